Context: an optimization exercise on an open-source flow, tuned for small area. The choices shown serve that exercise and are no tape-out recipe. At most, simulation tests tie the RTL to the original design; equivalence was not proved. Runs are listed by start time; runs that overlapped did not see each other's results, and the first one shown may already differ from the original design. Some runs may be left out. An edit can pass the tests and still lose a function that they never use. For runs 3, 4, 23, 27 and 30, only the layout was checked, not whether the RTL still works. No driver is modelled on the clock port, so clocking that relies on it looks cheaper here than on a real chip. Power and IR drop assume default switching activity.

$ cat flow/design.v
`timescale 1ns / 1ps
module ALU(
    input  [7:0] SrcA, 
    input  [7:0] SrcB,
    input  [3:0] ALUControl,
    output reg [7:0] ALUResult,
    output reg Zero
);
parameter ADD          = 4'b1000;
parameter SUBTRACT     = 4'b1001;
parameter MULTIPLY     = 4'b1010;
parameter DIVIDE       = 4'b1011;
parameter AND          = 4'b1100;
parameter OR           = 4'b1101;
parameter NOT          = 4'b1110;
parameter XOR          = 4'b1111;
parameter Right_Shift  = 4'b0110;
parameter Left_Shift   = 4'b0111;
parameter LOAD         = 4'b0010;  
parameter STORE        = 4'b0011;   
parameter JUMP         = 4'b0100;
parameter Equal_to     = 4'b0101;
always @(*) begin
    case (ALUControl)
        ADD:          ALUResult = SrcA + SrcB;
        SUBTRACT:     ALUResult = SrcA + (~SrcB + 1'b1);
        MULTIPLY:     ALUResult = SrcA * SrcB;
        DIVIDE:       ALUResult = (SrcB != 0) ? SrcA / SrcB : 8'b0;
        AND:          ALUResult = SrcA & SrcB;
        OR:           ALUResult = SrcA | SrcB;
        NOT:          ALUResult = ~SrcA;
        XOR:          ALUResult = SrcA ^ SrcB;
        Right_Shift:  ALUResult = $signed(SrcA) >>> 1;
        Left_Shift:   ALUResult = $signed(SrcA) << 1;
        Equal_to:    ALUResult = (SrcA == SrcB) ? 8'b00000001 : 8'b00000000;
        default:   begin
          ALUResult = 8'b00000000;
        end
    endcase
      Zero = (ALUResult == 0) ? 1'b1 : 1'b0;
end
endmodule
module ControlUnit(
    input [3:0] opcode,
    input [2:0] funct,
    input Zero,
    output reg RegWrite,
    output reg ALUSrc,
    output reg MemWrite,
    output reg [3:0] ALUControl,
    output reg ResultSrc,
    output reg PCSrc
);
parameter OP_RTYPE        = 4'b0000;
parameter OP_LOAD_IM      = 4'b0001;
parameter OP_LOAD         = 4'b0010;
parameter OP_STORE        = 4'b0011;
parameter OP_JUMP         = 4'b0100;
parameter OP_EQUAL_TO     = 4'b0101;
parameter OP_RIGHT_SHIFT  = 4'b0110;
parameter OP_LEFT_SHIFT   = 4'b0111;
parameter OP_ADDI         = 4'b1000;
parameter OP_BEQ          = 4'b1001;
parameter F_ADD           = 3'b000;
parameter F_SUBTRACT      = 3'b001;
parameter F_MULTIPLY      = 3'b010;
parameter F_DIVIDE        = 3'b011;
parameter F_AND           = 3'b100;
parameter F_OR            = 3'b101;
parameter F_XOR           = 3'b110;
parameter F_NOT           = 3'b111;
parameter ALU_ADD         = 4'b1000;
parameter ALU_SUBTRACT    = 4'b1001;
parameter ALU_MULTIPLY    = 4'b1010;
parameter ALU_DIVIDE      = 4'b1011;
parameter ALU_AND         = 4'b1100;
parameter ALU_OR          = 4'b1101;
parameter ALU_NOT         = 4'b1110;
parameter ALU_XOR         = 4'b1111;
parameter ALU_RIGHT_SHIFT = 4'b0110;
parameter ALU_LEFT_SHIFT  = 4'b0111;
parameter ALU_EQUAL_TO    = 4'b0101;
  always @(*) begin
    RegWrite    = 0;
    ALUSrc      = 0;
    MemWrite    = 0;
    ALUControl  = 4'b0000;
    ResultSrc   = 0;
    PCSrc       = 0;
    case (opcode)
        OP_RTYPE: begin
            RegWrite = 1;
            ALUSrc   = 0;
            case (funct)
                F_ADD:      ALUControl = ALU_ADD;
                F_SUBTRACT: ALUControl = ALU_SUBTRACT;
                F_MULTIPLY: ALUControl = ALU_MULTIPLY;
                F_DIVIDE:   ALUControl = ALU_DIVIDE;
                F_AND:      ALUControl = ALU_AND;
                F_OR:       ALUControl = ALU_OR;
                F_XOR:      ALUControl = ALU_XOR;
                F_NOT:      ALUControl = ALU_NOT;
            endcase
        end
        OP_LOAD_IM: begin
            RegWrite   = 1;
            ALUSrc     = 1;
            ALUControl = ALU_ADD;
            ResultSrc  = 0;
        end
        OP_LOAD: begin
            RegWrite   = 1;
            ALUSrc     = 1;
            ALUControl = ALU_ADD;
            ResultSrc  = 1;
        end
        OP_STORE: begin
        RegWrite = 1;
            ALUSrc     = 1;
            ResultSrc = 0;
            MemWrite   = 1;
            ALUControl = ALU_ADD;
        end
        OP_EQUAL_TO: begin
            ALUControl = ALU_EQUAL_TO;
            PCSrc      = Zero;
        end
        OP_JUMP: begin
            PCSrc = 1;
        end
        OP_RIGHT_SHIFT: begin
            RegWrite   = 1;
            ALUSrc     = 0;
            ALUControl = ALU_RIGHT_SHIFT;
        end
        OP_LEFT_SHIFT: begin
            RegWrite   = 1;
            ALUSrc     = 0;
            ALUControl = ALU_LEFT_SHIFT;
        end
        OP_ADDI: begin
        RegWrite   = 1;
    ALUSrc     = 1;
    ALUControl = ALU_ADD;
    ResultSrc  = 0;
        end
        OP_BEQ: begin
       RegWrite = 0;
       ALUControl = ALU_EQUAL_TO;
       MemWrite = 0;
       ResultSrc = 0;
       ALUSrc = 0;
       PCSrc = Zero;
       end
        default: ALUControl = 4'b0000;
    endcase
end
endmodule
module Extender(
    input  [2:0] in0,
    output reg [7:0] ImmExt
);
    always @(*) begin
        if (in0[2] == 0)
            ImmExt = {5'b00000, in0};  
        else
            ImmExt = {5'b11111, in0};  
    end
endmodule
module Register_file(rdata1, rdata2, wrtData, srcreg1, srcreg2, destreg, write, clk, reset);
input clk, reset, write;
input [2:0] srcreg1, srcreg2, destreg;
input [7:0] wrtData;
output [7:0] rdata1, rdata2;
integer i;
reg [7:0] regfile [0:7];
assign rdata1 = regfile[srcreg1];
assign rdata2 = regfile[srcreg2];
always @ (posedge   clk or posedge reset )begin
if (reset) begin
  for ( i = 0; i < 8; i = i + 1)
    regfile[i] <= i;
end
else  if (write) begin 
    regfile[destreg] <= wrtData;
end
end
endmodule
module MUX_2x1(
input [7:0] in0, input [7:0] in1, input select, output [7:0] out0
    );
    assign out0 = (select ==0) ? in0 : in1;
endmodule
module Forwarding_Mux( Src_in, Result, ALU_Result, forward, Src_out);
input [7:0] Src_in;
input [7:0] Result;
input [7:0] ALU_Result;
input [1:0] forward;
output [7:0] Src_out;
assign Src_out = (forward == 2'b00) ? Src_in:
                 (forward == 2'b01) ? ALU_Result:
                 (forward == 2'b10) ? Result:
                 Src_in;
                 endmodule 
module pc(pc, clk, reset, pcnext, stallF);
input clk, reset;
input [7:0] pcnext;
input stallF;
output reg [7:0] pc;
always  @(posedge   clk or posedge reset) begin
if(reset)
pc <= 8'b0;
else if (!stallF)
pc <= pcnext;
end
endmodule
module IF_ID(
  input [7:0] pcplus1_f,
  input [15:0] instr_f,
  input [7:0] pc_f,
  output reg [7:0] pc_d,
  output reg [7:0] pcplus1_d,
  output reg [15:0] instr_d,
  input clk, input reset,
  input stallD, flushD
);
 always @(posedge clk or posedge reset) begin
  if (reset) begin
    pcplus1_d <= 8'd0;
    instr_d <= 16'd0;
    pc_d <= 8'd0;
  end else if (flushD) begin
    pcplus1_d <= 8'd0;
    instr_d <= 16'd0;
    pc_d <= 8'd0;
  end else if (!stallD) begin
    pcplus1_d <= pcplus1_f;
    instr_d <= instr_f;
    pc_d <= pc_f;
  end
end
endmodule
module ID_EX(
  input [7:0] SrcA, SrcB_reg, pcplus1, ImmExt,
  input [2:0] destreg, Rs1D, Rs2D,
  input RegWrite, ALUSrc, ResultSrc, MemWrite,
  input [3:0] ALUControl,
  output reg [7:0] SrcA_out, SrcB_reg_out, pcplus1_out, ImmExt_out,
  output reg [2:0] destreg_out, Rs1E, Rs2E,
  output reg RegWrite_out, ALUSrc_out, ResultSrc_out, MemWrite_out,
  output reg [3:0] ALUControl_out,
  input clk, input reset, flushE
);
  always @(posedge clk or posedge reset) begin
  if (reset) begin
    SrcA_out <= 0; SrcB_reg_out <= 0; pcplus1_out <= 0; ImmExt_out <= 0;
    destreg_out <= 0; Rs1E <= 0; Rs2E <= 0; RegWrite_out <= 0; ALUSrc_out <= 0; ResultSrc_out <= 0;
    MemWrite_out <= 0; ALUControl_out <= 0;
  end else begin
    if (flushE) begin
      SrcA_out <= 0; SrcB_reg_out <= 0; pcplus1_out <= 0; ImmExt_out <= 0;
      destreg_out <= 0; Rs1E <= 0; Rs2E <= 0; RegWrite_out <= 0; ALUSrc_out <= 0; ResultSrc_out <= 0;
      MemWrite_out <= 0; ALUControl_out <= 0;
    end else begin
      SrcA_out <= SrcA; SrcB_reg_out <= SrcB_reg; pcplus1_out <= pcplus1; ImmExt_out <= ImmExt;
      destreg_out <= destreg; Rs1E <= Rs1D; Rs2E <= Rs2D;
      RegWrite_out <= RegWrite; ALUSrc_out <= ALUSrc; ResultSrc_out <= ResultSrc;
      MemWrite_out <= MemWrite; ALUControl_out <= ALUControl;
    end
  end
end
endmodule
module EX_MEM(
  input [7:0] ALUResult, SrcB_reg, pcplus1,
  input [2:0] destreg,
  input RegWrite, MemWrite, ResultSrc,
  output reg [7:0] ALUResult_out, WriteData_out, pcplus1_out,
  output reg [2:0] destreg_out,
  output reg RegWrite_out, MemWrite_out, ResultSrc_out,
  input clk, input reset
);
  always @(posedge clk or posedge reset) begin
    if (reset) begin
      ALUResult_out <= 0; WriteData_out <= 0; pcplus1_out <= 0;
      destreg_out <= 0; RegWrite_out <= 0; MemWrite_out <= 0; ResultSrc_out <= 0;
    end else begin
      ALUResult_out <= ALUResult; WriteData_out <= SrcB_reg; pcplus1_out <= pcplus1;
      destreg_out <= destreg;
      RegWrite_out <= RegWrite; MemWrite_out <= MemWrite; ResultSrc_out <= ResultSrc;
    end
  end
endmodule
module MEM_WB(
  input [7:0] ReadData, ALUResult, pcplus1,
  input [2:0] destreg,
  input RegWrite, ResultSrc,
  output reg [7:0] ReadData_out, ALUResult_out, pcplus1_out,
  output reg [2:0] destreg_out,
  output reg RegWrite_out, ResultSrc_out,
  input clk, input reset
);
  always @(posedge clk or posedge reset) begin
    if (reset) begin
      ReadData_out <= 0; ALUResult_out <= 0; pcplus1_out <= 0;
      destreg_out <= 0; RegWrite_out <= 0; ResultSrc_out <= 0;
    end else begin
      ReadData_out <= ReadData; ALUResult_out <= ALUResult; pcplus1_out <= pcplus1;
      destreg_out <= destreg;
      RegWrite_out <= RegWrite; ResultSrc_out <= ResultSrc;
    end
  end
endmodule
module Hazard_unit( 
input [2:0] Rs1D, Rs2D, Rs1E, Rs2E, a1_d, a1_e, a1_w, a1_m,
input [3:0] opcode,
input regwrite_m, regwrite_w, ResultSrc_e, pcsrc,
output reg StallF, StallD, FlushD, FlushE,
output reg [1:0] ForwardAE, ForwardBE);
wire hzd;
assign hzd = (ResultSrc_e && (a1_e != 0) &&
              ((a1_e == a1_d) || (a1_e == Rs1D) || (a1_e == Rs2D)) &&
              (opcode != 4'b0101) && (opcode != 4'b0100));
always @(*) begin
        StallF = hzd;
        StallD = hzd;
        FlushE = hzd;
        FlushD = pcsrc;  
    end                           
always @(*) begin
        if (regwrite_m && (a1_m != 0) && (a1_m == Rs1E))
            ForwardAE = 2'b01;  
        else if (regwrite_w && (a1_w != 0) && (a1_w == Rs1E))
            ForwardAE = 2'b10;  
        else
            ForwardAE = 2'b00;  
        if (regwrite_m && (a1_m != 0) && (a1_m == Rs2E))
            ForwardBE = 2'b01;  
        else if (regwrite_w && (a1_w != 0) && (a1_w == Rs2E))
            ForwardBE = 2'b10;  
        else
            ForwardBE = 2'b00;  
    end
endmodule
module Pipelined_Processor(
input CLK,
input reset,
output [7:0] imem_addr,
input [15:0] imem_data,
output [7:0] dmem_addr,
output [7:0] dmem_wdata,
output dmem_we,
input [7:0] dmem_rdata,
output [7:0] result 
   );
wire pcsrc;
wire [7:0] pcplus1_f;
wire [7:0] pcnext_f;
wire [7:0] pc_f, pc_d;
wire [15:0] instr_f, instr_d;
wire signed [7:0] SrcA_d, SrcA_e;
wire signed [7:0] RD1e, RD2e;  
wire signed [7:0] SrcB ;
wire Zero;
wire [7:0] ALUResult_e, ALUResult_m, ALUResult_w;
wire [3:0] ALUControl_d, ALUControl_e;
wire ALUSrc_d, ALUSrc_e, ResultSrc_e, ResultSrc_d, ResultSrc_m, ResultSrc_w;
wire [7:0] pcplus1_d, pcplus1_e, pcplus1_m, pcplus1_w;
wire [2:0] a1_d, Rs1D, Rs2D;
wire [2:0] Rs1E, Rs2E;
wire [2:0] a1_e, a1_m, a1_w;  
wire [3:0] opcode;
wire [2:0] funct;
wire [7:0] SrcB_reg, SrcB_reg_e, SrcB_reg_m;
wire [7:0] wrtdata;
wire [7:0] read_data_w, read_data_m;
wire MemWrite_d, MemWrite_e, MemWrite_m;
wire regwrite_d, regwrite_e, regwrite_w, regwrite_m;
wire [7:0] ImmExt_d, ImmExt_e;  
wire [1:0] ForwardAE, ForwardBE;
wire stallF, flushD, stallD, flushE;
pc p0(.pcnext(pcnext_f),. reset(reset), .pc(pc_f), .stallF(stallF), .clk(CLK));
assign pcplus1_f = pc_f + 1;
assign imem_addr = pc_f;
assign instr_f = imem_data;
assign opcode = instr_f[15:12];
assign pcnext_f = (opcode == 4'b0101 && Zero) ? (pc_f + ImmExt_d) : 
  (pcsrc) ? ImmExt_d :
                (pc_f + 1);
assign a1_d = instr_f[8:6];   
assign funct = instr_f[11:9];
assign Rs1D = instr_f[5:3];
assign Rs2D = instr_f[2:0];
  Extender e0(.in0(Rs2D), .ImmExt(ImmExt_d));
IF_ID l0(.clk(CLK), .flushD(flushD), .stallD(stallD), .pcplus1_f(pcnext_f), .pcplus1_d(pcplus1_d),  .reset(reset), .pc_f(pc_f), .pc_d(pc_d),  .instr_d(instr_d), .instr_f(instr_f));
ControlUnit c0(.opcode(opcode), .funct(funct), .Zero(Zero), .ALUSrc(ALUSrc_d), .MemWrite(MemWrite_d), .ALUControl(ALUControl_d), .ResultSrc(ResultSrc_d), .PCSrc(pcsrc), .RegWrite(regwrite_d));
  Register_file r0(.clk(CLK), .reset(reset), .write(regwrite_w), .destreg(a1_w), .srcreg1(Rs1D), .srcreg2(Rs2D), .rdata1(SrcA_d), .rdata2(SrcB_reg), .wrtData(wrtdata));
ID_EX l1(.clk(CLK), .flushE(flushE), .reset(reset), .SrcA(SrcA_d), .SrcB_reg(SrcB_reg), 
.pcplus1(pcplus1_d), .ImmExt(ImmExt_d), 
.destreg(a1_d), .Rs1D(Rs1D), .Rs2D(Rs2D), .Rs1E(Rs1E), .Rs2E(Rs2E),
.RegWrite(regwrite_d), .ALUSrc(ALUSrc_d), .ResultSrc(ResultSrc_d), 
.MemWrite(MemWrite_d), .ALUControl(ALUControl_d), 
.SrcA_out(RD1e),
.SrcB_reg_out(RD2e), 
.pcplus1_out(pcplus1_e),
.ImmExt_out(ImmExt_e), .destreg_out(a1_e), 
.RegWrite_out(regwrite_e), .ALUSrc_out(ALUSrc_e), 
.ResultSrc_out(ResultSrc_e), 
.MemWrite_out(MemWrite_e), 
.ALUControl_out(ALUControl_e));
Forwarding_Mux m0(.Src_in(RD1e), .Result(wrtdata), .ALU_Result(ALUResult_m), .forward(ForwardAE), .Src_out(SrcA_e));
Forwarding_Mux m1(.Src_in(RD2e), .Result(wrtdata), .ALU_Result(ALUResult_m), .forward(ForwardBE), .Src_out(SrcB_reg_e));
MUX_2x1 alu(.in0(SrcB_reg_e), .in1(ImmExt_e), .select(ALUSrc_e), .out0(SrcB));
ALU a0( .SrcA(SrcA_e), .SrcB(SrcB), .Zero(Zero), .ALUResult(ALUResult_e), .ALUControl(ALUControl_e));
EX_MEM l2(.clk(CLK), .reset(reset), 
.ALUResult(ALUResult_e), .SrcB_reg(SrcB_reg_e),
.pcplus1(pcplus1_e), 
          .RegWrite(regwrite_e), .MemWrite(MemWrite_e),
          .ResultSrc(ResultSrc_e), 
.ALUResult_out(ALUResult_m), .destreg(a1_e), 
.WriteData_out(SrcB_reg_m ), .pcplus1_out(pcplus1_m), .destreg_out(a1_m), .RegWrite_out(regwrite_m), .MemWrite_out(MemWrite_m), .ResultSrc_out(ResultSrc_m));
assign dmem_addr = ALUResult_m;
assign dmem_wdata = SrcB_reg_m;
assign dmem_we = MemWrite_m;
assign read_data_m = dmem_rdata;
MEM_WB l3(.clk(CLK), .reset(reset), .ReadData(read_data_m), .ALUResult(ALUResult_m), .pcplus1(pcplus1_m), .destreg(a1_m), .RegWrite(regwrite_m), .ResultSrc(ResultSrc_m), .ReadData_out(read_data_w), .ALUResult_out(ALUResult_w), .pcplus1_out(pcplus1_w), .destreg_out(a1_w), .RegWrite_out(regwrite_w), .ResultSrc_out(ResultSrc_w));
MUX_2x1 read(.in0(ALUResult_w), .in1(read_data_w), .select(ResultSrc_w), .out0(wrtdata));
assign result = wrtdata;
Hazard_unit h0(.Rs1D(Rs1D), .Rs2D(Rs2D), .Rs1E(Rs1E), .Rs2E(Rs2E), .a1_d(a1_d), .a1_e(a1_e), .a1_w(a1_w), .a1_m(a1_m), .opcode(opcode), .regwrite_m(regwrite_m), .regwrite_w(regwrite_w), .ResultSrc_e(ResultSrc_e), .pcsrc(pcsrc), .StallF(stallF), .StallD(stallD), .FlushD(flushD), .FlushE(flushE), .ForwardAE(ForwardAE), .ForwardBE(ForwardBE));
endmodule
$ cat flow/run.sh
#!/bin/bash
# synth_recipe.tcl (not shown) runs the flow's synth.tcl, then flattens the netlist and writes it again
# the make line also repeats each setting of config.mk as NAME=value (left out here)
make -C /OpenROAD-flow-scripts/flow DESIGN_CONFIG=/design/flow/config.mk WORK_HOME=/design/flow/orfs CLKGATE_MAP_FILE= SYNTH_SCRIPT=/design/flow/synth_recipe.tcl finish
$ cat flow/config.mk
export PLATFORM = sky130hd
export DESIGN_NAME = Pipelined_Processor
export DESIGN_NICKNAME = Pipelined_Processor
export VERILOG_FILES = /design/flow/design.v
export SDC_FILE = /design/flow/constraint.sdc
export NUM_CORES = 4
export LEC_CHECK = 0
export CAP_MARGIN = 20
export CORE_MARGIN = 2
export CORE_UTILIZATION = 40
export SLEW_MARGIN = 20
$ cat flow/constraint.sdc
create_clock -name core_clock -period 13.5 [get_ports {CLK}]
set_input_delay 2.7000 -clock core_clock [delete_from_list [all_inputs] [get_ports {CLK}]]
set_output_delay 2.7000 -clock core_clock [all_outputs]
set_load 0.01 [all_outputs]
==> impl_metrics.csv, run 1 <==
group,metric,value,unit
status,outcome,"complete, no violations",
power_and_ir_drop,sw_frac_of_total,0.4385,
setup_path,worstPathRequired,13.82,ns
yosys,synth.largest_area_cell,"dfrtp_1",
sta,fin_crit_sh,0.9572,
grt,grt_overflow,0,
setup_path,reg2reg_to,"p0.pc[7]",
route,wl,35.84,mm
yosys,synth-compound-area-share,0.2146,
yosys,syn_avg_cell_area,8.804,um2
yosys,postSynthCellCount,1287,
power_and_ir_drop,power_leakage,6.009,nW
floorplan,core,27860,um2
setup_path,cp-endpoint,"p0.pc[7]",
setup_path,startpoint_type,"flop",
sta,worstMarginPinSlew,1.063,ns
finish,area.growth.synth_to_final,19.94,%
floorplan,die_area,29690,um2
floorplan,io_pins,59,
placed_design,globalplace.congestion,0.9357,
setup_path,cp.depth,71,
grt,grt_max_degree,81,
yosys,yosysSeqAreaShare,0.3282,
placed_design,io_buffers,58,
yosys,synth.distinct_cells,94,
floorplan,die_h,172.3,um
sta,timing.final.ws_setup,0.5774,ns
cts,clk_path_buf_depth,2,
floorplan,start_util,0.4067,
sta,maxSlewHeadroom,0.2819,
setup_path,worstPathArrival,13.25,ns
power_and_ir_drop,p_int,1.621,mW
job,drv_cap,0,
setup_path,critPathSlowestCell,"dfrtp_2",
cts,clkTransAtPathRegs,0.07,ns
yosys,synthMuxAreaShare,0.06868,
sta,worst_clock_skew,0.01579,ns
yosys,ys_warn_count,11,
grt,grt.total_usage,0.2494,
setup_path,r2r_slack,0.58,ns
yosys,synth_top_area_share,0.3004,
route,dr.first_iter.drc_count,821,
placed_design,pre_cts_ws,-0.5845,ns
power_and_ir_drop,p_comb_frac,0.601,
cts,htree_levels,4,
setup_path,crit_path_end_kind,"flop",
yosys,synthArstFlopShare,1.000,
route,vias_per_cell,5.724,
setup_path,slowest_delay,0.45,ns
yosys,synth_top_family_by_area,"compound AO/OA/AOI/OAI gates",
cts,root_buffer,"clkbuf_16",
cts,hold_buffers,0,
yosys,synth.net_count,1414,
grt,grt_pass1_vias,9930,
grt,antenna_found_initial,1,
cts,cts_tree,"built",
min_path,min_from,"l1.MemWrite_out",
setup_path,r2r-start,"l2.destreg_out[2]",
setup_path,reg2regPathDepth,71,
setup_path,critPathBufInv,2,
route,firstDrtPassIters,5,
sta,drv_slew,0,
cts,cts_inserted_buffers,17,
setup_path,worstSetupPathType,"flop to flop",
finish,fin_nets,1513,
cts,worstSkewPairLatency,0.44,ns
power_and_ir_drop,powerDensity,212.3,nW/um2
grt,grt_pass1_wl,56.33,mm
power_and_ir_drop,irDropWorstVdd,0.00008810,V
route,drc,0,
cts,cts_sinks,148,
sta,setup_viol,0,
setup_path,cpLargestDelayFamily,"compound AO/OA/AOI/OAI gates",
route,final_antenna_net_count,0,
yosys,synth_simple_gate_area_frac,0.1676,
setup_path,cpMostUsedCell,"o21a_1",
power_and_ir_drop,p_switching,1.265,mW
power_and_ir_drop,seq_power_share,0.233,
floorplan,die_w,172.3,um
yosys,synth_ff_type,"dfrtp_1",
setup_path,cp_max_fo,8,
yosys,synth-edff-count,0,
power_and_ir_drop,pwr-share-clk,0.165,
yosys,synth_area_leaders,"dfrtp_1 30%, ha_1 9.5%, nor2_1 4.4%",
yosys,synth_adder_area_share,0.1215,
sta,fmax,77.38,MHz
setup_path,crit_start,"l2.destreg_out[2]",
route,wl_per_cell,20.16,um
sta,hold_viol,0,
yosys,synth_area,11330,um2
placed_design,detailed_place_hpwl,26.27,mm
floorplan,rows,61,
finish,fillers,2658,
yosys,synth_xor_area_frac,0.04859,
sta,min_period,12.92,ns
route,num_vias,10180,
min_path,hold_path_class,"flop to flop",
sta,tns,0,ns
yosys,ys_ff_latch,148,
finish,final_util,0.4879,
finish,drive_above_1_share,0.1658,
## registers in the layout, summed over array words and instances (netlist names), 2 cells and up
| name | flops |
|---|---|
| p0.pc | 8 |
| r0.regfile | 64 |
| l2.destreg_out | 3 |
| l2.WriteData_out | 8 |
| l1.Rs2E | 2 |
| l1.SrcB_reg_out | 8 |
| l1.destreg_out | 3 |
| l2.ALUResult_out | 8 |
| l1.ALUControl_out | 4 |
| l3.destreg_out | 3 |
| l3.ReadData_out | 8 |
| l1.SrcA_out | 8 |
| l1.Rs1E | 3 |
| l3.ALUResult_out | 8 |
## cell usage in the layout, fill, tap and decap left out, drive strengths merged, types with 8 or more instances in the layout
master | netlist | final
mux2i | 36 | 36
and3 | 8 | 8
o21a | 18 | 18
o21bai | 10 | 10
clkinv | 3 | 9
nand2b | 16 | 16
ha | 86 | 86
clkdlybuf4s50 | 0 | 58
mux2 | 26 | 26
nand2 | 108 | 108
xor2 | 16 | 16
a21o | 14 | 14
o21ai | 98 | 98
a22oi | 9 | 9
clkbuf | 42 | 17
xnor2 | 40 | 40
dfstp | 12 | 12
a221oi | 8 | 8
o221ai | 12 | 12
a31oi | 8 | 8
fa | 15 | 15
nor2b | 18 | 18
a211oi | 19 | 19
o22ai | 17 | 17
dfrtp | 136 | 136
a21oi | 97 | 97
o211ai | 8 | 8
nor3 | 36 | 36
nor2 | 135 | 135
nand3 | 32 | 32
buf | 18 | 82
inv | 78 | 87
and2 | 8 | 8
## cell usage after synthesis (all sizes together) (14+ instances only)
cell type	instances
inv	78
nor2	135
nand2b	16
a21oi	97
nor3	36
nand2	108
ha	86
o21a	18
dfrtp	136
xor2	16
xnor2	40
a21o	14
o21ai	98
nand3	32
a211oi	19
mux2i	36
buf	18
mux2	26
nor2b	18
clkbuf	42
o22ai	17
fa	15
## worst min path at each step
stage	to	cells past startpoint
finish	l2.MemWrite_out	0
global route	l2.MemWrite_out	0
CTS	l2.MemWrite_out	0
detailed placement	l2.MemWrite_out	0
global placement	l2.MemWrite_out	0
floorplan	l2.MemWrite_out	0
## power groups by stage
stage	Sequential [mW]	Clock (mW)	Combinational, mW
2_1_floorplan	0.659	0	1.12
3_3_place_gp	0.676	0	1.57
3_5_place_dp	0.676	0	1.59
4_1_cts	0.669	0.488	1.62
5_1_grt	0.689	0.506	1.92
6_report	0.673	0.478	1.74
## worst reg2reg max path, delay by kind of cell, from the launching register on
| family | cells | cell delay [ns] |
|---|---|---|
| mux | 3 | 0.82 |
| compound gates | 34 | 5.54 |
| buf+inv | 2 | 0.24 |
| flops | 1 | 0.45 |
| simple gates | 24 | 3.37 |
| fa+ha+maj | 8 | 2.37 |
## metrics by stage
step                instance area [um2]  power (mW)  instances  hold slack [ns]
floorplan                         11330       1.777       1287           0.3312
global placement                  12660       2.242       1731           0.3354
detailed placement                12660       2.268       1731           0.3397
CTS                               13300       2.772       1764           0.3567
global route                      13590       3.111       1777           0.3829
finish                            13590       2.886       1778           0.3548
## cell type report
cell class / count / area, um2 / share of cell area
Sequential cell: 148 / 3720 / 0.2737
Multi-Input combinational cell: 998 / 7283 / 0.5359
Clock buffer: 17 / 425.4 / 0.03130
Timing Repair Buffer: 140 / 1196 / 0.08801
Clock inverter: 15 / 176.4 / 0.01298
Antenna cell: 1 / 2.502 / 0.0001841
Tap cell: 378 / 473.0 / 0.03480
Inverter: 81 / 314.1 / 0.02311
## kinds of logic (layout without fill, tap and decap cells)
logic type	count (synthesis)	in the layout
buf+inv	141	253
flops	148	148
simple gates	402	402
mux	67	67
xor+xnor	58	58
other cells	0	1
compound gates	370	370
fa+ha+maj	101	101
## timing repair
item | 4_1_cts | 5_1_grt
gates resized for setup | 7 | 44
cloned | 0 | 0
endpoints found under the setup margin | 8 | 9
buffers inserted | 1 | 13
pin swaps | 1 | 17
## layer usage
layer,vias up,wire (um),GRT usage
met1,4943,16320,0.3466
met3,58,2575,0.05631
met4,0,852,0.07673
li1,4809,-,-
met5,-,0,0
met2,367,16090,0.3873
==> inputs of run 2 (changes only) <==
==> flow/design.v (replaced) <==
`timescale 1ns / 1ps
module Pipelined_Processor(
    input CLK,
    input reset,
    output [7:0] imem_addr,
    input [15:0] imem_data,
    output [7:0] dmem_addr,
    output [7:0] dmem_wdata,
    output dmem_we,
    input [7:0] dmem_rdata,
    output [7:0] result
);
localparam ALU_NOP = 4'b0000, ALU_EQ  = 4'b0101, ALU_SRA = 4'b0110, ALU_SLL = 4'b0111,
           ALU_ADD = 4'b1000, ALU_SUB = 4'b1001, ALU_MUL = 4'b1010, ALU_DIV = 4'b1011,
           ALU_AND = 4'b1100, ALU_OR  = 4'b1101, ALU_NOT = 4'b1110, ALU_XOR = 4'b1111;
reg  [7:0] pc;
reg  [7:0] rf [0:7];
reg  [7:0] a_e, b_e;
reg  [2:0] imm_e, rd_e;
reg  [3:0] alu_e;
reg        rw_e, mw_e, ld_e, src_e;
reg  [7:0] res_m, wd_m;
reg  [2:0] rd_m;
reg        rw_m, mw_m, ld_m;
reg  [7:0] res_w;
reg  [2:0] rd_w;
reg        rw_w;
wire [3:0] op  = imem_data[15:12];
wire [2:0] fn  = imem_data[11:9];
wire [2:0] rd  = imem_data[8:6];
wire [2:0] rs1 = imem_data[5:3];
wire [2:0] rs2 = imem_data[2:0];
wire [7:0] imm = {{5{rs2[2]}}, rs2};
reg        rw_d, mw_d, ld_d, src_d;
reg  [3:0] alu_d;
always @(*) begin
    rw_d = 1'b0; mw_d = 1'b0; ld_d = 1'b0; src_d = 1'b0; alu_d = ALU_NOP;
    case (op)
        4'b0000: begin
            rw_d = 1'b1;
            case (fn)
                3'b000: alu_d = ALU_ADD;
                3'b001: alu_d = ALU_SUB;
                3'b010: alu_d = ALU_MUL;
                3'b011: alu_d = ALU_DIV;
                3'b100: alu_d = ALU_AND;
                3'b101: alu_d = ALU_OR;
                3'b110: alu_d = ALU_XOR;
                default: alu_d = ALU_NOT;
            endcase
        end
        4'b0001, 4'b1000: begin rw_d = 1'b1; src_d = 1'b1; alu_d = ALU_ADD; end
        4'b0010: begin rw_d = 1'b1; src_d = 1'b1; ld_d = 1'b1; alu_d = ALU_ADD; end
        4'b0011: begin rw_d = 1'b1; src_d = 1'b1; mw_d = 1'b1; alu_d = ALU_ADD; end
        4'b0101, 4'b1001: alu_d = ALU_EQ;
        4'b0110: begin rw_d = 1'b1; alu_d = ALU_SRA; end
        4'b0111: begin rw_d = 1'b1; alu_d = ALU_SLL; end
        default: ;
    endcase
end
wire [7:0] a = a_e;
wire [7:0] b = b_e;
wire [7:0] addb = src_e ? {{5{imm_e[2]}}, imm_e} : b;
wire [8:1] bz;                       
assign bz[8] = 1'b1;
genvar k;
generate
    for (k = 7; k >= 1; k = k - 1) begin : gbz
        assign bz[k] = bz[k+1] & ~b[k];
    end
endgenerate
wire [7:0] quo;
generate
    for (k = 0; k < 8; k = k + 1) begin : dv
        wire [k:0]   t;
        wire [k+1:0] d;
        wire         q;
        wire [k:0]   r;
        if (k == 0) begin : g0
            assign t = a[7];
        end else begin : gn
            assign t = {dv[k-1].r, a[7-k]};
        end
        assign d = {1'b0, t} - {1'b0, b[k:0]};
        assign q = ~d[k+1] & bz[k+1];
        assign r = q ? d[k:0] : t;
        assign quo[7-k] = q;
    end
endgenerate
wire bnz = ~(bz[1] & ~b[0]);
wire [7:0] prod = a * b;
reg [7:0] y;
always @(*) begin
    case (alu_e)
        ALU_ADD: y = a + addb;
        ALU_SUB: y = a - b;
        ALU_MUL: y = prod;
        ALU_DIV: y = bnz ? quo : 8'd0;
        ALU_AND: y = a & b;
        ALU_OR:  y = a | b;
        ALU_NOT: y = ~a;
        ALU_XOR: y = a ^ b;
        ALU_SRA: y = {a[7], a[7:1]};
        ALU_SLL: y = {a[6:0], 1'b0};
        ALU_EQ:  y = {7'd0, a == b};
        default: y = 8'd0;
    endcase
end
wire zero = (y == 8'd0);
wire hzd = ld_e && (rd_e != 3'd0) &&
           ((rd_e == rd) || (rd_e == rs1) || (rd_e == rs2)) &&
           (op != 4'b0101) && (op != 4'b0100);
wire [7:0] wb_m = ld_m ? dmem_rdata : res_m;    
wire fe1 = rw_e && (rd_e != 3'd0) && (rd_e == rs1);
wire fm1 = rw_m && (rd_m != 3'd0) && (rd_m == rs1);
wire fe2 = rw_e && (rd_e != 3'd0) && (rd_e == rs2);
wire fm2 = rw_m && (rd_m != 3'd0) && (rd_m == rs2);
wire [7:0] opa = fe1 ? y : fm1 ? wb_m : rf[rs1];
wire [7:0] opb = fe2 ? y : fm2 ? wb_m : rf[rs2];
wire rel   = (op == 4'b0101) && zero;
wire pcsrc = (op == 4'b0100) || (((op == 4'b0101) || (op == 4'b1001)) && zero);
wire [7:0] pcnext = rel ? pc + imm : pcsrc ? imm : pc + 8'd1;
always @(posedge CLK or posedge reset) begin
    if (reset)
        pc <= 8'd0;
    else if (!hzd)
        pc <= pcnext;
end
always @(posedge CLK or posedge reset) begin
    if (reset) begin
        rw_e <= 1'b0; mw_e <= 1'b0; ld_e <= 1'b0; alu_e <= ALU_NOP;
    end else if (hzd) begin
        rw_e <= 1'b0; mw_e <= 1'b0; ld_e <= 1'b0; alu_e <= ALU_NOP;
    end else begin
        rw_e <= rw_d; mw_e <= mw_d; ld_e <= ld_d; alu_e <= alu_d;
    end
end
always @(posedge CLK) begin
    a_e <= opa; b_e <= opb; imm_e <= rs2; rd_e <= rd; src_e <= src_d;
    wd_m <= b_e; rd_m <= rd_e;
    rd_w <= rd_m;
end
always @(posedge CLK or posedge reset) begin
    if (reset) begin
        res_m <= 8'd0; rw_m <= 1'b0; mw_m <= 1'b0; ld_m <= 1'b0;
        res_w <= 8'd0; rw_w <= 1'b0;
    end else begin
        res_m <= y; rw_m <= rw_e; mw_m <= mw_e; ld_m <= ld_e;
        res_w <= wb_m; rw_w <= rw_m;
    end
end
integer i;
always @(posedge CLK or posedge reset) begin
    if (reset) begin
        for (i = 0; i < 8; i = i + 1)
            rf[i] <= i;
    end else if (rw_w) begin
        rf[rd_w] <= res_w;
    end
end
assign imem_addr  = pc;
assign dmem_addr  = res_m;
assign dmem_wdata = wd_m;
assign dmem_we    = mw_m;
assign result     = res_w;
endmodule
==> impl_metrics.csv, run 2 <==
group,metric,value,unit
job,drv_cap,0,
yosys,synthTopCellsByCount,"95 x ha_1, 89 x nor2_1, 87 x dfrtp_1",
route,firstDrtPassIters,8,
setup_path,reg2reg_to,"pc[5]",
floorplan,start_util,0.4034,
yosys,synth_ff_type,"dfrtp_1",
finish,fillers,2591,
finish,layout_common_cells,"95 x ha_1, 88 x nor2_1, 87 x dfrtp_1",
route,vias_per_cell,5.722,
sta,worstMarginPinSlew,1.027,ns
finish,top_register,"rf",
yosys,synth.net_count,1279,
grt,antenna_found_initial,0,
grt,use_met1,0.3156,
grt,grt.total_usage,0.2228,
sta,drv_slew,0,
placed_design,detailed_place_hpwl,22.20,mm
yosys,synth.largest_area_cell,"dfrtp_1",
yosys,synth_area_leaders,"dfrtp_1 20%, ha_1 11%, mux2_2 8.9%",
floorplan,core,26730,um2
status,outcome,"complete, no violations",
grt,grt_max_degree,61,
finish,area.growth.synth_to_final,14.26,%
finish,fin_cells,1536,
setup_path,cp_max_fo,13,
finish,final_util,0.4610,
yosys,ys_ff_latch,136,
sta,worst_clock_skew,0.01168,ns
grt,use_met2,0.3626,
finish,final_common_cell,"ha_1",
cts,hold_buffers,0,
route,num_vias,8789,
finish,largest_register_ff_count,64,
floorplan,die_h,168.2,um
yosys,synth_most_common_cell,"ha_1",
setup_path,worstSetupPathType,"flop to flop",
cts,htree_levels,4,
min_path,min_from,"mw_e",
yosys,synth-edff-count,0,
yosys,synthArstFlopShare,0.7279,
setup_path,startpoint_type,"flop",
grt,grt_pass1_vias,8675,
grt,grt_overflow,0,
finish,fin_nets,1324,
setup_path,reg2regPathDepth,54,
finish,drive_above_1_share,0.1598,
placed_design,globalplace.congestion,0.8819,
setup_path,slowest_delay,0.61,ns
cts,clkTransAtPathRegs,0.06,ns
floorplan,rows,60,
placed_design,io_buffers,58,
finish,num_antenna_cells,0,
grt,grt-busiest-layer,"met2",
setup_path,worstPathRequired,13.81,ns
sta,fmax,79.24,MHz
sta,hold_viol,0,
setup_path,r2r_slack,0.88,ns
grt,grt_use_met3,0.02703,
cts,root_buffer,"clkbuf_16",
yosys,postSynthCellCount,1137,
sta,timing.final.ws_setup,0.8805,ns
setup_path,r2r-start,"b_e[4]",
route,final_antenna_net_count,0,
min_path,hold_path_end,"mw_m",
floorplan,die_area,28280,um2
setup_path,crit_path_end_kind,"flop",
sta,min_period,12.62,ns
sta,maxSlewHeadroom,0.3113,
cts,cts_inserted_buffers,17,
yosys,syn_avg_cell_area,9.482,um2
min_path,hold_path_class,"flop to flop",
yosys,synth_top_area_share,0.2019,
route,wl,30.86,mm
setup_path,worstPathArrival,12.93,ns
yosys,ys_warn_count,2,
grt,grt_pass1_wl,49.62,mm
route,wl_per_cell,20.09,um
sta,setup_viol,0,
yosys,synth.distinct_cells,88,
cts,worstSkewPairLatency,0.43,ns
cts,cts_sinks,136,
floorplan,io_pins,59,
sta,fin_crit_sh,0.9348,
min_path,hold_path_depth,0,
setup_path,critPathSlowestCell,"or4_4",
sta,whs,0.3550,ns
setup_path,crit_start,"b_e[4]",
cts,cts_tree,"built",
placed_design,pre_cts_ws,0.8217,ns
floorplan,die_w,168.2,um
yosys,yosysSeqAreaShare,0.2999,
route,drc,0,
route,dr.first_iter.drc_count,684,
yosys,synth_area,10780,um2
placed_design,placed_cells,1504,
cts,clk_path_buf_depth,2,
==> run 2: repair_timing <==
item	CTS	global route
endpoints found under the setup margin	0	8
resized for setup	0	3
buffers inserted	0	0
==> run 2: layout make-up <==
cell class / instances / area (um2) / area share
tap: 341 / 426.7 / 0.03463
timing repair buffer: 77 / 718.2 / 0.05830
clock inverter: 12 / 163.9 / 0.01330
clock buffer: 20 / 456.7 / 0.03707
sequential: 136 / 3233 / 0.2624
multi-input combinational: 873 / 7029 / 0.5706
inverter: 77 / 291.5 / 0.02366
==> run 2: kinds of logic after synthesis <==
kind of cell | count (synthesis) | share of synthesized area
simple gates | 306 | 0.1469
fa+ha+maj | 116 | 0.1492
mux | 129 | 0.1436
flops | 136 | 0.2999
compound gates | 264 | 0.1578
buf+inv | 128 | 0.05118
xor+xnor | 58 | 0.05141
==> run 2: how the worst max path moves through the flow <==
stage | endpoint | slack (ns)
6_report | pc[5] | 0.88
5_1_grt | pc[5] | -0.007
4_1_cts | pc[5] | 0.74
3_5_place_dp | pc[5] | 0.82
3_3_place_gp | pc[5] | 1.26
2_1_floorplan | pc[5] | 1.46
==> run 2: routing by layer <==
metal,vias to the layer above,part of all wire
met5,-,0
li1,4177,-
met1,4293,0.46
met3,42,0.046
met4,0,0.019
met2,277,0.47
==> run 2: metrics by stage <==
step / instance area (um2) / setup TNS, ns
6_report: 12320 / 0
5_1_grt: 12320 / -0.01127
4_1_cts: 12300 / 0
3_5_place_dp: 11680 / 0
3_3_place_gp: 11680 / 0
2_1_floorplan: 10780 / 0
==> run 2: critical path, delay by kind of cell, from the launching register on <==
kind | cells | cell delay (ns)
mux | 6 | 1.61
buf+inv | 3 | 0.51
flops | 1 | 0.35
compound gates | 25 | 5.60
simple gates | 13 | 2.10
fa+ha+maj | 7 | 2.28
Power of run 2 is not shown: the default activity estimate is doubtful for this run.
==> inputs of run 3 (changes only) <==
==> flow/design.v (replaced) <==
`timescale 1ns / 1ps
module Pipelined_Processor(
    input CLK,
    input reset,
    output [7:0] imem_addr,
    input [15:0] imem_data,
    output [7:0] dmem_addr,
    output [7:0] dmem_wdata,
    output dmem_we,
    input [7:0] dmem_rdata,
    output [7:0] result
);
localparam C_NOP = 4'b0000, C_EQ  = 4'b0001, C_SRA = 4'b0010, C_SLL  = 4'b0011,
           C_AND = 4'b0100, C_OR  = 4'b0101, C_XOR = 4'b0110, C_NOT  = 4'b0111,
           C_ADD = 4'b1000, C_SUB = 4'b1001, C_MUL = 4'b1010, C_DIV  = 4'b1011,
           C_ADI = 4'b1100, C_LD  = 4'b1101, C_ST  = 4'b1110;
reg  [7:0] pc;
reg  [7:0] rf [0:7];
reg  [7:0] a_e, b_e;
reg  [2:0] imm_e, rd_e;
reg  [3:0] c_e;
reg  [7:0] res_m, wd_m;
reg  [2:0] rd_m;
reg        rw_m, mw_m, ld_m;
reg  [7:0] res_w;
reg  [2:0] rd_w;
reg        rw_w;
wire [3:0] op  = imem_data[15:12];
wire [2:0] fn  = imem_data[11:9];
wire [2:0] rd  = imem_data[8:6];
wire [2:0] rs1 = imem_data[5:3];
wire [2:0] rs2 = imem_data[2:0];
reg  [3:0] c_d;
always @(*) begin
    case (op)
        4'b0000:
            case (fn)
                3'b000: c_d = C_ADD;
                3'b001: c_d = C_SUB;
                3'b010: c_d = C_MUL;
                3'b011: c_d = C_DIV;
                3'b100: c_d = C_AND;
                3'b101: c_d = C_OR;
                3'b110: c_d = C_XOR;
                default: c_d = C_NOT;
            endcase
        4'b0001, 4'b1000: c_d = C_ADI;
        4'b0010: c_d = C_LD;
        4'b0011: c_d = C_ST;
        4'b0101, 4'b1001: c_d = C_EQ;
        4'b0110: c_d = C_SRA;
        4'b0111: c_d = C_SLL;
        default: c_d = C_NOP;
    endcase
end
wire [7:0] a = a_e;
wire [7:0] b = b_e;
wire rw_e = c_e[3] | c_e[2] | c_e[1];
wire ld_e = (c_e == C_LD);
wire mw_e = (c_e == C_ST);
wire src  = c_e[3] & c_e[2];
wire sub  = c_e[0] & ~c_e[2];       
wire dvm  = c_e[0];                  
genvar k, i;
wire [7:0] addb = src ? {{5{imm_e[2]}}, imm_e} : b;
wire [7:0] addx = addb ^ {8{sub}};
wire [7:0] sum;
wire [8:0] ac;                       
assign ac[0] = sub;
generate
    for (i = 0; i < 8; i = i + 1) begin : ad
        assign sum[i]  = a[i] ^ addx[i] ^ ac[i];
        assign ac[i+1] = (a[i] & addx[i]) | (ac[i] & (a[i] ^ addx[i]));
    end
endgenerate
wire [8:1] bz;                       
assign bz[8] = 1'b1;
generate
    for (k = 7; k >= 1; k = k - 1) begin : gbz
        assign bz[k] = bz[k+1] & ~b[k];
    end
endgenerate
wire [7:0] quo;
generate
    for (k = 0; k < 8; k = k + 1) begin : st
        wire [k:0]   x, yy, s, o;
        wire [k+1:0] c;
        wire         q;
        wire         m = dvm | a[7-k];
        assign c[0] = 1'b0;
        for (i = 0; i <= k; i = i + 1) begin : cb
            if (i == 0) begin : g0
                assign x[0] = dvm & ~a[7-k];
            end else begin : gn
                assign x[i] = st[k-1].o[i-1];
            end
            assign yy[i] = b[i] & m;
            assign s[i] = x[i] ^ yy[i] ^ c[i];
            assign c[i+1] = (x[i] & yy[i]) | (x[i] & c[i]) | (yy[i] & c[i]);
            if (k == 7) begin : gl
                assign o[i] = s[i];
            end else begin : gm
                assign o[i] = (q | ~dvm) ? s[i] : x[i];
            end
        end
        assign q = ~c[k+1] & bz[k+1];
        assign quo[7-k] = q;
    end
endgenerate
wire bnz = ~(bz[1] & ~b[0]);
wire [7:0] prod = st[7].o;
wire [7:0] axb = a ^ b;
reg  [7:0] ynd;                      
always @(*) begin
    case (c_e)
        C_ADD, C_SUB, C_ADI, C_LD, C_ST, 4'b1111: ynd = sum;
        C_MUL: ynd = prod;
        C_AND: ynd = a & b;
        C_OR:  ynd = a | b;
        C_NOT: ynd = ~a;
        C_XOR: ynd = axb;
        C_SRA: ynd = {a[7], a[7:1]};
        C_SLL: ynd = {a[6:0], 1'b0};
        C_EQ:  ynd = {7'd0, ~|axb};
        default: ynd = 8'd0;
    endcase
end
wire isdiv = (c_e == C_DIV);
wire [7:0] y = isdiv ? (bnz ? quo : 8'd0) : ynd;
wire zero = isdiv ? (~bnz | ~ac[8]) : (ynd == 8'd0);
wire hzd = ld_e && (rd_e != 3'd0) &&
           ((rd_e == rd) || (rd_e == rs1) || (rd_e == rs2)) &&
           (op != 4'b0101) && (op != 4'b0100);
wire [7:0] wb_m = ld_m ? dmem_rdata : res_m;    
wire fe1 = rw_e && (rd_e != 3'd0) && (rd_e == rs1);
wire fm1 = rw_m && (rd_m != 3'd0) && (rd_m == rs1);
wire fe2 = rw_e && (rd_e != 3'd0) && (rd_e == rs2);
wire fm2 = rw_m && (rd_m != 3'd0) && (rd_m == rs2);
wire [7:0] opa = fe1 ? y : fm1 ? wb_m : rf[rs1];
wire [7:0] opb = fe2 ? y : fm2 ? wb_m : rf[rs2];
wire [7:0] imm   = {{5{rs2[2]}}, rs2};
wire [7:0] pc1   = pc + 8'd1;
wire [7:0] pcimm = pc + imm;
wire [7:0] pcnz  = (op == 4'b0100) ? imm : pc1;
wire [7:0] pcz   = (op == 4'b0101) ? pcimm :
                   ((op == 4'b0100) || (op == 4'b1001)) ? imm : pc1;
wire [7:0] pcnext = zero ? pcz : pcnz;
always @(posedge CLK or posedge reset) begin
    if (reset)
        pc <= 8'd0;
    else if (!hzd)
        pc <= pcnext;
end
always @(posedge CLK or posedge reset) begin
    if (reset)
        c_e <= C_NOP;
    else if (hzd)
        c_e <= C_NOP;
    else
        c_e <= c_d;
end
always @(posedge CLK) begin
    a_e <= opa; b_e <= opb; imm_e <= rs2; rd_e <= rd;
    wd_m <= b_e; rd_m <= rd_e;
    rd_w <= rd_m;
end
always @(posedge CLK or posedge reset) begin
    if (reset) begin
        res_m <= 8'd0; rw_m <= 1'b0; mw_m <= 1'b0; ld_m <= 1'b0;
        res_w <= 8'd0; rw_w <= 1'b0;
    end else begin
        res_m <= y; rw_m <= rw_e; mw_m <= mw_e; ld_m <= ld_e;
        res_w <= wb_m; rw_w <= rw_m;
    end
end
integer n;
always @(posedge CLK or posedge reset) begin
    if (reset) begin
        for (n = 0; n < 8; n = n + 1)
            rf[n] <= n;
    end else if (rw_w) begin
        rf[rd_w] <= res_w;
    end
end
assign imem_addr  = pc;
assign dmem_addr  = res_m;
assign dmem_wdata = wd_m;
assign dmem_we    = mw_m;
assign result     = res_w;
endmodule
--- a/flow/config.mk
+++ b/flow/config.mk
@@ -5,7 +5,9 @@
 export SDC_FILE = /design/flow/constraint.sdc
 export NUM_CORES = 4
 export LEC_CHECK = 0
+export ABC_AREA = 1
 export CAP_MARGIN = 20
 export CORE_MARGIN = 2
-export CORE_UTILIZATION = 40
+export CORE_UTILIZATION = 50
+export CTS_BUF_LIST = sky130_fd_sc_hd__clkbuf_8
 export SLEW_MARGIN = 20
==> impl_metrics.csv, run 3 <==
group,metric,value,unit
status,outcome,"finished with violations",
status,violations,"setup timing",
cts,cts_inserted_buffers,17,
finish,largest_register_ff_count,64,
setup_path,critPathSlowestCell,"fa_2",
floorplan,core,17300,um2
finish,final_common_cell,"nand2_1",
placed_design,detailed_place_hpwl,20.76,mm
cts,clk_path_buf_depth,2,
floorplan,start_util,0.5101,
cts,worstSkewPairLatency,0.47,ns
setup_path,reg2regPathDepth,74,
setup_path,r2r-start,"b_e[7]",
grt,antenna_found_initial,0,
route,wl,28.54,mm
yosys,synth.net_count,1275,
yosys,yosysSeqAreaShare,0.3556,
yosys,postSynthCellCount,1181,
route,wl_per_cell,18.01,um
cts,cts_sinks,132,
cts,htree_levels,4,
cts,cts_tree,"built",
yosys,synth_area,8823,um2
grt,grt_pass1_wl,43.84,mm
placed_design,io_buffers,58,
setup_path,worstPathRequired,13.84,ns
placed_design,globalplace.congestion,0.9827,
sta,fmax,71.34,MHz
setup_path,startpoint_type,"flop",
yosys,ys_warn_count,2,
min_path,hold_path_class,"flop to flop",
yosys,synth.distinct_cells,49,
finish,fin_cells,1585,
route,firstDrtPassIters,6,
yosys,synth_ff_type,"dfrtp_1",
yosys,synth_top_area_share,0.2382,
route,dr.first_iter.drc_count,905,
cts,clkTransAtPathRegs,0.09,ns
grt,grt_pass1_vias,8082,
finish,layout_common_cells,"315 x nand2_1, 120 x inv_1, 119 x o21ai_0",
sta,drv_slew,0,
setup_path,r2r_slack,-0.52,ns
yosys,synthTopCellsByCount,"333 x nand2_1, 132 x inv_1, 125 x o21ai_0",
sta,timing.final.ws_setup,-0.5179,ns
finish,fin_nets,1441,
yosys,synth-edff-count,0,
finish,area.growth.synth_to_final,26.74,%
floorplan,die_h,136.8,um
floorplan,die_area,18730,um2
setup_path,cpMostUsedCell,"fa_2",
yosys,synth_area_leaders,"dfrtp_1 24%, nand2_1 14%, dfxtp_1 8.2%",
setup_path,slowest_delay,0.42,ns
sta,maxSlewHeadroom,0.2876,
setup_path,worstSetupPathType,"flop to flop",
setup_path,crit_path_end_kind,"flop",
power_and_ir_drop,powerDensity,215.1,nW/um2
placed_design,placed_cells,1509,
sta,worstMarginPinSlew,1.060,ns
finish,num_antenna_cells,0,
sta,rsz0062_at_grt,"true",
finish,drive_above_1_share,0.1949,
sta,setup_viol,14,
floorplan,rows,48,
cts,hold_buffers,0,
route,drc,0,
sta,hold_viol,0,
yosys,syn_avg_cell_area,7.471,um2
sta,whs,0.4165,ns
route,vias_per_cell,5.588,
sta,fin_crit_sh,1.038,
floorplan,io_pins,59,
setup_path,worstPathArrival,14.36,ns
power_and_ir_drop,irDropWorstVdd,0.0001406,V
yosys,synth_most_common_cell,"nand2_1",
grt,grt_overflow,0,
route,final_antenna_net_count,0,
setup_path,cp_max_fo,8,
yosys,synth.largest_area_cell,"dfrtp_1",
min_path,min_from,"rd_m[2]",
finish,top_register,"rf",
yosys,ys_ff_latch,132,
route,num_vias,8857,
yosys,synthArstFlopShare,0.7273,
job,drv_cap,0,
min_path,hold_path_end,"rd_w[2]",
grt,grt.total_usage,0.3113,
cts,root_buffer,"clkbuf_8",
min_path,hold_path_depth,0,
grt,grt_max_degree,77,
power_and_ir_drop,power_leakage,5.243,nW
setup_path,reg2reg_to,"pc[7]",
sta,min_period,14.02,ns
floorplan,die_w,136.8,um
sta,worst_clock_skew,0.01848,ns
run 3: how the worst max path moves through the flow:
stage	from	end	slack [ns]	cells after the start
final	b_e[7]	pc[7]	-0.52	74
after global routing	b_e[7]	pc[7]	-1.07	74
after CTS	c_e[0]	pc[7]	-0.40	75
after detailed placement	b_e[6]	pc[7]	-0.71	76
after global placement	b_e[6]	pc[4]	-0.46	76
after floorplan	c_e[0]	pc[2]	-0.33	77
run 3: through the flow:
stage	TNS (ns)	area (um2)	util	power [mW]	setup slack, ns
after CTS	-3.583	10970	0.6342	2.319	-0.3976
after floorplan	-2.452	8967	-	1.389	-0.3337
after detailed placement	-7.284	10260	0.5932	1.894	-0.7086
final	-5.508	11180	0.6466	2.406	-0.5179
after global routing	-13.98	11180	0.6466	2.607	-1.071
after global placement	-4.258	10260	0.5932	1.884	-0.4610
run 3: cell families (layout without fill, tap and decap cells):
family / count (synthesis) / in the layout / share of synthesized area
muxes: 8 / 8 / 0.009501
and+or+nand+nor: 554 / 554 / 0.2611
AOI/OAI and AO/OA: 225 / 225 / 0.1468
DFF: 132 / 132 / 0.3556
xor gates and xnor gates: 30 / 30 / 0.02978
adders and majority gates: 68 / 68 / 0.1271
buffers and inverters: 164 / 343 / 0.07019
run 3: timing repair:
action                                  4_1_cts  5_1_grt
buffers inserted                             32       11
pin swaps                                    17       27
gates resized for setup                      21       31
endpoints found under the setup margin       16       25
run 3: cell type report:
cell class | instances | area, um2
clock inverters | 15 | 157.7
well taps | 225 | 281.5
fillers | 1560 | 6113
repair buffers | 172 | 1469
inverters | 139 | 531.8
flip-flops and latches | 132 | 3141
multi-input cells | 885 | 5369
clock buffers | 17 | 234.0
run 3: power by group:
part | total, mW | switching [mW] | internal, mW
clock network | 0.340 | 0.186 | 0.154
logic | 1.40 | 0.766 | 0.635
registers | 0.665 | 0.131 | 0.534
total | 2.41 | 1.08 | 1.32
run 3: metal layers:
metal / track usage / up-vias / part of all wire
met1: 0.4585 / 4185 / 0.45
met4: 0.09622 / 0 / 0.024
li1: - / 4224 / -
met3: 0.06037 / 53 / 0.082
met5: 0 / - / 0
met2: 0.4631 / 395 / 0.44
run 3: critical path, delay by kind of cell, from the launching register on:
family | cells | cell delay [ns]
buffers and inverters | 8 | 0.51
AND/OR/NAND/NOR | 32 | 3.21
adder cells (fa/ha/maj) | 28 | 9.36
AO/OA/AOI/OAI | 6 | 0.49
flip-flops | 1 | 0.34
==> inputs of run 4 (changes only) <==
--- a/flow/config.mk
+++ b/flow/config.mk
@@ -9,5 +9,4 @@
 export CAP_MARGIN = 20
 export CORE_MARGIN = 2
 export CORE_UTILIZATION = 50
-export CTS_BUF_LIST = sky130_fd_sc_hd__clkbuf_8
 export SLEW_MARGIN = 20
==> impl_metrics.csv, run 4 <==
group,metric,value,unit
sta,min_period,14.06,ns
yosys,synthMuxAreaShare,0.009501,
yosys,ys_ff_latch,132,
floorplan,core,17300,um2
route,dr.first_iter.drc_count,998,
cts,clkTransAtPathRegs,0.06,ns
yosys,synth.distinct_cells,49,
power_and_ir_drop,powerDensity,224.9,nW/um2
route,drc,0,
sta,timing.final.ws_setup,-0.5633,ns
finish,final_util,0.6663,
cts,hold_buffers,0,
setup_path,critPathSlowestCell,"fa_2",
yosys,synth_area,8823,um2
sta,worst_clock_skew,0.01374,ns
setup_path,worstPathRequired,13.81,ns
power_and_ir_drop,power_leakage,5.416,nW
finish,largest_register_ff_count,64,
setup_path,slowest_delay,0.42,ns
yosys,synthTopCellsByCount,"333 x nand2_1, 132 x inv_1, 125 x o21ai_0",
grt,grt_use_met3,0.05667,
status,violations,"setup timing",
sta,drv_slew,0,
finish,num_antenna_cells,0,
cts,htree_levels,4,
cts,worstSkewPairLatency,0.43,ns
yosys,postSynthCellCount,1181,
yosys,yosysSeqAreaShare,0.3556,
cts,root_buffer,"clkbuf_16",
route,vias_per_cell,5.619,
yosys,synth-edff-count,0,
route,wl,28.86,mm
finish,area.growth.synth_to_final,30.62,%
yosys,synth_xor_area_frac,0.02978,
sta,fin_crit_sh,1.042,
setup_path,worstPathArrival,14.38,ns
sta,rsz0062_at_grt,"true",
min_path,hold_path_class,"flop to flop",
power_and_ir_drop,irDropWorstVdd,0.0001411,V
yosys,synth.largest_area_cell,"dfrtp_1",
grt,grt_overflow,0,
sta,setup_viol,14,
cts,cts_tree,"built",
power_and_ir_drop,seq_power_share,0.257,
grt,grt-busiest-layer,"met2",
placed_design,io_buffers,58,
power_and_ir_drop,power.total,2.592,mW
floorplan,io_pins,59,
sta,tns,-5.583,ns
yosys,synth-compound-area-share,0.1468,
cts,cts_sinks,132,
finish,top_register,"rf",
grt,use_met1,0.4616,
status,outcome,"finished with violations",
finish,layout_common_cells,"315 x nand2_1, 127 x buf_4, 119 x inv_1",
yosys,synth_top_family_by_area,"simple AND/OR/NAND/NOR gates",
sta,hold_viol,0,
route,firstDrtPassIters,6,
finish,drive_above_1_share,0.2077,
grt,grt_pass1_vias,8194,
grt,use_met2,0.4739,
grt,antenna_found_initial,0,
finish,final_common_cell,"nand2_1",
placed_design,pre_cts_ws,-0.7086,ns
floorplan,die_area,18730,um2
job,drv_cap,0,
floorplan,die_w,136.8,um
yosys,ys_warn_count,2,
route,final_antenna_net_count,0,
power_and_ir_drop,p_int,1.476,mW
yosys,synth.net_count,1275,
grt,grt_pass1_wl,44.42,mm
setup_path,cp_max_fo,8,
floorplan,die_h,136.8,um
floorplan,start_util,0.5101,
finish,fin_nets,1458,
power_and_ir_drop,p_switching,1.116,mW
yosys,synth_simple_gate_area_frac,0.2611,
finish,design_area,11520,um2
yosys,synth_adder_area_share,0.1271,
setup_path,crit_path_end_kind,"flop",
setup_path,startpoint_type,"flop",
placed_design,globalplace.congestion,0.9827,
sta,maxSlewHeadroom,0.2465,
sta,fmax,71.11,MHz
yosys,synth_ff_type,"dfrtp_1",
yosys,synth_top_area_share,0.2382,
route,num_vias,9001,
yosys,synth_most_common_cell,"nand2_1",
placed_design,postPlaceCellArea,10260,um2
grt,grt.total_usage,0.3138,
cts,clk_path_buf_depth,2,
yosys,synth_area_leaders,"dfrtp_1 24%, nand2_1 14%, dfxtp_1 8.2%",
placed_design,detailed_place_hpwl,20.76,mm
power_and_ir_drop,p_comb_frac,0.564,
grt,grt_max_degree,77,
floorplan,rows,48,
yosys,synthArstFlopShare,0.7273,
setup_path,worstSetupPathType,"flop to flop",
power_and_ir_drop,pwr-share-clk,0.179,
power_and_ir_drop,sw_frac_of_total,0.4305,
cts,cts_inserted_buffers,17,
setup_path,cpMostUsedCell,"fa_2",
yosys,syn_avg_cell_area,7.471,um2
route,wl_per_cell,18.02,um
sta,worstMarginPinSlew,1.122,ns
## run 4: kinds of logic (layout without fill, tap and decap cells)
logic type | after synthesis | in the layout
AOI/OAI and AO/OA | 225 | 225
muxes | 8 | 8
xor gates and xnor gates | 30 | 30
DFF | 132 | 132
and+or+nand+nor | 554 | 554
buffers and inverters | 164 | 360
adders and majority gates | 68 | 68
## run 4: layout make-up
type	count	area [um2]
clock inverters	15	157.7
repair buffers	189	1597
inverters	139	531.8
flip-flops and latches	132	3142
multi-input cells	885	5390
clock buffers	17	425.4
fillers	1520	5772
well taps	225	281.5
## run 4: power groups by stage
stage	Sequential, mW	Clock (mW)	Combinational, mW
finish	0.665	0.463	1.46
global route	0.682	0.487	1.62
CTS	0.660	0.467	1.36
detailed placement	0.663	0	1.23
global placement	0.664	0	1.22
floorplan	0.647	0	0.743
## run 4: critical path: cells and delay by family (launching register included)
| kind | cells | cell delay [ns] |
|---|---|---|
| compound gates | 5 | 0.44 |
| fa+ha+maj | 25 | 8.37 |
| buf+inv | 23 | 2.44 |
| flops | 1 | 0.34 |
| simple gates | 24 | 2.35 |
## run 4: layer usage
| metal | vias to the layer above | share of wire |
|---|---|---|
| met2 | 456 | 0.44 |
| met3 | 71 | 0.088 |
| met4 | 0 | 0.027 |
| met1 | 4223 | 0.44 |
| li1 | 4251 | - |
| met5 | - | 0 |
## run 4: stage by stage
stage	hold WS, ns	cells
4_1_cts	0.4150	1589
2_1_floorplan	0.3537	1181
5_1_grt	0.4244	1602
3_5_place_dp	0.3816	1509
3_3_place_gp	0.3970	1509
6_report	0.4153	1602
## run 4: worst paths after layout
check / from / to / slack [ns] / cells past startpoint
worst max-delay path: b_e[7] / pc[3] / -0.56 / 77
worst min-delay path: rd_m[2] / rd_w[2] / 0.42 / 0
worst max register to register: b_e[7] / pc[3] / -0.56 / 77
worst min register to register: rd_m[2] / rd_w[2] / 0.42 / 0
max in group asynchronous: reset / rf[6][2] / 9.85 / 4
min in group asynchronous: reset / rf[4][1] / 2.56 / 2
## run 4: what timing repair did
action / CTS / global route
endpoints found under the hold margin: 0 / 0
endpoints found under the setup margin: 16 / 26
gates cloned: 0 / 0
pin swaps: 20 / 34
buffers inserted: 48 / 15
gates resized for setup: 23 / 40
==> inputs of run 5 (changes only) <==
--- a/flow/design.v
+++ b/flow/design.v
@@ -83,10 +83,11 @@
 wire [7:0] quo;
 generate
     for (k = 0; k < 8; k = k + 1) begin : st
-        wire [k:0]   x, yy, s, o;
+        wire [k:0]   x, yy, o;
         wire [k+1:0] c;
         wire         q;
-        wire         m = dvm | a[7-k];
+        wire         m   = dvm | a[7-k];
+        wire         sel = q | ~dvm;         
         assign c[0] = 1'b0;
         for (i = 0; i <= k; i = i + 1) begin : cb
             if (i == 0) begin : g0
@@ -94,13 +95,12 @@
             end else begin : gn
                 assign x[i] = st[k-1].o[i-1];
             end
-            assign yy[i] = b[i] & m;
-            assign s[i] = x[i] ^ yy[i] ^ c[i];
-            assign c[i+1] = (x[i] & yy[i]) | (x[i] & c[i]) | (yy[i] & c[i]);
+            assign yy[i]  = b[i] & m;
+            assign c[i+1] = (x[i] & yy[i]) | (c[i] & (x[i] | yy[i]));
             if (k == 7) begin : gl
-                assign o[i] = s[i];
+                assign o[i] = x[i] ^ yy[i] ^ c[i];
             end else begin : gm
-                assign o[i] = (q | ~dvm) ? s[i] : x[i];
+                assign o[i] = x[i] ^ (sel & (yy[i] ^ c[i]));
             end
         end
         assign q = ~c[k+1] & bz[k+1];
--- a/flow/config.mk
+++ b/flow/config.mk
@@ -9,4 +9,5 @@
 export CAP_MARGIN = 20
 export CORE_MARGIN = 2
 export CORE_UTILIZATION = 50
+export CTS_BUF_LIST = sky130_fd_sc_hd__clkbuf_8
 export SLEW_MARGIN = 20
==> impl_metrics.csv, run 5 <==
group,metric,value,unit
placed_design,postPlaceCellArea,9796,um2
cts,htree_levels,4,
setup_path,critPathBufInv,7,
setup_path,reg2regPathDepth,66,
min_path,hold_path_class,"flop to flop",
finish,layout_common_cells,"279 x nand2_1, 169 x inv_1, 124 x o21ai_0",
power_and_ir_drop,p_switching,976.4,uW
cts,worstSkewPairLatency,0.46,ns
yosys,yosysSeqAreaShare,0.3499,
sta,hold_viol,0,
yosys,synth_area,8969,um2
min_path,hold_path_end,"wd_m[5]",
yosys,synth_most_common_cell,"nand2_1",
finish,final_common_cell,"nand2_1",
yosys,synth_ff_type,"dfrtp_1",
route,dr.first_iter.drc_count,706,
cts,cts_resized,0,
yosys,synth.net_count,1293,
setup_path,worstPathRequired,13.83,ns
placed_design,detailed_place_hpwl,20.38,mm
sta,maxSlewHeadroom,0.2151,
setup_path,reg2reg_to,"pc[1]",
finish,fin_nets,1356,
cts,postCtsSetupRepairBufs,0,
setup_path,cp_max_fo,14,
cts,cts_sinks,132,
power_and_ir_drop,pwr-share-clk,0.166,
sta,tns,0,ns
yosys,synth_top_area_share,0.2344,
finish,design_area,10220,um2
floorplan,io_pins,59,
grt,grt_pass1_wl,42.22,mm
yosys,synth.distinct_cells,56,
power_and_ir_drop,p_comb_frac,0.507,
yosys,ys_ff_latch,132,
sta,fmax,97.91,MHz
power_and_ir_drop,seq_power_share,0.327,
setup_path,worstSetupPathType,"flop to flop",
placed_design,pre_cts_ws,3.484,ns
route,wl_per_cell,17.55,um
sta,worst_clock_skew,0.01508,ns
grt,grt_pass1_vias,7876,
sta,rsz0062_at_grt,"false",
yosys,synth.largest_area_cell,"dfrtp_1",
cts,hold_buffers,0,
setup_path,r2r-start,"b_e[0]",
yosys,postSynthCellCount,1227,
floorplan,die_area,19020,um2
power_and_ir_drop,power.total,2.087,mW
setup_path,critPathSlowestCell,"nor4_1",
finish,top_register,"rf",
sta,drv_slew,0,
setup_path,worstPathArrival,10.55,ns
yosys,synth_area_leaders,"dfrtp_1 23%, nand2_1 12%, dfxtp_1 8.0%",
sta,worstMarginPinSlew,1.168,ns
grt,use_met1,0.4369,
setup_path,r2r_slack,3.29,ns
sta,min_period,10.21,ns
power_and_ir_drop,sw_frac_of_total,0.4679,
grt,grt_max_degree,78,
power_and_ir_drop,irDropWorstVdd,0.0001260,V
route,vias_per_cell,5.503,
yosys,synthArstFlopShare,0.7273,
min_path,hold_path_depth,0,
yosys,synth-edff-count,0,
grt,grt-busiest-layer,"met1",
cts,root_buffer,"clkbuf_8",
route,wl,26.81,mm
yosys,synthTopCellsByCount,"279 x nand2_1, 170 x inv_1, 124 x o21ai_0",
grt,use_met2,0.4365,
power_and_ir_drop,p_int,1.110,mW
setup_path,slowest_delay,0.53,ns
finish,largest_register_ff_count,64,
power_and_ir_drop,power_leakage,4.723,nW
grt,grt_use_met3,0.05848,
sta,timing.final.ws_setup,3.286,ns
cts,cts_inserted_buffers,17,
route,firstDrtPassIters,5,
grt,grt.total_usage,0.2933,
yosys,ys_warn_count,2,
placed_design,globalplace.congestion,0.9978,
placed_design,io_buffers,58,
sta,fin_crit_sh,0.7566,
route,drc,0,
floorplan,start_util,0.5149,
route,num_vias,8408,
cts,cts_tree,"built",
finish,fillers,1687,
job,drv_cap,0,
setup_path,cpMostUsedCell,"nand2_1",
min_path,min_from,"b_e[5]",
cts,clk_path_buf_depth,2,
grt,antenna_found_initial,0,
sta,setup_viol,0,
finish,area.growth.synth_to_final,13.94,%
floorplan,core,17420,um2
status,outcome,"complete, no violations",
route,final_antenna_net_count,0,
floorplan,rows,48,
setup_path,startpoint_type,"flop",
setup_path,cpLargestDelayFamily,"simple AND/OR/NAND/NOR gates",
yosys,syn_avg_cell_area,7.309,um2
power_and_ir_drop,powerDensity,204.2,nW/um2
setup_path,crit_path_end_kind,"flop",
grt,grt_overflow,0,
finish,num_antenna_cells,0,
finish,drive_above_1_share,0.08596,
floorplan,die_h,137.9,um
floorplan,die_w,137.9,um
cts,clkTransAtPathRegs,0.09,ns
==> run 5: layout make-up <==
type                       count  area [um2]  area share
clock inverter                14       160.2     0.01567
sequential                   132        3138      0.3071
multi-input combinational    891        5061      0.4953
timing repair buffer          67       648.1     0.06343
inverter                     181       681.9     0.06673
clock buffer                  18       247.7     0.02424
tap                          225       281.5     0.02755
==> run 5: routing by layer <==
layer / wire (um) / share of wire / vias up
met5: 0 / 0 / -
met4: 467 / 0.017 / 0
met3: 2179 / 0.081 / 43
met2: 11530 / 0.43 / 307
met1: 12630 / 0.47 / 3858
li1: - / - / 4200
==> run 5: through the flow <==
stage | instances | util | hold slack, ns
after global routing | 1528 | 0.5867 | 0.4082
after global placement | 1496 | 0.5624 | 0.3738
after CTS | 1528 | 0.5858 | 0.4030
final | 1528 | 0.5867 | 0.3987
after floorplan | 1227 | - | 0.3497
after detailed placement | 1496 | 0.5624 | 0.3889
==> run 5: worst max path at each step <==
stage | start | endpoint | slack, ns | cells after the start
2_1_floorplan | b_e[7] | pc[1] | 5.02 | 70
3_3_place_gp | b_e[0] | pc[1] | 3.73 | 63
3_5_place_dp | b_e[0] | pc[1] | 3.48 | 68
4_1_cts | b_e[0] | pc[1] | 3.48 | 66
5_1_grt | b_e[0] | pc[1] | 2.29 | 65
6_report | b_e[0] | pc[1] | 3.29 | 66
==> run 5: kinds of logic (layout without fill, tap and decap cells) <==
kind of cell,after synthesis,in the layout,share of synthesized area
AND/OR/NAND/NOR,535,535,0.2617
buffers and inverters,204,280,0.08747
flip-flops,132,132,0.3499
XOR/XNOR,46,46,0.04660
adder cells (fa/ha/maj),40,40,0.06836
AO/OA/AOI/OAI,262,262,0.1763
multiplexers,8,8,0.009626
==> run 5: power by group through the flow <==
stage / clock network (mW) / logic [mW] / registers, mW
floorplan: 0 / 0.723 / 0.663
global placement: 0 / 1.04 / 0.686
detailed placement: 0 / 1.05 / 0.686
CTS: 0.350 / 1.05 / 0.680
global route: 0.371 / 1.20 / 0.701
finish: 0.346 / 1.06 / 0.683
==> inputs of run 6 (changes only) <==
--- a/flow/config.mk
+++ b/flow/config.mk
@@ -8,6 +8,6 @@
 export ABC_AREA = 1
 export CAP_MARGIN = 20
 export CORE_MARGIN = 2
-export CORE_UTILIZATION = 50
+export CORE_UTILIZATION = 65
 export CTS_BUF_LIST = sky130_fd_sc_hd__clkbuf_8
 export SLEW_MARGIN = 20
==> impl_metrics.csv, run 6 <==
group,metric,value,unit
route,firstDrtPassIters,6,
cts,cts_resized,0,
yosys,synth_area,8969,um2
power_and_ir_drop,powerDensity,210.0,nW/um2
placed_design,globalplace.congestion,1.022,
yosys,synth_adder_area_share,0.06836,
job,drv_cap,0,
setup_path,worstPathRequired,13.84,ns
grt,grt.total_usage,0.3717,
cts,worstSkewPairLatency,0.47,ns
min_path,min_from,"b_e[4]",
route,wl,26.24,mm
route,num_vias,8893,
yosys,synth_top_area_share,0.2344,
route,drc,0,
sta,tns,0,ns
yosys,synth.largest_area_cell,"dfrtp_1",
cts,clk_path_buf_depth,2,
setup_path,reg2reg_to,"pc[1]",
floorplan,die_w,121.5,um
sta,rsz0062_at_grt,"false",
setup_path,worstSetupPathType,"flop to flop",
route,vias_per_cell,6.029,
finish,fin_cells,1475,
route,final_antenna_net_count,0,
grt,grt_max_degree,69,
setup_path,crit_path_end_kind,"flop",
cts,hold_buffers,0,
yosys,synth_most_common_cell,"nand2_1",
power_and_ir_drop,p_comb_frac,0.499,
yosys,synth_area_leaders,"dfrtp_1 23%, nand2_1 12%, dfxtp_1 8.0%",
power_and_ir_drop,pwr-share-clk,0.179,
sta,setup_viol,0,
power_and_ir_drop,sw_frac_of_total,0.4557,
cts,cts_inserted_buffers,17,
sta,min_period,10.39,ns
yosys,synth.distinct_cells,56,
yosys,postSynthCellCount,1227,
sta,fmax,96.24,MHz
setup_path,r2r-start,"c_e[0]",
power_and_ir_drop,p_int,1.161,mW
yosys,ys_warn_count,2,
cts,cts_tree,"built",
floorplan,die_area,14750,um2
finish,num_antenna_cells,0,
status,outcome,"complete, no violations",
finish,area.growth.synth_to_final,13.23,%
setup_path,reg2regPathDepth,69,
placed_design,io_buffers,58,
yosys,synth_xor_area_frac,0.04660,
yosys,synthTopCellsByCount,"279 x nand2_1, 170 x inv_1, 124 x o21ai_0",
setup_path,cp_max_fo,20,
placed_design,detailed_place_hpwl,19.28,mm
yosys,yosysSeqAreaShare,0.3499,
finish,largest_register_ff_count,64,
grt,grt_pass1_vias,8349,
setup_path,worstPathArrival,10.73,ns
yosys,syn_avg_cell_area,7.309,um2
floorplan,die_h,121.5,um
cts,cts_sinks,132,
route,wl_per_cell,17.79,um
sta,worstMarginPinSlew,1.246,ns
sta,fin_crit_sh,0.7697,
finish,final_common_cell,"nand2_1",
min_path,hold_path_depth,0,
route,dr.first_iter.drc_count,1217,
yosys,synth-compound-area-share,0.1763,
sta,worst_clock_skew,0.01518,ns
power_and_ir_drop,p_switching,971.9,uW
sta,hold_viol,0,
yosys,ys_ff_latch,132,
cts,root_buffer,"clkbuf_8",
power_and_ir_drop,power_leakage,4.716,nW
yosys,synthMuxAreaShare,0.009626,
setup_path,r2r_slack,3.11,ns
grt,grt_pass1_wl,42.19,mm
yosys,synthArstFlopShare,0.7273,
setup_path,startpoint_type,"flop",
floorplan,rows,42,
finish,top_register,"rf",
yosys,synth_top_family_by_area,"simple AND/OR/NAND/NOR gates",
sta,whs,0.3911,ns
setup_path,critPathSlowestCell,"a2111oi_0",
setup_path,cpMostUsedCell,"nand2_1",
grt,antenna_found_initial,0,
finish,fin_nets,1352,
cts,htree_levels,4,
min_path,hold_path_end,"wd_m[4]",
setup_path,slowest_delay,0.78,ns
floorplan,core,13350,um2
yosys,synth.net_count,1293,
grt,grt_overflow,0,
placed_design,placed_cells,1443,
floorplan,io_pins,59,
yosys,synth-edff-count,0,
cts,postCtsSetupRepairBufs,0,
finish,layout_common_cells,"279 x nand2_1, 170 x inv_1, 124 x o21ai_0",
sta,maxSlewHeadroom,0.1631,
cts,clkTransAtPathRegs,0.08,ns
floorplan,start_util,0.6719,
yosys,synth_ff_type,"dfrtp_1",
finish,drive_above_1_share,0.08006,
yosys,synth_simple_gate_area_frac,0.2617,
power_and_ir_drop,irDropWorstVdd,0.0001206,V
power_and_ir_drop,seq_power_share,0.322,
min_path,hold_path_class,"flop to flop",
sta,drv_slew,0,
run 6: cell counts after synthesis:
No cell type changed its count.
run 6: cell type report:
| class | instances | area [um2] |
|---|---|---|
| multi-input cells | 891 | 5046 |
| clock buffers | 18 | 247.7 |
| fillers | 1059 | 3193 |
| well taps | 176 | 220.2 |
| clock inverters | 14 | 202.7 |
| inverters | 181 | 681.9 |
| flip-flops and latches | 132 | 3138 |
| repair buffers | 63 | 618.1 |
run 6: worst max path at each step:
stage	from	depth (start not counted)	slack, ns	endpoint
after floorplan	b_e[7]	70	5.02	pc[1]
after global placement	c_e[0]	69	3.68	pc[1]
after detailed placement	c_e[0]	69	3.41	pc[1]
after CTS	c_e[0]	69	3.36	pc[1]
after global routing	c_e[0]	67	2.19	pc[1]
final	c_e[0]	69	3.11	pc[1]
run 6: power groups by stage:
stage          sequential [mW]  clock, mW  combinational [mW]
3_3_place_gp             0.684          0                1.02
5_1_grt                  0.703      0.397                1.19
6_report                 0.687      0.382                1.06
3_5_place_dp             0.686          0                1.04
4_1_cts                  0.681      0.381                1.05
2_1_floorplan            0.663          0               0.723
run 6: cells by family (layout without fill, tap and decap cells):
logic type	after synthesis	in the layout
AOI/OAI and AO/OA	262	262
xor gates and xnor gates	46	46
adders and majority gates	40	40
buffers and inverters	204	276
DFF	132	132
muxes	8	8
and+or+nand+nor	535	535
run 6: critical path: cells and delay by family, from the launching register on:
kind / cells / cell delay (ns)
XOR/XNOR: 2 / 0.52
flip-flops: 1 / 0.33
adder cells (fa/ha/maj): 6 / 2.37
AND/OR/NAND/NOR: 50 / 4.70
AO/OA/AOI/OAI: 4 / 1.07
buffers and inverters: 7 / 1.24
run 6: metrics by stage:
stage               power [mW]    util  setup WS (ns)  instance area (um2)
floorplan                1.386       -          5.017                 8969
global placement         1.704  0.7270          3.676                 9704
detailed placement       1.727  0.7270          3.409                 9704
CTS                      2.112  0.7608          3.362                10150
global route             2.288  0.7608          2.185                10150
finish                   2.133  0.7608          3.110                10150
run 6: metal layers:
metal / track usage / share of wire
met5: 0 / 0
met4: 0.1394 / 0.029
met3: 0.09821 / 0.11
met2: 0.5600 / 0.45
met1: 0.5160 / 0.41
==> inputs of run 7 (changes only) <==
==> flow/flow/run.sh (new file) <==
#!/bin/bash
# Standard layout, but the port buffers use the smallest buffer cell.
set -euo pipefail
bash standard.sh "BUFFER_PORTS_ARGS=-buffer_cell sky130_fd_sc_hd__buf_1" finish > make_finish.log 2>&1
==> flow/standard.sh (new file) <==
#!/bin/bash
# synth_recipe.tcl (not shown) runs the flow's synth.tcl, then flattens the netlist and writes it again
# the make line also repeats each setting of config.mk as NAME=value (left out here)
make -C /OpenROAD-flow-scripts/flow DESIGN_CONFIG=/design/flow/config.mk WORK_HOME=/design/flow/orfs CLKGATE_MAP_FILE= SYNTH_SCRIPT=/design/flow/synth_recipe.tcl "${@:-finish}"
--- a/flow/config.mk
+++ b/flow/config.mk
@@ -8,6 +8,6 @@
 export ABC_AREA = 1
 export CAP_MARGIN = 20
 export CORE_MARGIN = 2
-export CORE_UTILIZATION = 65
+export CORE_UTILIZATION = 50
 export CTS_BUF_LIST = sky130_fd_sc_hd__clkbuf_8
 export SLEW_MARGIN = 20
removed: flow/run.sh
==> impl_metrics.csv, run 7 <==
group,metric,value,unit
floorplan,die_w,137.9,um
status,outcome,"complete, no violations",
cts,htree_levels,4,
sta,drv_slew,0,
yosys,postSynthCellCount,1227,
grt,grt.total_usage,0.2991,
route,drc,0,
cts,cts_inserted_buffers,17,
setup_path,cpMostUsedCell,"nand2_1",
job,drv_cap,0,
power_and_ir_drop,p_int,1.073,mW
grt,grt_overflow,0,
setup_path,crit_path_end_kind,"flop",
sta,worstMarginPinSlew,1.181,ns
yosys,synth_ff_type,"dfrtp_1",
min_path,hold_path_end,"wd_m[4]",
yosys,yosysSeqAreaShare,0.3499,
finish,fin_cells,1530,
min_path,hold_path_class,"flop to flop",
cts,clkTransAtPathRegs,0.09,ns
sta,whs,0.3941,ns
setup_path,critPathSlowestCell,"a2111oi_0",
power_and_ir_drop,power.total,2.039,mW
power_and_ir_drop,pwr-share-clk,0.166,
yosys,synth_most_common_cell,"nand2_1",
min_path,hold_path_depth,0,
route,num_vias,8567,
cts,hold_buffers,0,
sta,fin_crit_sh,0.7638,
finish,layout_common_cells,"279 x nand2_1, 170 x inv_1, 124 x o21ai_0",
route,final_antenna_net_count,0,
finish,regArea,3138,um2
finish,area.growth.synth_to_final,10.09,%
finish,multi_input_area,5071,um2
floorplan,die_area,19020,um2
route,wl,27.22,mm
route,vias_per_cell,5.599,
finish,final_util,0.5669,
grt,grt_pass1_wl,42.85,mm
sta,setup_viol,0,
cts,cts_tree,"built",
yosys,synth.distinct_cells,56,
power_and_ir_drop,sw_frac_of_total,0.4737,
placed_design,globalplace.congestion,0.9617,
setup_path,cp_max_fo,20,
floorplan,io_pins,59,
setup_path,r2r-start,"c_e[0]",
setup_path,slowest_delay,0.71,ns
grt,grt_max_degree,55,
sta,fmax,96.98,MHz
power_and_ir_drop,p_switching,966.1,uW
setup_path,reg2regPathDepth,69,
finish,final_common_cell,"nand2_1",
setup_path,worstSetupPathType,"flop to flop",
yosys,synth_top_area_share,0.2344,
sta,rsz0062_at_grt,"false",
finish,drive_above_1_share,0.08812,
yosys,syn_avg_cell_area,7.309,um2
cts,root_buffer,"clkbuf_8",
finish,top_register,"rf",
yosys,synth.net_count,1293,
finish,num_antenna_cells,0,
setup_path,startpoint_type,"flop",
sta,min_period,10.31,ns
setup_path,reg2reg_to,"pc[1]",
finish,fillers,1686,
yosys,ys_ff_latch,132,
setup_path,r2r_slack,3.19,ns
sta,tns,0,ns
finish,fin_nets,1358,
power_and_ir_drop,irDropWorstVdd,0.0001713,V
cts,worstSkewPairLatency,0.45,ns
finish,largest_register_ff_count,64,
yosys,synthArstFlopShare,0.7273,
sta,maxSlewHeadroom,0.2067,
setup_path,worstPathArrival,10.64,ns
sta,worst_clock_skew,0.01688,ns
placed_design,detailed_place_hpwl,20.28,mm
power_and_ir_drop,seq_power_share,0.335,
power_and_ir_drop,p_comb_frac,0.498,
yosys,synth_area_leaders,"dfrtp_1 23%, nand2_1 12%, dfxtp_1 8.0%",
floorplan,rows,48,
power_and_ir_drop,power_leakage,4.582,nW
cts,cts_resized,0,
grt,antenna_found_initial,0,
sta,hold_viol,0,
cts,postCtsSetupRepairBufs,0,
placed_design,placed_cells,1498,
grt,grt_pass1_vias,7940,
cts,clk_path_buf_depth,2,
yosys,synth_area,8969,um2
power_and_ir_drop,powerDensity,206.5,nW/um2
route,dr.first_iter.drc_count,683,
min_path,min_from,"b_e[4]",
route,wl_per_cell,17.79,um
yosys,synthTopCellsByCount,"279 x nand2_1, 170 x inv_1, 124 x o21ai_0",
placed_design,io_buffers,58,
yosys,synth.largest_area_cell,"dfrtp_1",
route,firstDrtPassIters,5,
floorplan,core,17420,um2
setup_path,worstPathRequired,13.83,ns
yosys,ys_warn_count,2,
cts,cts_sinks,132,
floorplan,die_h,137.9,um
yosys,synth-edff-count,0,
floorplan,start_util,0.5149,
==> run 7: cell count changes in the layout (fill, tap and decap cells not counted) <==
cell             change
clkinv_4             -1
nor3_2               +5
clkinv_2             +2
clkdlybuf4s50_1     -58
nor3_1               -5
buf_4                +6
inv_6                +1
buf_1               +58
bufinv_16            -2
==> run 7: how the worst max path moves through the flow <==
stage	startpoint	end	slack [ns]	depth (start not counted)
2_1_floorplan	b_e[7]	pc[1]	5.02	70
3_3_place_gp	c_e[0]	pc[1]	3.63	69
3_5_place_dp	c_e[0]	pc[1]	3.43	69
4_1_cts	c_e[0]	pc[1]	3.41	69
5_1_grt	c_e[0]	pc[1]	2.15	66
6_report	c_e[0]	pc[1]	3.19	69
==> run 7: kinds of logic (layout without fill, tap and decap cells) <==
group                      Yosys count  after routing  synth area share
and+or+nand+nor                    535            535            0.2617
AOI/OAI and AO/OA                  262            262            0.1763
buffers and inverters              204            282           0.08747
DFF                                132            132            0.3499
xor gates and xnor gates            46             46           0.04660
adders and majority gates           40             40           0.06836
muxes                                8              8          0.009626
==> run 7: power by group through the flow <==
stage	Sequential, mW	Clock [mW]	Combinational [mW]
finish	0.684	0.339	1.02
global route	0.702	0.364	1.15
CTS	0.681	0.346	1.01
detailed placement	0.686	0	1.01
global placement	0.687	0	1.00
floorplan	0.663	0	0.723
==> run 7: layout make-up <==
type / count / area share
sequential: 132 / 0.3178
timing repair buffer: 69 / 0.03041
inverter: 181 / 0.06907
clock inverter: 14 / 0.01546
multi-input combinational: 891 / 0.5136
tap: 225 / 0.02851
clock buffer: 18 / 0.02509
==> run 7: metrics by stage <==
step	instance area [um2]	setup slack, ns
floorplan	8969	5.017
global placement	9448	3.629
detailed placement	9463	3.427
CTS	9863	3.411
global route	9873	2.154
finish	9873	3.189
==> run 7: critical path, delay by kind of cell, from the launching register on <==
family	cells	cell delay [ns]
AND/OR/NAND/NOR	51	4.92
flip-flops	1	0.32
buffers and inverters	7	1.23
AO/OA/AOI/OAI	4	1.01
adder cells (fa/ha/maj)	6	2.36
XOR/XNOR	1	0.29
==> run 7: metal layers <==
metal | share of wire | up-vias | GRT usage
met5 | 0 | - | 0
met4 | 0.016 | 0 | 0.08220
met3 | 0.069 | 31 | 0.05592
met2 | 0.43 | 328 | 0.4321
met1 | 0.49 | 4006 | 0.4556
li1 | - | 4202 | -
==> inputs of run 8 (changes only) <==
==> flow/run.sh (new file) <==
#!/bin/bash
# synth_recipe.tcl (not shown) runs the flow's synth.tcl, then flattens the netlist and writes it again
# the make line also repeats each setting of config.mk as NAME=value (left out here)
make -C /OpenROAD-flow-scripts/flow DESIGN_CONFIG=/design/flow/config.mk WORK_HOME=/design/flow/orfs CLKGATE_MAP_FILE= SYNTH_SCRIPT=/design/flow/synth_recipe.tcl finish
--- a/flow/config.mk
+++ b/flow/config.mk
@@ -10,4 +10,6 @@
 export CORE_MARGIN = 2
 export CORE_UTILIZATION = 50
 export CTS_BUF_LIST = sky130_fd_sc_hd__clkbuf_8
+export CTS_CLUSTER_DIAMETER = 100
+export CTS_CLUSTER_SIZE = 30
 export SLEW_MARGIN = 20
removed: flow/flow/run.sh
removed: flow/standard.sh
==> impl_metrics.csv, run 8 <==
group,metric,value,unit
power_and_ir_drop,p_comb_frac,0.507,
sta,fmax,97.91,MHz
power_and_ir_drop,sw_frac_of_total,0.4679,
power_and_ir_drop,powerDensity,204.2,nW/um2
setup_path,cp_max_fo,14,
sta,whs,0.3987,ns
placed_design,io_buffers,58,
sta,tns,0,ns
setup_path,worstPathArrival,10.55,ns
cts,htree_levels,4,
grt,antenna_found_initial,0,
yosys,ys_ff_latch,132,
route,routed-wl-met3,2.179,mm
cts,postCtsSetupRepairBufs,0,
finish,final_common_cell,"nand2_1",
yosys,synth.largest_area_cell,"dfrtp_1",
yosys,postSynthCellCount,1227,
yosys,synthArstFlopShare,0.7273,
sta,setup_viol,0,
power_and_ir_drop,power_leakage,4.723,nW
yosys,yosysSeqAreaShare,0.3499,
cts,worstSkewPairLatency,0.46,ns
sta,worstMarginPinSlew,1.168,ns
route,wl_met2,11.53,mm
yosys,ys_warn_count,2,
yosys,syn_avg_cell_area,7.309,um2
grt,grt_pass1_wl,42.22,mm
finish,layout_common_cells,"279 x nand2_1, 169 x inv_1, 124 x o21ai_0",
finish,top_register,"rf",
sta,fin_crit_sh,0.7566,
route,wl_per_cell,17.55,um
floorplan,die_w,137.9,um
cts,clk_path_buf_depth,2,
finish,num_antenna_cells,0,
finish,regArea,3138,um2
setup_path,cpMostUsedCell,"nand2_1",
yosys,synth.distinct_cells,56,
cts,cts_inserted_buffers,17,
route,dr.first_iter.drc_count,706,
sta,rsz0062_at_grt,"false",
yosys,synth_most_common_cell,"nand2_1",
route,num_vias,8408,
floorplan,start_util,0.5149,
placed_design,postPlaceCellArea,9796,um2
placed_design,detailed_place_hpwl,20.38,mm
yosys,synth_area,8969,um2
finish,fillers,1687,
route,vias_per_cell,5.503,
finish,fin_nets,1356,
floorplan,io_pins,59,
route,drc,0,
finish,drive_above_1_share,0.08596,
placed_design,pre_cts_ws,3.484,ns
grt,grt_pass1_vias,7876,
sta,drv_slew,0,
floorplan,die_h,137.9,um
power_and_ir_drop,irDropWorstVdd,0.0001260,V
setup_path,critPathSlowestCell,"nor4_1",
floorplan,rows,48,
setup_path,worstSetupPathType,"flop to flop",
finish,final_util,0.5867,
setup_path,startpoint_type,"flop",
grt,grt.total_usage,0.2933,
status,outcome,"complete, no violations",
power_and_ir_drop,seq_power_share,0.327,
finish,largest_register_ff_count,64,
sta,worst_clock_skew,0.01508,ns
yosys,synth_ff_type,"dfrtp_1",
min_path,hold_path_class,"flop to flop",
grt,grt_overflow,0,
yosys,synth-edff-count,0,
yosys,synth_top_area_share,0.2344,
cts,cts_sinks,132,
power_and_ir_drop,p_int,1.110,mW
placed_design,globalplace.congestion,0.9978,
setup_path,crit_path_end_kind,"flop",
sta,timing.final.ws_setup,3.286,ns
finish,multi_input_area,5061,um2
finish,area.growth.synth_to_final,13.94,%
route,firstDrtPassIters,5,
power_and_ir_drop,pwr-share-clk,0.166,
sta,hold_viol,0,
route,wl,26.81,mm
sta,maxSlewHeadroom,0.2151,
setup_path,slowest_delay,0.53,ns
route,final_antenna_net_count,0,
yosys,synth_area_leaders,"dfrtp_1 23%, nand2_1 12%, dfxtp_1 8.0%",
power_and_ir_drop,p_switching,976.4,uW
cts,cts_resized,0,
yosys,synthTopCellsByCount,"279 x nand2_1, 170 x inv_1, 124 x o21ai_0",
floorplan,die_area,19020,um2
yosys,synth.net_count,1293,
cts,root_buffer,"clkbuf_8",
setup_path,worstPathRequired,13.83,ns
finish,design_area,10220,um2
cts,hold_buffers,0,
cts,cts_tree,"built",
job,drv_cap,0,
sta,min_period,10.21,ns
route,highest_layer,"met4",
cts,clkTransAtPathRegs,0.09,ns
grt,grt_max_degree,78,
route,met1_length,12.63,mm
floorplan,core,17420,um2
-- run 8: cell types whose count changed in the layout (fill, tap and decap cells not counted), sizes merged --
| cell | change |
|---|---|
| bufinv | -1 |
| clkinv | -3 |
| inv | +5 |
| buf | -60 |
| clkinvlp | -1 |
| clkdlybuf4s50 | +58 |
-- run 8: power by group through the flow --
stage	Sequential, mW	Clock (mW)	Combinational, mW
2_1_floorplan	0.663	0	0.723
3_3_place_gp	0.686	0	1.04
3_5_place_dp	0.686	0	1.05
4_1_cts	0.680	0.350	1.05
5_1_grt	0.701	0.371	1.20
6_report	0.683	0.346	1.06
-- run 8: worst max-delay path: cells and delay by family, from the launching register on --
family	cells	cell delay [ns]
compound gates	5	0.57
xor+xnor	2	0.61
fa+ha+maj	7	2.61
buf+inv	7	1.24
flops	1	0.30
simple gates	45	4.77
-- run 8: area by class of cell --
type | instances | share of cell area
tap | 225 | 0.02755
sequential | 132 | 0.3071
timing repair buffer | 67 | 0.06343
clock inverter | 14 | 0.01567
multi-input combinational | 891 | 0.4953
clock buffer | 18 | 0.02424
inverter | 181 | 0.06673
-- run 8: final timing paths --
kind | to | start | slack [ns] | cells after the start
setup / recovery | pc[1] | b_e[0] | 3.29 | 66
hold / removal | wd_m[5] | b_e[5] | 0.40 | 0
setup reg to reg | pc[1] | b_e[0] | 3.29 | 66
hold reg to reg | wd_m[5] | b_e[5] | 0.40 | 0
max in group asynchronous | res_m[4] | reset | 9.71 | 3
min in group asynchronous | rf[2][0] | reset | 2.53 | 2
-- run 8: logic make-up after synthesis --
kind of cell,count (synthesis),synth area share
AO/OA/AOI/OAI,262,0.1763
XOR/XNOR,46,0.04660
adder cells (fa/ha/maj),40,0.06836
buffers and inverters,204,0.08747
flip-flops,132,0.3499
multiplexers,8,0.009626
AND/OR/NAND/NOR,535,0.2617
-- run 8: per-layer routing --
layer / vias up / track usage
met2: 307 / 0.4365
met5: - / 0
met4: 0 / 0.07256
li1: 4200 / -
met1: 3858 / 0.4369
met3: 43 / 0.05848
-- run 8: metrics by stage --
step,cells,power (mW)
after floorplan,1227,1.386
after global placement,1496,1.728
after detailed placement,1496,1.734
after CTS,1528,2.083
after global routing,1528,2.268
final,1528,2.087
==> inputs of run 9 (changes only) <==
--- a/flow/design.v
+++ b/flow/design.v
@@ -110,24 +110,40 @@
 wire bnz = ~(bz[1] & ~b[0]);
 wire [7:0] prod = st[7].o;
 wire [7:0] axb = a ^ b;
-reg  [7:0] ynd;                      
+reg  [7:0] yl;                       
 always @(*) begin
     case (c_e)
-        C_ADD, C_SUB, C_ADI, C_LD, C_ST, 4'b1111: ynd = sum;
-        C_MUL: ynd = prod;
-        C_AND: ynd = a & b;
-        C_OR:  ynd = a | b;
-        C_NOT: ynd = ~a;
-        C_XOR: ynd = axb;
-        C_SRA: ynd = {a[7], a[7:1]};
-        C_SLL: ynd = {a[6:0], 1'b0};
-        C_EQ:  ynd = {7'd0, ~|axb};
-        default: ynd = 8'd0;
+        C_ADD, C_SUB, C_ADI, C_LD, C_ST, 4'b1111: yl = sum;
+        C_AND: yl = a & b;
+        C_OR:  yl = a | b;
+        C_NOT: yl = ~a;
+        C_XOR: yl = axb;
+        C_SRA: yl = {a[7], a[7:1]};
+        C_SLL: yl = {a[6:0], 1'b0};
+        C_EQ:  yl = {7'd0, ~|axb};
+        default: yl = 8'd0;
     endcase
 end
 wire isdiv = (c_e == C_DIV);
-wire [7:0] y = isdiv ? (bnz ? quo : 8'd0) : ynd;
-wire zero = isdiv ? (~bnz | ~ac[8]) : (ynd == 8'd0);
+wire ismul = (c_e == C_MUL);
+wire [7:0] y = isdiv ? (bnz ? quo : 8'd0) : ismul ? prod : yl;
+wire [8:0] za, zb;                   
+assign za[0] = 1'b1;
+assign zb[0] = 1'b1;
+generate
+    for (k = 0; k < 8; k = k + 1) begin : gz
+        assign za[k+1] = za[k] & ~a[k];
+        assign zb[k+1] = zb[k] & ~b[k];
+    end
+endgenerate
+reg zmul;
+integer z;
+always @(*) begin
+    zmul = 1'b0;
+    for (z = 0; z <= 8; z = z + 1)
+        zmul = zmul | (za[z] & zb[8-z]);
+end
+wire zero = isdiv ? (~bnz | ~ac[8]) : ismul ? zmul : (yl == 8'd0);
 wire hzd = ld_e && (rd_e != 3'd0) &&
            ((rd_e == rd) || (rd_e == rs1) || (rd_e == rs2)) &&
            (op != 4'b0101) && (op != 4'b0100);
@@ -136,8 +152,18 @@
 wire fm1 = rw_m && (rd_m != 3'd0) && (rd_m == rs1);
 wire fe2 = rw_e && (rd_e != 3'd0) && (rd_e == rs2);
 wire fm2 = rw_m && (rd_m != 3'd0) && (rd_m == rs2);
-wire [7:0] opa = fe1 ? y : fm1 ? wb_m : rf[rs1];
-wire [7:0] opb = fe2 ? y : fm2 ? wb_m : rf[rs2];
+wire       se1 = fe1, sm1 = fm1 & ~fe1, sr1 = ~fe1 & ~fm1;
+wire       se2 = fe2, sm2 = fm2 & ~fe2, sr2 = ~fe2 & ~fm2;
+reg  [7:0] opa, opb;
+integer j;
+always @(*) begin
+    opa = (y & {8{se1}}) | (wb_m & {8{sm1}});
+    opb = (y & {8{se2}}) | (wb_m & {8{sm2}});
+    for (j = 0; j < 8; j = j + 1) begin
+        opa = opa | (rf[j] & {8{sr1 & (rs1 == j)}});
+        opb = opb | (rf[j] & {8{sr2 & (rs2 == j)}});
+    end
+end
 wire [7:0] imm   = {{5{rs2[2]}}, rs2};
 wire [7:0] pc1   = pc + 8'd1;
 wire [7:0] pcimm = pc + imm;
==> flow/flow/run.sh (new file) <==
#!/bin/bash
# Own layout flow: the standard ORFS flow (standard.sh) with three changes:
#  - synthesis maps logic with flow/abc.script, an area-oriented ABC script,
#    instead of ORFS's speed script (everything else in synthesis is unchanged);
#  - the port buffers use the smallest buffer cell;
#  - the clock tree is built without dummy loads.
# Each make run's full output goes to a log file in this folder; ORFS's own
# per-step logs are under orfs/logs.
set -euo pipefail
W=$PWD
F=$W/flow
sed "s#source \$::env(SCRIPTS_DIR)/synth.tcl#source $W/synth_abc.tcl#" synth_recipe.tcl > $W/synth_recipe_abc.tcl
sed "s#log_cmd abc {\*}\$abc_args#log_cmd abc {*}[lreplace \$abc_args 1 1 $F/abc.script]#" \
    $FLOW_HOME/scripts/synth.tcl > $W/synth_abc.tcl
grep -q "$W/synth_abc.tcl" $W/synth_recipe_abc.tcl
grep -q "$F/abc.script" $W/synth_abc.tcl
CTS="-sink_clustering_enable -repair_clock_nets -dont_use_dummy_load -buf_list sky130_fd_sc_hd__clkbuf_8"
bash standard.sh SYNTH_SCRIPT=$W/synth_recipe_abc.tcl \
    "BUFFER_PORTS_ARGS=-buffer_cell sky130_fd_sc_hd__buf_1" \
    "CTS_ARGS=$CTS" finish > $W/make_finish.log 2>&1
==> flow/flow/abc.script (new file) <==
strash
dch
amap
topo
stime -c
==> flow/standard.sh (new file) <==
#!/bin/bash
# synth_recipe.tcl (not shown) runs the flow's synth.tcl, then flattens the netlist and writes it again
# the make line also repeats each setting of config.mk as NAME=value (left out here)
make -C /OpenROAD-flow-scripts/flow DESIGN_CONFIG=/design/flow/config.mk WORK_HOME=/design/flow/orfs CLKGATE_MAP_FILE= SYNTH_SCRIPT=/design/flow/synth_recipe.tcl "${@:-finish}"
--- a/flow/config.mk
+++ b/flow/config.mk
@@ -5,11 +5,8 @@
 export SDC_FILE = /design/flow/constraint.sdc
 export NUM_CORES = 4
 export LEC_CHECK = 0
-export ABC_AREA = 1
 export CAP_MARGIN = 20
 export CORE_MARGIN = 2
 export CORE_UTILIZATION = 50
 export CTS_BUF_LIST = sky130_fd_sc_hd__clkbuf_8
-export CTS_CLUSTER_DIAMETER = 100
-export CTS_CLUSTER_SIZE = 30
 export SLEW_MARGIN = 20
removed: flow/run.sh
==> impl_metrics.csv, run 9 <==
group,metric,value,unit
yosys,synthMuxAreaShare,0,
setup_path,slowest_delay,0.46,ns
cts,clk_path_buf_depth,2,
yosys,synth_adder_area_share,0.07465,
yosys,yosysSeqAreaShare,0.3821,
setup_path,critPathSlowestCell,"fa_1",
sta,min_period,12.39,ns
finish,final_util,0.5914,
power_and_ir_drop,irDropWorstVdd,0.0001399,V
finish,largest_register_ff_count,64,
grt,grt.total_usage,0.3277,
route,firstDrtPassIters,5,
route,drc,0,
route,num_vias,8600,
finish,layout_common_cells,"195 x nor2_1, 183 x clkinv_1, 143 x o22ai_1",
setup_path,worstSetupPathType,"flop to flop",
sta,drv_slew,0,
yosys,synth_top_family_by_area,"compound AO/OA/AOI/OAI gates",
sta,fmax,80.72,MHz
route,final_antenna_net_count,0,
route,dr.first_iter.drc_count,1005,
yosys,syn_avg_cell_area,7.748,um2
cts,worstSkewPairLatency,0.45,ns
placed_design,detailed_place_hpwl,21.07,mm
cts,clkTransAtPathRegs,0.07,ns
job,drv_cap,0,
power_and_ir_drop,power_leakage,3.542,nW
sta,fin_crit_sh,0.9176,
setup_path,cp_max_fo,5,
route,wl,28.70,mm
grt,antenna_found_initial,0,
yosys,synth_most_common_cell,"nor2_1",
yosys,synth_ff_type,"dfrtp_1",
cts,htree_levels,4,
yosys,synth_xor_area_frac,0,
setup_path,worstPathArrival,12.67,ns
yosys,synth.net_count,1126,
setup_path,crit_path_end_kind,"flop",
sta,worstMarginPinSlew,1.067,ns
sta,setup_viol,0,
grt,grt_max_degree,59,
floorplan,die_h,132.2,um
floorplan,rows,46,
yosys,synth_area,8213,um2
sta,worst_clock_skew,0.03963,ns
floorplan,start_util,0.5151,
yosys,synth-compound-area-share,0.2715,
route,wl_per_cell,20.68,um
finish,top_register,"rf",
yosys,synth-edff-count,0,
cts,hold_buffers,0,
cts,cts_tree,"built",
yosys,postSynthCellCount,1060,
setup_path,worstPathRequired,13.78,ns
floorplan,core,15940,um2
min_path,hold_path_class,"flop to flop",
yosys,synth.distinct_cells,43,
cts,cts_inserted_buffers,17,
finish,num_antenna_cells,0,
finish,fin_nets,1240,
yosys,synthTopCellsByCount,"202 x nor2_1, 188 x clkinv_1, 150 x o22ai_1",
grt,grt_pass1_wl,44.41,mm
yosys,synth_area_leaders,"dfrtp_1 26%, o22ai_1 11%, nor2_1 9.2%",
placed_design,globalplace.congestion,1.010,
floorplan,io_pins,59,
sta,hold_viol,0,
finish,drive_above_1_share,0.09727,
sta,maxSlewHeadroom,0.2832,
route,vias_per_cell,6.196,
status,outcome,"complete, no violations",
finish,area.growth.synth_to_final,14.81,%
yosys,synthArstFlopShare,0.7273,
yosys,synth_simple_gate_area_frac,0.1859,
setup_path,startpoint_type,"flop",
yosys,synth_top_area_share,0.2559,
cts,root_buffer,"clkbuf_8",
yosys,ys_ff_latch,132,
finish,final_common_cell,"nor2_1",
floorplan,die_w,132.2,um
yosys,ys_warn_count,2,
grt,grt_overflow,0,
cts,cts_sinks,132,
yosys,synth.largest_area_cell,"dfrtp_1",
power_and_ir_drop,powerDensity,215.9,nW/um2
setup_path,cpMostUsedCell,"fa_1",
grt,grt_pass1_vias,7883,
floorplan,die_area,17470,um2
power_and_ir_drop,power.total,2.036,mW
placed_design,io_buffers,58,
[run 9: cell count changes after synthesis, moves of 16 or more]
| cell | delta |
|---|---|
| or3_1 | +17 |
| o21ai_0 | -69 |
| xor2_1 | -26 |
| o22ai_1 | +129 |
| nor3_1 | +22 |
| clkbuf_1 | -16 |
| inv_1 | -170 |
| nor2_1 | +86 |
| clkinv_1 | +185 |
| nand2_2 | -17 |
| nand2_1 | -226 |
| nor4_1 | +18 |
| nand3_1 | -53 |
| xnor2_1 | -18 |
[run 9: worst max-delay path, delay by kind of cell, from the launching register on]
family | cells | cell delay, ns
AOI/OAI and AO/OA | 31 | 4.73
adders and majority gates | 7 | 3.05
buffers and inverters | 9 | 0.87
DFF | 1 | 0.33
and+or+nand+nor | 30 | 3.25
[run 9: layout make-up]
class                      count  area, um2
clock buffer                  17      234.0
fill                        1529       6514
inverter                     188      708.2
multi-input combinational    740       4583
sequential                   132       3138
tap                          216      270.3
timing repair buffer          95      495.5
[run 9: through the flow]
stage                     std cells  instance area, um2  TNS [ns]  setup slack, ns  hold slack [ns]
after global routing           1388                9429  -0.09539         -0.04994           0.3979
after floorplan                1060                8213         0           0.2032           0.3537
final                          1388                9429         0            1.112           0.3912
after global placement         1366                8950         0           0.1875           0.3895
after detailed placement       1366                8950    -1.849          -0.4575           0.3818
after CTS                      1383                9225         0          0.03234           0.3928
[run 9: timing repair]
item	CTS	global route
setup buffers	0	5
cloned	0	0
setup endpoints to repair	9	22
pin swaps	0	10
gates resized for setup	11	52
[run 9: kinds of logic after synthesis]
logic type                 count (synthesis)
DFF                                      132
and+or+nand+nor                          355
buffers and inverters                    188
AOI/OAI and AO/OA                        345
adders and majority gates                 40
[run 9: layer usage]
layer,vias to the layer above,share of wire,global-route usage
met1,3987,0.45,0.4873
li1,4048,-,-
met5,-,0,0.01667
met4,0,0.020,0.08575
met2,514,0.42,0.4711
met3,51,0.11,0.08535
[run 9: path summary, 6_finish.rpt]
check	startpoint	end	slack, ns	depth (start not counted)
setup / recovery	b_e[6]	a_e[7]	1.11	77
hold / removal	rw_m	rw_w	0.39	0
setup reg to reg	b_e[6]	a_e[7]	1.11	77
hold reg to reg	rw_m	rw_w	0.39	0
max in group asynchronous	reset	rf[5][3]	10.07	3
min in group asynchronous	reset	rf[1][6]	2.28	2
[run 9: power by group]
| group | switching, mW | internal, mW | total (mW) |
|---|---|---|---|
| Combinational | 0.741 | 0.398 | 1.14 |
| Sequential | 0.100 | 0.553 | 0.654 |
| Clock | 0.132 | 0.111 | 0.242 |
==> inputs of run 10 (changes only) <==
--- a/flow/flow/run.sh
+++ b/flow/flow/run.sh
@@ -14,7 +14,7 @@
     $FLOW_HOME/scripts/synth.tcl > $W/synth_abc.tcl
 grep -q "$W/synth_abc.tcl" $W/synth_recipe_abc.tcl
 grep -q "$F/abc.script" $W/synth_abc.tcl
-CTS="-sink_clustering_enable -repair_clock_nets -dont_use_dummy_load -buf_list sky130_fd_sc_hd__clkbuf_8"
+CTS="-sink_clustering_enable -repair_clock_nets -dont_use_dummy_load -buf_list \"sky130_fd_sc_hd__clkbuf_4 sky130_fd_sc_hd__clkbuf_8 sky130_fd_sc_hd__clkbuf_16\""
 bash standard.sh SYNTH_SCRIPT=$W/synth_recipe_abc.tcl \
     "BUFFER_PORTS_ARGS=-buffer_cell sky130_fd_sc_hd__buf_1" \
     "CTS_ARGS=$CTS" finish > $W/make_finish.log 2>&1
==> flow/flow/abc.script (replaced) <==
strash
dch
map -D 7000
topo
stime -c
==> impl_metrics.csv, run 10 <==
group,metric,value,unit
placed_design,io_buffers,58,
yosys,ys_warn_count,2,
yosys,synth.largest_area_cell,"dfrtp_1",
yosys,synth_top_area_share,0.2504,
floorplan,die_w,133.6,um
yosys,synth_most_common_cell,"nand2_1",
status,error_line,"[ERROR STA-0564] clock_tree_synthesis positional arguments not supported.",
yosys,postSynthCellCount,1114,
yosys,synthTopCellsByCount,"185 x nand2_1, 177 x clkinv_1, 170 x nor2_1",
yosys,synth-edff-count,0,
floorplan,start_util,0.5081,
yosys,yosysSeqAreaShare,0.3738,
yosys,synth_area_leaders,"dfrtp_1 25%, dfxtp_1 8.6%, nand2_1 8.3%",
floorplan,rows,47,
status,outcome,"did not finish",
placed_design,globalplace.congestion,0.9680,
placed_design,detailed_place_hpwl,20.95,mm
floorplan,die_h,133.6,um
yosys,synth_ff_type,"dfrtp_1",
yosys,synth_area,8396,um2
yosys,syn_avg_cell_area,7.536,um2
floorplan,io_pins,59,
placed_design,pre_cts_ws,0.1659,ns
yosys,synth.net_count,1180,
status,haltStage,"clock tree synthesis (4_1_cts)",
yosys,ys_ff_latch,132,
yosys,synth.distinct_cells,38,
yosys,synthArstFlopShare,0.7273,
-- run 10: cell count changes after synthesis, moves of 13 or more --
cell / before / now
nand2_1: 53 / 185
o22ai_1: 150 / 24
o21ai_0: 55 / 124
xor2_1: 0 / 33
nor2_1: 202 / 170
nor3_1: 38 / 11
a221oi_1: 8 / 27
xnor2_1: 0 / 19
or3_1: 18 / 0
nor4_1: 21 / 5
a21oi_1: 41 / 54
-- run 10: how the worst max path moves through the flow --
stage,startpoint,end,depth (start not counted)
after global placement,b_e[7],a_e[0],83
after detailed placement,b_e[7],a_e[0],85
after floorplan,c_e[0],a_e[0],80
-- run 10: through the flow --
stage               hold slack, ns    util  instance area, um2  std cells
floorplan                   0.3539       -                8396       1114
global placement            0.4181  0.5443                8994       1405
detailed placement          0.3965  0.5443                8994       1405
-- run 10: cell families after synthesis --
kind of cell | after synthesis | share of synthesized area
adder cells (fa/ha/maj) | 43 | 0.07660
buffers and inverters | 177 | 0.07914
flip-flops | 132 | 0.3738
multiplexers | 2 | 0.002385
XOR/XNOR | 52 | 0.05425
AO/OA/AOI/OAI | 300 | 0.2192
AND/OR/NAND/NOR | 408 | 0.1946
==> inputs of run 11 (changes only) <==
--- a/flow/flow/run.sh
+++ b/flow/flow/run.sh
@@ -14,7 +14,7 @@
     $FLOW_HOME/scripts/synth.tcl > $W/synth_abc.tcl
 grep -q "$W/synth_abc.tcl" $W/synth_recipe_abc.tcl
 grep -q "$F/abc.script" $W/synth_abc.tcl
-CTS="-sink_clustering_enable -repair_clock_nets -dont_use_dummy_load -buf_list \"sky130_fd_sc_hd__clkbuf_4 sky130_fd_sc_hd__clkbuf_8 sky130_fd_sc_hd__clkbuf_16\""
+CTS="-sink_clustering_enable -repair_clock_nets -dont_use_dummy_load -sink_clustering_size 40 -sink_clustering_max_diameter 200 -buf_list sky130_fd_sc_hd__clkbuf_16"
 bash standard.sh SYNTH_SCRIPT=$W/synth_recipe_abc.tcl \
     "BUFFER_PORTS_ARGS=-buffer_cell sky130_fd_sc_hd__buf_1" \
     "CTS_ARGS=$CTS" finish > $W/make_finish.log 2>&1
==> impl_metrics.csv, run 11 <==
group,metric,value,unit
route,wl_per_cell,19.39,um
power_and_ir_drop,power_leakage,3.762,nW
route,dr.first_iter.drc_count,856,
grt,grt_pass1_vias,7739,
setup_path,critPathSlowestCell,"fa_2",
floorplan,die_area,17840,um2
floorplan,rows,47,
finish,drive_above_1_share,0.07337,
min_path,hold_path_class,"flop to flop",
cts,hold_buffers,0,
sta,hold_viol,0,
power_and_ir_drop,p_comb_frac,0.464,
finish,fin_nets,1281,
floorplan,start_util,0.5081,
placed_design,globalplace.congestion,0.9680,
floorplan,io_pins,59,
grt,grt_max_degree,75,
yosys,ys_warn_count,2,
min_path,min_from,"rw_m",
yosys,synth_most_common_cell,"nand2_1",
setup_path,worstPathRequired,13.78,ns
yosys,synth-edff-count,0,
sta,timing.final.ws_setup,1.161,ns
yosys,synth_top_area_share,0.2504,
yosys,synth_area,8396,um2
yosys,synth_ff_type,"dfrtp_1",
min_path,hold_path_end,"rw_w",
setup_path,cp_max_fo,7,
power_and_ir_drop,p_int,1.094,mW
sta,min_period,12.34,ns
status,outcome,"complete, no violations",
yosys,synth.largest_area_cell,"dfrtp_1",
route,vias_per_cell,5.809,
setup_path,startpoint_type,"flop",
setup_path,cpMostUsedCell,"nand2_1",
power_and_ir_drop,powerDensity,207.5,nW/um2
grt,use_met1,0.4438,
cts,clkTransAtPathRegs,0.06,ns
yosys,synth.distinct_cells,38,
grt,antenna_found_initial,0,
sta,fin_crit_sh,0.9140,
power_and_ir_drop,p_switching,896.1,uW
yosys,synthTopCellsByCount,"185 x nand2_1, 177 x clkinv_1, 170 x nor2_1",
cts,root_buffer,"clkbuf_16",
sta,fmax,81.04,MHz
cts,cts_inserted_buffers,17,
min_path,hold_path_depth,0,
power_and_ir_drop,sw_frac_of_total,0.4502,
placed_design,io_buffers,58,
finish,fin_cells,1433,
sta,worstMarginPinSlew,0.9934,ns
grt,grt_overflow,0,
finish,layout_common_cells,"183 x nand2_1, 174 x clkinv_1, 162 x nor2_1",
power_and_ir_drop,pwr-share-clk,0.184,
yosys,synth.net_count,1180,
route,final_antenna_net_count,0,
grt,use_met2,0.4897,
finish,largest_register_ff_count,64,
sta,drv_slew,0,
cts,clk_path_buf_depth,2,
sta,maxSlewHeadroom,0.3327,
route,drc,0,
grt,grt_use_met3,0.05099,
setup_path,crit_path_end_kind,"flop",
finish,final_common_cell,"nand2_1",
setup_path,worstPathArrival,12.62,ns
finish,final_util,0.5805,
finish,num_antenna_cells,0,
sta,worst_clock_skew,0.02966,ns
finish,top_register,"rf",
sta,setup_viol,0,
cts,worstSkewPairLatency,0.43,ns
placed_design,pre_cts_ws,0.1659,ns
yosys,postSynthCellCount,1114,
floorplan,core,16520,um2
grt,grt_pass1_wl,43.18,mm
setup_path,crit_start,"b_e[7]",
power_and_ir_drop,irDropWorstVdd,0.0001103,V
power_and_ir_drop,power.total,1.990,mW
floorplan,die_h,133.6,um
setup_path,worstSetupPathType,"flop to flop",
setup_path,r2r_slack,1.16,ns
setup_path,reg2regPathDepth,83,
yosys,syn_avg_cell_area,7.536,um2
power_and_ir_drop,seq_power_share,0.352,
route,num_vias,8324,
yosys,yosysSeqAreaShare,0.3738,
job,drv_cap,0,
grt,grt-busiest-layer,"met2",
route,wl,27.78,mm
placed_design,detailed_place_hpwl,20.95,mm
cts,htree_levels,4,
route,firstDrtPassIters,6,
finish,area.growth.synth_to_final,14.25,%
yosys,ys_ff_latch,132,
cts,cts_sinks,132,
placed_design,placed_cells,1405,
setup_path,r2r-start,"b_e[7]",
floorplan,die_w,133.6,um
setup_path,slowest_delay,0.43,ns
setup_path,reg2reg_to,"a_e[0]",
yosys,synth_area_leaders,"dfrtp_1 25%, dfxtp_1 8.6%, nand2_1 8.3%",
cts,cts_tree,"built",
grt,grt.total_usage,0.3175,
yosys,synthArstFlopShare,0.7273,
[run 11: worst max path at each step]
stage	slack, ns	endpoint	cells after the start
CTS	0.08	a_e[0]	85
global placement	0.53	a_e[0]	83
floorplan	1.44	a_e[0]	80
global route	-0.06	a_e[0]	83
finish	1.16	a_e[0]	83
detailed placement	0.17	a_e[0]	85
[run 11: worst max-delay path, delay by kind of cell, from the launching register on]
family	cells	cell delay [ns]
AOI/OAI and AO/OA	32	4.32
buffers and inverters	6	0.42
and+or+nand+nor	34	3.22
adders and majority gates	10	3.65
xor gates and xnor gates	1	0.24
DFF	1	0.36
[run 11: routing by layer]
| layer | wire [um] | up-vias |
|---|---|---|
| met5 | 0 | - |
| met4 | 1119 | 0 |
| met3 | 1750 | 84 |
| met2 | 12360 | 354 |
| met1 | 12550 | 3904 |
| li1 | - | 3982 |
[run 11: area by class of cell]
class                      count  area (um2)
tap                          220       275.3
inverter                     177       666.9
clock buffer                  17       425.4
sequential                   132        3139
fill                        1571        6933
timing repair buffer          82       397.9
multi-input combinational    805        4687
[run 11: metrics by stage]
| step | instance area [um2] | TNS (ns) | hold WS (ns) |
|---|---|---|---|
| 5_1_grt | 9592 | -0.05923 | 0.4448 |
| 3_5_place_dp | 8994 | 0 | 0.3965 |
| 4_1_cts | 9419 | 0 | 0.4366 |
| 3_3_place_gp | 8994 | 0 | 0.4181 |
| 2_1_floorplan | 8396 | 0 | 0.3539 |
| 6_report | 9592 | 0 | 0.4313 |
[run 11: kinds of logic after synthesis]
logic type	after synthesis	share of synthesized area
fa+ha+maj	43	0.07660
simple gates	408	0.1946
flops	132	0.3738
mux	2	0.002385
compound gates	300	0.2192
buf+inv	177	0.07914
xor+xnor	52	0.05425
[run 11: timing repair]
| action | in CTS | in global routing |
|---|---|---|
| buffers inserted | 0 | 11 |
| resized for setup | 0 | 36 |
| endpoints found under the setup margin | 0 | 14 |
[run 11: power groups by stage]
stage / Sequential [mW] / Clock, mW / Combinational, mW
2_1_floorplan: 0.670 / 0 / 0.582
3_3_place_gp: 0.696 / 0 / 0.870
3_5_place_dp: 0.696 / 0 / 0.869
4_1_cts: 0.692 / 0.374 / 0.874
5_1_grt: 0.714 / 0.389 / 1.03
6_report: 0.700 / 0.367 / 0.923
==> inputs of run 12 (changes only) <==
--- a/flow/flow/run.sh
+++ b/flow/flow/run.sh
@@ -14,7 +14,7 @@
     $FLOW_HOME/scripts/synth.tcl > $W/synth_abc.tcl
 grep -q "$W/synth_abc.tcl" $W/synth_recipe_abc.tcl
 grep -q "$F/abc.script" $W/synth_abc.tcl
-CTS="-sink_clustering_enable -repair_clock_nets -dont_use_dummy_load -sink_clustering_size 40 -sink_clustering_max_diameter 200 -buf_list sky130_fd_sc_hd__clkbuf_16"
+CTS="-sink_clustering_enable -repair_clock_nets -dont_use_dummy_load -buf_list {sky130_fd_sc_hd__clkbuf_4 sky130_fd_sc_hd__clkbuf_8 sky130_fd_sc_hd__clkbuf_16}"
 bash standard.sh SYNTH_SCRIPT=$W/synth_recipe_abc.tcl \
     "BUFFER_PORTS_ARGS=-buffer_cell sky130_fd_sc_hd__buf_1" \
     "CTS_ARGS=$CTS" finish > $W/make_finish.log 2>&1
==> impl_metrics.csv, run 12 <==
group,metric,value,unit
setup_path,worstPathRequired,13.78,ns
cts,cts_tree,"built",
power_and_ir_drop,p_comb_frac,0.464,
setup_path,worstSetupPathType,"flop to flop",
min_path,hold_path_depth,0,
setup_path,reg2reg_to,"a_e[0]",
yosys,synth_top_area_share,0.2504,
min_path,hold_path_end,"rw_w",
setup_path,cpMostUsedCell,"nand2_1",
sta,fin_crit_sh,0.9140,
grt,grt_max_degree,75,
floorplan,die_area,17840,um2
cts,cts_sinks,132,
setup_path,startpoint_type,"flop",
cts,root_buffer,"clkbuf_16",
yosys,synthArstFlopShare,0.7273,
finish,top_register,"rf",
cts,clkTransAtPathRegs,0.06,ns
sta,fmax,81.04,MHz
setup_path,slowest_delay,0.43,ns
finish,regArea,3139,um2
sta,drv_slew,0,
power_and_ir_drop,powerDensity,207.5,nW/um2
grt,grt_overflow,0,
min_path,min_from,"rw_m",
finish,design_area,9592,um2
placed_design,detailed_place_hpwl,20.95,mm
cts,cts_inserted_buffers,17,
power_and_ir_drop,irDropWorstVdd,0.0001103,V
route,met1_length,12.55,mm
yosys,synth_most_common_cell,"nand2_1",
setup_path,reg2regPathDepth,83,
job,drv_cap,0,
min_path,hold_path_class,"flop to flop",
floorplan,rows,47,
cts,htree_levels,4,
route,num_vias,8324,
finish,layout_common_cells,"183 x nand2_1, 174 x clkinv_1, 162 x nor2_1",
grt,antenna_found_initial,0,
yosys,synth_ff_type,"dfrtp_1",
placed_design,io_buffers,58,
sta,hold_viol,0,
route,highest_layer,"met4",
power_and_ir_drop,power_leakage,3.762,nW
sta,tns,0,ns
sta,worstMarginPinSlew,0.9934,ns
finish,final_common_cell,"nand2_1",
yosys,yosysSeqAreaShare,0.3738,
yosys,synth_area,8396,um2
power_and_ir_drop,seq_power_share,0.352,
yosys,postSynthCellCount,1114,
status,outcome,"complete, no violations",
route,wl_met2,12.36,mm
cts,hold_buffers,0,
finish,area.growth.synth_to_final,14.25,%
finish,fin_cells,1433,
route,wl_per_cell,19.39,um
setup_path,r2r-start,"b_e[7]",
route,final_antenna_net_count,0,
route,dr.first_iter.drc_count,856,
setup_path,critPathSlowestCell,"fa_2",
cts,worstSkewPairLatency,0.43,ns
finish,fin_nets,1281,
floorplan,start_util,0.5081,
yosys,synth.net_count,1180,
yosys,synth-edff-count,0,
sta,timing.final.ws_setup,1.161,ns
setup_path,crit_path_end_kind,"flop",
setup_path,cp_max_fo,7,
finish,fillers,1571,
placed_design,pre_cts_ws,0.1659,ns
route,wl,27.78,mm
cts,clk_path_buf_depth,2,
route,vias_per_cell,5.809,
placed_design,globalplace.congestion,0.9680,
yosys,synth_area_leaders,"dfrtp_1 25%, dfxtp_1 8.6%, nand2_1 8.3%",
yosys,synth.distinct_cells,38,
yosys,ys_warn_count,2,
route,drc,0,
floorplan,core,16520,um2
sta,maxSlewHeadroom,0.3327,
floorplan,die_h,133.6,um
sta,worst_clock_skew,0.02966,ns
sta,whs,0.4313,ns
grt,grt_pass1_wl,43.18,mm
sta,min_period,12.34,ns
finish,drive_above_1_share,0.07337,
setup_path,r2r_slack,1.16,ns
yosys,synth.largest_area_cell,"dfrtp_1",
grt,grt_pass1_vias,7739,
floorplan,io_pins,59,
placed_design,postPlaceCellArea,8994,um2
placed_design,placed_cells,1405,
yosys,ys_ff_latch,132,
power_and_ir_drop,pwr-share-clk,0.184,
yosys,synthTopCellsByCount,"185 x nand2_1, 177 x clkinv_1, 170 x nor2_1",
route,routed-wl-met3,1.750,mm
sta,setup_viol,0,
finish,num_antenna_cells,0,
power_and_ir_drop,sw_frac_of_total,0.4502,
yosys,syn_avg_cell_area,7.536,um2
power_and_ir_drop,p_int,1.094,mW
floorplan,die_w,133.6,um
grt,grt.total_usage,0.3175,
route,firstDrtPassIters,6,
setup_path,worstPathArrival,12.62,ns
power_and_ir_drop,p_switching,896.1,uW
finish,multi_input_area,4687,um2
finish,largest_register_ff_count,64,
==> run 12: stage by stage <==
step | power [mW] | utilization
after floorplan | 1.252 | -
after global placement | 1.565 | 0.5443
after detailed placement | 1.566 | 0.5443
after CTS | 1.939 | 0.5700
after global routing | 2.136 | 0.5805
final | 1.990 | 0.5805
==> run 12: cells by family (layout without fill, tap and decap cells) <==
logic type / after synthesis / in the layout / synth area share
compound gates: 300 / 300 / 0.2192
xor+xnor: 52 / 52 / 0.05425
fa+ha+maj: 43 / 43 / 0.07660
buf+inv: 177 / 276 / 0.07914
flops: 132 / 132 / 0.3738
mux: 2 / 2 / 0.002385
simple gates: 408 / 408 / 0.1946
==> run 12: how the worst max path moves through the flow <==
stage           start  endpoint  slack [ns]  cells after the start
2_1_floorplan  c_e[0]    a_e[0]        1.44                     80
3_3_place_gp   b_e[7]    a_e[0]        0.53                     83
3_5_place_dp   b_e[7]    a_e[0]        0.17                     85
4_1_cts        b_e[7]    a_e[0]        0.08                     85
5_1_grt        b_e[7]    a_e[0]       -0.06                     83
6_report       b_e[7]    a_e[0]        1.16                     83
==> run 12: what timing repair did <==
item	4_1_cts	5_1_grt
resized for setup	0	36
setup buffers	0	11
endpoints found under the setup margin	0	14
==> run 12: layout make-up <==
type,count,area share
Timing Repair Buffer,82,0.04148
Tap cell,220,0.02870
Inverter,177,0.06953
Multi-Input combinational cell,805,0.4887
Clock buffer,17,0.04435
Sequential cell,132,0.3273
==> run 12: worst max-delay path, delay by kind of cell, from the launching register on <==
kind | cells | cell delay, ns
fa+ha+maj | 10 | 3.65
xor+xnor | 1 | 0.24
flops | 1 | 0.36
simple gates | 34 | 3.22
compound gates | 32 | 4.32
buf+inv | 6 | 0.42
==> run 12: per-layer routing <==
| metal | track usage | up-vias |
|---|---|---|
| met5 | 0 | - |
| met4 | 0.1383 | 0 |
| met3 | 0.05099 | 84 |
| met2 | 0.4897 | 354 |
| met1 | 0.4438 | 3904 |
| li1 | - | 3982 |
==> run 12: power groups by stage <==
stage / registers (mW) / logic, mW / clock network, mW
after CTS: 0.692 / 0.874 / 0.374
final: 0.700 / 0.923 / 0.367
after detailed placement: 0.696 / 0.869 / 0
after global routing: 0.714 / 1.03 / 0.389
after global placement: 0.696 / 0.870 / 0
after floorplan: 0.670 / 0.582 / 0
==> inputs of run 13 (changes only) <==
--- a/flow/flow/run.sh
+++ b/flow/flow/run.sh
@@ -14,7 +14,7 @@
     $FLOW_HOME/scripts/synth.tcl > $W/synth_abc.tcl
 grep -q "$W/synth_abc.tcl" $W/synth_recipe_abc.tcl
 grep -q "$F/abc.script" $W/synth_abc.tcl
-CTS="-sink_clustering_enable -repair_clock_nets -dont_use_dummy_load -buf_list {sky130_fd_sc_hd__clkbuf_4 sky130_fd_sc_hd__clkbuf_8 sky130_fd_sc_hd__clkbuf_16}"
+CTS="-sink_clustering_enable -repair_clock_nets -dont_use_dummy_load -buf_list sky130_fd_sc_hd__clkbuf_8"
 bash standard.sh SYNTH_SCRIPT=$W/synth_recipe_abc.tcl \
     "BUFFER_PORTS_ARGS=-buffer_cell sky130_fd_sc_hd__buf_1" \
     "CTS_ARGS=$CTS" finish > $W/make_finish.log 2>&1
==> impl_metrics.csv, run 13 <==
group,metric,value,unit
floorplan,core,16520,um2
setup_path,cpLargestDelayFamily,"compound AO/OA/AOI/OAI gates",
grt,grt_pass1_vias,7711,
sta,worstMarginPinSlew,0.9952,ns
yosys,synthArstFlopShare,0.7273,
route,drc,0,
setup_path,startpoint_type,"flop",
min_path,hold_path_class,"flop to flop",
finish,multi_input_area,4687,um2
power_and_ir_drop,p_int,986.9,uW
sta,setup_viol,0,
finish,fin_nets,1281,
cts,htree_levels,4,
cts,cts_sinks,132,
yosys,synth.net_count,1180,
floorplan,die_w,133.6,um
power_and_ir_drop,p_switching,881.9,uW
finish,largest_register_ff_count,64,
setup_path,critPathSlowestCell,"fa_2",
route,num_vias,8331,
finish,top_register,"rf",
grt,grt.total_usage,0.3167,
placed_design,globalplace.congestion,0.9680,
sta,tns,0,ns
yosys,ys_ff_latch,132,
yosys,synth_xor_area_frac,0.05425,
power_and_ir_drop,irDropWorstVdd,0.00009676,V
yosys,synth_ff_type,"dfrtp_1",
sta,drv_slew,0,
floorplan,io_pins,59,
grt,grt_pass1_wl,43.14,mm
power_and_ir_drop,power_leakage,3.674,nW
route,wl_per_cell,19.35,um
route,vias_per_cell,5.814,
cts,clk_path_buf_depth,2,
sta,hold_viol,0,
yosys,synth_area,8396,um2
power_and_ir_drop,pwr-share-clk,0.131,
route,dr.first_iter.drc_count,814,
cts,cts_inserted_buffers,17,
yosys,synth_most_common_cell,"nand2_1",
yosys,synth.largest_area_cell,"dfrtp_1",
yosys,syn_avg_cell_area,7.536,um2
finish,design_area,9400,um2
finish,final_common_cell,"nand2_1",
finish,final_util,0.5689,
grt,grt_max_degree,75,
cts,cts_tree,"built",
sta,min_period,12.41,ns
power_and_ir_drop,p_comb_frac,0.494,
finish,fin_cells,1433,
placed_design,io_buffers,58,
finish,drive_above_1_share,0.07337,
sta,timing.final.ws_setup,1.094,ns
setup_path,r2r-start,"b_e[7]",
power_and_ir_drop,powerDensity,198.8,nW/um2
sta,whs,0.4390,ns
power_and_ir_drop,seq_power_share,0.375,
yosys,synth_top_family_by_area,"compound AO/OA/AOI/OAI gates",
status,outcome,"complete, no violations",
setup_path,slowest_delay,0.43,ns
yosys,ys_warn_count,2,
placed_design,placed_cells,1405,
floorplan,die_area,17840,um2
route,firstDrtPassIters,5,
yosys,synth-edff-count,0,
yosys,synth-compound-area-share,0.2192,
cts,worstSkewPairLatency,0.46,ns
sta,fin_crit_sh,0.9189,
sta,maxSlewHeadroom,0.3314,
finish,fillers,1599,
power_and_ir_drop,power.total,1.869,mW
grt,antenna_found_initial,0,
setup_path,worstPathArrival,12.71,ns
floorplan,start_util,0.5081,
setup_path,crit_path_end_kind,"flop",
finish,layout_common_cells,"183 x nand2_1, 174 x clkinv_1, 162 x nor2_1",
setup_path,worstSetupPathType,"flop to flop",
yosys,synth_area_leaders,"dfrtp_1 25%, dfxtp_1 8.6%, nand2_1 8.3%",
power_and_ir_drop,sw_frac_of_total,0.4719,
sta,fmax,80.61,MHz
yosys,yosysSeqAreaShare,0.3738,
floorplan,rows,47,
setup_path,cpMostUsedCell,"nand2_1",
cts,clkTransAtPathRegs,0.08,ns
finish,regArea,3139,um2
floorplan,die_h,133.6,um
setup_path,critPathBufInv,6,
setup_path,worstPathRequired,13.80,ns
yosys,synth_top_area_share,0.2504,
yosys,synthMuxAreaShare,0.002385,
finish,area.growth.synth_to_final,11.97,%
placed_design,pre_cts_ws,0.1659,ns
yosys,synthTopCellsByCount,"185 x nand2_1, 177 x clkinv_1, 170 x nor2_1",
route,wl,27.73,mm
yosys,synth_adder_area_share,0.07660,
yosys,synth.distinct_cells,38,
min_path,min_from,"rw_m",
cts,root_buffer,"clkbuf_8",
job,drv_cap,0,
setup_path,crit_start,"b_e[7]",
grt,grt_overflow,0,
yosys,postSynthCellCount,1114,
placed_design,detailed_place_hpwl,20.95,mm
setup_path,cp_max_fo,7,
finish,num_antenna_cells,0,
sta,worst_clock_skew,0.04755,ns
placed_design,postPlaceCellArea,8994,um2
yosys,synth_simple_gate_area_frac,0.1946,
route,final_antenna_net_count,0,
[run 13: cell counts after synthesis]
No cell type changed its count.
[run 13: power groups by stage]
| stage | sequential, mW | combinational, mW | clock [mW] |
|---|---|---|---|
| 2_1_floorplan | 0.670 | 0.582 | 0 |
| 3_3_place_gp | 0.696 | 0.870 | 0 |
| 3_5_place_dp | 0.696 | 0.869 | 0 |
| 4_1_cts | 0.691 | 0.874 | 0.250 |
| 5_1_grt | 0.713 | 1.03 | 0.267 |
| 6_report | 0.700 | 0.924 | 0.245 |
[run 13: cell families after synthesis]
family | after synthesis
compound gates | 300
xor+xnor | 52
fa+ha+maj | 43
buf+inv | 177
flops | 132
mux | 2
simple gates | 408
[run 13: path summary, 6_finish.rpt]
kind                             to  slack [ns]  cells past startpoint
setup reg to reg             a_e[0]        1.09                     83
min in group asynchronous    c_e[3]        2.23                      2
hold / removal                 rw_w        0.44                      0
setup / recovery             a_e[0]        1.09                     83
hold reg to reg                rw_w        0.44                      0
max in group asynchronous  rf[4][1]       10.00                      3
[run 13: what timing repair did]
action,in CTS,in global routing
hold buffers,0,0
endpoints found under the hold margin,0,0
resized for setup,0,36
buffers inserted,0,11
endpoints found under the setup margin,0,14
[run 13: layer usage]
metal  vias to the layer above  global-route usage  routed length [um]
met2                       351              0.4897               12440
met3                        69             0.05099                1677
met1                      3934              0.4408               12590
met5                         -                   0                   0
li1                       3977                   -                   -
met4                         0              0.1401                1028
[run 13: layout make-up]
class / count / share of cell area
clock buffer: 17 / 0.02489
inverter: 177 / 0.07094
multi-input combinational: 805 / 0.4986
sequential: 132 / 0.3340
tap: 220 / 0.02928
timing repair buffer: 82 / 0.04233
==> inputs of run 14 (changes only) <==
--- a/flow/config.mk
+++ b/flow/config.mk
@@ -5,8 +5,8 @@
 export SDC_FILE = /design/flow/constraint.sdc
 export NUM_CORES = 4
 export LEC_CHECK = 0
-export CAP_MARGIN = 20
+export CAP_MARGIN = 0
 export CORE_MARGIN = 2
 export CORE_UTILIZATION = 50
 export CTS_BUF_LIST = sky130_fd_sc_hd__clkbuf_8
-export SLEW_MARGIN = 20
+export SLEW_MARGIN = 0
==> impl_metrics.csv, run 14 <==
group,metric,value,unit
status,outcome,"complete, no violations",
yosys,ys_warn_count,2,
floorplan,core,16520,um2
min_path,hold_path_class,"flop to flop",
yosys,synth.net_count,1180,
floorplan,die_h,133.6,um
power_and_ir_drop,power_leakage,3.672,nW
route,dr.first_iter.drc_count,904,
grt,grt.total_usage,0.3167,
sta,worstMarginPinSlew,1.044,ns
setup_path,startpoint_type,"flop",
grt,grt_max_degree,75,
placed_design,globalplace.congestion,0.9680,
power_and_ir_drop,p_comb_frac,0.494,
setup_path,r2r_slack,1.14,ns
yosys,synth_most_common_cell,"nand2_1",
sta,min_period,12.36,ns
setup_path,reg2reg_to,"a_e[0]",
cts,clkTransAtPathRegs,0.07,ns
placed_design,postPlaceCellArea,8994,um2
power_and_ir_drop,pwr-share-clk,0.131,
power_and_ir_drop,irDropWorstVdd,0.00009576,V
floorplan,die_area,17840,um2
route,wl_per_cell,19.33,um
cts,cts_sinks,132,
setup_path,worstPathRequired,13.80,ns
route,final_antenna_net_count,0,
finish,fin_cells,1433,
cts,root_buffer,"clkbuf_8",
cts,cts_tree,"built",
finish,design_area,9394,um2
setup_path,slowest_delay,0.44,ns
yosys,synth.distinct_cells,38,
yosys,postSynthCellCount,1114,
sta,maxSlewHeadroom,0.3002,
setup_path,critPathSlowestCell,"fa_2",
cts,cts_inserted_buffers,17,
setup_path,crit_path_end_kind,"flop",
yosys,synth_ff_type,"dfrtp_1",
yosys,synthArstFlopShare,0.7273,
floorplan,io_pins,59,
setup_path,reg2regPathDepth,83,
power_and_ir_drop,p_int,986.6,uW
yosys,ys_ff_latch,132,
grt,grt_pass1_vias,7711,
route,num_vias,8316,
placed_design,placed_cells,1405,
finish,fin_nets,1281,
setup_path,worstSetupPathType,"flop to flop",
finish,final_util,0.5685,
sta,fin_crit_sh,0.9158,
job,drv_cap,0,
setup_path,cp_max_fo,7,
finish,multi_input_area,4681,um2
sta,worst_clock_skew,0.04744,ns
grt,antenna_found_initial,0,
yosys,synthTopCellsByCount,"185 x nand2_1, 177 x clkinv_1, 170 x nor2_1",
placed_design,io_buffers,58,
grt,grt_overflow,0,
sta,fmax,80.88,MHz
route,wl,27.70,mm
power_and_ir_drop,p_switching,881.3,uW
cts,worstSkewPairLatency,0.45,ns
finish,regArea,3139,um2
setup_path,worstPathArrival,12.67,ns
sta,timing.final.ws_setup,1.136,ns
route,firstDrtPassIters,5,
finish,num_antenna_cells,0,
finish,fillers,1601,
route,drc,0,
setup_path,cpMostUsedCell,"nand2_1",
floorplan,rows,47,
cts,htree_levels,4,
cts,clk_path_buf_depth,2,
grt,grt_pass1_wl,43.14,mm
cts,hold_buffers,0,
min_path,hold_path_end,"wd_m[7]",
sta,setup_viol,0,
min_path,min_from,"b_e[7]",
finish,drive_above_1_share,0.07337,
sta,hold_viol,0,
route,vias_per_cell,5.803,
yosys,synth_area_leaders,"dfrtp_1 25%, dfxtp_1 8.6%, nand2_1 8.3%",
placed_design,detailed_place_hpwl,20.95,mm
yosys,syn_avg_cell_area,7.536,um2
yosys,synth-edff-count,0,
sta,drv_slew,0,
finish,area.growth.synth_to_final,11.89,%
placed_design,pre_cts_ws,0.1659,ns
finish,top_register,"rf",
sta,whs,0.4428,ns
floorplan,die_w,133.6,um
yosys,synth_top_area_share,0.2504,
floorplan,start_util,0.5081,
min_path,hold_path_depth,0,
yosys,yosysSeqAreaShare,0.3738,
power_and_ir_drop,powerDensity,198.8,nW/um2
yosys,synth.largest_area_cell,"dfrtp_1",
finish,largest_register_ff_count,64,
finish,layout_common_cells,"183 x nand2_1, 174 x clkinv_1, 162 x nor2_1",
finish,final_common_cell,"nand2_1",
yosys,synth_area,8396,um2
setup_path,r2r-start,"b_e[7]",
power_and_ir_drop,seq_power_share,0.375,
power_and_ir_drop,sw_frac_of_total,0.4718,
-- run 14: per-stage QoR --
step	total power, mW	TNS (ns)
4_1_cts	1.814	0
3_5_place_dp	1.566	0
6_report	1.868	0
5_1_grt	2.011	-0.07045
3_3_place_gp	1.565	0
2_1_floorplan	1.252	0
-- run 14: cell type report --
class,count,share of cell area
Inverter,177,0.07099
Tap cell,220,0.02930
Multi-Input combinational cell,805,0.4983
Sequential cell,132,0.3342
Clock buffer,17,0.02491
Timing Repair Buffer,82,0.04235
-- run 14: kinds of logic (layout without fill, tap and decap cells) --
family / after synthesis / in the layout / share of synthesized area
AOI/OAI and AO/OA: 300 / 300 / 0.2192
buffers and inverters: 177 / 276 / 0.07914
adders and majority gates: 43 / 43 / 0.07660
DFF: 132 / 132 / 0.3738
and+or+nand+nor: 408 / 408 / 0.1946
muxes: 2 / 2 / 0.002385
xor gates and xnor gates: 52 / 52 / 0.05425
-- run 14: critical path: cells and delay by family, from the launching register on --
kind	cells	cell delay, ns
and+or+nand+nor	34	3.23
xor gates and xnor gates	1	0.24
buffers and inverters	6	0.42
AOI/OAI and AO/OA	32	4.30
DFF	1	0.37
adders and majority gates	10	3.64
-- run 14: power groups by stage --
| stage | combinational, mW | sequential, mW | clock, mW |
|---|---|---|---|
| global placement | 0.870 | 0.696 | 0 |
| finish | 0.923 | 0.700 | 0.245 |
| floorplan | 0.582 | 0.670 | 0 |
| detailed placement | 0.869 | 0.696 | 0 |
| global route | 1.03 | 0.713 | 0.267 |
| CTS | 0.874 | 0.691 | 0.250 |
-- run 14: metal layers --
layer	vias to the layer above	wire length, um	GRT usage
li1	3966	-	-
met1	3919	12440	0.4408
met2	354	12380	0.4897
met3	77	1782	0.05099
met4	0	1097	0.1401
met5	-	0	0
-- run 14: repair_timing --
item | in CTS | in global routing
setup buffers | 0 | 11
gates resized for setup | 0 | 36
setup endpoints to repair | 0 | 14
-- run 14: worst max-delay path by stage --
stage	slack (ns)	endpoint	startpoint	depth (start not counted)
global placement	0.53	a_e[0]	b_e[7]	83
CTS	0.07	a_e[0]	b_e[7]	85
floorplan	1.44	a_e[0]	c_e[0]	80
global route	-0.07	a_e[0]	b_e[7]	83
detailed placement	0.17	a_e[0]	b_e[7]	85
finish	1.14	a_e[0]	b_e[7]	83
==> inputs of run 15 (changes only) <==
--- a/flow/config.mk
+++ b/flow/config.mk
@@ -5,8 +5,9 @@
 export SDC_FILE = /design/flow/constraint.sdc
 export NUM_CORES = 4
 export LEC_CHECK = 0
-export CAP_MARGIN = 0
+export CAP_MARGIN = 20
 export CORE_MARGIN = 2
 export CORE_UTILIZATION = 50
 export CTS_BUF_LIST = sky130_fd_sc_hd__clkbuf_8
-export SLEW_MARGIN = 0
+export GPL_TIMING_DRIVEN = 0
+export SLEW_MARGIN = 20
==> impl_metrics.csv, run 15 <==
group,metric,value,unit
status,outcome,"complete, no violations",
placed_design,detailed_place_hpwl,19.80,mm
route,num_vias,8287,
cts,clkTransAtPathRegs,0.07,ns
yosys,synthArstFlopShare,0.7273,
min_path,min_from,"rw_m",
setup_path,worstPathRequired,13.79,ns
grt,grt_max_degree,52,
yosys,synth_top_family_by_area,"compound AO/OA/AOI/OAI gates",
grt,grt_pass1_wl,43.30,mm
cts,root_buffer,"clkbuf_8",
sta,worstMarginPinSlew,1.010,ns
floorplan,start_util,0.5081,
finish,fin_nets,1278,
yosys,synth_area_leaders,"dfrtp_1 25%, dfxtp_1 8.6%, nand2_1 8.3%",
yosys,synth-edff-count,0,
route,vias_per_cell,5.795,
sta,setup_viol,0,
cts,worstSkewPairLatency,0.44,ns
route,dr.first_iter.drc_count,763,
route,final_antenna_net_count,0,
grt,antenna_found_initial,0,
setup_path,slowest_delay,0.43,ns
yosys,syn_avg_cell_area,7.536,um2
yosys,synth_ff_type,"dfrtp_1",
finish,final_common_cell,"nand2_1",
sta,fin_crit_sh,0.9447,
sta,worst_clock_skew,0.02410,ns
floorplan,io_pins,59,
finish,layout_common_cells,"182 x nand2_1, 170 x clkinv_1, 162 x nor2_1",
floorplan,die_h,133.6,um
floorplan,die_area,17840,um2
floorplan,die_w,133.6,um
power_and_ir_drop,irDropWorstVdd,0.00009147,V
placed_design,io_buffers,58,
finish,area.growth.synth_to_final,12.74,%
power_and_ir_drop,power_leakage,3.681,nW
grt,grt_pass1_vias,7924,
finish,final_util,0.5728,
finish,largest_register_ff_count,64,
job,drv_cap,0,
yosys,synthMuxAreaShare,0.002385,
route,wl_per_cell,19.14,um
cts,htree_levels,4,
setup_path,critPathSlowestCell,"fa_2",
yosys,ys_warn_count,2,
setup_path,cp_max_fo,7,
sta,fmax,78.41,MHz
setup_path,startpoint_type,"flop",
floorplan,rows,47,
yosys,synth_top_area_share,0.2504,
yosys,synth.largest_area_cell,"dfrtp_1",
sta,min_period,12.75,ns
yosys,synth_area,8396,um2
setup_path,r2r-start,"b_e[6]",
power_and_ir_drop,powerDensity,199.7,nW/um2
setup_path,r2r_slack,0.75,ns
yosys,synth_most_common_cell,"nand2_1",
sta,hold_viol,0,
yosys,synthTopCellsByCount,"185 x nand2_1, 177 x clkinv_1, 170 x nor2_1",
yosys,ys_ff_latch,132,
route,wl,27.37,mm
power_and_ir_drop,power.total,1.890,mW
route,firstDrtPassIters,5,
sta,drv_slew,0,
yosys,yosysSeqAreaShare,0.3738,
finish,num_antenna_cells,0,
setup_path,reg2regPathDepth,83,
cts,clk_path_buf_depth,2,
setup_path,worstSetupPathType,"flop to flop",
yosys,synth_adder_area_share,0.07660,
yosys,synth.net_count,1180,
yosys,postSynthCellCount,1114,
setup_path,worstPathArrival,13.05,ns
cts,cts_sinks,132,
yosys,synth_xor_area_frac,0.05425,
route,drc,0,
finish,drive_above_1_share,0.08182,
cts,cts_inserted_buffers,17,
sta,maxSlewHeadroom,0.3193,
min_path,hold_path_depth,0,
yosys,synth.distinct_cells,38,
cts,hold_buffers,0,
min_path,hold_path_end,"rw_w",
floorplan,core,16520,um2
min_path,hold_path_class,"flop to flop",
placed_design,globalplace.congestion,0.9897,
setup_path,reg2reg_to,"a_e[0]",
yosys,synth_simple_gate_area_frac,0.1946,
grt,grt_overflow,0,
setup_path,crit_path_end_kind,"flop",
cts,cts_tree,"built",
finish,top_register,"rf",
grt,grt.total_usage,0.3179,
yosys,synth-compound-area-share,0.2192,
setup_path,cpMostUsedCell,"nand2_1",
sta,tns,0,ns
## run 15: how the worst max path moves through the flow
stage,endpoint,from
after global routing,a_e[0],b_e[6]
after floorplan,a_e[0],c_e[0]
after CTS,a_e[0],c_e[0]
final,a_e[0],b_e[6]
after detailed placement,a_e[0],c_e[0]
after global placement,a_e[0],c_e[0]
## run 15: final cells by class
type / instances / area, um2
Tap cell: 220 / 275.3
Sequential cell: 132 / 3153
Clock buffer: 17 / 234.0
Timing Repair Buffer: 79 / 399.1
Fill cell: 1647 / 7059
Inverter: 177 / 680.7
Multi-Input combinational cell: 805 / 4723
## run 15: power breakdown
group / total [mW] / internal [mW] / switching (mW)
registers: 0.710 / 0.546 / 0.164
logic: 0.933 / 0.344 / 0.588
clock network: 0.247 / 0.111 / 0.137
## run 15: logic make-up after synthesis
kind of cell | Yosys count
and+or+nand+nor | 408
xor gates and xnor gates | 52
buffers and inverters | 177
AOI/OAI and AO/OA | 300
DFF | 132
muxes | 2
adders and majority gates | 43
## run 15: worst max-delay path: cells and delay by family, from the launching register on
kind / cells / cell delay, ns
XOR/XNOR: 1 / 0.23
AND/OR/NAND/NOR: 34 / 3.45
buffers and inverters: 6 / 0.44
adder cells (fa/ha/maj): 10 / 3.59
AO/OA/AOI/OAI: 32 / 4.48
flip-flops: 1 / 0.39
## run 15: through the flow
| step | area [um2] | setup slack, ns | std cells | hold slack (ns) |
|---|---|---|---|---|
| 2_1_floorplan | 8396 | 1.441 | 1114 | 0.3539 |
| 3_3_place_gp | 8889 | -1.252 | 1392 | 0.3882 |
| 3_5_place_dp | 8937 | -1.331 | 1394 | 0.3745 |
| 4_1_cts | 9266 | 0.006793 | 1416 | 0.3836 |
| 5_1_grt | 9465 | -0.1348 | 1430 | 0.3958 |
| 6_report | 9465 | 0.7459 | 1430 | 0.3793 |
## run 15: routing by layer
layer,up-vias,GRT usage,part of all wire
li1,3964,-,-
met1,3891,0.4254,0.44
met2,369,0.5054,0.46
met3,63,0.07040,0.070
met4,0,0.1223,0.030
met5,-,0,0
## run 15: timing repair
item	in CTS	in global routing
setup endpoints to repair	9	9
setup buffers	5	14
resized for setup	20	38
pin swaps	3	22
==> inputs of run 16 (changes only) <==
--- a/flow/design.v
+++ b/flow/design.v
@@ -110,20 +110,30 @@
 wire bnz = ~(bz[1] & ~b[0]);
 wire [7:0] prod = st[7].o;
 wire [7:0] axb = a ^ b;
-reg  [7:0] yl;                       
+reg  [3:0] lu;
 always @(*) begin
     case (c_e)
-        C_ADD, C_SUB, C_ADI, C_LD, C_ST, 4'b1111: yl = sum;
-        C_AND: yl = a & b;
-        C_OR:  yl = a | b;
-        C_NOT: yl = ~a;
-        C_XOR: yl = axb;
-        C_SRA: yl = {a[7], a[7:1]};
-        C_SLL: yl = {a[6:0], 1'b0};
-        C_EQ:  yl = {7'd0, ~|axb};
-        default: yl = 8'd0;
+        C_AND:   lu = 4'b1000;
+        C_OR:    lu = 4'b1110;
+        C_XOR:   lu = 4'b0110;
+        C_NOT:   lu = 4'b0011;
+        default: lu = 4'b0000;
     endcase
 end
+wire en_sum = c_e[3] & ~(c_e[1] & ~c_e[2]);      
+wire en_sra = (c_e == C_SRA);
+wire en_sll = (c_e == C_SLL);
+wire en_eq  = (c_e == C_EQ);
+wire [7:0] yl;                       
+generate
+    for (i = 0; i < 8; i = i + 1) begin : gl
+        wire sra_i = (i == 7) ? a[7] : a[(i == 7) ? 7 : i + 1];
+        wire sll_i = (i == 0) ? 1'b0 : a[(i == 0) ? 0 : i - 1];
+        wire eq_i  = (i == 0) ? (en_eq & ~|axb) : 1'b0;
+        assign yl[i] = (en_sum & sum[i]) | lu[{a[i], b[i]}] |
+                       (en_sra & sra_i) | (en_sll & sll_i) | eq_i;
+    end
+endgenerate
 wire isdiv = (c_e == C_DIV);
 wire ismul = (c_e == C_MUL);
 wire [7:0] y = isdiv ? (bnz ? quo : 8'd0) : ismul ? prod : yl;
@@ -165,12 +175,19 @@
     end
 end
 wire [7:0] imm   = {{5{rs2[2]}}, rs2};
-wire [7:0] pc1   = pc + 8'd1;
-wire [7:0] pcimm = pc + imm;
-wire [7:0] pcnz  = (op == 4'b0100) ? imm : pc1;
-wire [7:0] pcz   = (op == 4'b0101) ? pcimm :
-                   ((op == 4'b0100) || (op == 4'b1001)) ? imm : pc1;
-wire [7:0] pcnext = zero ? pcz : pcnz;
+wire       selimm = (op == 4'b0100) || ((op == 4'b1001) && zero);
+wire       selrel = (op == 4'b0101) && zero;
+wire [7:0] pbase  = pc & {8{~selimm}};
+wire [7:0] poff   = (selimm || selrel) ? imm : 8'd1;
+wire [7:0] pcnext;
+wire [8:0] pcc;
+assign pcc[0] = 1'b0;
+generate
+    for (i = 0; i < 8; i = i + 1) begin : pa
+        assign pcnext[i] = pbase[i] ^ poff[i] ^ pcc[i];
+        assign pcc[i+1]  = (pbase[i] & poff[i]) | (pcc[i] & (pbase[i] | poff[i]));
+    end
+endgenerate
 always @(posedge CLK or posedge reset) begin
     if (reset)
         pc <= 8'd0;
==> flow/flow/abc.script (replaced) <==
strash
dch
amap
topo
stime -c
--- a/flow/config.mk
+++ b/flow/config.mk
@@ -9,5 +9,4 @@
 export CORE_MARGIN = 2
 export CORE_UTILIZATION = 50
 export CTS_BUF_LIST = sky130_fd_sc_hd__clkbuf_8
-export GPL_TIMING_DRIVEN = 0
 export SLEW_MARGIN = 20
==> impl_metrics.csv, run 16 <==
group,metric,value,unit
route,num_vias,8091,
yosys,synth_top_area_share,0.2735,
setup_path,cp_max_fo,4,
min_path,hold_path_end,"rd_m[2]",
finish,final_util,0.5983,
sta,fmax,79.37,MHz
setup_path,worstPathArrival,12.90,ns
finish,final_common_cell,"clkinv_1",
grt,grt.total_usage,0.3318,
grt,grt_max_degree,68,
sta,drv_slew,0,
floorplan,rows,45,
cts,clkTransAtPathRegs,0.06,ns
yosys,synth-edff-count,0,
sta,maxSlewHeadroom,0.1636,
finish,fillers,1443,
setup_path,cpMostUsedCell,"nor2_1",
yosys,synth_most_common_cell,"nor2_1",
cts,cts_inserted_buffers,17,
route,wl,26.86,mm
finish,area.growth.synth_to_final,17.47,%
route,wl_per_cell,20.72,um
setup_path,crit_start,"b_e[6]",
route,dr.first_iter.drc_count,807,
yosys,postSynthCellCount,975,
floorplan,die_h,128.0,um
finish,drive_above_1_share,0.1327,
yosys,syn_avg_cell_area,7.883,um2
sta,hold_viol,0,
grt,grt_pass1_wl,41.02,mm
yosys,synth_area_leaders,"dfrtp_1 27%, o22ai_1 12%, dfxtp_1 9.4%",
yosys,yosysSeqAreaShare,0.4083,
cts,cts_tree,"built",
cts,clk_path_buf_depth,2,
cts,htree_levels,4,
sta,whs,0.4061,ns
setup_path,worstPathRequired,13.80,ns
placed_design,io_buffers,58,
grt,grt_overflow,0,
setup_path,startpoint_type,"flop",
grt,antenna_found_initial,0,
yosys,synth.largest_area_cell,"dfrtp_1",
floorplan,core,15090,um2
floorplan,start_util,0.5094,
route,vias_per_cell,6.243,
yosys,synth.distinct_cells,45,
floorplan,die_w,128.0,um
cts,root_buffer,"clkbuf_8",
yosys,synth.net_count,1023,
route,drc,0,
finish,fin_nets,1158,
grt,grt_pass1_vias,7355,
status,outcome,"complete, no violations",
job,drv_cap,0,
placed_design,postPlaceCellArea,8517,um2
sta,setup_viol,0,
min_path,hold_path_class,"flop to flop",
min_path,min_from,"rd_e[2]",
power_and_ir_drop,irDropWorstVdd,0.0001026,V
yosys,ys_ff_latch,132,
power_and_ir_drop,powerDensity,206.7,nW/um2
cts,worstSkewPairLatency,0.45,ns
setup_path,r2r_slack,0.90,ns
sta,worst_clock_skew,0.03049,ns
placed_design,pre_cts_ws,-0.4461,ns
min_path,hold_path_depth,0,
route,final_antenna_net_count,0,
finish,fin_cells,1296,
setup_path,reg2regPathDepth,87,
setup_path,crit_path_end_kind,"flop",
yosys,synthArstFlopShare,0.7273,
setup_path,slowest_delay,0.54,ns
floorplan,io_pins,59,
yosys,ys_warn_count,2,
setup_path,critPathSlowestCell,"fa_1",
setup_path,r2r-start,"b_e[6]",
power_and_ir_drop,power_leakage,3.360,nW
placed_design,detailed_place_hpwl,19.46,mm
sta,worstMarginPinSlew,1.247,ns
floorplan,die_area,16380,um2
finish,layout_common_cells,"161 x clkinv_1, 159 x nor2_1, 143 x o22ai_1",
placed_design,globalplace.congestion,0.9958,
placed_design,placed_cells,1270,
finish,largest_register_ff_count,64,
cts,cts_sinks,132,
finish,design_area,9029,um2
route,firstDrtPassIters,6,
setup_path,reg2reg_to,"b_e[6]",
setup_path,worstSetupPathType,"flop to flop",
sta,fin_crit_sh,0.9333,
yosys,synth_area,7686,um2
sta,tns,0,ns
sta,min_period,12.60,ns
yosys,synth_ff_type,"dfrtp_1",
yosys,synthTopCellsByCount,"170 x nor2_1, 168 x clkinv_1, 146 x o22ai_1",
sta,timing.final.ws_setup,0.9001,ns
finish,top_register,"rf",
power_and_ir_drop,power.total,1.866,mW
finish,num_antenna_cells,0,
## run 16: layout make-up
| class | count | area, um2 | area share |
|---|---|---|---|
| Tap cell | 188 | 235.2 | 0.02605 |
| Timing Repair Buffer | 116 | 650.6 | 0.07206 |
| Inverter | 168 | 633.1 | 0.07012 |
| Multi-Input combinational cell | 675 | 4136 | 0.4581 |
| Sequential cell | 132 | 3139 | 0.3477 |
| Clock buffer | 17 | 234.0 | 0.02591 |
## run 16: how the worst max path moves through the flow
stage,end,cells after the start
finish,b_e[6],87
global route,b_e[6],88
CTS,a_e[0],86
detailed placement,a_e[0],86
global placement,a_e[0],87
floorplan,b_e[6],86
## run 16: cell families after synthesis
kind of cell,synth area share
AO/OA/AOI/OAI,0.2715
AND/OR/NAND/NOR,0.1817
buffers and inverters,0.08204
flip-flops,0.4083
adder cells (fa/ha/maj),0.05535
XOR/XNOR,0.001140
## run 16: timing repair
action,in CTS,in global routing
gates resized for setup,12,62
setup buffers,0,8
hold buffers,0,0
pin swaps,1,40
endpoints found under the setup margin,4,16
## run 16: metal layers
metal / vias up / part of all wire / track usage
met4: 0 / 0.036 / 0.1099
met3: 89 / 0.11 / 0.09516
li1: 3767 / - / -
met5: - / 0 / 0
met2: 464 / 0.42 / 0.4781
met1: 3771 / 0.44 / 0.4812
## run 16: where the power goes
| group | total (mW) | switching (mW) | internal, mW |
|---|---|---|---|
| Clock | 0.241 | 0.131 | 0.110 |
| Combinational | 0.996 | 0.630 | 0.365 |
| Sequential | 0.629 | 0.0870 | 0.542 |
| Total | 1.87 | 0.848 | 1.02 |
## run 16: critical path, delay by kind of cell, from the launching register on
kind,cells,cell delay [ns]
compound gates,36,5.20
flops,1,0.33
buf+inv,9,0.71
simple gates,36,3.85
fa+ha+maj,6,2.38
==> inputs of run 17 (changes only) <==
==> flow/flow/abc.script (replaced) <==
strash
dch
map -D 7000
topo
stime -c
==> impl_metrics.csv, run 17 <==
group,metric,value,unit
power_and_ir_drop,powerDensity,198.3,nW/um2
grt,grt_overflow,0,
finish,fillers,1570,
sta,worstMarginPinSlew,0.9153,ns
yosys,synth.largest_area_cell,"dfrtp_1",
setup_path,worstPathRequired,13.77,ns
placed_design,placed_cells,1334,
finish,final_common_cell,"nand2_1",
route,drc,0,
power_and_ir_drop,sw_frac_of_total,0.4623,
cts,root_buffer,"clkbuf_8",
yosys,postSynthCellCount,1047,
floorplan,die_h,130.1,um
cts,cts_tree,"built",
yosys,synth_most_common_cell,"nand2_1",
yosys,synthArstFlopShare,0.7273,
power_and_ir_drop,irDropWorstVdd,0.0001007,V
route,firstDrtPassIters,7,
yosys,synth_top_area_share,0.2645,
yosys,syn_avg_cell_area,7.591,um2
yosys,synth_area,7948,um2
finish,top_register,"rf",
floorplan,die_w,130.1,um
cts,worstSkewPairLatency,0.44,ns
finish,area.growth.synth_to_final,12.15,%
setup_path,cp_max_fo,7,
sta,fmax,80.07,MHz
power_and_ir_drop,power_leakage,3.405,nW
route,final_antenna_net_count,0,
cts,clk_path_buf_depth,2,
setup_path,worstPathArrival,12.76,ns
job,drv_cap,0,
cts,hold_buffers,0,
floorplan,core,15710,um2
route,vias_per_cell,5.765,
finish,layout_common_cells,"178 x nand2_1, 167 x clkinv_1, 144 x nor2_1",
route,wl_per_cell,18.94,um
grt,grt_pass1_wl,39.25,mm
finish,largest_register_ff_count,64,
grt,grt_max_degree,62,
sta,setup_viol,0,
sta,min_period,12.49,ns
placed_design,detailed_place_hpwl,18.89,mm
route,wl,25.72,mm
setup_path,crit_path_end_kind,"flop",
floorplan,die_area,16920,um2
status,outcome,"complete, no violations",
placed_design,postPlaceCellArea,8541,um2
power_and_ir_drop,pwr-share-clk,0.139,
route,num_vias,7829,
floorplan,rows,46,
setup_path,worstSetupPathType,"flop to flop",
yosys,synth_ff_type,"dfrtp_1",
sta,worst_clock_skew,0.03445,ns
cts,clkTransAtPathRegs,0.06,ns
placed_design,pre_cts_ws,0.04053,ns
finish,design_area,8914,um2
cts,htree_levels,4,
setup_path,critPathSlowestCell,"fa_1",
route,dr.first_iter.drc_count,698,
cts,cts_sinks,132,
yosys,synthTopCellsByCount,"180 x nand2_1, 169 x clkinv_1, 149 x nor2_1",
grt,antenna_found_initial,0,
min_path,hold_path_class,"flop to flop",
sta,drv_slew,0,
yosys,synth.net_count,1095,
placed_design,io_buffers,58,
grt,grt_pass1_vias,7063,
finish,drive_above_1_share,0.07093,
floorplan,start_util,0.5058,
setup_path,slowest_delay,0.58,ns
power_and_ir_drop,p_int,950.3,uW
yosys,ys_warn_count,2,
yosys,yosysSeqAreaShare,0.3948,
yosys,ys_ff_latch,132,
sta,timing.final.ws_setup,1.011,ns
finish,fin_cells,1358,
floorplan,io_pins,59,
yosys,synth-edff-count,0,
power_and_ir_drop,seq_power_share,0.384,
setup_path,startpoint_type,"flop",
power_and_ir_drop,p_switching,817.1,uW
power_and_ir_drop,p_comb_frac,0.476,
yosys,synth.distinct_cells,41,
cts,cts_inserted_buffers,17,
finish,num_antenna_cells,0,
finish,final_util,0.5673,
yosys,synth_area_leaders,"dfrtp_1 26%, dfxtp_1 9.1%, nand2_1 8.5%",
setup_path,cpMostUsedCell,"nand2_1",
grt,grt.total_usage,0.3101,
finish,fin_nets,1192,
sta,hold_viol,0,
placed_design,globalplace.congestion,1.019,
sta,tns,0,ns
sta,fin_crit_sh,0.9251,
sta,maxSlewHeadroom,0.3876,
## run 17: cell count changes after synthesis, sizes merged, moves of 14 or more
cell,change
nor4,-16
a221oi,+16
xor2,+21
o22ai,-124
nand2,+112
or3,-14
nor2,-21
a21oi,+39
xnor2,+34
o21ai,+39
## run 17: area by class of cell
class                      instances  area [um2]  area share
clock buffer                      17       234.0     0.02625
tap                              216       270.3     0.03032
sequential                       132        3147      0.3530
timing repair buffer              78       367.9     0.04127
multi-input combinational        746        4254      0.4773
inverter                         169       640.6     0.07187
## run 17: per-layer routing
| layer | vias up | part of all wire | GRT usage |
|---|---|---|---|
| li1 | 3706 | - | - |
| met2 | 445 | 0.43 | 0.4601 |
| met4 | 0 | 0.027 | 0.1031 |
| met5 | - | 0 | 0 |
| met1 | 3599 | 0.45 | 0.4501 |
| met3 | 79 | 0.093 | 0.07052 |
## run 17: metrics by stage
step	power, mW	hold WS (ns)
after global placement	1.476	0.3936
after CTS	1.723	0.4069
after floorplan	1.187	0.3539
after detailed placement	1.472	0.3857
after global routing	1.896	0.4126
final	1.767	0.4056
## run 17: kinds of logic after synthesis
| group | Yosys count | share of synthesized area |
|---|---|---|
| flops | 132 | 0.3948 |
| xor+xnor | 56 | 0.06171 |
| compound gates | 277 | 0.2083 |
| fa+ha+maj | 22 | 0.05353 |
| simple gates | 388 | 0.1979 |
| buf+inv | 169 | 0.07982 |
| mux | 3 | 0.003936 |
## run 17: path summary, 6_finish.rpt
path                              from  endpoint  slack, ns  depth (start not counted)
worst min-delay path              rw_m      rw_w       0.41                          0
min in group asynchronous        reset  res_w[6]       2.27                          2
max in group asynchronous        reset  res_m[1]      10.04                          3
worst max register to register  b_e[5]    b_e[6]       1.01                         81
worst min register to register    rw_m      rw_w       0.41                          0
worst max-delay path            b_e[5]    b_e[6]       1.01                         81
## run 17: worst max-delay path: cells and delay by family (launching register included)
| family | cells | cell delay, ns |
|---|---|---|
| adders and majority gates | 6 | 2.86 |
| buffers and inverters | 4 | 0.42 |
| and+or+nand+nor | 39 | 3.63 |
| DFF | 1 | 0.39 |
| AOI/OAI and AO/OA | 32 | 5.01 |
## run 17: what timing repair did
action                                  4_1_cts  5_1_grt
gates resized for setup                       1       33
setup buffers                                 0        7
pin swaps                                     0        5
endpoints found under the setup margin        1       14
cloned                                        0        0
## run 17: power by group through the flow
stage	registers (mW)	logic, mW	clock network, mW
2_1_floorplan	0.659	0.529	0
3_3_place_gp	0.678	0.798	0
3_5_place_dp	0.676	0.796	0
4_1_cts	0.671	0.803	0.250
5_1_grt	0.694	0.936	0.265
6_report	0.679	0.842	0.246
==> inputs of run 18 (changes only) <==
--- a/flow/design.v
+++ b/flow/design.v
@@ -162,18 +162,26 @@
 wire fm1 = rw_m && (rd_m != 3'd0) && (rd_m == rs1);
 wire fe2 = rw_e && (rd_e != 3'd0) && (rd_e == rs2);
 wire fm2 = rw_m && (rd_m != 3'd0) && (rd_m == rs2);
-wire       se1 = fe1, sm1 = fm1 & ~fe1, sr1 = ~fe1 & ~fm1;
-wire       se2 = fe2, sm2 = fm2 & ~fe2, sr2 = ~fe2 & ~fm2;
-reg  [7:0] opa, opb;
-integer j;
-always @(*) begin
-    opa = (y & {8{se1}}) | (wb_m & {8{sm1}});
-    opb = (y & {8{se2}}) | (wb_m & {8{sm2}});
-    for (j = 0; j < 8; j = j + 1) begin
-        opa = opa | (rf[j] & {8{sr1 & (rs1 == j)}});
-        opb = opb | (rf[j] & {8{sr2 & (rs2 == j)}});
-    end
-end
+wire [9:0] sel1, sel2;
+assign sel1[8] = fe1;
+assign sel1[9] = fm1 & ~fe1;
+assign sel2[8] = fe2;
+assign sel2[9] = fm2 & ~fe2;
+generate
+    for (k = 0; k < 8; k = k + 1) begin : gsel
+        assign sel1[k] = ~fe1 & ~fm1 & (rs1 == k);
+        assign sel2[k] = ~fe2 & ~fm2 & (rs2 == k);
+    end
+endgenerate
+wire [7:0] opa, opb;
+generate
+    for (i = 0; i < 8; i = i + 1) begin : gop
+        wire [9:0] d = {wb_m[i], y[i], rf[7][i], rf[6][i], rf[5][i], rf[4][i],
+                        rf[3][i], rf[2][i], rf[1][i], rf[0][i]};
+        AndOr10 ua (.s(sel1), .d(d), .y(opa[i]));
+        AndOr10 ub (.s(sel2), .d(d), .y(opb[i]));
+    end
+endgenerate
 wire [7:0] imm   = {{5{rs2[2]}}, rs2};
 wire       selimm = (op == 4'b0100) || ((op == 4'b1001) && zero);
 wire       selrel = (op == 4'b0101) && zero;
@@ -231,3 +239,10 @@
 assign dmem_we    = mw_m;
 assign result     = res_w;
 endmodule
+module AndOr10(
+    input  [9:0] s,
+    input  [9:0] d,
+    output       y
+);
+assign y = |(s & d);
+endmodule
--- a/flow/config.mk
+++ b/flow/config.mk
@@ -10,3 +10,4 @@
 export CORE_UTILIZATION = 50
 export CTS_BUF_LIST = sky130_fd_sc_hd__clkbuf_8
 export SLEW_MARGIN = 20
+export SYNTH_HIERARCHICAL = 1
==> impl_metrics.csv, run 18 <==
group,metric,value,unit
floorplan,core,15150,um2
grt,grt.total_usage,0.3126,
finish,area.growth.synth_to_final,11.60,%
route,wl,24.66,mm
floorplan,die_area,16400,um2
cts,cts_sinks,132,
job,drv_cap,0,
finish,largest_register_ff_count,64,
setup_path,worstSetupPathType,"flop to flop",
sta,min_period,12.35,ns
finish,num_antenna_cells,0,
cts,worstSkewPairLatency,0.43,ns
route,firstDrtPassIters,6,
route,final_antenna_net_count,0,
cts,htree_levels,4,
cts,root_buffer,"clkbuf_8",
power_and_ir_drop,powerDensity,192.8,nW/um2
setup_path,r2r_slack,1.15,ns
sta,timing.final.ws_setup,1.148,ns
setup_path,critPathBufInv,5,
setup_path,cp_max_fo,7,
setup_path,critPathSlowestCell,"fa_1",
setup_path,reg2regPathDepth,78,
finish,design_area,8586,um2
placed_design,pre_cts_ws,0.07879,ns
route,vias_per_cell,5.997,
setup_path,worstPathArrival,12.62,ns
power_and_ir_drop,irDropWorstVdd,0.0001063,V
sta,fmax,80.96,MHz
yosys,yosysSeqAreaShare,0.4079,
floorplan,die_h,128.0,um
min_path,min_from,"rd_m[1]",
route,drc,0,
route,num_vias,7358,
status,outcome,"complete, no violations",
sta,hold_viol,0,
finish,drive_above_1_share,0.09240,
floorplan,die_w,128.0,um
cts,cts_tree,"built",
grt,grt_pass1_wl,38.85,mm
yosys,synth.largest_area_cell,"dfrtp_1",
setup_path,reg2reg_to,"a_e[7]",
placed_design,postPlaceCellArea,8260,um2
finish,final_common_cell,"nand2_1",
finish,fin_nets,1089,
yosys,synth_ff_type,"dfrtp_1",
yosys,synth_most_common_cell,"nand2_1",
min_path,hold_path_depth,0,
route,dr.first_iter.drc_count,763,
yosys,synth_area_leaders,"dfrtp_1 27%, dfxtp_1 9.4%, nand2_1 7.9%",
route,wl_per_cell,20.10,um
yosys,synth-edff-count,0,
yosys,synthArstFlopShare,0.7273,
floorplan,io_pins,59,
setup_path,startpoint_type,"flop",
floorplan,start_util,0.5080,
yosys,synthTopCellsByCount,"162 x nand2_1, 144 x nor2_1, 97 x clkinv_1",
placed_design,detailed_place_hpwl,18.52,mm
power_and_ir_drop,power_leakage,3.402,nW
setup_path,cpLargestDelayFamily,"compound AO/OA/AOI/OAI gates",
cts,cts_inserted_buffers,17,
sta,worstMarginPinSlew,1.129,ns
yosys,ys_warn_count,8,
finish,top_register,"rf",
sta,worst_clock_skew,0.02570,ns
setup_path,slowest_delay,0.47,ns
sta,setup_viol,0,
sta,drv_slew,0,
sta,tns,0,ns
yosys,synth_top_area_share,0.2732,
yosys,syn_avg_cell_area,8.116,um2
finish,layout_common_cells,"162 x nand2_1, 139 x nor2_1, 95 x clkinv_1",
setup_path,worstPathRequired,13.77,ns
yosys,synth.distinct_cells,42,
sta,fin_crit_sh,0.9149,
grt,grt_overflow,0,
min_path,hold_path_class,"flop to flop",
grt,grt_max_degree,86,
setup_path,r2r-start,"b_e[6]",
cts,clk_path_buf_depth,2,
yosys,synth_area,7694,um2
sta,maxSlewHeadroom,0.2418,
grt,grt_pass1_vias,6880,
placed_design,io_buffers,58,
setup_path,crit_path_end_kind,"flop",
floorplan,rows,45,
min_path,hold_path_end,"rd_w[1]",
yosys,postSynthCellCount,948,
placed_design,globalplace.congestion,1.011,
yosys,ys_ff_latch,132,
yosys,synth.net_count,996,
cts,clkTransAtPathRegs,0.07,ns
grt,antenna_found_initial,0,
==> run 18: cell types whose count changed after synthesis, moves of 7 or more <==
cell | before | now
nand2_1 | 180 | 162
mux2_2 | 1 | 8
o22ai_1 | 22 | 2
xnor2_1 | 34 | 19
a22o_2 | 0 | 16
o21ai_0 | 115 | 95
a22oi_1 | 13 | 52
nand4_1 | 11 | 23
a21oi_1 | 65 | 55
o2111ai_1 | 8 | 1
clkinv_1 | 169 | 97
==> run 18: cell families after synthesis <==
logic type,after synthesis,share of synthesized area
xor gates and xnor gates,47,0.05351
DFF,132,0.4079
adders and majority gates,23,0.05659
and+or+nand+nor,375,0.2020
buffers and inverters,97,0.04732
muxes,8,0.01171
AOI/OAI and AO/OA,266,0.2210
==> run 18: cell type report <==
| cell class | instances | area, um2 |
|---|---|---|
| Inverter | 97 | 366.6 |
| Timing Repair Buffer | 74 | 341.6 |
| Fill cell | 1450 | 6560 |
| Tap cell | 188 | 235.2 |
| Sequential cell | 132 | 3139 |
| Clock buffer | 17 | 234.0 |
| Multi-Input combinational cell | 719 | 4269 |
==> run 18: worst max-delay path by stage <==
stage | cells past startpoint | start | slack [ns] | to
detailed placement | 78 | b_e[6] | 0.08 | a_e[7]
finish | 78 | b_e[6] | 1.15 | a_e[7]
global route | 78 | b_e[6] | -0.05 | a_e[7]
global placement | 79 | b_e[6] | 0.69 | b_e[7]
CTS | 78 | b_e[6] | 0.02 | a_e[7]
floorplan | 78 | b_e[5] | 1.49 | a_e[7]
==> run 18: where the power goes <==
| part | leakage, nW | internal, mW | total, mW | switching (mW) |
|---|---|---|---|---|
| sequential | 1.53 | 0.531 | 0.664 | 0.134 |
| clock | 0.122 | 0.111 | 0.238 | 0.128 |
| combinational | 1.75 | 0.266 | 0.753 | 0.487 |
==> run 18: per-module statistics from Yosys, one instance, submodules excluded <==
module,cells inside,times used,flops+latches
AndOr10,6,16,0
Pipelined_Processor,852,1,132
==> run 18: per-layer routing <==
layer,global-route usage,share of wire
met2,0.4517,0.42
met5,0,0
met4,0.08339,0.019
met3,0.08723,0.090
met1,0.4622,0.47
==> run 18: per-stage QoR <==
stage	util	hold slack (ns)	total power, mW	instances
6_report	0.5669	0.4104	1.655	1227
4_1_cts	0.5608	0.4074	1.626	1225
3_5_place_dp	0.5454	0.4025	1.381	1208
5_1_grt	0.5669	0.4191	1.787	1227
3_3_place_gp	0.5454	0.3891	1.389	1208
2_1_floorplan	-	0.3539	1.123	948
==> run 18: repair_timing <==
action | 4_1_cts | 5_1_grt
resized for setup | 0 | 27
endpoints found under the setup margin | 0 | 17
buffers inserted | 0 | 2
endpoints found under the hold margin | 0 | 0
hold buffers | 0 | 0
==> inputs of run 19 (changes only) <==
==> flow/flow/abc.script (replaced) <==
strash
dch
amap
topo
stime -c
==> impl_metrics.csv, run 19 <==
group,metric,value,unit
status,outcome,"complete, no violations",
power_and_ir_drop,seq_power_share,0.364,
route,firstDrtPassIters,6,
yosys,synth.largest_area_cell,"dfrtp_1",
setup_path,worstSetupPathType,"flop to flop",
cts,cts_tree,"built",
finish,drive_above_1_share,0.1020,
placed_design,placed_cells,1184,
sta,min_period,12.88,ns
setup_path,crit_path_end_kind,"flop",
yosys,ys_warn_count,8,
yosys,ys_ff_latch,132,
setup_path,worstPathArrival,13.19,ns
cts,cts_inserted_buffers,17,
cts,worstSkewPairLatency,0.45,ns
route,wl_per_cell,19.44,um
setup_path,worstPathRequired,13.80,ns
min_path,hold_path_class,"flop to flop",
yosys,synth-edff-count,0,
cts,clkTransAtPathRegs,0.07,ns
sta,timing.final.ws_setup,0.6172,ns
yosys,synth.distinct_cells,43,
finish,final_common_cell,"nor2_1",
route,num_vias,7703,
setup_path,critPathBufInv,10,
sta,worst_clock_skew,0.02775,ns
route,wl,23.58,mm
job,drv_cap,0,
finish,fillers,1329,
power_and_ir_drop,p_comb_frac,0.506,
yosys,postSynthCellCount,917,
power_and_ir_drop,p_int,998.0,uW
cts,root_buffer,"clkbuf_8",
yosys,yosysSeqAreaShare,0.4175,
route,dr.first_iter.drc_count,796,
finish,fin_cells,1213,
power_and_ir_drop,sw_frac_of_total,0.4602,
floorplan,die_h,126.6,um
finish,multi_input_area,4215,um2
cts,clk_path_buf_depth,2,
finish,top_register,"rf",
sta,fmax,77.62,MHz
grt,antenna_found_initial,0,
setup_path,cpLargestDelayFamily,"compound AO/OA/AOI/OAI gates",
setup_path,slowest_delay,0.46,ns
power_and_ir_drop,irDropWorstVdd,0.00008515,V
sta,tns,0,ns
sta,setup_viol,0,
yosys,synth_most_common_cell,"nor2_1",
grt,grt_max_degree,77,
finish,fin_nets,1079,
power_and_ir_drop,p_switching,850.8,uW
yosys,synthArstFlopShare,0.7273,
yosys,synth_ff_type,"dfrtp_1",
sta,hold_viol,0,
finish,num_antenna_cells,0,
setup_path,startpoint_type,"flop",
sta,fin_crit_sh,0.9543,
placed_design,detailed_place_hpwl,17.80,mm
route,vias_per_cell,6.350,
placed_design,globalplace.congestion,1.022,
yosys,synth_area_leaders,"dfrtp_1 28%, dfxtp_1 9.6%, nor2_1 9.5%",
yosys,synth_top_area_share,0.2797,
route,drc,0,
yosys,synth.net_count,965,
sta,worstMarginPinSlew,1.083,ns
floorplan,die_area,16030,um2
grt,grt.total_usage,0.2952,
finish,area.growth.synth_to_final,15.03,%
route,final_antenna_net_count,0,
grt,grt_overflow,0,
power_and_ir_drop,pwr-share-clk,0.131,
power_and_ir_drop,powerDensity,213.8,nW/um2
floorplan,start_util,0.5152,
cts,htree_levels,4,
finish,regArea,3139,um2
grt,grt_pass1_wl,37.46,mm
yosys,synth_area,7516,um2
floorplan,core,14590,um2
sta,whs,0.3923,ns
yosys,syn_avg_cell_area,8.196,um2
placed_design,pre_cts_ws,-0.4906,ns
setup_path,critPathSlowestCell,"fa_1",
cts,cts_sinks,132,
floorplan,die_w,126.6,um
finish,largest_register_ff_count,64,
finish,layout_common_cells,"183 x nor2_1, 89 x a21oi_1, 85 x clkinv_1",
floorplan,rows,44,
floorplan,io_pins,59,
yosys,synthTopCellsByCount,"191 x nor2_1, 97 x a21oi_1, 88 x clkinv_1",
power_and_ir_drop,power.total,1.849,mW
placed_design,io_buffers,58,
grt,grt_pass1_vias,7249,
sta,maxSlewHeadroom,0.2753,
sta,drv_slew,0,
setup_path,cp_max_fo,6,
power_and_ir_drop,power_leakage,3.241,nW
==> run 19: changes by cell type in the layout (fill, tap and decap cells not counted), moves of 26 or more <==
| cell | change |
|---|---|
| a21oi_1 | +37 |
| o22ai_1 | +26 |
| xor2_1 | -28 |
| o21ai_0 | -36 |
| nor2_1 | +44 |
| nand2_1 | -89 |
==> run 19: through the flow <==
step / area, um2 / util
finish: 8646 / 0.5926
global route: 8646 / 0.5926
CTS: 8406 / 0.5762
detailed placement: 8153 / 0.5588
global placement: 8153 / 0.5588
floorplan: 7516 / -
==> run 19: final timing paths <==
| path | start | to | slack, ns | cells after the start |
|---|---|---|---|---|
| hold reg to reg | b_e[5] | wd_m[5] | 0.39 | 0 |
| min in group asynchronous | reset | pc[6] | 2.21 | 2 |
| setup reg to reg | b_e[5] | b_e[7] | 0.62 | 80 |
| max in group asynchronous | reset | rf[5][4] | 10.03 | 3 |
| hold / removal | b_e[5] | wd_m[5] | 0.39 | 0 |
| setup / recovery | b_e[5] | b_e[7] | 0.62 | 80 |
==> run 19: kinds of logic after synthesis <==
family / synth area share
AOI/OAI and AO/OA: 0.2972
adders and majority gates: 0.05660
DFF: 0.4175
and+or+nand+nor: 0.1848
buffers and inverters: 0.04395
==> run 19: modules after synthesis (local to each module, per instance) <==
module	area (um2)	cells inside	flops+latches
AndOr10	46.29	6	0
Pipelined_Processor	6775	821	132
==> run 19: power by group through the flow <==
stage	Clock (mW)	Combinational, mW	Sequential, mW
after CTS	0.247	0.856	0.666
final	0.242	0.935	0.672
after floorplan	0	0.551	0.661
after global placement	0	0.831	0.667
after detailed placement	0	0.845	0.672
after global routing	0.265	1.04	0.688
==> run 19: worst reg2reg max path, delay by kind of cell (launching register included) <==
kind | cells | cell delay [ns]
compound gates | 35 | 5.07
fa+ha+maj | 7 | 2.84
buf+inv | 10 | 1.06
flops | 1 | 0.35
simple gates | 28 | 3.48
==> run 19: what timing repair did <==
action | 4_1_cts | 5_1_grt
setup buffers | 0 | 12
hold buffers | 0 | 0
pin swaps | 0 | 16
resized for setup | 10 | 43
setup endpoints to repair | 9 | 15
cloned | 0 | 0
==> run 19: final cells by class <==
class	count	area share
Timing Repair Buffer	95	0.05731
Multi-Input combinational cell	697	0.4876
Inverter	88	0.03835
Sequential cell	132	0.3631
Clock buffer	17	0.02706
Tap cell	184	0.02663
==> run 19: layer usage <==
layer	part of all wire	wire length (um)	track usage
met5	0	0	0
met4	0.033	769	0.1209
met2	0.49	11600	0.4958
met3	0.065	1527	0.05652
met1	0.41	9677	0.3758
==> inputs of run 20 (changes only) <==
==> flow/flow/run.sh (replaced) <==
#!/bin/bash
set -euo pipefail
W=$PWD
F=$W/flow
sed "s#source \$::env(SCRIPTS_DIR)/synth.tcl#source $W/synth_abc.tcl#" synth_recipe.tcl > $W/synth_recipe_abc.tcl
sed "s#log_cmd abc {\*}\$abc_args#log_cmd abc {*}[lreplace \$abc_args 1 1 $F/abc.script]#" \
    $FLOW_HOME/scripts/synth.tcl > $W/synth_abc.tcl
grep -q "$W/synth_abc.tcl" $W/synth_recipe_abc.tcl
grep -q "$F/abc.script" $W/synth_abc.tcl
CTS="-sink_clustering_enable -repair_clock_nets -dont_use_dummy_load -buf_list sky130_fd_sc_hd__clkbuf_8"
export CTS_LEAF_SINKS=24
export CTS_LEAF_PY=$F/cts_leaf.py
cp $F/openroad_wrap.sh $W/openroad_wrap.sh
chmod +x $W/openroad_wrap.sh
bash standard.sh SYNTH_SCRIPT=$W/synth_recipe_abc.tcl \
    OPENROAD_EXE=$W/openroad_wrap.sh \
    "BUFFER_PORTS_ARGS=-buffer_cell sky130_fd_sc_hd__buf_1" \
    "CTS_ARGS=$CTS" POST_CTS_TCL=$F/cts_post.tcl finish > $W/make_finish.log 2>&1
==> flow/flow/abc.script (replaced) <==
strash
dch
map -D 7000
topo
stime -c
==> flow/flow/cts_leaf.py (new file) <==
# Run ORFS's cts.tcl with a larger limit on sinks per clock-tree leaf.
import os
from openroad import Tech, Design
tech = Tech()
design = Design(tech)
parms = design.getTritonCts().getParms()
parms.setNumMaxLeafSinks(int(os.environ.get("CTS_LEAF_SINKS", "24")))
print("clock tree: at most %d sinks per leaf" % parms.getNumMaxLeafSinks())
design.evalTclString("source $::env(SCRIPTS_DIR)/cts.tcl")
==> flow/flow/cts_post.tcl (new file) <==
# After clock-tree synthesis: upsize any clock buffer whose flip-flop loads see
# a slow clock edge, then legalize the placement again.
estimate_parasitics -placement
set upsized 0
foreach inst [get_cells -quiet -filter "ref_name == sky130_fd_sc_hd__clkbuf_8"] {
    set out [get_pins -quiet [get_full_name $inst]/X]
    if { [llength $out] == 0 } { continue }
    set worst 0.0
    foreach pin [get_pins -quiet -of_objects [get_nets -of_objects $out] -filter "direction == input"] {
        set s [get_property $pin slew_max]
        if { $s > $worst } { set worst $s }
    }
    if { $worst > 0.105 } {
        puts "upsizing [get_full_name $inst]: clock slew [format %.3f $worst] ns"
        replace_cell $inst sky130_fd_sc_hd__clkbuf_16
        incr upsized
    }
}
if { $upsized > 0 } {
    detailed_placement
    check_placement -verbose
    estimate_parasitics -placement
}
==> flow/flow/openroad_wrap.sh (new file) <==
#!/bin/bash
# OpenROAD for the ORFS steps. The clock-tree step (cts.tcl) runs through
# OpenROAD's Python mode, which can raise TritonCTS's limit on sinks per
# H-tree leaf (fixed at 15 in the Tcl command) before sourcing ORFS's cts.tcl.
OR=/OpenROAD-flow-scripts/tools/install/OpenROAD/bin/openroad
for a in "$@"; do
    case "$a" in
        */scripts/cts.tcl)
            exec "$OR" -python -no_init -exit "$CTS_LEAF_PY" ;;
    esac
done
exec "$OR" "$@"
==> impl_metrics.csv, run 20 <==
group,metric,value,unit
status,outcome,"complete, no violations",
sta,min_period,12.38,ns
yosys,synthTopCellsByCount,"162 x nand2_1, 144 x nor2_1, 97 x clkinv_1",
route,wl,24.52,mm
min_path,hold_path_depth,0,
job,drv_cap,0,
setup_path,worstPathRequired,13.71,ns
sta,hold_viol,0,
cts,cts_sinks,132,
setup_path,r2r-start,"b_e[6]",
finish,area.growth.synth_to_final,10.78,%
setup_path,reg2reg_to,"a_e[7]",
yosys,synth_area,7694,um2
cts,cts_tree,"built",
setup_path,startpoint_type,"flop",
yosys,synth.distinct_cells,42,
route,dr.first_iter.drc_count,680,
route,num_vias,7313,
sta,tns,0,ns
route,firstDrtPassIters,6,
setup_path,crit_path_end_kind,"flop",
yosys,synth_area_leaders,"dfrtp_1 27%, dfxtp_1 9.4%, nand2_1 7.9%",
yosys,synth_top_area_share,0.2732,
placed_design,io_buffers,58,
finish,drive_above_1_share,0.08535,
grt,grt_pass1_wl,38.72,mm
grt,grt_pass1_vias,6799,
floorplan,io_pins,59,
floorplan,die_h,128.0,um
yosys,synth_most_common_cell,"nand2_1",
finish,design_area,8523,um2
sta,timing.final.ws_setup,1.125,ns
sta,worst_clock_skew,0.02744,ns
power_and_ir_drop,power_leakage,3.365,nW
placed_design,detailed_place_hpwl,18.52,mm
cts,worstSkewPairLatency,0.35,ns
finish,fin_cells,1220,
route,final_antenna_net_count,0,
grt,grt_overflow,0,
sta,fmax,80.81,MHz
placed_design,postPlaceCellArea,8260,um2
sta,setup_viol,0,
floorplan,die_w,128.0,um
sta,whs,0.4109,ns
setup_path,r2r_slack,1.12,ns
placed_design,placed_cells,1208,
sta,maxSlewHeadroom,0.2476,
setup_path,worstPathArrival,12.59,ns
finish,largest_register_ff_count,64,
min_path,min_from,"rd_m[1]",
placed_design,pre_cts_ws,0.07879,ns
finish,regArea,3139,um2
power_and_ir_drop,power.total,1.620,mW
grt,grt.total_usage,0.3099,
placed_design,globalplace.congestion,1.011,
yosys,synth.largest_area_cell,"dfrtp_1",
finish,multi_input_area,4269,um2
floorplan,core,15150,um2
yosys,postSynthCellCount,948,
yosys,ys_ff_latch,132,
setup_path,critPathSlowestCell,"fa_1",
sta,fin_crit_sh,0.9167,
finish,final_common_cell,"nand2_1",
setup_path,reg2regPathDepth,78,
min_path,hold_path_end,"rd_w[1]",
min_path,hold_path_class,"flop to flop",
finish,fin_nets,1081,
yosys,yosysSeqAreaShare,0.4079,
route,vias_per_cell,5.994,
finish,final_util,0.5627,
yosys,synthArstFlopShare,0.7273,
yosys,synth_ff_type,"dfrtp_1",
finish,layout_common_cells,"162 x nand2_1, 139 x nor2_1, 95 x clkinv_1",
yosys,synth.net_count,996,
yosys,ys_warn_count,8,
setup_path,slowest_delay,0.47,ns
grt,grt_max_degree,86,
route,drc,0,
sta,drv_slew,0,
floorplan,die_area,16400,um2
finish,fillers,1461,
floorplan,start_util,0.5080,
power_and_ir_drop,powerDensity,190.1,nW/um2
sta,worstMarginPinSlew,1.120,ns
setup_path,worstSetupPathType,"flop to flop",
yosys,syn_avg_cell_area,8.116,um2
grt,antenna_found_initial,0,
floorplan,rows,45,
cts,clkTransAtPathRegs,0.10,ns
setup_path,cp_max_fo,7,
route,wl_per_cell,20.10,um
finish,top_register,"rf",
yosys,synth-edff-count,0,
power_and_ir_drop,irDropWorstVdd,0.00009617,V
-- run 20: changes by cell type after synthesis, sizes merged, moves of 12 or more --
cell	change
xnor2	+19
nand2	+89
a221o	-18
nor2	-47
a221oi	+12
a22oi	-15
o22ai	-28
o21ai	+33
a21oi	-42
xor2	+28
-- run 20: cells by family (layout without fill, tap and decap cells) --
| kind of cell | Yosys count | in the layout | share of synthesized area |
|---|---|---|---|
| and+or+nand+nor | 375 | 375 | 0.2020 |
| AOI/OAI and AO/OA | 266 | 266 | 0.2210 |
| DFF | 132 | 132 | 0.4079 |
| buffers and inverters | 97 | 180 | 0.04732 |
| xor gates and xnor gates | 47 | 47 | 0.05351 |
| adders and majority gates | 23 | 23 | 0.05659 |
| muxes | 8 | 8 | 0.01171 |
| other | 0 | 1 | 0 |
-- run 20: area by class of cell --
cell class	count	area share
Timing Repair Buffer	74	0.04008
Antenna cell	1	0.0002936
Tap cell	188	0.02760
Clock buffer	9	0.01982
Inverter	97	0.04301
Multi-Input combinational cell	719	0.5009
Sequential cell	132	0.3683
-- run 20: worst max-delay path by stage --
stage               endpoint  slack (ns)  depth (start not counted)    from
floorplan             a_e[7]        1.49                         78  b_e[5]
global placement      b_e[7]        0.69                         79  b_e[6]
detailed placement    a_e[7]        0.08                         78  b_e[6]
global route          a_e[7]       -0.05                         78  b_e[6]
finish                a_e[7]        1.12                         78  b_e[6]
-- run 20: metal layers --
metal,track usage,vias up,share of wire
met5,0,-,0
met4,0.08209,0,0.018
met3,0.07387,39,0.078
met2,0.4527,315,0.43
met1,0.4624,3480,0.48
li1,-,3479,-
-- run 20: Yosys stat by module (local to each module, per instance) --
| module | cell area (um2) | copies in the design | flops+latches |
|---|---|---|---|
| AndOr10 | 47.55 | 16 | 0 |
| Pipelined_Processor | 6933 | 1 | 132 |
-- run 20: report_power, final --
group | internal, mW | leakage (nW) | switching [mW]
registers | 0.530 | 1.53 | 0.134
clock network | 0.0869 | 0.0852 | 0.120
logic | 0.266 | 1.75 | 0.485
total | 0.882 | 3.37 | 0.738
-- run 20: critical path: cells and delay by family, from the launching register on --
kind                       cells  cell delay (ns)
buffers and inverters          5             0.55
AOI/OAI and AO/OA             28             4.27
xor gates and xnor gates       1             0.27
and+or+nand+nor               36             3.51
DFF                            1             0.44
adders and majority gates      8             3.21
==> inputs of run 21 (changes only) <==
==> flow/flow/abc.script (replaced) <==
strash
dch
map -D 7000
strash
dch
map -D 7000
topo
stime -c
==> impl_metrics.csv, run 21 <==
group,metric,value,unit
yosys,synth.distinct_cells,39,
grt,use_met2,0.4687,
yosys,synth_ff_type,"dfrtp_1",
floorplan,io_pins,59,
yosys,synthArstFlopShare,0.7273,
setup_path,worstPathRequired,13.71,ns
floorplan,die_area,16220,um2
yosys,synth.net_count,983,
setup_path,critPathSlowestCell,"fa_1",
finish,fin_nets,1069,
route,final_antenna_net_count,0,
sta,setup_viol,0,
floorplan,die_w,127.4,um
sta,whs,0.4078,ns
floorplan,start_util,0.5061,
finish,largest_register_ff_count,64,
floorplan,rows,45,
finish,area.growth.synth_to_final,11.45,%
cts,cts_tree,"built",
placed_design,detailed_place_hpwl,18.18,mm
sta,worstMarginPinSlew,1.248,ns
power_and_ir_drop,p_int,908.5,uW
placed_design,io_buffers,58,
route,wl_per_cell,20.08,um
status,outcome,"complete, no violations",
route,drc,0,
sta,min_period,12.37,ns
min_path,hold_path_class,"flop to flop",
yosys,synth-edff-count,0,
grt,grt_overflow,0,
grt,grt.total_usage,0.2990,
setup_path,startpoint_type,"flop",
placed_design,globalplace.congestion,0.9563,
power_and_ir_drop,powerDensity,198.7,nW/um2
power_and_ir_drop,seq_power_share,0.395,
sta,fin_crit_sh,0.9166,
grt,grt_pass1_wl,37.78,mm
setup_path,r2r_slack,1.13,ns
yosys,synth_area,7609,um2
power_and_ir_drop,p_switching,776.5,uW
setup_path,cp_max_fo,12,
yosys,synth_top_area_share,0.2763,
cts,clkTransAtPathRegs,0.08,ns
finish,final_util,0.5640,
finish,final_common_cell,"nand2_1",
route,firstDrtPassIters,7,
route,vias_per_cell,6.206,
sta,worst_clock_skew,0.03051,ns
yosys,syn_avg_cell_area,8.137,um2
yosys,synth.largest_area_cell,"dfrtp_1",
yosys,ys_ff_latch,132,
setup_path,crit_path_end_kind,"flop",
finish,layout_common_cells,"189 x nand2_1, 88 x o21ai_0, 86 x clkinv_1",
min_path,hold_path_depth,0,
power_and_ir_drop,p_comb_frac,0.479,
cts,cts_sinks,132,
setup_path,worstSetupPathType,"flop to flop",
route,dr.first_iter.drc_count,911,
finish,drive_above_1_share,0.07949,
grt,grt-busiest-layer,"met2",
setup_path,cpMostUsedCell,"nand2_1",
grt,grt_use_met3,0.05863,
job,drv_cap,0,
sta,fmax,80.81,MHz
power_and_ir_drop,pwr-share-clk,0.126,
yosys,postSynthCellCount,935,
yosys,ys_warn_count,8,
setup_path,worstPathArrival,12.58,ns
yosys,yosysSeqAreaShare,0.4124,
grt,grt_pass1_vias,7004,
yosys,synth_area_leaders,"dfrtp_1 28%, dfxtp_1 9.5%, nand2_1 9.4%",
grt,antenna_found_initial,1,
sta,maxSlewHeadroom,0.1618,
finish,num_antenna_cells,0,
floorplan,core,15030,um2
setup_path,slowest_delay,0.47,ns
power_and_ir_drop,power_leakage,3.329,nW
sta,hold_viol,0,
finish,top_register,"rf",
grt,use_met1,0.3955,
route,num_vias,7491,
floorplan,die_h,127.4,um
sta,drv_slew,0,
yosys,synth_most_common_cell,"nand2_1",
yosys,synthTopCellsByCount,"190 x nand2_1, 91 x o21ai_0, 89 x clkinv_1",
route,wl,24.23,mm
power_and_ir_drop,irDropWorstVdd,0.0001087,V
grt,grt_max_degree,78,
power_and_ir_drop,sw_frac_of_total,0.4608,
cts,worstSkewPairLatency,0.35,ns
setup_path,reg2regPathDepth,83,
[run 21: cell types whose count changed after synthesis, sizes merged, moves of 8 or more]
| cell | before | now |
|---|---|---|
| clkinv | 97 | 89 |
| nand4 | 23 | 6 |
| nor3 | 15 | 39 |
| a22oi | 52 | 68 |
| xor2 | 28 | 19 |
| nand2 | 162 | 190 |
| nor2 | 144 | 83 |
| a22o | 16 | 0 |
| nand3 | 15 | 47 |
[run 21: path summary, 6_finish.rpt]
| check | startpoint | end |
|---|---|---|
| setup / recovery | b_e[2] | a_e[7] |
| min in group asynchronous | reset | pc[2] |
| hold reg to reg | rd_m[0] | rd_w[0] |
| max in group asynchronous | reset | res_w[6] |
| hold / removal | rd_m[0] | rd_w[0] |
| setup reg to reg | b_e[2] | a_e[7] |
[run 21: worst max-delay path, delay by kind of cell (launching register included)]
| kind | cells | cell delay (ns) |
|---|---|---|
| flops | 1 | 0.31 |
| simple gates | 44 | 4.49 |
| fa+ha+maj | 7 | 2.85 |
| compound gates | 27 | 3.91 |
| buf+inv | 5 | 0.73 |
[run 21: cells by family after synthesis]
family | after synthesis | synth area share
multiplexers | 8 | 0.01184
buffers and inverters | 89 | 0.04391
adder cells (fa/ha/maj) | 22 | 0.05591
AO/OA/AOI/OAI | 268 | 0.2230
flip-flops | 132 | 0.4124
XOR/XNOR | 44 | 0.05065
AND/OR/NAND/NOR | 372 | 0.2023
[run 21: layout make-up]
| cell class | instances | area, um2 |
|---|---|---|
| multi-input cells | 714 | 4238 |
| repair buffers | 75 | 340.3 |
| inverters | 89 | 344.1 |
| fillers | 1373 | 6554 |
| flip-flops and latches | 132 | 3142 |
| clock buffers | 9 | 180.2 |
| well taps | 188 | 235.2 |
[run 21: through the flow]
stage / cells / setup TNS [ns] / setup WS (ns) / power, mW / cell area [um2]
6_report: 1207 / 0 / 1.125 / 1.685 / 8479
5_1_grt: 1207 / -0.08903 / -0.04511 / 1.799 / 8479
3_5_place_dp: 1190 / 0 / 0.5461 / 1.425 / 8132
3_3_place_gp: 1190 / 0 / 1.394 / 1.412 / 8132
2_1_floorplan: 935 / 0 / 2.248 / 1.155 / 7609
[run 21: Yosys stat by module (local to each module, per instance)]
module | times used | cells inside
AndOr10 | 16 | 7
Pipelined_Processor | 1 | 823
[run 21: routing by layer]
| layer | vias to the layer above | wire length (um) |
|---|---|---|
| met3 | 87 | 1668 |
| met1 | 3605 | 10160 |
| met5 | - | 16 |
| met2 | 334 | 11260 |
| li1 | 3463 | - |
| met4 | 2 | 1125 |
[run 21: power groups by stage]
stage	logic (mW)	registers, mW	clock network, mW
after floorplan	0.504	0.651	0
after global placement	0.753	0.659	0
after detailed placement	0.761	0.664	0
after global routing	0.889	0.679	0.231
final	0.806	0.666	0.212
==> inputs of run 22 (changes only) <==
==> flow/flow/cts_post.tcl (replaced) <==
# After clock-tree synthesis: upsize any clock buffer whose flip-flop clock
# pins see a slow clock edge, then legalize the placement again.
estimate_parasitics -placement
set upsized 0
foreach inst [get_cells -quiet -filter "ref_name == sky130_fd_sc_hd__clkbuf_8"] {
    set out [get_pins -quiet [get_full_name $inst]/X]
    if { [llength $out] == 0 } { continue }
    set worst 0.0
    foreach pin [get_pins -quiet -of_objects [get_nets -of_objects $out] -filter "direction == input"] {
        if { [get_property $pin lib_pin_name] != "CLK" } { continue }
        set s [get_property $pin slew_max]
        if { $s > $worst } { set worst $s }
    }
    if { $worst > 0.120 } {
        puts "upsizing [get_full_name $inst]: flip-flop clock slew [format %.3f $worst] ns"
        replace_cell $inst sky130_fd_sc_hd__clkbuf_16
        incr upsized
    }
}
if { $upsized > 0 } {
    detailed_placement
    check_placement -verbose
    estimate_parasitics -placement
}
==> impl_metrics.csv, run 22 <==
group,metric,value,unit
status,outcome,"complete, no violations",
route,dr.first_iter.drc_count,998,
placed_design,pre_cts_ws,0.5461,ns
sta,fin_crit_sh,0.9186,
setup_path,cp_max_fo,10,
route,final_antenna_net_count,0,
setup_path,slowest_delay,0.52,ns
yosys,synth_ff_type,"dfrtp_1",
finish,num_antenna_cells,0,
placed_design,io_buffers,58,
power_and_ir_drop,powerDensity,196.3,nW/um2
yosys,synth_area,7609,um2
setup_path,cpLargestDelayFamily,"simple AND/OR/NAND/NOR gates",
route,firstDrtPassIters,7,
power_and_ir_drop,sw_frac_of_total,0.4672,
yosys,synthArstFlopShare,0.7273,
setup_path,worstPathRequired,13.74,ns
yosys,syn_avg_cell_area,8.137,um2
cts,clkTransAtPathRegs,0.10,ns
setup_path,critPathBufInv,3,
grt,use_met1,0.3980,
finish,area.growth.synth_to_final,10.99,%
sta,tns,0,ns
sta,worst_clock_skew,0.03857,ns
floorplan,start_util,0.5061,
power_and_ir_drop,pwr-share-clk,0.110,
yosys,postSynthCellCount,935,
yosys,synth.distinct_cells,39,
yosys,synth.net_count,983,
power_and_ir_drop,power_leakage,3.312,nW
floorplan,core,15030,um2
yosys,ys_warn_count,8,
setup_path,worstPathArrival,12.64,ns
finish,layout_common_cells,"189 x nand2_1, 88 x o21ai_0, 86 x clkinv_1",
yosys,synth-edff-count,0,
finish,fin_nets,1069,
power_and_ir_drop,p_switching,774.5,uW
power_and_ir_drop,seq_power_share,0.401,
sta,drv_slew,0,
setup_path,critPathSlowestCell,"nor2_1",
floorplan,die_w,127.4,um
finish,final_common_cell,"nand2_1",
setup_path,startpoint_type,"flop",
cts,cts_tree,"built",
yosys,synth_area_leaders,"dfrtp_1 28%, dfxtp_1 9.5%, nand2_1 9.4%",
route,drc,0,
finish,regArea,3142,um2
sta,timing.final.ws_setup,1.100,ns
sta,maxSlewHeadroom,0.1763,
setup_path,cpMostUsedCell,"nand2_1",
route,wl,24.17,mm
finish,drive_above_1_share,0.08047,
power_and_ir_drop,power.total,1.658,mW
yosys,synth.largest_area_cell,"dfrtp_1",
finish,fin_cells,1207,
placed_design,globalplace.congestion,0.9563,
power_and_ir_drop,p_comb_frac,0.488,
yosys,yosysSeqAreaShare,0.4124,
cts,cts_sinks,132,
floorplan,die_area,16220,um2
power_and_ir_drop,irDropWorstVdd,0.0001089,V
yosys,ys_ff_latch,132,
finish,multi_input_area,4244,um2
finish,fillers,1381,
floorplan,io_pins,59,
setup_path,worstSetupPathType,"flop to flop",
power_and_ir_drop,p_int,883.4,uW
cts,worstSkewPairLatency,0.40,ns
floorplan,die_h,127.4,um
finish,top_register,"rf",
placed_design,detailed_place_hpwl,18.18,mm
yosys,synthTopCellsByCount,"190 x nand2_1, 91 x o21ai_0, 89 x clkinv_1",
sta,hold_viol,0,
grt,grt_pass1_wl,37.76,mm
route,vias_per_cell,6.291,
placed_design,postPlaceCellArea,8132,um2
grt,grt_use_met3,0.05360,
grt,grt_max_degree,78,
yosys,synth_most_common_cell,"nand2_1",
job,drv_cap,0,
grt,grt_pass1_vias,6997,
finish,design_area,8444,um2
grt,grt.total_usage,0.2990,
grt,use_met2,0.4700,
sta,setup_viol,0,
finish,largest_register_ff_count,64,
min_path,hold_path_class,"flop to flop",
sta,fmax,80.64,MHz
sta,min_period,12.40,ns
setup_path,crit_path_end_kind,"flop",
grt,antenna_found_initial,0,
floorplan,rows,45,
grt,grt_overflow,0,
route,num_vias,7593,
route,wl_per_cell,20.03,um
placed_design,placed_cells,1190,
grt,grt-busiest-layer,"met2",
sta,worstMarginPinSlew,1.226,ns
yosys,synth_top_area_share,0.2763,
run 22: cell counts after synthesis:
No cell type changed its count.
run 22: cell families (layout without fill, tap and decap cells):
group / after synthesis / after routing / synth area share
xor gates and xnor gates: 44 / 44 / 0.05065
buffers and inverters: 89 / 173 / 0.04391
and+or+nand+nor: 372 / 372 / 0.2023
DFF: 132 / 132 / 0.4124
adders and majority gates: 22 / 22 / 0.05591
muxes: 8 / 8 / 0.01184
AOI/OAI and AO/OA: 268 / 268 / 0.2230
run 22: power groups by stage:
stage | combinational [mW] | clock, mW | sequential, mW
after floorplan | 0.504 | 0 | 0.651
after global placement | 0.753 | 0 | 0.659
after detailed placement | 0.761 | 0 | 0.664
after global routing | 0.892 | 0.202 | 0.679
final | 0.810 | 0.183 | 0.666
run 22: routing by layer:
metal  up-vias  part of all wire
met5         -                 0
met3        84             0.071
met1      3654              0.42
met2       386              0.46
met4         0             0.048
li1       3469                 -
run 22: per-stage QoR:
step / utilization / hold WS [ns]
after floorplan: - / 0.3539
after global placement: 0.5409 / 0.3975
after detailed placement: 0.5409 / 0.3984
after global routing: 0.5617 / 0.4205
final: 0.5617 / 0.4123
run 22: worst paths after layout:
| path | start | endpoint | slack [ns] | cells after the start |
|---|---|---|---|---|
| hold reg to reg | rd_m[0] | rd_w[0] | 0.41 | 0 |
| min in group asynchronous | reset | rw_w | 2.24 | 2 |
| hold / removal | rd_m[0] | rd_w[0] | 0.41 | 0 |
| max in group asynchronous | reset | res_w[6] | 10.01 | 3 |
| setup reg to reg | b_e[1] | a_e[7] | 1.10 | 78 |
| setup / recovery | b_e[1] | a_e[7] | 1.10 | 78 |
run 22: layout make-up:
cell class,instances,share of cell area
Clock buffer,9,0.01600
Tap cell,188,0.02786
Multi-Input combinational cell,714,0.5026
Timing Repair Buffer,75,0.04075
Sequential cell,132,0.3721
Inverter,89,0.04075
run 22: worst register-to-register path, delay by kind of cell, from the launching register on:
kind / cells / cell delay (ns)
AND/OR/NAND/NOR: 42 / 4.71
adder cells (fa/ha/maj): 7 / 2.86
AO/OA/AOI/OAI: 26 / 3.79
buffers and inverters: 3 / 0.61
flip-flops: 1 / 0.35
run 22: per-module statistics from Yosys, one instance, submodules excluded:
module | cell area (um2) | flip-flops and latches | times used | cells inside
AndOr10 | 47.55 | 0 | 16 | 7
Pipelined_Processor | 6848 | 132 | 1 | 823
==> inputs of run 23 (changes only) <==
--- a/flow/design.v
+++ b/flow/design.v
@@ -244,5 +244,16 @@
     input  [9:0] d,
     output       y
 );
-assign y = |(s & d);
+wire n0, n1, n2;
+AndOrInv6 g0 (.s(s[2:0]), .d(d[2:0]), .y(n0));
+AndOrInv6 g1 (.s(s[5:3]), .d(d[5:3]), .y(n1));
+AndOrInv6 g2 (.s(s[8:6]), .d(d[8:6]), .y(n2));
+assign y = ~(n0 & n1 & n2 & ~(s[9] & d[9]));
 endmodule
+module AndOrInv6(
+    input  [2:0] s,
+    input  [2:0] d,
+    output       y
+);
+assign y = ~|(s & d);
+endmodule
--- a/flow/flow/run.sh
+++ b/flow/flow/run.sh
@@ -3,10 +3,13 @@
 W=$PWD
 F=$W/flow
 sed "s#source \$::env(SCRIPTS_DIR)/synth.tcl#source $W/synth_abc.tcl#" synth_recipe.tcl > $W/synth_recipe_abc.tcl
-sed "s#log_cmd abc {\*}\$abc_args#log_cmd abc {*}[lreplace \$abc_args 1 1 $F/abc.script]#" \
+# ABC maps the small AND-OR-invert cells (AndOrInv6) with an area-only script
+# (flow/abc_area.script) and every other module with flow/abc.script.
+sed "s#log_cmd abc {\*}\$abc_args#log_cmd abc {*}[lreplace \$abc_args 1 1 $F/abc.script] AndOrInv6 %n\n  log_cmd abc {*}[lreplace \$abc_args 1 1 $F/abc_area.script] AndOrInv6#" \
     $FLOW_HOME/scripts/synth.tcl > $W/synth_abc.tcl
 grep -q "$W/synth_abc.tcl" $W/synth_recipe_abc.tcl
 grep -q "$F/abc.script" $W/synth_abc.tcl
+grep -q "$F/abc_area.script" $W/synth_abc.tcl
 CTS="-sink_clustering_enable -repair_clock_nets -dont_use_dummy_load -buf_list sky130_fd_sc_hd__clkbuf_8"
 export CTS_LEAF_SINKS=24
 export CTS_LEAF_PY=$F/cts_leaf.py
==> flow/flow/abc_area.script (new file) <==
strash
dch
amap
topo
stime -c
==> impl_metrics.csv, run 23 <==
group,metric,value,unit
status,outcome,"complete, no violations",
floorplan,io_pins,59,
cts,cts_tree,"built",
floorplan,die_area,16050,um2
yosys,ys_ff_latch,132,
cts,cts_sinks,132,
power_and_ir_drop,irDropWorstVdd,0.00009462,V
setup_path,cpMostUsedCell,"nand2_1",
setup_path,critPathSlowestCell,"or4_2",
grt,grt_pass1_wl,38.34,mm
power_and_ir_drop,power_leakage,3.258,nW
route,final_antenna_net_count,0,
setup_path,crit_path_end_kind,"flop",
finish,final_common_cell,"nand2_1",
yosys,synth_most_common_cell,"nand2_1",
yosys,synth_area,7526,um2
power_and_ir_drop,pwr-share-clk,0.107,
yosys,yosysSeqAreaShare,0.4170,
yosys,synth.largest_area_cell,"dfrtp_1",
sta,drv_slew,0,
sta,hold_viol,0,
route,drc,0,
placed_design,globalplace.congestion,0.9848,
power_and_ir_drop,seq_power_share,0.403,
grt,grt.total_usage,0.3066,
grt,grt_overflow,0,
yosys,synth-edff-count,0,
setup_path,worstPathArrival,12.89,ns
grt,grt_pass1_vias,7130,
job,drv_cap,0,
power_and_ir_drop,powerDensity,198.2,nW/um2
setup_path,cpLargestDelayFamily,"simple AND/OR/NAND/NOR gates",
setup_path,worstSetupPathType,"flop to flop",
sta,timing.final.ws_setup,0.8289,ns
setup_path,cp_max_fo,6,
finish,drive_above_1_share,0.09443,
setup_path,worstPathRequired,13.72,ns
grt,grt_max_degree,60,
sta,maxSlewHeadroom,0.1897,
setup_path,slowest_delay,0.56,ns
placed_design,pre_cts_ws,0.1288,ns
grt,antenna_found_initial,0,
yosys,synth_area_leaders,"dfrtp_1 28%, dfxtp_1 9.6%, nand2_1 8.9%",
finish,fillers,1375,
placed_design,detailed_place_hpwl,18.27,mm
route,wl_per_cell,20.54,um
power_and_ir_drop,p_int,901.9,uW
yosys,synthTopCellsByCount,"179 x nand2_1, 106 x o21ai_0, 99 x clkinv_1",
yosys,synth.net_count,962,
sta,min_period,12.67,ns
sta,setup_viol,0,
floorplan,rows,44,
floorplan,start_util,0.5139,
floorplan,die_w,126.7,um
sta,worst_clock_skew,0.03636,ns
finish,area.growth.synth_to_final,12.17,%
sta,fmax,78.92,MHz
power_and_ir_drop,p_switching,771.5,uW
yosys,synthArstFlopShare,0.7273,
power_and_ir_drop,p_comb_frac,0.490,
cts,worstSkewPairLatency,0.39,ns
route,wl,24.44,mm
placed_design,io_buffers,58,
finish,design_area,8442,um2
route,firstDrtPassIters,8,
sta,fin_crit_sh,0.9386,
finish,largest_register_ff_count,64,
placed_design,postPlaceCellArea,8083,um2
min_path,hold_path_class,"flop to flop",
route,dr.first_iter.drc_count,1135,
finish,layout_common_cells,"178 x nand2_1, 96 x clkinv_1, 95 x o21ai_0",
route,num_vias,7517,
route,vias_per_cell,6.317,
power_and_ir_drop,sw_frac_of_total,0.4610,
yosys,postSynthCellCount,914,
setup_path,critPathBufInv,3,
finish,num_antenna_cells,0,
floorplan,core,14640,um2
yosys,synth.distinct_cells,40,
yosys,synth_top_area_share,0.2793,
power_and_ir_drop,power.total,1.673,mW
finish,top_register,"rf",
yosys,syn_avg_cell_area,8.234,um2
yosys,ys_warn_count,8,
yosys,synth_ff_type,"dfrtp_1",
cts,clkTransAtPathRegs,0.10,ns
floorplan,die_h,126.7,um
setup_path,startpoint_type,"flop",
sta,worstMarginPinSlew,1.206,ns
finish,fin_nets,1056,
run 23: power by group through the flow:
stage | Sequential, mW | Clock, mW | Combinational [mW]
finish | 0.675 | 0.178 | 0.820
global route | 0.689 | 0.197 | 0.909
detailed placement | 0.671 | 0 | 0.760
global placement | 0.666 | 0 | 0.749
floorplan | 0.649 | 0 | 0.511
run 23: worst paths after layout:
check,cells past startpoint,to,slack (ns),start
max in group asynchronous,3,res_m[4],10.03,reset
worst max register to register,80,b_e[7],0.83,b_e[5]
worst min-delay path,0,rd_w[0],0.42,rd_m[0]
worst max-delay path,80,b_e[7],0.83,b_e[5]
worst min register to register,0,rd_w[0],0.42,rd_m[0]
min in group asynchronous,2,rf[2][2],2.32,reset
run 23: Yosys stat by module, one instance, submodules excluded:
module / copies in the design / cells inside / area (um2) / flip-flops and latches
AndOr10: 16 / 2 / 10.01 / 0
AndOrInv6: 48 / 1 / 10.01 / 0
Pipelined_Processor: 1 / 834 / 6885 / 132
run 23: metal layers:
layer  vias up  share of wire  GRT usage
met4         0          0.025     0.1047
met5         -              0          0
met3        64          0.097    0.06369
met2       451           0.45     0.4798
met1      3555           0.42     0.4285
li1       3447              -          -
run 23: final cells by class:
cell class,instances,area (um2),share of cell area
Clock buffer,9,135.1,0.01601
Inverter,99,381.6,0.04521
Multi-Input combinational cell,683,4145,0.4910
Sequential cell,132,3148,0.3729
Tap cell,184,230.2,0.02727
Timing Repair Buffer,83,401.6,0.04758
run 23: kinds of logic after synthesis:
logic type | synth area share
compound gates | 0.2093
simple gates | 0.2058
flops | 0.4170
mux | 0.01197
buf+inv | 0.04938
fa+ha+maj | 0.05652
xor+xnor | 0.05004
run 23: metrics by stage:
| step | cells | util | hold WS [ns] | setup TNS [ns] |
|---|---|---|---|---|
| floorplan | 914 | - | 0.3539 | 0 |
| global placement | 1168 | 0.5513 | 0.4102 | 0 |
| detailed placement | 1168 | 0.5519 | 0.4157 | 0 |
| global route | 1190 | 0.5765 | 0.4382 | -0.2584 |
| finish | 1190 | 0.5765 | 0.4220 | 0 |
==> inputs of run 24 (changes only) <==
--- a/flow/design.v
+++ b/flow/design.v
@@ -244,16 +244,5 @@
     input  [9:0] d,
     output       y
 );
-wire n0, n1, n2;
-AndOrInv6 g0 (.s(s[2:0]), .d(d[2:0]), .y(n0));
-AndOrInv6 g1 (.s(s[5:3]), .d(d[5:3]), .y(n1));
-AndOrInv6 g2 (.s(s[8:6]), .d(d[8:6]), .y(n2));
-assign y = ~(n0 & n1 & n2 & ~(s[9] & d[9]));
+assign y = |(s & d);
 endmodule
-module AndOrInv6(
-    input  [2:0] s,
-    input  [2:0] d,
-    output       y
-);
-assign y = ~|(s & d);
-endmodule
==> flow/flow/run.sh (replaced) <==
#!/bin/bash
set -euo pipefail
W=$PWD
F=$W/flow
sed "s#source \$::env(SCRIPTS_DIR)/synth.tcl#source $W/synth_abc.tcl#" synth_recipe.tcl > $W/synth_recipe_abc.tcl
sed "s#log_cmd abc {\*}\$abc_args#log_cmd abc {*}[lreplace \$abc_args 1 1 $F/abc.script]#" \
    $FLOW_HOME/scripts/synth.tcl > $W/synth_abc.tcl
grep -q "$W/synth_abc.tcl" $W/synth_recipe_abc.tcl
grep -q "$F/abc.script" $W/synth_abc.tcl
CTS="-sink_clustering_enable -repair_clock_nets -dont_use_dummy_load -buf_list sky130_fd_sc_hd__clkbuf_8"
export CTS_LEAF_SINKS=24
export CTS_LEAF_PY=$F/cts_leaf.py
cp $F/openroad_wrap.sh $W/openroad_wrap.sh
chmod +x $W/openroad_wrap.sh
bash standard.sh SYNTH_SCRIPT=$W/synth_recipe_abc.tcl \
    OPENROAD_EXE=$W/openroad_wrap.sh \
    "BUFFER_PORTS_ARGS=-buffer_cell sky130_fd_sc_hd__buf_1" \
    "CTS_ARGS=$CTS" POST_CTS_TCL=$F/cts_post.tcl finish > $W/make_finish.log 2>&1
--- a/flow/config.mk
+++ b/flow/config.mk
@@ -9,5 +9,6 @@
 export CORE_MARGIN = 2
 export CORE_UTILIZATION = 50
 export CTS_BUF_LIST = sky130_fd_sc_hd__clkbuf_8
+export SETUP_SLACK_MARGIN = -0.4
 export SLEW_MARGIN = 20
 export SYNTH_HIERARCHICAL = 1
removed: flow/flow/abc_area.script
==> impl_metrics.csv, run 24 <==
group,metric,value,unit
status,outcome,"complete, no violations",
setup_path,crit_path_end_kind,"flop",
placed_design,placed_cells,1190,
yosys,synth_ff_type,"dfrtp_1",
finish,drive_above_1_share,0.06693,
route,vias_per_cell,6.266,
route,met1_length,10.18,mm
floorplan,core,15030,um2
finish,final_util,0.5571,
sta,fmax,78.34,MHz
grt,grt_max_degree,78,
route,routed-wl-met3,1.702,mm
setup_path,critPathSlowestCell,"fa_1",
yosys,synthTopCellsByCount,"190 x nand2_1, 91 x o21ai_0, 89 x clkinv_1",
finish,fillers,1391,
yosys,synthArstFlopShare,0.7273,
finish,num_antenna_cells,0,
route,final_antenna_net_count,0,
yosys,ys_ff_latch,132,
finish,fin_nets,1066,
power_and_ir_drop,seq_power_share,0.405,
power_and_ir_drop,powerDensity,196.1,nW/um2
grt,grt.total_usage,0.2990,
sta,maxSlewHeadroom,0.1894,
grt,grt_overflow,0,
route,highest_layer,"met4",
setup_path,reg2reg_to,"a_e[7]",
finish,largest_register_ff_count,64,
route,dr.first_iter.drc_count,950,
finish,area.growth.synth_to_final,10.08,%
setup_path,worstPathRequired,13.74,ns
finish,final_common_cell,"nand2_1",
placed_design,detailed_place_hpwl,18.18,mm
setup_path,cp_max_fo,12,
yosys,ys_warn_count,8,
sta,hold_viol,0,
setup_path,r2r_slack,0.73,ns
finish,fin_cells,1204,
cts,clkTransAtPathRegs,0.12,ns
sta,worst_clock_skew,0.04285,ns
floorplan,start_util,0.5061,
floorplan,rows,45,
route,drc,0,
power_and_ir_drop,sw_frac_of_total,0.4674,
power_and_ir_drop,pwr-share-clk,0.112,
yosys,synth.net_count,983,
yosys,synth_top_area_share,0.2763,
placed_design,io_buffers,58,
sta,tns,0,ns
setup_path,slowest_delay,0.47,ns
sta,drv_slew,0,
cts,cts_sinks,132,
setup_path,cp-endpoint,"a_e[7]",
route,wl,24.21,mm
grt,grt_pass1_wl,37.76,mm
power_and_ir_drop,irDropWorstVdd,0.0001098,V
route,wl_met2,11.13,mm
sta,fin_crit_sh,0.9456,
route,num_vias,7544,
sta,worstMarginPinSlew,1.207,ns
yosys,postSynthCellCount,935,
yosys,syn_avg_cell_area,8.137,um2
finish,top_register,"rf",
min_path,hold_path_class,"flop to flop",
sta,whs,0.4117,ns
yosys,synth.distinct_cells,39,
sta,setup_viol,0,
cts,worstSkewPairLatency,0.40,ns
floorplan,die_area,16220,um2
setup_path,cpMostUsedCell,"nand2_1",
yosys,synth.largest_area_cell,"dfrtp_1",
route,firstDrtPassIters,7,
setup_path,worstSetupPathType,"flop to flop",
power_and_ir_drop,power.total,1.643,mW
cts,cts_tree,"built",
power_and_ir_drop,power_leakage,3.284,nW
floorplan,io_pins,59,
power_and_ir_drop,p_switching,767.8,uW
yosys,yosysSeqAreaShare,0.4124,
job,drv_cap,0,
yosys,synth_area_leaders,"dfrtp_1 28%, dfxtp_1 9.5%, nand2_1 9.4%",
grt,antenna_found_initial,0,
placed_design,globalplace.congestion,0.9563,
power_and_ir_drop,p_int,874.8,uW
yosys,synth_most_common_cell,"nand2_1",
floorplan,die_h,127.4,um
setup_path,reg2regPathDepth,83,
yosys,synth_area,7609,um2
setup_path,crit_start,"b_e[2]",
sta,min_period,12.77,ns
yosys,synth-edff-count,0,
power_and_ir_drop,p_comb_frac,0.483,
grt,grt_pass1_vias,6997,
floorplan,die_w,127.4,um
setup_path,worstPathArrival,13.00,ns
route,wl_per_cell,20.10,um
setup_path,startpoint_type,"flop",
setup_path,r2r-start,"b_e[2]",
finish,layout_common_cells,"190 x nand2_1, 88 x o21ai_0, 86 x clkinv_1",
==> run 24: stage by stage <==
| stage | instance area, um2 | setup slack (ns) |
|---|---|---|
| floorplan | 7609 | 2.248 |
| global placement | 8132 | 1.394 |
| detailed placement | 8132 | 0.5461 |
| global route | 8376 | -0.4102 |
| finish | 8376 | 0.7345 |
==> run 24: modules after synthesis, one instance, submodules excluded <==
module | cells inside | flip-flops and latches | copies in the design | area, um2
AndOr10 | 7 | 0 | 16 | 47.55
Pipelined_Processor | 823 | 132 | 1 | 6848
==> run 24: per-layer routing <==
| metal | vias to the layer above | GRT usage |
|---|---|---|
| met4 | 0 | 0.1545 |
| met2 | 378 | 0.4700 |
| met3 | 92 | 0.05360 |
| met5 | - | 0 |
| li1 | 3461 | - |
| met1 | 3613 | 0.3980 |
==> run 24: worst min path at each step <==
stage	from	endpoint	slack, ns	cells after the start
after detailed placement	rd_m[0]	rd_w[0]	0.40	0
final	rd_m[0]	rd_w[0]	0.41	0
after global routing	b_e[6]	wd_m[6]	0.42	0
after global placement	rd_m[0]	rd_w[0]	0.40	0
after floorplan	rw_m	rw_w	0.35	0
==> run 24: final cells by class <==
| cell class | count | area [um2] | share of cell area |
|---|---|---|---|
| inverter | 89 | 344.1 | 0.04108 |
| tap | 188 | 235.2 | 0.02808 |
| timing repair buffer | 72 | 317.8 | 0.03794 |
| multi-input combinational | 714 | 4203 | 0.5018 |
| sequential | 132 | 3141 | 0.3750 |
| clock buffer | 9 | 135.1 | 0.01613 |
==> run 24: power groups by stage <==
stage | combinational, mW | sequential [mW] | clock (mW)
finish | 0.793 | 0.666 | 0.183
global route | 0.875 | 0.679 | 0.202
detailed placement | 0.761 | 0.664 | 0
global placement | 0.753 | 0.659 | 0
floorplan | 0.504 | 0.651 | 0
==> run 24: cells by family (layout without fill, tap and decap cells) <==
| logic type | count (synthesis) | count (layout) | share of synthesized area |
|---|---|---|---|
| adders and majority gates | 22 | 22 | 0.05591 |
| AOI/OAI and AO/OA | 268 | 268 | 0.2230 |
| muxes | 8 | 8 | 0.01184 |
| and+or+nand+nor | 372 | 372 | 0.2023 |
| buffers and inverters | 89 | 170 | 0.04391 |
| xor gates and xnor gates | 44 | 44 | 0.05065 |
| DFF | 132 | 132 | 0.4124 |
==> run 24: worst max-delay path, delay by kind of cell (launching register included) <==
kind,cells,cell delay (ns)
AND/OR/NAND/NOR,44,4.55
flip-flops,1,0.33
buffers and inverters,5,0.74
adder cells (fa/ha/maj),7,2.84
AO/OA/AOI/OAI,27,4.13
==> inputs of run 25 (changes only) <==
--- a/flow/config.mk
+++ b/flow/config.mk
@@ -9,6 +9,6 @@
 export CORE_MARGIN = 2
 export CORE_UTILIZATION = 50
 export CTS_BUF_LIST = sky130_fd_sc_hd__clkbuf_8
-export SETUP_SLACK_MARGIN = -0.4
+export GPL_TIMING_DRIVEN = 0
 export SLEW_MARGIN = 20
 export SYNTH_HIERARCHICAL = 1
==> impl_metrics.csv, run 25 <==
group,metric,value,unit
status,outcome,"complete, no violations",
sta,fin_crit_sh,0.9157,
placed_design,io_buffers,58,
power_and_ir_drop,seq_power_share,0.422,
placed_design,detailed_place_hpwl,18.23,mm
sta,setup_viol,0,
setup_path,worstPathRequired,13.75,ns
sta,hold_viol,0,
sta,worstMarginPinSlew,1.305,ns
setup_path,worstSetupPathType,"flop to flop",
setup_path,slowest_delay,0.48,ns
yosys,synth_most_common_cell,"nand2_1",
power_and_ir_drop,sw_frac_of_total,0.4646,
setup_path,cp_max_fo,7,
finish,drive_above_1_share,0.08540,
finish,top_register,"rf",
finish,fin_nets,1057,
route,final_antenna_net_count,0,
yosys,synth-edff-count,0,
placed_design,pre_cts_ws,-0.1443,ns
yosys,ys_ff_latch,132,
power_and_ir_drop,pwr-share-clk,0.111,
setup_path,startpoint_type,"flop",
power_and_ir_drop,power_leakage,3.277,nW
finish,largest_register_ff_count,64,
finish,final_common_cell,"nand2_1",
yosys,synthArstFlopShare,0.7273,
finish,fillers,1434,
setup_path,r2r-start,"b_e[6]",
grt,grt_pass1_wl,38.41,mm
yosys,postSynthCellCount,935,
floorplan,io_pins,59,
yosys,synthTopCellsByCount,"190 x nand2_1, 91 x o21ai_0, 89 x clkinv_1",
floorplan,die_h,127.4,um
cts,cts_tree,"built",
yosys,yosysSeqAreaShare,0.4124,
floorplan,start_util,0.5061,
floorplan,core,15030,um2
route,num_vias,7433,
setup_path,reg2regPathDepth,82,
sta,drv_slew,0,
cts,clkTransAtPathRegs,0.11,ns
grt,grt_overflow,0,
yosys,synth_area,7609,um2
route,dr.first_iter.drc_count,609,
min_path,hold_path_class,"flop to flop",
yosys,ys_warn_count,8,
route,wl,24.23,mm
power_and_ir_drop,powerDensity,193.3,nW/um2
sta,worst_clock_skew,0.03043,ns
route,firstDrtPassIters,5,
yosys,synth_ff_type,"dfrtp_1",
grt,grt_pass1_vias,7151,
sta,min_period,12.36,ns
placed_design,postPlaceCellArea,8139,um2
min_path,min_from,"rd_m[0]",
sta,maxSlewHeadroom,0.1235,
power_and_ir_drop,p_int,874.9,uW
route,vias_per_cell,6.220,
yosys,syn_avg_cell_area,8.137,um2
setup_path,worstPathArrival,12.61,ns
setup_path,crit_path_end_kind,"flop",
grt,grt_max_degree,78,
sta,fmax,80.90,MHz
yosys,synth.largest_area_cell,"dfrtp_1",
finish,num_antenna_cells,0,
setup_path,cpMostUsedCell,"nand2_1",
yosys,synth_area_leaders,"dfrtp_1 28%, dfxtp_1 9.5%, nand2_1 9.4%",
route,drc,0,
setup_path,reg2reg_to,"b_e[7]",
finish,area.growth.synth_to_final,11.12,%
finish,layout_common_cells,"189 x nand2_1, 88 x o21ai_0, 83 x dfrtp_1",
cts,cts_sinks,132,
min_path,hold_path_depth,0,
power_and_ir_drop,irDropWorstVdd,0.0001012,V
sta,tns,0,ns
placed_design,globalplace.congestion,0.9602,
grt,antenna_found_initial,0,
yosys,synth.net_count,983,
grt,grt.total_usage,0.3041,
power_and_ir_drop,p_comb_frac,0.466,
floorplan,die_w,127.4,um
power_and_ir_drop,p_switching,759.3,uW
route,wl_per_cell,20.27,um
setup_path,r2r_slack,1.14,ns
floorplan,rows,45,
floorplan,die_area,16220,um2
job,drv_cap,0,
sta,timing.final.ws_setup,1.138,ns
yosys,synth.distinct_cells,39,
setup_path,critPathSlowestCell,"fa_1",
min_path,hold_path_end,"rd_w[0]",
cts,worstSkewPairLatency,0.39,ns
finish,design_area,8454,um2
yosys,synth_top_area_share,0.2763,
==> run 25: cell count changes in the layout (fill, tap and decap cells not counted), sizes merged <==
cell	previous run	this run
clkinvlp	2	3
buf	72	63
clkinv	86	83
inv	1	3
==> run 25: critical path: cells and delay by family, from the launching register on <==
family | cells | cell delay (ns)
compound gates | 25 | 3.61
fa+ha+maj | 7 | 2.84
buf+inv | 2 | 0.15
flops | 1 | 0.40
simple gates | 48 | 5.26
==> run 25: kinds of logic after synthesis <==
kind of cell / share of synthesized area
AO/OA/AOI/OAI: 0.2230
adder cells (fa/ha/maj): 0.05591
flip-flops: 0.4124
multiplexers: 0.01184
buffers and inverters: 0.04391
XOR/XNOR: 0.05065
AND/OR/NAND/NOR: 0.2023
==> run 25: Yosys stat by module (local to each module, per instance) <==
module / cell area (um2) / flip-flops and latches / copies in the design / cells
AndOr10: 47.55 / 0 / 16 / 7
Pipelined_Processor: 6848 / 132 / 1 / 823
==> run 25: how the worst max path moves through the flow <==
stage / from / endpoint / slack, ns / depth (start not counted)
6_report: b_e[6] / b_e[7] / 1.14 / 82
3_5_place_dp: c_e[0] / b_e[7] / -0.14 / 79
5_1_grt: b_e[6] / b_e[7] / -0.05 / 85
3_3_place_gp: c_e[0] / a_e[7] / 0.25 / 79
2_1_floorplan: c_e[0] / a_e[7] / 2.25 / 79
==> run 25: power groups by stage <==
stage / Sequential, mW / Combinational (mW) / Clock [mW]
after floorplan: 0.651 / 0.504 / 0
after global placement: 0.678 / 0.703 / 0
after detailed placement: 0.683 / 0.730 / 0
after global routing: 0.707 / 0.854 / 0.201
final: 0.690 / 0.762 / 0.182
==> run 25: through the flow <==
stage	total power [mW]	std cells	hold WS, ns	utilization
floorplan	1.155	935	0.3539	-
global placement	1.381	1181	0.3947	0.5362
detailed placement	1.413	1183	0.3921	0.5414
global route	1.762	1195	0.4284	0.5624
finish	1.634	1195	0.4077	0.5624
==> run 25: layer usage <==
metal  vias up  GRT usage  wire (um)
met5         -          0          0
met4         0     0.1080        719
met3        57    0.04648       1469
met2       320     0.5077      11960
met1      3606     0.4051      10080
li1       3450          -          -
==> run 25: layout make-up <==
class                           count  area, um2  share of cell area
Clock buffer                        9      135.1             0.01598
Timing Repair Buffer               63      272.8             0.03226
Sequential cell                   132       3163              0.3741
Multi-Input combinational cell    714       4293              0.5078
Tap cell                          188      235.2             0.02782
Inverter                           89      355.3             0.04203
==> inputs of run 26 (changes only) <==
--- a/flow/config.mk
+++ b/flow/config.mk
@@ -9,6 +9,6 @@
 export CORE_MARGIN = 2
 export CORE_UTILIZATION = 50
 export CTS_BUF_LIST = sky130_fd_sc_hd__clkbuf_8
-export GPL_TIMING_DRIVEN = 0
+export SETUP_SLACK_MARGIN = -0.7
 export SLEW_MARGIN = 20
 export SYNTH_HIERARCHICAL = 1
==> impl_metrics.csv, run 26 <==
group,metric,value,unit
status,outcome,"complete, no violations",
sta,whs,0.4171,ns
placed_design,globalplace.congestion,0.9563,
grt,antenna_found_initial,0,
job,drv_cap,0,
grt,grt_overflow,0,
route,wl,24.10,mm
floorplan,die_w,127.4,um
floorplan,die_h,127.4,um
floorplan,core,15030,um2
sta,min_period,12.91,ns
power_and_ir_drop,irDropWorstVdd,0.0001091,V
yosys,synth.net_count,983,
power_and_ir_drop,powerDensity,195.7,nW/um2
sta,drv_slew,0,
setup_path,cp_max_fo,8,
grt,grt_pass1_vias,6997,
setup_path,critPathSlowestCell,"dfxtp_1",
route,dr.first_iter.drc_count,857,
sta,fmax,77.46,MHz
finish,area.growth.synth_to_final,9.669,%
yosys,synth.distinct_cells,39,
setup_path,r2r_slack,0.59,ns
power_and_ir_drop,power_leakage,3.277,nW
grt,grt_pass1_wl,37.76,mm
floorplan,rows,45,
floorplan,start_util,0.5061,
finish,fin_nets,1065,
setup_path,reg2reg_to,"a_e[7]",
yosys,synth_ff_type,"dfrtp_1",
route,final_antenna_net_count,0,
finish,layout_common_cells,"190 x nand2_1, 89 x o21ai_0, 86 x clkinv_1",
finish,top_register,"rf",
yosys,synth-edff-count,0,
finish,multi_input_area,4182,um2
finish,drive_above_1_share,0.05911,
power_and_ir_drop,power.total,1.633,mW
route,wl_per_cell,20.04,um
yosys,postSynthCellCount,935,
cts,cts_tree,"built",
floorplan,die_area,16220,um2
cts,worstSkewPairLatency,0.40,ns
route,vias_per_cell,6.249,
yosys,synthArstFlopShare,0.7273,
grt,grt.total_usage,0.2990,
setup_path,crit_path_end_kind,"flop",
setup_path,cpMostUsedCell,"nand2_1",
yosys,synth_top_area_share,0.2763,
yosys,synthTopCellsByCount,"190 x nand2_1, 91 x o21ai_0, 89 x clkinv_1",
setup_path,r2r-start,"b_e[7]",
sta,hold_viol,0,
finish,fillers,1395,
sta,fin_crit_sh,0.9563,
floorplan,io_pins,59,
cts,cts_sinks,132,
grt,grt_max_degree,78,
yosys,ys_ff_latch,132,
sta,worst_clock_skew,0.04261,ns
route,drc,0,
setup_path,worstPathRequired,13.74,ns
yosys,synth_most_common_cell,"nand2_1",
yosys,synth.largest_area_cell,"dfrtp_1",
placed_design,detailed_place_hpwl,18.18,mm
setup_path,reg2regPathDepth,84,
sta,maxSlewHeadroom,0.1604,
setup_path,worstPathArrival,13.15,ns
setup_path,crit_start,"b_e[7]",
setup_path,cp-endpoint,"a_e[7]",
yosys,synth_area,7609,um2
route,num_vias,7517,
sta,setup_viol,0,
yosys,synth_area_leaders,"dfrtp_1 28%, dfxtp_1 9.5%, nand2_1 9.4%",
setup_path,startpoint_type,"flop",
finish,regArea,3138,um2
setup_path,slowest_delay,0.62,ns
finish,num_antenna_cells,0,
finish,final_common_cell,"nand2_1",
route,firstDrtPassIters,7,
yosys,yosysSeqAreaShare,0.4124,
cts,clkTransAtPathRegs,0.10,ns
sta,worstMarginPinSlew,1.250,ns
min_path,hold_path_class,"flop to flop",
setup_path,worstSetupPathType,"flop to flop",
yosys,ys_warn_count,8,
placed_design,io_buffers,58,
finish,largest_register_ff_count,64,
yosys,syn_avg_cell_area,8.137,um2
## run 26: cell types whose count changed in the layout (fill, tap and decap cells not counted), sizes merged
cell      previous run  this run
buf                 63        71
clkinv              83        86
clkinvlp             3         2
inv                  3         1
## run 26: worst min path at each step
stage / startpoint / endpoint / slack, ns / cells past startpoint
after floorplan: rw_m / rw_w / 0.35 / 0
after global placement: rd_m[0] / rd_w[0] / 0.40 / 0
after detailed placement: rd_m[0] / rd_w[0] / 0.40 / 0
after global routing: rd_m[0] / rd_w[0] / 0.42 / 0
final: rd_m[0] / rd_w[0] / 0.42 / 0
## run 26: metrics by stage
stage / util / area (um2) / setup slack, ns / instances / setup TNS [ns]
floorplan: - / 7609 / 2.248 / 935 / 0
global placement: 0.5409 / 8132 / 1.394 / 1190 / 0
detailed placement: 0.5409 / 8132 / 0.5461 / 1190 / 0
global route: 0.5551 / 8344 / -0.6588 / 1203 / -3.362
finish: 0.5551 / 8344 / 0.5894 / 1203 / 0
## run 26: cells by family after synthesis
kind of cell / count (synthesis) / synth area share
compound gates: 268 / 0.2230
xor+xnor: 44 / 0.05065
fa+ha+maj: 22 / 0.05591
buf+inv: 89 / 0.04391
flops: 132 / 0.4124
mux: 8 / 0.01184
simple gates: 372 / 0.2023
## run 26: cell type report
class                           instances  share of cell area
Multi-Input combinational cell        714              0.5011
Sequential cell                       132              0.3761
Inverter                               89             0.04124
Timing Repair Buffer                   71             0.03719
Tap cell                              188             0.02819
Clock buffer                            9             0.01619
## run 26: metal layers
layer	track usage	vias to the layer above	share of wire
met5	0	-	0
met4	0.1545	0	0.047
met3	0.05360	87	0.070
met2	0.4700	368	0.46
met1	0.3980	3601	0.42
li1	-	3461	-
## run 26: per-module statistics from Yosys (local to each module, per instance)
module | flops+latches | cells inside | copies in the design
Pipelined_Processor | 132 | 823 | 1
AndOr10 | 0 | 7 | 16
## run 26: worst max-delay path: cells and delay by family, from the launching register on
family | cells | cell delay [ns]
buf+inv | 3 | 0.31
compound gates | 24 | 3.84
simple gates | 50 | 5.16
fa+ha+maj | 7 | 2.84
flops | 1 | 0.62
## run 26: power by group
part	total [mW]	switching, mW	leakage, nW	internal (mW)
Sequential	0.663	0.131	1.52	0.532
Combinational	0.787	0.515	1.69	0.272
Clock	0.183	0.116	0.0698	0.0670
Total	1.63	0.762	3.28	0.872
==> inputs of run 27 (changes only) <==
--- a/flow/design.v
+++ b/flow/design.v
@@ -244,5 +244,16 @@
     input  [9:0] d,
     output       y
 );
-assign y = |(s & d);
+wire n0, n1, n2;
+AndOrInv6 g0 (.s(s[2:0]), .d(d[2:0]), .y(n0));
+AndOrInv6 g1 (.s(s[5:3]), .d(d[5:3]), .y(n1));
+AndOrInv6 g2 (.s(s[8:6]), .d(d[8:6]), .y(n2));
+assign y = ~(n0 & n1 & n2 & ~(s[9] & d[9]));
 endmodule
+module AndOrInv6(
+    input  [2:0] s,
+    input  [2:0] d,
+    output       y
+);
+assign y = ~|(s & d);
+endmodule
--- a/flow/flow/run.sh
+++ b/flow/flow/run.sh
@@ -3,10 +3,13 @@
 W=$PWD
 F=$W/flow
 sed "s#source \$::env(SCRIPTS_DIR)/synth.tcl#source $W/synth_abc.tcl#" synth_recipe.tcl > $W/synth_recipe_abc.tcl
-sed "s#log_cmd abc {\*}\$abc_args#log_cmd abc {*}[lreplace \$abc_args 1 1 $F/abc.script]#" \
+# ABC maps the small AND-OR-invert cells (AndOrInv6) with an area-only script
+# (flow/abc_area.script) and every other module with flow/abc.script.
+sed "s#log_cmd abc {\*}\$abc_args#log_cmd abc {*}[lreplace \$abc_args 1 1 $F/abc.script] AndOrInv6 %n\n  log_cmd abc {*}[lreplace \$abc_args 1 1 $F/abc_area.script] AndOrInv6#" \
     $FLOW_HOME/scripts/synth.tcl > $W/synth_abc.tcl
 grep -q "$W/synth_abc.tcl" $W/synth_recipe_abc.tcl
 grep -q "$F/abc.script" $W/synth_abc.tcl
+grep -q "$F/abc_area.script" $W/synth_abc.tcl
 CTS="-sink_clustering_enable -repair_clock_nets -dont_use_dummy_load -buf_list sky130_fd_sc_hd__clkbuf_8"
 export CTS_LEAF_SINKS=24
 export CTS_LEAF_PY=$F/cts_leaf.py
==> flow/flow/abc_area.script (new file) <==
strash
dch
amap
topo
stime -c
==> impl_metrics.csv, run 27 <==
group,metric,value,unit
status,outcome,"complete, no violations",
yosys,synth_adder_area_share,0.05653,
yosys,synth_area,7526,um2
route,wl_per_cell,20.56,um
setup_path,cpMostUsedCell,"nand2_1",
setup_path,r2r-start,"b_e[2]",
yosys,synth.net_count,962,
route,num_vias,7506,
yosys,synth_xor_area_frac,0.05004,
setup_path,cpLargestDelayFamily,"simple AND/OR/NAND/NOR gates",
min_path,hold_path_depth,0,
setup_path,cp_max_fo,11,
sta,setup_viol,0,
grt,grt_overflow,0,
power_and_ir_drop,irDropWorstVdd,0.00009443,V
sta,fin_crit_sh,0.9680,
yosys,yosysSeqAreaShare,0.4170,
sta,timing.final.ws_setup,0.4325,ns
finish,layout_common_cells,"179 x nand2_1, 102 x o21ai_0, 96 x clkinv_1",
placed_design,io_buffers,58,
finish,final_common_cell,"nand2_1",
floorplan,rows,44,
floorplan,die_w,126.7,um
finish,num_antenna_cells,0,
sta,fmax,76.53,MHz
setup_path,r2r_slack,0.43,ns
job,drv_cap,0,
yosys,synth_ff_type,"dfrtp_1",
yosys,synthArstFlopShare,0.7273,
setup_path,worstPathArrival,13.29,ns
setup_path,worstPathRequired,13.72,ns
yosys,synth.largest_area_cell,"dfrtp_1",
route,vias_per_cell,6.356,
floorplan,die_h,126.7,um
yosys,synth_most_common_cell,"nand2_1",
grt,grt_pass1_vias,7130,
yosys,synth-compound-area-share,0.2093,
route,firstDrtPassIters,9,
floorplan,die_area,16050,um2
yosys,postSynthCellCount,914,
route,wl,24.28,mm
power_and_ir_drop,seq_power_share,0.410,
cts,cts_sinks,132,
power_and_ir_drop,powerDensity,197.1,nW/um2
setup_path,crit_path_end_kind,"flop",
placed_design,pre_cts_ws,0.1288,ns
yosys,synthMuxAreaShare,0.01197,
sta,worst_clock_skew,0.03894,ns
min_path,hold_path_end,"rd_w[0]",
power_and_ir_drop,p_switching,760.2,uW
placed_design,placed_cells,1168,
setup_path,startpoint_type,"flop",
min_path,min_from,"rd_m[0]",
grt,grt_max_degree,60,
sta,drv_slew,0,
yosys,synth.distinct_cells,40,
finish,regArea,3142,um2
setup_path,reg2reg_to,"b_e[7]",
finish,area.growth.synth_to_final,10.74,%
min_path,hold_path_class,"flop to flop",
setup_path,critPathBufInv,5,
sta,hold_viol,0,
power_and_ir_drop,p_comb_frac,0.481,
yosys,synth-edff-count,0,
route,drc,0,
power_and_ir_drop,p_int,882.2,uW
finish,fillers,1384,
placed_design,detailed_place_hpwl,18.27,mm
power_and_ir_drop,pwr-share-clk,0.109,
finish,design_area,8334,um2
setup_path,slowest_delay,0.56,ns
sta,min_period,13.07,ns
floorplan,start_util,0.5139,
power_and_ir_drop,power_leakage,3.206,nW
placed_design,globalplace.congestion,0.9848,
finish,top_register,"rf",
yosys,synth_top_area_share,0.2793,
placed_design,postPlaceCellArea,8083,um2
sta,maxSlewHeadroom,0.2276,
grt,grt.total_usage,0.3066,
cts,cts_tree,"built",
grt,grt_pass1_wl,38.34,mm
route,final_antenna_net_count,0,
finish,fin_nets,1047,
setup_path,worstSetupPathType,"flop to flop",
finish,drive_above_1_share,0.07623,
yosys,syn_avg_cell_area,8.234,um2
yosys,synth_top_family_by_area,"compound AO/OA/AOI/OAI gates",
floorplan,core,14640,um2
finish,multi_input_area,4115,um2
power_and_ir_drop,sw_frac_of_total,0.4629,
finish,largest_register_ff_count,64,
grt,antenna_found_initial,0,
finish,fin_cells,1181,
sta,worstMarginPinSlew,1.129,ns
yosys,synthTopCellsByCount,"179 x nand2_1, 106 x o21ai_0, 99 x clkinv_1",
setup_path,reg2regPathDepth,81,
floorplan,io_pins,59,
setup_path,critPathSlowestCell,"or4_2",
yosys,synth_area_leaders,"dfrtp_1 28%, dfxtp_1 9.6%, nand2_1 8.9%",
route,dr.first_iter.drc_count,1078,
cts,clkTransAtPathRegs,0.12,ns
yosys,ys_ff_latch,132,
yosys,synth_simple_gate_area_frac,0.2058,
yosys,ys_warn_count,8,
cts,worstSkewPairLatency,0.40,ns
run 27: cell families after synthesis:
group	count (synthesis)
and+or+nand+nor	370
AOI/OAI and AO/OA	240
adders and majority gates	22
DFF	132
muxes	8
buffers and inverters	99
xor gates and xnor gates	43
run 27: worst max-delay path by stage:
stage	from	to	depth (start not counted)
final	b_e[2]	b_e[7]	81
after global routing	b_e[2]	b_e[7]	81
after detailed placement	b_e[5]	b_e[7]	80
after global placement	b_e[5]	b_e[7]	79
after floorplan	c_e[0]	a_e[7]	78
run 27: per-module statistics from Yosys (local to each module, per instance):
module / times used / flops+latches
AndOr10: 16 / 0
AndOrInv6: 48 / 0
Pipelined_Processor: 1 / 132
run 27: final cells by class:
type                            instances  area share
Multi-Input combinational cell        683      0.4938
Inverter                               99     0.04579
Timing Repair Buffer                   74     0.03963
Clock buffer                            9     0.01621
Tap cell                              184     0.02762
Sequential cell                       132      0.3770
run 27: power by group through the flow:
| stage | logic, mW | registers (mW) | clock network (mW) |
|---|---|---|---|
| floorplan | 0.511 | 0.649 | 0 |
| detailed placement | 0.760 | 0.671 | 0 |
| global placement | 0.749 | 0.666 | 0 |
| finish | 0.790 | 0.674 | 0.179 |
| global route | 0.880 | 0.688 | 0.197 |
run 27: metal layers:
metal  vias to the layer above  wire length [um]  track usage
met2                       467             10870       0.4798
li1                       3425                 -            -
met1                      3548             10320       0.4285
met4                         0               658       0.1047
met3                        66              2429      0.06369
met5                         -                 0            0
run 27: metrics by stage:
stage	hold slack (ns)	TNS, ns	total power [mW]	utilization
2_1_floorplan	0.3539	0	1.160	-
6_report	0.4221	0	1.642	0.5691
3_3_place_gp	0.4102	0	1.415	0.5513
3_5_place_dp	0.4157	0	1.432	0.5519
5_1_grt	0.4382	-5.941	1.765	0.5691
==> inputs of run 28 (changes only) <==
--- a/flow/design.v
+++ b/flow/design.v
@@ -244,16 +244,5 @@
     input  [9:0] d,
     output       y
 );
-wire n0, n1, n2;
-AndOrInv6 g0 (.s(s[2:0]), .d(d[2:0]), .y(n0));
-AndOrInv6 g1 (.s(s[5:3]), .d(d[5:3]), .y(n1));
-AndOrInv6 g2 (.s(s[8:6]), .d(d[8:6]), .y(n2));
-assign y = ~(n0 & n1 & n2 & ~(s[9] & d[9]));
+assign y = |(s & d);
 endmodule
-module AndOrInv6(
-    input  [2:0] s,
-    input  [2:0] d,
-    output       y
-);
-assign y = ~|(s & d);
-endmodule
==> flow/flow/run.sh (replaced) <==
#!/bin/bash
set -euo pipefail
W=$PWD
F=$W/flow
sed "s#source \$::env(SCRIPTS_DIR)/synth.tcl#source $W/synth_abc.tcl#" synth_recipe.tcl > $W/synth_recipe_abc.tcl
sed "s#log_cmd abc {\*}\$abc_args#log_cmd abc {*}[lreplace \$abc_args 1 1 $F/abc.script]#" \
    $FLOW_HOME/scripts/synth.tcl > $W/synth_abc.tcl
grep -q "$W/synth_abc.tcl" $W/synth_recipe_abc.tcl
grep -q "$F/abc.script" $W/synth_abc.tcl
CTS="-sink_clustering_enable -repair_clock_nets -dont_use_dummy_load -buf_list sky130_fd_sc_hd__clkbuf_8"
export CTS_LEAF_SINKS=24
export CTS_LEAF_PY=$F/cts_leaf.py
cp $F/openroad_wrap.sh $W/openroad_wrap.sh
chmod +x $W/openroad_wrap.sh
bash standard.sh SYNTH_SCRIPT=$W/synth_recipe_abc.tcl \
    OPENROAD_EXE=$W/openroad_wrap.sh \
    "BUFFER_PORTS_ARGS=-buffer_cell sky130_fd_sc_hd__buf_1" \
    "CTS_ARGS=$CTS" POST_CTS_TCL=$F/cts_post.tcl finish > $W/make_finish.log 2>&1
==> flow/flow/abc.script (replaced) <==
strash
dch
map -D 7000
strash
dch -f
map -D 7000
topo
stime -c
--- a/flow/config.mk
+++ b/flow/config.mk
@@ -5,10 +5,10 @@
 export SDC_FILE = /design/flow/constraint.sdc
 export NUM_CORES = 4
 export LEC_CHECK = 0
-export CAP_MARGIN = 20
+export CAP_MARGIN = 0
 export CORE_MARGIN = 2
 export CORE_UTILIZATION = 50
 export CTS_BUF_LIST = sky130_fd_sc_hd__clkbuf_8
 export SETUP_SLACK_MARGIN = -0.7
-export SLEW_MARGIN = 20
+export SLEW_MARGIN = 0
 export SYNTH_HIERARCHICAL = 1
removed: flow/flow/abc_area.script
==> impl_metrics.csv, run 28 <==
group,metric,value,unit
yosys,synth_area,7580,um2
yosys,synth_top_area_share,0.2773,
route,final_antenna_net_count,0,
sta,hold_viol,0,
yosys,synth.largest_area_cell,"dfrtp_1",
sta,fin_crit_sh,0.9447,
power_and_ir_drop,powerDensity,195.6,nW/um2
cts,clkTransAtPathRegs,0.11,ns
yosys,synth.distinct_cells,38,
finish,top_register,"rf",
floorplan,die_w,127.1,um
job,drv_cap,0,
floorplan,die_h,127.1,um
yosys,synth-edff-count,0,
status,outcome,"complete, no violations",
floorplan,start_util,0.5042,
route,firstDrtPassIters,5,
yosys,synth_ff_type,"dfrtp_1",
yosys,synthArstFlopShare,0.7273,
yosys,synth_most_common_cell,"nand2_1",
sta,whs,0.4074,ns
power_and_ir_drop,irDropWorstVdd,0.0001011,V
sta,drv_slew,0,
setup_path,worstSetupPathType,"flop to flop",
yosys,synth_adder_area_share,0.05612,
grt,grt_pass1_vias,7087,
route,wl_per_cell,20.43,um
yosys,synth-compound-area-share,0.2328,
grt,grt.total_usage,0.3129,
sta,fmax,78.41,MHz
yosys,synth.net_count,972,
placed_design,pre_cts_ws,0.3148,ns
yosys,syn_avg_cell_area,8.203,um2
yosys,ys_warn_count,8,
finish,fin_cells,1204,
placed_design,placed_cells,1192,
sta,min_period,12.75,ns
finish,area.growth.synth_to_final,10.55,%
route,dr.first_iter.drc_count,799,
yosys,postSynthCellCount,924,
finish,num_antenna_cells,0,
route,wl,24.60,mm
power_and_ir_drop,power.total,1.639,mW
finish,drive_above_1_share,0.07087,
finish,layout_common_cells,"174 x nand2_1, 96 x o21ai_0, 85 x clkinv_1, 85 x nor2_1, 84 x dfrtp_1",
floorplan,die_area,16160,um2
route,vias_per_cell,6.169,
yosys,synth_top_family_by_area,"compound AO/OA/AOI/OAI gates",
finish,fillers,1403,
sta,worst_clock_skew,0.03219,ns
setup_path,crit_path_end_kind,"flop",
yosys,synthTopCellsByCount,"174 x nand2_1, 99 x o21ai_0, 88 x nor2_1",
sta,tns,0,ns
yosys,ys_ff_latch,132,
yosys,synth_xor_area_frac,0.04969,
sta,maxSlewHeadroom,0.09860,
yosys,synthMuxAreaShare,0.01189,
setup_path,startpoint_type,"flop",
sta,setup_viol,0,
sta,timing.final.ws_setup,0.7472,ns
floorplan,core,15030,um2
cts,cts_tree,"built",
placed_design,detailed_place_hpwl,18.77,mm
setup_path,worstPathRequired,13.77,ns
setup_path,worstPathArrival,13.02,ns
floorplan,io_pins,59,
yosys,synth_area_leaders,"dfrtp_1 28%, dfxtp_1 9.5%, nand2_1 8.6%",
yosys,yosysSeqAreaShare,0.4140,
grt,grt_overflow,0,
floorplan,rows,45,
finish,largest_register_ff_count,64,
setup_path,slowest_delay,0.46,ns
setup_path,critPathSlowestCell,"fa_1",
setup_path,cp_max_fo,6,
placed_design,globalplace.congestion,0.9795,
grt,grt_max_degree,78,
finish,fin_nets,1066,
yosys,synth_simple_gate_area_frac,0.1930,
cts,cts_sinks,132,
route,drc,0,
setup_path,cpMostUsedCell,"nand2_1",
cts,worstSkewPairLatency,0.40,ns
finish,final_common_cell,"nand2_1",
min_path,hold_path_class,"flop to flop",
placed_design,io_buffers,58,
route,num_vias,7427,
power_and_ir_drop,power_leakage,3.310,nW
grt,antenna_found_initial,0,
sta,worstMarginPinSlew,1.342,ns
grt,grt_pass1_wl,39.37,mm
[run 28: changes by cell type in the layout (fill, tap and decap cells not counted), sizes merged, moves of 11 or more]
cell,before,now
a21oi,41,52
clkinv,96,85
a22oi,6,67
nand4,21,1
a222oi,48,0
a221oi,1,17
[run 28: per-stage QoR]
step,utilization,cell area [um2]
floorplan,-,7580
global placement,0.5455,8200
detailed placement,0.5455,8200
global route,0.5574,8379
finish,0.5574,8379
[run 28: routing by layer]
layer,vias up,wire [um],global-route usage
met2,336,11440,0.5006
met5,-,0,0
li1,3454,-,-
met1,3585,10590,0.4386
met4,0,642,0.1054
met3,52,1919,0.04858
[run 28: modules after synthesis (local to each module, per instance)]
module	cells	copies in the design	cell area, um2
AndOr10	7	16	47.55
Pipelined_Processor	812	1	6819
[run 28: cell families after synthesis]
logic type,after synthesis
xor+xnor,43
flops,132
mux,8
compound gates,281
fa+ha+maj,22
simple gates,352
buf+inv,86
[run 28: power by group]
| group | switching, mW | leakage, nW | internal [mW] | total [mW] |
|---|---|---|---|---|
| registers | 0.117 | 1.52 | 0.529 | 0.645 |
| logic | 0.525 | 1.72 | 0.286 | 0.812 |
| clock network | 0.115 | 0.0698 | 0.0670 | 0.182 |
[run 28: critical path, delay by kind of cell (launching register included)]
family                     cells  cell delay [ns]
DFF                            1             0.41
adders and majority gates      7             2.83
buffers and inverters          2             0.16
AOI/OAI and AO/OA             27             3.83
and+or+nand+nor               44             5.39
[run 28: final cells by class]
class / count / area (um2) / share of cell area
timing repair buffer: 83 / 405.4 / 0.04838
inverter: 86 / 325.3 / 0.03882
sequential: 132 / 3138 / 0.3745
multi-input combinational: 706 / 4140 / 0.4941
tap: 188 / 235.2 / 0.02807
clock buffer: 9 / 135.1 / 0.01613
[run 28: path summary, 6_finish.rpt]
kind                             start       end  slack [ns]  cells past startpoint
worst min-delay path              rw_m      rw_w        0.41                      0
max in group asynchronous        reset  res_w[0]       10.02                      3
min in group asynchronous        reset     pc[0]        2.23                      2
worst max register to register  b_e[5]    a_e[7]        0.75                     80
worst min register to register    rw_m      rw_w        0.41                      0
worst max-delay path            b_e[5]    a_e[7]        0.75                     80
==> inputs of run 29 (changes only) <==
==> flow/flow/abc.script (replaced) <==
strash
dch
map -D 7000
strash
dch
map -D 7000
topo
stime -c
==> impl_metrics.csv, run 29 <==
group,metric,value,unit
sta,hold_viol,0,
yosys,synth.net_count,983,
power_and_ir_drop,irDropWorstVdd,0.0001091,V
min_path,hold_path_class,"flop to flop",
yosys,ys_ff_latch,132,
floorplan,start_util,0.5061,
yosys,synth_area,7609,um2
min_path,min_from,"rd_m[0]",
route,firstDrtPassIters,6,
finish,area.growth.synth_to_final,9.143,%
floorplan,die_h,127.4,um
grt,grt_max_degree,78,
sta,timing.final.ws_setup,0.5892,ns
setup_path,critPathSlowestCell,"dfxtp_1",
finish,largest_register_ff_count,64,
setup_path,cpLargestDelayFamily,"simple AND/OR/NAND/NOR gates",
cts,clkTransAtPathRegs,0.10,ns
finish,final_common_cell,"nand2_1",
power_and_ir_drop,power_leakage,3.261,nW
sta,min_period,12.91,ns
sta,maxSlewHeadroom,0.1739,
sta,whs,0.4142,ns
sta,drv_slew,0,
placed_design,postPlaceCellArea,8132,um2
sta,worst_clock_skew,0.04255,ns
placed_design,pre_cts_ws,0.5461,ns
status,outcome,"complete, no violations",
yosys,synth-edff-count,0,
route,vias_per_cell,6.249,
setup_path,reg2reg_to,"a_e[7]",
finish,design_area,8304,um2
cts,cts_tree,"built",
setup_path,crit_path_end_kind,"flop",
setup_path,worstSetupPathType,"flop to flop",
setup_path,r2r-start,"b_e[7]",
route,drc,0,
route,dr.first_iter.drc_count,843,
yosys,synthArstFlopShare,0.7273,
sta,fin_crit_sh,0.9564,
placed_design,detailed_place_hpwl,18.18,mm
yosys,syn_avg_cell_area,8.137,um2
setup_path,cpMostUsedCell,"nand2_1",
sta,setup_viol,0,
finish,drive_above_1_share,0.05133,
finish,num_antenna_cells,0,
floorplan,rows,45,
setup_path,slowest_delay,0.61,ns
yosys,synth_area_leaders,"dfrtp_1 28%, dfxtp_1 9.5%, nand2_1 9.4%",
sta,worstMarginPinSlew,1.230,ns
route,wl_per_cell,20.03,um
setup_path,r2r_slack,0.59,ns
setup_path,cp_max_fo,8,
power_and_ir_drop,powerDensity,196.8,nW/um2
finish,top_register,"rf",
setup_path,startpoint_type,"flop",
placed_design,io_buffers,58,
grt,grt_overflow,0,
floorplan,io_pins,59,
yosys,postSynthCellCount,935,
floorplan,die_w,127.4,um
min_path,hold_path_depth,0,
setup_path,worstPathRequired,13.74,ns
job,drv_cap,0,
route,final_antenna_net_count,0,
yosys,yosysSeqAreaShare,0.4124,
yosys,synth.largest_area_cell,"dfrtp_1",
yosys,ys_warn_count,8,
grt,grt_pass1_wl,37.76,mm
yosys,synthTopCellsByCount,"190 x nand2_1, 91 x o21ai_0, 89 x clkinv_1",
yosys,synth.distinct_cells,39,
cts,cts_sinks,132,
setup_path,critPathBufInv,3,
sta,fmax,77.45,MHz
grt,grt.total_usage,0.2990,
min_path,hold_path_end,"rd_w[0]",
yosys,synth_most_common_cell,"nand2_1",
placed_design,placed_cells,1190,
placed_design,globalplace.congestion,0.9563,
finish,layout_common_cells,"190 x nand2_1, 89 x o21ai_0, 86 x clkinv_1",
grt,grt_pass1_vias,6997,
setup_path,worstPathArrival,13.15,ns
floorplan,die_area,16220,um2
finish,fin_cells,1201,
finish,fin_nets,1063,
grt,antenna_found_initial,0,
floorplan,core,15030,um2
route,wl,24.06,mm
route,num_vias,7505,
setup_path,crit_start,"b_e[7]",
yosys,synth_top_area_share,0.2763,
setup_path,reg2regPathDepth,84,
cts,worstSkewPairLatency,0.40,ns
yosys,synth_ff_type,"dfrtp_1",
## run 29: cell count changes after synthesis, sizes merged, moves of 5 or more
cell   previous run  this run
nand2           174       190
nand3            38        47
nand4             1         6
nor2             88        83
o21ai            99        91
## run 29: worst max path at each step
stage | endpoint | slack, ns | cells past startpoint
after floorplan | a_e[7] | 2.25 | 79
after global placement | a_e[7] | 1.39 | 81
after detailed placement | a_e[7] | 0.55 | 82
after global routing | a_e[7] | -0.66 | 84
final | a_e[7] | 0.59 | 84
## run 29: Yosys stat by module (local to each module, per instance)
module / flip-flops and latches / cell area [um2] / cells
AndOr10: 0 / 47.55 / 7
Pipelined_Processor: 132 / 6848 / 823
## run 29: layout make-up
cell class	count	area, um2
Inverter	89	344.1
Clock buffer	9	135.1
Timing Repair Buffer	69	300.3
Sequential cell	132	3138
Tap cell	188	235.2
Multi-Input combinational cell	714	4151
Fill cell	1399	6729
## run 29: routing by layer
metal	global-route usage	vias up	share of wire
li1	-	3454	-
met1	0.3980	3611	0.42
met2	0.4700	358	0.46
met3	0.05360	82	0.070
met4	0.1545	0	0.045
met5	0	-	0
## run 29: cells by family after synthesis
logic type,share of synthesized area
adder cells (fa/ha/maj),0.05591
buffers and inverters,0.04391
AND/OR/NAND/NOR,0.2023
XOR/XNOR,0.05065
flip-flops,0.4124
multiplexers,0.01184
AO/OA/AOI/OAI,0.2230
## run 29: through the flow
stage | power (mW) | utilization | setup TNS (ns)
finish | 1.635 | 0.5524 | 0
floorplan | 1.155 | - | 0
global route | 1.747 | 0.5524 | -3.367
global placement | 1.412 | 0.5409 | 0
detailed placement | 1.425 | 0.5409 | 0
## run 29: where the power goes
group          switching, mW  total [mW]  internal (mW)
sequential             0.132       0.665          0.532
combinational          0.514       0.786          0.272
clock                  0.117       0.184         0.0670
total                  0.763        1.63          0.871
==> inputs of run 30 (changes only) <==
--- a/flow/design.v
+++ b/flow/design.v
@@ -130,7 +130,9 @@
         wire sra_i = (i == 7) ? a[7] : a[(i == 7) ? 7 : i + 1];
         wire sll_i = (i == 0) ? 1'b0 : a[(i == 0) ? 0 : i - 1];
         wire eq_i  = (i == 0) ? (en_eq & ~|axb) : 1'b0;
-        assign yl[i] = (en_sum & sum[i]) | lu[{a[i], b[i]}] |
+        wire lu_i = (lu[3] & a[i] & b[i]) | (lu[2] & a[i] & ~b[i]) |
+                    (lu[1] & ~a[i] & b[i]) | (lu[0] & ~a[i] & ~b[i]);
+        assign yl[i] = (en_sum & sum[i]) | lu_i |
                        (en_sra & sra_i) | (en_sll & sll_i) | eq_i;
     end
 endgenerate
==> impl_metrics.csv, run 30 <==
group,metric,value,unit
floorplan,rows,45,
setup_path,cpLargestDelayFamily,"simple AND/OR/NAND/NOR gates",
yosys,synth.net_count,986,
sta,min_period,12.83,ns
finish,drive_above_1_share,0.05211,
route,highest_layer,"met4",
grt,grt_overflow,0,
setup_path,critPathSlowestCell,"fa_1",
yosys,ys_ff_latch,132,
sta,drv_slew,0,
setup_path,critPathBufInv,2,
yosys,ys_warn_count,8,
power_and_ir_drop,power_leakage,3.304,nW
placed_design,globalplace.congestion,0.9594,
floorplan,die_w,127.5,um
status,outcome,"complete, no violations",
route,num_vias,7517,
route,met1_length,10.12,mm
finish,largest_register_ff_count,64,
floorplan,core,15030,um2
floorplan,die_h,127.5,um
yosys,synth-edff-count,0,
finish,num_antenna_cells,0,
yosys,synthArstFlopShare,0.7273,
grt,grt_pass1_vias,7134,
finish,fillers,1411,
placed_design,postPlaceCellArea,8163,um2
yosys,synth.distinct_cells,38,
cts,cts_sinks,132,
finish,design_area,8330,um2
setup_path,worstSetupPathType,"flop to flop",
setup_path,cpMostUsedCell,"nand2_1",
placed_design,io_buffers,58,
cts,worstSkewPairLatency,0.40,ns
cts,clkTransAtPathRegs,0.10,ns
finish,layout_common_cells,"180 x nand2_1, 99 x nor2_1, 95 x o21ai_0",
sta,fin_crit_sh,0.9503,
finish,multi_input_area,4170,um2
sta,whs,0.4159,ns
yosys,synth_most_common_cell,"nand2_1",
grt,grt.total_usage,0.3080,
yosys,synth_top_area_share,0.2757,
sta,worst_clock_skew,0.02715,ns
yosys,synth_area_leaders,"dfrtp_1 28%, dfxtp_1 9.5%, nand2_1 8.9%",
sta,worstMarginPinSlew,1.320,ns
job,drv_cap,0,
grt,antenna_found_initial,0,
grt,grt_max_degree,74,
power_and_ir_drop,irDropWorstVdd,0.00008497,V
route,wl_met2,11.66,mm
yosys,synth_area,7625,um2
route,final_antenna_net_count,0,
cts,cts_tree,"built",
route,routed-wl-met3,1.540,mm
min_path,hold_path_class,"flop to flop",
route,drc,0,
sta,fmax,77.95,MHz
yosys,synth.largest_area_cell,"dfrtp_1",
setup_path,crit_path_end_kind,"flop",
yosys,syn_avg_cell_area,8.129,um2
finish,top_register,"rf",
finish,area.growth.synth_to_final,9.255,%
route,firstDrtPassIters,7,
finish,fin_nets,1067,
sta,setup_viol,0,
setup_path,worstPathRequired,13.77,ns
route,wl_per_cell,20.17,um
route,wl,24.31,mm
finish,final_util,0.5541,
setup_path,startpoint_type,"flop",
power_and_ir_drop,powerDensity,197.0,nW/um2
placed_design,detailed_place_hpwl,18.51,mm
yosys,synth_ff_type,"dfrtp_1",
setup_path,cp_max_fo,7,
floorplan,die_area,16250,um2
floorplan,io_pins,59,
setup_path,slowest_delay,0.46,ns
route,dr.first_iter.drc_count,674,
floorplan,start_util,0.5072,
yosys,postSynthCellCount,938,
route,vias_per_cell,6.238,
yosys,synthTopCellsByCount,"180 x nand2_1, 101 x nor2_1, 98 x o21ai_0",
yosys,yosysSeqAreaShare,0.4116,
grt,grt_pass1_wl,38.76,mm
finish,final_common_cell,"nand2_1",
setup_path,worstPathArrival,13.10,ns
sta,hold_viol,0,
finish,regArea,3138,um2
sta,maxSlewHeadroom,0.1133,
run 30: layout make-up:
type                            instances  area share
Inverter                               91     0.04130
Multi-Input combinational cell        715      0.5006
Sequential cell                       132      0.3767
Clock buffer                            9     0.01622
Timing Repair Buffer                   70     0.03695
Tap cell                              188     0.02824
run 30: routing by layer:
layer / vias to the layer above / global-route usage
met3: 80 / 0.04816
li1: 3468 / -
met5: - / 0
met4: 0 / 0.1235
met1: 3631 / 0.4049
met2: 338 / 0.5124
run 30: final timing paths:
kind / startpoint / end / slack (ns) / cells past startpoint
max in group asynchronous: reset / rf[6][3] / 10.05 / 3
min in group asynchronous: reset / rw_m / 2.24 / 2
worst max-delay path: b_e[5] / b_e[7] / 0.67 / 83
worst max register to register: b_e[5] / b_e[7] / 0.67 / 83
worst min-delay path: rw_m / rw_w / 0.42 / 0
worst min register to register: rw_m / rw_w / 0.42 / 0
run 30: logic make-up (layout without fill, tap and decap cells):
group                    after synthesis  count (layout)  share of synthesized area
flip-flops                           132             132                     0.4116
AO/OA/AOI/OAI                        274             274                     0.2286
AND/OR/NAND/NOR                      368             368                     0.1981
XOR/XNOR                              43              43                    0.04939
buffers and inverters                 91             170                    0.04480
adder cells (fa/ha/maj)               22              22                    0.05579
multiplexers                           8               8                    0.01182
run 30: Yosys stat by module (local to each module, per instance):
module | copies in the design | cells | flip-flops and latches
Pipelined_Processor | 1 | 826 | 132
AndOr10 | 16 | 7 | 0
run 30: report_power, final:
part | switching [mW] | total (mW) | internal [mW]
clock network | 0.117 | 0.184 | 0.0670
registers | 0.124 | 0.654 | 0.531
logic | 0.533 | 0.803 | 0.270
run 30: stage by stage:
stage / setup TNS (ns) / total power [mW] / std cells / worst slack, ns
floorplan: 0 / 1.160 / 938 / 2.023
global placement: 0 / 1.437 / 1195 / 1.080
detailed placement: 0 / 1.440 / 1195 / 0.2678
global route: -4.125 / 1.776 / 1205 / -0.6739
finish: 0 / 1.641 / 1205 / 0.6715
==> inputs of run 31 (changes only) <==
--- a/flow/design.v
+++ b/flow/design.v
@@ -110,16 +110,9 @@
 wire bnz = ~(bz[1] & ~b[0]);
 wire [7:0] prod = st[7].o;
 wire [7:0] axb = a ^ b;
-reg  [3:0] lu;
-always @(*) begin
-    case (c_e)
-        C_AND:   lu = 4'b1000;
-        C_OR:    lu = 4'b1110;
-        C_XOR:   lu = 4'b0110;
-        C_NOT:   lu = 4'b0011;
-        default: lu = 4'b0000;
-    endcase
-end
+wire en_ab  = (c_e == C_AND) | (c_e == C_OR);    
+wire en_axb = (c_e == C_XOR) | (c_e == C_OR);    
+wire en_na  = (c_e == C_NOT);
 wire en_sum = c_e[3] & ~(c_e[1] & ~c_e[2]);      
 wire en_sra = (c_e == C_SRA);
 wire en_sll = (c_e == C_SLL);
@@ -130,8 +123,7 @@
         wire sra_i = (i == 7) ? a[7] : a[(i == 7) ? 7 : i + 1];
         wire sll_i = (i == 0) ? 1'b0 : a[(i == 0) ? 0 : i - 1];
         wire eq_i  = (i == 0) ? (en_eq & ~|axb) : 1'b0;
-        wire lu_i = (lu[3] & a[i] & b[i]) | (lu[2] & a[i] & ~b[i]) |
-                    (lu[1] & ~a[i] & b[i]) | (lu[0] & ~a[i] & ~b[i]);
+        wire lu_i = (en_ab & a[i] & b[i]) | (en_axb & axb[i]) | (en_na & ~a[i]);
         assign yl[i] = (en_sum & sum[i]) | lu_i |
                        (en_sra & sra_i) | (en_sll & sll_i) | eq_i;
     end
==> impl_metrics.csv, run 31 <==
group,metric,value,unit
status,outcome,"complete, no violations",
sta,timing.final.ws_setup,0.6933,ns
cts,clkTransAtPathRegs,0.11,ns
yosys,synth_area,7543,um2
setup_path,critPathBufInv,3,
yosys,synth_ff_type,"dfrtp_1",
yosys,synthArstFlopShare,0.7273,
grt,antenna_found_initial,0,
grt,grt_pass1_wl,38.11,mm
setup_path,critPathSlowestCell,"fa_1",
finish,fin_cells,1190,
sta,drv_slew,0,
cts,cts_sinks,132,
finish,num_antenna_cells,0,
finish,drive_above_1_share,0.06262,
finish,final_common_cell,"nand2_1",
route,vias_per_cell,6.212,
finish,area.growth.synth_to_final,10.00,%
placed_design,pre_cts_ws,0.5839,ns
floorplan,die_area,16090,um2
grt,grt.total_usage,0.3047,
floorplan,io_pins,59,
floorplan,rows,44,
sta,whs,0.4189,ns
sta,fin_crit_sh,0.9486,
min_path,hold_path_class,"flop to flop",
sta,maxSlewHeadroom,0.08977,
yosys,syn_avg_cell_area,8.191,um2
finish,layout_common_cells,"172 x nand2_1, 103 x nor2_1, 91 x o21ai_0",
yosys,synth.largest_area_cell,"dfrtp_1",
sta,worstMarginPinSlew,1.331,ns
sta,tns,0,ns
floorplan,die_w,126.8,um
job,drv_cap,0,
setup_path,crit_path_end_kind,"flop",
sta,hold_viol,0,
route,final_antenna_net_count,0,
yosys,synth-edff-count,0,
yosys,synth.distinct_cells,36,
yosys,synth_top_area_share,0.2787,
floorplan,die_h,126.8,um
yosys,postSynthCellCount,921,
floorplan,start_util,0.5151,
yosys,synth_area_leaders,"dfrtp_1 28%, dfxtp_1 9.6%, nand2_1 8.6%",
power_and_ir_drop,powerDensity,200.9,nW/um2
placed_design,detailed_place_hpwl,18.35,mm
yosys,ys_ff_latch,132,
grt,grt_overflow,0,
yosys,synthTopCellsByCount,"173 x nand2_1, 104 x nor2_1, 93 x o21ai_0",
yosys,synth_most_common_cell,"nand2_1",
setup_path,worstPathArrival,13.10,ns
placed_design,postPlaceCellArea,8129,um2
finish,final_util,0.5666,
grt,grt_pass1_vias,7068,
setup_path,worstSetupPathType,"flop to flop",
sta,worst_clock_skew,0.03137,ns
sta,min_period,12.81,ns
placed_design,globalplace.congestion,0.9657,
route,wl,23.83,mm
route,wl_per_cell,20.02,um
finish,design_area,8298,um2
yosys,ys_warn_count,8,
power_and_ir_drop,power_leakage,3.328,nW
setup_path,cpLargestDelayFamily,"compound AO/OA/AOI/OAI gates",
power_and_ir_drop,irDropWorstVdd,0.0001171,V
cts,worstSkewPairLatency,0.40,ns
finish,top_register,"rf",
setup_path,r2r_slack,0.69,ns
power_and_ir_drop,power.total,1.667,mW
route,firstDrtPassIters,6,
route,drc,0,
cts,cts_tree,"built",
setup_path,cpMostUsedCell,"nand2_1",
route,num_vias,7392,
floorplan,core,14640,um2
placed_design,io_buffers,58,
route,dr.first_iter.drc_count,581,
setup_path,startpoint_type,"flop",
finish,fin_nets,1056,
yosys,synth.net_count,969,
yosys,yosysSeqAreaShare,0.4160,
sta,fmax,78.08,MHz
setup_path,slowest_delay,0.47,ns
placed_design,placed_cells,1181,
finish,largest_register_ff_count,64,
grt,grt_max_degree,85,
setup_path,worstPathRequired,13.79,ns
sta,setup_viol,0,
setup_path,cp_max_fo,6,
## run 31: report_power, final
group / internal (mW) / total, mW / switching [mW]
Sequential: 0.537 / 0.665 / 0.128
Combinational: 0.280 / 0.805 / 0.525
Clock: 0.0736 / 0.197 / 0.124
Total: 0.891 / 1.67 / 0.776
## run 31: layer usage
metal	track usage	up-vias	part of all wire
met5	0	-	0
met1	0.4234	3576	0.43
met3	0.05483	64	0.074
met4	0.1222	0	0.041
li1	-	3402	-
met2	0.4756	350	0.45
## run 31: Yosys stat by module, one instance, submodules excluded
module / cells inside / flops+latches / cell area [um2]
AndOr10: 7 / 0 / 47.55
Pipelined_Processor: 809 / 132 / 6783
## run 31: worst paths after layout
check,from,end,depth (start not counted)
min,rw_m,rw_w,0
min reg2reg,rw_m,rw_w,0
max,b_e[4],b_e[7],79
max reg2reg,b_e[4],b_e[7],79
max in group asynchronous,reset,res_w[0],3
min in group asynchronous,reset,pc[1],2
## run 31: layout make-up
class,instances,area [um2]
Fill cell,1390,6346
Multi-Input combinational cell,702,4096
Sequential cell,132,3139
Timing Repair Buffer,76,352.8
Inverter,87,332.8
Tap cell,184,230.2
Clock buffer,9,146.4
## run 31: worst register-to-register path: cells and delay by family (launching register included)
kind                       cells  cell delay [ns]
buffers and inverters          3             0.35
AOI/OAI and AO/OA             28             4.54
and+or+nand+nor               41             4.52
DFF                            1             0.38
adders and majority gates      7             2.88
## run 31: kinds of logic (layout without fill, tap and decap cells)
family                   after synthesis  in the layout  share of synthesized area
flip-flops                           132            132                     0.4160
buffers and inverters                 87            172                    0.04329
AO/OA/AOI/OAI                        253            253                     0.2133
adder cells (fa/ha/maj)               22             22                    0.05639
multiplexers                           8              8                    0.01194
AND/OR/NAND/NOR                      371            371                     0.2033
XOR/XNOR                              48             48                    0.05573
==> inputs of run 32 (changes only) <==
==> flow/flow/run.sh (replaced) <==
#!/bin/bash
# Own layout flow: the standard ORFS flow (standard.sh) with these changes:
#  - synthesis maps logic with flow/abc.script, an ABC script that maps for
#    area under a delay target (two rounds of dch + map), instead of ORFS's
#    speed script; everything else in synthesis is the standard flow's unchanged script;
#  - the port buffers use the smallest buffer cell (buf_1);
set -euo pipefail
W=$PWD
F=$W/flow

# The standard flow's synthesis script, with ORFS's synth.tcl using our ABC script
sed "s#source \$::env(SCRIPTS_DIR)/synth.tcl#source $W/synth_abc.tcl#" synth_recipe.tcl > $W/synth_recipe_abc.tcl
sed "s#log_cmd abc {\*}\$abc_args#log_cmd abc {*}[lreplace \$abc_args 1 1 $F/abc.script]#" \
    $FLOW_HOME/scripts/synth.tcl > $W/synth_abc.tcl
grep -q "$W/synth_abc.tcl" $W/synth_recipe_abc.tcl
grep -q "$F/abc.script" $W/synth_abc.tcl

CTS="-sink_clustering_enable -repair_clock_nets -dont_use_dummy_load -buf_list sky130_fd_sc_hd__clkbuf_8"
export CTS_LEAF_SINKS=24
export CTS_LEAF_PY=$F/cts_leaf.py
cp $F/openroad_wrap.sh $W/openroad_wrap.sh
chmod +x $W/openroad_wrap.sh

bash standard.sh SYNTH_SCRIPT=$W/synth_recipe_abc.tcl \
    OPENROAD_EXE=$W/openroad_wrap.sh \
    "BUFFER_PORTS_ARGS=-buffer_cell sky130_fd_sc_hd__buf_1" \
    "CTS_ARGS=$CTS" POST_CTS_TCL=$F/cts_post.tcl finish > $W/make_finish.log 2>&1
==> impl_metrics.csv, run 32 <==
group,metric,value,unit
status,outcome,"complete, no violations",
grt,grt_pass1_vias,7068,
route,wl,23.83,mm
sta,min_period,12.81,ns
setup_path,worstPathArrival,13.10,ns
sta,fin_crit_sh,0.9486,
sta,fmax,78.08,MHz
grt,grt_max_degree,85,
grt,antenna_found_initial,0,
sta,worst_clock_skew,0.03137,ns
yosys,synth_top_area_share,0.2787,
setup_path,worstSetupPathType,"flop to flop",
finish,final_common_cell,"nand2_1",
floorplan,io_pins,59,
route,drc,0,
floorplan,rows,44,
placed_design,io_buffers,58,
cts,clkTransAtPathRegs,0.11,ns
setup_path,slowest_delay,0.47,ns
floorplan,die_w,126.8,um
sta,hold_viol,0,
setup_path,worstPathRequired,13.79,ns
sta,setup_viol,0,
floorplan,core,14640,um2
finish,largest_register_ff_count,64,
route,num_vias,7392,
route,dr.first_iter.drc_count,581,
sta,timing.final.ws_setup,0.6933,ns
grt,grt_use_met3,0.05483,
yosys,synth.distinct_cells,36,
route,firstDrtPassIters,6,
yosys,synth-edff-count,0,
route,final_antenna_net_count,0,
cts,cts_sinks,132,
yosys,synth_area,7543,um2
route,vias_per_cell,6.212,
cts,cts_tree,"built",
yosys,syn_avg_cell_area,8.191,um2
yosys,postSynthCellCount,921,
yosys,synth.net_count,969,
yosys,synthTopCellsByCount,"173 x nand2_1, 104 x nor2_1, 93 x o21ai_0",
floorplan,die_area,16090,um2
setup_path,critPathSlowestCell,"fa_1",
power_and_ir_drop,powerDensity,200.9,nW/um2
grt,grt_overflow,0,
yosys,synth_ff_type,"dfrtp_1",
route,wl_per_cell,20.02,um
job,drv_cap,0,
setup_path,cpMostUsedCell,"nand2_1",
finish,area.growth.synth_to_final,10.00,%
yosys,ys_warn_count,8,
yosys,synthArstFlopShare,0.7273,
finish,fin_nets,1056,
sta,drv_slew,0,
grt,grt.total_usage,0.3047,
yosys,yosysSeqAreaShare,0.4160,
placed_design,postPlaceCellArea,8129,um2
grt,use_met1,0.4234,
floorplan,start_util,0.5151,
finish,top_register,"rf",
setup_path,startpoint_type,"flop",
finish,design_area,8298,um2
yosys,synth_area_leaders,"dfrtp_1 28%, dfxtp_1 9.6%, nand2_1 8.6%",
yosys,ys_ff_latch,132,
power_and_ir_drop,irDropWorstVdd,0.0001171,V
finish,final_util,0.5666,
sta,worstMarginPinSlew,1.331,ns
grt,grt_pass1_wl,38.11,mm
cts,worstSkewPairLatency,0.40,ns
power_and_ir_drop,power_leakage,3.328,nW
placed_design,detailed_place_hpwl,18.35,mm
min_path,hold_path_class,"flop to flop",
sta,maxSlewHeadroom,0.08977,
yosys,synth_most_common_cell,"nand2_1",
sta,whs,0.4189,ns
finish,fillers,1390,
yosys,synth.largest_area_cell,"dfrtp_1",
finish,layout_common_cells,"172 x nand2_1, 103 x nor2_1, 91 x o21ai_0",
placed_design,globalplace.congestion,0.9657,
setup_path,cp_max_fo,6,
floorplan,die_h,126.8,um
placed_design,pre_cts_ws,0.5839,ns
finish,drive_above_1_share,0.06262,
sta,tns,0,ns
finish,num_antenna_cells,0,
grt,use_met2,0.4756,
setup_path,crit_path_end_kind,"flop",
grt,grt-busiest-layer,"met2",
## run 32: cell counts in the layout (fill, tap and decap cells not counted)
No cell type changed its count.
## run 32: report_power, final
part | total, mW | switching [mW] | leakage (nW) | internal (mW)
logic | 0.805 | 0.525 | 1.73 | 0.280
clock network | 0.197 | 0.124 | 0.0750 | 0.0736
registers | 0.665 | 0.128 | 1.52 | 0.537
## run 32: per-module statistics from Yosys, one instance, submodules excluded
module / copies in the design / cell area (um2) / cells / flip-flops and latches
AndOr10: 16 / 47.55 / 7 / 0
Pipelined_Processor: 1 / 6783 / 809 / 132
## run 32: kinds of logic (layout without fill, tap and decap cells)
| kind of cell | Yosys count | after routing | synth area share |
|---|---|---|---|
| XOR/XNOR | 48 | 48 | 0.05573 |
| AO/OA/AOI/OAI | 253 | 253 | 0.2133 |
| buffers and inverters | 87 | 172 | 0.04329 |
| multiplexers | 8 | 8 | 0.01194 |
| AND/OR/NAND/NOR | 371 | 371 | 0.2033 |
| flip-flops | 132 | 132 | 0.4160 |
| adder cells (fa/ha/maj) | 22 | 22 | 0.05639 |
## run 32: area by class of cell
| type | count | area [um2] | area share |
|---|---|---|---|
| clock buffers | 9 | 146.4 | 0.01764 |
| inverters | 87 | 332.8 | 0.04011 |
| multi-input cells | 702 | 4096 | 0.4937 |
| flip-flops and latches | 132 | 3139 | 0.3783 |
| well taps | 184 | 230.2 | 0.02774 |
| repair buffers | 76 | 352.8 | 0.04252 |
## run 32: worst max-delay path, delay by kind of cell, from the launching register on
kind	cells	cell delay, ns
AOI/OAI and AO/OA	28	4.54
and+or+nand+nor	41	4.52
adders and majority gates	7	2.88
DFF	1	0.38
buffers and inverters	3	0.35
## run 32: final timing paths
check | cells past startpoint | slack, ns | end | startpoint
setup / recovery | 79 | 0.69 | b_e[7] | b_e[4]
hold / removal | 0 | 0.42 | rw_w | rw_m
max in group asynchronous | 3 | 9.99 | res_w[0] | reset
setup reg to reg | 79 | 0.69 | b_e[7] | b_e[4]
min in group asynchronous | 2 | 2.18 | pc[1] | reset
hold reg to reg | 0 | 0.42 | rw_w | rw_m
## run 32: per-stage QoR
step / std cells / total power [mW]
finish: 1190 / 1.667
global placement: 1181 / 1.435
detailed placement: 1181 / 1.448
global route: 1190 / 1.792
floorplan: 921 / 1.167
## run 32: routing by layer
| metal | part of all wire | vias up | wire, um |
|---|---|---|---|
| li1 | - | 3402 | - |
| met1 | 0.43 | 3576 | 10360 |
| met2 | 0.45 | 350 | 10720 |
| met3 | 0.074 | 64 | 1758 |
| met4 | 0.041 | 0 | 985 |
| met5 | 0 | - | 0 |
==> inputs of run 33 (changes only) <==
--- a/flow/design.v
+++ b/flow/design.v
@@ -157,10 +157,10 @@
 wire fe2 = rw_e && (rd_e != 3'd0) && (rd_e == rs2);
 wire fm2 = rw_m && (rd_m != 3'd0) && (rd_m == rs2);
 wire [9:0] sel1, sel2;
-assign sel1[8] = fe1;
-assign sel1[9] = fm1 & ~fe1;
-assign sel2[8] = fe2;
-assign sel2[9] = fm2 & ~fe2;
+assign sel1[9] = fe1;
+assign sel1[8] = fm1 & ~fe1;
+assign sel2[9] = fe2;
+assign sel2[8] = fm2 & ~fe2;
 generate
     for (k = 0; k < 8; k = k + 1) begin : gsel
         assign sel1[k] = ~fe1 & ~fm1 & (rs1 == k);
@@ -170,7 +170,7 @@
 wire [7:0] opa, opb;
 generate
     for (i = 0; i < 8; i = i + 1) begin : gop
-        wire [9:0] d = {wb_m[i], y[i], rf[7][i], rf[6][i], rf[5][i], rf[4][i],
+        wire [9:0] d = {y[i], wb_m[i], rf[7][i], rf[6][i], rf[5][i], rf[4][i],
                         rf[3][i], rf[2][i], rf[1][i], rf[0][i]};
         AndOr10 ua (.s(sel1), .d(d), .y(opa[i]));
         AndOr10 ub (.s(sel2), .d(d), .y(opb[i]));
@@ -238,5 +238,16 @@
     input  [9:0] d,
     output       y
 );
-assign y = |(s & d);
+wire n0, n1, n2;
+AndOrInv6 g0 (.s(s[2:0]), .d(d[2:0]), .y(n0));
+AndOrInv6 g1 (.s(s[5:3]), .d(d[5:3]), .y(n1));
+AndOrInv6 g2 (.s(s[8:6]), .d(d[8:6]), .y(n2));
+assign y = ~(n0 & n1 & n2 & ~(s[9] & d[9]));
 endmodule
+module AndOrInv6(
+    input  [2:0] s,
+    input  [2:0] d,
+    output       y
+);
+assign y = ~|(s & d);
+endmodule
--- a/flow/flow/run.sh
+++ b/flow/flow/run.sh
@@ -2,7 +2,9 @@
 # Own layout flow: the standard ORFS flow (standard.sh) with these changes:
 #  - synthesis maps logic with flow/abc.script, an ABC script that maps for
 #    area under a delay target (two rounds of dch + map), instead of ORFS's
-#    speed script; everything else in synthesis is the standard flow's unchanged script;
+#    speed script, and the AND-OR-invert cells of the operand selects with
+#    ABC's area mapper (flow/abc_area.script); everything else in synthesis
+#    is the standard flow's unchanged script;
 #  - the port buffers use the smallest buffer cell (buf_1);
 set -euo pipefail
 W=$PWD
@@ -10,10 +12,14 @@
 
 # The standard flow's synthesis script, with ORFS's synth.tcl using our ABC script
 sed "s#source \$::env(SCRIPTS_DIR)/synth.tcl#source $W/synth_abc.tcl#" synth_recipe.tcl > $W/synth_recipe_abc.tcl
-sed "s#log_cmd abc {\*}\$abc_args#log_cmd abc {*}[lreplace \$abc_args 1 1 $F/abc.script]#" \
+# (the small AND-OR-invert cells, module AndOrInv6, are mapped by
+# flow/abc_area.script, ABC's area-oriented mapper; every other module by
+# flow/abc.script)
+sed "s#log_cmd abc {\*}\$abc_args#log_cmd abc {*}[lreplace \$abc_args 1 1 $F/abc.script] AndOrInv6 %n\n  log_cmd abc {*}[lreplace \$abc_args 1 1 $F/abc_area.script] AndOrInv6#" \
     $FLOW_HOME/scripts/synth.tcl > $W/synth_abc.tcl
 grep -q "$W/synth_abc.tcl" $W/synth_recipe_abc.tcl
 grep -q "$F/abc.script" $W/synth_abc.tcl
+grep -q "$F/abc_area.script" $W/synth_abc.tcl
 
 CTS="-sink_clustering_enable -repair_clock_nets -dont_use_dummy_load -buf_list sky130_fd_sc_hd__clkbuf_8"
 export CTS_LEAF_SINKS=24
==> flow/flow/abc_area.script (new file) <==
strash
dch
amap
topo
stime -c
--- a/flow/config.mk
+++ b/flow/config.mk
@@ -5,10 +5,10 @@
 export SDC_FILE = /design/flow/constraint.sdc
 export NUM_CORES = 4
 export LEC_CHECK = 0
-export CAP_MARGIN = 0
+export CAP_MARGIN = 20
 export CORE_MARGIN = 2
 export CORE_UTILIZATION = 50
 export CTS_BUF_LIST = sky130_fd_sc_hd__clkbuf_8
 export SETUP_SLACK_MARGIN = -0.7
-export SLEW_MARGIN = 0
+export SLEW_MARGIN = 20
 export SYNTH_HIERARCHICAL = 1
==> impl_metrics.csv, run 33 <==
group,metric,value,unit
yosys,synth.net_count,934,
finish,fin_nets,1022,
grt,grt_pass1_wl,38.07,mm
grt,grt-busiest-layer,"met2",
setup_path,cpMostUsedCell,"nand2_1",
grt,grt_pass1_vias,7180,
grt,use_met2,0.4715,
sta,fin_crit_sh,0.9503,
yosys,synth_area_leaders,"dfrtp_1 28%, dfxtp_1 9.7%, nand2_1 8.3%",
sta,fmax,77.95,MHz
cts,cts_tree,"built",
grt,antenna_found_initial,0,
placed_design,io_buffers,58,
finish,drive_above_1_share,0.07099,
yosys,synth-edff-count,0,
yosys,yosysSeqAreaShare,0.4216,
yosys,synth_most_common_cell,"nand2_1",
yosys,synthTopCellsByCount,"164 x nand2_1, 94 x nor2_1, 93 x clkinv_1",
min_path,hold_path_class,"flop to flop",
route,dr.first_iter.drc_count,716,
sta,drv_slew,0,
floorplan,die_h,126.0,um
yosys,synth_area,7443,um2
route,vias_per_cell,6.290,
setup_path,worstSetupPathType,"flop to flop",
cts,cts_sinks,132,
job,drv_cap,0,
grt,grt_max_degree,85,
yosys,synthArstFlopShare,0.7273,
route,num_vias,7271,
setup_path,worstPathArrival,13.06,ns
finish,num_antenna_cells,0,
setup_path,cp_max_fo,6,
yosys,synth.largest_area_cell,"dfrtp_1",
setup_path,slowest_delay,0.46,ns
yosys,synth.distinct_cells,37,
power_and_ir_drop,powerDensity,198.8,nW/um2
setup_path,startpoint_type,"flop",
sta,hold_viol,0,
status,outcome,"complete, no violations",
cts,clkTransAtPathRegs,0.11,ns
floorplan,io_pins,59,
floorplan,rows,44,
cts,worstSkewPairLatency,0.39,ns
finish,top_register,"rf",
route,drc,0,
finish,final_common_cell,"nand2_1",
power_and_ir_drop,power_leakage,3.184,nW
placed_design,pre_cts_ws,0.5443,ns
power_and_ir_drop,irDropWorstVdd,0.00007920,V
floorplan,die_area,15880,um2
finish,area.growth.synth_to_final,10.62,%
yosys,synth_ff_type,"dfrtp_1",
grt,grt_overflow,0,
floorplan,start_util,0.5121,
yosys,synth_top_area_share,0.2824,
route,wl_per_cell,20.77,um
setup_path,critPathSlowestCell,"fa_1",
finish,largest_register_ff_count,64,
placed_design,globalplace.congestion,0.9717,
sta,worstMarginPinSlew,1.310,ns
sta,timing.final.ws_setup,0.6712,ns
yosys,postSynthCellCount,886,
finish,layout_common_cells,"164 x nand2_1, 92 x nor2_1, 91 x clkinv_1",
sta,maxSlewHeadroom,0.1199,
floorplan,die_w,126.0,um
yosys,syn_avg_cell_area,8.401,um2
sta,whs,0.4092,ns
route,final_antenna_net_count,0,
yosys,ys_ff_latch,132,
grt,grt.total_usage,0.3074,
grt,use_met1,0.4186,
setup_path,crit_path_end_kind,"flop",
grt,grt_use_met3,0.07137,
floorplan,core,14530,um2
route,firstDrtPassIters,6,
route,wl,24.01,mm
sta,worst_clock_skew,0.03210,ns
sta,min_period,12.83,ns
sta,setup_viol,0,
placed_design,detailed_place_hpwl,18.15,mm
setup_path,worstPathRequired,13.73,ns
yosys,ys_warn_count,8,
-- run 33: cell count changes after synthesis, moves of 9 or more --
cell      change
nand4_1      +17
nand2_1       -9
a222oi_1     +48
a221oi_1     -12
a22oi_1      -64
nor2_1       -10
-- run 33: worst paths after layout --
path,start,to,slack [ns],depth (start not counted)
min in group asynchronous,reset,pc[3],2.19,2
hold / removal,rw_m,rw_w,0.41,0
max in group asynchronous,reset,res_m[7],10.29,3
setup / recovery,b_e[5],a_e[7],0.67,82
setup reg to reg,b_e[5],a_e[7],0.67,82
hold reg to reg,rw_m,rw_w,0.41,0
-- run 33: critical path: cells and delay by family (launching register included) --
kind / cells / cell delay, ns
AOI/OAI and AO/OA: 22 / 3.34
adders and majority gates: 9 / 3.34
DFF: 1 / 0.44
and+or+nand+nor: 49 / 5.36
buffers and inverters: 2 / 0.26
-- run 33: modules after synthesis (local to each module, per instance) --
| module | flops+latches | cell area, um2 | cells |
|---|---|---|---|
| Pipelined_Processor | 132 | 6803 | 806 |
| AndOrInv6 | 0 | 10.01 | 1 |
| AndOr10 | 0 | 10.01 | 2 |
-- run 33: kinds of logic after synthesis --
kind of cell / after synthesis / share of synthesized area
multiplexers: 8 / 0.01210
XOR/XNOR: 49 / 0.05766
adder cells (fa/ha/maj): 24 / 0.05984
AND/OR/NAND/NOR: 363 / 0.2074
buffers and inverters: 93 / 0.04690
AO/OA/AOI/OAI: 217 / 0.1945
flip-flops: 132 / 0.4216
-- run 33: cell type report --
| type | instances | area (um2) |
|---|---|---|
| Clock buffer | 9 | 135.1 |
| Fill cell | 1366 | 6300 |
| Inverter | 93 | 355.3 |
| Multi-Input combinational cell | 661 | 4016 |
| Sequential cell | 132 | 3138 |
| Tap cell | 184 | 230.2 |
| Timing Repair Buffer | 77 | 359.1 |
-- run 33: routing by layer --
| metal | vias up | share of wire |
|---|---|---|
| li1 | 3338 | - |
| met1 | 3478 | 0.42 |
| met2 | 387 | 0.45 |
| met3 | 68 | 0.093 |
| met4 | 0 | 0.037 |
| met5 | - | 0 |
-- run 33: report_power, final --
| group | internal, mW | switching [mW] |
|---|---|---|
| combinational | 0.278 | 0.503 |
| clock | 0.0670 | 0.115 |
| sequential | 0.535 | 0.139 |
-- run 33: stage by stage --
step           std cells  utilization  instance area [um2]  power (mW)  TNS, ns
2_1_floorplan        886            -                 7443       1.155        0
6_report            1156       0.5665                 8234       1.637        0
3_3_place_gp        1141       0.5498                 7991       1.411        0
5_1_grt             1156       0.5665                 8234       1.760   -6.112
3_5_place_dp        1143       0.5521                 8024       1.428        0
==> inputs of run 34 (changes only) <==
--- a/flow/config.mk
+++ b/flow/config.mk
@@ -7,7 +7,7 @@
 export LEC_CHECK = 0
 export CAP_MARGIN = 20
 export CORE_MARGIN = 2
-export CORE_UTILIZATION = 50
+export CORE_UTILIZATION = 60
 export CTS_BUF_LIST = sky130_fd_sc_hd__clkbuf_8
 export SETUP_SLACK_MARGIN = -0.7
 export SLEW_MARGIN = 20
==> impl_metrics.csv, run 34 <==
group,metric,value,unit
power_and_ir_drop,powerDensity,202.0,nW/um2
grt,grt.total_usage,0.3753,
yosys,syn_avg_cell_area,8.401,um2
sta,min_period,13.01,ns
setup_path,worstPathArrival,13.27,ns
finish,fin_cells,1130,
yosys,synth.net_count,934,
cts,worstSkewPairLatency,0.41,ns
setup_path,cp_max_fo,6,
placed_design,globalplace.congestion,1.012,
floorplan,io_pins,59,
status,outcome,"complete, no violations",
finish,drive_above_1_share,0.06341,
setup_path,cpMostUsedCell,"nand2_1",
route,firstDrtPassIters,13,
setup_path,crit_path_end_kind,"flop",
yosys,postSynthCellCount,886,
yosys,synth_top_area_share,0.2824,
finish,final_common_cell,"nand2_1",
cts,cts_sinks,132,
placed_design,io_buffers,58,
sta,setup_viol,0,
yosys,synth.largest_area_cell,"dfrtp_1",
floorplan,rows,40,
route,vias_per_cell,6.603,
finish,fin_nets,1012,
sta,timing.final.ws_setup,0.4914,ns
grt,grt_overflow,0,
route,drc,0,
finish,layout_common_cells,"164 x nand2_1, 92 x nor2_1, 91 x clkinv_1",
sta,maxSlewHeadroom,0.06689,
setup_path,critPathSlowestCell,"fa_1",
grt,grt_max_degree,56,
route,wl_per_cell,21.40,um
setup_path,critPathBufInv,3,
finish,regArea,3142,um2
floorplan,core,12060,um2
yosys,synth_area,7443,um2
placed_design,postPlaceCellArea,7940,um2
floorplan,die_h,115.4,um
sta,worst_clock_skew,0.03320,ns
min_path,hold_path_class,"flop to flop",
sta,fmax,76.87,MHz
finish,design_area,8147,um2
yosys,synthArstFlopShare,0.7273,
sta,hold_viol,0,
yosys,synth.distinct_cells,37,
finish,multi_input_area,4020,um2
sta,worstMarginPinSlew,1.389,ns
floorplan,start_util,0.6171,
yosys,yosysSeqAreaShare,0.4216,
setup_path,cpLargestDelayFamily,"simple AND/OR/NAND/NOR gates",
sta,drv_slew,0,
yosys,synth_ff_type,"dfrtp_1",
grt,grt_pass1_wl,37.99,mm
floorplan,die_w,115.4,um
finish,largest_register_ff_count,64,
route,dr.first_iter.drc_count,1167,
cts,clkTransAtPathRegs,0.09,ns
yosys,synth_area_leaders,"dfrtp_1 28%, dfxtp_1 9.7%, nand2_1 8.3%",
finish,num_antenna_cells,0,
placed_design,placed_cells,1121,
floorplan,die_area,13310,um2
sta,fin_crit_sh,0.9636,
route,final_antenna_net_count,0,
power_and_ir_drop,power_leakage,3.132,nW
setup_path,slowest_delay,0.46,ns
yosys,synthTopCellsByCount,"164 x nand2_1, 94 x nor2_1, 93 x clkinv_1",
cts,cts_tree,"built",
power_and_ir_drop,irDropWorstVdd,0.0001187,V
job,drv_cap,0,
yosys,synth-edff-count,0,
placed_design,detailed_place_hpwl,17.93,mm
route,num_vias,7461,
power_and_ir_drop,power.total,1.646,mW
yosys,synth_most_common_cell,"nand2_1",
finish,top_register,"rf",
route,wl,24.18,mm
yosys,ys_ff_latch,132,
finish,final_util,0.6754,
grt,grt_pass1_vias,6960,
setup_path,worstSetupPathType,"flop to flop",
finish,area.growth.synth_to_final,9.447,%
finish,fillers,1007,
placed_design,pre_cts_ws,0.2307,ns
yosys,ys_warn_count,8,
setup_path,startpoint_type,"flop",
setup_path,worstPathRequired,13.77,ns
grt,antenna_found_initial,0,
==> run 34: cell counts after synthesis <==
Identical to the previous run, type by type.
==> run 34: through the flow <==
step | hold WS [ns] | TNS (ns)
global placement | 0.3769 | 0
floorplan | 0.3539 | 0
global route | 0.4037 | -6.165
detailed placement | 0.3792 | 0
finish | 0.3935 | 0
==> run 34: final timing paths <==
| check | startpoint | endpoint | slack, ns | cells past startpoint |
|---|---|---|---|---|
| max | b_e[4] | b_e[7] | 0.49 | 82 |
| min | rw_m | rw_w | 0.39 | 0 |
| max reg2reg | b_e[4] | b_e[7] | 0.49 | 82 |
| min reg2reg | rw_m | rw_w | 0.39 | 0 |
| max in group asynchronous | reset | res_m[5] | 9.96 | 3 |
| min in group asynchronous | reset | pc[0] | 2.36 | 2 |
==> run 34: metal layers <==
metal  vias up  track usage  routed length [um]
met5         -            0                  38
met4         2       0.1253                 810
met3        84       0.1028                2961
met2       500       0.5786               10940
met1      3560       0.5166                9432
li1       3315            -                   -
==> run 34: cell families after synthesis <==
group / count (synthesis) / synth area share
XOR/XNOR: 49 / 0.05766
flip-flops: 132 / 0.4216
buffers and inverters: 93 / 0.04690
AND/OR/NAND/NOR: 363 / 0.2074
multiplexers: 8 / 0.01210
AO/OA/AOI/OAI: 217 / 0.1945
adder cells (fa/ha/maj): 24 / 0.05984
==> run 34: layout make-up <==
| type | count | share of cell area |
|---|---|---|
| timing repair buffer | 67 | 0.03502 |
| clock buffer | 9 | 0.01659 |
| sequential | 132 | 0.3857 |
| inverter | 93 | 0.04346 |
| tap | 168 | 0.02580 |
| multi-input combinational | 661 | 0.4935 |
==> run 34: Yosys stat by module (local to each module, per instance) <==
module,cells,flip-flops and latches
AndOrInv6,1,0
Pipelined_Processor,806,132
AndOr10,2,0
==> run 34: where the power goes <==
group	leakage, nW	switching, mW	internal, mW
registers	1.52	0.139	0.535
logic	1.54	0.515	0.273
clock network	0.0698	0.118	0.0669
==> inputs of run 35 (changes only) <==
--- a/flow/config.mk
+++ b/flow/config.mk
@@ -7,8 +7,8 @@
 export LEC_CHECK = 0
 export CAP_MARGIN = 20
 export CORE_MARGIN = 2
-export CORE_UTILIZATION = 60
+export CORE_UTILIZATION = 65
 export CTS_BUF_LIST = sky130_fd_sc_hd__clkbuf_8
-export SETUP_SLACK_MARGIN = -0.7
+export SETUP_SLACK_MARGIN = -0.4
 export SLEW_MARGIN = 20
 export SYNTH_HIERARCHICAL = 1
==> impl_metrics.csv, run 35 <==
group,metric,value,unit
grt,grt_max_degree,81,
sta,maxSlewHeadroom,0.2061,
setup_path,worstPathArrival,12.96,ns
yosys,synth_top_area_share,0.2824,
setup_path,crit_path_end_kind,"flop",
grt,grt_overflow,0,
grt,use_met1,0.5265,
yosys,postSynthCellCount,886,
finish,area.growth.synth_to_final,9.682,%
floorplan,start_util,0.6603,
setup_path,cp_max_fo,7,
route,dr.first_iter.drc_count,1240,
yosys,synth.largest_area_cell,"dfrtp_1",
sta,tns,0,ns
finish,final_common_cell,"nand2_1",
sta,min_period,12.70,ns
yosys,yosysSeqAreaShare,0.4216,
finish,fin_nets,1013,
power_and_ir_drop,p_comb_frac,0.479,
floorplan,io_pins,59,
grt,grt.total_usage,0.3793,
route,vias_per_cell,6.743,
sta,hold_viol,0,
setup_path,startpoint_type,"flop",
sta,fmax,78.75,MHz
setup_path,cpMostUsedCell,"nand2_1",
power_and_ir_drop,p_switching,765.8,uW
route,wl_per_cell,20.93,um
setup_path,r2r_slack,0.80,ns
route,num_vias,7458,
yosys,synth_area,7443,um2
status,outcome,"complete, no violations",
setup_path,worstPathRequired,13.77,ns
yosys,syn_avg_cell_area,8.401,um2
finish,layout_common_cells,"164 x nand2_1, 92 x nor2_1, 89 x clkinv_1",
cts,cts_sinks,132,
yosys,ys_ff_latch,132,
sta,drv_slew,0,
yosys,synthArstFlopShare,0.7273,
setup_path,crit_start,"b_e[5]",
floorplan,core,11270,um2
placed_design,globalplace.congestion,1.005,
floorplan,die_w,111.0,um
grt,antenna_found_initial,0,
grt,grt-busiest-layer,"met2",
grt,grt_pass1_vias,6918,
finish,top_register,"rf",
power_and_ir_drop,powerDensity,201.1,nW/um2
yosys,synth_area_leaders,"dfrtp_1 28%, dfxtp_1 9.7%, nand2_1 8.3%",
power_and_ir_drop,power_leakage,3.142,nW
placed_design,detailed_place_hpwl,17.25,mm
cts,worstSkewPairLatency,0.39,ns
setup_path,worstSetupPathType,"flop to flop",
floorplan,rows,39,
setup_path,cp-endpoint,"b_e[7]",
yosys,synthTopCellsByCount,"164 x nand2_1, 94 x nor2_1, 93 x clkinv_1",
power_and_ir_drop,sw_frac_of_total,0.4665,
power_and_ir_drop,pwr-share-clk,0.111,
finish,final_util,0.7243,
grt,grt_use_met3,0.08201,
placed_design,io_buffers,58,
route,firstDrtPassIters,10,
floorplan,die_area,12320,um2
setup_path,slowest_delay,0.45,ns
power_and_ir_drop,seq_power_share,0.410,
floorplan,die_h,111.0,um
yosys,ys_warn_count,8,
sta,worstMarginPinSlew,1.182,ns
yosys,synth.distinct_cells,37,
power_and_ir_drop,irDropWorstVdd,0.0001485,V
sta,setup_viol,0,
job,drv_cap,0,
setup_path,reg2reg_to,"b_e[7]",
finish,num_antenna_cells,0,
sta,fin_crit_sh,0.9407,
power_and_ir_drop,p_int,875.7,uW
yosys,synth.net_count,934,
yosys,synth_most_common_cell,"nand2_1",
route,drc,0,
setup_path,r2r-start,"b_e[5]",
min_path,hold_path_class,"flop to flop",
cts,clkTransAtPathRegs,0.11,ns
route,final_antenna_net_count,0,
yosys,synth_ff_type,"dfrtp_1",
cts,cts_tree,"built",
finish,largest_register_ff_count,64,
yosys,synth-edff-count,0,
grt,use_met2,0.5922,
setup_path,reg2regPathDepth,82,
finish,drive_above_1_share,0.06957,
setup_path,critPathSlowestCell,"fa_1",
route,wl,23.15,mm
sta,worst_clock_skew,0.03241,ns
grt,grt_pass1_wl,36.80,mm
run 35: cell count changes in the layout (fill, tap and decap cells not counted), moves of 2 or more:
cell and delta:
clkinvlp_4 +2, clkinv_1 -2, a21oi_2 +2, a21oi_1 -2
run 35: final cells by class:
cell class	instances	area, um2
inverter	93	361.6
timing repair buffer	68	312.8
fill	863	3108
clock buffer	9	135.1
sequential	132	3141
multi-input combinational	661	4035
tap	143	178.9
run 35: worst min path at each step:
| stage | cells past startpoint | startpoint | to |
|---|---|---|---|
| floorplan | 0 | rw_m | rw_w |
| global placement | 0 | rw_m | rw_w |
| detailed placement | 0 | rw_m | rw_w |
| global route | 0 | rd_m[1] | rd_w[1] |
| finish | 0 | rd_m[1] | rd_w[1] |
run 35: worst max-delay path: cells and delay by family (launching register included):
kind	cells	cell delay, ns
fa+ha+maj	9	3.33
simple gates	49	5.36
compound gates	22	3.17
buf+inv	2	0.27
flops	1	0.43
run 35: logic make-up (layout without fill, tap and decap cells):
kind of cell               count (synthesis)  after routing  share of synthesized area
buffers and inverters                     93            170                    0.04690
xor gates and xnor gates                  49             49                    0.05766
AOI/OAI and AO/OA                        217            217                     0.1945
muxes                                      8              8                    0.01210
DFF                                      132            132                     0.4216
adders and majority gates                 24             24                    0.05984
and+or+nand+nor                          363            363                     0.2074
run 35: metrics by stage:
step	instances	power [mW]	setup WS [ns]	hold slack [ns]	instance area (um2)
final	1106	1.641	0.8012	0.4026	8164
after global routing	1106	1.753	-0.4292	0.4086	8164
after detailed placement	1093	1.407	0.4621	0.3746	7886
after global placement	1093	1.383	1.170	0.3773	7886
after floorplan	886	1.155	1.915	0.3539	7443
run 35: per-module statistics from Yosys, one instance, submodules excluded:
module / flip-flops and latches / area, um2
AndOr10: 0 / 10.01
AndOrInv6: 0 / 10.01
Pipelined_Processor: 132 / 6803
run 35: routing by layer:
layer | part of all wire | vias up
met1 | 0.38 | 3532
met5 | 0 | -
met4 | 0.035 | 0
met3 | 0.12 | 75
li1 | - | 3315
met2 | 0.46 | 536
run 35: power by group through the flow:
stage | combinational (mW) | clock, mW | sequential, mW
floorplan | 0.503 | 0 | 0.652
global route | 0.870 | 0.197 | 0.686
detailed placement | 0.738 | 0 | 0.669
global placement | 0.725 | 0 | 0.658
finish | 0.786 | 0.183 | 0.673
==> inputs of run 36 (changes only) <==
--- a/flow/config.mk
+++ b/flow/config.mk
@@ -9,6 +9,6 @@
 export CORE_MARGIN = 2
 export CORE_UTILIZATION = 65
 export CTS_BUF_LIST = sky130_fd_sc_hd__clkbuf_8
-export SETUP_SLACK_MARGIN = -0.4
+export SETUP_SLACK_MARGIN = -0.7
 export SLEW_MARGIN = 20
 export SYNTH_HIERARCHICAL = 1
==> impl_metrics.csv, run 36 <==
group,metric,value,unit
floorplan,start_util,0.6603,
setup_path,worstPathArrival,13.28,ns
route,wl_per_cell,20.91,um
grt,grt_pass1_wl,36.80,mm
setup_path,crit_path_end_kind,"flop",
finish,top_register,"rf",
floorplan,die_w,111.0,um
setup_path,r2r-start,"b_e[1]",
yosys,synth_xor_area_frac,0.05766,
yosys,synthMuxAreaShare,0.01210,
power_and_ir_drop,irDropWorstVdd,0.0001478,V
yosys,synth_most_common_cell,"nand2_1",
sta,min_period,13.01,ns
setup_path,crit_start,"b_e[1]",
setup_path,worstSetupPathType,"flop to flop",
setup_path,slowest_delay,0.69,ns
grt,grt_pass1_vias,6918,
finish,fillers,868,
yosys,synth_area,7443,um2
yosys,synth.largest_area_cell,"dfrtp_1",
setup_path,cpLargestDelayFamily,"simple AND/OR/NAND/NOR gates",
finish,fin_cells,1103,
yosys,synth_ff_type,"dfrtp_1",
route,num_vias,7436,
finish,layout_common_cells,"164 x nand2_1, 93 x nor2_1, 92 x clkinv_1",
yosys,synth.net_count,934,
route,dr.first_iter.drc_count,1181,
route,final_antenna_net_count,0,
finish,largest_register_ff_count,64,
route,firstDrtPassIters,9,
route,vias_per_cell,6.742,
sta,worstMarginPinSlew,1.167,ns
yosys,synth_top_family_by_area,"simple AND/OR/NAND/NOR gates",
status,outcome,"complete, no violations",
yosys,synth.distinct_cells,37,
placed_design,postPlaceCellArea,7886,um2
sta,worst_clock_skew,0.03572,ns
yosys,synthArstFlopShare,0.7273,
cts,cts_sinks,132,
setup_path,startpoint_type,"flop",
yosys,synth_area_leaders,"dfrtp_1 28%, dfxtp_1 9.7%, nand2_1 8.3%",
setup_path,critPathSlowestCell,"dfxtp_1",
sta,whs,0.4031,ns
setup_path,cp_max_fo,11,
placed_design,io_buffers,58,
sta,drv_slew,0,
yosys,yosysSeqAreaShare,0.4216,
yosys,synth_simple_gate_area_frac,0.2074,
sta,fin_crit_sh,0.9637,
sta,setup_viol,0,
placed_design,globalplace.congestion,1.005,
yosys,ys_ff_latch,132,
yosys,synth-compound-area-share,0.1945,
setup_path,cpMostUsedCell,"nand2_1",
route,wl,23.07,mm
job,drv_cap,0,
power_and_ir_drop,powerDensity,200.7,nW/um2
finish,final_common_cell,"nand2_1",
yosys,postSynthCellCount,886,
sta,hold_viol,0,
yosys,syn_avg_cell_area,8.401,um2
setup_path,critPathBufInv,2,
finish,fin_nets,1010,
setup_path,cp-endpoint,"b_e[7]",
route,drc,0,
yosys,synth-edff-count,0,
yosys,synthTopCellsByCount,"164 x nand2_1, 94 x nor2_1, 93 x clkinv_1",
floorplan,die_area,12320,um2
sta,fmax,76.87,MHz
setup_path,cp.depth,77,
sta,timing.final.ws_setup,0.4904,ns
cts,clkTransAtPathRegs,0.11,ns
finish,design_area,8107,um2
floorplan,core,11270,um2
finish,num_antenna_cells,0,
cts,cts_tree,"built",
setup_path,reg2reg_to,"b_e[7]",
min_path,hold_path_depth,0,
min_path,hold_path_class,"flop to flop",
setup_path,worstPathRequired,13.77,ns
sta,tns,0,ns
grt,antenna_found_initial,0,
placed_design,pre_cts_ws,0.4621,ns
floorplan,rows,39,
finish,drive_above_1_share,0.05833,
finish,area.growth.synth_to_final,8.909,%
floorplan,die_h,111.0,um
grt,grt_max_degree,81,
power_and_ir_drop,power_leakage,3.125,nW
floorplan,io_pins,59,
placed_design,detailed_place_hpwl,17.25,mm
yosys,synth_adder_area_share,0.05984,
sta,maxSlewHeadroom,0.2160,
cts,worstSkewPairLatency,0.39,ns
placed_design,placed_cells,1093,
grt,grt_overflow,0,
yosys,synth_top_area_share,0.2824,
grt,grt.total_usage,0.3793,
setup_path,r2r_slack,0.49,ns
yosys,ys_warn_count,8,
setup_path,reg2regPathDepth,77,
==> run 36: worst min path at each step <==
stage / start / endpoint / slack (ns)
after floorplan: rw_m / rw_w / 0.35
after global placement: rw_m / rw_w / 0.38
after detailed placement: rw_m / rw_w / 0.37
after global routing: rd_m[1] / rd_w[1] / 0.41
final: rd_m[1] / rd_w[1] / 0.40
==> run 36: report_power, final <==
group	internal [mW]	switching [mW]
sequential	0.535	0.136
clock	0.0670	0.115
combinational	0.266	0.508
total	0.868	0.759
==> run 36: per-module statistics from Yosys (local to each module, per instance) <==
module | cell area (um2) | cells | flip-flops and latches | copies in the design
Pipelined_Processor | 6803 | 806 | 132 | 1
AndOr10 | 10.01 | 2 | 0 | 16
AndOrInv6 | 10.01 | 1 | 0 | 48
==> run 36: layout make-up <==
class	count	area [um2]	share of cell area
multi-input cells	661	4013	0.4950
well taps	143	178.9	0.02207
inverters	93	350.3	0.04322
clock buffers	9	135.1	0.01667
flip-flops and latches	132	3139	0.3873
repair buffers	65	290.3	0.03581
==> run 36: worst reg2reg max path: cells and delay by family, from the launching register on <==
kind	cells	cell delay (ns)
and+or+nand+nor	45	4.87
AOI/OAI and AO/OA	21	3.40
adders and majority gates	9	3.34
DFF	1	0.69
buffers and inverters	2	0.56
==> run 36: metrics by stage <==
step | utilization | power, mW
floorplan | - | 1.155
global placement | 0.6996 | 1.383
detailed placement | 0.6996 | 1.407
global route | 0.7192 | 1.738
finish | 0.7192 | 1.627
==> run 36: routing by layer <==
metal / track usage / vias up / wire, um
met5: 0 / - / 0
met4: 0.1440 / 0 / 952
met3: 0.08201 / 91 / 2815
met2: 0.5922 / 557 / 10420
met1: 0.5265 / 3473 / 8883
li1: - / 3315 / -
==> run 36: kinds of logic (layout without fill, tap and decap cells) <==
| logic type | Yosys count | count (layout) |
|---|---|---|
| AO/OA/AOI/OAI | 217 | 217 |
| flip-flops | 132 | 132 |
| adder cells (fa/ha/maj) | 24 | 24 |
| AND/OR/NAND/NOR | 363 | 363 |
| multiplexers | 8 | 8 |
| XOR/XNOR | 49 | 49 |
| buffers and inverters | 93 | 167 |

==> afterwards: timing with drivers on the ports <==
No port has a modelled driver above. Below, the same layouts with a new extraction and two added sets of constraints. Step 1: set_driving_cell puts a clkbuf_16 on CLK and a buf_2 on each other input, an assumption about the parent block. Step 2 adds t to the input delays and takes it off the output delays; t is the mean of the earliest and latest rising clock arrival at the registers after step 1. Input paths then give back, and output paths get back, about the clock's delay inside the block. Three values: no drivers, after step 1, after step 2; two values: the first two.
run	shift t [ns]	slack for setup (ns)	pins driven straight from the clock port
run 1	0.476	0.577 / 0.577 / 0.577	1
run 2	0.463	0.880 / 0.880 / 0.880	1
run 3	0.500	-0.518 / -0.518 / -0.518	1
run 4	0.470	-0.563 / -0.563 / -0.563	1
run 5	0.491	3.286 / 3.286 / 3.286	1
run 6	0.498	3.110 / 3.110 / 3.110	1
run 7	0.490	3.189 / 3.189 / 3.189	1
run 8	0.491	3.286 / 3.286 / 3.286	1
run 9	0.469	1.112 / 1.112 / 1.112	1
run 11	0.458	1.161 / 1.161 / 1.161	1
run 12	0.458	1.161 / 1.161 / 1.161	1
run 13	0.473	1.094 / 1.094 / 1.094	1
run 14	0.472	1.136 / 1.136 / 1.136	1
run 15	0.476	0.746 / 0.746 / 0.746	1
run 16	0.472	0.900 / 0.900 / 0.900	1
run 17	0.461	1.011 / 1.011 / 1.011	1
run 18	0.461	1.148 / 1.148 / 1.148	1
run 19	0.473	0.617 / 0.617 / 0.617	1
run 20	0.381	1.125 / 1.125 / 1.125	1
run 21	0.383	1.125 / 1.125 / 1.125	1
run 22	0.414	1.100 / 1.100 / 1.100	1
run 23	0.416	0.829 / 0.829 / 0.829	1
run 24	0.416	0.735 / 0.735 / 0.735	1
run 25	0.408	1.138 / 1.138 / 1.138	1
run 26	0.415	0.589 / 0.589 / 0.589	1
run 27	0.418	0.432 / 0.432 / 0.432	1
run 28	0.420	0.747 / 0.747 / 0.747	1
run 29	0.415	0.589 / 0.589 / 0.589	1
run 30	0.426	0.671 / 0.671 / 0.671	1
run 31	0.428	0.693 / 0.693 / 0.693	1
run 32	0.428	0.693 / 0.693 / 0.693	1
run 33	0.416	0.671 / 0.671 / 0.671	1
run 34	0.432	0.491 / 0.491 / 0.491	1
run 35	0.415	0.801 / 0.801 / 0.801	1
run 36	0.415	0.490 / 0.490 / 0.490	1
